Background: an optimization exercise with open tools, aiming at small area, a short achievable clock period and few clock cycles per item. Do not read the settings as production practice.
RTL that was checked went through simulation tests only; none was proved equivalent to the original.
Runs are listed by start time; runs that overlapped did not see each other's results, and the first one shown may already differ from the original design.
Some runs may be left out. An edit can pass the tests and still lose a function that they never use.
The RTL of runs 1, 7 to 10, 14 to 16 and 25 was laid out without a check of its function.

<file path="flow/config.mk">
export PLATFORM = sky130hd
export DESIGN_NAME = SNN
export DESIGN_NICKNAME = SNN
export VERILOG_FILES = /design/flow/design.v
export SDC_FILE = /design/flow/constraint.sdc
export NUM_CORES = 4
export LEC_CHECK = 0
export CAP_MARGIN = 20
export CORE_MARGIN = 2
export CORE_UTILIZATION = 40
export SLEW_MARGIN = 20
</file>
<file path="flow/constraint.sdc">
create_clock -name core_clock -period 16.0 [get_ports {clk}]
set_input_delay 3.2000 -clock core_clock [delete_from_list [all_inputs] [get_ports {clk}]]
set_output_delay 3.2000 -clock core_clock [all_outputs]
set_load 0.01 [all_outputs]
</file>
<file path="flow/design.v">
module SNN(
	input            clk,
	input            rst_n,
	input            in_valid,
	input [7:0]      img,
	input [7:0]      ker,
	input [7:0]      weight,
	output reg       out_valid,
	output reg [9:0] out_data
);
integer i, j, k;
reg [2:0] input_img_row;
reg [2:0] input_img_col;
reg [7:0] input_img_reg  [0:2][0:5];
reg [7:0] ker_reg        [0:2][0:2];
reg [7:0] ker_reg_mux    [0:2][0:2];
reg [7:0] weight_reg     [0:1][0:1];
reg       doin_0_or_1;
reg [1:0] input_lut;
reg [7:0] input_conv_img [0:2][0:2];
wire [19:0] conv_out;
reg         conv_valid;
wire        conv_out_valid;
reg [19:0] conv_out_reg;
reg [19:0] conv_out_reg_mux;
reg        conv_out_valid_reg;
reg  [1:0] max_pool_cnt;
reg  [7:0] max_pool [0:1];
wire [7:0] quant_out; 
reg        max_pool_row;
reg        max_pool_valid;
reg [7:0] ker_mux;
reg [7:0] img_mux;
reg        encode_up_or_down;
reg [16:0] fc_res [0:1];
wire [7:0] encode_res_quant_0; 
wire [7:0] encode_res_quant_1; 
reg [7:0] encode_res_four [0:3];
reg [7:0] encode_res_four_mux [0:3];
wire [9:0] before_relu; 
reg encode_valid;
reg delay_in_val, delay_in_val1;
quant_2295 u_quant_2295(
	.conv_out(conv_out_reg),
	.quant_out(quant_out)
);
final_add_four u_final_add_four(
	.encode_res_four({encode_res_four[0], encode_res_four[1], encode_res_four[2], encode_res_four[3]}),
	.before_relu(before_relu)
);
always @(posedge clk or negedge rst_n) begin
	if (!rst_n) begin
		out_valid <= 0;
		delay_in_val <= 0;
		delay_in_val1 <= 0;
	end 
	else begin
		delay_in_val <= in_valid;
		delay_in_val1 <= delay_in_val;
		out_valid <= delay_in_val1 && !delay_in_val;
	end
end
always @(*) begin
	out_data = 0;
	if (out_valid) begin
		if (before_relu >= 16) begin
			out_data = before_relu;
		end
	end
end
always @(posedge clk, negedge rst_n) begin
	if (!rst_n) begin
		doin_0_or_1 <= 0;
	end
	else begin
		if (!doin_0_or_1 && input_img_col == 5 && input_img_row == 3) begin
			doin_0_or_1 <= 1;
		end
		else if (out_valid) begin
			doin_0_or_1 <= 0;
		end
	end
end
always @(*) begin
	if      (input_img_row == 6 || input_img_row == 1) begin
		input_lut = 0;
	end
	else if (input_img_row == 7 || input_img_row == 2) begin
		input_lut = 1;
	end
	else if (input_img_row == 0 || input_img_row == 3) begin
		input_lut = 2;
	end
	else begin
		input_lut = 3;
	end
end
always @(*) begin
	if (in_valid) ker_mux = ker;
	else ker_mux = 0;
end
wire img_clk [0:5];
wire img_cg_en [0:5]; 
assign img_cg_en[0] = !(input_img_col == 0);
assign img_cg_en[1] = !(input_img_col == 1);
assign img_cg_en[2] = !(input_img_col == 2);
assign img_cg_en[3] = !(input_img_col == 3);
assign img_cg_en[4] = !(input_img_col == 4);
assign img_cg_en[5] = !(input_img_col == 5);
always @(*) begin
	if (in_valid) img_mux = img;
	else img_mux = 0;
end
always @(posedge clk) begin
	if (input_img_col == 0) begin
		input_img_reg[input_lut][0] <= img;
	end
end
always @(posedge clk) begin
	if (input_img_col == 1) begin
		input_img_reg[input_lut][1] <= img;
	end
end
always @(posedge clk) begin
	if (input_img_col == 2) begin
		input_img_reg[input_lut][2] <= img;
	end
end
always @(posedge clk) begin
	if (input_img_col == 3) begin
		input_img_reg[input_lut][3] <= img;
	end
end
always @(posedge clk) begin
	if (input_img_col == 4) begin
		input_img_reg[input_lut][4] <= img;
	end
end
always @(posedge clk) begin
	if (input_img_col == 5) begin
		input_img_reg[input_lut][5] <= img;
	end
end
wire fuck_kernel_clk_6;
wire cond_kernel_clk_6 = !(!doin_0_or_1 && input_img_row == 6);
always @(posedge clk) begin
	if (!doin_0_or_1) begin
		if (input_img_row == 6 && input_img_col == 0) begin
			ker_reg[0][0] <= ker;
		end
		if (input_img_row == 6 && input_img_col == 1) begin
			ker_reg[0][1] <= ker;
		end
		if (input_img_row == 6 && input_img_col == 2) begin
			ker_reg[0][2] <= ker;
		end
		if (input_img_row == 6 && input_img_col == 3) begin
			ker_reg[1][0] <= ker;
		end
		if (input_img_row == 6 && input_img_col == 4) begin
			ker_reg[1][1] <= ker;
		end
		if (input_img_row == 6 && input_img_col == 5) begin
			ker_reg[1][2] <= ker;
		end
	end
end
always @(posedge clk) begin
	if (!doin_0_or_1) begin
		if (input_img_row == 7 && input_img_col == 0) begin
			ker_reg[2][0] <= ker;
		end
		if (input_img_row == 7 && input_img_col == 1) begin
			ker_reg[2][1] <= ker;
		end
		if (input_img_row == 7 && input_img_col == 2) begin
			ker_reg[2][2] <= ker;
		end
	end
end
always @(posedge clk) begin
	if (!doin_0_or_1 && input_img_row == 6) begin
		if (input_img_col == 0) begin
			weight_reg[0][0] <= weight;
		end
		if (input_img_col == 1) begin
			weight_reg[0][1] <= weight;
		end
	end
end
always @(posedge clk) begin
	if (!doin_0_or_1 && input_img_row == 6) begin
		if (input_img_col == 2) begin
			weight_reg[1][0] <= weight;
		end
		if (input_img_col == 3) begin
			weight_reg[1][1] <= weight;
		end
	end
end
always @(posedge clk, negedge rst_n) begin
	if (!rst_n) begin
		input_img_col <= 0;
	end
	else begin
		if (in_valid) begin
			if (input_img_col == 5) begin
				input_img_col <= 0;
			end
			else begin
				input_img_col <= input_img_col + 1;
			end
		end
	end
end
always @(posedge clk, negedge rst_n) begin
	if (!rst_n) begin
		input_img_row <= 6;
	end
	else begin
		if (input_img_col == 5) begin
			if (input_img_row == 3) begin
				input_img_row <= 6;
			end
			else begin
				input_img_row <= input_img_row + 1;
			end
		end
	end
end
always @(*) begin
	if (input_img_row[1:0] == 1) begin
		input_conv_img[0][0] = input_img_reg[1][input_img_col-2];
		input_conv_img[0][1] = input_img_reg[1][input_img_col-1];
		input_conv_img[0][2] = input_img_reg[1][input_img_col  ];
		input_conv_img[1][0] = input_img_reg[2][input_img_col-2];
		input_conv_img[1][1] = input_img_reg[2][input_img_col-1];
		input_conv_img[1][2] = input_img_reg[2][input_img_col  ];
		input_conv_img[2][0] = input_img_reg[0][input_img_col-2];
		input_conv_img[2][1] = input_img_reg[0][input_img_col-1];
		input_conv_img[2][2] = img;
	end
	else if (input_img_row[1:0] == 2) begin
		input_conv_img[0][0] = input_img_reg[2][input_img_col-2];
		input_conv_img[0][1] = input_img_reg[2][input_img_col-1];
		input_conv_img[0][2] = input_img_reg[2][input_img_col  ];
		input_conv_img[1][0] = input_img_reg[0][input_img_col-2];
		input_conv_img[1][1] = input_img_reg[0][input_img_col-1];
		input_conv_img[1][2] = input_img_reg[0][input_img_col  ];
		input_conv_img[2][0] = input_img_reg[1][input_img_col-2];
		input_conv_img[2][1] = input_img_reg[1][input_img_col-1];
		input_conv_img[2][2] = img;
	end
	else begin
		input_conv_img[0][0] = input_img_reg[0][input_img_col-2];
		input_conv_img[0][1] = input_img_reg[0][input_img_col-1];
		input_conv_img[0][2] = input_img_reg[0][input_img_col  ];
		input_conv_img[1][0] = input_img_reg[1][input_img_col-2];
		input_conv_img[1][1] = input_img_reg[1][input_img_col-1];
		input_conv_img[1][2] = input_img_reg[1][input_img_col  ];
		input_conv_img[2][0] = input_img_reg[2][input_img_col-2];
		input_conv_img[2][1] = input_img_reg[2][input_img_col-1];
		input_conv_img[2][2] = img;
	end
end
always @(*) begin
		ker_reg_mux[0][0] = ker_reg[0][0];
		ker_reg_mux[0][1] = ker_reg[0][1];
		ker_reg_mux[0][2] = ker_reg[0][2];
		ker_reg_mux[1][0] = ker_reg[1][0];
		ker_reg_mux[1][1] = ker_reg[1][1];
		ker_reg_mux[1][2] = ker_reg[1][2];
		ker_reg_mux[2][0] = ker_reg[2][0];
		ker_reg_mux[2][1] = ker_reg[2][1];
		ker_reg_mux[2][2] = ker_reg[2][2];
end
always @(*) begin
	conv_valid = 0;
	if (input_img_row == 0 || input_img_row == 1 || input_img_row == 2 || input_img_row == 3) begin
		if (input_img_col == 2 || input_img_col == 3 || input_img_col == 4 || input_img_col == 5) begin
			conv_valid = 1;
		end
	end
end
cool_conv u_cool_conv(
	.in_valid  (conv_valid),
	.ker       ({ker_reg_mux[0][0], ker_reg_mux[0][1], ker_reg_mux[0][2], ker_reg_mux[1][0], ker_reg_mux[1][1], ker_reg_mux[1][2], ker_reg_mux[2][0], ker_reg_mux[2][1], ker_reg_mux[2][2]}), 
	.img       ({input_conv_img[0][0], input_conv_img[0][1], input_conv_img[0][2], input_conv_img[1][0], input_conv_img[1][1], input_conv_img[1][2], input_conv_img[2][0], input_conv_img[2][1], input_conv_img[2][2]}), 
	.out_valid (conv_out_valid),
	.out_data  (conv_out)
);
always @(posedge clk) begin
	if (out_valid) begin
		conv_out_reg <= 0;
	end
	else begin
		conv_out_reg <= conv_out;
	end
end
always @(*) begin
	if (conv_out_valid_reg) begin
		conv_out_reg_mux = conv_out_reg;
	end
	else begin
		conv_out_reg_mux = 0;
	end
end
always @(posedge clk, negedge rst_n) begin
	if (!rst_n) begin
		max_pool_cnt <= 0;
	end
	else begin
		if (conv_out_valid_reg) begin
			max_pool_cnt <= max_pool_cnt + 1;
		end
	end
end
always @(posedge clk, negedge rst_n) begin
	if (!rst_n) begin
		conv_out_valid_reg <= 0;
	end
	else begin
		conv_out_valid_reg <= conv_out_valid;
	end
end
always @(posedge clk, negedge rst_n) begin
	if (!rst_n) begin
		max_pool_row <= 0;
	end
	else begin
		if (max_pool_cnt == 3) begin
			max_pool_row <= max_pool_row + 1;
		end
	end
end
always @(posedge clk, negedge rst_n) begin
	if (!rst_n) begin
		max_pool[0] <= 0;
		max_pool[1] <= 0;
	end
	else begin
		if (conv_out_valid_reg) begin
			if (!max_pool_cnt[1]) begin
				if (max_pool[0] < quant_out) begin
					max_pool[0] <= quant_out;
				end
			end
			else begin
				if (max_pool[1] < quant_out) begin
					max_pool[1] <= quant_out;
				end
			end
		end
		else if (max_pool_cnt == 0 && !max_pool_row) begin
			max_pool[0] <= 0;
			max_pool[1] <= 0;
		end
	end
end
always @(*) begin
	max_pool_valid = 0;
	if (max_pool_row && max_pool_cnt == 3) begin
		max_pool_valid = 1;
	end
end
reg [7:0] max_pool_mux [0:1];
reg [7:0] weight_reg_mux [0:1][0:1];
always @(*) begin
	if (encode_valid) begin
		max_pool_mux[0] = max_pool[0];
		max_pool_mux[1] = max_pool[1];
		weight_reg_mux[0][0] = weight_reg[0][0];
		weight_reg_mux[0][1] = weight_reg[0][1];
		weight_reg_mux[1][0] = weight_reg[1][0];
		weight_reg_mux[1][1] = weight_reg[1][1];
	end
	else begin
		max_pool_mux[0] = 0;
		max_pool_mux[1] = 0;
		weight_reg_mux[0][0] = 0;
		weight_reg_mux[0][1] = 0;
		weight_reg_mux[1][0] = 0;
		weight_reg_mux[1][1] = 0;
	end
end
wire [7:0] abb[0:1];
fc u_fc(
	.max_pool  ({max_pool_mux[0], max_pool_mux[1]}),
	.weight_reg({weight_reg_mux[0][0], weight_reg_mux[0][1], weight_reg_mux[1][0], weight_reg_mux[1][1]}),
	.fc_res_quant    ({abb[0], abb[1]})
);
assign encode_res_quant_0 = abb[0];
assign encode_res_quant_1 = abb[1];
always @(posedge clk, negedge rst_n) begin
	if (!rst_n) begin
		encode_up_or_down <= 0;
	end
	else begin
		if (max_pool_valid) begin
			encode_up_or_down <= encode_up_or_down + 1;
		end
	end
end
always @(posedge clk, negedge rst_n) begin
	if (!rst_n) begin
		encode_valid <= 0;
	end
	else begin
		encode_valid <= max_pool_valid;
	end
end
always @(posedge clk) begin
		if (encode_valid) begin
			if (encode_up_or_down == 1) begin
				encode_res_four[0] <= (encode_res_four[0] > encode_res_quant_0) ? encode_res_four[0] - encode_res_quant_0 : encode_res_quant_0 - encode_res_four[0];
				encode_res_four[1] <= (encode_res_four[1] > encode_res_quant_1) ? encode_res_four[1] - encode_res_quant_1 : encode_res_quant_1 - encode_res_four[1];
			end
			else if (encode_up_or_down == 0) begin
				encode_res_four[2] <= (encode_res_four[2] > encode_res_quant_0) ? encode_res_four[2] - encode_res_quant_0 : encode_res_quant_0 - encode_res_four[2];
				encode_res_four[3] <= (encode_res_four[3] > encode_res_quant_1) ? encode_res_four[3] - encode_res_quant_1 : encode_res_quant_1 - encode_res_four[3];
			end
		end
		else if (!delay_in_val1 && delay_in_val) begin
			encode_res_four[0] <= 0;
			encode_res_four[1] <= 0;
			encode_res_four[2] <= 0;
			encode_res_four[3] <= 0;
		end
end
endmodule
module quant_2295(
	input  [19:0] conv_out,
	output reg [7:0] quant_out
);
always @(*) begin
	quant_out = conv_out / 'd2295;
end
endmodule
module final_add_four(
    input  [31:0] encode_res_four,   
    output reg [9:0]  before_relu
);
wire [7:0] e[0:3];
genvar i;
generate
  for (i = 0; i < 4; i = i + 1) begin : UNPACK
    assign e[i] = encode_res_four[8*(3-i) +: 8];
  end
endgenerate
always @(*) begin
    before_relu = e[0] + e[1] + e[2] + e[3];
end
endmodule
module fc(
    input  [15:0] max_pool,     
    input  [31:0] weight_reg,   
    output reg [15:0] fc_res_quant  
);
wire [7:0] mp[0:1];
wire [7:0] w [0:1][0:1];
assign mp[0] = max_pool[15:8];
assign mp[1] = max_pool[ 7:0];
assign w[0][0] = weight_reg[31:24];
assign w[0][1] = weight_reg[23:16];
assign w[1][0] = weight_reg[15: 8];
assign w[1][1] = weight_reg[ 7: 0];
reg [16:0] fc_res[0:1];
always @(*) begin
    fc_res[0] = mp[0] * w[0][0] + mp[1] * w[1][0];
    fc_res[1] = mp[0] * w[0][1] + mp[1] * w[1][1];
    fc_res_quant[15:8] = (fc_res[0] / 'd510);
	fc_res_quant[7:0]  = (fc_res[1] / 'd510);
end
endmodule
module cool_conv(
    input            in_valid,
    input  [71:0]    ker,    
    input  [71:0]    img,    
    output           out_valid,
    output reg [19:0] out_data
);
wire [7:0] ker_[0:2][0:2];
wire [7:0] img_[0:2][0:2];
generate
  genvar r, c;
  for (r = 0; r < 3; r = r + 1) begin: UPK_ROW
    for (c = 0; c < 3; c = c + 1) begin: UPK_COL
      localparam idx = r*3 + c;
      assign ker_[r][c] = ker[(9-idx)*8-1 -: 8];
      assign img_[r][c] = img[(9-idx)*8-1 -: 8];
    end
  end
endgenerate
always @(*) begin
    out_data = 
        (ker_[0][0]*img_[0][0]) + (ker_[0][1]*img_[0][1]) + (ker_[0][2]*img_[0][2]) +
        (ker_[1][0]*img_[1][0]) + (ker_[1][1]*img_[1][1]) + (ker_[1][2]*img_[1][2]) +
        (ker_[2][0]*img_[2][0]) + (ker_[2][1]*img_[2][1]) + (ker_[2][2]*img_[2][2]);
end
assign out_valid = in_valid;
endmodule
</file>
<file path="flow/run.sh">
#!/bin/bash
# synth_recipe.tcl (not shown) runs the flow's synth.tcl, then flattens the netlist and writes it again
# the make line also repeats each setting of config.mk as NAME=value (left out here)
make -C /OpenROAD-flow-scripts/flow DESIGN_CONFIG=/design/flow/config.mk WORK_HOME=/design/flow/orfs CLKGATE_MAP_FILE= SYNTH_SCRIPT=/design/flow/synth_recipe.tcl finish
</file>
==> notes.md, run 1 <==
status = no timing/DRC/antenna violations
achievable clock frequency = 66.5 MHz
R2R Path End = encode_res_four[2][5]$_SDFFCE_PN0P_
crit path capture type = flip-flop
DR vias = 45900
chip width = 385 um
Synth area leaders = fa_1 21%, edfxtp_1 14%, ha_1 14%
DR pass1 iterations = 6
largest family of logic cells by synthesized area = adder cells
max cap viols = 0
CTS tree = built
routing usage on met1 = 29.9%
cell count after synthesis = 6351
critical path fanouts, max = 83
Slew Viols, Final = 0
Final HPWL DP = 129000 um
HP Start = delay_in_val$_DFF_PN0_
register area = 9620 um^2
Synth Area in Compound Gates = 13.3%
min cycle time layout = 15.03 ns
GR Util met2 = 36.4%
number of synthesized flops with an enable pin = 280
IO Pins = 38
Clock Sinks = 332
H-tree depth = 2
Root Buffer Master = clkbuf_16
post-synthesis adder-cell area fraction = 34.4%
hold slack = 0.444 ns
hold worst-path end = delay_in_val1$_DFF_PN0_
Min-Delay Path Class = flip-flop to flip-flop
Post-Synthesis Cell Area = 58100 um^2
global placement routability congestion = 0.923
DRT Wirelength = 162000 um
initial antenna violation count = 5
DRC viols = 0
worst-margin pin slew = 1.25 ns
Syn-to-layout area delta = 7.92%
final period utilization = 93.9%
multiplexer area fraction after synthesis = 7.47%
area fraction of the dominant cell type after synthesis = 20.6%
gr usage total = 21.7%
area leader, netlist = fa_1
commonest non-fill, non-tap cell in the layout = inv_1
post-synth cell types = 114
standard-cell rows = 139
Initial Util = 40.4%
Reg2Reg Setup Slack = 0.97 ns
Post-Synth Simple-Gate Area = 16.2%
die area = 148000 um^2
clk buf depth = 3
Die H = 385 um
global-route wire length before repair = 255000 um
Worst Setup Start Kind = flip-flop
Slew headroom = 16.5%
gr busiest metal = met2
CTS Buf Count = 43
DP Cell Count = 8176
WS Path Type = flip-flop to flip-flop
Finished Layout Cells = 8272
worst skew pair latency = 0.63 ns
Seq/Total Area, Yosys = 16.6%
Final setup viols = 0
Worst Path Arrival = 15.41 ns
slowest cell delay on critical path = 0.54 ns
Via density = 5.55
WHS Path Cells = 0
Yosys reg bits = 332
core area = 144000 um^2
syn_area_per_cell = 9.14 um^2
Final Skew = 0.0288 ns
Final nets = 7592
Worst-path clk slew = 0.06 ns
Main synth FF type = edfxtp_1
Antenna Nets Post-Route = 0
total congestion overflow = 0
Crit path top cell by count = fa_1
CP Data Required Time = 16.38 ns
drt wl/cell = 19.5 um
routing usage on met3 = 2.20%
hold bufs inserted after CTS = 0
Filler Cells Inserted = 13900
commonest non-fill, non-tap cells in the layout = 958 x inv_1, 630 x ha_1, 598 x fa_1
IO buf count = 37
final hold viol count = 0
Worst path slowest cell = fa_1
YS warnings = 14
area of the multi-input gates = 44300 um^2
ys async rst share = 9.64%
largest net degree at the start of global routing = 167
Register-to-Register Path Depth = 63
layout cells sized above 1 = 7.11%
vias in the first global route = 45500
Iter 0 DRT Violations = 3538
RR Startpoint = encode_valid$_DFF_PN0_
Largest register FFs = 144
area share of xor/xnor cells in the synthesized design = 4.48%
[metal layers]
layer / routed length, um / vias up
met5: 15 / -
met4: 4280 / 2
met3: 8890 / 207
met2: 76800 / 1220
met1: 71600 / 22800
li1: - / 21600
[worst max-delay path: cells and delay by family, from the launching register on]
kind / cells / cell delay (ns)
mux: 1 / 0.16
simple gates: 18 / 3.56
fa+ha+maj: 8 / 3.07
compound gates: 26 / 6.14
buf+inv: 7 / 0.84
flops: 1 / 0.52
xor+xnor: 3 / 0.50
[logic make-up after synthesis]
group	after synthesis
adders and majority gates	1239
DFF	332
xor gates and xnor gates	295
muxes	322
and+or+nand+nor	1841
buffers and inverters	1161
AOI/OAI and AO/OA	1161
[repair_timing]
| action | in CTS | in global routing |
|---|---|---|
| buffers inserted | 0 | 14 |
| gates resized for setup | 0 | 38 |
| endpoints found under the setup margin | 0 | 18 |
| endpoints found under the hold margin | 0 | 0 |
[per-stage QoR]
stage	cell area (um^2)	setup WS (ns)	setup TNS (ns)	util (%)
after floorplan	58100	1.25	0	-
after global placement	60800	0.504	0	42.3
after detailed placement	60800	0.206	0	42.3
after CTS	62300	0.163	0	43.3
after global routing	62700	-0.0641	-0.0641	43.6
final	62700	0.971	0	43.6
[synthesized netlist by cell type (all sizes together) (15+ instances only)]
cell type and instances:
xor2 58, or3 24, a21oi 385, a211oi 54, ha 634, o31ai 18, nand2 537, xnor2 237
nor2b 94, fa 598, mux2 79, nand3 99, and3 234, dfrtp 30, a21o 92, edfxtp 280
mux2i 162, buf 40, nor4 18, or2 23, o21bai 125, inv 960, and2 301, o211ai 34
and4 15, o21a 28, nor3 61, clkbuf 155, mux4 81, nor2 298, nand2b 71, o21ai 171
dfxtp 20, nand4 16, a31oi 40, a311oi 18
[worst max-delay path by stage]
stage / from / endpoint
after floorplan: encode_valid$_DFF_PN0_ / encode_res_four[1][5]$_SDFFCE_PN0P_
after global placement: encode_valid$_DFF_PN0_ / encode_res_four[2][5]$_SDFFCE_PN0P_
after detailed placement: encode_valid$_DFF_PN0_ / encode_res_four[2][5]$_SDFFCE_PN0P_
after CTS: encode_valid$_DFF_PN0_ / encode_res_four[2][5]$_SDFFCE_PN0P_
after global routing: encode_valid$_DFF_PN0_ / encode_res_four[2][5]$_SDFFCE_PN0P_
final: encode_valid$_DFF_PN0_ / encode_res_four[2][5]$_SDFFCE_PN0P_
[layout make-up]
| type | count | area share [%] |
|---|---|---|
| multi-input combinational | 4858 | 70.7 |
| sequential | 332 | 15.4 |
| inverter | 966 | 5.79 |
| tap | 1903 | 3.80 |
| timing repair buffer | 132 | 1.86 |
| clock buffer | 50 | 1.82 |
| clock inverter | 29 | 0.637 |
| antenna | 2 | 0.00799 |
Power of run 1 is not shown: default switching activity piles up to over one toggle a cycle in this logic, so the estimate is an artifact.
==> run 2: too many edits to list; what changed since run 1 <==
flow/design.v: 501 -> 2313 lines; modules unchanged: 0
  SNN: edited, 430 -> 190 lines, not shown
  csa_conv_a: new, 541 lines, not shown
  csa_conv_b: new, 609 lines, not shown
  csa_conv_c: new, 611 lines, shown in part
  csa_div255: new, 56 lines
  csa_div9: new, 112 lines, not shown
  csa_mac: new, 186 lines, not shown
  snn_fa: new, 4 lines
  snn_ha: new, 4 lines
  removed: quant_2295, final_add_four, fc, cool_conv
==> module csa_conv_c as of run 2, first 73 of 611 lines <==
module csa_conv_c(
  input [7:0] k0,
  input [7:0] x0,
  input [7:0] k1,
  input [7:0] x1,
  input [7:0] k2,
  input [7:0] x2,
  input [18:0] r0,
  input [18:0] r1,
  output [19:0] s,
  output [19:0] c
);
wire p0 = k0[0] & x0[0];
wire p1 = k0[0] & x0[1];
wire p2 = k0[0] & x0[2];
wire p3 = k0[0] & x0[3];
wire p4 = k0[0] & x0[4];
wire p5 = k0[0] & x0[5];
wire p6 = k0[0] & x0[6];
wire p7 = k0[0] & x0[7];
wire p8 = k0[1] & x0[0];
wire p9 = k0[1] & x0[1];
wire p10 = k0[1] & x0[2];
wire p11 = k0[1] & x0[3];
wire p12 = k0[1] & x0[4];
wire p13 = k0[1] & x0[5];
wire p14 = k0[1] & x0[6];
wire p15 = k0[1] & x0[7];
wire p16 = k0[2] & x0[0];
wire p17 = k0[2] & x0[1];
wire p18 = k0[2] & x0[2];
wire p19 = k0[2] & x0[3];
wire p20 = k0[2] & x0[4];
wire p21 = k0[2] & x0[5];
wire p22 = k0[2] & x0[6];
wire p23 = k0[2] & x0[7];
wire p24 = k0[3] & x0[0];
wire p25 = k0[3] & x0[1];
wire p26 = k0[3] & x0[2];
wire p27 = k0[3] & x0[3];
wire p28 = k0[3] & x0[4];
wire p29 = k0[3] & x0[5];
wire p30 = k0[3] & x0[6];
wire p31 = k0[3] & x0[7];
wire p32 = k0[4] & x0[0];
wire p33 = k0[4] & x0[1];
wire p34 = k0[4] & x0[2];
wire p35 = k0[4] & x0[3];
wire p36 = k0[4] & x0[4];
wire p37 = k0[4] & x0[5];
wire p38 = k0[4] & x0[6];
wire p39 = k0[4] & x0[7];
wire p40 = k0[5] & x0[0];
wire p41 = k0[5] & x0[1];
wire p42 = k0[5] & x0[2];
wire p43 = k0[5] & x0[3];
wire p44 = k0[5] & x0[4];
wire p45 = k0[5] & x0[5];
wire p46 = k0[5] & x0[6];
wire p47 = k0[5] & x0[7];
wire p48 = k0[6] & x0[0];
wire p49 = k0[6] & x0[1];
wire p50 = k0[6] & x0[2];
wire p51 = k0[6] & x0[3];
wire p52 = k0[6] & x0[4];
wire p53 = k0[6] & x0[5];
wire p54 = k0[6] & x0[6];
wire p55 = k0[6] & x0[7];
wire p56 = k0[7] & x0[0];
wire p57 = k0[7] & x0[1];
wire p58 = k0[7] & x0[2];
wire p59 = k0[7] & x0[3];
wire p60 = k0[7] & x0[4];
==> module csa_div255 as of run 2 <==
module csa_div255(
  input [19:0] r0,
  output [35:0] s,
  output [35:0] c
);
wire n0, n1;
snn_fa un0(.a(r0[16]), .b(r0[8]), .c(r0[0]), .s(n0), .co(n1));
wire n2, n3;
snn_fa un2(.a(r0[17]), .b(r0[9]), .c(r0[1]), .s(n2), .co(n3));
wire n4, n5;
snn_fa un4(.a(r0[18]), .b(r0[10]), .c(r0[2]), .s(n4), .co(n5));
wire n6, n7;
snn_fa un6(.a(r0[19]), .b(r0[11]), .c(r0[3]), .s(n6), .co(n7));
wire n8, n9;
snn_fa un8(.a(r0[8]), .b(r0[0]), .c(1'b1), .s(n8), .co(n9));
wire n10, n11;
snn_ha un10(.a(r0[9]), .b(r0[1]), .s(n10), .co(n11));
wire n12, n13;
snn_ha un12(.a(r0[10]), .b(r0[2]), .s(n12), .co(n13));
wire n14, n15;
snn_ha un14(.a(r0[11]), .b(r0[3]), .s(n14), .co(n15));
wire n16, n17;
snn_ha un16(.a(r0[12]), .b(r0[4]), .s(n16), .co(n17));
wire n18, n19;
snn_ha un18(.a(r0[13]), .b(r0[5]), .s(n18), .co(n19));
wire n20, n21;
snn_ha un20(.a(r0[14]), .b(r0[6]), .s(n20), .co(n21));
wire n22, n23;
snn_ha un22(.a(r0[15]), .b(r0[7]), .s(n22), .co(n23));
wire n24, n25;
snn_ha un24(.a(n0), .b(1'b1), .s(n24), .co(n25));
wire n26, n27;
snn_ha un26(.a(n2), .b(n1), .s(n26), .co(n27));
wire n28, n29;
snn_ha un28(.a(n4), .b(n3), .s(n28), .co(n29));
wire n30, n31;
snn_ha un30(.a(n6), .b(n5), .s(n30), .co(n31));
wire n32, n33;
snn_fa un32(.a(r0[12]), .b(r0[4]), .c(n7), .s(n32), .co(n33));
wire n34, n35;
snn_ha un34(.a(r0[13]), .b(r0[5]), .s(n34), .co(n35));
wire n36, n37;
snn_ha un36(.a(r0[14]), .b(r0[6]), .s(n36), .co(n37));
wire n38, n39;
snn_ha un38(.a(r0[15]), .b(r0[7]), .s(n38), .co(n39));
wire n40, n41;
snn_ha un40(.a(r0[16]), .b(r0[8]), .s(n40), .co(n41));
wire n42, n43;
snn_ha un42(.a(r0[17]), .b(r0[9]), .s(n42), .co(n43));
wire n44, n45;
snn_ha un44(.a(r0[18]), .b(r0[10]), .s(n44), .co(n45));
wire n46, n47;
snn_ha un46(.a(r0[19]), .b(r0[11]), .s(n46), .co(n47));
assign s = {r0[19], r0[18], r0[17], r0[16], r0[15], r0[14], r0[13], r0[12], n46, n44, n42, n40, n38, n36, n34, n32, n30, n28, n26, n24, n22, n20, n18, n16, n14, n12, n10, n8, r0[7], r0[6], r0[5], r0[4], r0[3], r0[2], r0[1], r0[0]};
assign c = {1'b0, 1'b0, 1'b0, 1'b0, 1'b0, 1'b0, 1'b0, n47, n45, n43, n41, n39, n37, n35, n33, n31, n29, n27, n25, n23, n21, n19, n17, n15, n13, n11, n9, 1'b0, 1'b0, 1'b0, 1'b0, 1'b0, 1'b0, 1'b0, 1'b0, 1'b1};
endmodule
==> module snn_fa as of run 2 <==
module snn_fa(input a, input b, input c, output s, output co);
assign s = a ^ b ^ c;
assign co = (a & b) | (a & c) | (b & c);
endmodule
==> module snn_ha as of run 2 <==
module snn_ha(input a, input b, output s, output co);
assign s = a ^ b;
assign co = a & b;
endmodule
--- a/flow/config.mk
+++ b/flow/config.mk
@@ -6,6 +6,9 @@
 export NUM_CORES = 4
 export LEC_CHECK = 0
+export ABC_CLOCK_PERIOD_IN_PS = 4000
 export CAP_MARGIN = 20
 export CORE_MARGIN = 2
 export CORE_UTILIZATION = 40
 export SLEW_MARGIN = 20
+export SYNTH_HIERARCHICAL = 1
+export SYNTH_MINIMUM_KEEP_SIZE = 0
==> notes.md, run 2 <==
CTS tree = built
post-CTS setup buffers = 0 (unchanged)
IO Pins = 38 (unchanged)
H-tree depth = 2 (unchanged)
standard-cell rows = 116 (-17%)
Initial Util = 40.3% (-0.065 points)
DR pass1 iterations = 5 (-1)
antenna cells = 0 (-2)
layout cells sized above 1 = 5.98% (-1.1 points)
area fraction of the dominant cell type after synthesis = 32.8% (+12 points)
Final Skew = 0.0233 ns (-0.00546 ns)
worst skew pair latency = 0.62 ns (about the same)
core area = 99900 um^2 (-31%)
largest net degree at the start of global routing = 32 (-81%)
WS Path Type = flip-flop to flip-flop
Slew headroom = 41.9% (+25 points)
die area = 103000 um^2 (-30%)
Slew Viols, Final = 0 (unchanged)
syn_area_per_cell = 13.2 um^2 (+44%)
Antenna Nets Post-Route = 0 (unchanged)
Final nets = 3803 (-50%)
Seq/Total Area, Yosys = 33.9% (+17 points)
gr usage total = 16.5% (-5.2 points)
DRT Wirelength = 81200 um (-50%)
CP Data Required Time = 16.28 ns (-0.10 ns)
Clock Sinks = 548 (+65%)
area leader, netlist = fa_1
setup TNS = 0 ns (unchanged)
YS warnings = 13 (-1)
Die H = 321 um (-17%)
most common cell in the synthesized netlist = fa_1
CP bufs+invs = 1 (-6)
post-cts sizing count = 0 (unchanged)
Main synth FF type = dfxtp_1
Syn-to-layout area delta = 5.23%
CTS Buf Count = 58 (+35%)
crit path capture type = flip-flop
vias in the first global route = 23600 (-48%)
RSZ-0062 raised after global routing = no
Register-to-Register Path Depth = 19 (-70%)
Worst-path clk slew = 0.06 ns (about the same)
Worst Setup Start Kind = flip-flop
status = no timing/DRC/antenna violations
ys async rst share = 4.74% (-4.9 points)
commonest non-fill, non-tap cells in the layout = 660 x fa_1, 645 x and2_1, 266 x dfxtp_1
Post-Synthesis Cell Area = 40200 um^2 (-31%)
Worst path slowest cell = nor4_1
initial antenna violation count = 6 (+1)
number of synthesized flops with an enable pin = 256 (-8.6%)
final hold viol count = 0 (unchanged)
critical path fanouts, max = 20 (-76%)
WHS Path Cells = 0 (unchanged)
DRC viols = 0 (unchanged)
max cap viols = 0 (unchanged)
achievable clock frequency = 206 MHz (+210%)
Iter 0 DRT Violations = 1063 (-70%)
DR vias = 21000 (-54%)
Min-Delay Path Class = flip-flop to flip-flop
slowest cell delay on critical path = 0.39 ns (-0.15 ns)
CP Cell Sequence = ha_1 -> a21o_1 -> a21oi_1 -> o211ai_1 -> nand3_1 -> nand3_1 -> o31a_1 -> a311o_1 -> a21oi_1 -> xnor2_1 -> ha_1 -> nand4_1 -> nor4_1 -> o21ai_0 -> o211ai_1 -> a2bb2oi_1 -> o21ai_0 -> nor2_1 -> buf_4
Via density = 4.94 (-11%)
IO buf count = 37 (unchanged)
Root Buffer Master = clkbuf_16
clk buf depth = 3 (unchanged)
worst-margin pin slew = 0.870 ns (-0.382 ns)
top cells by count, synth = 660 x fa_1, 645 x and2_1, 266 x dfxtp_1, 264 x buf_4, 256 x edfxtp_1
CP top delay family = compound AO/OA/AOI/OAI gates
Worst Path Arrival = 5.14 ns (-10.27 ns)
Largest register FFs = 104 (-28%)
Final setup viols = 0 (unchanged)
cell count after synthesis = 3060 (-52%)
final period utilization = 30.4% (-64 points)
min cycle time layout = 4.86 ns (-10.17 ns)
commonest non-fill, non-tap cell in the layout = fa_1
critical path depth = 19 (-70%)
drt wl/cell = 19.1 um (-2.2%)
chip width = 321 um (-17%)
Yosys reg bits = 548 (+65%)
global placement routability congestion = 0.827 (-10%)
hold bufs inserted after CTS = 0 (unchanged)
global-route wire length before repair = 132000 um (-48%)
total congestion overflow = 0 (unchanged)
Final HPWL DP = 65800 um (-49%)
post-synth cell types = 64 (-44%)
Synth area leaders = fa_1 33%, edfxtp_1 19%, dfxtp_1 13%
-- run 2: cell types whose count changed in the layout (fill, tap and decap cells not counted), sizes merged, moves of 116 or more --
| cell | previous run | this run |
|---|---|---|
| nor2 | 298 | 60 |
| o21ai | 171 | 36 |
| mux2i | 162 | 35 |
| ha | 634 | 206 |
| and2 | 301 | 645 |
| xnor2 | 237 | 46 |
| and3 | 234 | 13 |
| dfxtp | 20 | 266 |
| inv | 965 | 88 |
| a21oi | 385 | 68 |
| nand2 | 537 | 51 |
| o21bai | 125 | 9 |
-- run 2: layout make-up --
type                       instances  area [um^2]
fill                            9133        57500
multi-input combinational       2166        24300
sequential                       548        13700
clock buffer                      83         1750
tap                             1298         1620
timing repair buffer              53          490
inverter                          83          312
clock inverter                    25          198
-- run 2: per-stage QoR --
| stage | setup slack [ns] | instance area (um^2) | util [%] | hold slack [ns] | cells |
|---|---|---|---|---|---|
| after floorplan | 10.91 | 40300 | - | 0.310 | 3084 |
| after global placement | 10.40 | 40400 | 40.5 | 0.310 | 4148 |
| after detailed placement | 10.32 | 40400 | 40.5 | 0.312 | 4148 |
| after CTS | 10.96 | 42300 | 42.4 | 0.323 | 4256 |
| after global routing | 10.72 | 42400 | 42.4 | 0.326 | 4256 |
| final | 11.14 | 42400 | 42.4 | 0.319 | 4256 |
-- run 2: Yosys stat by module (local to each module, per instance) --
module,area [um^2],flip-flops and latches,cells inside,times used
SNN,20600,548,1446,1
csa_conv_a,1480,0,229,1
csa_conv_b,1490,0,231,1
csa_conv_c,1510,0,233,1
csa_div255,548,0,74,1
csa_div9,334,0,45,1
csa_mac,659,0,99,1
snn_fa,20.0,0,1,642
snn_ha,12.5,0,1,61
-- run 2: path summary, 6_finish.rpt --
kind / startpoint / endpoint / slack [ns]
max: rc_s[8]$_DFF_P_ / pm[0][19]$_DFFE_PP_ / 11.14
min: im$_DFF_P_ / d_im$_DFF_P_ / 0.32
max reg2reg: rc_s[8]$_DFF_P_ / pm[0][19]$_DFFE_PP_ / 11.14
min reg2reg: im$_DFF_P_ / d_im$_DFF_P_ / 0.32
max in group asynchronous: rst_n / f_v$_DFF_PN0_ / 12.73
min in group asynchronous: rst_n / out_data[4]$_DFF_PN0_ / 2.97
-- run 2: per-layer routing --
layer | share of wire (%) | global-route usage [%] | vias to the layer above
li1 | - | - | 9584
met1 | 45 | 22.8 | 11000
met2 | 49 | 27.5 | 368
met3 | 3.6 | 2.10 | 105
met4 | 2.2 | 4.09 | 4
met5 | 0.032 | 0 | -
-- run 2: cells by family after synthesis --
logic type | after synthesis | synth area share (%)
flops | 548 | 33.9
simple gates | 870 | 12.8
xor+xnor | 75 | 1.63
buf+inv | 370 | 5.92
mux | 80 | 2.35
other cells | 7 | 0.0653
compound gates | 244 | 4.08
fa+ha+maj | 866 | 39.2
Testbench counts for the RTL of run 2, summed over its fixed seeds: cycles 25,920, items 320.
Power of run 2 is not shown: the default activity estimate is doubtful for this run.
==> run 3, diff against run 2 <==
==> flow/flow/run.sh (new file) <==
#!/bin/bash
# Standard ORFS layout (standard.sh), with repair_timing asked for
# extra setup margin and the port buffers given a regular buffer cell.
set -euo pipefail
bash standard.sh SETUP_SLACK_MARGIN=11.8 "BUFFER_PORTS_ARGS=-buffer_cell sky130_fd_sc_hd__buf_2" finish > standard_flow.log 2>&1
==> flow/standard.sh (new file) <==
#!/bin/bash
# synth_recipe.tcl (not shown) runs the flow's synth.tcl, then flattens the netlist and writes it again
# the make line also repeats each setting of config.mk as NAME=value (left out here)
make -C /OpenROAD-flow-scripts/flow DESIGN_CONFIG=/design/flow/config.mk WORK_HOME=/design/flow/orfs CLKGATE_MAP_FILE= SYNTH_SCRIPT=/design/flow/synth_recipe.tcl "${@:-finish}"
removed: flow/run.sh
==> notes.md, run 3 <==
status = no timing/DRC/antenna violations
Via density = 4.95 (+0.36%)
register area = 13700 um^2 (+0.34%)
placed instance area = 40600 um^2 (+0.41%)
Synth area leaders = fa_1 33%, edfxtp_1 19%, dfxtp_1 13%
Root Buffer Master = clkbuf_16
standard-cell rows = 116 (unchanged)
DP Worst Slack = 11.06 ns (+0.744 ns)
Worst-path clk slew = 0.06 ns (about the same)
final hold viol count = 0 (unchanged)
IO buf count = 37 (unchanged)
gr usage total = 17.6% (+1.1 points)
Filler Cells Inserted = 8968 (-1.8%)
post-synth cell types = 64 (unchanged)
CP Data Required Time = 16.58 ns (+0.30 ns)
commonest non-fill, non-tap cell in the layout = fa_1
final period utilization = 27.5% (-2.8 points)
Yosys reg bits = 548 (unchanged)
Main synth FF type = dfxtp_1
commonest non-fill, non-tap cells in the layout = 565 x fa_1, 535 x and2_1, 256 x edfxtp_1
Post-Synthesis Cell Area = 40200 um^2 (unchanged)
Syn-to-layout area delta = 10.1%
area of the multi-input gates = 25300 um^2 (+4.2%)
Iter 0 DRT Violations = 1174 (+10%)
area leader, netlist = fa_1
Final setup viols = 0 (unchanged)
core area = 99900 um^2 (unchanged)
Slew headroom = 40.9% (-1.1 points)
clk buf depth = 3 (unchanged)
Min-Delay Path Class = flip-flop to flip-flop
Slew Viols, Final = 0 (unchanged)
top routing layer used = met5
worst skew pair latency = 0.65 ns (+0.03 ns)
Clock Sinks = 548 (unchanged)
worst-margin pin slew = 0.887 ns (+0.0177 ns)
critical path fanouts, max = 8 (-60%)
RSZ-0062 raised after global routing = yes
DRT Wirelength = 87400 um (+7.5%)
met1 wire length = 38000 um (+4.4%)
top cells by count, synth = 660 x fa_1, 645 x and2_1, 266 x dfxtp_1, 264 x buf_4, 256 x edfxtp_1
global placement routability congestion = 0.810 (-2.0%)
Worst Path Arrival = 4.99 ns (-0.15 ns)
Die H = 321 um (unchanged)
Initial Util = 40.3% (unchanged)
number of synthesized flops with an enable pin = 256 (unchanged)
IO Pins = 38 (unchanged)
Final Skew = 0.0179 ns (-0.00549 ns)
Final Cell Area = 44300 um^2 (+4.7%)
Largest register FFs = 104 (unchanged)
max cap viols = 0 (unchanged)
ys async rst share = 4.74% (unchanged)
drt wl/cell = 20.0 um (+4.7%)
DR vias = 21700 (+3.1%)
Seq/Total Area, Yosys = 33.9% (unchanged)
initial antenna violation count = 10 (+4)
Worst Setup Start Kind = flip-flop
largest net degree at the start of global routing = 32 (unchanged)
chip width = 321 um (unchanged)
Final nets = 3915 (+2.9%)
crit path capture type = flip-flop
YS warnings = 13 (unchanged)
Register-to-Register Path Depth = 8 (-11)
syn_area_per_cell = 13.2 um^2 (unchanged)
die area = 103000 um^2 (unchanged)
WHS Path Cells = 0 (unchanged)
hold bufs inserted after CTS = 0 (unchanged)
setup TNS = 0 ns (unchanged)
most common cell in the synthesized netlist = fa_1
metal2 WL = 43300 um (+7.9%)
global-route wire length before repair = 138000 um (+5.1%)
Antenna Nets Post-Route = 0 (unchanged)
Final HPWL DP = 67700 um (+2.9%)
vias in the first global route = 24000 (+1.8%)
WS Path Type = flip-flop to flip-flop
min cycle time layout = 4.41 ns (-0.451 ns)
layout cells sized above 1 = 20.1% (+14 points)
H-tree depth = 2 (unchanged)
DRC viols = 0 (unchanged)
CTS tree = built
area fraction of the dominant cell type after synthesis = 32.8% (unchanged)
achievable clock frequency = 227 MHz (+10%)
CTS Buf Count = 59 (+1.7%)
final core occ = 44.4% (+2.0 points)
total congestion overflow = 0 (unchanged)
cell count after synthesis = 3060 (unchanged)
metal3 WL = 3690 um (+28%)
DR pass1 iterations = 7 (+2)
setup ws final = 11.59 ns (+0.451 ns)
[run 3: changes by cell type in the layout (fill, tap and decap cells not counted), sizes merged]
cell / before / now
buf: 16 / 161
clkdlybuf4s50: 37 / 0
bufinv: 1 / 6
clkinv: 16 / 13
clkinvlp: 3 / 6
clkbuf: 83 / 81
diode: 0 / 2
inv: 88 / 90
nor2: 60 / 62
[run 3: cell type report]
| type | instances | area share (%) |
|---|---|---|
| antenna | 2 | 0.0113 |
| clock buffer | 80 | 3.81 |
| clock inverter | 32 | 0.898 |
| inverter | 83 | 0.703 |
| multi-input combinational | 2168 | 57.1 |
| sequential | 548 | 30.9 |
| tap | 1298 | 3.66 |
| timing repair buffer | 162 | 2.87 |
[run 3: repair_timing]
| action | in CTS | in global routing |
|---|---|---|
| pin swaps | 104 | 127 |
| resized for setup | 108 | 110 |
| gates cloned | 2 | 1 |
| setup buffers | 85 | 31 |
| endpoints found under the setup margin | 126 | 179 |
[run 3: final timing paths]
path,to,slack [ns],from
max in group asynchronous,f_v$_DFF_PN0_,12.93,rst_n
worst min register to register,win[5][5]$_DFF_P_,0.32,win[4][5]$_DFF_P_
worst max-delay path,ra_s[8]$_DFF_P_,11.59,kr[1][2]$_DFFE_PP_
worst max register to register,ra_s[8]$_DFF_P_,11.59,kr[1][2]$_DFFE_PP_
worst min-delay path,win[5][5]$_DFF_P_,0.32,win[4][5]$_DFF_P_
min in group asynchronous,out_data[9]$_DFF_PN0_,2.59,rst_n
[run 3: metal layers]
layer,global-route usage [%],up-vias
met5,0,-
met4,4.91,8
met3,2.85,138
met2,29.8,399
met1,23.3,11300
li1,-,9803
[run 3: critical path, cell delays in order, from the launching register on]
cell,delay [ns]
edfxtp_1,0.53
and2_4,0.23
fa_1,0.46
fa_1,0.59
fa_1,0.46
fa_2,0.58
fa_1,0.44
fa_1,0.49
fa_2,0.57
[run 3: logic make-up after synthesis]
group	count (synthesis)	synth area share, %
buf+inv	370	5.92
other cells	7	0.0653
fa+ha+maj	866	39.2
simple gates	870	12.8
mux	80	2.35
xor+xnor	75	1.63
compound gates	244	4.08
flops	548	33.9
[run 3: stage by stage]
step | std cells | hold WS (ns)
4_1_cts | 4339 | 0.322
5_1_grt | 4371 | 0.330
3_5_place_dp | 4140 | 0.312
2_1_floorplan | 3084 | 0.310
3_3_place_gp | 4140 | 0.310
6_report | 4373 | 0.319
[run 3: modules after synthesis, one instance, submodules excluded]
| module | area, um^2 | cells |
|---|---|---|
| SNN | 20600 | 1446 |
| csa_conv_c | 1510 | 233 |
| csa_conv_b | 1490 | 231 |
| csa_conv_a | 1480 | 229 |
| csa_mac | 659 | 99 |
| csa_div255 | 548 | 74 |
| csa_div9 | 334 | 45 |
| snn_fa | 20.0 | 1 |
| snn_ha | 12.5 | 1 |
Power of run 3 is not shown: default switching activity piles up to over one toggle a cycle in this logic, so the estimate is an artifact.
==> run 4, diff against run 3 <==
==> flow/flow/run.sh (replaced) <==
#!/bin/bash
# Standard ORFS layout (standard.sh), with repair_timing asked for
# extra setup margin and the port buffers given a regular buffer cell.
set -euo pipefail
bash standard.sh SETUP_SLACK_MARGIN=11.4 "BUFFER_PORTS_ARGS=-buffer_cell sky130_fd_sc_hd__buf_2" finish > standard_flow.log 2>&1
==> notes.md, run 4 <==
hold slack = 0.323 ns (+0.00409 ns)
Antenna Nets Post-Route = 0 (unchanged)
CTS Buf Count = 57 (-3.4%)
worst skew pair latency = 0.64 ns (about the same)
H-tree depth = 2 (unchanged)
status = no timing/DRC/antenna violations
register area = 13700 um^2 (-0.24%)
Final Skew = 0.0199 ns (+0.00206 ns)
Final setup viols = 0 (unchanged)
global-route wire length before repair = 133000 um (-3.6%)
Synth area leaders = fa_1 33%, edfxtp_1 19%, dfxtp_1 13%
gr usage total = 16.8% (-0.79 points)
Via density = 4.92 (-0.76%)
worst-margin pin slew = 0.867 ns (-0.0203 ns)
syn_area_per_cell = 13.2 um^2 (unchanged)
top cells by count, synth = 660 x fa_1, 645 x and2_1, 266 x dfxtp_1, 264 x buf_4, 256 x edfxtp_1
DR vias = 21200 (-2.3%)
DRT Wirelength = 83200 um (-4.7%)
standard-cell rows = 116 (unchanged)
commonest non-fill, non-tap cells in the layout = 656 x fa_1, 628 x and2_1, 261 x dfxtp_1
hold bufs inserted after CTS = 0 (unchanged)
largest net degree at the start of global routing = 32 (unchanged)
Root Buffer Master = clkbuf_16
critical path fanouts, max = 7 (-1)
IO Pins = 38 (unchanged)
core area = 99900 um^2 (unchanged)
final period utilization = 28.4% (+0.89 points)
global placement routability congestion = 0.817 (+0.80%)
cell count after synthesis = 3060 (unchanged)
chip width = 321 um (unchanged)
IO buf count = 37 (unchanged)
Worst-path clk slew = 0.06 ns (about the same)
max cap viols = 0 (unchanged)
Largest register FFs = 104 (unchanged)
Worst Setup Start Kind = flip-flop
die area = 103000 um^2 (unchanged)
final hold viol count = 0 (unchanged)
YS warnings = 13 (unchanged)
Min-Delay Path Class = flip-flop to flip-flop
Initial Util = 40.3% (unchanged)
Post-Synthesis Cell Area = 40200 um^2 (unchanged)
Syn-to-layout area delta = 6.44%
ys async rst share = 4.74% (unchanged)
setup TNS = 0 ns (unchanged)
total congestion overflow = 0 (unchanged)
min cycle time layout = 4.55 ns (+0.143 ns)
clk buf depth = 3 (unchanged)
Yosys reg bits = 548 (unchanged)
RSZ-0062 raised after global routing = yes
Slew Viols, Final = 0 (unchanged)
WS Path Type = flip-flop to flip-flop
number of synthesized flops with an enable pin = 256 (unchanged)
most common cell in the synthesized netlist = fa_1
Clock Sinks = 548 (unchanged)
DRC viols = 0 (unchanged)
Final HPWL DP = 66400 um (-1.9%)
Filler Cells Inserted = 9199 (+2.6%)
Seq/Total Area, Yosys = 33.9% (unchanged)
Final nets = 3847 (-1.7%)
area fraction of the dominant cell type after synthesis = 32.8% (unchanged)
vias in the first global route = 23500 (-2.0%)
Iter 0 DRT Violations = 972 (-17%)
initial antenna violation count = 10 (unchanged)
drt wl/cell = 19.3 um (-3.2%)
area of the multi-input gates = 24600 um^2 (-2.8%)
DR pass1 iterations = 5 (-2)
layout cells sized above 1 = 10.7% (-9.4 points)
Slew headroom = 42.2% (+1.4 points)
Main synth FF type = dfxtp_1
CP Data Required Time = 16.50 ns (-0.08 ns)
post-synth cell types = 64 (unchanged)
commonest non-fill, non-tap cell in the layout = fa_1
Worst Path Arrival = 5.05 ns (+0.06 ns)
CTS tree = built
achievable clock frequency = 220 MHz (-3.1%)
area leader, netlist = fa_1
crit path capture type = flip-flop
Die H = 321 um (unchanged)
[run 4: area by class of cell]
| class | instances | share of cell area, % |
|---|---|---|
| sequential | 548 | 31.9 |
| antenna | 2 | 0.0117 |
| multi-input combinational | 2166 | 57.4 |
| inverter | 83 | 0.727 |
| clock inverter | 38 | 0.829 |
| clock buffer | 70 | 3.71 |
| tap | 1298 | 3.79 |
| timing repair buffer | 98 | 1.58 |
[run 4: path summary, 6_finish.rpt]
kind,from,endpoint,slack (ns),cells past startpoint
min in group asynchronous,rst_n,m1_v$_DFF_PN0_,2.61,1
hold reg to reg,win[9][2]$_DFF_P_,win[10][2]$_DFF_P_,0.32,0
hold / removal,win[9][2]$_DFF_P_,win[10][2]$_DFF_P_,0.32,0
setup reg to reg,kr[6][5]$_DFFE_PP_,rc_s[9]$_DFF_P_,11.45,8
setup / recovery,kr[6][5]$_DFFE_PP_,rc_s[9]$_DFF_P_,11.45,8
max in group asynchronous,rst_n,col_i[0]$_DFFE_PN0P_,12.94,1
[run 4: kinds of logic (layout without fill, tap and decap cells)]
group / Yosys count / count (layout) / synth area share [%]
buf+inv: 370 / 289 / 5.92
fa+ha+maj: 866 / 866 / 39.2
xor+xnor: 75 / 75 / 1.63
simple gates: 870 / 870 / 12.8
other cells: 7 / 33 / 0.0653
mux: 80 / 80 / 2.35
flops: 548 / 548 / 33.9
compound gates: 244 / 244 / 4.08
[run 4: routing by layer]
layer | wire length, um | track usage [%]
met1 | 36100 | 22.2
met2 | 41300 | 28.5
met3 | 4000 | 3.11
met4 | 1720 | 4.06
met5 | 69 | 0
[run 4: critical path, cell delays in order, from the launching register on]
cell      delay [ns]
edfxtp_1        0.53
and2_1          0.25
fa_1            0.58
fa_1            0.45
fa_1            0.59
fa_1            0.46
fa_1            0.53
fa_1            0.54
fa_1            0.50
[run 4: metrics by stage]
step | setup WS, ns | cell area [um^2] | cells | util (%)
global placement | 10.86 | 40200 | 4144 | 40.3
detailed placement | 10.71 | 40200 | 4144 | 40.3
global route | 11.37 | 42800 | 4301 | 42.9
floorplan | 11.31 | 40400 | 3084 | -
finish | 11.45 | 42800 | 4303 | 42.9
CTS | 11.40 | 42300 | 4259 | 42.3
[run 4: modules after synthesis, one instance, submodules excluded]
module	flops+latches	cells inside
SNN	548	1446
csa_mac	0	99
snn_fa	0	1
csa_conv_c	0	233
snn_ha	0	1
csa_div9	0	45
csa_conv_a	0	229
csa_conv_b	0	231
csa_div255	0	74
[run 4: repair_timing]
item,CTS,global route
resized for setup,20,50
setup endpoints to repair,51,75
pin swaps,3,39
cloned,0,1
buffers inserted,7,41
Power of run 4 is left out for the same reason.
## Run 5: large edit since run 4, in outline
flow/design.v: 2313 -> 2373 lines; modules unchanged: 4
  SNN: edited, 190 -> 194 lines, not shown
  csa_conv_1: new, 347 lines, not shown
  csa_conv_2: new, 413 lines, not shown
  csa_conv_3: new, 415 lines, not shown
  csa_conv_4: new, 417 lines, shown in part
  csa_conv_5: new, 225 lines, not shown
  csa_div9: edited, 112 -> 108 lines
  snn_hai: new, 4 lines
  removed: csa_conv_a, csa_conv_b, csa_conv_c
==> module csa_conv_4 as of run 5, first 66 of 417 lines <==
module csa_conv_4(
  input [7:0] k0,
  input [7:0] x0,
  input [7:0] k1,
  input [7:0] x1,
  input [18:0] r0,
  input [18:0] r1,
  output [18:0] s,
  output [18:0] c
);
wire p0 = ~(k0[0] & x0[0]);
wire p1 = ~(k0[0] & x0[1]);
wire p2 = ~(k0[0] & x0[2]);
wire p3 = ~(k0[0] & x0[3]);
wire p4 = ~(k0[0] & x0[4]);
wire p5 = ~(k0[0] & x0[5]);
wire p6 = ~(k0[0] & x0[6]);
wire p7 = ~(k0[0] & x0[7]);
wire p8 = ~(k0[1] & x0[0]);
wire p9 = ~(k0[1] & x0[1]);
wire p10 = ~(k0[1] & x0[2]);
wire p11 = ~(k0[1] & x0[3]);
wire p12 = ~(k0[1] & x0[4]);
wire p13 = ~(k0[1] & x0[5]);
wire p14 = ~(k0[1] & x0[6]);
wire p15 = ~(k0[1] & x0[7]);
wire p16 = ~(k0[2] & x0[0]);
wire p17 = ~(k0[2] & x0[1]);
wire p18 = ~(k0[2] & x0[2]);
wire p19 = ~(k0[2] & x0[3]);
wire p20 = ~(k0[2] & x0[4]);
wire p21 = ~(k0[2] & x0[5]);
wire p22 = ~(k0[2] & x0[6]);
wire p23 = ~(k0[2] & x0[7]);
wire p24 = ~(k0[3] & x0[0]);
wire p25 = ~(k0[3] & x0[1]);
wire p26 = ~(k0[3] & x0[2]);
wire p27 = ~(k0[3] & x0[3]);
wire p28 = ~(k0[3] & x0[4]);
wire p29 = ~(k0[3] & x0[5]);
wire p30 = ~(k0[3] & x0[6]);
wire p31 = ~(k0[3] & x0[7]);
wire p32 = ~(k0[4] & x0[0]);
wire p33 = ~(k0[4] & x0[1]);
wire p34 = ~(k0[4] & x0[2]);
wire p35 = ~(k0[4] & x0[3]);
wire p36 = ~(k0[4] & x0[4]);
wire p37 = ~(k0[4] & x0[5]);
wire p38 = ~(k0[4] & x0[6]);
wire p39 = ~(k0[4] & x0[7]);
wire p40 = ~(k0[5] & x0[0]);
wire p41 = ~(k0[5] & x0[1]);
wire p42 = ~(k0[5] & x0[2]);
wire p43 = ~(k0[5] & x0[3]);
wire p44 = ~(k0[5] & x0[4]);
wire p45 = ~(k0[5] & x0[5]);
wire p46 = ~(k0[5] & x0[6]);
wire p47 = ~(k0[5] & x0[7]);
wire p48 = ~(k0[6] & x0[0]);
wire p49 = ~(k0[6] & x0[1]);
wire p50 = ~(k0[6] & x0[2]);
wire p51 = ~(k0[6] & x0[3]);
wire p52 = ~(k0[6] & x0[4]);
wire p53 = ~(k0[6] & x0[5]);
wire p54 = ~(k0[6] & x0[6]);
wire p55 = ~(k0[6] & x0[7]);
==> module csa_div9 as of run 5 <==
module csa_div9(
  input [11:0] r0,
  output [21:0] s,
  output [21:0] c
);
wire p0 = ~r0[0];
wire p1 = ~r0[1];
wire p2 = ~r0[2];
wire p3 = ~r0[3];
wire p4 = ~r0[4];
wire p5 = ~r0[5];
wire p6 = ~r0[6];
wire p7 = ~r0[7];
wire p8 = ~r0[8];
wire p9 = ~r0[9];
wire p10 = ~r0[10];
wire p11 = ~r0[11];
wire p12 = ~r0[0];
wire p13 = ~r0[1];
wire p14 = ~r0[2];
wire p15 = ~r0[3];
wire p16 = ~r0[4];
wire p17 = ~r0[5];
wire p18 = ~r0[6];
wire p19 = ~r0[7];
wire p20 = ~r0[8];
wire p21 = ~r0[9];
wire p22 = ~r0[10];
wire p23 = ~r0[11];
wire n24, n25;
snn_fa un24(.a(p0), .b(r0[3]), .c(p18), .s(n24), .co(n25));
wire n26, n27;
snn_fa un26(.a(p1), .b(r0[4]), .c(p19), .s(n26), .co(n27));
wire n28, n29;
snn_fa un28(.a(p2), .b(r0[5]), .c(p20), .s(n28), .co(n29));
wire n30, n31;
snn_fa un30(.a(r0[0]), .b(p3), .c(r0[6]), .s(n30), .co(n31));
wire n32, n33;
snn_fa un32(.a(r0[1]), .b(p4), .c(r0[7]), .s(n32), .co(n33));
wire n34, n35;
snn_fa un34(.a(r0[2]), .b(p5), .c(r0[8]), .s(n34), .co(n35));
wire n36, n37;
snn_fa un36(.a(r0[3]), .b(p6), .c(r0[9]), .s(n36), .co(n37));
wire n38, n39;
snn_fa un38(.a(r0[4]), .b(p7), .c(r0[10]), .s(n38), .co(n39));
wire n40, n41;
snn_fa un40(.a(r0[5]), .b(p8), .c(r0[11]), .s(n40), .co(n41));
wire n42, n43;
snn_fa un42(.a(n30), .b(p21), .c(r0[11]), .s(n42), .co(n43));
wire n44, n45;
snn_fa un44(.a(n32), .b(p22), .c(n31), .s(n44), .co(n45));
wire n46, n47;
snn_fa un46(.a(n34), .b(p23), .c(n33), .s(n46), .co(n47));
wire n48, n49;
snn_fa un48(.a(n36), .b(1'b1), .c(n35), .s(n48), .co(n49));
wire n50, n51;
snn_fa un50(.a(n38), .b(1'b1), .c(n37), .s(n50), .co(n51));
wire n52, n53;
snn_fa un52(.a(n40), .b(1'b1), .c(n39), .s(n52), .co(n53));
wire n54, n55;
snn_fa un54(.a(r0[6]), .b(p9), .c(1'b1), .s(n54), .co(n55));
wire n56, n57;
snn_fa un56(.a(r0[7]), .b(p10), .c(1'b1), .s(n56), .co(n57));
wire n58, n59;
snn_fa un58(.a(r0[8]), .b(p11), .c(1'b1), .s(n58), .co(n59));
wire n60, n61;
snn_fa un60(.a(p12), .b(r0[2]), .c(1'b1), .s(n60), .co(n61));
wire n62, n63;
snn_ha un62(.a(p13), .b(r0[3]), .s(n62), .co(n63));
wire n64, n65;
snn_ha un64(.a(p14), .b(r0[4]), .s(n64), .co(n65));
wire n66, n67;
snn_fa un66(.a(r0[0]), .b(p15), .c(r0[5]), .s(n66), .co(n67));
wire n68, n69;
snn_fa un68(.a(r0[1]), .b(p16), .c(r0[6]), .s(n68), .co(n69));
wire n70, n71;
snn_fa un70(.a(r0[2]), .b(p17), .c(r0[7]), .s(n70), .co(n71));
wire n72, n73;
snn_fa un72(.a(n24), .b(r0[8]), .c(1'b1), .s(n72), .co(n73));
wire n74, n75;
snn_fa un74(.a(n26), .b(r0[9]), .c(n25), .s(n74), .co(n75));
wire n76, n77;
snn_fa un76(.a(n28), .b(r0[10]), .c(n27), .s(n76), .co(n77));
wire n78, n79;
snn_ha un78(.a(n42), .b(n29), .s(n78), .co(n79));
wire n80, n81;
snn_ha un80(.a(n44), .b(n43), .s(n80), .co(n81));
wire n82, n83;
snn_ha un82(.a(n46), .b(n45), .s(n82), .co(n83));
wire n84, n85;
snn_ha un84(.a(n48), .b(n47), .s(n84), .co(n85));
wire n86, n87;
snn_ha un86(.a(n50), .b(n49), .s(n86), .co(n87));
wire n88, n89;
snn_ha un88(.a(n52), .b(n51), .s(n88), .co(n89));
wire n90, n91;
snn_fa un90(.a(n54), .b(n41), .c(n53), .s(n90), .co(n91));
wire n92, n93;
snn_ha un92(.a(n56), .b(n55), .s(n92), .co(n93));
wire n94, n95;
snn_ha un94(.a(n58), .b(n57), .s(n94), .co(n95));
wire n96, n97;
snn_ha un96(.a(r0[9]), .b(n59), .s(n96), .co(n97));
wire n98, n99;
snn_ha un98(.a(r0[10]), .b(1'b1), .s(n98), .co(n99));
assign s = {n98, n96, n94, n92, n90, n88, n86, n84, n82, n80, n78, n76, n74, n72, n70, n68, n66, n64, n62, n60, r0[1], r0[0]};
assign c = {n97, n95, n93, n91, n89, n87, n85, n83, n81, n79, n77, n75, n73, n71, n69, n67, n65, n63, n61, 1'b0, 1'b0, 1'b0};
endmodule
==> module snn_hai as of run 5 <==
module snn_hai(input a, input b, output s, output co);
assign s = ~(a ^ b);
assign co = a | b;
endmodule
==> flow/flow/run.sh (replaced) <==
#!/bin/bash
# Standard ORFS layout (standard.sh, unchanged synthesis and
# clock tree), with repair_timing aiming for 11.7 ns of setup margin at
# the design's 16 ns clock, and the port buffers given buf_2 cells.
set -euo pipefail
bash standard.sh SETUP_SLACK_MARGIN=11.7 "BUFFER_PORTS_ARGS=-buffer_cell sky130_fd_sc_hd__buf_2" finish > standard_flow.log 2>&1
==> notes.md, run 5 <==
Largest register FFs = 88 (-15%)
critical path fanouts, max = 5 (-2)
clk buf depth = 3 (unchanged)
commonest non-fill, non-tap cell in the layout = fa_1
Clock Sinks = 611 (+11%)
status = no timing/DRC/antenna violations
worst skew pair latency = 0.63 ns (about the same)
Syn-to-layout area delta = 3.87%
final hold viol count = 0 (unchanged)
Slew Viols, Final = 0 (unchanged)
cell count after synthesis = 3585 (+17%)
Initial Util = 40.3% (about the same)
total congestion overflow = 0 (unchanged)
Post-Synthesis Cell Area = 43200 um^2 (+7.3%)
Final Skew = 0.0328 ns (+0.0128 ns)
achievable clock frequency = 217 MHz (-1.3%)
CTS tree = built
Worst Setup Start Kind = flip-flop
Root Buffer Master = clkbuf_16
YS warnings = 13 (unchanged)
RSZ-0062 raised after global routing = yes
CTS Buf Count = 72 (+26%)
Via density = 4.80 (-2.5%)
Slew headroom = 29.8% (-12 points)
DR vias = 22700 (+7.5%)
Min-Delay Path Class = flip-flop to flip-flop
WS Path Type = flip-flop to flip-flop
Final setup viols = 0 (unchanged)
Final HPWL DP = 65200 um (-1.8%)
commonest non-fill, non-tap cells in the layout = 654 x fa_1, 626 x nand2_1, 320 x inv_1
chip width = 333 um (+3.5%)
global-route wire length before repair = 137000 um (+2.3%)
layout cells sized above 1 = 12.3% (+1.6 points)
setup TNS = 0 ns (unchanged)
CP Data Required Time = 16.50 ns (about the same)
IO Pins = 38 (unchanged)
initial antenna violation count = 2 (-8)
DR pass1 iterations = 5 (unchanged)
die area = 111000 um^2 (+7.2%)
standard-cell rows = 120 (+3.4%)
Reg2Reg Setup Slack = 11.39 ns (-0.06 ns)
vias in the first global route = 24800 (+5.4%)
Die H = 333 um (+3.5%)
crit path capture type = flip-flop
Final nets = 4197 (+9.1%)
syn_area_per_cell = 12.0 um^2 (-8.5%)
core area = 107000 um^2 (+7.2%)
drt wl/cell = 17.7 um (-8.3%)
worst-margin pin slew = 1.05 ns (+0.186 ns)
Worst Path Arrival = 5.11 ns (+0.06 ns)
Iter 0 DRT Violations = 1346 (+38%)
Antenna Nets Post-Route = 0 (unchanged)
final period utilization = 28.8% (+0.39 points)
Worst-path clk slew = 0.06 ns (about the same)
min cycle time layout = 4.61 ns (+0.0622 ns)
Filler Cells Inserted = 9882 (+7.4%)
H-tree depth = 3 (+1)
DRT Wirelength = 84200 um (+1.1%)
global placement routability congestion = 0.856 (+4.8%)
max cap viols = 0 (unchanged)
gr usage total = 15.7% (-1.1 points)
largest net degree at the start of global routing = 32 (unchanged)
DRC viols = 0 (unchanged)
IO buf count = 37 (unchanged)
-- run 5: cell count changes in the layout (fill, tap and decap cells not counted), sizes merged, moves of 19 or more --
cell / previous run / this run
ha: 206 / 225
inv: 93 / 337
mux2i: 35 / 13
nand2: 51 / 637
dfxtp: 266 / 330
and2: 645 / 76
-- run 5: path summary, 6_finish.rpt --
check | start | end | depth (start not counted)
setup / recovery | mres[2]$_DFF_P_ | out_data[1]$_DFF_PN0_ | 20
hold / removal | win[8][3]$_DFF_P_ | win[9][3]$_DFF_P_ | 0
setup reg to reg | mres[2]$_DFF_P_ | out_data[1]$_DFF_PN0_ | 20
hold reg to reg | win[8][3]$_DFF_P_ | win[9][3]$_DFF_P_ | 0
max in group asynchronous | rst_n | col[1]$_DFFE_PN0P_ | 1
min in group asynchronous | rst_n | out_data[0]$_DFF_PN0_ | 1
-- run 5: layout make-up --
type,instances,area [um^2],share of cell area (%)
Clock inverter,45,571,1.27
Inverter,326,1220,2.73
Timing Repair Buffer,89,619,1.38
Tap cell,1403,1760,3.91
Multi-Input combinational cell,2181,23800,53.0
Antenna cell,1,2.50,0.00558
Clock buffer,88,1950,4.36
Sequential cell,611,15000,33.4
-- run 5: per-layer routing --
layer	GRT usage [%]	wire, um	vias to the layer above
met4	4.13	1620	0
met5	0	0	-
met3	2.15	3880	92
met2	25.9	40800	517
li1	-	-	10300
met1	21.9	37900	11800
-- run 5: critical path, stage by stage (launching register included) --
cell and delay [ns]:
dfxtp_1 0.36, ha_4 0.21, o21a_1 0.10, o21a_1 0.16, o21a_1 0.16, o21a_1 0.17
o21ai_2 0.18, a211oi_4 0.12, buf_4 0.19, xnor2_4 0.15, fa_1 0.55, inv_2 0.07
ha_1 0.29, a21o_1 0.20, a2111oi_4 0.41, o31ai_2 0.16, xor2_1 0.16, mux2_4 0.30
nor4_4 0.24, and3_4 0.25, nor3b_2 0.05
-- run 5: through the flow --
stage               hold WS (ns)  worst slack [ns]  cell area, um^2  util (%)  cells
floorplan                  0.310             11.70            43400         -   3617
global placement           0.310             11.16            41400      38.6   4569
detailed placement         0.312             11.07            41400      38.6   4569
CTS                        0.308             11.39            44400      41.5   4727
global route               0.316             11.18            44800      41.9   4743
finish                     0.307             11.39            44800      41.9   4744
-- run 5: timing repair --
item                                    4_1_cts  5_1_grt
pin swaps                                    36       30
buffers inserted                             25       15
endpoints found under the setup margin      105      112
cloned                                        0        1
hold buffers                                  0        0
resized for setup                            79       64
Testbench counts for the RTL of run 5, summed over its fixed seeds: cycles 25,600, items 320.
Power of run 5 is not shown: the default activity estimate is doubtful for this run.
## Run 6: large edit since run 5, in outline
flow/design.v: 2373 -> 2308 lines; modules unchanged: 6
  SNN: edited, 194 -> 185 lines
  csa_conv_a: new, 541 lines, not shown
  csa_conv_b: new, 609 lines, not shown
  csa_conv_c: new, 611 lines, shown in part
  removed: csa_conv_1, csa_conv_2, csa_conv_3, csa_conv_4, csa_conv_5
==> module SNN, changes in run 6 <==
@@ -14,5 +14,5 @@
 reg  [2:0] col, row;
 reg        im;
-reg  [7:0] win [0:10];           
+reg  [7:0] win [0:12];           
 always @(posedge clk or negedge rst_n) begin
 	if (!rst_n) v0 <= 1'b0;
@@ -23,5 +23,5 @@
 	wt_r   <= weight;
 	win[0] <= img;
-	for (k = 1; k < 11; k = k + 1) win[k] <= win[k-1];
+	for (k = 1; k < 13; k = k + 1) win[k] <= win[k-1];
 end
 always @(posedge clk or negedge rst_n) begin
@@ -52,29 +52,20 @@
 		if (ld_ok && ld_idx == k) wr[k] <= wt_r;
 end
-wire [16:0] s1_s, s1_c;
-wire [17:0] s2_s, s2_c;
-wire [18:0] s3_s, s3_c;
-wire [18:0] s4_s, s4_c;
-wire [19:0] s5_s, s5_c;
-reg  [16:0] r1_s, r1_c;
-reg  [17:0] r2_s, r2_c;
-reg  [18:0] r3_s, r3_c;
-reg  [18:0] r4_s, r4_c;
+wire [17:0] a_s, a_c;
+wire [18:0] b_s, b_c;
+wire [19:0] c_s, c_c;
+reg  [17:0] ra_s, ra_c;
+reg  [18:0] rb_s, rb_c;
 reg  [19:0] rc_s, rc_c;
-csa_conv_1 u_1(.k0(kr[0]), .x0(win[10]), .k1(kr[1]), .x1(win[9]), .s(s1_s), .c(s1_c));
-csa_conv_2 u_2(.k0(kr[2]), .x0(win[9]),  .k1(kr[3]), .x1(win[5]),
-               .r0(r1_s), .r1(r1_c), .s(s2_s), .c(s2_c));
-csa_conv_3 u_3(.k0(kr[4]), .x0(win[5]),  .k1(kr[5]), .x1(win[4]),
-               .r0(r2_s), .r1(r2_c), .s(s3_s), .c(s3_c));
-csa_conv_4 u_4(.k0(kr[6]), .x0(win[1]),  .k1(kr[7]), .x1(win[0]),
-               .r0(r3_s), .r1(r3_c), .s(s4_s), .c(s4_c));
-csa_conv_5 u_5(.k0(kr[8]), .x0(win[0]),
-               .r0(r4_s), .r1(r4_c), .s(s5_s), .c(s5_c));
+csa_conv_a u_a(.k0(kr[0]), .x0(win[12]), .k1(kr[1]), .x1(win[11]), .k2(kr[2]), .x2(win[10]),
+               .s(a_s), .c(a_c));
+csa_conv_b u_b(.k0(kr[3]), .x0(win[7]), .k1(kr[4]), .x1(win[6]), .k2(kr[5]), .x2(win[5]),
+               .r0(ra_s), .r1(ra_c), .s(b_s), .c(b_c));
+csa_conv_c u_c(.k0(kr[6]), .x0(win[2]), .k1(kr[7]), .x1(win[1]), .k2(kr[8]), .x2(win[0]),
+               .r0(rb_s), .r1(rb_c), .s(c_s), .c(c_c));
 always @(posedge clk) begin
-	r1_s <= s1_s; r1_c <= s1_c;
-	r2_s <= s2_s; r2_c <= s2_c;
-	r3_s <= s3_s; r3_c <= s3_c;
-	r4_s <= s4_s; r4_c <= s4_c;
-	rc_s <= s5_s; rc_c <= s5_c;
+	ra_s <= a_s; ra_c <= a_c;
+	rb_s <= b_s; rb_c <= b_c;
+	rc_s <= c_s; rc_c <= c_c;
 end
 reg       d_v;
==> module csa_conv_c as of run 6, first 67 of 611 lines <==
module csa_conv_c(
  input [7:0] k0,
  input [7:0] x0,
  input [7:0] k1,
  input [7:0] x1,
  input [7:0] k2,
  input [7:0] x2,
  input [18:0] r0,
  input [18:0] r1,
  output [19:0] s,
  output [19:0] c
);
wire p0 = ~(k0[0] & x0[0]);
wire p1 = ~(k0[0] & x0[1]);
wire p2 = ~(k0[0] & x0[2]);
wire p3 = ~(k0[0] & x0[3]);
wire p4 = ~(k0[0] & x0[4]);
wire p5 = ~(k0[0] & x0[5]);
wire p6 = ~(k0[0] & x0[6]);
wire p7 = ~(k0[0] & x0[7]);
wire p8 = ~(k0[1] & x0[0]);
wire p9 = ~(k0[1] & x0[1]);
wire p10 = ~(k0[1] & x0[2]);
wire p11 = ~(k0[1] & x0[3]);
wire p12 = ~(k0[1] & x0[4]);
wire p13 = ~(k0[1] & x0[5]);
wire p14 = ~(k0[1] & x0[6]);
wire p15 = ~(k0[1] & x0[7]);
wire p16 = ~(k0[2] & x0[0]);
wire p17 = ~(k0[2] & x0[1]);
wire p18 = ~(k0[2] & x0[2]);
wire p19 = ~(k0[2] & x0[3]);
wire p20 = ~(k0[2] & x0[4]);
wire p21 = ~(k0[2] & x0[5]);
wire p22 = ~(k0[2] & x0[6]);
wire p23 = ~(k0[2] & x0[7]);
wire p24 = ~(k0[3] & x0[0]);
wire p25 = ~(k0[3] & x0[1]);
wire p26 = ~(k0[3] & x0[2]);
wire p27 = ~(k0[3] & x0[3]);
wire p28 = ~(k0[3] & x0[4]);
wire p29 = ~(k0[3] & x0[5]);
wire p30 = ~(k0[3] & x0[6]);
wire p31 = ~(k0[3] & x0[7]);
wire p32 = ~(k0[4] & x0[0]);
wire p33 = ~(k0[4] & x0[1]);
wire p34 = ~(k0[4] & x0[2]);
wire p35 = ~(k0[4] & x0[3]);
wire p36 = ~(k0[4] & x0[4]);
wire p37 = ~(k0[4] & x0[5]);
wire p38 = ~(k0[4] & x0[6]);
wire p39 = ~(k0[4] & x0[7]);
wire p40 = ~(k0[5] & x0[0]);
wire p41 = ~(k0[5] & x0[1]);
wire p42 = ~(k0[5] & x0[2]);
wire p43 = ~(k0[5] & x0[3]);
wire p44 = ~(k0[5] & x0[4]);
wire p45 = ~(k0[5] & x0[5]);
wire p46 = ~(k0[5] & x0[6]);
wire p47 = ~(k0[5] & x0[7]);
wire p48 = ~(k0[6] & x0[0]);
wire p49 = ~(k0[6] & x0[1]);
wire p50 = ~(k0[6] & x0[2]);
wire p51 = ~(k0[6] & x0[3]);
wire p52 = ~(k0[6] & x0[4]);
wire p53 = ~(k0[6] & x0[5]);
wire p54 = ~(k0[6] & x0[6]);
==> notes.md, run 6 <==
clk buf depth = 3 (unchanged)
drt wl/cell = 18.4 um (+3.5%)
area fraction of the dominant cell type after synthesis = 32.2%
Final HPWL DP = 65600 um (+0.56%)
Die H = 325 um (-2.3%)
YS warnings = 13 (unchanged)
Final nets = 4125 (-1.7%)
post-synth cell types = 71
achievable clock frequency = 224 MHz (+3.2%)
Main synth FF type = dfxtp_1
Min-Delay Path Class = flip-flop to flip-flop
DRC viols = 0 (unchanged)
IO Pins = 38 (unchanged)
Yosys reg bits = 555
DR pass1 iterations = 7 (+2)
ys async rst share = 4.50%
critical path fanouts, max = 5 (unchanged)
total congestion overflow = 0 (unchanged)
status = no timing/DRC/antenna violations
CP Cell Sequence = buf_6 -> and2_4 -> fa_1 -> fa_1 -> fa_1 -> fa_1 -> ha_4 -> a21o_1 -> a21o_1 -> a21oi_4 -> o21ai_4 -> a2111oi_4 -> o21bai_1 -> a21oi_2 -> xnor2_2
Worst Setup Start Kind = flip-flop
layout cells sized above 1 = 18.1% (+5.8 points)
slowest cell delay on critical path = 0.55 ns (about the same)
Largest register FFs = 104 (+18%)
Worst-path clk slew = 0.06 ns (about the same)
Crit path top cell by count = fa_1
DRT Wirelength = 85400 um (+1.4%)
die area = 106000 um^2 (-4.5%)
min cycle time layout = 4.47 ns (-0.143 ns)
Worst path slowest cell = fa_1
Worst Path Arrival = 4.88 ns (-0.23 ns)
global-route wire length before repair = 136000 um (-0.29%)
Root Buffer Master = clkbuf_16
final period utilization = 27.9% (-0.89 points)
gr usage total = 16.5% (+0.77 points)
commonest non-fill, non-tap cell in the layout = fa_1
Iter 0 DRT Violations = 1271 (-5.6%)
Syn-to-layout area delta = 6.30%
vias in the first global route = 24600 (-0.65%)
Slew Viols, Final = 0 (unchanged)
hold bufs inserted after CTS = 0 (unchanged)
Final setup viols = 0 (unchanged)
Reg2Reg Setup Slack = 11.53 ns (+0.14 ns)
Post-Synthesis Cell Area = 41200 um^2 (-4.6%)
Final Skew = 0.0422 ns (+0.00946 ns)
CTS Buf Count = 61 (-15%)
commonest non-fill, non-tap cells in the layout = 607 x fa_1, 600 x nand2_1, 256 x edfxtp_1
antenna cells = 0 (-1)
WHS Path Cells = 0 (unchanged)
worst-margin pin slew = 1.08 ns (+0.0284 ns)
Synth area leaders = fa_1 32%, edfxtp_1 19%, dfxtp_1 13%
CP top delay family = adder cells
standard-cell rows = 117 (-2.5%)
core area = 102000 um^2 (-4.7%)
Via density = 4.80 (+0.13%)
H-tree depth = 2 (-1)
Initial Util = 40.4% (+0.052 points)
Slew headroom = 27.7% (-2.1 points)
CP Data Required Time = 16.41 ns (-0.09 ns)
area leader, netlist = fa_1
RSZ-0062 raised after global routing = yes
CP bufs+invs = 1 (-1)
Register-to-Register Path Depth = 15 (-25%)
CTS tree = built
cell count after synthesis = 3380 (-5.7%)
top cells by count, synth = 663 x fa_1, 625 x nand2_1, 274 x dfxtp_1, 264 x buf_4, 259 x inv_1
largest net degree at the start of global routing = 32 (unchanged)
hold worst-path end = win[9][0]$_DFF_P_
IO buf count = 37 (unchanged)
global placement routability congestion = 0.846 (-1.2%)
Antenna Nets Post-Route = 0 (unchanged)
RR Startpoint = mw[4]$_DFFE_PP_
R2R Path End = acc_o[16]$_DFFE_PP_
worst skew pair latency = 0.67 ns (+0.04 ns)
chip width = 325 um (-2.3%)
WS Path Type = flip-flop to flip-flop
final hold viol count = 0 (unchanged)
Clock Sinks = 555 (-9.2%)
initial antenna violation count = 1 (-1)
hold slack = 0.285 ns (-0.0214 ns)
max cap viols = 0 (unchanged)
setup TNS = 0 ns (unchanged)
most common cell in the synthesized netlist = fa_1
DR vias = 22300 (-1.9%)
HP Start = win[8][0]$_DFF_P_
crit path capture type = flip-flop
Seq/Total Area, Yosys = 33.5%
syn_area_per_cell = 12.2 um^2 (+1.2%)
number of synthesized flops with an enable pin = 256
critical path depth = 15 (-25%)
[run 6: cell count changes in the layout (fill, tap and decap cells not counted), moves of 10 or more]
cell and delta:
dfxtp_1 -77, nand2_2 +14, clkbuf_16 -10, nand2_1 -26
buf_4 +79, nor2_1 +18, ha_1 -21, fa_1 -47
a21oi_1 -13, inv_1 -71, dfxtp_2 +19, fa_2 +46
[run 6: cell families (layout without fill, tap and decap cells)]
| logic type | Yosys count | count (layout) | synth area share (%) |
|---|---|---|---|
| buffers and inverters | 687 | 556 | 11.3 |
| other | 8 | 40 | 0.0729 |
| AO/OA/AOI/OAI | 229 | 229 | 3.89 |
| multiplexers | 59 | 59 | 1.80 |
| flip-flops | 555 | 555 | 33.5 |
| AND/OR/NAND/NOR | 897 | 897 | 9.35 |
| XOR/XNOR | 75 | 75 | 1.59 |
| adder cells (fa/ha/maj) | 870 | 870 | 38.5 |
[run 6: how the worst max path moves through the flow]
stage / start / end / slack [ns]
after detailed placement: mres[10]$_DFF_P_ / out_data[1]$_DFF_PN0_ / 11.22
final: mw[4]$_DFFE_PP_ / acc_o[16]$_DFFE_PP_ / 11.53
after global routing: mres[2]$_DFF_P_ / out_data[1]$_DFF_PN0_ / 11.33
after floorplan: d_b$_DFF_P_ / pm[0][0]$_DFFE_PP_ / 10.95
after global placement: mres[10]$_DFF_P_ / out_data[1]$_DFF_PN0_ / 11.28
after CTS: pq[4]$_DFFE_PP_ / acc_e[16]$_DFFE_PP_ / 11.47
[run 6: worst reg2reg max path, stage by stage, from the launching register on]
cell	delay [ns]
edfxtp_1	0.40
buf_6	0.15
and2_4	0.15
fa_1	0.50
fa_1	0.54
fa_1	0.43
fa_1	0.55
ha_4	0.22
a21o_1	0.16
a21o_1	0.20
a21oi_4	0.20
o21ai_4	0.11
a2111oi_4	0.20
o21bai_1	0.12
a21oi_2	0.18
xnor2_2	0.10
[run 6: layout make-up]
type | instances | area (um^2)
inverters | 259 | 972
well taps | 1368 | 1710
clock inverters | 35 | 352
flip-flops and latches | 555 | 13900
clock buffers | 81 | 1780
repair buffers | 181 | 1370
multi-input cells | 2170 | 23700
fillers | 9401 | 58200
[run 6: timing repair]
item	CTS	global route
endpoints found under the hold margin	0	0
gates resized for setup	108	153
setup buffers	95	37
endpoints found under the setup margin	89	94
pin swaps	80	155
[run 6: per-module statistics from Yosys, one instance, submodules excluded]
module / flops+latches / cells
csa_div255: 0 / 74
snn_fa: 0 / 1
csa_conv_a: 0 / 277
csa_conv_c: 0 / 281
snn_ha: 0 / 1
csa_mac: 0 / 99
csa_div9: 0 / 58
snn_hai: 0 / 5
SNN: 555 / 1515
csa_conv_b: 0 / 279
[run 6: routing by layer]
metal	vias up	part of all wire [%]	wire, um	track usage [%]
li1	10200	-	-	-
met1	11500	43	36300	21.9
met2	534	49	42100	27.5
met3	131	5.4	4600	2.98
met4	0	2.8	2390	4.90
met5	-	0	0	0
[run 6: per-stage QoR]
stage / cells / utilization (%) / setup WS, ns / instance area (um^2)
floorplan: 3412 / - / 10.95 / 41400
global placement: 4400 / 38.9 / 11.28 / 39700
detailed placement: 4400 / 38.9 / 11.22 / 39700
CTS: 4611 / 42.1 / 11.47 / 42900
global route: 4649 / 42.9 / 11.33 / 43800
finish: 4649 / 42.9 / 11.53 / 43800
Testbench counts for the RTL of run 6, summed over its fixed seeds: cycles 25,600, items 320.
Power of run 6 is not shown: the default activity estimate is doubtful for this run.
--- run 7: outline of the changes from run 6 ---
flow/design.v: 2308 -> 2373 lines; modules unchanged: 4
  SNN: edited, 185 -> 216 lines
  csa_conv_1: new, 347 lines, not shown
  csa_conv_2: new, 413 lines, not shown
  csa_conv_3: new, 415 lines, not shown
  csa_conv_4: new, 417 lines, shown in part
  csa_conv_5: new, 225 lines, not shown
  csa_mac: edited, 186 -> 168 lines, not shown
  removed: csa_conv_a, csa_conv_b, csa_conv_c, snn_hai
==> module SNN as of run 7 <==
module SNN(
	input            clk,
	input            rst_n,
	input            in_valid,
	input [7:0]      img,
	input [7:0]      ker,
	input [7:0]      weight,
	output reg       out_valid,
	output reg [9:0] out_data
);
integer k;
reg        v0;
reg  [7:0] ker_r, wt_r;
reg  [2:0] col, row;
reg        im;
reg  [7:0] win [0:10];           
always @(posedge clk or negedge rst_n) begin
	if (!rst_n) v0 <= 1'b0;
	else        v0 <= in_valid;
end
always @(posedge clk) begin
	ker_r  <= ker;
	wt_r   <= weight;
	win[0] <= img;
	for (k = 1; k < 11; k = k + 1) win[k] <= win[k-1];
end
always @(posedge clk or negedge rst_n) begin
	if (!rst_n) begin
		col <= 3'd0; row <= 3'd0; im <= 1'b0;
	end else if (v0) begin
		if (col == 3'd5) begin
			col <= 3'd0;
			if (row == 3'd5) begin
				row <= 3'd0;
				im  <= ~im;
			end else begin
				row <= row + 3'd1;
			end
		end else begin
			col <= col + 3'd1;
		end
	end
end
reg  [7:0] kr [0:8];
reg  [7:0] wr [0:3];
wire       ld_ok  = v0 && !im && (row[2:1] == 2'b00);
wire [3:0] ld_idx = row[0] ? {1'b0, col} + 4'd6 : {1'b0, col};
always @(posedge clk) begin
	for (k = 0; k < 9; k = k + 1)
		if (ld_ok && ld_idx == k) kr[k] <= ker_r;
	for (k = 0; k < 4; k = k + 1)
		if (ld_ok && ld_idx == k) wr[k] <= wt_r;
end
wire [16:0] s1_s, s1_c;
wire [17:0] s2_s, s2_c;
wire [18:0] s3_s, s3_c;
wire [18:0] s4_s, s4_c;
wire [19:0] s5_s, s5_c;
reg  [16:0] r1_s, r1_c;
reg  [17:0] r2_s, r2_c;
reg  [18:0] r3_s, r3_c;
reg  [18:0] r4_s, r4_c;
reg  [19:0] rc_s, rc_c;
csa_conv_1 u_1(.k0(kr[0]), .x0(win[10]), .k1(kr[1]), .x1(win[9]), .s(s1_s), .c(s1_c));
csa_conv_2 u_2(.k0(kr[2]), .x0(win[9]),  .k1(kr[3]), .x1(win[5]),
               .r0(r1_s), .r1(r1_c), .s(s2_s), .c(s2_c));
csa_conv_3 u_3(.k0(kr[4]), .x0(win[5]),  .k1(kr[5]), .x1(win[4]),
               .r0(r2_s), .r1(r2_c), .s(s3_s), .c(s3_c));
csa_conv_4 u_4(.k0(kr[6]), .x0(win[1]),  .k1(kr[7]), .x1(win[0]),
               .r0(r3_s), .r1(r3_c), .s(s4_s), .c(s4_c));
csa_conv_5 u_5(.k0(kr[8]), .x0(win[0]),
               .r0(r4_s), .r1(r4_c), .s(s5_s), .c(s5_c));
always @(posedge clk) begin
	r1_s <= s1_s; r1_c <= s1_c;
	r2_s <= s2_s; r2_c <= s2_c;
	r3_s <= s3_s; r3_c <= s3_c;
	r4_s <= s4_s; r4_c <= s4_c;
	rc_s <= s5_s; rc_c <= s5_c;
end
reg       d_v;
reg [1:0] d_i, d_j;
reg       d_im;
always @(posedge clk or negedge rst_n) begin
	if (!rst_n) d_v <= 1'b0;
	else        d_v <= v0 && (row >= 3'd2) && (col >= 3'd2);
end
always @(posedge clk) begin
	d_i  <= row[1:0] - 2'd2;
	d_j  <= col[1:0] - 2'd2;
	d_im <= im;
end
wire [19:0] cs_s     = ~rc_s;
wire [19:0] cs_c     = ~rc_c;
wire [19:0] conv_sum = cs_s + cs_c;
reg  [19:0] pm [0:1];
wire        d_b     = d_j[1];
wire        d_first = !d_i[0] && !d_j[0];
wire        d_last  =  d_i[0] &&  d_j[0];
wire [19:0] pm_cur  = pm[d_b];
wire [20:0] d_cmp   = {1'b0, cs_s} + {1'b0, cs_c} + {1'b0, ~pm_cur};
always @(posedge clk) begin
	if (d_v && (d_first || d_cmp[20])) pm[d_b] <= conv_sum;
end
reg       e_v, e_b, e_a, e_im;
always @(posedge clk or negedge rst_n) begin
	if (!rst_n) e_v <= 1'b0;
	else        e_v <= d_v && d_last;
end
always @(posedge clk) begin
	e_b <= d_b; e_a <= d_i[1]; e_im <= d_im;
end
wire [35:0] e_s, e_c;
csa_div255 u_e(.r0(pm[e_b]), .s(e_s), .c(e_c));
wire [35:0] e_sum = e_s + e_c;
reg  [11:0] q1;
reg         f_v, f_b, f_a, f_im;
always @(posedge clk or negedge rst_n) begin
	if (!rst_n) f_v <= 1'b0;
	else        f_v <= e_v;
end
always @(posedge clk) begin
	q1 <= e_sum[35:24];
	f_b <= e_b; f_a <= e_a; f_im <= e_im;
end
wire [21:0] f_s, f_c;
csa_div9 u_f(.r0(q1), .s(f_s), .c(f_c));
wire [21:0] f_sum = f_s + f_c;
reg  [7:0]  pq;
reg  [4:0]  mo;                  
reg  [3:0]  mt, mn;              
function [12:0] booth;           
	input [7:0] y;
	integer i;
	reg [8:0] z;
	begin
		z = {y, 1'b0};
		for (i = 0; i < 4; i = i + 1) begin
			booth[i]     = z[2*i+1] ^ z[2*i];
			booth[5+i]   = (z[2*i+2] & ~z[2*i+1] & ~z[2*i]) | (~z[2*i+2] & z[2*i+1] & z[2*i]);
			booth[9+i]   = z[2*i+2] & ~(z[2*i+1] & z[2*i]);
		end
		booth[4] = y[7];
	end
endfunction
reg         m0_v, m1_v, m_b, m_a, m_im;
always @(posedge clk or negedge rst_n) begin
	if (!rst_n) begin
		m0_v <= 1'b0; m1_v <= 1'b0;
	end else begin
		m0_v <= f_v;
		m1_v <= m0_v;
	end
end
always @(posedge clk) begin
	if (f_v) begin
		pq  <= f_sum[21:14];
		m_b <= f_b; m_a <= f_a; m_im <= f_im;
		{mn, mt, mo} <= booth(f_b ? wr[2] : wr[0]);
	end else if (m0_v) begin
		{mn, mt, mo} <= booth(m_b ? wr[3] : wr[1]);
	end
end
reg  [16:0] mres, mres_d;
wire [16:0] madd = m_b ? mres_d : 17'd0;
wire [16:0] m_s, m_c;
csa_mac u_m(.x(pq), .one(mo), .two(mt), .neg(mn), .r0(madd), .s(m_s), .c(m_c));
wire [16:0] mac_res = m_s + m_c;
always @(posedge clk) begin
	mres   <= mac_res;
	mres_d <= mres;
end
reg        h_v, h_s;
always @(posedge clk or negedge rst_n) begin
	if (!rst_n) h_v <= 1'b0;
	else        h_v <= (m0_v || m1_v) && m_b;
end
always @(posedge clk) begin
	h_s <= m1_v;
end
wire [15:0] h_y   = mres[16:1];
wire [16:0] h_t   = h_y + {8'd0, h_y[15:8]} + 17'd1;
reg  [7:0]  eqv, eref;
reg  [7:0]  e0 [0:3];
reg         i_v, i_s;
wire [1:0]  h_idx = {m_a, h_s};
always @(posedge clk or negedge rst_n) begin
	if (!rst_n) i_v <= 1'b0;
	else        i_v <= h_v;
end
always @(posedge clk) begin
	eqv  <= h_t[15:8];
	eref <= e0[h_idx];
	i_s  <= h_s;
end
wire [1:0] i_idx = {m_a, i_s};
always @(posedge clk) begin
	if (i_v && !m_im) e0[i_idx] <= eqv;
end
reg  [9:0] dacc;
wire [9:0] dbase = (i_idx == 2'd0) ? 10'd0 : dacc;
wire [9:0] dnew  = (eref > eqv) ? dbase + {2'd0, eref} - {2'd0, eqv}
                                : dbase + {2'd0, eqv} - {2'd0, eref};
wire       i_fin = i_v && m_im && (i_idx == 2'd3);
always @(posedge clk) begin
	if (i_v && m_im) dacc <= dnew;
end
always @(posedge clk or negedge rst_n) begin
	if (!rst_n) begin
		out_valid <= 1'b0;
		out_data  <= 10'd0;
	end else begin
		out_valid <= i_fin;
		out_data  <= (i_fin && dnew[9:4] != 6'd0) ? dnew : 10'd0;
	end
end
endmodule
==> module csa_conv_4 as of run 7, first 66 of 417 lines <==
module csa_conv_4(
  input [7:0] k0,
  input [7:0] x0,
  input [7:0] k1,
  input [7:0] x1,
  input [18:0] r0,
  input [18:0] r1,
  output [18:0] s,
  output [18:0] c
);
wire p0 = ~(k0[0] & x0[0]);
wire p1 = ~(k0[0] & x0[1]);
wire p2 = ~(k0[0] & x0[2]);
wire p3 = ~(k0[0] & x0[3]);
wire p4 = ~(k0[0] & x0[4]);
wire p5 = ~(k0[0] & x0[5]);
wire p6 = ~(k0[0] & x0[6]);
wire p7 = ~(k0[0] & x0[7]);
wire p8 = ~(k0[1] & x0[0]);
wire p9 = ~(k0[1] & x0[1]);
wire p10 = ~(k0[1] & x0[2]);
wire p11 = ~(k0[1] & x0[3]);
wire p12 = ~(k0[1] & x0[4]);
wire p13 = ~(k0[1] & x0[5]);
wire p14 = ~(k0[1] & x0[6]);
wire p15 = ~(k0[1] & x0[7]);
wire p16 = ~(k0[2] & x0[0]);
wire p17 = ~(k0[2] & x0[1]);
wire p18 = ~(k0[2] & x0[2]);
wire p19 = ~(k0[2] & x0[3]);
wire p20 = ~(k0[2] & x0[4]);
wire p21 = ~(k0[2] & x0[5]);
wire p22 = ~(k0[2] & x0[6]);
wire p23 = ~(k0[2] & x0[7]);
wire p24 = ~(k0[3] & x0[0]);
wire p25 = ~(k0[3] & x0[1]);
wire p26 = ~(k0[3] & x0[2]);
wire p27 = ~(k0[3] & x0[3]);
wire p28 = ~(k0[3] & x0[4]);
wire p29 = ~(k0[3] & x0[5]);
wire p30 = ~(k0[3] & x0[6]);
wire p31 = ~(k0[3] & x0[7]);
wire p32 = ~(k0[4] & x0[0]);
wire p33 = ~(k0[4] & x0[1]);
wire p34 = ~(k0[4] & x0[2]);
wire p35 = ~(k0[4] & x0[3]);
wire p36 = ~(k0[4] & x0[4]);
wire p37 = ~(k0[4] & x0[5]);
wire p38 = ~(k0[4] & x0[6]);
wire p39 = ~(k0[4] & x0[7]);
wire p40 = ~(k0[5] & x0[0]);
wire p41 = ~(k0[5] & x0[1]);
wire p42 = ~(k0[5] & x0[2]);
wire p43 = ~(k0[5] & x0[3]);
wire p44 = ~(k0[5] & x0[4]);
wire p45 = ~(k0[5] & x0[5]);
wire p46 = ~(k0[5] & x0[6]);
wire p47 = ~(k0[5] & x0[7]);
wire p48 = ~(k0[6] & x0[0]);
wire p49 = ~(k0[6] & x0[1]);
wire p50 = ~(k0[6] & x0[2]);
wire p51 = ~(k0[6] & x0[3]);
wire p52 = ~(k0[6] & x0[4]);
wire p53 = ~(k0[6] & x0[5]);
wire p54 = ~(k0[6] & x0[6]);
wire p55 = ~(k0[6] & x0[7]);
--- a/flow/config.mk
+++ b/flow/config.mk
@@ -10,4 +10,6 @@
 export CORE_MARGIN = 2
 export CORE_UTILIZATION = 40
+export CTS_CLUSTER_DIAMETER = 80
+export CTS_CLUSTER_SIZE = 25
 export SLEW_MARGIN = 20
 export SYNTH_HIERARCHICAL = 1
==> notes.md, run 7 <==
area leader, netlist = fa_1
number of synthesized flops with an enable pin = 210 (-18%)
Worst Setup Start Kind = flip-flop
Worst path slowest cell = dfrtp_1
standard-cell rows = 120 (+2.6%)
Yosys reg bits = 601 (+8.3%)
DRC viols = 0 (unchanged)
Worst-path clk slew = 0.10 ns (+0.04 ns)
antenna cells = 0 (unchanged)
worst-margin pin slew = 1.02 ns (-0.0632 ns)
DP Worst Slack = 11.48 ns (+0.260 ns)
setup ws final = 11.68 ns (+0.149 ns)
Slew Viols, Final = 0 (unchanged)
most common cell in the synthesized netlist = fa_1
Clock Sinks = 601 (+8.3%)
Worst Path Arrival = 1.12 ns (-3.76 ns)
Main synth FF type = dfxtp_1
min cycle time layout = 4.32 ns (-0.149 ns)
final core occ = 40.2% (-2.7 points)
achievable clock frequency = 231 MHz (+3.4%)
DRT Wirelength = 82600 um (-3.2%)
DR pass1 iterations = 6 (-1)
Min-Delay Path Class = flip-flop to flip-flop
Seq/Total Area, Yosys = 33.0% (-0.53 points)
setup TNS = 0 ns (unchanged)
final hold viol count = 0 (unchanged)
Filler Cells Inserted = 10200 (+8.4%)
area of the multi-input gates = 24500 um^2 (+3.3%)
Final setup viols = 0 (unchanged)
CP top delay family = flip-flops
Iter 0 DRT Violations = 1393 (+9.6%)
YS warnings = 13 (unchanged)
area fraction of the dominant cell type after synthesis = 32.7% (+0.50 points)
Slew headroom = 31.8% (+4.1 points)
clk buf depth = 3 (unchanged)
chip width = 333 um (+2.4%)
ys async rst share = 4.33% (-0.18 points)
commonest non-fill, non-tap cell in the layout = fa_1
max cap viols = 0 (unchanged)
drt wl/cell = 17.9 um (-2.8%)
initial antenna violation count = 1 (unchanged)
slowest cell delay on critical path = 0.38 ns (-0.17 ns)
WS Path Type = flip-flop to output port
IO buf count = 37 (unchanged)
final period utilization = 27.0% (-0.93 points)
syn_area_per_cell = 12.4 um^2 (+1.5%)
core area = 107000 um^2 (+5.1%)
Syn-to-layout area delta = -0.457%
total congestion overflow = 0 (unchanged)
die area = 111000 um^2 (+5.0%)
Via density = 4.89 (+1.8%)
status = no timing/DRC/antenna violations
cell count after synthesis = 3498 (+3.5%)
worst skew pair latency = 0.63 ns (-0.04 ns)
IO Pins = 38 (unchanged)
layout cells sized above 1 = 9.18% (-8.9 points)
critical path fanouts, max = 1 (-4)
post-synth cell types = 76 (+7.0%)
Final HPWL DP = 64900 um (-1.0%)
crit path capture type = output port
Initial Util = 40.4% (about the same)
RSZ-0062 raised after global routing = yes
Die H = 333 um (+2.4%)
Antenna Nets Post-Route = 0 (unchanged)
commonest non-fill, non-tap cells in the layout = 707 x fa_1, 629 x nand2_1, 347 x dfxtp_1
top cells by count, synth = 707 x fa_1, 629 x nand2_1, 379 x buf_4, 365 x dfxtp_1, 210 x edfxtp_1
CP bufs+invs = 1 (unchanged)
global placement routability congestion = 0.829 (-2.0%)
H-tree depth = 2 (unchanged)
Synth area leaders = fa_1 33%, dfxtp_1 17%, edfxtp_1 15%
CTS tree = built
Largest register FFs = 88 (-15%)
vias in the first global route = 24300 (-1.5%)
CP Data Required Time = 12.80 ns (-3.61 ns)
global-route wire length before repair = 133000 um (-2.2%)
register area = 14300 um^2 (+3.0%)
Post-Synthesis Cell Area = 43300 um^2 (+5.0%)
largest net degree at the start of global routing = 37 (+16%)
Root Buffer Master = clkbuf_16
Final nets = 4118 (-0.17%)
CP Cell Sequence = buf_2
CTS Buf Count = 36 (-41%)
gr usage total = 15.2% (-1.3 points)
Final Skew = 0.0327 ns (-0.00953 ns)
DR vias = 22600 (+1.3%)
==> run 7: cell types whose count changed after synthesis, moves of 14 or more <==
cell / change
ha_1: -19
and2_1: -35
xnor2_1: +36
buf_4: +115
inv_1: -123
a22oi_2: +28
nor2_1: -15
edfxtp_1: -46
a31oi_1: +14
buf_6: -23
dfxtp_1: +91
a22o_1: -16
fa_1: +44
==> run 7: layout make-up <==
| type | count | area share (%) |
|---|---|---|
| clock inverter | 18 | 0.566 |
| timing repair buffer | 103 | 1.68 |
| clock buffer | 48 | 2.37 |
| inverter | 136 | 1.19 |
| multi-input combinational | 2318 | 57.0 |
| sequential | 601 | 33.2 |
| tap | 1403 | 4.08 |
==> run 7: final timing paths <==
path                                         endpoint  slack, ns  cells past startpoint                  start
min in group asynchronous       out_data[8]$_DFF_PN0_       2.61                      1                  rst_n
worst min-delay path                win[8][3]$_DFF_P_       0.33                      0      win[7][3]$_DFF_P_
worst min register to register      win[8][3]$_DFF_P_       0.33                      0      win[7][3]$_DFF_P_
worst max-delay path                      out_data[2]      11.68                      1  out_data[2]$_DFF_PN0_
worst max register to register       mres[13]$_DFF_P_      11.88                     13        mo[1]$_DFFE_PP_
max in group asynchronous          col[0]$_DFFE_PN0P_      12.97                      1                  rst_n
==> run 7: layer usage <==
metal	wire length, um	vias to the layer above	track usage [%]
li1	-	10300	-
met1	35800	11800	20.4
met2	41200	448	25.9
met3	3810	95	2.29
met4	1860	0	3.73
met5	0	-	0
==> run 7: cell families after synthesis <==
family,count (synthesis),share of synthesized area (%)
other cells,10,0.0868
compound gates,265,4.53
mux,75,2.12
buf+inv,655,11.1
xor+xnor,109,2.21
fa+ha+maj,895,38.1
simple gates,888,8.87
flops,601,33.0
==> run 7: repair_timing <==
| action | in CTS | in global routing |
|---|---|---|
| endpoints found under the setup margin | 19 | 56 |
| hold buffers | 0 | 0 |
| pin swaps | 0 | 0 |
| resized for setup | 2 | 20 |
| hold endpoints to repair | 0 | 0 |
| buffers inserted | 7 | 44 |
==> run 7: per-module statistics from Yosys, one instance, submodules excluded, excerpt <==
module / flops+latches / cells
snn_ha: 0 / 1
csa_conv_1: 0 / 195
csa_div9: 0 / 58
csa_div255: 0 / 74
snn_fa: 0 / 1
csa_conv_5: 0 / 121
==> run 7: stage by stage <==
stage                     cells  hold WS (ns)  area [um^2]
final                      4627         0.330        43100
after global routing       4627         0.337        43100
after global placement     4510         0.311        41300
after CTS                  4583         0.330        42700
after detailed placement   4510         0.312        41300
after floorplan            3574         0.310        43600
Power of run 7 is not shown: the default activity estimate is doubtful for this run.
==> run 8, diff against run 7 <==
--- a/flow/config.mk
+++ b/flow/config.mk
@@ -10,6 +10,6 @@
 export CORE_MARGIN = 2
 export CORE_UTILIZATION = 40
-export CTS_CLUSTER_DIAMETER = 80
-export CTS_CLUSTER_SIZE = 25
+export CTS_CLUSTER_DIAMETER = 60
+export CTS_CLUSTER_SIZE = 30
 export SLEW_MARGIN = 20
 export SYNTH_HIERARCHICAL = 1
==> notes.md, run 8 <==
global-route wire length before repair = 133000 um (+0.13%)
Clock Sinks = 601 (unchanged)
top cells by count, synth = 707 x fa_1, 629 x nand2_1, 379 x buf_4, 365 x dfxtp_1, 210 x edfxtp_1
CTS tree = built
gr usage total = 15.2% (about the same)
cell count after synthesis = 3498 (unchanged)
YS warnings = 13 (unchanged)
final period utilization = 27.3% (+0.26 points)
H-tree depth = 2 (unchanged)
Syn-to-layout area delta = 0.486%
most common cell in the synthesized netlist = fa_1
CP top delay family = flip-flops
CP endpoint = out_data[2]
R2R Path End = mres[13]$_DFF_P_
Synth area leaders = fa_1 33%, dfxtp_1 17%, edfxtp_1 15%
placed instance area = 41300 um^2 (unchanged)
commonest non-fill, non-tap cells in the layout = 707 x fa_1, 629 x nand2_1, 347 x dfxtp_1
Reg2Reg Setup Slack = 11.79 ns (-0.09 ns)
post-synth cell types = 76 (unchanged)
Worst Path Arrival = 1.16 ns (+0.04 ns)
area fraction of the dominant cell type after synthesis = 32.7% (unchanged)
drt wl/cell = 17.8 um (-0.32%)
largest net degree at the start of global routing = 37 (unchanged)
achievable clock frequency = 229 MHz (-0.94%)
Worst-path clk slew = 0.10 ns (about the same)
ys async rst share = 4.33% (unchanged)
RSZ-0062 raised after global routing = yes
Final setup viols = 0 (unchanged)
Worst Setup Start Kind = flip-flop
DR vias = 22700 (+0.24%)
initial antenna violation count = 1 (unchanged)
critical path fanouts, max = 1 (unchanged)
clk buf depth = 3 (unchanged)
Register-to-Register Path Depth = 13 (unchanged)
Initial Util = 40.4% (unchanged)
RR Startpoint = pq[5]$_DFFE_PP_
Die H = 333 um (unchanged)
syn_area_per_cell = 12.4 um^2 (unchanged)
Post-Synthesis Cell Area = 43300 um^2 (unchanged)
DRC viols = 0 (unchanged)
CP Cell Sequence = buf_2
Worst path slowest cell = dfrtp_1
standard-cell rows = 120 (unchanged)
Final Skew = 0.0436 ns (+0.0109 ns)
worst-margin pin slew = 0.960 ns (-0.0576 ns)
CP Data Required Time = 12.80 ns (about the same)
commonest non-fill, non-tap cell in the layout = fa_1
area leader, netlist = fa_1
worst skew pair latency = 0.65 ns (+0.02 ns)
Min-Delay Path Class = flip-flop to flip-flop
layout cells sized above 1 = 9.40% (+0.21 points)
crit path from = out_data[2]$_DFF_PN0_
DRT Wirelength = 82400 um (-0.30%)
Seq/Total Area, Yosys = 33.0% (unchanged)
Main synth FF type = dfxtp_1
IO Pins = 38 (unchanged)
setup TNS = 0 ns (unchanged)
Root Buffer Master = clkbuf_16
Slew Viols, Final = 0 (unchanged)
Yosys reg bits = 601 (unchanged)
antenna cells = 0 (unchanged)
Slew headroom = 35.6% (+3.9 points)
Final HPWL DP = 64900 um (unchanged)
Largest register FFs = 88 (unchanged)
status = no timing/DRC/antenna violations
crit path capture type = output port
IO buf count = 37 (unchanged)
die area = 111000 um^2 (unchanged)
total congestion overflow = 0 (unchanged)
number of synthesized flops with an enable pin = 210 (unchanged)
CTS Buf Count = 46 (+28%)
CP bufs+invs = 1 (unchanged)
critical path depth = 1 (unchanged)
Iter 0 DRT Violations = 1429 (+2.6%)
final hold viol count = 0 (unchanged)
Via density = 4.90 (+0.22%)
vias in the first global route = 24300 (+0.012%)
Final Cell Area = 43500 um^2 (+0.95%)
min cycle time layout = 4.36 ns (+0.0408 ns)
DR pass1 iterations = 5 (-1)
Antenna Nets Post-Route = 0 (unchanged)
WS Path Type = flip-flop to output port
hold bufs inserted after CTS = 0 (unchanged)
global placement routability congestion = 0.829 (unchanged)
core area = 107000 um^2 (unchanged)
slowest cell delay on critical path = 0.39 ns (about the same)
Final nets = 4109 (-0.22%)
chip width = 333 um (unchanged)
max cap viols = 0 (unchanged)
[run 8: cell counts after synthesis]
No cell type changed its count.
[run 8: area by class of cell]
cell class	instances	area [um^2]
Clock buffer	47	1150
Clock inverter	39	657
Fill cell	10100	63700
Inverter	136	510
Multi-Input combinational cell	2318	24500
Sequential cell	601	14300
Tap cell	1403	1760
Timing Repair Buffer	84	582
[run 8: cell families after synthesis]
group	synth area share, %
fa+ha+maj	38.1
simple gates	8.87
buf+inv	11.1
flops	33.0
compound gates	4.53
xor+xnor	2.21
mux	2.12
other cells	0.0868
[run 8: worst min-delay path by stage]
| stage | start | endpoint | slack, ns | cells after the start |
|---|---|---|---|---|
| 4_1_cts | e_im$_DFF_P_ | f_im$_DFF_P_ | 0.31 | 0 |
| 2_1_floorplan | d_i[1]$_DFF_P_ | e_a$_DFF_P_ | 0.31 | 0 |
| 6_report | e_im$_DFF_P_ | f_im$_DFF_P_ | 0.32 | 0 |
| 5_1_grt | win[7][1]$_DFF_P_ | win[8][1]$_DFF_P_ | 0.33 | 0 |
| 3_5_place_dp | win[2][2]$_DFF_P_ | win[3][2]$_DFF_P_ | 0.31 | 0 |
| 3_3_place_gp | win[6][0]$_DFF_P_ | win[7][0]$_DFF_P_ | 0.31 | 0 |
[run 8: per-module statistics from Yosys (local to each module, per instance)]
| module | flops+latches | area [um^2] | cells inside |
|---|---|---|---|
| csa_conv_3 | 0 | 1020 | 199 |
| csa_conv_5 | 0 | 727 | 121 |
| csa_conv_4 | 0 | 1130 | 199 |
| snn_fa | 0 | 20.0 | 1 |
| csa_mac | 0 | 1170 | 135 |
| csa_conv_2 | 0 | 1120 | 197 |
| SNN | 601 | 22200 | 1612 |
| csa_conv_1 | 0 | 1100 | 195 |
| snn_ha | 0 | 12.5 | 1 |
| csa_div9 | 0 | 383 | 58 |
| csa_div255 | 0 | 548 | 74 |
[run 8: what timing repair did]
item / CTS / global route
gates resized for setup: 2 / 21
pin swaps: 0 / 0
endpoints found under the setup margin: 19 / 55
setup buffers: 4 / 28
[run 8: layer usage]
metal | share of wire (%) | track usage [%] | up-vias
li1 | - | - | 10300
met1 | 43 | 20.4 | 11800
met2 | 50 | 25.8 | 502
met3 | 5.0 | 2.45 | 106
met4 | 2.3 | 3.73 | 0
met5 | 0 | 0 | -
[run 8: stage by stage]
stage / worst slack [ns] / std cells / util (%) / hold WS, ns
after floorplan: 11.72 / 3574 / - / 0.310
after global placement: 11.55 / 4510 / 38.6 / 0.311
after detailed placement: 11.48 / 4510 / 38.6 / 0.312
after CTS: 11.60 / 4600 / 40.3 / 0.312
after global routing: 11.59 / 4628 / 40.6 / 0.331
final: 11.64 / 4628 / 40.6 / 0.315
Power of run 8 is not shown: the default activity estimate is doubtful for this run.
--- run 9: outline of the changes from run 8 ---
flow/design.v: 2373 -> 2308 lines; modules unchanged: 5
  SNN: edited, 216 -> 207 lines
  csa_conv_a: new, 541 lines, not shown
  csa_conv_b: new, 609 lines, not shown
  csa_conv_c: new, 611 lines, shown in part
  removed: csa_conv_1, csa_conv_2, csa_conv_3, csa_conv_4, csa_conv_5
==> module SNN, changes in run 9 <==
@@ -14,5 +14,5 @@
 reg  [2:0] col, row;
 reg        im;
-reg  [7:0] win [0:10];           
+reg  [7:0] win [0:12];           
 always @(posedge clk or negedge rst_n) begin
 	if (!rst_n) v0 <= 1'b0;
@@ -23,5 +23,5 @@
 	wt_r   <= weight;
 	win[0] <= img;
-	for (k = 1; k < 11; k = k + 1) win[k] <= win[k-1];
+	for (k = 1; k < 13; k = k + 1) win[k] <= win[k-1];
 end
 always @(posedge clk or negedge rst_n) begin
@@ -52,29 +52,20 @@
 		if (ld_ok && ld_idx == k) wr[k] <= wt_r;
 end
-wire [16:0] s1_s, s1_c;
-wire [17:0] s2_s, s2_c;
-wire [18:0] s3_s, s3_c;
-wire [18:0] s4_s, s4_c;
-wire [19:0] s5_s, s5_c;
-reg  [16:0] r1_s, r1_c;
-reg  [17:0] r2_s, r2_c;
-reg  [18:0] r3_s, r3_c;
-reg  [18:0] r4_s, r4_c;
+wire [17:0] a_s, a_c;
+wire [18:0] b_s, b_c;
+wire [19:0] c_s, c_c;
+reg  [17:0] ra_s, ra_c;
+reg  [18:0] rb_s, rb_c;
 reg  [19:0] rc_s, rc_c;
-csa_conv_1 u_1(.k0(kr[0]), .x0(win[10]), .k1(kr[1]), .x1(win[9]), .s(s1_s), .c(s1_c));
-csa_conv_2 u_2(.k0(kr[2]), .x0(win[9]),  .k1(kr[3]), .x1(win[5]),
-               .r0(r1_s), .r1(r1_c), .s(s2_s), .c(s2_c));
-csa_conv_3 u_3(.k0(kr[4]), .x0(win[5]),  .k1(kr[5]), .x1(win[4]),
-               .r0(r2_s), .r1(r2_c), .s(s3_s), .c(s3_c));
-csa_conv_4 u_4(.k0(kr[6]), .x0(win[1]),  .k1(kr[7]), .x1(win[0]),
-               .r0(r3_s), .r1(r3_c), .s(s4_s), .c(s4_c));
-csa_conv_5 u_5(.k0(kr[8]), .x0(win[0]),
-               .r0(r4_s), .r1(r4_c), .s(s5_s), .c(s5_c));
-always @(posedge clk) begin
-	r1_s <= s1_s; r1_c <= s1_c;
-	r2_s <= s2_s; r2_c <= s2_c;
-	r3_s <= s3_s; r3_c <= s3_c;
-	r4_s <= s4_s; r4_c <= s4_c;
-	rc_s <= s5_s; rc_c <= s5_c;
+csa_conv_a u_a(.k0(kr[0]), .x0(win[12]), .k1(kr[1]), .x1(win[11]), .k2(kr[2]), .x2(win[10]),
+               .s(a_s), .c(a_c));
+csa_conv_b u_b(.k0(kr[3]), .x0(win[7]), .k1(kr[4]), .x1(win[6]), .k2(kr[5]), .x2(win[5]),
+               .r0(ra_s), .r1(ra_c), .s(b_s), .c(b_c));
+csa_conv_c u_c(.k0(kr[6]), .x0(win[2]), .k1(kr[7]), .x1(win[1]), .k2(kr[8]), .x2(win[0]),
+               .r0(rb_s), .r1(rb_c), .s(c_s), .c(c_c));
+always @(posedge clk) begin
+	ra_s <= a_s; ra_c <= a_c;
+	rb_s <= b_s; rb_c <= b_c;
+	rc_s <= c_s; rc_c <= c_c;
 end
 reg       d_v;
==> module csa_conv_c as of run 9, first 67 of 611 lines <==
module csa_conv_c(
  input [7:0] k0,
  input [7:0] x0,
  input [7:0] k1,
  input [7:0] x1,
  input [7:0] k2,
  input [7:0] x2,
  input [18:0] r0,
  input [18:0] r1,
  output [19:0] s,
  output [19:0] c
);
wire p0 = ~(k0[0] & x0[0]);
wire p1 = ~(k0[0] & x0[1]);
wire p2 = ~(k0[0] & x0[2]);
wire p3 = ~(k0[0] & x0[3]);
wire p4 = ~(k0[0] & x0[4]);
wire p5 = ~(k0[0] & x0[5]);
wire p6 = ~(k0[0] & x0[6]);
wire p7 = ~(k0[0] & x0[7]);
wire p8 = ~(k0[1] & x0[0]);
wire p9 = ~(k0[1] & x0[1]);
wire p10 = ~(k0[1] & x0[2]);
wire p11 = ~(k0[1] & x0[3]);
wire p12 = ~(k0[1] & x0[4]);
wire p13 = ~(k0[1] & x0[5]);
wire p14 = ~(k0[1] & x0[6]);
wire p15 = ~(k0[1] & x0[7]);
wire p16 = ~(k0[2] & x0[0]);
wire p17 = ~(k0[2] & x0[1]);
wire p18 = ~(k0[2] & x0[2]);
wire p19 = ~(k0[2] & x0[3]);
wire p20 = ~(k0[2] & x0[4]);
wire p21 = ~(k0[2] & x0[5]);
wire p22 = ~(k0[2] & x0[6]);
wire p23 = ~(k0[2] & x0[7]);
wire p24 = ~(k0[3] & x0[0]);
wire p25 = ~(k0[3] & x0[1]);
wire p26 = ~(k0[3] & x0[2]);
wire p27 = ~(k0[3] & x0[3]);
wire p28 = ~(k0[3] & x0[4]);
wire p29 = ~(k0[3] & x0[5]);
wire p30 = ~(k0[3] & x0[6]);
wire p31 = ~(k0[3] & x0[7]);
wire p32 = ~(k0[4] & x0[0]);
wire p33 = ~(k0[4] & x0[1]);
wire p34 = ~(k0[4] & x0[2]);
wire p35 = ~(k0[4] & x0[3]);
wire p36 = ~(k0[4] & x0[4]);
wire p37 = ~(k0[4] & x0[5]);
wire p38 = ~(k0[4] & x0[6]);
wire p39 = ~(k0[4] & x0[7]);
wire p40 = ~(k0[5] & x0[0]);
wire p41 = ~(k0[5] & x0[1]);
wire p42 = ~(k0[5] & x0[2]);
wire p43 = ~(k0[5] & x0[3]);
wire p44 = ~(k0[5] & x0[4]);
wire p45 = ~(k0[5] & x0[5]);
wire p46 = ~(k0[5] & x0[6]);
wire p47 = ~(k0[5] & x0[7]);
wire p48 = ~(k0[6] & x0[0]);
wire p49 = ~(k0[6] & x0[1]);
wire p50 = ~(k0[6] & x0[2]);
wire p51 = ~(k0[6] & x0[3]);
wire p52 = ~(k0[6] & x0[4]);
wire p53 = ~(k0[6] & x0[5]);
wire p54 = ~(k0[6] & x0[6]);
--- a/flow/config.mk
+++ b/flow/config.mk
@@ -10,6 +10,6 @@
 export CORE_MARGIN = 2
 export CORE_UTILIZATION = 40
-export CTS_CLUSTER_DIAMETER = 60
-export CTS_CLUSTER_SIZE = 30
+export CTS_CLUSTER_DIAMETER = 80
+export CTS_CLUSTER_SIZE = 25
 export SLEW_MARGIN = 20
 export SYNTH_HIERARCHICAL = 1
==> notes.md, run 9 <==
status = no timing/DRC/antenna violations
Slew Viols, Final = 0 (unchanged)
Post-Synthesis Cell Area = 41100 um^2 (-4.9%)
Seq/Total Area, Yosys = 31.9% (-1.0 points)
CP bufs+invs = 1 (unchanged)
final period utilization = 26.7% (-0.53 points)
Worst Path Arrival = 1.08 ns (-0.08 ns)
number of synthesized flops with an enable pin = 210 (unchanged)
crit path capture type = output port
Final Skew = 0.0267 ns (-0.0170 ns)
worst skew pair latency = 0.60 ns (-0.05 ns)
drt wl/cell = 18.7 um (+4.8%)
setup TNS = 0 ns (unchanged)
Largest register FFs = 104 (+18%)
R2R Path End = rc_s[7]$_DFF_P_
final hold viol count = 0 (unchanged)
Via density = 4.89 (-0.27%)
Syn-to-layout area delta = 2.29%
worst-margin pin slew = 1.11 ns (+0.155 ns)
register area = 13200 um^2 (-7.3%)
Root Buffer Master = clkbuf_16
placed instance area = 39500 um^2 (-4.5%)
Yosys reg bits = 545 (-9.3%)
HP Start = win[3][7]$_DFF_P_
top cells by count, synth = 688 x fa_1, 623 x nand2_1, 309 x dfxtp_1, 278 x buf_4, 210 x edfxtp_1
achievable clock frequency = 234 MHz (+2.0%)
DRT Wirelength = 85000 um (+3.2%)
CP Cell Sequence = buf_2
Final HPWL DP = 67600 um (+4.2%)
Initial Util = 40.4% (about the same)
standard-cell rows = 117 (-2.5%)
DR pass1 iterations = 5 (unchanged)
initial antenna violation count = 1 (unchanged)
clk buf depth = 3 (unchanged)
Register-to-Register Path Depth = 10 (-3)
WS Path Type = flip-flop to output port
post-synth cell types = 71 (-6.6%)
DR vias = 22300 (-1.8%)
commonest non-fill, non-tap cells in the layout = 663 x fa_1, 607 x nand2_1, 260 x dfxtp_1
global-route wire length before repair = 136000 um (+2.3%)
vias in the first global route = 24600 (+1.4%)
CTS Buf Count = 37 (-20%)
hold bufs inserted after CTS = 0 (unchanged)
Worst-path clk slew = 0.09 ns (about the same)
IO Pins = 38 (unchanged)
CP endpoint = out_data[5]
Filler Cells Inserted = 9599 (-5.0%)
max cap viols = 0 (unchanged)
WHS Path Cells = 0 (unchanged)
layout cells sized above 1 = 13.8% (+4.4 points)
cell count after synthesis = 3334 (-4.7%)
critical path depth = 1 (unchanged)
Die H = 325 um (-2.5%)
area of the multi-input gates = 24000 um^2 (-2.0%)
Worst path slowest cell = dfrtp_1
commonest non-fill, non-tap cell in the layout = fa_1
Final Cell Area = 42100 um^2 (-3.2%)
global placement routability congestion = 0.861 (+3.8%)
syn_area_per_cell = 12.3 um^2 (-0.25%)
Synth area leaders = fa_1 33%, edfxtp_1 15%, dfxtp_1 15%
most common cell in the synthesized netlist = fa_1
Min-Delay Path Class = flip-flop to flip-flop
RSZ-0062 raised after global routing = yes
Slew headroom = 25.4% (-10 points)
DRC viols = 0 (unchanged)
Reg2Reg Setup Slack = 11.73 ns (-0.06 ns)
Final setup viols = 0 (unchanged)
Iter 0 DRT Violations = 1241 (-13%)
Main synth FF type = dfxtp_1
RR Startpoint = kr[6][3]$_DFFE_PP_
largest net degree at the start of global routing = 37 (unchanged)
critical path fanouts, max = 1 (unchanged)
CP top delay family = flip-flops
antenna cells = 0 (unchanged)
area fraction of the dominant cell type after synthesis = 33.5% (+0.77 points)
YS warnings = 13 (unchanged)
IO buf count = 37 (unchanged)
Final nets = 4063 (-1.1%)
total congestion overflow = 0 (unchanged)
slowest cell delay on critical path = 0.37 ns (-0.02 ns)
ys async rst share = 4.77% (+0.44 points)
chip width = 325 um (-2.5%)
Antenna Nets Post-Route = 0 (unchanged)
H-tree depth = 2 (unchanged)
core area = 102000 um^2 (-5.0%)
hold slack = 0.321 ns (+0.00574 ns)
die area = 105000 um^2 (-4.9%)
final core occ = 41.3% (+0.74 points)
gr usage total = 16.5% (+1.3 points)
crit path from = out_data[5]$_DFF_PN0_
min cycle time layout = 4.28 ns (-0.0847 ns)
CTS tree = built
Clock Sinks = 545 (-9.3%)
Worst Setup Start Kind = flip-flop
CP Data Required Time = 12.80 ns (about the same)
area leader, netlist = fa_1
==> run 9: per-stage QoR <==
stage | worst slack (ns) | std cells
CTS | 11.67 | 4510
finish | 11.72 | 4557
detailed placement | 11.41 | 4360
floorplan | 11.72 | 3392
global route | 11.61 | 4557
global placement | 11.43 | 4360
==> run 9: how the worst min path moves through the flow <==
stage / endpoint / slack [ns]
after floorplan: e_a$_DFF_P_ / 0.31
after global placement: e_a$_DFF_P_ / 0.31
after detailed placement: mres_d[0]$_DFF_P_ / 0.31
after CTS: win[4][7]$_DFF_P_ / 0.33
after global routing: win[4][4]$_DFF_P_ / 0.33
final: win[4][7]$_DFF_P_ / 0.32
==> run 9: timing repair <==
| item | 4_1_cts | 5_1_grt |
|---|---|---|
| buffers inserted | 82 | 46 |
| gates cloned | 0 | 1 |
| setup endpoints to repair | 77 | 78 |
| gates resized for setup | 53 | 70 |
| pin swaps | 44 | 106 |
==> run 9: metal layers <==
| metal | GRT usage (%) | share of wire [%] |
|---|---|---|
| met1 | 21.5 | 42 |
| met2 | 28.5 | 51 |
| met3 | 2.60 | 5.0 |
| met4 | 4.51 | 2.7 |
| met5 | 0 | 0 |
==> run 9: Yosys stat by module (local to each module, per instance) <==
module	times used	flip-flops and latches	cell area [um^2]
SNN	1	545	20900
csa_conv_c	1	0	1570
csa_conv_b	1	0	1550
csa_conv_a	1	0	1540
csa_mac	1	0	1170
csa_div255	1	0	548
csa_div9	1	0	383
snn_fa	651	0	20.0
snn_ha	38	0	12.5
==> run 9: final cells by class <==
class	instances	share of cell area (%)
well taps	1368	4.07
repair buffers	176	2.97
clock buffers	46	2.38
flip-flops and latches	545	31.5
inverters	138	1.23
clock inverters	22	0.761
multi-input cells	2262	57.1
==> run 9: cell families after synthesis <==
kind of cell / after synthesis / synth area share, %
fa+ha+maj: 876 / 39.2
compound gates: 256 / 4.52
buf+inv: 586 / 10.6
other cells: 8 / 0.0730
xor+xnor: 110 / 2.34
flops: 545 / 31.9
simple gates: 877 / 9.06
mux: 76 / 2.24
Power of run 9 is not shown: the default activity estimate is doubtful for this run.
==> run 10, diff against run 9 <==
==> flow/design.v: back to that of run 7 <==
--- a/flow/config.mk
+++ b/flow/config.mk
@@ -10,6 +10,6 @@
 export CORE_MARGIN = 2
 export CORE_UTILIZATION = 40
-export CTS_CLUSTER_DIAMETER = 80
-export CTS_CLUSTER_SIZE = 25
+export CTS_CLUSTER_DIAMETER = 70
+export CTS_CLUSTER_SIZE = 20
 export SLEW_MARGIN = 20
 export SYNTH_HIERARCHICAL = 1
==> notes.md, run 10 <==
status = no timing/DRC/antenna violations
Yosys reg bits = 601 (+10%)
IO Pins = 38 (unchanged)
Slew Viols, Final = 0 (unchanged)
syn_area_per_cell = 12.4 um^2 (+0.25%)
Final HPWL DP = 64900 um (-4.0%)
Min-Delay Path Class = flip-flop to flip-flop
total congestion overflow = 0 (unchanged)
ys async rst share = 4.33% (-0.44 points)
number of synthesized flops with an enable pin = 210 (unchanged)
standard-cell rows = 120 (+2.6%)
Worst path slowest cell = dfrtp_1
Worst-path clk slew = 0.08 ns (about the same)
DR vias = 22700 (+1.7%)
post-synth cell types = 76 (+7.0%)
CP top delay family = flip-flops
die area = 111000 um^2 (+5.1%)
CTS tree = built
top cells by count, synth = 707 x fa_1, 629 x nand2_1, 379 x buf_4, 365 x dfxtp_1, 210 x edfxtp_1
area fraction of the dominant cell type after synthesis = 32.7% (-0.77 points)
Antenna Nets Post-Route = 0 (unchanged)
CTS Buf Count = 42 (+14%)
Synth area leaders = fa_1 33%, dfxtp_1 17%, edfxtp_1 15%
most common cell in the synthesized netlist = fa_1
Final Skew = 0.0410 ns (+0.0143 ns)
Iter 0 DRT Violations = 1351 (+8.9%)
initial antenna violation count = 1 (unchanged)
YS warnings = 13 (unchanged)
final hold viol count = 0 (unchanged)
slowest cell delay on critical path = 0.38 ns (about the same)
achievable clock frequency = 231 MHz (-1.4%)
Final nets = 4122 (+1.5%)
WS Path Type = flip-flop to output port
area leader, netlist = fa_1
gr usage total = 15.2% (-1.3 points)
largest net degree at the start of global routing = 37 (unchanged)
CP Cell Sequence = buf_2
worst skew pair latency = 0.63 ns (+0.03 ns)
min cycle time layout = 4.34 ns (+0.0603 ns)
cell count after synthesis = 3498 (+4.9%)
final period utilization = 27.1% (+0.38 points)
antenna cells = 0 (unchanged)
Reg2Reg Setup Slack = 11.91 ns (+0.18 ns)
Final setup viols = 0 (unchanged)
chip width = 333 um (+2.5%)
Syn-to-layout area delta = -0.208%
Clock Sinks = 601 (+10%)
CP Data Required Time = 12.80 ns (about the same)
Seq/Total Area, Yosys = 33.0% (+1.0 points)
DRT Wirelength = 82600 um (-2.9%)
Largest register FFs = 88 (-15%)
max cap viols = 0 (unchanged)
vias in the first global route = 24200 (-1.4%)
Post-Synthesis Cell Area = 43300 um^2 (+5.2%)
Worst Path Arrival = 1.14 ns (+0.06 ns)
H-tree depth = 2 (unchanged)
Filler Cells Inserted = 10200 (+6.0%)
clk buf depth = 3 (unchanged)
Slew headroom = 35.2% (+9.8 points)
Main synth FF type = dfxtp_1
global-route wire length before repair = 133000 um (-2.3%)
critical path fanouts, max = 1 (unchanged)
layout cells sized above 1 = 9.25% (-4.5 points)
worst-margin pin slew = 0.967 ns (-0.148 ns)
final core occ = 40.3% (-1.0 points)
RSZ-0062 raised after global routing = yes
drt wl/cell = 17.8 um (-4.6%)
DR pass1 iterations = 7 (+2)
Worst Setup Start Kind = flip-flop
Via density = 4.88 (about the same)
global placement routability congestion = 0.829 (-3.7%)
IO buf count = 37 (unchanged)
crit path capture type = output port
CP bufs+invs = 1 (unchanged)
DRC viols = 0 (unchanged)
commonest non-fill, non-tap cell in the layout = fa_1
Initial Util = 40.4% (about the same)
core area = 107000 um^2 (+5.2%)
Root Buffer Master = clkbuf_16
Die H = 333 um (+2.5%)
setup TNS = 0 ns (unchanged)
commonest non-fill, non-tap cells in the layout = 707 x fa_1, 629 x nand2_1, 347 x dfxtp_1
hold bufs inserted after CTS = 0 (unchanged)
[run 10: cell families after synthesis]
family / count (synthesis) / synth area share, %
adders and majority gates: 895 / 38.1
other: 10 / 0.0868
DFF: 601 / 33.0
and+or+nand+nor: 888 / 8.87
xor gates and xnor gates: 109 / 2.21
muxes: 75 / 2.12
buffers and inverters: 655 / 11.1
AOI/OAI and AO/OA: 265 / 4.53
[run 10: cell type report]
class	count	area (um^2)	share of cell area, %
inverter	136	510	1.18
timing repair buffer	101	722	1.67
clock buffer	58	1140	2.65
sequential	601	14300	33.1
clock inverter	20	225	0.522
tap	1403	1760	4.07
multi-input combinational	2318	24500	56.8
[run 10: metrics by stage]
step	setup slack (ns)	area [um^2]	instances	hold slack, ns
floorplan	11.72	43600	3574	0.310
global placement	11.55	41300	4510	0.311
detailed placement	11.48	41300	4510	0.312
CTS	11.61	42700	4592	0.309
global route	11.61	43200	4637	0.326
finish	11.66	43200	4637	0.295
[run 10: final timing paths]
| kind | from | to | cells past startpoint |
|---|---|---|---|
| hold reg to reg | win[3][0]$_DFF_P_ | win[4][0]$_DFF_P_ | 0 |
| max in group asynchronous | rst_n | im$_DFFE_PN0P_ | 1 |
| min in group asynchronous | rst_n | out_data[8]$_DFF_PN0_ | 1 |
| setup / recovery | out_data[2]$_DFF_PN0_ | out_data[2] | 1 |
| setup reg to reg | mt[2]$_DFFE_PP_ | mres[13]$_DFF_P_ | 13 |
| hold / removal | win[3][0]$_DFF_P_ | win[4][0]$_DFF_P_ | 0 |
[run 10: per-layer routing]
metal  vias to the layer above  GRT usage, %  share of wire, %
met5                         -             0                 0
met3                        95          2.41               4.6
li1                      10300             -                 -
met1                     11800          20.3                43
met2                       457          25.8                50
met4                         0          3.80               2.2
[run 10: timing repair]
item                                    in CTS  in global routing
endpoints found under the setup margin      18                 57
endpoints found under the hold margin        0                  0
gates cloned                                 0                  0
gates resized for setup                      2                 21
buffers inserted                             4                 45
pin swaps                                    0                  0
[run 10: worst register-to-register path, cell delays in order (launching register included)]
cell and delay (ns):
edfxtp_1 0.56, a22oi_2 0.21, xnor2_1 0.11, fa_1 0.60, fa_1 0.47, fa_1 0.49
ha_1 0.37, and2_1 0.19, a31o_2 0.22, a31oi_2 0.15, a21oi_1 0.14, a21o_1 0.20
a21oi_1 0.18, xnor2_1 0.13
[run 10: per-module statistics from Yosys, one instance, submodules excluded]
| module | cells | flops+latches | copies in the design | cell area (um^2) |
|---|---|---|---|---|
| SNN | 1612 | 601 | 1 | 22200 |
| csa_mac | 135 | 0 | 1 | 1170 |
| csa_conv_4 | 199 | 0 | 1 | 1130 |
| csa_conv_2 | 197 | 0 | 1 | 1120 |
| csa_conv_1 | 195 | 0 | 1 | 1100 |
| csa_conv_3 | 199 | 0 | 1 | 1020 |
| csa_conv_5 | 121 | 0 | 1 | 727 |
| csa_div255 | 74 | 0 | 1 | 548 |
| csa_div9 | 58 | 0 | 1 | 383 |
| snn_fa | 1 | 0 | 670 | 20.0 |
| snn_ha | 1 | 0 | 38 | 12.5 |
Power of run 10 is not shown: the default activity estimate is doubtful for this run.
==> run 11: too many edits to list; what changed since run 10 <==
flow/design.v: 2373 -> 2310 lines; modules unchanged: 5
  SNN: edited, 216 -> 209 lines
  csa_conv_a: new, 541 lines, not shown
  csa_conv_b: new, 609 lines, not shown
  csa_conv_c: new, 611 lines, shown in part
  removed: csa_conv_1, csa_conv_2, csa_conv_3, csa_conv_4, csa_conv_5
==> module SNN, changes in run 11 <==
@@ -11,8 +11,7 @@
 integer k;
 reg        v0;
-reg  [7:0] ker_r, wt_r;
 reg  [2:0] col, row;
 reg        im;
-reg  [7:0] win [0:10];           
+reg  [7:0] win [0:12];           
 always @(posedge clk or negedge rst_n) begin
 	if (!rst_n) v0 <= 1'b0;
@@ -20,8 +19,6 @@
 end
 always @(posedge clk) begin
-	ker_r  <= ker;
-	wt_r   <= weight;
 	win[0] <= img;
-	for (k = 1; k < 11; k = k + 1) win[k] <= win[k-1];
+	for (k = 1; k < 13; k = k + 1) win[k] <= win[k-1];
 end
 always @(posedge clk or negedge rst_n) begin
@@ -44,37 +41,33 @@
 reg  [7:0] kr [0:8];
 reg  [7:0] wr [0:3];
-wire       ld_ok  = v0 && !im && (row[2:1] == 2'b00);
-wire [3:0] ld_idx = row[0] ? {1'b0, col} + 4'd6 : {1'b0, col};
-always @(posedge clk) begin
+wire [3:0] w0_idx = row[0] ? {1'b0, col} + 4'd6 : {1'b0, col};
+wire       w0_ok  = !im && (row[2:1] == 2'b00);
+reg  [8:0] ld_sel;
+always @(*) begin
 	for (k = 0; k < 9; k = k + 1)
-		if (ld_ok && ld_idx == k) kr[k] <= ker_r;
+		ld_sel[k] = (k == 0) ? !v0 : (v0 && w0_ok && w0_idx == k - 1);
+end
+always @(posedge clk) begin
+	for (k = 0; k < 9; k = k + 1)
+		if (in_valid && ld_sel[k]) kr[k] <= ker;
 	for (k = 0; k < 4; k = k + 1)
-		if (ld_ok && ld_idx == k) wr[k] <= wt_r;
-end
-wire [16:0] s1_s, s1_c;
-wire [17:0] s2_s, s2_c;
-wire [18:0] s3_s, s3_c;
-wire [18:0] s4_s, s4_c;
-wire [19:0] s5_s, s5_c;
-reg  [16:0] r1_s, r1_c;
-reg  [17:0] r2_s, r2_c;
-reg  [18:0] r3_s, r3_c;
-reg  [18:0] r4_s, r4_c;
+		if (in_valid && ld_sel[k]) wr[k] <= weight;
+end
+wire [17:0] a_s, a_c;
+wire [18:0] b_s, b_c;
+wire [19:0] c_s, c_c;
+reg  [17:0] ra_s, ra_c;
+reg  [18:0] rb_s, rb_c;
 reg  [19:0] rc_s, rc_c;
-csa_conv_1 u_1(.k0(kr[0]), .x0(win[10]), .k1(kr[1]), .x1(win[9]), .s(s1_s), .c(s1_c));
-csa_conv_2 u_2(.k0(kr[2]), .x0(win[9]),  .k1(kr[3]), .x1(win[5]),
-               .r0(r1_s), .r1(r1_c), .s(s2_s), .c(s2_c));
-csa_conv_3 u_3(.k0(kr[4]), .x0(win[5]),  .k1(kr[5]), .x1(win[4]),
-               .r0(r2_s), .r1(r2_c), .s(s3_s), .c(s3_c));
-csa_conv_4 u_4(.k0(kr[6]), .x0(win[1]),  .k1(kr[7]), .x1(win[0]),
-               .r0(r3_s), .r1(r3_c), .s(s4_s), .c(s4_c));
-csa_conv_5 u_5(.k0(kr[8]), .x0(win[0]),
-               .r0(r4_s), .r1(r4_c), .s(s5_s), .c(s5_c));
-always @(posedge clk) begin
-	r1_s <= s1_s; r1_c <= s1_c;
-	r2_s <= s2_s; r2_c <= s2_c;
-	r3_s <= s3_s; r3_c <= s3_c;
-	r4_s <= s4_s; r4_c <= s4_c;
-	rc_s <= s5_s; rc_c <= s5_c;
+csa_conv_a u_a(.k0(kr[0]), .x0(win[12]), .k1(kr[1]), .x1(win[11]), .k2(kr[2]), .x2(win[10]),
+               .s(a_s), .c(a_c));
+csa_conv_b u_b(.k0(kr[3]), .x0(win[7]), .k1(kr[4]), .x1(win[6]), .k2(kr[5]), .x2(win[5]),
+               .r0(ra_s), .r1(ra_c), .s(b_s), .c(b_c));
+csa_conv_c u_c(.k0(kr[6]), .x0(win[2]), .k1(kr[7]), .x1(win[1]), .k2(kr[8]), .x2(win[0]),
+               .r0(rb_s), .r1(rb_c), .s(c_s), .c(c_c));
+always @(posedge clk) begin
+	ra_s <= a_s; ra_c <= a_c;
+	rb_s <= b_s; rb_c <= b_c;
+	rc_s <= c_s; rc_c <= c_c;
 end
 reg       d_v;
==> module csa_conv_c as of run 11, first 67 of 611 lines <==
module csa_conv_c(
  input [7:0] k0,
  input [7:0] x0,
  input [7:0] k1,
  input [7:0] x1,
  input [7:0] k2,
  input [7:0] x2,
  input [18:0] r0,
  input [18:0] r1,
  output [19:0] s,
  output [19:0] c
);
wire p0 = ~(k0[0] & x0[0]);
wire p1 = ~(k0[0] & x0[1]);
wire p2 = ~(k0[0] & x0[2]);
wire p3 = ~(k0[0] & x0[3]);
wire p4 = ~(k0[0] & x0[4]);
wire p5 = ~(k0[0] & x0[5]);
wire p6 = ~(k0[0] & x0[6]);
wire p7 = ~(k0[0] & x0[7]);
wire p8 = ~(k0[1] & x0[0]);
wire p9 = ~(k0[1] & x0[1]);
wire p10 = ~(k0[1] & x0[2]);
wire p11 = ~(k0[1] & x0[3]);
wire p12 = ~(k0[1] & x0[4]);
wire p13 = ~(k0[1] & x0[5]);
wire p14 = ~(k0[1] & x0[6]);
wire p15 = ~(k0[1] & x0[7]);
wire p16 = ~(k0[2] & x0[0]);
wire p17 = ~(k0[2] & x0[1]);
wire p18 = ~(k0[2] & x0[2]);
wire p19 = ~(k0[2] & x0[3]);
wire p20 = ~(k0[2] & x0[4]);
wire p21 = ~(k0[2] & x0[5]);
wire p22 = ~(k0[2] & x0[6]);
wire p23 = ~(k0[2] & x0[7]);
wire p24 = ~(k0[3] & x0[0]);
wire p25 = ~(k0[3] & x0[1]);
wire p26 = ~(k0[3] & x0[2]);
wire p27 = ~(k0[3] & x0[3]);
wire p28 = ~(k0[3] & x0[4]);
wire p29 = ~(k0[3] & x0[5]);
wire p30 = ~(k0[3] & x0[6]);
wire p31 = ~(k0[3] & x0[7]);
wire p32 = ~(k0[4] & x0[0]);
wire p33 = ~(k0[4] & x0[1]);
wire p34 = ~(k0[4] & x0[2]);
wire p35 = ~(k0[4] & x0[3]);
wire p36 = ~(k0[4] & x0[4]);
wire p37 = ~(k0[4] & x0[5]);
wire p38 = ~(k0[4] & x0[6]);
wire p39 = ~(k0[4] & x0[7]);
wire p40 = ~(k0[5] & x0[0]);
wire p41 = ~(k0[5] & x0[1]);
wire p42 = ~(k0[5] & x0[2]);
wire p43 = ~(k0[5] & x0[3]);
wire p44 = ~(k0[5] & x0[4]);
wire p45 = ~(k0[5] & x0[5]);
wire p46 = ~(k0[5] & x0[6]);
wire p47 = ~(k0[5] & x0[7]);
wire p48 = ~(k0[6] & x0[0]);
wire p49 = ~(k0[6] & x0[1]);
wire p50 = ~(k0[6] & x0[2]);
wire p51 = ~(k0[6] & x0[3]);
wire p52 = ~(k0[6] & x0[4]);
wire p53 = ~(k0[6] & x0[5]);
wire p54 = ~(k0[6] & x0[6]);
--- a/flow/config.mk
+++ b/flow/config.mk
@@ -10,6 +10,6 @@
 export CORE_MARGIN = 2
 export CORE_UTILIZATION = 40
-export CTS_CLUSTER_DIAMETER = 70
-export CTS_CLUSTER_SIZE = 20
+export CTS_CLUSTER_DIAMETER = 80
+export CTS_CLUSTER_SIZE = 25
 export SLEW_MARGIN = 20
 export SYNTH_HIERARCHICAL = 1
==> notes.md, run 11 <==
status = no timing/DRC/antenna violations
number of synthesized flops with an enable pin = 210 (unchanged)
Worst Path Arrival = 4.96 ns (+3.82 ns)
Reg2Reg Setup Slack = 11.60 ns (-0.31 ns)
HP Start = win[3][5]$_DFF_P_
top cells by count, synth = 688 x fa_1, 625 x nand2_1, 293 x dfxtp_1, 278 x buf_4, 210 x edfxtp_1
max cap viols = 0 (unchanged)
final hold viol count = 0 (unchanged)
CP Cell Sequence = buf_4 -> buf_6 -> nand2_1 -> fa_1 -> fa_2 -> fa_2 -> fa_2 -> fa_2 -> fa_1 -> fa_2
achievable clock frequency = 227 MHz (-1.5%)
Synth area leaders = fa_1 34%, edfxtp_1 16%, dfxtp_1 14%
vias in the first global route = 23600 (-2.7%)
setup ws final = 11.60 ns (-0.0642 ns)
Root Buffer Master = clkbuf_16
IO Pins = 38 (unchanged)
Crit path top cell by count = fa_2
hold worst-path end = win[4][5]$_DFF_P_
Worst path slowest cell = fa_2
Largest register FFs = 104 (+18%)
DRT Wirelength = 81800 um (-0.86%)
commonest non-fill, non-tap cells in the layout = 652 x fa_1, 599 x nand2_1, 251 x dfxtp_1
min cycle time layout = 4.40 ns (+0.0642 ns)
Slew headroom = 47.0% (+12 points)
Synth Area in Compound Gates = 4.16% (-0.37 points)
CTS tree = built
DRC viols = 0 (unchanged)
syn_area_per_cell = 12.4 um^2 (+0.46%)
area share of xor/xnor cells in the synthesized design = 2.44% (+0.24 points)
Yosys reg bits = 529 (-12%)
total congestion overflow = 0 (unchanged)
worst skew pair latency = 0.63 ns (about the same)
Final setup viols = 0 (unchanged)
crit path capture type = flip-flop
post-synthesis adder-cell area fraction = 39.8% (+1.7 points)
Via density = 4.91 (+0.55%)
DR pass1 iterations = 5 (-2)
Min-Delay Path Class = flip-flop to flip-flop
Die H = 322 um (-3.2%)
multiplexer area fraction after synthesis = 2.31% (+0.19 points)
Clock Sinks = 529 (-12%)
RR Startpoint = kr[6][4]$_DFFE_PP_
cell count after synthesis = 3258 (-6.9%)
global placement routability congestion = 0.846 (+2.1%)
critical path fanouts, max = 3 (+2)
Register-to-Register Path Depth = 10 (-3)
layout cells sized above 1 = 14.8% (+5.5 points)
Final Skew = 0.0411 ns (+0.000113 ns)
Worst Setup Start Kind = flip-flop
most common cell in the synthesized netlist = fa_1
Seq/Total Area, Yosys = 31.7% (-1.3 points)
largest family of logic cells by synthesized area = adder cells
WS Path Type = flip-flop to flip-flop
die area = 104000 um^2 (-6.4%)
Main synth FF type = dfxtp_1
CP Data Required Time = 16.56 ns (+3.76 ns)
initial antenna violation count = 3 (+2)
largest net degree at the start of global routing = 27 (-27%)
WHS Path Cells = 0 (unchanged)
Slew Viols, Final = 0 (unchanged)
drt wl/cell = 18.5 um (+4.1%)
commonest non-fill, non-tap cell in the layout = fa_1
post-synth cell types = 63 (-17%)
worst-margin pin slew = 0.792 ns (-0.175 ns)
CTS Buf Count = 36 (-14%)
area fraction of the dominant cell type after synthesis = 34.0% (+1.3 points)
RSZ-0062 raised after global routing = yes
CP top delay family = adder cells
Post-Synthesis Cell Area = 40500 um^2 (-6.4%)
clk buf depth = 3 (unchanged)
Antenna Nets Post-Route = 0 (unchanged)
Initial Util = 40.4% (+0.065 points)
Post-Synth Simple-Gate Area = 8.81% (-0.058 points)
H-tree depth = 2 (unchanged)
IO buf count = 37 (unchanged)
setup TNS = 0 ns (unchanged)
Final nets = 3993 (-3.1%)
YS warnings = 13 (unchanged)
slowest cell delay on critical path = 0.59 ns (+0.21 ns)
Final HPWL DP = 64900 um (about the same)
Iter 0 DRT Violations = 1102 (-18%)
core area = 100000 um^2 (-6.6%)
final period utilization = 27.5% (+0.40 points)
chip width = 322 um (-3.2%)
CP bufs+invs = 2 (+1)
ys async rst share = 4.91% (+0.59 points)
Worst-path clk slew = 0.09 ns (about the same)
DP Worst Slack = 10.92 ns (-0.563 ns)
global-route wire length before repair = 131000 um (-1.6%)
area leader, netlist = fa_1
R2R Path End = rc_s[9]$_DFF_P_
Syn-to-layout area delta = 2.30%
DR vias = 21700 (-4.2%)
gr usage total = 16.4% (+1.2 points)
standard-cell rows = 116 (-3.3%)
run 11: changes by cell type in the layout (fill, tap and decap cells not counted), moves of 10 or more:
cell and change:
nand2_2 +23, fa_1 -55, dfxtp_1 -96, a21oi_1 -11, buf_4 +75, nand4_1 -10, conb_1 -20, dfxtp_2 +11
nand2_1 -30, fa_2 +36, dfxtp_4 +13
run 11: cell families (layout without fill, tap and decap cells):
group / after synthesis / after routing
adders and majority gates: 876 / 876
and+or+nand+nor: 849 / 849
buffers and inverters: 577 / 379
DFF: 529 / 529
AOI/OAI and AO/OA: 229 / 229
xor gates and xnor gates: 113 / 113
muxes: 77 / 77
other: 8 / 67
run 11: Yosys stat by module (local to each module, per instance):
| module | cell area, um^2 | cells |
|---|---|---|
| SNN | 20200 | 1465 |
| csa_conv_c | 1570 | 281 |
| csa_conv_b | 1550 | 279 |
| csa_conv_a | 1540 | 277 |
| csa_mac | 1170 | 135 |
| csa_div255 | 548 | 74 |
| csa_div9 | 383 | 58 |
| snn_fa | 20.0 | 1 |
| snn_ha | 12.5 | 1 |
run 11: final cells by class:
type                            instances  area (um^2)
Antenna cell                            1         2.50
Clock buffer                           44          931
Clock inverter                         22          320
Fill cell                            9348        58700
Inverter                              129          484
Multi-Input combinational cell       2210        23800
Sequential cell                       529        12900
Tap cell                             1298         1620
Timing Repair Buffer                  184         1340
run 11: worst max path at each step:
| stage | from | to | slack [ns] | depth (start not counted) |
|---|---|---|---|---|
| finish | kr[6][4]$_DFFE_PP_ | rc_s[9]$_DFF_P_ | 11.60 | 10 |
| global route | kr[6][3]$_DFFE_PP_ | rc_s[9]$_DFF_P_ | 11.55 | 10 |
| CTS | in_valid | kr[5][3]$_DFFE_PP_ | 11.56 | 5 |
| detailed placement | in_valid | kr[5][6]$_DFFE_PP_ | 10.92 | 5 |
| global placement | in_valid | kr[7][2]$_DFFE_PP_ | 10.96 | 5 |
| floorplan | in_valid | kr[5][0]$_DFFE_PP_ | 11.52 | 4 |
run 11: what timing repair did:
item,4_1_cts,5_1_grt
pin swaps,54,97
buffers inserted,79,57
endpoints found under the hold margin,0,0
hold buffers,0,0
resized for setup,54,84
setup endpoints to repair,82,90
run 11: per-layer routing:
metal	vias to the layer above	global-route usage, %	wire length (um)
li1	9791	-	-
met1	11200	21.1	34200
met2	512	27.6	40200
met3	144	3.15	4620
met4	2	5.70	2860
met5	-	0	8
run 11: worst register-to-register path: stages (launching register included):
cell      delay (ns)
edfxtp_1        0.47
buf_4           0.18
buf_6           0.12
nand2_1         0.07
fa_1            0.43
fa_2            0.59
fa_2            0.44
fa_2            0.55
fa_2            0.44
fa_1            0.49
fa_2            0.59
run 11: per-stage QoR:
step                      cells  hold WS, ns  cell area [um^2]  util (%)
after global placement     4213        0.311             38800      38.7
final                      4417        0.322             41400      41.4
after detailed placement   4213        0.312             38800      38.7
after floorplan            3316        0.310             40700         -
after global routing       4417        0.324             41400      41.4
after CTS                  4358        0.322             40700      40.7
Testbench counts for the RTL of run 11, summed over its fixed seeds: cycles 25,920, items 320.
Power of run 11 is not shown: the default activity estimate is doubtful for this run.
==> run 12, diff against run 11 <==
==> flow/flow/run.sh (replaced) <==
#!/bin/bash
# Standard ORFS layout (standard.sh, unchanged synthesis and
# clock tree), with repair_timing aiming for 11.7 ns of setup margin at
# the design's 16 ns clock, and the port buffers given buf_2 cells.
set -euo pipefail
bash standard.sh SETUP_SLACK_MARGIN=11.8 "BUFFER_PORTS_ARGS=-buffer_cell sky130_fd_sc_hd__buf_2" finish > standard_flow.log 2>&1
==> notes.md, run 12 <==
post-synth cell types = 63 (unchanged)
area of the multi-input gates = 24000 um^2 (+0.93%)
worst skew pair latency = 0.60 ns (-0.03 ns)
YS warnings = 13 (unchanged)
hold worst-path end = win[5][5]$_DFF_P_
DRT Wirelength = 82000 um (+0.25%)
Final Cell Area = 42000 um^2 (+1.3%)
HP Start = win[4][5]$_DFF_P_
max cap viols = 0 (unchanged)
Root Buffer Master = clkbuf_16
most common cell in the synthesized netlist = fa_1
register area = 12900 um^2 (-0.15%)
WS Path Type = flip-flop to flip-flop
area share of xor/xnor cells in the synthesized design = 2.44% (unchanged)
Via density = 4.88 (-0.71%)
DR pass1 iterations = 5 (unchanged)
Worst Setup Start Kind = flip-flop
setup TNS = 0 ns (unchanged)
Seq/Total Area, Yosys = 31.7% (unchanged)
WHS Path Cells = 0 (unchanged)
Antenna Nets Post-Route = 0 (unchanged)
critical path fanouts, max = 5 (+2)
Synth area leaders = fa_1 34%, edfxtp_1 16%, dfxtp_1 14%
cell count after synthesis = 3258 (unchanged)
global placement routability congestion = 0.856 (+1.2%)
commonest non-fill, non-tap cell in the layout = fa_1
H-tree depth = 2 (unchanged)
Filler Cells Inserted = 9220 (-1.4%)
final hold viol count = 0 (unchanged)
Register-to-Register Path Depth = 9 (-1)
top cells by count, synth = 688 x fa_1, 625 x nand2_1, 293 x dfxtp_1, 278 x buf_4, 210 x edfxtp_1
Largest register FFs = 104 (unchanged)
hold slack = 0.319 ns (-0.00286 ns)
Worst-path clk slew = 0.09 ns (about the same)
worst-margin pin slew = 0.774 ns (-0.0186 ns)
ys async rst share = 4.91% (unchanged)
IO buf count = 37 (unchanged)
largest net degree at the start of global routing = 27 (unchanged)
Final Skew = 0.0235 ns (-0.0176 ns)
clk buf depth = 3 (unchanged)
CP Data Required Time = 16.47 ns (-0.09 ns)
R2R Path End = rc_s[9]$_DFF_P_
final period utilization = 27.0% (-0.45 points)
gr usage total = 16.3% (-0.091 points)
drt wl/cell = 18.5 um (-0.14%)
initial antenna violation count = 6 (+3)
Syn-to-layout area delta = 3.66%
post-synthesis adder-cell area fraction = 39.8% (unchanged)
Reg2Reg Setup Slack = 11.67 ns (+0.07 ns)
RSZ-0062 raised after global routing = yes
crit path capture type = flip-flop
layout cells sized above 1 = 17.4% (+2.7 points)
hold bufs inserted after CTS = 0 (unchanged)
CTS tree = built
global-route wire length before repair = 130000 um (-0.56%)
Worst Path Arrival = 4.80 ns (-0.16 ns)
chip width = 322 um (unchanged)
Die H = 322 um (unchanged)
area leader, netlist = fa_1
Slew headroom = 48.2% (+1.2 points)
Final setup viols = 0 (unchanged)
achievable clock frequency = 231 MHz (+1.7%)
Iter 0 DRT Violations = 1114 (+1.1%)
syn_area_per_cell = 12.4 um^2 (unchanged)
Min-Delay Path Class = flip-flop to flip-flop
Final HPWL DP = 64400 um (-0.74%)
final core occ = 41.9% (+0.55 points)
number of synthesized flops with an enable pin = 210 (unchanged)
vias in the first global route = 23300 (-1.1%)
IO Pins = 38 (unchanged)
Main synth FF type = dfxtp_1
Initial Util = 40.4% (unchanged)
Post-Synth Simple-Gate Area = 8.81% (unchanged)
status = no timing/DRC/antenna violations
Synth Area in Compound Gates = 4.16% (unchanged)
min cycle time layout = 4.33 ns (-0.0727 ns)
total congestion overflow = 0 (unchanged)
CTS Buf Count = 37 (+2.8%)
RR Startpoint = kr[6][2]$_DFFE_PP_
multiplexer area fraction after synthesis = 2.31% (unchanged)
commonest non-fill, non-tap cells in the layout = 600 x fa_1, 596 x nand2_1, 251 x dfxtp_1
Yosys reg bits = 529 (unchanged)
standard-cell rows = 116 (unchanged)
die area = 104000 um^2 (unchanged)
Slew Viols, Final = 0 (unchanged)
Post-Synthesis Cell Area = 40500 um^2 (unchanged)
largest family of logic cells by synthesized area = adder cells
Clock Sinks = 529 (unchanged)
Final nets = 4010 (+0.43%)
area fraction of the dominant cell type after synthesis = 34.0% (unchanged)
DR vias = 21600 (-0.33%)
placed instance area = 38800 um^2 (+0.11%)
core area = 100000 um^2 (unchanged)
DRC viols = 0 (unchanged)
## run 12: worst max-delay path by stage
stage / startpoint / endpoint / cells after the start
after floorplan: in_valid / kr[5][0]$_DFFE_PP_ / 4
after global placement: in_valid / kr[7][3]$_DFFE_PP_ / 5
after detailed placement: in_valid / kr[5][6]$_DFFE_PP_ / 5
after CTS: in_valid / kr[5][0]$_DFFE_PP_ / 5
after global routing: kr[6][2]$_DFFE_PP_ / rc_s[9]$_DFF_P_ / 9
final: kr[6][2]$_DFFE_PP_ / rc_s[9]$_DFF_P_ / 9
## run 12: Yosys stat by module, one instance, submodules excluded
| module | flops+latches | area (um^2) |
|---|---|---|
| csa_conv_c | 0 | 1570 |
| snn_fa | 0 | 20.0 |
| snn_ha | 0 | 12.5 |
| csa_conv_b | 0 | 1550 |
| csa_mac | 0 | 1170 |
| SNN | 529 | 20200 |
| csa_div255 | 0 | 548 |
| csa_conv_a | 0 | 1540 |
| csa_div9 | 0 | 383 |
## run 12: what timing repair did
item | 4_1_cts | 5_1_grt
resized for setup | 88 | 101
pin swaps | 142 | 96
buffers inserted | 91 | 63
hold endpoints to repair | 0 | 0
setup endpoints to repair | 119 | 106
## run 12: worst max-delay path, stage by stage (launching register included)
cell	delay, ns
edfxtp_1	0.52
buf_6	0.18
nand2_4	0.06
fa_2	0.44
fa_2	0.60
fa_1	0.44
fa_2	0.56
fa_2	0.45
fa_2	0.56
fa_2	0.41
## run 12: area by class of cell
class / instances / area share [%]
multi-input cells: 2210 / 57.2
flip-flops and latches: 529 / 30.7
repair buffers: 200 / 3.91
well taps: 1298 / 3.87
clock buffers: 44 / 2.32
inverters: 129 / 1.15
clock inverters: 23 / 0.787
diodes: 1 / 0.00596
## run 12: routing by layer
layer	global-route usage, %	up-vias	routed length [um]
met5	0	-	27
li1	-	9814	-
met2	27.4	521	40300
met3	2.85	133	4290
met4	5.62	4	2910
met1	21.3	11200	34500
## run 12: cell families (layout without fill, tap and decap cells)
logic type / count (synthesis) / after routing
AND/OR/NAND/NOR: 849 / 849
XOR/XNOR: 113 / 113
multiplexers: 77 / 77
buffers and inverters: 577 / 396
adder cells (fa/ha/maj): 876 / 876
other: 8 / 67
flip-flops: 529 / 529
AO/OA/AOI/OAI: 229 / 229
## run 12: stage by stage
step	instances	setup WS (ns)
after floorplan	3316	11.52
after global placement	4212	10.95
after detailed placement	4212	10.98
after CTS	4370	11.63
after global routing	4434	11.60
final	4434	11.67
Power of run 12 is not shown: the default activity estimate is doubtful for this run.
==> run 13, diff against run 12 <==
==> flow/flow/run.sh (replaced) <==
#!/bin/bash
# Standard ORFS layout (standard.sh, unchanged synthesis and
# clock tree), with repair_timing aiming for 11.7 ns of setup margin at
# the design's 16 ns clock, and the port buffers given buf_2 cells.
set -euo pipefail
bash standard.sh SETUP_SLACK_MARGIN=11.7 "BUFFER_PORTS_ARGS=-buffer_cell sky130_fd_sc_hd__buf_2" finish > standard_flow.log 2>&1
--- a/flow/config.mk
+++ b/flow/config.mk
@@ -9,7 +9,8 @@
 export CAP_MARGIN = 20
 export CORE_MARGIN = 2
-export CORE_UTILIZATION = 40
+export CORE_UTILIZATION = 55
 export CTS_CLUSTER_DIAMETER = 80
 export CTS_CLUSTER_SIZE = 25
+export PLACE_DENSITY = 0.65
 export SLEW_MARGIN = 20
 export SYNTH_HIERARCHICAL = 1
==> notes.md, run 13 <==
Slew Viols, Final = 0 (unchanged)
Antenna Nets Post-Route = 0 (unchanged)
hold bufs inserted after CTS = 0 (unchanged)
hold slack = 0.330 ns (+0.0116 ns)
Seq/Total Area, Yosys = 31.7% (unchanged)
Syn-to-layout area delta = 1.47%
H-tree depth = 2 (unchanged)
met1 wire length = 33300 um (-3.7%)
Worst Setup Start Kind = flip-flop
Final setup viols = 0 (unchanged)
DR vias = 22300 (+3.3%)
syn_area_per_cell = 12.4 um^2 (unchanged)
top routing layer used = met5
Root Buffer Master = clkbuf_16
DRC viols = 0 (unchanged)
IO Pins = 38 (unchanged)
CP Data Required Time = 16.43 ns (-0.04 ns)
Crit path top cell by count = fa_1
area fraction of the dominant cell type after synthesis = 34.0% (unchanged)
Initial Util = 55.5% (+15 points)
largest net degree at the start of global routing = 37 (+37%)
min cycle time layout = 4.36 ns (+0.0270 ns)
WS Path Type = flip-flop to flip-flop
final period utilization = 27.2% (+0.17 points)
top cells by count, synth = 688 x fa_1, 625 x nand2_1, 293 x dfxtp_1, 278 x buf_4, 210 x edfxtp_1
setup ws final = 11.65 ns (-0.0270 ns)
commonest non-fill, non-tap cells in the layout = 651 x fa_1, 596 x nand2_1, 250 x dfxtp_1
Final Skew = 0.0423 ns (+0.0189 ns)
layout cells sized above 1 = 15.4% (-2.0 points)
Min-Delay Path Class = flip-flop to flip-flop
Clock Sinks = 529 (unchanged)
global-route wire length before repair = 134000 um (+3.1%)
RSZ-0062 raised after global routing = yes
setup TNS = 0 ns (unchanged)
metal2 WL = 42200 um (+4.8%)
post-synth cell types = 63 (unchanged)
number of synthesized flops with an enable pin = 210 (unchanged)
worst-margin pin slew = 0.976 ns (+0.202 ns)
Die H = 275 um (-15%)
Worst Path Arrival = 4.79 ns (about the same)
cell count after synthesis = 3258 (unchanged)
Main synth FF type = dfxtp_1
total congestion overflow = 0 (unchanged)
vias in the first global route = 24900 (+6.8%)
CTS Buf Count = 36 (-2.7%)
standard-cell rows = 99 (-15%)
Worst path slowest cell = fa_2
max cap viols = 0 (unchanged)
Via density = 5.45 (+12%)
Worst-path clk slew = 0.09 ns (about the same)
Slew headroom = 34.7% (-14 points)
gr usage total = 23.0% (+6.7 points)
Yosys reg bits = 529 (unchanged)
achievable clock frequency = 230 MHz (-0.62%)
final hold viol count = 0 (unchanged)
chip width = 275 um (-15%)
Synth area leaders = fa_1 34%, edfxtp_1 16%, dfxtp_1 14%
CP Cell Sequence = buf_6 -> nand2_2 -> fa_1 -> fa_2 -> fa_1 -> fa_2 -> fa_1 -> fa_2 -> fa_1
ys async rst share = 4.91% (unchanged)
drt wl/cell = 20.3 um (+9.5%)
DP Worst Slack = 11.01 ns (+0.0245 ns)
core area = 73000 um^2 (-27%)
commonest non-fill, non-tap cell in the layout = fa_1
crit path capture type = flip-flop
status = no timing/DRC/antenna violations
die area = 75800 um^2 (-27%)
Final nets = 4011 (+0.025%)
Iter 0 DRT Violations = 1611 (+45%)
global placement routability congestion = 0.888 (+3.7%)
slowest cell delay on critical path = 0.61 ns (about the same)
DR pass1 iterations = 6 (+1)
Largest register FFs = 104 (unchanged)
Reg2Reg Setup Slack = 11.65 ns (-0.03 ns)
YS warnings = 13 (unchanged)
area leader, netlist = fa_1
metal3 WL = 4940 um (+15%)
initial antenna violation count = 7 (+1)
CTS tree = built
most common cell in the synthesized netlist = fa_1
DP Cell Count = 3870 (-8.1%)
Final HPWL DP = 65600 um (+1.8%)
DRT Wirelength = 83000 um (+1.2%)
worst skew pair latency = 0.59 ns (about the same)
Finished Layout Cells = 4097 (-7.6%)
IO buf count = 37 (unchanged)
Post-Synthesis Cell Area = 40500 um^2 (unchanged)
clk buf depth = 3 (unchanged)
critical path fanouts, max = 5 (unchanged)
run 13: area by class of cell:
cell class,count,area (um^2)
diodes,3,7.51
clock buffers,43,927
clock inverters,22,325
fillers,5864,31900
inverters,129,484
multi-input cells,2210,23800
flip-flops and latches,529,12900
well taps,959,1200
repair buffers,202,1460
run 13: through the flow:
stage	cell area [um^2]	utilization, %
after global routing	41100	56.3
after global placement	38300	52.5
after detailed placement	38300	52.5
after CTS	40300	55.2
final	41100	56.3
after floorplan	40700	-
run 13: worst paths after layout:
kind	start	end	depth (start not counted)
hold / removal	win[3][3]$_DFF_P_	win[4][3]$_DFF_P_	0
hold reg to reg	win[3][3]$_DFF_P_	win[4][3]$_DFF_P_	0
max in group asynchronous	rst_n	d_v$_DFF_PN0_	1
setup reg to reg	kr[6][1]$_DFFE_PP_	rc_s[8]$_DFF_P_	9
min in group asynchronous	rst_n	out_data[0]$_DFF_PN0_	1
setup / recovery	kr[6][1]$_DFFE_PP_	rc_s[8]$_DFF_P_	9
run 13: what timing repair did:
action | in CTS | in global routing
pin swaps | 53 | 93
buffers inserted | 79 | 80
gates resized for setup | 55 | 74
setup endpoints to repair | 78 | 68
run 13: worst max-delay path: cells and delay by family (launching register included):
family	cells	cell delay [ns]
buffers and inverters	1	0.18
adders and majority gates	7	3.42
and+or+nand+nor	1	0.05
DFF	1	0.54
run 13: metal layers:
| metal | track usage, % | up-vias |
|---|---|---|
| li1 | - | 9815 |
| met1 | 30.2 | 11600 |
| met2 | 39.5 | 718 |
| met3 | 3.49 | 171 |
| met4 | 7.23 | 2 |
| met5 | 0 | - |
run 13: per-module statistics from Yosys, one instance, submodules excluded:
module,flip-flops and latches,cells inside
SNN,529,1465
csa_conv_c,0,281
csa_conv_b,0,279
csa_conv_a,0,277
csa_mac,0,135
csa_div255,0,74
csa_div9,0,58
snn_fa,0,1
snn_ha,0,1
run 13: kinds of logic after synthesis:
logic type                 synth area share, %
AOI/OAI and AO/OA                         4.16
other                                   0.0742
buffers and inverters                     10.7
and+or+nand+nor                           8.81
DFF                                       31.7
xor gates and xnor gates                  2.44
adders and majority gates                 39.8
muxes                                     2.31
Power of run 13 is not shown: the default activity estimate is doubtful for this run.
==> run 14: too many edits to list; what changed since run 13 <==
flow/design.v: 2310 -> 2375 lines; modules unchanged: 5
  SNN: edited, 209 -> 218 lines
  csa_conv_1: new, 347 lines, not shown
  csa_conv_2: new, 413 lines, not shown
  csa_conv_3: new, 415 lines, not shown
  csa_conv_4: new, 417 lines, shown in part
  csa_conv_5: new, 225 lines, not shown
  removed: csa_conv_a, csa_conv_b, csa_conv_c
==> module SNN, changes in run 14 <==
@@ -13,5 +13,5 @@
 reg  [2:0] col, row;
 reg        im;
-reg  [7:0] win [0:12];           
+reg  [7:0] win [0:10];           
 always @(posedge clk or negedge rst_n) begin
 	if (!rst_n) v0 <= 1'b0;
@@ -20,5 +20,5 @@
 always @(posedge clk) begin
 	win[0] <= img;
-	for (k = 1; k < 13; k = k + 1) win[k] <= win[k-1];
+	for (k = 1; k < 11; k = k + 1) win[k] <= win[k-1];
 end
 always @(posedge clk or negedge rst_n) begin
@@ -54,20 +54,29 @@
 		if (in_valid && ld_sel[k]) wr[k] <= weight;
 end
-wire [17:0] a_s, a_c;
-wire [18:0] b_s, b_c;
-wire [19:0] c_s, c_c;
-reg  [17:0] ra_s, ra_c;
-reg  [18:0] rb_s, rb_c;
+wire [16:0] s1_s, s1_c;
+wire [17:0] s2_s, s2_c;
+wire [18:0] s3_s, s3_c;
+wire [18:0] s4_s, s4_c;
+wire [19:0] s5_s, s5_c;
+reg  [16:0] r1_s, r1_c;
+reg  [17:0] r2_s, r2_c;
+reg  [18:0] r3_s, r3_c;
+reg  [18:0] r4_s, r4_c;
 reg  [19:0] rc_s, rc_c;
-csa_conv_a u_a(.k0(kr[0]), .x0(win[12]), .k1(kr[1]), .x1(win[11]), .k2(kr[2]), .x2(win[10]),
-               .s(a_s), .c(a_c));
-csa_conv_b u_b(.k0(kr[3]), .x0(win[7]), .k1(kr[4]), .x1(win[6]), .k2(kr[5]), .x2(win[5]),
-               .r0(ra_s), .r1(ra_c), .s(b_s), .c(b_c));
-csa_conv_c u_c(.k0(kr[6]), .x0(win[2]), .k1(kr[7]), .x1(win[1]), .k2(kr[8]), .x2(win[0]),
-               .r0(rb_s), .r1(rb_c), .s(c_s), .c(c_c));
-always @(posedge clk) begin
-	ra_s <= a_s; ra_c <= a_c;
-	rb_s <= b_s; rb_c <= b_c;
-	rc_s <= c_s; rc_c <= c_c;
+csa_conv_1 u_1(.k0(kr[0]), .x0(win[10]), .k1(kr[1]), .x1(win[9]), .s(s1_s), .c(s1_c));
+csa_conv_2 u_2(.k0(kr[2]), .x0(win[9]),  .k1(kr[3]), .x1(win[5]),
+               .r0(r1_s), .r1(r1_c), .s(s2_s), .c(s2_c));
+csa_conv_3 u_3(.k0(kr[4]), .x0(win[5]),  .k1(kr[5]), .x1(win[4]),
+               .r0(r2_s), .r1(r2_c), .s(s3_s), .c(s3_c));
+csa_conv_4 u_4(.k0(kr[6]), .x0(win[1]),  .k1(kr[7]), .x1(win[0]),
+               .r0(r3_s), .r1(r3_c), .s(s4_s), .c(s4_c));
+csa_conv_5 u_5(.k0(kr[8]), .x0(win[0]),
+               .r0(r4_s), .r1(r4_c), .s(s5_s), .c(s5_c));
+always @(posedge clk) begin
+	r1_s <= s1_s; r1_c <= s1_c;
+	r2_s <= s2_s; r2_c <= s2_c;
+	r3_s <= s3_s; r3_c <= s3_c;
+	r4_s <= s4_s; r4_c <= s4_c;
+	rc_s <= s5_s; rc_c <= s5_c;
 end
 reg       d_v;
==> module csa_conv_4 as of run 14, first 66 of 417 lines <==
module csa_conv_4(
  input [7:0] k0,
  input [7:0] x0,
  input [7:0] k1,
  input [7:0] x1,
  input [18:0] r0,
  input [18:0] r1,
  output [18:0] s,
  output [18:0] c
);
wire p0 = ~(k0[0] & x0[0]);
wire p1 = ~(k0[0] & x0[1]);
wire p2 = ~(k0[0] & x0[2]);
wire p3 = ~(k0[0] & x0[3]);
wire p4 = ~(k0[0] & x0[4]);
wire p5 = ~(k0[0] & x0[5]);
wire p6 = ~(k0[0] & x0[6]);
wire p7 = ~(k0[0] & x0[7]);
wire p8 = ~(k0[1] & x0[0]);
wire p9 = ~(k0[1] & x0[1]);
wire p10 = ~(k0[1] & x0[2]);
wire p11 = ~(k0[1] & x0[3]);
wire p12 = ~(k0[1] & x0[4]);
wire p13 = ~(k0[1] & x0[5]);
wire p14 = ~(k0[1] & x0[6]);
wire p15 = ~(k0[1] & x0[7]);
wire p16 = ~(k0[2] & x0[0]);
wire p17 = ~(k0[2] & x0[1]);
wire p18 = ~(k0[2] & x0[2]);
wire p19 = ~(k0[2] & x0[3]);
wire p20 = ~(k0[2] & x0[4]);
wire p21 = ~(k0[2] & x0[5]);
wire p22 = ~(k0[2] & x0[6]);
wire p23 = ~(k0[2] & x0[7]);
wire p24 = ~(k0[3] & x0[0]);
wire p25 = ~(k0[3] & x0[1]);
wire p26 = ~(k0[3] & x0[2]);
wire p27 = ~(k0[3] & x0[3]);
wire p28 = ~(k0[3] & x0[4]);
wire p29 = ~(k0[3] & x0[5]);
wire p30 = ~(k0[3] & x0[6]);
wire p31 = ~(k0[3] & x0[7]);
wire p32 = ~(k0[4] & x0[0]);
wire p33 = ~(k0[4] & x0[1]);
wire p34 = ~(k0[4] & x0[2]);
wire p35 = ~(k0[4] & x0[3]);
wire p36 = ~(k0[4] & x0[4]);
wire p37 = ~(k0[4] & x0[5]);
wire p38 = ~(k0[4] & x0[6]);
wire p39 = ~(k0[4] & x0[7]);
wire p40 = ~(k0[5] & x0[0]);
wire p41 = ~(k0[5] & x0[1]);
wire p42 = ~(k0[5] & x0[2]);
wire p43 = ~(k0[5] & x0[3]);
wire p44 = ~(k0[5] & x0[4]);
wire p45 = ~(k0[5] & x0[5]);
wire p46 = ~(k0[5] & x0[6]);
wire p47 = ~(k0[5] & x0[7]);
wire p48 = ~(k0[6] & x0[0]);
wire p49 = ~(k0[6] & x0[1]);
wire p50 = ~(k0[6] & x0[2]);
wire p51 = ~(k0[6] & x0[3]);
wire p52 = ~(k0[6] & x0[4]);
wire p53 = ~(k0[6] & x0[5]);
wire p54 = ~(k0[6] & x0[6]);
wire p55 = ~(k0[6] & x0[7]);
--- a/flow/config.mk
+++ b/flow/config.mk
@@ -9,8 +9,7 @@
 export CAP_MARGIN = 20
 export CORE_MARGIN = 2
-export CORE_UTILIZATION = 55
+export CORE_UTILIZATION = 40
 export CTS_CLUSTER_DIAMETER = 80
 export CTS_CLUSTER_SIZE = 25
-export PLACE_DENSITY = 0.65
 export SLEW_MARGIN = 20
 export SYNTH_HIERARCHICAL = 1
==> notes.md, run 14 <==
slowest cell delay on critical path = 0.38 ns (-0.23 ns)
Slew headroom = 42.3% (+7.6 points)
Root Buffer Master = clkbuf_16
Via density = 4.83 (-11%)
drt wl/cell = 17.7 um (-12%)
CP bufs+invs = 1 (unchanged)
die area = 109000 um^2 (+44%)
area leader, netlist = fa_1
min cycle time layout = 4.30 ns (-0.0506 ns)
global-route wire length before repair = 132000 um (-2.1%)
number of synthesized flops with an enable pin = 210 (unchanged)
WS Path Type = flip-flop to output port
top cells by count, synth = 707 x fa_1, 627 x nand2_1, 379 x buf_4, 349 x dfxtp_1, 210 x edfxtp_1
DRC viols = 0 (unchanged)
Iter 0 DRT Violations = 1279 (-21%)
layout cells sized above 1 = 9.97% (-5.5 points)
Worst path slowest cell = dfrtp_1
initial antenna violation count = 11 (+4)
H-tree depth = 2 (unchanged)
Main synth FF type = dfxtp_1
worst-margin pin slew = 0.862 ns (-0.113 ns)
hold bufs inserted after CTS = 0 (unchanged)
syn_area_per_cell = 12.4 um^2 (-0.20%)
RSZ-0062 raised after global routing = yes
CP Cell Sequence = buf_2
Final HPWL DP = 63300 um (-3.5%)
CTS Buf Count = 38 (+5.6%)
global placement routability congestion = 0.816 (-8.2%)
ys async rst share = 4.44% (-0.47 points)
commonest non-fill, non-tap cell in the layout = fa_1
standard-cell rows = 119 (+20%)
total congestion overflow = 0 (unchanged)
Min-Delay Path Class = flip-flop to flip-flop
most common cell in the synthesized netlist = fa_1
Worst Setup Start Kind = flip-flop
Antenna Nets Post-Route = 0 (unchanged)
final hold viol count = 0 (unchanged)
DRT Wirelength = 81100 um (-2.3%)
Worst-path clk slew = 0.09 ns (about the same)
area fraction of the dominant cell type after synthesis = 33.2% (-0.86 points)
gr usage total = 15.4% (-7.5 points)
CP top delay family = flip-flops
clk buf depth = 3 (unchanged)
IO Pins = 38 (unchanged)
status = no timing/DRC/antenna violations
crit path capture type = output port
achievable clock frequency = 232 MHz (+1.2%)
Largest register FFs = 88 (-15%)
YS warnings = 13 (unchanged)
Synth area leaders = fa_1 33%, dfxtp_1 16%, edfxtp_1 15%
vias in the first global route = 23900 (-3.9%)
Die H = 331 um (+20%)
Reg2Reg Setup Slack = 11.87 ns (+0.22 ns)
Final setup viols = 0 (unchanged)
Syn-to-layout area delta = 0.126%
largest net degree at the start of global routing = 37 (unchanged)
post-synth cell types = 77 (+22%)
setup TNS = 0 ns (unchanged)
Final Skew = 0.0330 ns (-0.00938 ns)
Yosys reg bits = 585 (+11%)
DR vias = 22100 (-1.0%)
Clock Sinks = 585 (+11%)
Slew Viols, Final = 0 (unchanged)
Seq/Total Area, Yosys = 32.7% (+0.99 points)
IO buf count = 37 (unchanged)
final period utilization = 26.9% (-0.32 points)
Worst Path Arrival = 1.10 ns (-3.69 ns)
CP Data Required Time = 12.80 ns (-3.63 ns)
CTS tree = built
core area = 106000 um^2 (+45%)
chip width = 331 um (+20%)
worst skew pair latency = 0.60 ns (about the same)
Final nets = 4072 (+1.5%)
Initial Util = 40.4% (-15 points)
critical path fanouts, max = 1 (-4)
commonest non-fill, non-tap cells in the layout = 707 x fa_1, 626 x nand2_1, 334 x dfxtp_1
Post-Synthesis Cell Area = 42700 um^2 (+5.4%)
cell count after synthesis = 3442 (+5.6%)
DR pass1 iterations = 5 (-1)
max cap viols = 0 (unchanged)
==> run 14: changes by cell type in the layout (fill, tap and decap cells not counted), moves of 10 or more <==
cell     delta
a21o_1     -10
buf_4      -90
conb_1     +20
dfxtp_1    +84
dfxtp_2    -22
fa_1       +56
fa_2       -37
inv_1      +13
nand2_1    +30
nand2_2    -27
nor2_1     -10
==> run 14: repair_timing <==
action | 4_1_cts | 5_1_grt
gates cloned | 2 | 0
gates resized for setup | 5 | 25
setup buffers | 26 | 34
pin swaps | 4 | 5
endpoints found under the setup margin | 60 | 129
==> run 14: layer usage <==
metal | routed length [um] | part of all wire (%) | GRT usage [%] | vias up
li1 | - | - | - | 10100
met1 | 34500 | 43 | 20.3 | 11500
met2 | 40200 | 50 | 26.0 | 423
met3 | 4800 | 5.9 | 3.50 | 102
met4 | 1520 | 1.9 | 3.36 | 16
met5 | 87 | 0.11 | 0 | -
==> run 14: cells by family after synthesis <==
family / count (synthesis) / synth area share (%)
adder cells (fa/ha/maj): 895 / 38.7
AND/OR/NAND/NOR: 855 / 8.50
buffers and inverters: 662 / 11.3
flip-flops: 585 / 32.7
AO/OA/AOI/OAI: 243 / 4.27
XOR/XNOR: 116 / 2.38
multiplexers: 76 / 2.16
other: 10 / 0.0879
==> run 14: area by class of cell <==
cell class                 instances  area [um^2]
fill                            9835        62800
multi-input combinational       2273        24400
sequential                       585        14000
tap                             1391         1740
clock buffer                      47         1010
timing repair buffer             110          797
inverter                         142          533
clock inverter                    23          327
antenna                            4         10.0
==> run 14: worst paths after layout <==
path | to | depth (start not counted) | start
setup / recovery | out_data[0] | 1 | out_data[0]$_DFF_PN0_
hold / removal | win[9][5]$_DFF_P_ | 0 | win[8][5]$_DFF_P_
setup reg to reg | mres[15]$_DFF_P_ | 12 | mo[1]$_DFFE_PP_
hold reg to reg | win[9][5]$_DFF_P_ | 0 | win[8][5]$_DFF_P_
max in group asynchronous | row[2]$_DFFE_PN0P_ | 1 | rst_n
min in group asynchronous | out_data[9]$_DFF_PN0_ | 1 | rst_n
==> run 14: stage by stage <==
step	hold WS (ns)	area [um^2]	util, %	std cells	setup WS (ns)
after detailed placement	0.312	40800	38.6	4438	11.08
after global placement	0.310	40800	38.6	4438	11.12
after global routing	0.338	42700	40.5	4572	11.63
after CTS	0.332	42400	40.2	4536	11.64
final	0.332	42700	40.5	4575	11.70
after floorplan	0.310	43000	-	3518	11.52
==> run 14: worst register-to-register path, cell delays in order, from the launching register on <==
cell      delay, ns
edfxtp_1       0.55
a22oi_2        0.25
xnor2_1        0.16
fa_1           0.47
fa_1           0.51
fa_1           0.49
ha_1           0.38
and3_1         0.20
and3_1         0.21
o311ai_1       0.39
o21ai_0        0.13
a21oi_1        0.18
xnor2_1        0.13
==> run 14: modules after synthesis (local to each module, per instance) <==
module	copies in the design	flip-flops and latches	area, um^2
csa_conv_1	1	0	1100
csa_div255	1	0	548
snn_ha	38	0	12.5
csa_div9	1	0	383
csa_conv_3	1	0	1020
csa_mac	1	0	1170
csa_conv_4	1	0	1130
snn_fa	670	0	20.0
csa_conv_2	1	0	1120
SNN	1	585	21600
csa_conv_5	1	0	727
Power of run 14 is not shown: the default activity estimate is doubtful for this run.
--- run 15: outline of the changes from run 14 ---
flow/design.v: 2375 -> 2301 lines; modules unchanged: 5
  SNN: edited, 218 -> 200 lines
  csa_conv_a: new, 541 lines, not shown
  csa_conv_b: new, 609 lines, not shown
  csa_conv_c: new, 611 lines, shown in part
  removed: csa_conv_1, csa_conv_2, csa_conv_3, csa_conv_4, csa_conv_5
==> module SNN, changes in run 15 <==
@@ -13,5 +13,5 @@
 reg  [2:0] col, row;
 reg        im;
-reg  [7:0] win [0:10];           
+reg  [7:0] win [0:12];           
 always @(posedge clk or negedge rst_n) begin
 	if (!rst_n) v0 <= 1'b0;
@@ -20,5 +20,5 @@
 always @(posedge clk) begin
 	win[0] <= img;
-	for (k = 1; k < 11; k = k + 1) win[k] <= win[k-1];
+	for (k = 1; k < 13; k = k + 1) win[k] <= win[k-1];
 end
 always @(posedge clk or negedge rst_n) begin
@@ -54,29 +54,20 @@
 		if (in_valid && ld_sel[k]) wr[k] <= weight;
 end
-wire [16:0] s1_s, s1_c;
-wire [17:0] s2_s, s2_c;
-wire [18:0] s3_s, s3_c;
-wire [18:0] s4_s, s4_c;
-wire [19:0] s5_s, s5_c;
-reg  [16:0] r1_s, r1_c;
-reg  [17:0] r2_s, r2_c;
-reg  [18:0] r3_s, r3_c;
-reg  [18:0] r4_s, r4_c;
+wire [17:0] a_s, a_c;
+wire [18:0] b_s, b_c;
+wire [19:0] c_s, c_c;
+reg  [17:0] ra_s, ra_c;
+reg  [18:0] rb_s, rb_c;
 reg  [19:0] rc_s, rc_c;
-csa_conv_1 u_1(.k0(kr[0]), .x0(win[10]), .k1(kr[1]), .x1(win[9]), .s(s1_s), .c(s1_c));
-csa_conv_2 u_2(.k0(kr[2]), .x0(win[9]),  .k1(kr[3]), .x1(win[5]),
-               .r0(r1_s), .r1(r1_c), .s(s2_s), .c(s2_c));
-csa_conv_3 u_3(.k0(kr[4]), .x0(win[5]),  .k1(kr[5]), .x1(win[4]),
-               .r0(r2_s), .r1(r2_c), .s(s3_s), .c(s3_c));
-csa_conv_4 u_4(.k0(kr[6]), .x0(win[1]),  .k1(kr[7]), .x1(win[0]),
-               .r0(r3_s), .r1(r3_c), .s(s4_s), .c(s4_c));
-csa_conv_5 u_5(.k0(kr[8]), .x0(win[0]),
-               .r0(r4_s), .r1(r4_c), .s(s5_s), .c(s5_c));
-always @(posedge clk) begin
-	r1_s <= s1_s; r1_c <= s1_c;
-	r2_s <= s2_s; r2_c <= s2_c;
-	r3_s <= s3_s; r3_c <= s3_c;
-	r4_s <= s4_s; r4_c <= s4_c;
-	rc_s <= s5_s; rc_c <= s5_c;
+csa_conv_a u_a(.k0(kr[0]), .x0(win[12]), .k1(kr[1]), .x1(win[11]), .k2(kr[2]), .x2(win[10]),
+               .s(a_s), .c(a_c));
+csa_conv_b u_b(.k0(kr[3]), .x0(win[7]), .k1(kr[4]), .x1(win[6]), .k2(kr[5]), .x2(win[5]),
+               .r0(ra_s), .r1(ra_c), .s(b_s), .c(b_c));
+csa_conv_c u_c(.k0(kr[6]), .x0(win[2]), .k1(kr[7]), .x1(win[1]), .k2(kr[8]), .x2(win[0]),
+               .r0(rb_s), .r1(rb_c), .s(c_s), .c(c_c));
+always @(posedge clk) begin
+	ra_s <= a_s; ra_c <= a_c;
+	rb_s <= b_s; rb_c <= b_c;
+	rc_s <= c_s; rc_c <= c_c;
 end
 reg       d_v;
@@ -182,28 +173,19 @@
 wire [15:0] h_y   = mres[16:1];
 wire [16:0] h_t   = h_y + {8'd0, h_y[15:8]} + 17'd1;
-reg  [7:0]  eqv, eref;
+wire [7:0]  h_e   = h_t[15:8];
 reg  [7:0]  e0 [0:3];
-reg         i_v, i_s;
 wire [1:0]  h_idx = {m_a, h_s};
-always @(posedge clk or negedge rst_n) begin
-	if (!rst_n) i_v <= 1'b0;
-	else        i_v <= h_v;
-end
-always @(posedge clk) begin
-	eqv  <= h_t[15:8];
-	eref <= e0[h_idx];
-	i_s  <= h_s;
-end
-wire [1:0] i_idx = {m_a, i_s};
-always @(posedge clk) begin
-	if (i_v && !m_im) e0[i_idx] <= eqv;
+wire [7:0]  eref  = e0[h_idx];
+always @(posedge clk) begin
+	if (h_v && !m_im) e0[h_idx] <= h_e;
 end
 reg  [9:0] dacc;
-wire [9:0] dbase = (i_idx == 2'd0) ? 10'd0 : dacc;
-wire [9:0] dnew  = (eref > eqv) ? dbase + {2'd0, eref} - {2'd0, eqv}
-                                : dbase + {2'd0, eqv} - {2'd0, eref};
-wire       i_fin = i_v && m_im && (i_idx == 2'd3);
-always @(posedge clk) begin
-	if (i_v && m_im) dacc <= dnew;
+wire [9:0] dbase = (h_idx == 2'd0) ? 10'd0 : dacc;
+wire [9:0] d_up  = dbase + {2'd0, h_e} - {2'd0, eref};
+wire [9:0] d_dn  = dbase + {2'd0, eref} - {2'd0, h_e};
+wire [9:0] dnew  = (eref > h_e) ? d_dn : d_up;
+wire       h_fin = h_v && m_im && (h_idx == 2'd3);
+always @(posedge clk) begin
+	if (h_v && m_im) dacc <= dnew;
 end
 always @(posedge clk or negedge rst_n) begin
@@ -212,6 +194,6 @@
 		out_data  <= 10'd0;
 	end else begin
-		out_valid <= i_fin;
-		out_data  <= (i_fin && dnew[9:4] != 6'd0) ? dnew : 10'd0;
+		out_valid <= h_fin;
+		out_data  <= (h_fin && dnew[9:4] != 6'd0) ? dnew : 10'd0;
 	end
 end
==> module csa_conv_c as of run 15, first 67 of 611 lines <==
module csa_conv_c(
  input [7:0] k0,
  input [7:0] x0,
  input [7:0] k1,
  input [7:0] x1,
  input [7:0] k2,
  input [7:0] x2,
  input [18:0] r0,
  input [18:0] r1,
  output [19:0] s,
  output [19:0] c
);
wire p0 = ~(k0[0] & x0[0]);
wire p1 = ~(k0[0] & x0[1]);
wire p2 = ~(k0[0] & x0[2]);
wire p3 = ~(k0[0] & x0[3]);
wire p4 = ~(k0[0] & x0[4]);
wire p5 = ~(k0[0] & x0[5]);
wire p6 = ~(k0[0] & x0[6]);
wire p7 = ~(k0[0] & x0[7]);
wire p8 = ~(k0[1] & x0[0]);
wire p9 = ~(k0[1] & x0[1]);
wire p10 = ~(k0[1] & x0[2]);
wire p11 = ~(k0[1] & x0[3]);
wire p12 = ~(k0[1] & x0[4]);
wire p13 = ~(k0[1] & x0[5]);
wire p14 = ~(k0[1] & x0[6]);
wire p15 = ~(k0[1] & x0[7]);
wire p16 = ~(k0[2] & x0[0]);
wire p17 = ~(k0[2] & x0[1]);
wire p18 = ~(k0[2] & x0[2]);
wire p19 = ~(k0[2] & x0[3]);
wire p20 = ~(k0[2] & x0[4]);
wire p21 = ~(k0[2] & x0[5]);
wire p22 = ~(k0[2] & x0[6]);
wire p23 = ~(k0[2] & x0[7]);
wire p24 = ~(k0[3] & x0[0]);
wire p25 = ~(k0[3] & x0[1]);
wire p26 = ~(k0[3] & x0[2]);
wire p27 = ~(k0[3] & x0[3]);
wire p28 = ~(k0[3] & x0[4]);
wire p29 = ~(k0[3] & x0[5]);
wire p30 = ~(k0[3] & x0[6]);
wire p31 = ~(k0[3] & x0[7]);
wire p32 = ~(k0[4] & x0[0]);
wire p33 = ~(k0[4] & x0[1]);
wire p34 = ~(k0[4] & x0[2]);
wire p35 = ~(k0[4] & x0[3]);
wire p36 = ~(k0[4] & x0[4]);
wire p37 = ~(k0[4] & x0[5]);
wire p38 = ~(k0[4] & x0[6]);
wire p39 = ~(k0[4] & x0[7]);
wire p40 = ~(k0[5] & x0[0]);
wire p41 = ~(k0[5] & x0[1]);
wire p42 = ~(k0[5] & x0[2]);
wire p43 = ~(k0[5] & x0[3]);
wire p44 = ~(k0[5] & x0[4]);
wire p45 = ~(k0[5] & x0[5]);
wire p46 = ~(k0[5] & x0[6]);
wire p47 = ~(k0[5] & x0[7]);
wire p48 = ~(k0[6] & x0[0]);
wire p49 = ~(k0[6] & x0[1]);
wire p50 = ~(k0[6] & x0[2]);
wire p51 = ~(k0[6] & x0[3]);
wire p52 = ~(k0[6] & x0[4]);
wire p53 = ~(k0[6] & x0[5]);
wire p54 = ~(k0[6] & x0[6]);
==> notes.md, run 15 <==
largest net degree at the start of global routing = 37 (unchanged)
DRC viols = 0 (unchanged)
area fraction of the dominant cell type after synthesis = 33.9% (+0.71 points)
Final nets = 4110 (+0.93%)
layout cells sized above 1 = 18.4% (+8.4 points)
Yosys reg bits = 511 (-13%)
post-synth cell types = 78 (+1.3%)
Final Skew = 0.0258 ns (-0.00716 ns)
Antenna Nets Post-Route = 0 (unchanged)
placed instance area = 39300 um^2 (-3.6%)
setup ws final = 11.29 ns (-0.410 ns)
worst-margin pin slew = 0.985 ns (+0.123 ns)
total congestion overflow = 0 (unchanged)
gr usage total = 17.3% (+1.9 points)
Slew Viols, Final = 0 (unchanged)
critical path fanouts, max = 4 (+3)
most common cell in the synthesized netlist = fa_1
DP Cell Count = 4369 (-1.6%)
initial antenna violation count = 12 (+1)
Post-Synthesis Cell Area = 40700 um^2 (-4.6%)
core area = 101000 um^2 (-4.0%)
WS Path Type = flip-flop to flip-flop
R2R Path End = out_data[1]$_DFF_PN0_
Finished Layout Cells = 4606 (+0.68%)
HP Start = d_i[1]$_DFF_P_
number of synthesized flops with an enable pin = 210 (unchanged)
chip width = 323 um (-2.3%)
min cycle time layout = 4.71 ns (+0.410 ns)
Initial Util = 40.2% (-0.24 points)
Synth area leaders = fa_1 34%, edfxtp_1 15%, dfxtp_1 14%
CP Data Required Time = 16.46 ns (+3.66 ns)
standard-cell rows = 117 (-1.7%)
CTS tree = built
crit path capture type = flip-flop
YS warnings = 13 (unchanged)
Filler Cells Inserted = 9461 (-3.8%)
achievable clock frequency = 212 MHz (-8.7%)
Worst Path Arrival = 5.18 ns (+4.08 ns)
hold worst-path end = e_a$_DFF_P_
DR vias = 22700 (+2.6%)
Clock Sinks = 511 (-13%)
Die H = 323 um (-2.3%)
Via density = 4.93 (+1.9%)
final hold viol count = 0 (unchanged)
die area = 104000 um^2 (-4.5%)
Final Cell Area = 42700 um^2 (about the same)
Syn-to-layout area delta = 4.89%
IO Pins = 38 (unchanged)
commonest non-fill, non-tap cells in the layout = 630 x fa_1, 604 x nand2_1, 232 x dfxtp_1
DRT Wirelength = 87400 um (+7.7%)
Reg2Reg Setup Slack = 11.29 ns (-0.58 ns)
Worst-path clk slew = 0.08 ns (about the same)
setup TNS = 0 ns (unchanged)
clk buf depth = 3 (unchanged)
RSZ-0062 raised after global routing = yes
DR pass1 iterations = 7 (+2)
Slew headroom = 34.1% (-8.2 points)
H-tree depth = 2 (unchanged)
Final HPWL DP = 69100 um (+9.2%)
Final setup viols = 0 (unchanged)
area of the multi-input gates = 24800 um^2 (+1.9%)
Register-to-Register Path Depth = 19 (+7)
worst skew pair latency = 0.60 ns (about the same)
DP Worst Slack = 11.02 ns (-0.0653 ns)
global-route wire length before repair = 139000 um (+5.8%)
top cells by count, synth = 689 x fa_1, 641 x nand2_1, 278 x buf_4, 276 x dfxtp_1, 210 x edfxtp_1
drt wl/cell = 19.0 um (+7.0%)
max cap viols = 0 (unchanged)
commonest non-fill, non-tap cell in the layout = fa_1
Largest register FFs = 104 (+18%)
Iter 0 DRT Violations = 1385 (+8.3%)
cell count after synthesis = 3350 (-2.7%)
global placement routability congestion = 0.838 (+2.7%)
area leader, netlist = fa_1
Seq/Total Area, Yosys = 30.6% (-2.1 points)
ys async rst share = 4.89% (+0.45 points)
vias in the first global route = 24800 (+3.8%)
final period utilization = 29.5% (+2.6 points)
Root Buffer Master = clkbuf_16
status = no timing/DRC/antenna violations
Main synth FF type = dfxtp_1
WHS Path Cells = 0 (unchanged)
RR Startpoint = mres[10]$_DFF_P_
syn_area_per_cell = 12.2 um^2 (-2.0%)
IO buf count = 37 (unchanged)
CTS Buf Count = 38 (unchanged)
Min-Delay Path Class = flip-flop to flip-flop
Worst Setup Start Kind = flip-flop
register area = 12500 um^2 (-10%)
## run 15: cell count changes after synthesis, sizes merged, moves of 15 or more
| cell | before | now |
|---|---|---|
| buf | 504 | 431 |
| fa | 707 | 689 |
| nor2 | 52 | 70 |
| xnor2 | 88 | 73 |
| dfxtp | 349 | 276 |
| inv | 142 | 161 |
## run 15: modules after synthesis, one instance, submodules excluded
module | cells | area [um^2]
csa_mac | 135 | 1170
csa_conv_a | 277 | 1540
SNN | 1557 | 20500
csa_div9 | 58 | 383
snn_ha | 1 | 12.5
snn_fa | 1 | 20.0
csa_div255 | 74 | 548
csa_conv_c | 281 | 1570
csa_conv_b | 279 | 1550
## run 15: kinds of logic (layout without fill, tap and decap cells)
family                   count (synthesis)  after routing  synth area share [%]
AO/OA/AOI/OAI                          293            293                  5.29
XOR/XNOR                               104            104                  2.26
adder cells (fa/ha/maj)                876            876                  39.6
buffers and inverters                  611            440                  10.9
flip-flops                             511            511                  30.6
multiplexers                            76             76                  2.29
other                                    8             67                0.0737
AND/OR/NAND/NOR                        871            871                  8.94
## run 15: cell type report
| cell class | count | share of cell area, % |
|---|---|---|
| clock buffers | 45 | 2.38 |
| diodes | 1 | 0.00586 |
| repair buffers | 208 | 3.76 |
| well taps | 1368 | 4.01 |
| flip-flops and latches | 511 | 29.3 |
| inverters | 162 | 1.42 |
| multi-input cells | 2286 | 58.2 |
| clock inverters | 25 | 0.923 |
## run 15: timing repair
item | CTS | global route
resized for setup | 86 | 132
setup buffers | 123 | 43
gates cloned | 0 | 0
setup endpoints to repair | 123 | 129
pin swaps | 100 | 131
hold buffers | 0 | 0
## run 15: per-layer routing
layer  wire length [um]  track usage (%)  up-vias
met5                 84                0        -
met4               2210             4.75       14
met3               5480             3.37      134
met2              42700             28.8      597
met1              36900             23.1    11700
li1                   -                -    10200
## run 15: worst max-delay path, cell delays in order (launching register included)
cell and delay [ns]:
dfxtp_4 0.36, ha_4 0.25, o21a_1 0.10, o21a_1 0.11, o2111ai_1 0.10, and3_4 0.21
a211oi_4 0.25, nand2_2 0.13, xor2_4 0.22, fa_1 0.58, inv_2 0.07, ha_4 0.25
a21oi_2 0.15, o21ai_2 0.09, o311a_1 0.38, o311a_4 0.34, nor4_4 0.33, o31ai_4 0.10
a2111oi_4 0.44, a21oi_1 0.12
## run 15: how the worst max path moves through the flow
| stage | start | to | cells after the start |
|---|---|---|---|
| floorplan | in_valid | kr[1][0]$_DFFE_PP_ | 4 |
| global placement | mres[10]$_DFF_P_ | out_data[2]$_DFF_PN0_ | 17 |
| detailed placement | mres[10]$_DFF_P_ | out_data[1]$_DFF_PN0_ | 17 |
| CTS | mres[10]$_DFF_P_ | out_data[1]$_DFF_PN0_ | 19 |
| global route | mres[10]$_DFF_P_ | out_data[1]$_DFF_PN0_ | 19 |
| finish | mres[10]$_DFF_P_ | out_data[1]$_DFF_PN0_ | 19 |
## run 15: metrics by stage
| step | hold slack (ns) | util, % |
|---|---|---|
| floorplan | 0.310 | - |
| global placement | 0.311 | 38.8 |
| detailed placement | 0.312 | 38.8 |
| CTS | 0.332 | 41.4 |
| global route | 0.336 | 42.2 |
| finish | 0.332 | 42.2 |
Power of run 15 is not shown: the default activity estimate is doubtful for this run.
==> run 16, diff against run 15 <==
--- a/flow/design.v
+++ b/flow/design.v
@@ -149,8 +149,6 @@
 		pq  <= f_sum[21:14];
 		m_b <= f_b; m_a <= f_a; m_im <= f_im;
-		{mn, mt, mo} <= booth(f_b ? wr[2] : wr[0]);
-	end else if (m0_v) begin
-		{mn, mt, mo} <= booth(m_b ? wr[3] : wr[1]);
 	end
+	{mn, mt, mo} <= booth(f_v ? (f_b ? wr[2] : wr[0]) : (m_b ? wr[3] : wr[1]));
 end
 reg  [16:0] mres, mres_d;
@@ -173,19 +171,28 @@
 wire [15:0] h_y   = mres[16:1];
 wire [16:0] h_t   = h_y + {8'd0, h_y[15:8]} + 17'd1;
-wire [7:0]  h_e   = h_t[15:8];
+reg  [7:0]  eqv, eref;
 reg  [7:0]  e0 [0:3];
+reg         i_v, i_s;
 wire [1:0]  h_idx = {m_a, h_s};
-wire [7:0]  eref  = e0[h_idx];
+always @(posedge clk or negedge rst_n) begin
+	if (!rst_n) i_v <= 1'b0;
+	else        i_v <= h_v;
+end
+always @(posedge clk) begin
+	eqv  <= h_t[15:8];
+	eref <= e0[h_idx];
+	i_s  <= h_s;
+end
+wire [1:0] i_idx = {m_a, i_s};
 always @(posedge clk) begin
-	if (h_v && !m_im) e0[h_idx] <= h_e;
+	if (i_v && !m_im) e0[i_idx] <= eqv;
 end
 reg  [9:0] dacc;
-wire [9:0] dbase = (h_idx == 2'd0) ? 10'd0 : dacc;
-wire [9:0] d_up  = dbase + {2'd0, h_e} - {2'd0, eref};
-wire [9:0] d_dn  = dbase + {2'd0, eref} - {2'd0, h_e};
-wire [9:0] dnew  = (eref > h_e) ? d_dn : d_up;
-wire       h_fin = h_v && m_im && (h_idx == 2'd3);
+wire [9:0] dbase = (i_idx == 2'd0) ? 10'd0 : dacc;
+wire [9:0] dnew  = (eref > eqv) ? dbase + {2'd0, eref} - {2'd0, eqv}
+                                : dbase + {2'd0, eqv} - {2'd0, eref};
+wire       i_fin = i_v && m_im && (i_idx == 2'd3);
 always @(posedge clk) begin
-	if (h_v && m_im) dacc <= dnew;
+	if (i_v && m_im) dacc <= dnew;
 end
 always @(posedge clk or negedge rst_n) begin
@@ -194,6 +201,6 @@
 		out_data  <= 10'd0;
 	end else begin
-		out_valid <= h_fin;
-		out_data  <= (h_fin && dnew[9:4] != 6'd0) ? dnew : 10'd0;
+		out_valid <= i_fin;
+		out_data  <= (i_fin && dnew[9:4] != 6'd0) ? dnew : 10'd0;
 	end
 end
==> flow/flow/run.sh (replaced) <==
#!/bin/bash
# Standard ORFS layout (standard.sh with its unchanged synthesis),
# with repair_timing aiming for 11.7 ns of setup margin at the design's
# 16 ns clock, port buffers of buf_2 cells, and clock tree synthesis with
# sink clusters of up to 25 flip-flops within 80 um and no dummy loads.
set -euo pipefail
bash standard.sh SETUP_SLACK_MARGIN=11.7 \
  "BUFFER_PORTS_ARGS=-buffer_cell sky130_fd_sc_hd__buf_2" \
  "CTS_ARGS=-sink_clustering_enable -repair_clock_nets -sink_clustering_size 25 -sink_clustering_max_diameter 80 -dont_use_dummy_load" \
  finish > standard_flow.log 2>&1
--- a/flow/config.mk
+++ b/flow/config.mk
@@ -10,6 +10,4 @@
 export CORE_MARGIN = 2
 export CORE_UTILIZATION = 40
-export CTS_CLUSTER_DIAMETER = 80
-export CTS_CLUSTER_SIZE = 25
 export SLEW_MARGIN = 20
 export SYNTH_HIERARCHICAL = 1
==> notes.md, run 16 <==
Reg2Reg Setup Slack = 11.62 ns (+0.33 ns)
global placement routability congestion = 0.844 (+0.78%)
Iter 0 DRT Violations = 1259 (-9.1%)
area fraction of the dominant cell type after synthesis = 33.9% (+0.074 points)
area leader, netlist = fa_1
Worst Setup Start Kind = flip-flop
Clock Sinks = 529 (+3.5%)
post-synth cell types = 83 (+6.4%)
die area = 104000 um^2 (-0.36%)
CTS Buf Count = 36 (-5.3%)
Final setup viols = 0 (unchanged)
Worst-path clk slew = 0.10 ns (+0.02 ns)
Syn-to-layout area delta = 1.36%
Crit path top cell by count = fa_1
largest net degree at the start of global routing = 29 (-22%)
gr usage total = 16.6% (-0.74 points)
DR pass1 iterations = 5 (-2)
Final HPWL DP = 66000 um (-4.5%)
top cells by count, synth = 688 x fa_1, 638 x nand2_1, 306 x dfxtp_1, 278 x buf_4, 197 x edfxtp_1
clk buf depth = 3 (unchanged)
core area = 100000 um^2 (-1.0%)
Worst path slowest cell = fa_2
hold bufs inserted after CTS = 0 (unchanged)
RR Startpoint = kr[6][3]$_DFFE_PP_
H-tree depth = 2 (unchanged)
hold worst-path end = win[9][2]$_DFF_P_
vias in the first global route = 23900 (-4.0%)
crit path capture type = flip-flop
DRC viols = 0 (unchanged)
CP top delay family = adder cells
final period utilization = 27.4% (-2.1 points)
CP Data Required Time = 16.45 ns (about the same)
Die H = 322 um (-0.18%)
Post-Synthesis Cell Area = 40600 um^2 (-0.36%)
Yosys reg bits = 529 (+3.5%)
worst-margin pin slew = 1.01 ns (+0.0242 ns)
Initial Util = 40.5% (+0.26 points)
Worst Path Arrival = 4.84 ns (-0.34 ns)
drt wl/cell = 18.6 um (-2.0%)
Main synth FF type = dfxtp_1
Final Cell Area = 41100 um^2 (-3.7%)
total congestion overflow = 0 (unchanged)
Slew Viols, Final = 0 (unchanged)
final hold viol count = 0 (unchanged)
commonest non-fill, non-tap cell in the layout = fa_1
achievable clock frequency = 228 MHz (+7.6%)
slowest cell delay on critical path = 0.60 ns (+0.02 ns)
WHS Path Cells = 0 (unchanged)
YS warnings = 13 (unchanged)
number of synthesized flops with an enable pin = 197 (-6.2%)
syn_area_per_cell = 12.3 um^2 (+1.3%)
min cycle time layout = 4.38 ns (-0.333 ns)
standard-cell rows = 116 (-0.85%)
placed instance area = 39000 um^2 (-0.84%)
DR vias = 21800 (-4.0%)
cell count after synthesis = 3296 (-1.6%)
initial antenna violation count = 10 (-2)
HP Start = win[8][2]$_DFF_P_
R2R Path End = rc_s[8]$_DFF_P_
setup TNS = 0 ns (unchanged)
ys async rst share = 4.91% (+0.023 points)
RSZ-0062 raised after global routing = yes
Slew headroom = 32.7% (-1.4 points)
chip width = 322 um (-0.18%)
IO Pins = 38 (unchanged)
Antenna Nets Post-Route = 0 (unchanged)
Root Buffer Master = clkbuf_16
layout cells sized above 1 = 13.7% (-4.7 points)
Largest register FFs = 104 (unchanged)
Final Skew = 0.0690 ns (+0.0432 ns)
Via density = 4.88 (-1.0%)
Register-to-Register Path Depth = 9 (-10)
Final nets = 4010 (-2.4%)
critical path fanouts, max = 5 (+1)
commonest non-fill, non-tap cells in the layout = 650 x fa_1, 620 x nand2_1, 258 x dfxtp_1
DRT Wirelength = 83000 um (-5.0%)
global-route wire length before repair = 132000 um (-4.9%)
Seq/Total Area, Yosys = 31.3% (+0.69 points)
IO buf count = 37 (unchanged)
CP Cell Sequence = buf_6 -> nand2_4 -> fa_1 -> fa_1 -> fa_1 -> fa_2 -> fa_1 -> fa_1 -> fa_1
worst skew pair latency = 0.59 ns (about the same)
status = no timing/DRC/antenna violations
CTS tree = built
Synth area leaders = fa_1 34%, dfxtp_1 15%, edfxtp_1 15%
most common cell in the synthesized netlist = fa_1
WS Path Type = flip-flop to flip-flop
Min-Delay Path Class = flip-flop to flip-flop
CP bufs+invs = 1 (unchanged)
max cap viols = 0 (unchanged)
-- run 16: cell families (layout without fill, tap and decap cells) --
kind of cell,Yosys count,after routing,share of synthesized area [%]
adders and majority gates,873,873,39.7
and+or+nand+nor,854,854,8.84
AOI/OAI and AO/OA,268,268,4.94
other,8,68,0.0740
buffers and inverters,584,338,10.7
muxes,68,68,2.05
xor gates and xnor gates,112,112,2.42
DFF,529,529,31.3
-- run 16: metal layers --
metal | GRT usage, % | up-vias | share of wire [%]
met5 | 0 | - | 0.095
met4 | 5.60 | 12 | 3.5
met3 | 3.23 | 159 | 5.5
met2 | 28.0 | 531 | 49
met1 | 21.3 | 11200 | 42
li1 | - | 9881 | -
-- run 16: repair_timing --
action                     in CTS  in global routing
setup endpoints to repair     113                118
resized for setup              50                 85
pin swaps                      60                 97
buffers inserted               76                 42
-- run 16: Yosys stat by module, one instance, submodules excluded, a selection --
module      flip-flops and latches  copies in the design  cell area [um^2]
snn_fa                           0                   651              20.0
csa_conv_a                       0                     1              1540
csa_mac                          0                     1              1170
csa_div9                         0                     1               383
csa_div255                       0                     1               548
SNN                            529                     1             20300
snn_ha                           0                    38              12.5
-- run 16: through the flow --
step | setup WS [ns] | utilization, % | hold slack, ns | std cells
after floorplan | 11.43 | - | 0.310 | 3354
after global placement | 10.74 | 38.8 | 0.311 | 4311
after detailed placement | 10.76 | 38.8 | 0.312 | 4311
after CTS | 11.37 | 40.4 | 0.309 | 4423
after global routing | 11.53 | 41.0 | 0.317 | 4466
final | 11.62 | 41.0 | 0.313 | 4467
-- run 16: worst max-delay path by stage --
stage / startpoint / slack, ns / depth (start not counted) / end
2_1_floorplan: in_valid / 11.43 / 4 / kr[5][0]$_DFFE_PP_
3_3_place_gp: in_valid / 10.74 / 5 / kr[7][4]$_DFFE_PP_
3_5_place_dp: in_valid / 10.76 / 5 / kr[7][7]$_DFFE_PP_
4_1_cts: in_valid / 11.37 / 5 / kr[5][0]$_DFFE_PP_
5_1_grt: kr[6][3]$_DFFE_PP_ / 11.53 / 9 / rc_s[8]$_DFF_P_
6_report: kr[6][3]$_DFFE_PP_ / 11.62 / 9 / rc_s[8]$_DFF_P_
-- run 16: final cells by class --
class / count / area [um^2]
sequential: 529 / 12800
multi-input combinational: 2241 / 24000
antenna: 2 / 5.00
fill: 9467 / 59200
timing repair buffer: 161 / 1200
inverter: 141 / 529
tap: 1357 / 1700
clock buffer: 36 / 901
Power of run 16 is not shown: the default activity estimate is doubtful for this run.
==> run 17: too many edits to list; what changed since run 16 <==
flow/design.v: 2308 -> 2373 lines; modules unchanged: 5
  SNN: edited, 207 -> 216 lines
  csa_conv_1: new, 347 lines, not shown
  csa_conv_2: new, 413 lines, not shown
  csa_conv_3: new, 415 lines, not shown
  csa_conv_4: new, 417 lines, shown in part
  csa_conv_5: new, 225 lines, not shown
  removed: csa_conv_a, csa_conv_b, csa_conv_c
==> module SNN, changes in run 17 <==
@@ -13,5 +13,5 @@
 reg  [2:0] col, row;
 reg        im;
-reg  [7:0] win [0:12];           
+reg  [7:0] win [0:10];           
 always @(posedge clk or negedge rst_n) begin
 	if (!rst_n) v0 <= 1'b0;
@@ -20,5 +20,5 @@
 always @(posedge clk) begin
 	win[0] <= img;
-	for (k = 1; k < 13; k = k + 1) win[k] <= win[k-1];
+	for (k = 1; k < 11; k = k + 1) win[k] <= win[k-1];
 end
 always @(posedge clk or negedge rst_n) begin
@@ -54,20 +54,29 @@
 		if (in_valid && ld_sel[k]) wr[k] <= weight;
 end
-wire [17:0] a_s, a_c;
-wire [18:0] b_s, b_c;
-wire [19:0] c_s, c_c;
-reg  [17:0] ra_s, ra_c;
-reg  [18:0] rb_s, rb_c;
+wire [16:0] s1_s, s1_c;
+wire [17:0] s2_s, s2_c;
+wire [18:0] s3_s, s3_c;
+wire [18:0] s4_s, s4_c;
+wire [19:0] s5_s, s5_c;
+reg  [16:0] r1_s, r1_c;
+reg  [17:0] r2_s, r2_c;
+reg  [18:0] r3_s, r3_c;
+reg  [18:0] r4_s, r4_c;
 reg  [19:0] rc_s, rc_c;
-csa_conv_a u_a(.k0(kr[0]), .x0(win[12]), .k1(kr[1]), .x1(win[11]), .k2(kr[2]), .x2(win[10]),
-               .s(a_s), .c(a_c));
-csa_conv_b u_b(.k0(kr[3]), .x0(win[7]), .k1(kr[4]), .x1(win[6]), .k2(kr[5]), .x2(win[5]),
-               .r0(ra_s), .r1(ra_c), .s(b_s), .c(b_c));
-csa_conv_c u_c(.k0(kr[6]), .x0(win[2]), .k1(kr[7]), .x1(win[1]), .k2(kr[8]), .x2(win[0]),
-               .r0(rb_s), .r1(rb_c), .s(c_s), .c(c_c));
-always @(posedge clk) begin
-	ra_s <= a_s; ra_c <= a_c;
-	rb_s <= b_s; rb_c <= b_c;
-	rc_s <= c_s; rc_c <= c_c;
+csa_conv_1 u_1(.k0(kr[0]), .x0(win[10]), .k1(kr[1]), .x1(win[9]), .s(s1_s), .c(s1_c));
+csa_conv_2 u_2(.k0(kr[2]), .x0(win[9]),  .k1(kr[3]), .x1(win[5]),
+               .r0(r1_s), .r1(r1_c), .s(s2_s), .c(s2_c));
+csa_conv_3 u_3(.k0(kr[4]), .x0(win[5]),  .k1(kr[5]), .x1(win[4]),
+               .r0(r2_s), .r1(r2_c), .s(s3_s), .c(s3_c));
+csa_conv_4 u_4(.k0(kr[6]), .x0(win[1]),  .k1(kr[7]), .x1(win[0]),
+               .r0(r3_s), .r1(r3_c), .s(s4_s), .c(s4_c));
+csa_conv_5 u_5(.k0(kr[8]), .x0(win[0]),
+               .r0(r4_s), .r1(r4_c), .s(s5_s), .c(s5_c));
+always @(posedge clk) begin
+	r1_s <= s1_s; r1_c <= s1_c;
+	r2_s <= s2_s; r2_c <= s2_c;
+	r3_s <= s3_s; r3_c <= s3_c;
+	r4_s <= s4_s; r4_c <= s4_c;
+	rc_s <= s5_s; rc_c <= s5_c;
 end
 reg       d_v;
==> module csa_conv_4 as of run 17, first 66 of 417 lines <==
module csa_conv_4(
  input [7:0] k0,
  input [7:0] x0,
  input [7:0] k1,
  input [7:0] x1,
  input [18:0] r0,
  input [18:0] r1,
  output [18:0] s,
  output [18:0] c
);
wire p0 = ~(k0[0] & x0[0]);
wire p1 = ~(k0[0] & x0[1]);
wire p2 = ~(k0[0] & x0[2]);
wire p3 = ~(k0[0] & x0[3]);
wire p4 = ~(k0[0] & x0[4]);
wire p5 = ~(k0[0] & x0[5]);
wire p6 = ~(k0[0] & x0[6]);
wire p7 = ~(k0[0] & x0[7]);
wire p8 = ~(k0[1] & x0[0]);
wire p9 = ~(k0[1] & x0[1]);
wire p10 = ~(k0[1] & x0[2]);
wire p11 = ~(k0[1] & x0[3]);
wire p12 = ~(k0[1] & x0[4]);
wire p13 = ~(k0[1] & x0[5]);
wire p14 = ~(k0[1] & x0[6]);
wire p15 = ~(k0[1] & x0[7]);
wire p16 = ~(k0[2] & x0[0]);
wire p17 = ~(k0[2] & x0[1]);
wire p18 = ~(k0[2] & x0[2]);
wire p19 = ~(k0[2] & x0[3]);
wire p20 = ~(k0[2] & x0[4]);
wire p21 = ~(k0[2] & x0[5]);
wire p22 = ~(k0[2] & x0[6]);
wire p23 = ~(k0[2] & x0[7]);
wire p24 = ~(k0[3] & x0[0]);
wire p25 = ~(k0[3] & x0[1]);
wire p26 = ~(k0[3] & x0[2]);
wire p27 = ~(k0[3] & x0[3]);
wire p28 = ~(k0[3] & x0[4]);
wire p29 = ~(k0[3] & x0[5]);
wire p30 = ~(k0[3] & x0[6]);
wire p31 = ~(k0[3] & x0[7]);
wire p32 = ~(k0[4] & x0[0]);
wire p33 = ~(k0[4] & x0[1]);
wire p34 = ~(k0[4] & x0[2]);
wire p35 = ~(k0[4] & x0[3]);
wire p36 = ~(k0[4] & x0[4]);
wire p37 = ~(k0[4] & x0[5]);
wire p38 = ~(k0[4] & x0[6]);
wire p39 = ~(k0[4] & x0[7]);
wire p40 = ~(k0[5] & x0[0]);
wire p41 = ~(k0[5] & x0[1]);
wire p42 = ~(k0[5] & x0[2]);
wire p43 = ~(k0[5] & x0[3]);
wire p44 = ~(k0[5] & x0[4]);
wire p45 = ~(k0[5] & x0[5]);
wire p46 = ~(k0[5] & x0[6]);
wire p47 = ~(k0[5] & x0[7]);
wire p48 = ~(k0[6] & x0[0]);
wire p49 = ~(k0[6] & x0[1]);
wire p50 = ~(k0[6] & x0[2]);
wire p51 = ~(k0[6] & x0[3]);
wire p52 = ~(k0[6] & x0[4]);
wire p53 = ~(k0[6] & x0[5]);
wire p54 = ~(k0[6] & x0[6]);
wire p55 = ~(k0[6] & x0[7]);
==> notes.md, run 17 <==
Syn-to-layout area delta = -1.76%
vias in the first global route = 24100 (+0.91%)
DR vias = 21600 (-0.78%)
Iter 0 DRT Violations = 1184 (-6.0%)
R2R Path End = mres[16]$_DFF_P_
global placement routability congestion = 0.822 (-2.7%)
Worst Path Arrival = 1.12 ns (-3.72 ns)
YS warnings = 13 (unchanged)
Worst path slowest cell = dfrtp_1
top cells by count, synth = 707 x fa_1, 640 x nand2_1, 379 x buf_4, 362 x dfxtp_1, 197 x edfxtp_1
Final setup viols = 0 (unchanged)
total congestion overflow = 0 (unchanged)
Post-Synth Simple-Gate Area = 8.35% (-0.49 points)
slowest cell delay on critical path = 0.39 ns (-0.21 ns)
IO buf count = 37 (unchanged)
H-tree depth = 2 (unchanged)
hold worst-path end = win[9][2]$_DFF_P_
RR Startpoint = pq[5]$_DFFE_PP_
ys async rst share = 4.44% (-0.47 points)
area leader, netlist = fa_1
min cycle time layout = 4.32 ns (-0.0615 ns)
crit path capture type = output port
Min-Delay Path Class = flip-flop to flip-flop
CP bufs+invs = 1 (unchanged)
Synth Area in Compound Gates = 4.39% (-0.55 points)
die area = 108000 um^2 (+4.2%)
area fraction of the dominant cell type after synthesis = 33.5% (-0.48 points)
CP Data Required Time = 12.80 ns (-3.65 ns)
worst-margin pin slew = 1.01 ns (+0.00345 ns)
Root Buffer Master = clkbuf_16
gr usage total = 15.6% (-0.99 points)
post-synth cell types = 68 (-18%)
final hold viol count = 0 (unchanged)
Reg2Reg Setup Slack = 11.91 ns (+0.29 ns)
number of synthesized flops with an enable pin = 197 (unchanged)
drt wl/cell = 17.7 um (-4.5%)
clk buf depth = 3 (unchanged)
global-route wire length before repair = 132000 um (-0.20%)
max cap viols = 0 (unchanged)
Final nets = 3993 (-0.42%)
DR pass1 iterations = 5 (unchanged)
commonest non-fill, non-tap cell in the layout = fa_1
Initial Util = 40.2% (-0.23 points)
area share of xor/xnor cells in the synthesized design = 2.34% (-0.077 points)
Slew headroom = 32.5% (-0.23 points)
syn_area_per_cell = 12.4 um^2 (+0.47%)
hold bufs inserted after CTS = 0 (unchanged)
Largest register FFs = 88 (-15%)
Main synth FF type = dfxtp_1
Slew Viols, Final = 0 (unchanged)
Post-Synthesis Cell Area = 42300 um^2 (+4.2%)
chip width = 329 um (+2.1%)
WHS Path Cells = 0 (unchanged)
worst skew pair latency = 0.60 ns (about the same)
Register-to-Register Path Depth = 12 (+3)
Die H = 329 um (+2.1%)
Worst-path clk slew = 0.09 ns (about the same)
IO Pins = 38 (unchanged)
Worst Setup Start Kind = flip-flop
Yosys reg bits = 585 (+11%)
CTS Buf Count = 38 (+5.6%)
Via density = 4.84 (-0.75%)
standard-cell rows = 119 (+2.6%)
core area = 105000 um^2 (+4.8%)
DRT Wirelength = 79300 um (-4.5%)
initial antenna violation count = 14 (+4)
final period utilization = 27.0% (-0.38 points)
Final Skew = 0.0763 ns (+0.00730 ns)
RSZ-0062 raised after global routing = yes
post-synthesis adder-cell area fraction = 38.9% (-0.71 points)
Seq/Total Area, Yosys = 32.7% (+1.4 points)
largest family of logic cells by synthesized area = adder cells
commonest non-fill, non-tap cells in the layout = 707 x fa_1, 639 x nand2_1, 343 x dfxtp_1
Antenna Nets Post-Route = 0 (unchanged)
largest net degree at the start of global routing = 31 (+6.9%)
most common cell in the synthesized netlist = fa_1
multiplexer area fraction after synthesis = 1.92% (-0.13 points)
setup TNS = 0 ns (unchanged)
CTS tree = built
cell count after synthesis = 3419 (+3.7%)
DRC viols = 0 (unchanged)
WS Path Type = flip-flop to output port
achievable clock frequency = 231 MHz (+1.4%)
HP Start = win[8][2]$_DFF_P_
critical path fanouts, max = 1 (-4)
Clock Sinks = 585 (+11%)
layout cells sized above 1 = 7.49% (-6.2 points)
Synth area leaders = fa_1 33%, dfxtp_1 17%, edfxtp_1 14%
CP Cell Sequence = buf_6
status = no timing/DRC/antenna violations
Final HPWL DP = 63300 um (-4.1%)
CP top delay family = flip-flops
-- run 17: cell count changes after synthesis, moves of 6 or more --
cell      before  now
a211oi_1       7   17
a21oi_1       64   58
buf_4        278  379
buf_6        149  120
dfxtp_1      306  362
fa_1         688  707
inv_1        141  135
nor2_1        61   53
o21a_1        15   28
-- run 17: how the worst max path moves through the flow --
stage / slack, ns / cells after the start / startpoint / end
floorplan: 11.20 / 13 / d_b$_DFF_P_ / pm[0][0]$_DFFE_PP_
global placement: 11.00 / 5 / in_valid / wr[3][1]$_DFFE_PP_
detailed placement: 10.94 / 5 / in_valid / kr[1][5]$_DFFE_PP_
CTS: 11.62 / 1 / out_data[5]$_DFF_PN0_ / out_data[5]
global route: 11.61 / 1 / out_data[5]$_DFF_PN0_ / out_data[5]
finish: 11.68 / 1 / out_data[5]$_DFF_PN0_ / out_data[5]
-- run 17: modules after synthesis (local to each module, per instance), a selection --
| module | times used | flip-flops and latches | cells | area (um^2) |
|---|---|---|---|---|
| SNN | 1 | 585 | 1533 | 21200 |
| csa_mac | 1 | 0 | 135 | 1170 |
| csa_conv_4 | 1 | 0 | 199 | 1130 |
| csa_conv_2 | 1 | 0 | 197 | 1120 |
| csa_conv_5 | 1 | 0 | 121 | 727 |
| csa_div255 | 1 | 0 | 74 | 548 |
| snn_ha | 38 | 0 | 1 | 12.5 |
-- run 17: worst register-to-register path, cell delays in order, from the launching register on --
cell and delay [ns]:
edfxtp_1 0.64, a22oi_2 0.15, xnor2_1 0.17, fa_1 0.60, fa_1 0.45, fa_1 0.49, ha_1 0.37, nand3_1 0.11
a2111oi_2 0.35, o31ai_2 0.18, o2111ai_1 0.23, a21oi_1 0.11, xnor2_1 0.13
-- run 17: timing repair --
| action | in CTS | in global routing |
|---|---|---|
| buffers inserted | 2 | 6 |
| pin swaps | 1 | 2 |
| setup endpoints to repair | 55 | 66 |
| resized for setup | 10 | 20 |
-- run 17: cell type report --
type	instances	area, um^2
Fill cell	10000	63600
Antenna cell	3	7.51
Clock buffer	38	951
Sequential cell	585	13800
Inverter	135	507
Multi-Input combinational cell	2257	24100
Tap cell	1391	1740
Timing Repair Buffer	57	395
-- run 17: kinds of logic (layout without fill, tap and decap cells) --
| group | Yosys count | in the layout |
|---|---|---|
| fa+ha+maj | 892 | 892 |
| simple gates | 846 | 846 |
| buf+inv | 653 | 230 |
| flops | 585 | 585 |
| compound gates | 254 | 254 |
| xor+xnor | 113 | 113 |
| mux | 66 | 66 |
| other cells | 10 | 89 |
-- run 17: stage by stage --
stage               std cells  util [%]  setup slack, ns  area, um^2  hold WS [ns]
global placement         4417      38.4            11.00       40400         0.310
CTS                      4457      39.4            11.62       41400         0.292
floorplan                3495         -            11.20       42700         0.310
finish                   4466      39.5            11.68       41500         0.297
detailed placement       4417      38.4            10.94       40400         0.312
global route             4463      39.5            11.61       41500         0.286
-- run 17: routing by layer --
layer | track usage (%) | routed length (um) | vias to the layer above | part of all wire, %
met2 | 26.4 | 38800 | 499 | 49
li1 | - | - | 9794 | -
met1 | 20.3 | 33500 | 11200 | 42
met4 | 4.20 | 2040 | 12 | 2.6
met5 | 0 | 76 | - | 0.096
met3 | 3.21 | 4850 | 122 | 6.1
Testbench counts for the RTL of run 17, summed over its fixed seeds: cycles 25,920, items 320.
Power of run 17 is not shown: the default activity estimate is doubtful for this run.
==> run 18, diff against run 17 <==
--- a/flow/flow/run.sh
+++ b/flow/flow/run.sh
@@ -7,4 +7,4 @@
 bash standard.sh SETUP_SLACK_MARGIN=11.7 \
   "BUFFER_PORTS_ARGS=-buffer_cell sky130_fd_sc_hd__buf_2" \
-  "CTS_ARGS=-sink_clustering_enable -repair_clock_nets -sink_clustering_size 25 -sink_clustering_max_diameter 80 -dont_use_dummy_load" \
+  "CTS_ARGS=-sink_clustering_enable -repair_clock_nets -sink_clustering_size 16 -sink_clustering_max_diameter 60 -dont_use_dummy_load -buf_list sky130_fd_sc_hd__clkbuf_8 -root_buf sky130_fd_sc_hd__clkbuf_16" \
   finish > standard_flow.log 2>&1
==> notes.md, run 18 <==
CP bufs+invs = 1 (unchanged)
syn_area_per_cell = 12.4 um^2 (unchanged)
Syn-to-layout area delta = -2.04%
DP Worst Slack = 10.94 ns (unchanged)
Worst path slowest cell = dfrtp_1
DRT Wirelength = 79500 um (+0.34%)
Root Buffer Master = clkbuf_16
min cycle time layout = 4.32 ns (+0.000400 ns)
DRC viols = 0 (unchanged)
final hold viol count = 0 (unchanged)
IO Pins = 38 (unchanged)
Worst-path clk slew = 0.09 ns (about the same)
CTS Buf Count = 56 (+47%)
ys async rst share = 4.44% (unchanged)
max cap viols = 0 (unchanged)
Final nets = 4013 (+0.50%)
slowest cell delay on critical path = 0.38 ns (about the same)
setup TNS = 0 ns (unchanged)
hold bufs inserted after CTS = 0 (unchanged)
setup ws final = 11.68 ns (-0.000400 ns)
standard-cell rows = 119 (unchanged)
Worst Path Arrival = 1.12 ns (about the same)
routing usage on met3 = 3.29% (+0.078 points)
Post-Synthesis Cell Area = 42300 um^2 (unchanged)
area leader, netlist = fa_1
vias in the first global route = 24300 (+0.77%)
YS warnings = 13 (unchanged)
critical path fanouts, max = 1 (unchanged)
CP Cell Sequence = buf_2
post-synth cell types = 68 (unchanged)
commonest non-fill, non-tap cell in the layout = fa_1
Die H = 329 um (unchanged)
Slew headroom = 33.4% (+0.92 points)
global placement routability congestion = 0.822 (unchanged)
drt wl/cell = 17.7 um (-0.13%)
WS Path Type = flip-flop to output port
Final setup viols = 0 (unchanged)
Antenna Nets Post-Route = 0 (unchanged)
hold slack = 0.309 ns (+0.0126 ns)
initial antenna violation count = 14 (unchanged)
Initial Util = 40.2% (unchanged)
crit path capture type = output port
Via density = 4.83 (-0.11%)
number of synthesized flops with an enable pin = 197 (unchanged)
Synth area leaders = fa_1 33%, dfxtp_1 17%, edfxtp_1 14%
layout cells sized above 1 = 8.02% (+0.53 points)
worst skew pair latency = 0.61 ns (about the same)
most common cell in the synthesized netlist = fa_1
Yosys reg bits = 585 (unchanged)
CTS tree = built
Filler Cells Inserted = 10100 (+0.19%)
Slew Viols, Final = 0 (unchanged)
cell count after synthesis = 3419 (unchanged)
gr busiest metal = met2
achievable clock frequency = 231 MHz (about the same)
IO buf count = 37 (unchanged)
H-tree depth = 2 (unchanged)
CP Data Required Time = 12.80 ns (about the same)
Clock Sinks = 585 (unchanged)
area fraction of the dominant cell type after synthesis = 33.5% (unchanged)
Final HPWL DP = 63300 um (unchanged)
GR Util met2 = 26.4% (about the same)
largest net degree at the start of global routing = 31 (unchanged)
chip width = 329 um (unchanged)
routing usage on met1 = 20.3% (+0.047 points)
final period utilization = 27.0% (about the same)
CP top delay family = flip-flops
total congestion overflow = 0 (unchanged)
Final Skew = 0.0754 ns (-0.000955 ns)
global-route wire length before repair = 133000 um (+0.40%)
Iter 0 DRT Violations = 1094 (-7.6%)
Worst Setup Start Kind = flip-flop
DR pass1 iterations = 5 (unchanged)
status = no timing/DRC/antenna violations
Reg2Reg Setup Slack = 11.74 ns (-0.17 ns)
Seq/Total Area, Yosys = 32.7% (unchanged)
final core occ = 39.4% (-0.11 points)
Min-Delay Path Class = flip-flop to flip-flop
core area = 105000 um^2 (unchanged)
die area = 108000 um^2 (unchanged)
Largest register FFs = 88 (unchanged)
gr usage total = 15.7% (+0.072 points)
DR vias = 21700 (+0.36%)
worst-margin pin slew = 0.999 ns (-0.0137 ns)
Main synth FF type = dfxtp_1
RSZ-0062 raised after global routing = yes
clk buf depth = 3 (unchanged)
commonest non-fill, non-tap cells in the layout = 707 x fa_1, 639 x nand2_1, 345 x dfxtp_1
top cells by count, synth = 707 x fa_1, 640 x nand2_1, 379 x buf_4, 362 x dfxtp_1, 197 x edfxtp_1
[run 18: metrics by stage]
stage / cells / area, um^2
floorplan: 3495 / 42700
global placement: 4417 / 40400
detailed placement: 4417 / 40400
CTS: 4475 / 41300
global route: 4483 / 41400
finish: 4487 / 41400
[run 18: logic make-up (layout without fill, tap and decap cells)]
group	Yosys count	in the layout	share of synthesized area [%]
adder cells (fa/ha/maj)	892	892	38.9
multiplexers	66	66	1.92
XOR/XNOR	113	113	2.34
AND/OR/NAND/NOR	846	846	8.35
AO/OA/AOI/OAI	254	254	4.39
flip-flops	585	585	32.7
other	10	90	0.0888
buffers and inverters	653	250	11.3
[run 18: layer usage]
metal,vias up,part of all wire [%]
met4,12,2.7
met1,11200,42
met2,501,49
met3,126,6.4
li1,9823,-
met5,-,0.096
[run 18: cell type report]
cell class              instances  area [um^2]  share of cell area [%]
diodes                          4         10.0                  0.0242
clock buffers                  56          827                    2.00
inverters                     135          507                    1.22
multi-input cells            2257        24100                    58.2
flip-flops and latches        585        13800                    33.4
well taps                    1391         1740                    4.20
repair buffers                 59          410                   0.991
[run 18: Yosys stat by module, one instance, submodules excluded, excerpt]
| module | cell area, um^2 | flops+latches | cells |
|---|---|---|---|
| SNN | 21200 | 585 | 1533 |
| csa_conv_1 | 1100 | 0 | 195 |
| csa_conv_3 | 1020 | 0 | 199 |
| csa_conv_4 | 1130 | 0 | 199 |
| csa_conv_5 | 727 | 0 | 121 |
| csa_div255 | 548 | 0 | 74 |
| csa_mac | 1170 | 0 | 135 |
| snn_fa | 20.0 | 0 | 1 |
[run 18: path summary, 6_finish.rpt]
kind | from | endpoint | cells past startpoint
worst max-delay path | out_data[0]$_DFF_PN0_ | out_data[0] | 1
worst min-delay path | win[8][0]$_DFF_P_ | win[9][0]$_DFF_P_ | 0
worst max register to register | pq[6]$_DFFE_PP_ | mres[16]$_DFF_P_ | 12
worst min register to register | win[8][0]$_DFF_P_ | win[9][0]$_DFF_P_ | 0
max in group asynchronous | rst_n | v0$_DFF_PN0_ | 1
min in group asynchronous | rst_n | out_data[8]$_DFF_PN0_ | 1
[run 18: worst register-to-register path: stages, from the launching register on]
cell and delay, ns:
edfxtp_1 0.59, a22oi_2 0.25, xnor2_1 0.16, fa_1 0.48, fa_1 0.52, fa_1 0.49
ha_1 0.37, nand3_1 0.10, a2111oi_1 0.51, o31ai_2 0.21, o2111ai_1 0.24, a21oi_1 0.11
xnor2_1 0.13
[run 18: timing repair]
| item | in CTS | in global routing |
|---|---|---|
| pin swaps | 1 | 2 |
| setup endpoints to repair | 56 | 73 |
| hold endpoints to repair | 0 | 0 |
| gates resized for setup | 8 | 18 |
| setup buffers | 2 | 8 |
Power of run 18 is not shown: the default activity estimate is doubtful for this run.
==> run 19, diff against run 18 <==
--- a/flow/flow/run.sh
+++ b/flow/flow/run.sh
@@ -7,4 +7,4 @@
 bash standard.sh SETUP_SLACK_MARGIN=11.7 \
   "BUFFER_PORTS_ARGS=-buffer_cell sky130_fd_sc_hd__buf_2" \
-  "CTS_ARGS=-sink_clustering_enable -repair_clock_nets -sink_clustering_size 16 -sink_clustering_max_diameter 60 -dont_use_dummy_load -buf_list sky130_fd_sc_hd__clkbuf_8 -root_buf sky130_fd_sc_hd__clkbuf_16" \
+  "CTS_ARGS=-sink_clustering_enable -repair_clock_nets -sink_clustering_size 25 -sink_clustering_max_diameter 80 -dont_use_dummy_load" \
   finish > standard_flow.log 2>&1
--- a/flow/config.mk
+++ b/flow/config.mk
@@ -6,5 +6,5 @@
 export NUM_CORES = 4
 export LEC_CHECK = 0
-export ABC_CLOCK_PERIOD_IN_PS = 4000
+export ABC_AREA = 1
 export CAP_MARGIN = 20
 export CORE_MARGIN = 2
==> notes.md, run 19 <==
status = no timing/DRC/antenna violations
Clock Sinks = 585 (unchanged)
Yosys reg bits = 585 (unchanged)
Worst path slowest cell = dfrtp_1
initial antenna violation count = 8 (-6)
commonest non-fill, non-tap cell in the layout = nand2_1
Root Buffer Master = clkbuf_16
critical path depth = 1 (unchanged)
Largest register FFs = 88 (unchanged)
Via density = 4.91 (+1.6%)
Iter 0 DRT Violations = 1537 (+40%)
Worst Setup Start Kind = flip-flop
DRT Wirelength = 90300 um (+14%)
Final Skew = 0.0766 ns (+0.00122 ns)
Register-to-Register Path Depth = 7 (-5)
standard-cell rows = 121 (+1.7%)
Post-Synthesis Cell Area = 44000 um^2 (+4.2%)
CP top delay family = flip-flops
CP endpoint = out_data[6]
global-route wire length before repair = 148000 um (+11%)
post-CTS setup buffers = 0 (-2)
Filler Cells Inserted = 10600 (+5.6%)
commonest non-fill, non-tap cells in the layout = 1116 x nand2_1, 707 x fa_1, 342 x dfxtp_1
most common cell in the synthesized netlist = nand2_1
total congestion overflow = 0 (unchanged)
Slew Viols, Final = 0 (unchanged)
clk buf depth = 3 (unchanged)
critical path fanouts, max = 1 (unchanged)
IO Pins = 38 (unchanged)
post-cts sizing count = 2 (-6)
crit path capture type = output port
top cells by count, synth = 1117 x nand2_1, 707 x fa_1, 365 x buf_4, 362 x dfxtp_1, 284 x inv_1
cell count after synthesis = 4158 (+22%)
Synth area leaders = fa_1 32%, dfxtp_1 16%, edfxtp_1 13%
post-synth cell types = 53 (-22%)
Reg2Reg Setup Slack = 11.81 ns (+0.07 ns)
max cap viols = 0 (unchanged)
Die H = 336 um (+2.0%)
IO buf count = 37 (unchanged)
Final nets = 4723 (+18%)
DR vias = 25600 (+18%)
global placement routability congestion = 0.870 (+5.8%)
CTS Buf Count = 38 (-32%)
hold bufs inserted after CTS = 0 (unchanged)
Antenna Nets Post-Route = 0 (unchanged)
YS warnings = 13 (unchanged)
DR pass1 iterations = 5 (unchanged)
setup TNS = 0 ns (unchanged)
Initial Util = 40.4% (+0.18 points)
RSZ-0062 raised after global routing = yes
register area = 13800 um^2 (about the same)
Syn-to-layout area delta = -2.18%
final hold viol count = 0 (unchanged)
crit path from = out_data[6]$_DFF_PN0_
ys async rst share = 4.44% (unchanged)
area fraction of the dominant cell type after synthesis = 32.1% (-1.3 points)
Final HPWL DP = 73200 um (+16%)
CP Data Required Time = 12.80 ns (about the same)
Seq/Total Area, Yosys = 31.4% (-1.3 points)
syn_area_per_cell = 10.6 um^2 (-14%)
layout cells sized above 1 = 3.87% (-4.2 points)
CTS tree = built
chip width = 336 um (+2.0%)
drt wl/cell = 17.3 um (-2.4%)
H-tree depth = 2 (unchanged)
Min-Delay Path Class = flip-flop to flip-flop
Slew headroom = 35.2% (+1.7 points)
number of synthesized flops with an enable pin = 197 (unchanged)
core area = 109000 um^2 (+3.7%)
die area = 113000 um^2 (+4.1%)
largest net degree at the start of global routing = 40 (+29%)
final period utilization = 26.8% (-0.20 points)
vias in the first global route = 27400 (+13%)
achievable clock frequency = 233 MHz (+0.74%)
gr usage total = 16.6% (+0.99 points)
Worst Path Arrival = 1.09 ns (-0.03 ns)
CP bufs+invs = 1 (unchanged)
Main synth FF type = dfxtp_1
RR Startpoint = win[5][3]$_DFF_P_
Worst-path clk slew = 0.10 ns (about the same)
R2R Path End = r3_s[6]$_DFF_P_
CP Cell Sequence = buf_2
worst-margin pin slew = 0.962 ns (-0.0363 ns)
WS Path Type = flip-flop to output port
slowest cell delay on critical path = 0.37 ns (about the same)
Final setup viols = 0 (unchanged)
min cycle time layout = 4.29 ns (-0.0315 ns)
DRC viols = 0 (unchanged)
worst skew pair latency = 0.62 ns (about the same)
area leader, netlist = fa_1
area of the multi-input gates = 25100 um^2 (+4.3%)
## run 19: cell type report
type | count | share of cell area, %
well taps | 1414 | 4.11
repair buffers | 48 | 0.621
multi-input cells | 2842 | 58.3
clock buffers | 38 | 2.21
inverters | 289 | 2.62
flip-flops and latches | 585 | 32.1
diodes | 1 | 0.00581
## run 19: Yosys stat by module (local to each module, per instance), a selection
module,copies in the design,area (um^2)
csa_conv_3,1,1020
csa_div9,1,383
csa_conv_4,1,1130
csa_mac,1,1360
snn_ha,38,12.5
csa_conv_2,1,1120
snn_fa,670,20.0
SNN,1,22800
csa_div255,1,548
csa_conv_1,1,1100
## run 19: cells by family (layout without fill, tap and decap cells)
logic type	count (synthesis)	count (layout)	synth area share, %
xor gates and xnor gates	71	71	1.41
muxes	2	2	0.0483
AOI/OAI and AO/OA	316	316	4.00
adders and majority gates	892	892	37.4
buffers and inverters	807	375	12.4
and+or+nand+nor	1475	1475	13.3
other	10	87	0.0852
DFF	585	585	31.4
## run 19: through the flow
step	util (%)	hold slack (ns)	instance area, um^2	setup WS [ns]	instances
6_report	39.5	0.280	43100	11.71	5217
3_5_place_dp	38.6	0.312	42100	11.04	5178
3_3_place_gp	38.6	0.310	42100	11.06	5178
4_1_cts	39.5	0.285	43100	11.67	5216
5_1_grt	39.5	0.277	43100	11.66	5217
2_1_floorplan	-	0.310	44400	11.61	4234
## run 19: worst min-delay path by stage
stage	start	endpoint	slack, ns	cells after the start
4_1_cts	win[7][3]$_DFF_P_	win[8][3]$_DFF_P_	0.28	0
6_report	win[7][3]$_DFF_P_	win[8][3]$_DFF_P_	0.28	0
3_5_place_dp	win[2][6]$_DFF_P_	win[3][6]$_DFF_P_	0.31	0
5_1_grt	win[7][3]$_DFF_P_	win[8][3]$_DFF_P_	0.28	0
3_3_place_gp	win[7][6]$_DFF_P_	win[8][6]$_DFF_P_	0.31	0
2_1_floorplan	d_i[1]$_DFF_P_	e_a$_DFF_P_	0.31	0
## run 19: layer usage
layer	wire length, um	share of wire, %	global-route usage (%)
met5	44	0.049	0
met4	2070	2.3	4.26
met3	5080	5.6	2.62
met2	44200	49	28.2
met1	38900	43	22.3
## run 19: worst reg2reg max path: cells and delay by family, from the launching register on
kind                       cells  cell delay, ns
adders and majority gates      6            3.11
DFF                            1            0.83
and+or+nand+nor                1            0.18
Power of run 19 is left out: the tool's default activity adds up to more than one toggle a clock period on the data nets, which glitch-free logic cannot reach.
==> run 20, diff against run 19 <==
--- a/flow/flow/run.sh
+++ b/flow/flow/run.sh
@@ -7,4 +7,4 @@
 bash standard.sh SETUP_SLACK_MARGIN=11.7 \
   "BUFFER_PORTS_ARGS=-buffer_cell sky130_fd_sc_hd__buf_2" \
-  "CTS_ARGS=-sink_clustering_enable -repair_clock_nets -sink_clustering_size 25 -sink_clustering_max_diameter 80 -dont_use_dummy_load" \
+  "CTS_ARGS=-sink_clustering_enable -repair_clock_nets -sink_clustering_size 40 -sink_clustering_max_diameter 60 -dont_use_dummy_load" \
   finish > standard_flow.log 2>&1
--- a/flow/config.mk
+++ b/flow/config.mk
@@ -6,5 +6,5 @@
 export NUM_CORES = 4
 export LEC_CHECK = 0
-export ABC_AREA = 1
+export ABC_CLOCK_PERIOD_IN_PS = 4000
 export CAP_MARGIN = 20
 export CORE_MARGIN = 2
==> notes.md, run 20 <==
area fraction of the dominant cell type after synthesis = 33.5% (+1.3 points)
Iter 0 DRT Violations = 1137 (-26%)
CP top delay family = flip-flops
drt wl/cell = 17.8 um (+2.7%)
post-synth cell types = 68 (+28%)
DR vias = 21700 (-15%)
Worst-path clk slew = 0.11 ns (about the same)
most common cell in the synthesized netlist = fa_1
vias in the first global route = 24200 (-11%)
Synth area leaders = fa_1 33%, dfxtp_1 17%, edfxtp_1 14%
CTS tree = built
CTS Buf Count = 48 (+26%)
total congestion overflow = 0 (unchanged)
Final setup viols = 0 (unchanged)
core area = 105000 um^2 (-3.6%)
global-route wire length before repair = 133000 um (-10%)
worst skew pair latency = 0.63 ns (about the same)
Syn-to-layout area delta = -1.14%
register area = 13800 um^2 (about the same)
Largest register FFs = 88 (unchanged)
number of synthesized flops with an enable pin = 197 (unchanged)
Seq/Total Area, Yosys = 32.7% (+1.3 points)
setup TNS = 0 ns (unchanged)
Slew headroom = 31.8% (-3.4 points)
Antenna Nets Post-Route = 0 (unchanged)
Yosys reg bits = 585 (unchanged)
gr usage total = 15.6% (-1.0 points)
Final Skew = 0.0688 ns (-0.00778 ns)
Clock Sinks = 585 (unchanged)
top cells by count, synth = 707 x fa_1, 640 x nand2_1, 379 x buf_4, 362 x dfxtp_1, 197 x edfxtp_1
commonest non-fill, non-tap cells in the layout = 707 x fa_1, 639 x nand2_1, 344 x dfxtp_1
clk buf depth = 3 (unchanged)
layout cells sized above 1 = 7.87% (+4.0 points)
Main synth FF type = dfxtp_1
Min-Delay Path Class = flip-flop to flip-flop
final hold viol count = 0 (unchanged)
Initial Util = 40.2% (-0.18 points)
Root Buffer Master = clkbuf_16
IO Pins = 38 (unchanged)
IO buf count = 37 (unchanged)
die area = 108000 um^2 (-3.9%)
Worst Path Arrival = 1.10 ns (about the same)
chip width = 329 um (-2.0%)
Die H = 329 um (-2.0%)
YS warnings = 13 (unchanged)
final period utilization = 26.9% (+0.059 points)
Post-Synthesis Cell Area = 42300 um^2 (-4.0%)
achievable clock frequency = 233 MHz (-0.22%)
area leader, netlist = fa_1
DR pass1 iterations = 5 (unchanged)
Slew Viols, Final = 0 (unchanged)
commonest non-fill, non-tap cell in the layout = fa_1
Final HPWL DP = 63300 um (-14%)
area of the multi-input gates = 24100 um^2 (-4.1%)
initial antenna violation count = 14 (+6)
Final nets = 4007 (-15%)
syn_area_per_cell = 12.4 um^2 (+17%)
worst-margin pin slew = 1.02 ns (+0.0606 ns)
status = no timing/DRC/antenna violations
slowest cell delay on critical path = 0.37 ns (about the same)
CP Data Required Time = 12.80 ns (about the same)
crit path capture type = output port
CP Cell Sequence = buf_2
Filler Cells Inserted = 10000 (-5.8%)
Via density = 4.85 (-1.3%)
DRC viols = 0 (unchanged)
global placement routability congestion = 0.822 (-5.5%)
max cap viols = 0 (unchanged)
CP bufs+invs = 1 (unchanged)
H-tree depth = 2 (unchanged)
largest net degree at the start of global routing = 33 (-18%)
Worst path slowest cell = dfrtp_1
ys async rst share = 4.44% (unchanged)
min cycle time layout = 4.30 ns (+0.00950 ns)
WS Path Type = flip-flop to output port
RSZ-0062 raised after global routing = yes
Worst Setup Start Kind = flip-flop
cell count after synthesis = 3419 (-18%)
DRT Wirelength = 79600 um (-12%)
critical path fanouts, max = 1 (unchanged)
standard-cell rows = 119 (-1.7%)
run 20: modules after synthesis (local to each module, per instance), excerpt:
module	times used	area, um^2	flops+latches
csa_conv_4	1	1130	0
csa_conv_5	1	727	0
csa_conv_1	1	1100	0
snn_ha	38	12.5	0
csa_conv_3	1	1020	0
csa_conv_2	1	1120	0
csa_mac	1	1170	0
SNN	1	21200	585
csa_div255	1	548	0
run 20: stage by stage:
stage	utilization [%]	hold WS, ns	instances	setup WS (ns)	instance area, um^2
final	39.8	0.284	4480	11.70	41800
after global routing	39.8	0.279	4477	11.62	41800
after CTS	39.6	0.285	4467	11.60	41700
after detailed placement	38.4	0.312	4417	10.94	40400
after global placement	38.4	0.310	4417	11.00	40400
after floorplan	-	0.310	3495	11.20	42700
run 20: cells by family after synthesis:
kind of cell               Yosys count  share of synthesized area, %
adders and majority gates          892                          38.9
AOI/OAI and AO/OA                  254                          4.39
and+or+nand+nor                    846                          8.35
xor gates and xnor gates           113                          2.34
DFF                                585                          32.7
muxes                               66                          1.92
other                               10                        0.0888
buffers and inverters              653                          11.3
run 20: cell type report:
cell class / count / share of cell area [%]
Antenna cell: 3 / 0.0180
Timing Repair Buffer: 61 / 0.988
Clock buffer: 48 / 2.87
Tap cell: 1391 / 4.16
Sequential cell: 585 / 33.1
Inverter: 135 / 1.21
Multi-Input combinational cell: 2257 / 57.6
run 20: worst paths after layout:
check | from | end | slack, ns | cells past startpoint
setup / recovery | out_data[1]$_DFF_PN0_ | out_data[1] | 11.70 | 1
hold / removal | win[8][2]$_DFF_P_ | win[9][2]$_DFF_P_ | 0.28 | 0
setup reg to reg | win[0][3]$_DFF_P_ | r4_s[8]$_DFF_P_ | 11.83 | 7
hold reg to reg | win[8][2]$_DFF_P_ | win[9][2]$_DFF_P_ | 0.28 | 0
max in group asynchronous | rst_n | out_data[5]$_DFF_PN0_ | 12.92 | 1
min in group asynchronous | rst_n | out_valid$_DFF_PN0_ | 2.63 | 1
run 20: metal layers:
| metal | up-vias | GRT usage [%] | wire length [um] |
|---|---|---|---|
| met3 | 144 | 3.02 | 4690 |
| met4 | 12 | 4.66 | 2310 |
| li1 | 9832 | - | - |
| met2 | 511 | 26.5 | 38700 |
| met5 | - | 0 | 76 |
| met1 | 11200 | 20.4 | 33800 |
run 20: what timing repair did:
action,in CTS,in global routing
pin swaps,2,1
setup buffers,2,10
setup endpoints to repair,55,61
hold buffers,0,0
resized for setup,8,20
Power of run 20 is not shown: the default activity estimate is doubtful for this run.
==> run 21, diff against run 20 <==
--- a/flow/flow/run.sh
+++ b/flow/flow/run.sh
@@ -7,4 +7,4 @@
 bash standard.sh SETUP_SLACK_MARGIN=11.7 \
   "BUFFER_PORTS_ARGS=-buffer_cell sky130_fd_sc_hd__buf_2" \
-  "CTS_ARGS=-sink_clustering_enable -repair_clock_nets -sink_clustering_size 40 -sink_clustering_max_diameter 60 -dont_use_dummy_load" \
+  "CTS_ARGS=-sink_clustering_enable -repair_clock_nets -sink_clustering_size 25 -sink_clustering_max_diameter 80 -dont_use_dummy_load" \
   finish > standard_flow.log 2>&1
--- a/flow/config.mk
+++ b/flow/config.mk
@@ -9,5 +9,6 @@
 export CAP_MARGIN = 20
 export CORE_MARGIN = 2
-export CORE_UTILIZATION = 40
+export CORE_UTILIZATION = 50
+export PLACE_DENSITY = 0.7
 export SLEW_MARGIN = 20
 export SYNTH_HIERARCHICAL = 1
==> notes.md, run 21 <==
status = no timing/DRC/antenna violations
post-synth cell types = 68 (unchanged)
standard-cell rows = 106 (-11%)
R2R Path End = mres[16]$_DFF_P_
CP top delay family = flip-flops
chip width = 295 um (-10%)
achievable clock frequency = 233 MHz (+0.15%)
die area = 86900 um^2 (-20%)
clk buf depth = 3 (unchanged)
ys async rst share = 4.44% (unchanged)
top cells by count, synth = 707 x fa_1, 640 x nand2_1, 379 x buf_4, 362 x dfxtp_1, 197 x edfxtp_1
post-synthesis adder-cell area fraction = 38.9% (unchanged)
initial antenna violation count = 13 (-1)
Final Cell Area = 41300 um^2 (-1.2%)
core area = 83700 um^2 (-20%)
DR vias = 22000 (+1.2%)
Syn-to-layout area delta = -2.30%
Largest register FFs = 88 (unchanged)
Post-Synthesis Cell Area = 42300 um^2 (unchanged)
H-tree depth = 2 (unchanged)
multiplexer area fraction after synthesis = 1.92% (unchanged)
RSZ-0062 raised after global routing = yes
drt wl/cell = 18.4 um (+3.3%)
gr usage total = 19.0% (+3.4 points)
Die H = 295 um (-10%)
YS warnings = 13 (unchanged)
commonest non-fill, non-tap cell in the layout = fa_1
worst skew pair latency = 0.59 ns (-0.04 ns)
CP endpoint = out_data[4]
CP bufs+invs = 1 (unchanged)
slowest cell delay on critical path = 0.38 ns (about the same)
Slew headroom = 34.6% (+2.8 points)
Clock Sinks = 585 (unchanged)
Worst-path clk slew = 0.09 ns (-0.02 ns)
largest family of logic cells by synthesized area = adder cells
Iter 0 DRT Violations = 1250 (+9.9%)
RR Startpoint = pq[4]$_DFFE_PP_
most common cell in the synthesized netlist = fa_1
setup TNS = 0 ns (unchanged)
global-route wire length before repair = 128000 um (-3.2%)
Final Skew = 0.0722 ns (+0.00342 ns)
Synth Area in Compound Gates = 4.39% (unchanged)
area share of xor/xnor cells in the synthesized design = 2.34% (unchanged)
register area = 13800 um^2 (about the same)
Root Buffer Master = clkbuf_16
Antenna Nets Post-Route = 0 (unchanged)
vias in the first global route = 24000 (-1.1%)
syn_area_per_cell = 12.4 um^2 (unchanged)
Post-Synth Simple-Gate Area = 8.35% (unchanged)
IO Pins = 38 (unchanged)
Final HPWL DP = 61300 um (-3.2%)
Min-Delay Path Class = flip-flop to flip-flop
final hold viol count = 0 (unchanged)
layout cells sized above 1 = 8.01% (+0.14 points)
final core occ = 49.4% (+9.6 points)
Initial Util = 50.5% (+10 points)
Worst Setup Start Kind = flip-flop
final period utilization = 26.8% (-0.041 points)
Filler Cells Inserted = 7212 (-28%)
area of the multi-input gates = 24100 um^2 (about the same)
max cap viols = 0 (unchanged)
crit path from = out_data[4]$_DFF_PN0_
critical path depth = 1 (unchanged)
DRT Wirelength = 77500 um (-2.7%)
CP Cell Sequence = buf_6
cell count after synthesis = 3419 (unchanged)
Seq/Total Area, Yosys = 32.7% (unchanged)
DR pass1 iterations = 7 (+2)
Worst path slowest cell = dfrtp_1
area fraction of the dominant cell type after synthesis = 33.5% (unchanged)
number of synthesized flops with an enable pin = 197 (unchanged)
CTS tree = built
Reg2Reg Setup Slack = 11.89 ns (+0.06 ns)
commonest non-fill, non-tap cells in the layout = 707 x fa_1, 639 x nand2_1, 337 x dfxtp_1
Synth area leaders = fa_1 33%, dfxtp_1 17%, edfxtp_1 14%
worst-margin pin slew = 0.980 ns (-0.0429 ns)
WS Path Type = flip-flop to output port
hold slack = 0.288 ns (+0.00318 ns)
Via density = 5.21 (+7.5%)
Final nets = 4003 (-0.10%)
Register-to-Register Path Depth = 13 (+6)
DRC viols = 0 (unchanged)
Yosys reg bits = 585 (unchanged)
area leader, netlist = fa_1
Main synth FF type = dfxtp_1
min cycle time layout = 4.29 ns (-0.00650 ns)
CP Data Required Time = 12.80 ns (about the same)
largest net degree at the start of global routing = 29 (-12%)
placed instance area = 40100 um^2 (-0.89%)
crit path capture type = output port
Slew Viols, Final = 0 (unchanged)
critical path fanouts, max = 1 (unchanged)
Final setup viols = 0 (unchanged)
global placement routability congestion = 0.851 (+3.6%)
IO buf count = 37 (unchanged)
Worst Path Arrival = 1.09 ns (about the same)
total congestion overflow = 0 (unchanged)
CTS Buf Count = 39 (-19%)
WHS Path Cells = 0 (unchanged)
[run 21: how the worst min path moves through the flow]
stage                      startpoint                 to  slack (ns)
finish              win[6][3]$_DFF_P_  win[7][3]$_DFF_P_        0.29
global route        win[6][3]$_DFF_P_  win[7][3]$_DFF_P_        0.29
CTS                 win[6][3]$_DFF_P_  win[7][3]$_DFF_P_        0.29
detailed placement    mres[0]$_DFF_P_  mres_d[0]$_DFF_P_        0.31
global placement    win[8][3]$_DFF_P_  win[9][3]$_DFF_P_        0.31
floorplan              d_i[1]$_DFF_P_        e_a$_DFF_P_        0.31
[run 21: kinds of logic (layout without fill, tap and decap cells)]
logic type	after synthesis	count (layout)
flops	585	585
other cells	10	90
xor+xnor	113	113
simple gates	846	846
mux	66	66
compound gates	254	254
buf+inv	653	240
fa+ha+maj	892	892
[run 21: modules after synthesis (local to each module, per instance), a selection]
module	area [um^2]	cells inside	copies in the design
csa_conv_4	1130	199	1
csa_conv_1	1100	195	1
csa_mac	1170	135	1
snn_ha	12.5	1	38
csa_div255	548	74	1
csa_conv_5	727	121	1
[run 21: layout make-up]
cell class,instances,share of cell area (%)
repair buffers,66,1.10
clock buffers,39,2.36
multi-input cells,2257,58.3
diodes,4,0.0242
flip-flops and latches,585,33.5
well taps,1134,3.43
inverters,135,1.23
[run 21: through the flow]
stage	instances	setup WS, ns
after floorplan	3495	11.20
after global placement	4155	11.06
after detailed placement	4155	11.02
after CTS	4198	11.66
after global routing	4216	11.65
final	4220	11.71
[run 21: per-layer routing]
| metal | GRT usage [%] | vias to the layer above | share of wire (%) |
|---|---|---|---|
| met4 | 5.91 | 8 | 3.1 |
| met2 | 32.4 | 694 | 50 |
| li1 | - | 9821 | - |
| met5 | 0 | - | 0.070 |
| met3 | 3.17 | 156 | 7.0 |
| met1 | 24.9 | 11300 | 40 |
[run 21: repair_timing]
item                                    CTS  global route
hold buffers                              0             0
buffers inserted                          4            18
endpoints found under the setup margin   64            54
resized for setup                        10            27
cloned                                    0             0
pin swaps                                 2             0
Power of run 21 is not shown: the default activity estimate is doubtful for this run.
==> run 22, diff against run 21 <==
--- a/flow/config.mk
+++ b/flow/config.mk
@@ -9,6 +9,6 @@
 export CAP_MARGIN = 20
 export CORE_MARGIN = 2
-export CORE_UTILIZATION = 50
-export PLACE_DENSITY = 0.7
+export CORE_UTILIZATION = 70
+export PLACE_DENSITY = 0.8
 export SLEW_MARGIN = 20
 export SYNTH_HIERARCHICAL = 1
==> notes.md, run 22 <==
most common cell in the synthesized netlist = fa_1
R2R Path End = mres[15]$_DFF_P_
Min-Delay Path Class = flip-flop to flip-flop
global-route wire length before repair = 134000 um (+4.5%)
commonest non-fill, non-tap cells in the layout = 707 x fa_1, 639 x nand2_1, 332 x dfxtp_1
worst skew pair latency = 0.58 ns (about the same)
Clock Sinks = 585 (unchanged)
critical path depth = 1 (unchanged)
Via density = 5.92 (+14%)
Final nets = 4001 (-0.050%)
min cycle time layout = 4.29 ns (-0.000200 ns)
Yosys reg bits = 585 (unchanged)
CP Cell Sequence = buf_2
Syn-to-layout area delta = -3.50%
WHS Path Cells = 0 (unchanged)
Worst Path Arrival = 1.09 ns (about the same)
CP endpoint = out_data[8]
chip width = 250 um (-15%)
worst-margin pin slew = 1.02 ns (+0.0440 ns)
Final Skew = 0.0732 ns (+0.00101 ns)
Worst-path clk slew = 0.09 ns (about the same)
standard-cell rows = 90 (-15%)
YS warnings = 13 (unchanged)
crit path from = out_data[8]$_DFF_PN0_
Slew Viols, Final = 0 (unchanged)
top cells by count, synth = 707 x fa_1, 640 x nand2_1, 379 x buf_4, 362 x dfxtp_1, 197 x edfxtp_1
Antenna Nets Post-Route = 0 (unchanged)
DR pass1 iterations = 5 (-2)
DRC viols = 0 (unchanged)
CP bufs+invs = 1 (unchanged)
Worst Setup Start Kind = flip-flop
Seq/Total Area, Yosys = 32.7% (unchanged)
IO buf count = 37 (unchanged)
critical path fanouts, max = 1 (unchanged)
IO Pins = 38 (unchanged)
commonest non-fill, non-tap cell in the layout = fa_1
core area = 60000 um^2 (-28%)
setup ws final = 11.71 ns (+0.000200 ns)
Final HPWL DP = 62900 um (+2.7%)
die area = 62400 um^2 (-28%)
Iter 0 DRT Violations = 1792 (+43%)
Die H = 250 um (-15%)
Initial Util = 70.5% (+20 points)
largest net degree at the start of global routing = 29 (unchanged)
max cap viols = 0 (unchanged)
drt wl/cell = 21.1 um (+15%)
slowest cell delay on critical path = 0.38 ns (about the same)
Slew headroom = 31.7% (-2.8 points)
number of synthesized flops with an enable pin = 197 (unchanged)
CTS Buf Count = 35 (-10%)
cell count after synthesis = 3419 (unchanged)
Post-Synthesis Cell Area = 42300 um^2 (unchanged)
final hold viol count = 0 (unchanged)
CP top delay family = flip-flops
area leader, netlist = fa_1
status = no timing/DRC/antenna violations
Main synth FF type = dfxtp_1
final period utilization = 26.8% (about the same)
Register-to-Register Path Depth = 12 (-1)
DRT Wirelength = 81600 um (+5.3%)
crit path capture type = output port
Final setup viols = 0 (unchanged)
Largest register FFs = 88 (unchanged)
WS Path Type = flip-flop to output port
Root Buffer Master = clkbuf_16
ys async rst share = 4.44% (unchanged)
layout cells sized above 1 = 8.18% (+0.17 points)
CTS tree = built
clk buf depth = 3 (unchanged)
DP Worst Slack = 11.03 ns (+0.0113 ns)
DR vias = 22900 (+4.1%)
Synth area leaders = fa_1 33%, dfxtp_1 17%, edfxtp_1 14%
total congestion overflow = 0 (unchanged)
setup TNS = 0 ns (unchanged)
global placement routability congestion = 0.915 (+7.5%)
syn_area_per_cell = 12.4 um^2 (unchanged)
Worst path slowest cell = dfrtp_1
achievable clock frequency = 233 MHz (about the same)
post-synth cell types = 68 (unchanged)
area fraction of the dominant cell type after synthesis = 33.5% (unchanged)
CP Data Required Time = 12.80 ns (about the same)
RSZ-0062 raised after global routing = yes
vias in the first global route = 25700 (+7.2%)
H-tree depth = 2 (unchanged)
initial antenna violation count = 13 (unchanged)
Reg2Reg Setup Slack = 11.85 ns (-0.04 ns)
RR Startpoint = pq[3]$_DFFE_PP_
gr usage total = 27.6% (+8.6 points)
## run 22: cell types whose count changed in the layout (fill, tap and decap cells not counted), moves of 4 or more
cell / delta
buf_2: +4
buf_6: -4
clkbuf_16: -4
dfxtp_1: -5
dfxtp_2: +4
## run 22: worst min path at each step
stage                            startpoint           endpoint
after floorplan              d_i[1]$_DFF_P_        e_a$_DFF_P_
after global placement    win[8][7]$_DFF_P_  win[9][7]$_DFF_P_
after detailed placement  win[2][3]$_DFF_P_  win[3][3]$_DFF_P_
after CTS                 win[6][4]$_DFF_P_  win[7][4]$_DFF_P_
after global routing      win[6][4]$_DFF_P_  win[7][4]$_DFF_P_
final                     win[6][4]$_DFF_P_  win[7][4]$_DFF_P_
## run 22: timing repair
action / in CTS / in global routing
endpoints found under the hold margin: 0 / 0
pin swaps: 2 / 2
hold buffers: 0 / 0
buffers inserted: 10 / 16
gates resized for setup: 9 / 33
endpoints found under the setup margin: 63 / 59
## run 22: stage by stage
step                instances  util (%)  hold WS, ns  cell area (um^2)
floorplan                3495         -        0.310             42700
global placement         3801      66.0        0.310             39600
detailed placement       3801      66.0        0.312             39600
CTS                      3846      67.6        0.291             40600
global route             3864      68.0        0.297             40800
finish                   3865      68.0        0.288             40800
## run 22: modules after synthesis, one instance, submodules excluded
module	cell area [um^2]	flops+latches	times used	cells
SNN	21200	585	1	1533
snn_fa	20.0	0	670	1
csa_conv_5	727	0	1	121
snn_ha	12.5	0	38	1
csa_conv_2	1120	0	1	197
csa_div9	383	0	1	58
csa_conv_1	1100	0	1	195
csa_div255	548	0	1	74
csa_mac	1170	0	1	135
csa_conv_4	1130	0	1	199
csa_conv_3	1020	0	1	199
## run 22: cell type report
cell class	instances	area, um^2
Antenna cell	3	7.51
Clock buffer	35	876
Multi-Input combinational cell	2257	24100
Timing Repair Buffer	68	455
Tap cell	782	978
Fill cell	4064	19200
Inverter	135	507
Sequential cell	585	13900
## run 22: kinds of logic after synthesis
group           share of synthesized area (%)
flops                                    32.7
simple gates                             8.35
compound gates                           4.39
fa+ha+maj                                38.9
other cells                            0.0888
mux                                      1.92
buf+inv                                  11.3
xor+xnor                                 2.34
## run 22: layer usage
metal  share of wire (%)  track usage [%]  vias to the layer above
met5               0.096                0                        -
met4                 4.0             10.6                       12
met3                 7.4             5.23                      244
met2                  51             47.1                      988
met1                  38             35.2                    11800
li1                    -                -                     9802
Power of run 22 is not shown: the default activity estimate is doubtful for this run.
==> run 23, diff against run 22 <==
--- a/flow/config.mk
+++ b/flow/config.mk
@@ -9,6 +9,6 @@
 export CAP_MARGIN = 20
 export CORE_MARGIN = 2
-export CORE_UTILIZATION = 70
-export PLACE_DENSITY = 0.8
+export CORE_UTILIZATION = 78
+export PLACE_DENSITY = 0.88
 export SLEW_MARGIN = 20
 export SYNTH_HIERARCHICAL = 1
==> notes.md, run 23 <==
top cells by count, synth = 707 x fa_1, 640 x nand2_1, 379 x buf_4, 362 x dfxtp_1, 197 x edfxtp_1
Slew headroom = 29.7% (-2.1 points)
worst skew pair latency = 0.62 ns (+0.04 ns)
Final nets = 3994 (-0.17%)
syn_area_per_cell = 12.4 um^2 (unchanged)
area leader, netlist = fa_1
standard-cell rows = 85 (-5.6%)
CTS Buf Count = 31 (-11%)
Synth area leaders = fa_1 33%, dfxtp_1 17%, edfxtp_1 14%
commonest non-fill, non-tap cells in the layout = 707 x fa_1, 639 x nand2_1, 331 x dfxtp_1
commonest non-fill, non-tap cell in the layout = fa_1
Die H = 237 um (-5.2%)
CP Data Required Time = 12.80 ns (about the same)
slowest cell delay on critical path = 0.37 ns (about the same)
Worst Setup Start Kind = flip-flop
worst-margin pin slew = 1.05 ns (+0.0308 ns)
Root Buffer Master = clkbuf_16
IO buf count = 37 (unchanged)
ys async rst share = 4.44% (unchanged)
Initial Util = 78.7% (+8.3 points)
Worst-path clk slew = 0.10 ns (about the same)
hold bufs inserted after CTS = 0 (unchanged)
IO Pins = 38 (unchanged)
Slew Viols, Final = 0 (unchanged)
Final setup viols = 0 (unchanged)
RR Startpoint = pq[7]$_DFFE_PP_
setup TNS = 0 ns (unchanged)
area fraction of the dominant cell type after synthesis = 33.5% (unchanged)
Yosys reg bits = 585 (unchanged)
layout cells sized above 1 = 7.94% (-0.24 points)
max cap viols = 0 (unchanged)
Worst path slowest cell = dfrtp_1
status = no timing/DRC/antenna violations
initial antenna violation count = 15 (+2)
CP bufs+invs = 1 (unchanged)
Largest register FFs = 88 (unchanged)
Clock Sinks = 585 (unchanged)
global-route wire length before repair = 144000 um (+7.0%)
DRC viols = 0 (unchanged)
WS Path Type = flip-flop to output port
CTS tree = built
CP Cell Sequence = buf_2
cell count after synthesis = 3419 (unchanged)
die area = 56100 um^2 (-10%)
DRT Wirelength = 89300 um (+9.4%)
core area = 53700 um^2 (-11%)
achievable clock frequency = 232 MHz (-0.28%)
clk buf depth = 3 (unchanged)
Post-Synthesis Cell Area = 42300 um^2 (unchanged)
CP top delay family = flip-flops
Iter 0 DRT Violations = 2407 (+34%)
DR vias = 23800 (+4.2%)
Syn-to-layout area delta = -4.03%
number of synthesized flops with an enable pin = 197 (unchanged)
Via density = 6.32 (+6.7%)
post-synth cell types = 68 (unchanged)
area of the multi-input gates = 24100 um^2 (about the same)
crit path capture type = output port
YS warnings = 13 (unchanged)
gr usage total = 33.3% (+5.7 points)
register area = 13900 um^2 (about the same)
crit path from = out_data[5]$_DFF_PN0_
Final HPWL DP = 65700 um (+4.4%)
min cycle time layout = 4.30 ns (+0.0123 ns)
global placement routability congestion = 0.910 (-0.58%)
RSZ-0062 raised after global routing = yes
final period utilization = 26.9% (+0.077 points)
Final Skew = 0.0547 ns (-0.0185 ns)
final hold viol count = 0 (unchanged)
Worst Path Arrival = 1.10 ns (about the same)
drt wl/cell = 23.7 um (+12%)
H-tree depth = 1 (-1)
Min-Delay Path Class = flip-flop to flip-flop
total congestion overflow = 0 (unchanged)
Antenna Nets Post-Route = 0 (unchanged)
Filler Cells Inserted = 2969 (-27%)
most common cell in the synthesized netlist = fa_1
critical path fanouts, max = 1 (unchanged)
chip width = 237 um (-5.2%)
vias in the first global route = 27600 (+7.4%)
DR pass1 iterations = 6 (+1)
Main synth FF type = dfxtp_1
Seq/Total Area, Yosys = 32.7% (unchanged)
largest net degree at the start of global routing = 29 (unchanged)
HP Start = win[8][5]$_DFF_P_
==> run 23: cell counts after synthesis <==
Identical to the previous run, type by type.
==> run 23: logic make-up (layout without fill, tap and decap cells) <==
| group | after synthesis | after routing | synth area share, % |
|---|---|---|---|
| and+or+nand+nor | 846 | 846 | 8.35 |
| xor gates and xnor gates | 113 | 113 | 2.34 |
| muxes | 66 | 66 | 1.92 |
| adders and majority gates | 892 | 892 | 38.9 |
| other | 10 | 90 | 0.0888 |
| AOI/OAI and AO/OA | 254 | 254 | 4.39 |
| buffers and inverters | 653 | 231 | 11.3 |
| DFF | 585 | 585 | 32.7 |
==> run 23: timing repair <==
action | CTS | global route
setup buffers | 13 | 11
pin swaps | 2 | 0
resized for setup | 9 | 34
endpoints found under the setup margin | 60 | 74
==> run 23: per-layer routing <==
layer  vias to the layer above  track usage, %  wire (um)
li1                       9790               -          -
met1                     12000            39.7      29800
met2                      1470            56.6      44700
met3                       516            7.11       8590
met4                        20            19.1       6080
met5                         -               0        122
==> run 23: cell type report <==
cell class	count	area share [%]
antenna	4	0.0247
sequential	585	34.1
inverter	135	1.25
clock buffer	31	1.91
timing repair buffer	65	1.13
multi-input combinational	2257	59.4
tap	696	2.15
==> run 23: through the flow <==
stage | instance area (um^2) | setup WS (ns) | hold WS [ns] | util [%] | std cells
floorplan | 42700 | 11.20 | 0.310 | - | 3495
global placement | 39500 | 11.08 | 0.310 | 73.5 | 3714
detailed placement | 39500 | 10.99 | 0.312 | 73.5 | 3714
CTS | 40400 | 11.67 | 0.274 | 75.2 | 3758
global route | 40600 | 11.66 | 0.290 | 75.6 | 3772
finish | 40600 | 11.70 | 0.272 | 75.6 | 3773
==> run 23: Yosys stat by module (local to each module, per instance) <==
| module | cell area [um^2] | flops+latches | cells | copies in the design |
|---|---|---|---|---|
| SNN | 21200 | 585 | 1533 | 1 |
| csa_mac | 1170 | 0 | 135 | 1 |
| csa_conv_4 | 1130 | 0 | 199 | 1 |
| csa_conv_2 | 1120 | 0 | 197 | 1 |
| csa_conv_1 | 1100 | 0 | 195 | 1 |
| csa_conv_3 | 1020 | 0 | 199 | 1 |
| csa_conv_5 | 727 | 0 | 121 | 1 |
| csa_div255 | 548 | 0 | 74 | 1 |
| csa_div9 | 383 | 0 | 58 | 1 |
| snn_fa | 20.0 | 0 | 1 | 670 |
| snn_ha | 12.5 | 0 | 1 | 38 |
==> run 23: path summary, 6_finish.rpt <==
path / end / slack [ns] / depth (start not counted)
setup / recovery: out_data[5] / 11.70 / 1
hold / removal: win[9][5]$_DFF_P_ / 0.27 / 0
setup reg to reg: mres[16]$_DFF_P_ / 11.82 / 12
hold reg to reg: win[9][5]$_DFF_P_ / 0.27 / 0
max in group asynchronous: i_v$_DFF_PN0_ / 12.99 / 1
min in group asynchronous: f_v$_DFF_PN0_ / 2.59 / 1
Power of run 23 is not shown: the default activity estimate is doubtful for this run.
==> run 24, diff against run 23 <==
--- a/flow/config.mk
+++ b/flow/config.mk
@@ -9,6 +9,6 @@
 export CAP_MARGIN = 20
 export CORE_MARGIN = 2
-export CORE_UTILIZATION = 78
-export PLACE_DENSITY = 0.88
+export CORE_UTILIZATION = 60
+export PLACE_DENSITY = 0.75
 export SLEW_MARGIN = 20
 export SYNTH_HIERARCHICAL = 1
==> notes.md, run 24 <==
critical path fanouts, max = 1 (unchanged)
WHS Path Cells = 0 (unchanged)
Initial Util = 60.5% (-18 points)
CP bufs+invs = 1 (unchanged)
Worst-path clk slew = 0.09 ns (about the same)
Final setup viols = 0 (unchanged)
Slew headroom = 32.6% (+2.9 points)
ys async rst share = 4.44% (unchanged)
worst skew pair latency = 0.59 ns (-0.03 ns)
commonest non-fill, non-tap cell in the layout = fa_1
Largest register FFs = 88 (unchanged)
WS Path Type = flip-flop to output port
critical path depth = 1 (unchanged)
largest net degree at the start of global routing = 29 (unchanged)
CP Cell Sequence = buf_2
vias in the first global route = 25200 (-8.5%)
commonest non-fill, non-tap cells in the layout = 707 x fa_1, 639 x nand2_1, 337 x dfxtp_1
Slew Viols, Final = 0 (unchanged)
crit path capture type = output port
YS warnings = 13 (unchanged)
Worst Setup Start Kind = flip-flop
Iter 0 DRT Violations = 1484 (-38%)
layout cells sized above 1 = 7.83% (-0.11 points)
Final Skew = 0.0701 ns (+0.0154 ns)
DRC viols = 0 (unchanged)
Antenna Nets Post-Route = 0 (unchanged)
worst-margin pin slew = 1.01 ns (-0.0442 ns)
RSZ-0062 raised after global routing = yes
total congestion overflow = 0 (unchanged)
cell count after synthesis = 3419 (unchanged)
Die H = 269 um (+14%)
RR Startpoint = pq[2]$_DFFE_PP_
final hold viol count = 0 (unchanged)
register area = 13800 um^2 (about the same)
Min-Delay Path Class = flip-flop to flip-flop
Yosys reg bits = 585 (unchanged)
Main synth FF type = dfxtp_1
DR vias = 22400 (-6.0%)
DRT Wirelength = 79100 um (-11%)
number of synthesized flops with an enable pin = 197 (unchanged)
Syn-to-layout area delta = -3.03%
IO Pins = 38 (unchanged)
Filler Cells Inserted = 5395 (+82%)
most common cell in the synthesized netlist = fa_1
final period utilization = 26.7% (-0.25 points)
CTS Buf Count = 35 (+13%)
Worst path slowest cell = dfrtp_1
hold worst-path end = win[3][3]$_DFF_P_
Seq/Total Area, Yosys = 32.7% (unchanged)
Reg2Reg Setup Slack = 11.83 ns (about the same)
chip width = 269 um (+14%)
slowest cell delay on critical path = 0.36 ns (about the same)
Final HPWL DP = 62300 um (-5.2%)
initial antenna violation count = 10 (-5)
gr usage total = 23.0% (-10 points)
status = no timing/DRC/antenna violations
area fraction of the dominant cell type after synthesis = 33.5% (unchanged)
achievable clock frequency = 235 MHz (+0.93%)
Synth area leaders = fa_1 33%, dfxtp_1 17%, edfxtp_1 14%
IO buf count = 37 (unchanged)
max cap viols = 0 (unchanged)
min cycle time layout = 4.26 ns (-0.0397 ns)
Clock Sinks = 585 (unchanged)
die area = 72600 um^2 (+29%)
Root Buffer Master = clkbuf_16
CTS tree = built
area leader, netlist = fa_1
Worst Path Arrival = 1.06 ns (-0.04 ns)
core area = 69900 um^2 (+30%)
global-route wire length before repair = 132000 um (-8.0%)
DR pass1 iterations = 7 (+1)
syn_area_per_cell = 12.4 um^2 (unchanged)
Register-to-Register Path Depth = 13 (+1)
R2R Path End = mres[16]$_DFF_P_
top cells by count, synth = 707 x fa_1, 640 x nand2_1, 379 x buf_4, 362 x dfxtp_1, 197 x edfxtp_1
CP top delay family = flip-flops
drt wl/cell = 19.7 um (-17%)
H-tree depth = 2 (+1)
Via density = 5.58 (-12%)
CP Data Required Time = 12.80 ns (about the same)
Post-Synthesis Cell Area = 42300 um^2 (unchanged)
setup TNS = 0 ns (unchanged)
standard-cell rows = 97 (+14%)
post-synth cell types = 68 (unchanged)
global placement routability congestion = 0.889 (-2.3%)
clk buf depth = 3 (unchanged)
area of the multi-input gates = 24100 um^2 (about the same)
Final nets = 3998 (+0.10%)
HP Start = win[2][3]$_DFF_P_
## run 24: worst max path at each step
stage	start	to
after detailed placement	in_valid	kr[1][2]$_DFFE_PP_
after floorplan	d_b$_DFF_P_	pm[0][0]$_DFFE_PP_
final	out_data[3]$_DFF_PN0_	out_data[3]
after global routing	pq[2]$_DFFE_PP_	mres[16]$_DFF_P_
after CTS	pq[5]$_DFFE_PP_	mres[16]$_DFF_P_
after global placement	in_valid	kr[1][2]$_DFFE_PP_
## run 24: cell type report
| type | instances | share of cell area (%) |
|---|---|---|
| Tap cell | 940 | 2.87 |
| Multi-Input combinational cell | 2257 | 58.8 |
| Inverter | 135 | 1.24 |
| Timing Repair Buffer | 65 | 1.18 |
| Sequential cell | 585 | 33.8 |
| Clock buffer | 35 | 2.14 |
| Antenna cell | 2 | 0.0122 |
## run 24: per-stage QoR
step / util [%] / cells / setup slack (ns) / instance area [um^2] / hold slack [ns]
after floorplan: - / 3495 / 11.20 / 42700 / 0.310
after global placement: 56.9 / 3960 / 11.02 / 39800 / 0.310
after detailed placement: 56.9 / 3960 / 10.93 / 39800 / 0.312
after CTS: 58.4 / 4004 / 11.67 / 40800 / 0.292
after global routing: 58.6 / 4017 / 11.61 / 41000 / 0.286
final: 58.7 / 4019 / 11.74 / 41000 / 0.287
## run 24: what timing repair did
item | in CTS | in global routing
buffers inserted | 9 | 13
resized for setup | 7 | 29
pin swaps | 3 | 2
endpoints found under the setup margin | 58 | 123
hold buffers | 0 | 0
## run 24: per-module statistics from Yosys (local to each module, per instance)
| module | cell area [um^2] | flip-flops and latches | cells |
|---|---|---|---|
| csa_div255 | 548 | 0 | 74 |
| csa_conv_4 | 1130 | 0 | 199 |
| csa_mac | 1170 | 0 | 135 |
| csa_conv_1 | 1100 | 0 | 195 |
| csa_conv_5 | 727 | 0 | 121 |
| csa_conv_3 | 1020 | 0 | 199 |
| csa_div9 | 383 | 0 | 58 |
| snn_ha | 12.5 | 0 | 1 |
| csa_conv_2 | 1120 | 0 | 197 |
| SNN | 21200 | 585 | 1533 |
| snn_fa | 20.0 | 0 | 1 |
## run 24: per-layer routing
metal  track usage [%]  share of wire, %  vias to the layer above
met1              29.7                39                    11600
met5                 0              0.12                        -
met3              3.89               6.6                      195
met4              7.57               3.2                       14
li1                  -                 -                     9796
met2              39.6                51                      797
## run 24: kinds of logic (layout without fill, tap and decap cells)
| family | count (synthesis) | count (layout) | share of synthesized area [%] |
|---|---|---|---|
| and+or+nand+nor | 846 | 846 | 8.35 |
| muxes | 66 | 66 | 1.92 |
| other | 10 | 88 | 0.0888 |
| DFF | 585 | 585 | 32.7 |
| AOI/OAI and AO/OA | 254 | 254 | 4.39 |
| adders and majority gates | 892 | 892 | 38.9 |
| buffers and inverters | 653 | 235 | 11.3 |
| xor gates and xnor gates | 113 | 113 | 2.34 |
Power of run 24 is not shown: the default activity estimate is doubtful for this run.
==> run 25, diff against run 24 <==
==> flow/design.v: back to that of run 16 <==
==> notes.md, run 25 <==
RSZ-0062 raised after global routing = yes
area fraction of the dominant cell type after synthesis = 33.9% (+0.48 points)
Final nets = 4011 (+0.33%)
DR pass1 iterations = 6 (-1)
standard-cell rows = 95 (-2.1%)
global placement routability congestion = 0.912 (+2.6%)
clk buf depth = 3 (unchanged)
Min-Delay Path Class = flip-flop to flip-flop
achievable clock frequency = 227 MHz (-3.4%)
Finished Layout Cells = 3985 (-0.85%)
Final setup viols = 0 (unchanged)
layout cells sized above 1 = 14.0% (+6.2 points)
WS Path Type = flip-flop to flip-flop
setup TNS = 0 ns (unchanged)
ys async rst share = 4.91% (+0.47 points)
Slew Viols, Final = 0 (unchanged)
Worst-path clk slew = 0.09 ns (about the same)
Final HPWL DP = 65800 um (+5.6%)
Largest register FFs = 104 (+18%)
crit path capture type = flip-flop
area leader, netlist = fa_1
Worst path slowest cell = fa_2
vias in the first global route = 25100 (-0.53%)
Via density = 5.75 (+3.1%)
hold slack = 0.319 ns (+0.0326 ns)
critical path fanouts, max = 3 (+2)
Iter 0 DRT Violations = 1682 (+13%)
cell count after synthesis = 3296 (-3.6%)
Antenna Nets Post-Route = 0 (unchanged)
top cells by count, synth = 688 x fa_1, 638 x nand2_1, 306 x dfxtp_1, 278 x buf_4, 197 x edfxtp_1
Clock Sinks = 529 (-9.6%)
Slew headroom = 34.2% (+1.6 points)
largest net degree at the start of global routing = 29 (unchanged)
worst skew pair latency = 0.63 ns (+0.04 ns)
final period utilization = 27.6% (+0.93 points)
commonest non-fill, non-tap cells in the layout = 644 x fa_1, 615 x nand2_1, 258 x dfxtp_1
IO buf count = 37 (unchanged)
core area = 67000 um^2 (-4.1%)
Synth area leaders = fa_1 34%, dfxtp_1 15%, edfxtp_1 15%
CP bufs+invs = 1 (unchanged)
YS warnings = 13 (unchanged)
IO Pins = 38 (unchanged)
DRC viols = 0 (unchanged)
syn_area_per_cell = 12.3 um^2 (-0.47%)
H-tree depth = 1 (-1)
slowest cell delay on critical path = 0.58 ns (+0.22 ns)
total congestion overflow = 0 (unchanged)
max cap viols = 0 (unchanged)
min cycle time layout = 4.41 ns (+0.148 ns)
Root Buffer Master = clkbuf_16
RR Startpoint = kr[7][4]$_DFFE_PP_
Final Cell Area = 40400 um^2 (-1.4%)
Main synth FF type = dfxtp_1
post-synth cell types = 83 (+22%)
DR vias = 22900 (+2.2%)
CTS tree = built
Syn-to-layout area delta = -0.330%
worst-margin pin slew = 0.987 ns (-0.0236 ns)
global-route wire length before repair = 134000 um (+1.6%)
Crit path top cell by count = fa_1
commonest non-fill, non-tap cell in the layout = fa_1
gr usage total = 24.6% (+1.7 points)
initial antenna violation count = 9 (-1)
die area = 69700 um^2 (-4.0%)
number of synthesized flops with an enable pin = 197 (unchanged)
crit path from = kr[7][4]$_DFFE_PP_
DRT Wirelength = 84400 um (+6.7%)
Yosys reg bits = 529 (-9.6%)
HP Start = win[9][1]$_DFF_P_
status = no timing/DRC/antenna violations
Initial Util = 60.5% (about the same)
CTS Buf Count = 31 (-11%)
Seq/Total Area, Yosys = 31.3% (-1.4 points)
Final Skew = 0.0497 ns (-0.0204 ns)
Filler Cells Inserted = 5099 (-5.5%)
Worst Setup Start Kind = flip-flop
drt wl/cell = 21.2 um (+7.6%)
Die H = 264 um (-2.0%)
Worst Path Arrival = 4.90 ns (+3.84 ns)
CP Data Required Time = 16.49 ns (+3.69 ns)
chip width = 264 um (-2.0%)
Post-Synthesis Cell Area = 40600 um^2 (-4.1%)
DP Cell Count = 3826 (-3.4%)
CP top delay family = adder cells
placed instance area = 38300 um^2 (-3.7%)
final hold viol count = 0 (unchanged)
most common cell in the synthesized netlist = fa_1
CP Cell Sequence = buf_4 -> nand2_2 -> fa_1 -> fa_2 -> fa_1 -> fa_2 -> fa_2 -> fa_1 -> fa_1
[run 25: worst paths after layout]
path / to / slack, ns / depth (start not counted)
worst max-delay path: rc_s[9]$_DFF_P_ / 11.59 / 9
worst min-delay path: win[10][1]$_DFF_P_ / 0.32 / 0
worst max register to register: rc_s[9]$_DFF_P_ / 11.59 / 9
worst min register to register: win[10][1]$_DFF_P_ / 0.32 / 0
max in group asynchronous: out_data[6]$_DFF_PN0_ / 12.97 / 1
min in group asynchronous: i_v$_DFF_PN0_ / 2.60 / 1
[run 25: routing by layer]
metal  GRT usage (%)  wire length, um  vias to the layer above  part of all wire, %
li1                -                -                     9861                    -
met4            8.98             3680                        4                  4.4
met1            31.5            31300                    11800                   37
met5               0               20                        -                0.024
met2            42.0            42500                     1017                   50
met3            4.74             6860                      259                  8.1
[run 25: Yosys stat by module (local to each module, per instance), excerpt]
module,cells inside,flops+latches,cell area (um^2),copies in the design
csa_conv_b,279,0,1550,1
csa_div9,58,0,383,1
csa_mac,135,0,1170,1
csa_div255,74,0,548,1
SNN,1503,529,20300,1
csa_conv_a,277,0,1540,1
csa_conv_c,281,0,1570,1
snn_fa,1,0,20.0,651
[run 25: area by class of cell]
class	instances	area, um^2	share of cell area [%]
Multi-Input combinational cell	2241	24000	59.4
Sequential cell	529	12800	31.6
Timing Repair Buffer	167	1230	3.05
Tap cell	873	1090	2.70
Clock buffer	31	776	1.92
Inverter	141	529	1.31
Antenna cell	3	7.51	0.0186
[run 25: cells by family after synthesis]
logic type	share of synthesized area [%]
fa+ha+maj	39.7
flops	31.3
mux	2.05
compound gates	4.94
simple gates	8.84
buf+inv	10.7
other cells	0.0740
xor+xnor	2.42
[run 25: stage by stage]
stage | util, % | setup WS [ns]
2_1_floorplan | - | 11.43
3_3_place_gp | 57.2 | 10.92
5_1_grt | 60.3 | 11.50
4_1_cts | 59.4 | 11.62
6_report | 60.3 | 11.59
3_5_place_dp | 57.2 | 10.87
[run 25: what timing repair did]
action / CTS / global route
pin swaps: 66 / 99
setup endpoints to repair: 107 / 107
hold buffers: 0 / 0
gates resized for setup: 66 / 79
setup buffers: 74 / 51
Power of run 25 is not shown: the default activity estimate is doubtful for this run.
==> run 26, diff against run 25 <==
==> flow/design.v: back to that of run 17 <==
--- a/flow/flow/run.sh
+++ b/flow/flow/run.sh
@@ -7,4 +7,4 @@
 bash standard.sh SETUP_SLACK_MARGIN=11.7 \
   "BUFFER_PORTS_ARGS=-buffer_cell sky130_fd_sc_hd__buf_2" \
-  "CTS_ARGS=-sink_clustering_enable -repair_clock_nets -sink_clustering_size 25 -sink_clustering_max_diameter 80 -dont_use_dummy_load" \
+  "CTS_ARGS=-sink_clustering_enable -repair_clock_nets -sink_clustering_size 30 -sink_clustering_max_diameter 60 -dont_use_dummy_load" \
   finish > standard_flow.log 2>&1
==> notes.md, run 26 <==
Main synth FF type = dfxtp_1
CTS Buf Count = 44 (+42%)
DR vias = 22300 (-2.5%)
post-synth cell types = 68 (-18%)
core area = 69900 um^2 (+4.3%)
Min-Delay Path Class = flip-flop to flip-flop
Filler Cells Inserted = 5368 (+5.3%)
Slew headroom = 32.5% (-1.7 points)
Synth area leaders = fa_1 33%, dfxtp_1 17%, edfxtp_1 14%
final hold viol count = 0 (unchanged)
area fraction of the dominant cell type after synthesis = 33.5% (-0.48 points)
Largest register FFs = 88 (-15%)
commonest non-fill, non-tap cell in the layout = fa_1
DR pass1 iterations = 7 (+1)
Post-Synthesis Cell Area = 42300 um^2 (+4.2%)
Yosys reg bits = 585 (+11%)
gr usage total = 23.0% (-1.6 points)
total congestion overflow = 0 (unchanged)
top cells by count, synth = 707 x fa_1, 640 x nand2_1, 379 x buf_4, 362 x dfxtp_1, 197 x edfxtp_1
worst-margin pin slew = 1.01 ns (+0.0257 ns)
global placement routability congestion = 0.889 (-2.5%)
IO Pins = 38 (unchanged)
critical path fanouts, max = 8 (+5)
CP Data Required Time = 16.23 ns (-0.26 ns)
Die H = 269 um (+2.1%)
chip width = 269 um (+2.1%)
layout cells sized above 1 = 8.19% (-5.8 points)
max cap viols = 0 (unchanged)
Slew Viols, Final = 0 (unchanged)
final period utilization = 26.8% (-0.76 points)
achievable clock frequency = 233 MHz (+2.8%)
clk buf depth = 3 (unchanged)
crit path capture type = flip-flop
Syn-to-layout area delta = -2.56%
number of synthesized flops with an enable pin = 197 (unchanged)
Initial Util = 60.5% (about the same)
WS Path Type = input pin to flip-flop
hold bufs inserted after CTS = 0 (unchanged)
CTS tree = built
ys async rst share = 4.44% (-0.47 points)
commonest non-fill, non-tap cells in the layout = 707 x fa_1, 639 x nand2_1, 337 x dfxtp_1
Final HPWL DP = 62300 um (-5.3%)
die area = 72600 um^2 (+4.2%)
Antenna Nets Post-Route = 0 (unchanged)
Clock Sinks = 585 (+11%)
area leader, netlist = fa_1
Worst-path clk slew = 0.07 ns (-0.02 ns)
Final nets = 4010 (-0.025%)
DRC viols = 0 (unchanged)
Final setup viols = 0 (unchanged)
Via density = 5.54 (-3.6%)
DRT Wirelength = 79200 um (-6.2%)
min cycle time layout = 4.29 ns (-0.121 ns)
H-tree depth = 2 (+1)
RSZ-0062 raised after global routing = yes
cell count after synthesis = 3419 (+3.7%)
Worst Path Arrival = 4.53 ns (-0.37 ns)
worst skew pair latency = 0.61 ns (-0.02 ns)
vias in the first global route = 25300 (+0.88%)
most common cell in the synthesized netlist = fa_1
Worst Setup Start Kind = input pin
YS warnings = 13 (unchanged)
drt wl/cell = 19.6 um (-7.3%)
Final Skew = 0.0627 ns (+0.0130 ns)
Seq/Total Area, Yosys = 32.7% (+1.4 points)
setup TNS = 0 ns (unchanged)
syn_area_per_cell = 12.4 um^2 (+0.47%)
IO buf count = 37 (unchanged)
largest net degree at the start of global routing = 31 (+6.9%)
global-route wire length before repair = 132000 um (-1.4%)
Root Buffer Master = clkbuf_16
hold slack = 0.291 ns (-0.0283 ns)
initial antenna violation count = 8 (-1)
Iter 0 DRT Violations = 1431 (-15%)
status = no timing/DRC/antenna violations
standard-cell rows = 97 (+2.1%)
==> run 26: cell count changes after synthesis, sizes merged, moves of 8 or more <==
cell	previous run	this run
a211oi	9	19
a21oi	68	58
buf	430	502
dfxtp	306	362
fa	688	707
nor2	62	54
o21a	15	28
==> run 26: per-module statistics from Yosys (local to each module, per instance), a selection <==
module      area [um^2]  times used
csa_div9            383           1
snn_ha             12.5          38
csa_div255          548           1
snn_fa             20.0         670
csa_conv_2         1120           1
csa_conv_5          727           1
csa_conv_1         1100           1
==> run 26: path summary, 6_finish.rpt <==
path / start / to / slack [ns] / cells past startpoint
setup / recovery: in_valid / kr[7][3]$_DFFE_PP_ / 11.71 / 5
hold / removal: win[8][7]$_DFF_P_ / win[9][7]$_DFF_P_ / 0.29 / 0
setup reg to reg: pq[6]$_DFFE_PP_ / mres[15]$_DFF_P_ / 11.85 / 12
hold reg to reg: win[8][7]$_DFF_P_ / win[9][7]$_DFF_P_ / 0.29 / 0
max in group asynchronous: rst_n / out_data[6]$_DFF_PN0_ / 12.99 / 1
min in group asynchronous: rst_n / row[0]$_DFFE_PN0P_ / 2.61 / 1
==> run 26: cell type report <==
cell class,instances,area (um^2),area share (%)
diodes,1,2.50,0.00607
clock buffers,44,1100,2.67
inverters,135,507,1.23
multi-input cells,2257,24100,58.5
flip-flops and latches,585,13800,33.6
well taps,940,1180,2.85
repair buffers,68,469,1.14
==> run 26: what timing repair did <==
| action | in CTS | in global routing |
|---|---|---|
| cloned | 0 | 0 |
| pin swaps | 2 | 1 |
| hold endpoints to repair | 0 | 0 |
| gates resized for setup | 9 | 27 |
| setup buffers | 6 | 19 |
| setup endpoints to repair | 61 | 99 |
==> run 26: routing by layer <==
metal	GRT usage, %	vias up	routed length [um]
li1	-	9821	-
met1	29.5	11600	31000
met2	39.8	745	40500
met3	4.35	183	5180
met4	7.46	10	2480
met5	0	-	63
==> run 26: logic make-up after synthesis <==
| kind of cell | share of synthesized area (%) |
|---|---|
| compound gates | 4.39 |
| xor+xnor | 2.34 |
| fa+ha+maj | 38.9 |
| buf+inv | 11.3 |
| flops | 32.7 |
| mux | 1.92 |
| other cells | 0.0888 |
| simple gates | 8.35 |
==> run 26: through the flow <==
| stage | setup slack, ns | instance area (um^2) | cells | util, % |
|---|---|---|---|---|
| floorplan | 11.20 | 42700 | 3495 | - |
| global placement | 11.02 | 39800 | 3960 | 56.9 |
| detailed placement | 10.93 | 39800 | 3960 | 56.9 |
| CTS | 11.65 | 41000 | 4010 | 58.6 |
| global route | 11.65 | 41200 | 4029 | 58.9 |
| finish | 11.71 | 41200 | 4030 | 58.9 |
==> run 26: critical path: stages <==
cell      delay (ns)
buf_2           0.11
nand3b_1        0.09
nor4_2          0.41
nand2b_2        0.30
nor3_4          0.42
Testbench counts for the RTL of run 26, summed over its fixed seeds: cycles 25,920, items 320.
Power of run 26 is not shown: the default activity estimate is doubtful for this run.
==> run 27, diff against run 26 <==
--- a/flow/flow/run.sh
+++ b/flow/flow/run.sh
@@ -7,4 +7,4 @@
 bash standard.sh SETUP_SLACK_MARGIN=11.7 \
   "BUFFER_PORTS_ARGS=-buffer_cell sky130_fd_sc_hd__buf_2" \
-  "CTS_ARGS=-sink_clustering_enable -repair_clock_nets -sink_clustering_size 30 -sink_clustering_max_diameter 60 -dont_use_dummy_load" \
+  "CTS_ARGS=-sink_clustering_enable -repair_clock_nets -sink_clustering_size 20 -sink_clustering_max_diameter 50 -dont_use_dummy_load" \
   finish > standard_flow.log 2>&1
==> notes.md, run 27 <==
status = no timing/DRC/antenna violations
Final Skew = 0.0481 ns (-0.0146 ns)
ys async rst share = 4.44% (unchanged)
CP bufs+invs = 1 (unchanged)
global placement routability congestion = 0.889 (unchanged)
critical path depth = 1 (-4)
DR pass1 iterations = 6 (-1)
crit path capture type = output port
Final nets = 4028 (+0.45%)
die area = 72600 um^2 (unchanged)
Min-Delay Path Class = flip-flop to flip-flop
hold bufs inserted after CTS = 0 (unchanged)
Yosys reg bits = 585 (unchanged)
core area = 69900 um^2 (unchanged)
global-route wire length before repair = 133000 um (+0.27%)
largest net degree at the start of global routing = 29 (-6.5%)
area of the multi-input gates = 24100 um^2 (unchanged)
Synth area leaders = fa_1 33%, dfxtp_1 17%, edfxtp_1 14%
total congestion overflow = 0 (unchanged)
final hold viol count = 0 (unchanged)
min cycle time layout = 4.32 ns (+0.0330 ns)
CP Data Required Time = 12.80 ns (-3.43 ns)
final period utilization = 27.0% (+0.21 points)
worst skew pair latency = 0.64 ns (+0.03 ns)
setup TNS = 0 ns (unchanged)
chip width = 269 um (unchanged)
cell count after synthesis = 3419 (unchanged)
initial antenna violation count = 9 (+1)
Filler Cells Inserted = 5338 (-0.56%)
RSZ-0062 raised after global routing = yes
critical path fanouts, max = 1 (-7)
Die H = 269 um (unchanged)
Via density = 5.57 (+0.50%)
syn_area_per_cell = 12.4 um^2 (unchanged)
H-tree depth = 2 (unchanged)
Slew Viols, Final = 0 (unchanged)
YS warnings = 13 (unchanged)
Final setup viols = 0 (unchanged)
Worst Setup Start Kind = flip-flop
Syn-to-layout area delta = -1.61%
Seq/Total Area, Yosys = 32.7% (unchanged)
Root Buffer Master = clkbuf_16
area fraction of the dominant cell type after synthesis = 33.5% (unchanged)
Initial Util = 60.5% (unchanged)
commonest non-fill, non-tap cell in the layout = fa_1
number of synthesized flops with an enable pin = 197 (unchanged)
standard-cell rows = 97 (unchanged)
IO Pins = 38 (unchanged)
IO buf count = 37 (unchanged)
layout cells sized above 1 = 8.69% (+0.50 points)
DRC viols = 0 (unchanged)
slowest cell delay on critical path = 0.36 ns (-0.06 ns)
max cap viols = 0 (unchanged)
DP Cell Count = 3960 (unchanged)
post-synth cell types = 68 (unchanged)
WHS Path Cells = 0 (unchanged)
CTS Buf Count = 60 (+36%)
top cells by count, synth = 707 x fa_1, 640 x nand2_1, 379 x buf_4, 362 x dfxtp_1, 197 x edfxtp_1
most common cell in the synthesized netlist = fa_1
clk buf depth = 3 (unchanged)
area leader, netlist = fa_1
Finished Layout Cells = 4048 (+0.45%)
drt wl/cell = 19.6 um (-0.43%)
Register-to-Register Path Depth = 7 (-5)
Slew headroom = 32.2% (-0.28 points)
Largest register FFs = 88 (unchanged)
Worst-path clk slew = 0.06 ns (about the same)
DRT Wirelength = 79200 um (about the same)
CP top delay family = flip-flops
CTS tree = built
worst-margin pin slew = 1.02 ns (+0.00424 ns)
Iter 0 DRT Violations = 1476 (+3.1%)
gr usage total = 23.1% (about the same)
register area = 13800 um^2 (about the same)
Worst path slowest cell = dfrtp_1
vias in the first global route = 25500 (+0.53%)
Post-Synthesis Cell Area = 42300 um^2 (unchanged)
Antenna Nets Post-Route = 0 (unchanged)
achievable clock frequency = 231 MHz (-0.76%)
CP Cell Sequence = buf_2
commonest non-fill, non-tap cells in the layout = 707 x fa_1, 639 x nand2_1, 338 x dfxtp_1
Main synth FF type = dfxtp_1
Worst Path Arrival = 1.12 ns (-3.41 ns)
Clock Sinks = 585 (unchanged)
Final HPWL DP = 62300 um (unchanged)
WS Path Type = flip-flop to output port
DR vias = 22500 (+0.95%)
## run 27: changes by cell type in the layout (fill, tap and decap cells not counted), sizes merged
cell / previous run / this run
clkbuf: 44 / 60
buf: 68 / 70
## run 27: path summary, 6_finish.rpt
kind / from / end / slack, ns
max reg2reg: win[5][0]$_DFF_P_ / r3_s[8]$_DFF_P_ / 11.81
min reg2reg: win[3][7]$_DFF_P_ / win[4][7]$_DFF_P_ / 0.29
min: win[3][7]$_DFF_P_ / win[4][7]$_DFF_P_ / 0.29
max in group asynchronous: rst_n / row[0]$_DFFE_PN0P_ / 13.00
min in group asynchronous: rst_n / out_data[9]$_DFF_PN0_ / 2.57
max: out_data[1]$_DFF_PN0_ / out_data[1] / 11.68
## run 27: kinds of logic (layout without fill, tap and decap cells)
| family | after synthesis | in the layout | synth area share, % |
|---|---|---|---|
| flops | 585 | 585 | 32.7 |
| xor+xnor | 113 | 113 | 2.34 |
| mux | 66 | 66 | 1.92 |
| fa+ha+maj | 892 | 892 | 38.9 |
| other cells | 10 | 87 | 0.0888 |
| simple gates | 846 | 846 | 8.35 |
| buf+inv | 653 | 265 | 11.3 |
| compound gates | 254 | 254 | 4.39 |
## run 27: per-stage QoR
step           hold WS (ns)  instance area, um^2  util (%)  setup WS, ns
3_5_place_dp          0.312                39800      56.9         10.93
6_report              0.294                41600      59.5         11.68
4_1_cts               0.293                41400      59.2         11.63
2_1_floorplan         0.310                42700         -         11.20
3_3_place_gp          0.310                39800      56.9         11.02
5_1_grt               0.313                41600      59.5         11.62
## run 27: final cells by class
| type | instances | share of cell area (%) |
|---|---|---|
| flip-flops and latches | 585 | 33.3 |
| clock buffers | 60 | 3.61 |
| repair buffers | 70 | 1.13 |
| well taps | 940 | 2.83 |
| diodes | 1 | 0.00601 |
| inverters | 135 | 1.22 |
| multi-input cells | 2257 | 57.9 |
## run 27: Yosys stat by module (local to each module, per instance)
module | times used | flops+latches | cells
csa_conv_4 | 1 | 0 | 199
csa_conv_3 | 1 | 0 | 199
SNN | 1 | 585 | 1533
csa_conv_1 | 1 | 0 | 195
snn_fa | 670 | 0 | 1
csa_conv_5 | 1 | 0 | 121
csa_div9 | 1 | 0 | 58
csa_mac | 1 | 0 | 135
csa_div255 | 1 | 0 | 74
snn_ha | 38 | 0 | 1
csa_conv_2 | 1 | 0 | 197
## run 27: per-layer routing
metal | part of all wire, % | routed length [um] | vias up | global-route usage [%]
li1 | - | - | 9863 | -
met5 | 0.092 | 73 | - | 0
met3 | 6.9 | 5450 | 209 | 4.08
met2 | 50 | 39800 | 795 | 39.3
met4 | 3.7 | 2960 | 12 | 8.63
met1 | 39 | 30900 | 11700 | 29.7
## run 27: what timing repair did
action,in CTS,in global routing
pin swaps,2,1
endpoints found under the setup margin,59,71
resized for setup,7,28
buffers inserted,8,19
Power of run 27 is not shown: the default activity estimate is doubtful for this run.
==> run 28, diff against run 27 <==
==> flow/flow/run.sh (replaced) <==
#!/bin/bash
# Standard ORFS layout (standard.sh with its unchanged synthesis),
# with repair_timing aiming for 11.7 ns of setup margin at the design's
# 16 ns clock, port buffers of buf_2 cells, and clock tree synthesis with
# sink clusters of up to 25 flip-flops within 80 um and no dummy loads.
set -euo pipefail
bash standard.sh SETUP_SLACK_MARGIN=11.76 \
  "BUFFER_PORTS_ARGS=-buffer_cell sky130_fd_sc_hd__buf_2" \
  "CTS_ARGS=-sink_clustering_enable -repair_clock_nets -sink_clustering_size 25 -sink_clustering_max_diameter 80 -dont_use_dummy_load" \
  finish > standard_flow.log 2>&1
==> notes.md, run 28 <==
standard-cell rows = 97 (unchanged)
most common cell in the synthesized netlist = fa_1
DR pass1 iterations = 5 (-1)
WS Path Type = flip-flop to output port
CP Cell Sequence = buf_2
max cap viols = 0 (unchanged)
Syn-to-layout area delta = -2.77%
vias in the first global route = 25500 (+0.24%)
Initial Util = 60.5% (unchanged)
drt wl/cell = 20.0 um (+2.4%)
global placement routability congestion = 0.877 (-1.3%)
slowest cell delay on critical path = 0.37 ns (about the same)
Worst Setup Start Kind = flip-flop
CTS Buf Count = 37 (-38%)
Synth Area in Compound Gates = 4.39% (unchanged)
Worst-path clk slew = 0.09 ns (+0.03 ns)
gr usage total = 23.2% (+0.19 points)
core area = 69900 um^2 (unchanged)
multiplexer area fraction after synthesis = 1.92% (unchanged)
critical path fanouts, max = 1 (unchanged)
chip width = 269 um (unchanged)
worst skew pair latency = 0.61 ns (-0.03 ns)
IO buf count = 37 (unchanged)
status = no timing/DRC/antenna violations
DRT Wirelength = 80700 um (+2.0%)
largest net degree at the start of global routing = 29 (unchanged)
layout cells sized above 1 = 8.39% (-0.30 points)
CTS tree = built
Root Buffer Master = clkbuf_16
Seq/Total Area, Yosys = 32.7% (unchanged)
area fraction of the dominant cell type after synthesis = 33.5% (unchanged)
commonest non-fill, non-tap cells in the layout = 707 x fa_1, 639 x nand2_1, 331 x dfxtp_1
Final HPWL DP = 62700 um (+0.65%)
RSZ-0062 raised after global routing = yes
commonest non-fill, non-tap cell in the layout = fa_1
global-route wire length before repair = 133000 um (+0.61%)
H-tree depth = 2 (unchanged)
IO Pins = 38 (unchanged)
DRC viols = 0 (unchanged)
area leader, netlist = fa_1
YS warnings = 13 (unchanged)
number of synthesized flops with an enable pin = 197 (unchanged)
clk buf depth = 3 (unchanged)
area share of xor/xnor cells in the synthesized design = 2.34% (unchanged)
post-synth cell types = 68 (unchanged)
final hold viol count = 0 (unchanged)
Via density = 5.57 (about the same)
hold bufs inserted after CTS = 0 (unchanged)
total congestion overflow = 0 (unchanged)
CP bufs+invs = 1 (unchanged)
Worst path slowest cell = dfrtp_1
Slew headroom = 35.3% (+3.1 points)
Min-Delay Path Class = flip-flop to flip-flop
CP Data Required Time = 12.80 ns (about the same)
post-synthesis adder-cell area fraction = 38.9% (unchanged)
achievable clock frequency = 233 MHz (+0.59%)
Final setup viols = 0 (unchanged)
worst-margin pin slew = 0.967 ns (-0.0502 ns)
top cells by count, synth = 707 x fa_1, 640 x nand2_1, 379 x buf_4, 362 x dfxtp_1, 197 x edfxtp_1
Slew Viols, Final = 0 (unchanged)
Synth area leaders = fa_1 33%, dfxtp_1 17%, edfxtp_1 14%
Post-Synth Simple-Gate Area = 8.35% (unchanged)
CP top delay family = flip-flops
crit path capture type = output port
Main synth FF type = dfxtp_1
syn_area_per_cell = 12.4 um^2 (unchanged)
Final Cell Area = 41100 um^2 (-1.2%)
Largest register FFs = 88 (unchanged)
Antenna Nets Post-Route = 0 (unchanged)
Clock Sinks = 585 (unchanged)
min cycle time layout = 4.30 ns (-0.0254 ns)
Worst Path Arrival = 1.10 ns (-0.02 ns)
DR vias = 22400 (-0.39%)
Iter 0 DRT Violations = 1462 (-0.95%)
Post-Synthesis Cell Area = 42300 um^2 (unchanged)
final period utilization = 26.9% (-0.16 points)
placed instance area = 39800 um^2 (about the same)
setup TNS = 0 ns (unchanged)
cell count after synthesis = 3419 (unchanged)
ys async rst share = 4.44% (unchanged)
Final Skew = 0.0732 ns (+0.0250 ns)
Yosys reg bits = 585 (unchanged)
initial antenna violation count = 13 (+4)
largest family of logic cells by synthesized area = adder cells
Die H = 269 um (unchanged)
die area = 72600 um^2 (unchanged)
Final nets = 4008 (-0.50%)
run 28: modules after synthesis (local to each module, per instance), excerpt:
module / flops+latches / times used / cell area (um^2) / cells inside
csa_conv_2: 0 / 1 / 1120 / 197
csa_conv_4: 0 / 1 / 1130 / 199
csa_div255: 0 / 1 / 548 / 74
csa_mac: 0 / 1 / 1170 / 135
snn_fa: 0 / 670 / 20.0 / 1
SNN: 585 / 1 / 21200 / 1533
snn_ha: 0 / 38 / 12.5 / 1
run 28: worst register-to-register path, stage by stage (launching register included):
cell      delay (ns)
edfxtp_1        0.65
nand2_1         0.17
fa_1            0.59
fa_1            0.45
fa_1            0.54
fa_1            0.52
fa_1            0.53
fa_1            0.49
run 28: cell families (layout without fill, tap and decap cells):
family / after synthesis / count (layout)
compound gates: 254 / 254
xor+xnor: 113 / 113
fa+ha+maj: 892 / 892
buf+inv: 653 / 245
flops: 585 / 585
mux: 66 / 66
other cells: 10 / 88
simple gates: 846 / 846
run 28: through the flow:
step                      utilization [%]  cells  setup slack (ns)  hold WS [ns]
after detailed placement             56.9   3960             10.92         0.312
after CTS                            58.4   4003             11.65         0.296
final                                58.8   4029             11.70         0.294
after global routing                 58.8   4029             11.65         0.288
after global placement               56.9   3960             11.01         0.310
after floorplan                         -   3495             11.20         0.310
run 28: repair_timing:
| item | 4_1_cts | 5_1_grt |
|---|---|---|
| buffers inserted | 6 | 24 |
| resized for setup | 19 | 25 |
| pin swaps | 3 | 2 |
| hold endpoints to repair | 0 | 0 |
| cloned | 0 | 0 |
| endpoints found under the setup margin | 86 | 108 |
run 28: per-layer routing:
| metal | part of all wire, % | global-route usage [%] |
|---|---|---|
| met3 | 7.3 | 4.51 |
| met4 | 3.4 | 8.10 |
| met5 | 0.12 | 0 |
| met1 | 39 | 29.6 |
| met2 | 51 | 40.0 |
run 28: worst paths after layout:
path / from / slack (ns) / to / depth (start not counted)
setup / recovery: out_data[1]$_DFF_PN0_ / 11.70 / out_data[1] / 1
setup reg to reg: kr[7][2]$_DFFE_PP_ / 11.92 / r4_s[9]$_DFF_P_ / 7
min in group asynchronous: rst_n / 2.61 / out_data[0]$_DFF_PN0_ / 1
max in group asynchronous: rst_n / 12.97 / col[1]$_DFFE_PN0P_ / 1
hold reg to reg: win[3][4]$_DFF_P_ / 0.29 / win[4][4]$_DFF_P_ / 0
hold / removal: win[3][4]$_DFF_P_ / 0.29 / win[4][4]$_DFF_P_ / 0
run 28: area by class of cell:
cell class              count  area, um^2
repair buffers             73         529
well taps                 940        1180
diodes                      2        5.00
inverters                 135         507
flip-flops and latches    585       13900
multi-input cells        2257       24100
fillers                  5457       28800
clock buffers              37         926
Power of run 28 is not shown: the default activity estimate is doubtful for this run.
==> run 29, diff against run 28 <==
--- a/flow/flow/run.sh
+++ b/flow/flow/run.sh
@@ -5,5 +5,5 @@
 # sink clusters of up to 25 flip-flops within 80 um and no dummy loads.
 set -euo pipefail
-bash standard.sh SETUP_SLACK_MARGIN=11.76 \
+bash standard.sh SETUP_SLACK_MARGIN=11.82 \
   "BUFFER_PORTS_ARGS=-buffer_cell sky130_fd_sc_hd__buf_2" \
   "CTS_ARGS=-sink_clustering_enable -repair_clock_nets -sink_clustering_size 25 -sink_clustering_max_diameter 80 -dont_use_dummy_load" \
==> notes.md, run 29 <==
CP bufs+invs = 1 (unchanged)
worst-margin pin slew = 0.997 ns (+0.0305 ns)
drt wl/cell = 19.9 um (-0.59%)
H-tree depth = 2 (unchanged)
hold bufs inserted after CTS = 0 (unchanged)
crit path capture type = output port
cell count after synthesis = 3419 (unchanged)
RSZ-0062 raised after global routing = yes
Main synth FF type = dfxtp_1
global-route wire length before repair = 132000 um (-1.0%)
Worst Path Arrival = 1.09 ns (about the same)
Worst-path clk slew = 0.09 ns (about the same)
Largest register FFs = 88 (unchanged)
global placement routability congestion = 0.883 (+0.63%)
Clock Sinks = 585 (unchanged)
critical path fanouts, max = 1 (unchanged)
CP Cell Sequence = buf_2
Slew headroom = 33.2% (-2.0 points)
placed instance area = 39800 um^2 (unchanged)
Worst path slowest cell = dfrtp_1
gr usage total = 23.0% (-0.22 points)
slowest cell delay on critical path = 0.37 ns (about the same)
Root Buffer Master = clkbuf_16
YS warnings = 13 (unchanged)
CTS Buf Count = 38 (+2.7%)
Final HPWL DP = 62300 um (-0.58%)
core area = 69900 um^2 (unchanged)
WS Path Type = flip-flop to output port
CP Data Required Time = 12.80 ns (about the same)
Die H = 269 um (unchanged)
Via density = 5.57 (about the same)
critical path depth = 1 (unchanged)
chip width = 269 um (unchanged)
DR pass1 iterations = 5 (unchanged)
Final Cell Area = 41200 um^2 (+0.19%)
DP Cell Count = 3960 (unchanged)
Initial Util = 60.5% (unchanged)
Synth area leaders = fa_1 33%, dfxtp_1 17%, edfxtp_1 14%
layout cells sized above 1 = 8.73% (+0.34 points)
DR vias = 22500 (+0.28%)
total congestion overflow = 0 (unchanged)
Worst Setup Start Kind = flip-flop
Finished Layout Cells = 4040 (+0.27%)
Final Skew = 0.0632 ns (-0.00995 ns)
final hold viol count = 0 (unchanged)
vias in the first global route = 25400 (-0.46%)
standard-cell rows = 97 (unchanged)
Final setup viols = 0 (unchanged)
Antenna Nets Post-Route = 0 (unchanged)
largest net degree at the start of global routing = 29 (unchanged)
Register-to-Register Path Depth = 7 (unchanged)
Seq/Total Area, Yosys = 32.7% (unchanged)
ys async rst share = 4.44% (unchanged)
Slew Viols, Final = 0 (unchanged)
achievable clock frequency = 233 MHz (+0.13%)
WHS Path Cells = 0 (unchanged)
CP top delay family = flip-flops
area fraction of the dominant cell type after synthesis = 33.5% (unchanged)
setup TNS = 0 ns (unchanged)
syn_area_per_cell = 12.4 um^2 (unchanged)
IO buf count = 37 (unchanged)
Min-Delay Path Class = flip-flop to flip-flop
Iter 0 DRT Violations = 1294 (-11%)
CTS tree = built
IO Pins = 38 (unchanged)
worst skew pair latency = 0.59 ns (-0.02 ns)
top cells by count, synth = 707 x fa_1, 640 x nand2_1, 379 x buf_4, 362 x dfxtp_1, 197 x edfxtp_1
clk buf depth = 3 (unchanged)
Yosys reg bits = 585 (unchanged)
commonest non-fill, non-tap cell in the layout = fa_1
DRT Wirelength = 80500 um (-0.32%)
Syn-to-layout area delta = -2.58%
max cap viols = 0 (unchanged)
number of synthesized flops with an enable pin = 197 (unchanged)
Post-Synthesis Cell Area = 42300 um^2 (unchanged)
final period utilization = 26.8% (-0.034 points)
status = no timing/DRC/antenna violations
initial antenna violation count = 12 (-1)
die area = 72600 um^2 (unchanged)
commonest non-fill, non-tap cells in the layout = 707 x fa_1, 639 x nand2_1, 332 x dfxtp_1
DRC viols = 0 (unchanged)
Filler Cells Inserted = 5414 (-0.79%)
Final nets = 4015 (+0.17%)
most common cell in the synthesized netlist = fa_1
area leader, netlist = fa_1
post-synth cell types = 68 (unchanged)
min cycle time layout = 4.29 ns (-0.00550 ns)
==> run 29: cells by family (layout without fill, tap and decap cells) <==
family / Yosys count / in the layout / share of synthesized area (%)
adders and majority gates: 892 / 892 / 38.9
and+or+nand+nor: 846 / 846 / 8.35
buffers and inverters: 653 / 252 / 11.3
DFF: 585 / 585 / 32.7
AOI/OAI and AO/OA: 254 / 254 / 4.39
xor gates and xnor gates: 113 / 113 / 2.34
muxes: 66 / 66 / 1.92
other: 10 / 92 / 0.0888
==> run 29: timing repair <==
item / CTS / global route
gates cloned: 0 / 1
pin swaps: 3 / 4
resized for setup: 26 / 28
hold endpoints to repair: 0 / 0
endpoints found under the setup margin: 120 / 136
setup buffers: 29 / 6
==> run 29: final timing paths <==
path,slack (ns),endpoint,from
setup / recovery,11.71,out_data[6],out_data[6]$_DFF_PN0_
hold / removal,0.29,win[3][3]$_DFF_P_,win[2][3]$_DFF_P_
setup reg to reg,11.93,r4_s[9]$_DFF_P_,kr[7][2]$_DFFE_PP_
hold reg to reg,0.29,win[3][3]$_DFF_P_,win[2][3]$_DFF_P_
max in group asynchronous,12.96,out_valid$_DFF_PN0_,rst_n
min in group asynchronous,2.61,out_data[3]$_DFF_PN0_,rst_n
==> run 29: stage by stage <==
stage	utilization, %	hold slack (ns)	setup slack [ns]
2_1_floorplan	-	0.310	11.20
3_3_place_gp	56.9	0.310	11.01
3_5_place_dp	56.9	0.312	10.92
4_1_cts	58.7	0.292	11.66
5_1_grt	58.9	0.286	11.64
6_report	58.9	0.285	11.71
==> run 29: cell type report <==
class	instances	area, um^2	share of cell area (%)
Antenna cell	6	15.0	0.0364
Clock buffer	38	951	2.31
Inverter	135	507	1.23
Multi-Input combinational cell	2257	24200	58.6
Sequential cell	585	13900	33.6
Tap cell	940	1180	2.86
Timing Repair Buffer	79	531	1.29
==> run 29: per-layer routing <==
metal	track usage, %	wire, um	share of wire [%]
met1	29.0	30600	38
met3	4.59	6090	7.6
met2	40.2	41200	51
met5	0	73	0.091
met4	7.32	2530	3.1
==> run 29: per-module statistics from Yosys, one instance, submodules excluded <==
| module | cells | flip-flops and latches | times used |
|---|---|---|---|
| csa_conv_1 | 195 | 0 | 1 |
| snn_fa | 1 | 0 | 670 |
| csa_conv_4 | 199 | 0 | 1 |
| csa_mac | 135 | 0 | 1 |
| csa_div9 | 58 | 0 | 1 |
| csa_conv_2 | 197 | 0 | 1 |
| SNN | 1533 | 585 | 1 |
| csa_div255 | 74 | 0 | 1 |
| snn_ha | 1 | 0 | 38 |
| csa_conv_5 | 121 | 0 | 1 |
| csa_conv_3 | 199 | 0 | 1 |
Power of run 29 is not shown: the default activity estimate is doubtful for this run.
==> run 30, diff against run 29 <==
==> flow/run.sh (new file) <==
#!/bin/bash
# synth_recipe.tcl (not shown) runs the flow's synth.tcl, then flattens the netlist and writes it again
# the make line also repeats each setting of config.mk as NAME=value (left out here)
make -C /OpenROAD-flow-scripts/flow DESIGN_CONFIG=/design/flow/config.mk WORK_HOME=/design/flow/orfs CLKGATE_MAP_FILE= SYNTH_SCRIPT=/design/flow/synth_recipe.tcl finish
--- a/flow/config.mk
+++ b/flow/config.mk
@@ -10,4 +10,6 @@
 export CORE_MARGIN = 2
 export CORE_UTILIZATION = 60
+export CTS_CLUSTER_DIAMETER = 80
+export CTS_CLUSTER_SIZE = 25
 export PLACE_DENSITY = 0.75
 export SLEW_MARGIN = 20
removed: flow/flow/run.sh
removed: flow/standard.sh
==> notes.md, run 30 <==
achievable clock frequency = 193 MHz (-17%)
RSZ-0062 raised after global routing = no
number of synthesized flops with an enable pin = 197 (unchanged)
die area = 72600 um^2 (unchanged)
YS warnings = 13 (unchanged)
register area = 13800 um^2 (-0.30%)
IO Pins = 38 (unchanged)
Iter 0 DRT Violations = 1532 (+18%)
layout cells sized above 1 = 5.60% (-3.1 points)
worst-margin pin slew = 0.991 ns (-0.00608 ns)
max cap viols = 0 (unchanged)
post-cts sizing count = 0 (-100%)
final period utilization = 32.3% (+5.5 points)
most common cell in the synthesized netlist = fa_1
DR pass1 iterations = 5 (unchanged)
Post-Synthesis Cell Area = 42300 um^2 (unchanged)
min cycle time layout = 5.17 ns (+0.877 ns)
Min-Delay Path Class = flip-flop to flip-flop
Die H = 269 um (unchanged)
ys async rst share = 4.44% (unchanged)
Syn-to-layout area delta = -2.49%
Slew headroom = 33.9% (+0.71 points)
Slew Viols, Final = 0 (unchanged)
Worst-path clk slew = 0.10 ns (about the same)
status = no timing/DRC/antenna violations
standard-cell rows = 97 (unchanged)
gr usage total = 23.1% (+0.025 points)
global placement routability congestion = 0.888 (+0.57%)
Seq/Total Area, Yosys = 32.7% (unchanged)
WS Path Type = input pin to flip-flop
Root Buffer Master = clkbuf_16
Final setup viols = 0 (unchanged)
initial antenna violation count = 5 (-7)
Clock Sinks = 585 (unchanged)
post-CTS setup buffers = 0 (-100%)
crit path capture type = flip-flop
total congestion overflow = 0 (unchanged)
CP Data Required Time = 16.23 ns (+3.43 ns)
cell count after synthesis = 3419 (unchanged)
Antenna Nets Post-Route = 0 (unchanged)
Via density = 5.60 (+0.59%)
Worst Path Arrival = 5.41 ns (+4.32 ns)
Main synth FF type = dfxtp_1
Filler Cells Inserted = 5444 (+0.55%)
chip width = 269 um (unchanged)
hold bufs inserted after CTS = 0 (unchanged)
Largest register FFs = 88 (unchanged)
final hold viol count = 0 (unchanged)
Final HPWL DP = 62400 um (about the same)
Final Skew = 0.0315 ns (-0.0317 ns)
area fraction of the dominant cell type after synthesis = 33.5% (unchanged)
clk buf depth = 3 (unchanged)
DRT Wirelength = 80200 um (-0.29%)
top cells by count, synth = 707 x fa_1, 640 x nand2_1, 379 x buf_4, 362 x dfxtp_1, 197 x edfxtp_1
critical path fanouts, max = 8 (+7)
area of the multi-input gates = 24000 um^2 (-0.59%)
worst skew pair latency = 0.59 ns (about the same)
core area = 69900 um^2 (unchanged)
largest net degree at the start of global routing = 29 (unchanged)
area leader, netlist = fa_1
Initial Util = 60.5% (unchanged)
CTS Buf Count = 37 (-2.6%)
CTS tree = built
DR vias = 22600 (+0.37%)
H-tree depth = 2 (unchanged)
Worst Setup Start Kind = input pin
Yosys reg bits = 585 (unchanged)
global-route wire length before repair = 132000 um (+0.28%)
vias in the first global route = 25400 (+0.094%)
drt wl/cell = 19.9 um (about the same)
setup TNS = 0 ns (unchanged)
commonest non-fill, non-tap cell in the layout = fa_1
IO buf count = 37 (unchanged)
commonest non-fill, non-tap cells in the layout = 707 x fa_1, 640 x nand2_1, 361 x dfxtp_1
DRC viols = 0 (unchanged)
post-synth cell types = 68 (unchanged)
syn_area_per_cell = 12.4 um^2 (unchanged)
Synth area leaders = fa_1 33%, dfxtp_1 17%, edfxtp_1 14%
Final nets = 3980 (-0.87%)
-- run 30: worst paths after layout --
path | start | to | slack [ns] | cells past startpoint
min in group asynchronous | rst_n | i_v$_DFF_PN0_ | 2.60 | 1
min | win[6][2]$_DFF_P_ | win[7][2]$_DFF_P_ | 0.32 | 0
max in group asynchronous | rst_n | im$_DFFE_PN0P_ | 12.99 | 1
max | in_valid | kr[5][2]$_DFFE_PP_ | 10.83 | 5
min reg2reg | win[6][2]$_DFF_P_ | win[7][2]$_DFF_P_ | 0.32 | 0
max reg2reg | mn[2]$_DFF_P_ | mres[16]$_DFF_P_ | 11.28 | 11
-- run 30: metrics by stage --
step / cells / worst slack (ns) / utilization (%) / area [um^2] / hold WS [ns]
after floorplan: 3495 / 10.76 / - / 42600 / 0.310
after global placement: 3962 / 10.12 / 57.1 / 39900 / 0.310
after detailed placement: 3962 / 9.99 / 57.1 / 39900 / 0.312
after CTS: 4030 / 10.61 / 59.0 / 41200 / 0.318
after global routing: 4030 / 10.67 / 59.0 / 41200 / 0.327
final: 4031 / 10.83 / 59.0 / 41200 / 0.322
-- run 30: cell type report --
type | count | share of cell area (%)
clock inverters | 22 | 0.786
flip-flops and latches | 585 | 33.5
diodes | 1 | 0.00607
inverters | 135 | 1.23
well taps | 940 | 2.85
multi-input cells | 2257 | 58.2
clock buffers | 46 | 2.35
repair buffers | 45 | 1.03
-- run 30: per-layer routing --
layer | GRT usage, % | vias up | part of all wire (%)
met5 | 0 | - | 0.054
met4 | 8.13 | 6 | 3.3
met3 | 4.44 | 202 | 7.4
met2 | 39.6 | 859 | 51
met1 | 29.4 | 11700 | 39
li1 | - | 9783 | -
-- run 30: cell families (layout without fill, tap and decap cells) --
kind of cell / Yosys count / count (layout) / share of synthesized area [%]
compound gates: 254 / 254 / 4.39
xor+xnor: 113 / 113 / 2.34
fa+ha+maj: 892 / 892 / 38.9
buf+inv: 653 / 248 / 11.3
flops: 585 / 585 / 32.7
mux: 66 / 66 / 1.92
other cells: 10 / 87 / 0.0888
simple gates: 846 / 846 / 8.35
-- run 30: modules after synthesis, one instance, submodules excluded --
module / cells inside / copies in the design / area [um^2]
csa_div9: 58 / 1 / 383
csa_conv_5: 121 / 1 / 727
SNN: 1533 / 1 / 21200
snn_fa: 1 / 670 / 20.0
csa_conv_1: 195 / 1 / 1100
csa_conv_3: 199 / 1 / 1020
csa_conv_4: 199 / 1 / 1130
csa_conv_2: 197 / 1 / 1120
csa_mac: 135 / 1 / 1170
snn_ha: 1 / 38 / 12.5
csa_div255: 74 / 1 / 548
-- run 30: worst max-delay path: stages --
cell	delay (ns)
clkdlybuf4s50_1	0.50
nand3b_1	0.09
nor4_1	0.52
nand2b_1	0.28
nor3_1	0.81
Power of run 30 is not shown: the default activity estimate is doubtful for this run.

[afterwards: timing with drivers on the ports]
Ports are ideal in the flow. The routed layouts listed here were re-timed in OpenROAD. Step 1, drivers: a clkbuf_16 drives clk and a buf_2 each remaining input, both assumed. Step 2 moves the port delays by t, midway between the first and last clock arrival at a register: inputs arrive t later, outputs are due t later. That takes back most of the time a late clock gives input paths. Slacks: no drivers / after step 1 / after step 2; pairs: no drivers / after step 1.
run	t (ns)	setup slack, ns	clock arrival spread, ns	pins driven straight from the clock port
run 1	0.696	0.971 / 0.971 / 0.971	0.029 / 0.029	1
run 2	0.673	11.143 / 11.143 / 10.526	0.024 / 0.025	1
run 3	0.708	11.593 / 11.579 / 11.103	0.025 / 0.025	1
run 4	0.695	11.450 / 11.450 / 10.995	0.026 / 0.026	1
run 5	0.677	11.388 / 11.388 / 11.388	0.039 / 0.038	1
run 6	0.710	11.531 / 11.531 / 11.531	0.051 / 0.050	1
run 7	0.673	11.680 / 11.611 / 11.875	0.043 / 0.043	1
run 8	0.687	11.639 / 11.570 / 11.789	0.056 / 0.056	1
run 9	0.651	11.724 / 11.657 / 11.729	0.035 / 0.034	1
run 10	0.671	11.664 / 11.595 / 11.913	0.055 / 0.055	1
run 11	0.668	11.599 / 11.599 / 11.140	0.050 / 0.050	1
run 12	0.651	11.672 / 11.655 / 11.215	0.027 / 0.027	1
run 13	0.641	11.645 / 11.628 / 11.163	0.043 / 0.044	1
run 14	0.658	11.696 / 11.629 / 11.131	0.039 / 0.040	1
run 15	0.651	11.285 / 11.285 / 11.073	0.034 / 0.034	1
run 16	0.626	11.619 / 11.619 / 11.126	0.071 / 0.072	1
run 17	0.633	11.680 / 11.614 / 11.128	0.079 / 0.079	1
run 18	0.640	11.680 / 11.612 / 11.114	0.078 / 0.078	1
run 19	0.640	11.711 / 11.644 / 11.074	0.096 / 0.095	1
run 20	0.663	11.702 / 11.637 / 11.088	0.071 / 0.071	1
run 21	0.627	11.708 / 11.646 / 11.144	0.093 / 0.093	1
run 22	0.607	11.708 / 11.645 / 11.180	0.080 / 0.080	1
run 23	0.655	11.696 / 11.633 / 11.031	0.063 / 0.063	1
run 24	0.615	11.736 / 11.673 / 11.189	0.073 / 0.073	1
run 25	0.667	11.587 / 11.587 / 11.030	0.052 / 0.052	1
run 26	0.648	11.709 / 11.661 / 11.039	0.069 / 0.068	1
run 27	0.670	11.676 / 11.610 / 11.059	0.067 / 0.068	1
run 28	0.623	11.701 / 11.637 / 11.101	0.095 / 0.095	1
run 29	0.623	11.707 / 11.641 / 11.239	0.086 / 0.087	1
run 30	0.645	10.830 / 10.797 / 10.152	0.041 / 0.041	1
After both steps every run listed still meets setup and hold. For run 30, which loses most, drivers alone change the setup slack by -0.033 ns; drivers and shift together by -0.678 ns.
